From an optimization exercise on the open Yosys and OpenROAD flow, aimed at small area; shortcuts taken in it are not production practice.
RTL that was checked went through simulation tests only; none was proved equivalent to the original.
Runs are listed by start time; runs that overlapped did not see each other's results, and the first one shown may already differ from the original design.
Not every run is shown, and edits may drop behaviour that the tests do not exercise.
The RTL of runs 1 and 5 was laid out without a check of its function.

## design/flow/design.v

```verilog
`timescale 1ns / 1ps
module signed_mult(a , b , out);
    output [31:0] out;
    input signed [31:0] a;
    input signed [31:0] b;
    wire signed [63:0] mult_out;
    assign mult_out = a*b;
    assign out  = {mult_out[63] , mult_out[55:25]};
endmodule
`timescale 1ns / 1ps
module Slowclock(
    input clk,
    input rst,
    output slowclock,
    output tick
    );
    reg [25:0] counter;
    reg clockout;
    always@(posedge clk)
    begin
        if (rst)
        begin
            counter <= 0;
            clockout <= 0;
        end
        else if( counter == 1)
        begin
            clockout <= !clockout;        
            counter <= 0;
        end
        else
            counter <= counter + 1;
    end
    assign slowclock = clockout;
    assign tick = (counter == 1) && !clockout;
endmodule
`timescale 1ns / 1ps
module Lorenz(clk , rst , en , x_init , y_init , z_init , x , y , z);
    wire signed [31:0] sigma = {7'b0001010 , 25'b0};  
    wire signed [31:0] beta = {7'b0000010 , 25'b1010101010101010101010101};  
    wire signed [31:0] rho = {7'b0011100 , 25'b0};  
    wire signed [31:0] dt = {7'b0 , 20'b00000001000000000000};
    input wire clk;
    input wire rst;
    input wire en;
    input wire signed [31:0] x_init;
    input wire signed [31:0] y_init;
    input wire signed [31:0] z_init;
    output reg signed [31:0] x;
    output reg signed [31:0] y;
    output reg signed [31:0] z;
    reg signed [26:0] dx;
    reg signed [26:0] dy;
    reg signed [26:0] dz;
    wire signed [31:0] m1 , m2 , m3 , m4 , m5 , m6 , m7 , m8 , m9;
    wire signed [31:0] xn , yn , zn;
    wire signed [31:0] scale = {7'b0000010 , 25'b0};
    signed_mult sm1 (.a(m1) , .b(sigma) , .out(m2));
    signed_mult sm2 (.a(m3) , .b(m4) , .out(m5));
    signed_mult sm3 (.a(m3) , .b(y) , .out(m6));
    signed_mult sm4 (.a(m7) , .b(beta) , .out(m8));
    assign m1 = (y - x) >>> 8;
    assign m3 = x >>> 8;
    assign m4 = rho - z;
    assign m7 = z >>> 8;
    assign m9 = (y >>> 8);
    always@(posedge clk)
    begin
        if (rst)
        begin
            x <= x_init;
            y <= y_init;
            z <= z_init;
        end
        else if (en)
        begin
            x <= x + m2;
            y <= y + m5 - m9;
            z <= z + m6 - m8;
        end
    end
    signed_mult sm5 (.a(x) , .b(scale) , .out(xn));
    signed_mult sm6 (.a(y) , .b(scale) , .out(yn));
    signed_mult sm7 (.a(z) , .b(scale) , .out(zn));
endmodule
`timescale 1ns / 1ps
module second_DSM_DAC#(
    parameter dac_bw = 16,
    parameter osr    = 6
)
(
    input clk,
    input rst,
    input wire [15:0] din,
    output wire dout
);
    localparam  mid_val = (1 << (dac_bw - 1)) + (1 << (osr + 2));
    localparam  bw_extra = 2;
    localparam  bw_total = dac_bw + bw_extra;
    reg  dout_r;
    reg  dac_dout;
    reg signed [bw_total - 1 : 0] DAC_ACC1;
    wire signed [bw_total - 1 : 0] max_val = mid_val;
    wire signed [bw_total - 1 : 0] min_val = -mid_val;
    wire signed [bw_total - 1 : 0] dac_val = (!dout_r) ? max_val : min_val;
    wire signed [bw_total - 1 : 0] in_ext = {{bw_extra{din[dac_bw - 1]}} , din};
    wire signed [bw_total - 1 : 0] delta_s0_c0 = in_ext + dac_val;
    wire signed [bw_total - 1 : 0] delta_s0_c1 = DAC_ACC1 + delta_s0_c0;
    always@(posedge clk)
    begin
        if (rst)
            DAC_ACC1 <= 0;
        else
            DAC_ACC1 <= delta_s0_c1;
    end
    localparam  bw_total2 = bw_total + osr;
    reg signed  [bw_total2 - 1 : 0] DAC_ACC2;
    wire signed [bw_total2 - 1 : 0] max_val2 = mid_val;
    wire signed [bw_total2 - 1 : 0] min_val2 = -mid_val;
    wire signed [bw_total2 - 1 : 0] dac_val2 = (!dout_r) ? max_val2 : min_val2;
    wire signed [bw_total2 - 1 : 0] in_ext2 = {{osr{delta_s0_c1[bw_total - 1]}} , delta_s0_c1};
    wire signed [bw_total2 - 1 : 0] delta_s1_c0 = in_ext2 + dac_val2;
    wire signed [bw_total2 - 1 : 0] delta_s1_c1 = DAC_ACC2 + delta_s1_c0;
    always@(posedge clk)
    begin
        if (rst)
            DAC_ACC2 <= 0;
        else
            DAC_ACC2 <= delta_s1_c1;
    end
    always@(posedge clk)
    begin
        if (rst)
        begin
            dout_r   <= 1'b0;
            dac_dout <= 1'b0;
        end
        else
        begin
            dout_r   <= delta_s1_c1[bw_total2 - 1];
            dac_dout <= ~dout_r;
        end
    end
    assign dout = dout_r;
endmodule
`timescale 1ns / 1ps
module Lorenz3D(
    clk,
    rst,
    x_init,
    y_init,
    z_init,
    pinX,
    pinY,
    pinZ,
    x,
    y,
    z
    );
   input wire clk;
   input wire rst;
   input wire [31:0] x_init;
   input wire [31:0] y_init;
   input wire [31:0] z_init;
   output wire pinX;
   output wire pinY;
   output wire pinZ;
   output wire [31:0] x;
   output wire [31:0] y;
   output wire [31:0] z;
	 wire signed [31:0] xm , ym , zm;
	 wire signed [31:0] scale1 = {7'b0000011 , 25'b11100001000000000000};
	 wire signed [7:0] xs , ys , zs;
	reg [31:0] key; 
	 wire slowclock;
	 wire tick;
	 Slowclock clock ( .clk(clk), .rst(rst), .slowclock(slowclock), .tick(tick));
     Lorenz  L1(
     .clk(clk),
     .rst(rst),
     .en(tick),
     .x_init(x_init),
     .y_init(y_init),
     .z_init(z_init),
     .x(x),
     .y(y),
     .z(z)
    );
	second_DSM_DAC #(16 , 6) DSA11 (.clk(clk) , .rst(rst) , .din(x[31:16]) , .dout(pinX));
	second_DSM_DAC #(16 , 6) DSA12 (.clk(clk) , .rst(rst) , .din(y[31:16]) , .dout(pinY));
	second_DSM_DAC #(16 , 6) DSA13 (.clk(clk) , .rst(rst) , .din(z[31:16]) , .dout(pinZ));
	signed_mult sm1 (.a(x) , .b(scale1) , .out(xm));
	signed_mult sm2 (.a(y) , .b(scale1) , .out(ym));
	signed_mult sm3 (.a(z) , .b(scale1) , .out(zm));
endmodule
```

## design/flow/run.sh

```bash
#!/bin/bash
# synth_recipe.tcl (not shown) runs the flow's synth.tcl, then flattens the netlist and writes it again
# the make line also repeats each setting of config.mk as NAME=value (left out here)
make -C /OpenROAD-flow-scripts/flow DESIGN_CONFIG=/design/flow/config.mk WORK_HOME=/design/flow/orfs CLKGATE_MAP_FILE= SYNTH_SCRIPT=/design/flow/synth_recipe.tcl finish
```

## design/flow/config.mk

```make
export PLATFORM = sky130hd
export DESIGN_NAME = Lorenz3D
export DESIGN_NICKNAME = Lorenz3D
export VERILOG_FILES = /design/flow/design.v
export SDC_FILE = /design/flow/constraint.sdc
export NUM_CORES = 4
export LEC_CHECK = 0
export CAP_MARGIN = 20
export CORE_MARGIN = 2
export CORE_UTILIZATION = 40
export SLEW_MARGIN = 20
```

## design/flow/constraint.sdc

```tcl
create_clock -name core_clock -period 18.0 [get_ports {clk}]
set_input_delay 3.6000 -clock core_clock [delete_from_list [all_inputs] [get_ports {clk}]]
set_output_delay 3.6000 -clock core_clock [all_outputs]
set_load 0.01 [all_outputs]
```

==> results of run 1 <==
[Yosys cell counts, drive strengths merged, types with 13 or more instances]
library cell  instances
inv                2071
fa                 1844
nand2              1038
ha                  840
nor2                520
and2                471
clkbuf              304
xnor2               240
a21oi               233
o21ai               207
dfxtp               153
xor2                136
a21o                105
edfxtp               96
nor3                 81
nand3                78
o21a                 58
nor2b                54
nand2b               43
nand4                41
o21bai               40
and3                 37
a211oi               31
or3                  28
clkinv               25
o31ai                24
a31oi                20
nor4                 18
buf                  16
or2                  15
a2111oi              13
o31a                 13
[metrics by stage]
step / util [%] / cells / instance area, sq um / setup slack (ps) / hold WS [ps]
detailed placement: 43.0 / 11700 / 88200 / 2890 / 478
floorplan: - / 9033 / 82700 / 5630 / 441
CTS: 43.7 / 11800 / 89600 / 2760 / 491
global placement: 43.0 / 11700 / 88200 / 3150 / 462
finish: 43.7 / 11800 / 89600 / 3200 / 489
global route: 43.7 / 11800 / 89600 / 2380 / 550
[cell type report]
class                   count  area, sq um
fillers                 19900       115000
multi-input cells        6368        68000
inverters                2096         7870
flip-flops and latches    249         5950
well taps                2688         3360
repair buffers            341         3080
clock buffers              54         1160
clock inverters            19          190
diodes                      3         7.51
[per-layer routing]
metal	routed length (microns)	up-vias
met5	101	-
met4	14100	16
met3	21100	548
met2	121000	2236
met1	106000	32200
li1	-	27400
[flip-flops by register name, indices dropped and copies added (netlist names)]
signal          flops
clock.clockout      1
DSA12.DAC_ACC1     18
DSA13.DAC_ACC1     18
DSA11.DAC_ACC2     24
DSA11.DAC_ACC1     18
DSA13.DAC_ACC2     24
L1.x               32
DSA12.DAC_ACC2     24
L1.z               32
clock.counter      26
L1.y               32
[how the worst min path moves through the flow]
stage | cells past startpoint | end | startpoint | slack (ps)
floorplan | 1 | clock.counter[0]$_SDFF_PP0_ | clock.counter[0]$_SDFF_PP0_ | 440
global placement | 1 | clock.counter[0]$_SDFF_PP0_ | clock.counter[0]$_SDFF_PP0_ | 460
detailed placement | 1 | clock.counter[0]$_SDFF_PP0_ | clock.counter[0]$_SDFF_PP0_ | 480
CTS | 1 | clock.counter[0]$_SDFF_PP0_ | clock.counter[0]$_SDFF_PP0_ | 490
global route | 1 | clock.counter[0]$_SDFF_PP0_ | clock.counter[0]$_SDFF_PP0_ | 550
finish | 1 | clock.counter[0]$_SDFF_PP0_ | clock.counter[0]$_SDFF_PP0_ | 490
[cell families (layout without fill, tap and decap cells)]
kind of cell	Yosys count	count (layout)	share of synthesized area (%)
compound gates	842	842	6.50
simple gates	2456	2456	13.8
fa+ha+maj	2684	2684	57.4
other cells	0	3	0
buf+inv	2416	2510	11.0
xor+xnor	378	378	4.05
flops	249	249	7.19
mux	8	8	0.104
[worst register-to-register path: cells and delay by family, from the launching register on]
kind                       cells  cell delay, ps
and+or+nand+nor               13            5200
adders and majority gates     10            4590
AOI/OAI and AO/OA             11            3180
buffers and inverters          5             560
DFF                            1             550
xor gates and xnor gates       3             480
==> run_results.csv, run 1 <==
group,metric,value,unit
status,outcome,"finished clean",
synth,postSynthCellCount,9033,
timing,drv_slew,0,
floorplanning,die_outline_area,0.210,sq mm
setup_path,crit_start,"L1.z[9]$_DFFE_PN_",
grt,gr-usage-met2,41.6,%
timing,clock.fmax,67.6,MHz
grt,gr-usage-met3,5.39,%
setup_path,critical_path_capture_point_type,"register",
floorplanning,starting_density_of_the_core,40.3,%
synth,post_synth_edffs,96,
setup_path,reg2reg_setup_slack,3200,ps
floorplanning,pin_count,197,
drt,detailedRoute.firstPassIterationCount,6,
place,hpwl,206,mm
clock_network,cts_inserted_buffers,40,
timing,timing_worst_slew_pin_value,1160,ps
clock_network,cts.htree.levels,2,
drt,vias_per_cell,5.28,
setup_path,crit_buf_inv,5,
synth,ys.flop_type,"sky130_fd_sc_hd__dfxtp_1",
drt,detail_route.iter0.violations,4324,
setup_path,crit_cells,42,
layout,post_route_cells_drive_above_1_share,3.21,%
floorplanning,placeable_core_area,0.205,sq mm
synth,postSynth.asyncResetShare,0,%
clock_network,tritoncts_clock_tree,"built",
grt,pin_count_of_the_biggest_net_entering_global_routing,96,
drt,drt-wirelength-per-cell,22.2,microns
layout,layout.cells.most_common_list,"2067 x sky130_fd_sc_hd__inv_1, 1844 x sky130_fd_sc_hd__fa_1, 1035 x sky130_fd_sc_hd__nand2_1, 840 x sky130_fd_sc_hd__ha_1, 520 x sky130_fd_sc_hd__nor2_1",
setup_path,critPathTopFamily,"simple AND/OR/NAND/NOR gates",
timing,finalWorstPathRequiredPeriod,14800,ps
synth,synth_cell_type_count,83,
drt,remaining_drc_errors,0,
setup_path,reg2regPathDepth,42,
grt,grt_overflow,0,
grt,vias_in_the_first_global_route,67700,
setup_path,critical-path-max-stage-delay,890,ps
grt,grt_util_all_layers,25.6,%
setup_path,cp_dominant_cell_by_count,"sky130_fd_sc_hd__fa_1",
setup_path,path_class,"reg -> reg",
clock_network,clock-root-buffer,"sky130_fd_sc_hd__clkbuf_16",
clock_network,post_cts.repair.setup_buffers,0,
clock_network,postCtsResizedCells,0,
synth,ys_seq_elements,249,
flow_run,cap_violations,0,
synth,yosys_warnings,3,
clock_network,cts_max_path_buffers,3,
clock_network,clkSlewWorstSetupHoldPaths,60,ps
drt,dr_total_vias,62400,
place,routabilityCongestion,0.963,
clock_network,clock_sinks,249,
timing,timing.clock.skew,29.9,ps
grt,grt_first_pass_wirelength,409,mm
setup_path,critPathRequiredTime,18340,ps
setup_path,cp_slowest_cell,"sky130_fd_sc_hd__nor4_1",
timing,final.setup.tns,0,ps
layout,final_nets,11900,
grt,met1_use_gr,32.9,%
setup_path,critPathCapture,"L1.y[31]$_DFFE_PN_",
synth,synth.top_cell.area_share,44.7,%
grt,number_of_antenna_violations_at_the_first_check_in_global_routing,14,
timing,share_of_the_clock_period_used_by_the_worst_path,82.2,%
timing,slew_headroom,21.9,%
setup_path,critical_path.reg2reg.endpoint,"L1.y[31]$_DFFE_PN_",
setup_path,worstSetupStartpointType,"register",
min_path,hold_crit_path_type,"reg -> reg",
setup_path,regToRegStartpoint,"L1.z[9]$_DFFE_PN_",
synth,synth.top_cells.by_area,"sky130_fd_sc_hd__fa_1 45%, sky130_fd_sc_hd__ha_1 13%, sky130_fd_sc_hd__inv_1 9.4%, sky130_fd_sc_hd__nand2_1 4.7%, sky130_fd_sc_hd__dfxtp_1 3.7%",
layout,area_growth,8.40,%
grt,grt-busiest-layer,"met2",
place,portBuffers,196,
timing,setup_repair_after_global_routing_missed_its_margin,"no",
floorplanning,floorplan.die.width,459,microns
clock_network,ctsHoldBuffers,0,
floorplanning,die_y,459,microns
drt,postRouteAntennaNets,0,
synth,synthesis.area,0.0827,sq mm
synth,avgSynthCellArea,9.15,sq um
floorplanning,placement_rows,166,
synth,ys_seq_area_share,7.19,%
timing,final-hold-violation-count,0,
drt,totalWireLength,262,mm
clock_network,clkLatencyLatePin,640,ps
synth,synth_top_area_cell,"sky130_fd_sc_hd__fa_1",
setup_path,critical_path_peak_fanout,24,
layout,layout_commonest_cell,"sky130_fd_sc_hd__inv_1",
setup_path,timing.critical_path.arrival,15140,ps
timing,report.final.setup_viol,0,
Power of run 1 is not shown: default switching activity piles up to over one toggle a cycle in this logic, so the estimate is an artifact.
==> run 2, diff against run 1 <==
==> design/flow/design.v (replaced) <==
`timescale 1ns / 1ps
module signed_mult(a, b, c, cin, out);
    input  wire [23:0] a;
    input  wire [31:0] b;
    input  wire [31:0] c;
    input  wire        cin;
    output wire [31:0] out;
    function [56:0] kconst;
        input dummy;
        integer k;
        begin
            kconst = 57'd0;
            for (k = 0; k < 12; k = k + 1)
                kconst = kconst - (57'd1 << (32 + 2 * k));
        end
    endfunction
    localparam [56:0] K = kconst(1'b0);
    wire [32:0] bx = {b[31], b};
    reg  [56:0] rows [0:11];
    reg  [56:0] negs;
    integer k, j;
    reg one, two, neg, s;
    reg [32:0] e;
    always @* begin
        negs = 57'd0;
        for (k = 0; k < 12; k = k + 1) begin
            neg = a[2*k+1];
            one = a[2*k] ^ ((k == 0) ? 1'b0 : a[2*k-1]);
            two = (a[2*k+1] & ~a[2*k] & ~((k == 0) ? 1'b0 : a[2*k-1])) |
                  (~a[2*k+1] & a[2*k] & ((k == 0) ? 1'b0 : a[2*k-1]));
            for (j = 0; j < 33; j = j + 1)
                e[j] = ((one & bx[j]) | (two & ((j == 0) ? 1'b0 : bx[j-1]))) ^ neg;
            rows[k] = {24'd0, ~e[32], e[31:0]} << (2 * k);
            negs[2*k] = neg;
        end
    end
    wire [56:0] sum = K + rows[0] + rows[1] + rows[2] + rows[3] + rows[4] + rows[5]
                    + rows[6] + rows[7] + rows[8] + rows[9] + rows[10] + rows[11]
                    + negs + {c, 25'd0} + {31'd0, cin, 25'd0};
    assign out = sum[56:25];
endmodule
`timescale 1ns / 1ps
module Slowclock(
    input clk,
    input rst,
    output reg [1:0] phase
    );
    always @(posedge clk)
    begin
        if (rst)
            phase <= 2'd0;
        else
            phase <= phase + 2'd1;
    end
endmodule
`timescale 1ns / 1ps
module Lorenz(clk, rst, phase, x_init, y_init, z_init, x, y, z);
    input wire clk;
    input wire rst;
    input wire [1:0] phase;
    input wire [31:0] x_init;
    input wire [31:0] y_init;
    input wire [31:0] z_init;
    output reg [31:0] x;
    output reg [31:0] y;
    output reg [31:0] z;
    localparam [31:0] RHO  = 32'h3800_0000;
    localparam [31:0] NEGB = 32'hFAAA_AAAB;    
    reg [31:0] t;
    wire [31:0] xs = rst ? x_init : x;
    wire [31:0] w  = RHO - z;
    wire [31:0] ym = y - {{8{y[31]}}, y[31:8]};
    wire [23:0] ma = (!rst && phase == 2'd0) ? z[31:8] : xs[31:8];
    wire [31:0] mb = rst ? y_init : phase[1] ? y : phase[0] ? w : NEGB;
    wire [31:0] mc = rst ? z_init : phase[1] ? z : phase[0] ? ym : t;
    wire        mcin = !rst && phase == 2'd0 && (z[31:8] != 24'd0);
    wire [31:0] mo;
    signed_mult mac (.a(ma), .b(mb), .c(mc), .cin(mcin), .out(mo));
    wire [31:0] d  = y - x;
    wire [31:0] d8 = {{8{d[31]}}, d[31:8]};
    wire [31:0] xn = x + {d8[28:0], 3'b0} + {d8[30:0], 1'b0};
    always @(posedge clk)
    begin
        if (rst || phase == 2'd3 || phase == 2'd0)
            t <= mo;
    end
    always @(posedge clk)
    begin
        if (rst)
        begin
            x <= x_init;
            y <= y_init;
            z <= z_init;
        end
        else if (phase == 2'd1)
        begin
            x <= xn;
            y <= mo;
            z <= t;
        end
    end
endmodule
`timescale 1ns / 1ps
module second_DSM_DAC(
    input clk,
    input rst,
    input wire [15:0] din,
    output reg dout
);
    reg  [17:0] acc1;
    reg  [23:0] acc2;
    wire [17:0] f1 = dout ? 18'h37F00 : 18'h08100;
    wire [17:0] s1 = acc1 + {{2{din[15]}}, din} + f1;
    wire [23:0] s2 = acc2 + {{6{s1[17]}}, s1} + {{6{f1[17]}}, f1};
    always @(posedge clk)
    begin
        if (rst)
        begin
            acc1 <= 18'd0;
            acc2 <= 24'd0;
            dout <= 1'b0;
        end
        else
        begin
            acc1 <= s1;
            acc2 <= s2;
            dout <= s2[23];
        end
    end
endmodule
`timescale 1ns / 1ps
module Lorenz3D(
    clk,
    rst,
    x_init,
    y_init,
    z_init,
    pinX,
    pinY,
    pinZ,
    x,
    y,
    z
    );
   input wire clk;
   input wire rst;
   input wire [31:0] x_init;
   input wire [31:0] y_init;
   input wire [31:0] z_init;
   output wire pinX;
   output wire pinY;
   output wire pinZ;
   output wire [31:0] x;
   output wire [31:0] y;
   output wire [31:0] z;
   wire [1:0] phase;
   Slowclock clock (.clk(clk), .rst(rst), .phase(phase));
   Lorenz L1 (
     .clk(clk),
     .rst(rst),
     .phase(phase),
     .x_init(x_init),
     .y_init(y_init),
     .z_init(z_init),
     .x(x),
     .y(y),
     .z(z)
   );
   second_DSM_DAC DSA11 (.clk(clk), .rst(rst), .din(x[31:16]), .dout(pinX));
   second_DSM_DAC DSA12 (.clk(clk), .rst(rst), .din(y[31:16]), .dout(pinY));
   second_DSM_DAC DSA13 (.clk(clk), .rst(rst), .din(z[31:16]), .dout(pinZ));
endmodule
==> run 2 against run 1 <==
Net effect:
- area after synthesis fell by 44%
- sequential cell count rose by 7
- still clean on timing, DRC and antenna
- critical path depth fell by 14
- critical endpoint is now L1.y[31]$_DFFE_PP_
==> run_results.csv, run 2 <==
group,metric,value,unit
grt,grt-busiest-layer,"met2",
clock_network,clkLatencyLatePin,630,ps
synth,ys_seq_elements,256,
setup_path,critPathRequiredTime,18350,ps
floorplanning,die_outline_area,0.118,sq mm
grt,vias_in_the_first_global_route,44000,
layout,top_regs,"L1.t: 32 flops, L1.y: 32 flops, L1.z: 32 flops",
synth,yosys_warnings,5,
floorplanning,placement_rows,124,
setup_path,critical_path_capture_point_type,"register",
grt,met1_use_gr,42.9,%
place,hpwl,141,mm
grt,pin_count_of_the_biggest_net_entering_global_routing,139,
drt,detail_route.iter0.violations,7037,
layout,final_nets,6592,
layout,post_route_cells_drive_above_1_share,5.96,%
drt,totalWireLength,195,mm
drt,drt-wirelength-per-cell,27.3,microns
timing,finalWorstPathRequiredPeriod,14120,ps
synth,synth.top_cell.area_share,18.5,%
timing,clock.fmax,70.8,MHz
place,dpl.cell_count,7077,
clock_network,tritoncts_clock_tree,"built",
floorplanning,pin_count,197,
clock_network,cts.htree.levels,1,
clock_network,cts_max_path_buffers,3,
synth,synth_top_area_cell,"sky130_fd_sc_hd__fa_1",
clock_network,cts_inserted_buffers,31,
floorplanning,die_y,343,microns
grt,grt_overflow,0,
timing,drv_slew,0,
drt,detailedRoute.firstPassIterationCount,11,
timing,report.final.setup_viol,0,
timing,final-hold-violation-count,0,
floorplanning,placeable_core_area,0.114,sq mm
synth,ys_seq_area_share,13.9,%
min_path,hold_crit_path_type,"reg -> reg",
clock_network,clkSlewWorstSetupHoldPaths,60,ps
drt,dr_total_vias,46500,
layout,layout.cells.most_common_list,"625 x sky130_fd_sc_hd__a21oi_1, 599 x sky130_fd_sc_hd__inv_1, 552 x sky130_fd_sc_hd__o21ai_0, 468 x sky130_fd_sc_hd__ha_1, 426 x sky130_fd_sc_hd__fa_1",
timing,final.setup.tns,0,ps
grt,grt_first_pass_wirelength,287,mm
clock_network,post_cts.repair.setup_buffers,0,
clock_network,clock_sinks,256,
setup_path,regToRegStartpoint,"clock.phase[1]$_SDFF_PP0_",
synth,avgSynthCellArea,8.06,sq um
setup_path,crit_start,"rst",
place,dp_worst_setup_slack,3610,ps
grt,gr-usage-met3,9.63,%
floorplanning,floorplan.die.width,343,microns
grt,grt_util_all_layers,32.2,%
timing,slew_headroom,19.6,%
setup_path,critPathCapture,"L1.y[31]$_DFFE_PP_",
place,portBuffers,196,
timing,timing.clock.skew,26.3,ps
timing,share_of_the_clock_period_used_by_the_worst_path,78.5,%
flow_run,cap_violations,0,
layout,layout_commonest_cell,"sky130_fd_sc_hd__a21oi_1",
setup_path,reg2regPathDepth,33,
clock_network,postCtsResizedCells,0,
setup_path,reg2reg_setup_slack,6100,ps
drt,vias_per_cell,6.51,
grt,gr-usage-met2,48.0,%
setup_path,critical_path.reg2reg.endpoint,"L1.y[31]$_DFFE_PP_",
synth,synthesis.area,0.0460,sq mm
drt,remaining_drc_errors,0,
synth,ys.flop_type,"sky130_fd_sc_hd__edfxtp_1",
layout,instances_no_fill,7139,
clock_network,clock-root-buffer,"sky130_fd_sc_hd__clkbuf_16",
synth,top_post_synthesis_cells_by_count,"626 x sky130_fd_sc_hd__a21oi_1, 599 x sky130_fd_sc_hd__inv_1, 555 x sky130_fd_sc_hd__o21ai_0",
place,routabilityCongestion,1.00,
timing,timing_worst_slew_pin_value,1190,ps
grt,number_of_antenna_violations_at_the_first_check_in_global_routing,6,
synth,synth.top_cells.by_area,"sky130_fd_sc_hd__fa_1 19%, sky130_fd_sc_hd__ha_1 13%, sky130_fd_sc_hd__edfxtp_1 8.4%, sky130_fd_sc_hd__a21oi_1 6.8%, sky130_fd_sc_hd__o21ai_0 6.0%",
synth,post_synth_edffs,128,
floorplanning,starting_density_of_the_core,40.3,%
setup_path,worstSetupStartpointType,"primary input",
timing,setup_repair_after_global_routing_missed_its_margin,"no",
status,outcome,"finished clean",
setup_path,timing.critical_path.arrival,14470,ps
drt,postRouteAntennaNets,0,
setup_path,path_class,"in -> reg",
synth,postSynth.asyncResetShare,0,%
timing,final_critical_path_setup_slack,3880,ps
synth,postSynthCellCount,5711,
layout,area_growth,9.80,%
clock_network,ctsHoldBuffers,0,
setup_path,critical_path_peak_fanout,138,
min_path,hold_path_startpoint,"DSA11.acc2[0]$_SDFF_PP0_",
synth,synth_cell_type_count,85,
synth,synth.most_common_cell,"sky130_fd_sc_hd__a21oi_1",
==> run 2: changes by cell type after synthesis, moves of 371 or more <==
cell | previous run | this run
sky130_fd_sc_hd__inv_1 | 2068 | 599
sky130_fd_sc_hd__a21oi_1 | 233 | 626
sky130_fd_sc_hd__and2_1 | 467 | 39
sky130_fd_sc_hd__ha_1 | 840 | 469
sky130_fd_sc_hd__nand2_1 | 1035 | 292
sky130_fd_sc_hd__fa_1 | 1844 | 426
==> run 2: worst min-delay path by stage <==
stage,endpoint,cells after the start
3_5_place_dp,DSA11.acc2[0]$_SDFF_PP0_,2
6_report,DSA11.acc2[0]$_SDFF_PP0_,2
4_1_cts,DSA11.acc2[0]$_SDFF_PP0_,2
3_3_place_gp,DSA13.acc2[0]$_SDFF_PP0_,2
2_1_floorplan,DSA11.acc2[0]$_SDFF_PP0_,2
5_1_grt,DSA12.acc2[0]$_SDFF_PP0_,2
==> run 2: stage by stage <==
step	hold WS, ps	cell area [sq um]	utilization, %
finish	564	50500	44.2
global route	580	50500	44.2
CTS	574	50500	44.2
detailed placement	552	49500	43.4
global placement	547	49500	43.4
floorplan	536	46000	-
==> run 2: worst max-delay path, stage by stage <==
cell                        delay, ps
sky130_fd_sc_hd__buf_8            370
sky130_fd_sc_hd__buf_12           560
sky130_fd_sc_hd__nand2_1          140
sky130_fd_sc_hd__o21a_1           150
sky130_fd_sc_hd__buf_4            260
sky130_fd_sc_hd__inv_1            660
sky130_fd_sc_hd__nand2_1          780
sky130_fd_sc_hd__o221ai_1         390
sky130_fd_sc_hd__a21oi_1          150
sky130_fd_sc_hd__fa_1             560
sky130_fd_sc_hd__fa_1             620
sky130_fd_sc_hd__fa_1             460
sky130_fd_sc_hd__fa_1             520
sky130_fd_sc_hd__fa_1             440
sky130_fd_sc_hd__ha_1             290
sky130_fd_sc_hd__ha_1             280
sky130_fd_sc_hd__nand4_1          200
sky130_fd_sc_hd__nor4_1           830
sky130_fd_sc_hd__nand3_1          140
sky130_fd_sc_hd__o211ai_1         800
sky130_fd_sc_hd__nand4_1          400
sky130_fd_sc_hd__a21oi_1          380
sky130_fd_sc_hd__nor3_1           160
sky130_fd_sc_hd__nand2b_1         190
sky130_fd_sc_hd__a2111oi_1        430
sky130_fd_sc_hd__xor2_1           290
sky130_fd_sc_hd__xor2_1           160
sky130_fd_sc_hd__o21ai_0           80
==> run 2: cells by family (layout without fill, tap and decap cells) <==
group | count (synthesis) | count (layout) | share of synthesized area, %
and+or+nand+nor | 914 | 914 | 9.13
xor gates and xnor gates | 247 | 247 | 4.70
other | 0 | 3 | 0
muxes | 73 | 73 | 1.67
AOI/OAI and AO/OA | 2221 | 2221 | 30.2
adders and majority gates | 896 | 896 | 31.3
DFF | 256 | 256 | 13.9
buffers and inverters | 1104 | 1017 | 9.04
==> run 2: area by class of cell <==
type / instances / area (sq um)
repair buffers: 355 / 3190
well taps: 1512 / 1890
diodes: 3 / 7.51
multi-input cells: 4351 / 35800
clock buffers: 48 / 912
fillers: 11400 / 63700
clock inverters: 10 / 75.1
inverters: 604 / 2270
flip-flops and latches: 256 / 6410
==> run 2: routing by layer <==
metal | share of wire (%) | routed length, microns
met5 | 0.029 | 57
met4 | 5.3 | 10300
met3 | 14 | 26300
met2 | 42 | 81300
met1 | 39 | 76700
Power of run 2 is left out for the same reason.
==> run 3, diff against run 2 <==
==> design/flow/design.v (replaced) <==
`timescale 1ns / 1ps
module signed_mult(a, b, c, r, cin, out);
    input  wire [23:0] a;
    input  wire [31:0] b;
    input  wire [31:0] c;
    input  wire [31:0] r;
    input  wire        cin;
    output wire [31:0] out;
    wire [11:0] neg, one, two;
    wire [24:0] ax = {a, 1'b0};
    genvar k;
    generate for (k = 0; k < 12; k = k + 1) begin : enc
        mac_benc be (.a2(ax[2*k+2]), .a1(ax[2*k+1]), .a0(ax[2*k]),
                     .one(one[k]), .two(two[k]), .neg(neg[k]));
    end endgenerate
    wire [32:0] e0;
    mac_brow br0 (.b(b), .one(one[0]), .two(two[0]), .neg(neg[0]), .e(e0));
    wire [32:0] e1;
    mac_brow br1 (.b(b), .one(one[1]), .two(two[1]), .neg(neg[1]), .e(e1));
    wire [32:0] e2;
    mac_brow br2 (.b(b), .one(one[2]), .two(two[2]), .neg(neg[2]), .e(e2));
    wire [32:0] e3;
    mac_brow br3 (.b(b), .one(one[3]), .two(two[3]), .neg(neg[3]), .e(e3));
    wire [32:0] e4;
    mac_brow br4 (.b(b), .one(one[4]), .two(two[4]), .neg(neg[4]), .e(e4));
    wire [32:0] e5;
    mac_brow br5 (.b(b), .one(one[5]), .two(two[5]), .neg(neg[5]), .e(e5));
    wire [32:0] e6;
    mac_brow br6 (.b(b), .one(one[6]), .two(two[6]), .neg(neg[6]), .e(e6));
    wire [32:0] e7;
    mac_brow br7 (.b(b), .one(one[7]), .two(two[7]), .neg(neg[7]), .e(e7));
    wire [32:0] e8;
    mac_brow br8 (.b(b), .one(one[8]), .two(two[8]), .neg(neg[8]), .e(e8));
    wire [32:0] e9;
    mac_brow br9 (.b(b), .one(one[9]), .two(two[9]), .neg(neg[9]), .e(e9));
    wire [32:0] e10;
    mac_brow br10 (.b(b), .one(one[10]), .two(two[10]), .neg(neg[10]), .e(e10));
    wire [32:0] e11;
    mac_brow br11 (.b(b), .one(one[11]), .two(two[11]), .neg(neg[11]), .e(e11));
    wire m0s, m0c, m1s, m1c, m2s, m2c, m3s, m3c, m4s, m4c, m5s, m5c, m6s, m6c, m7s, m7c;
    wire m8s, m8c, m9s, m9c, m10s, m10c, m11s, m11c, m12s, m12c, m13s, m13c, m14s, m14c, m15s, m15c;
    wire m16s, m16c, m17s, m17c, m18s, m18c, m19s, m19c, m20s, m20c, m21s, m21c, m22s, m22c, m23s, m23c;
    wire m24s, m24c, m25s, m25c, m26s, m26c, m27s, m27c, m28s, m28c, m29s, m29c, m30s, m30c, m31s, m31c;
    wire m32s, m32c, m33s, m33c, m34s, m34c, m35s, m35c, m36s, m36c, m37s, m37c, m38s, m38c, m39s, m39c;
    wire m40s, m40c, m41s, m41c, m42s, m42c, m43s, m43c, m44s, m44c, m45s, m45c, m46s, m46c, m47s, m47c;
    wire m48s, m48c, m49s, m49c, m50s, m50c, m51s, m51c, m52s, m52c, m53s, m53c, m54s, m54c, m55s, m55c;
    wire m56s, m56c, m57s, m57c, m58s, m58c, m59s, m59c, m60s, m60c, m61s, m61c, m62s, m62c, m63s, m63c;
    wire m64s, m64c, m65s, m65c, m66s, m66c, m67s, m67c, m68s, m68c, m69s, m69c, m70s, m70c, m71s, m71c;
    wire m72s, m72c, m73s, m73c, m74s, m74c, m75s, m75c, m76s, m76c, m77s, m77c, m78s, m78c, m79s, m79c;
    wire m80s, m80c, m81s, m81c, m82s, m82c, m83s, m83c, m84s, m84c, m85s, m85c, m86s, m86c, m87s, m87c;
    wire m88s, m88c, m89s, m89c, m90s, m90c, m91s, m91c, m92s, m92c, m93s, m93c, m94s, m94c, m95s, m95c;
    wire m96s, m96c, m97s, m97c, m98s, m98c, m99s, m99c, m100s, m100c, m101s, m101c, m102s, m102c, m103s, m103c;
    wire m104s, m104c, m105s, m105c, m106s, m106c, m107s, m107c, m108s, m108c, m109s, m109c, m110s, m110c, m111s, m111c;
    wire m112s, m112c, m113s, m113c, m114s, m114c, m115s, m115c, m116s, m116c, m117s, m117c, m118s, m118c, m119s, m119c;
    wire m120s, m120c, m121s, m121c, m122s, m122c, m123s, m123c, m124s, m124c, m125s, m125c, m126s, m126c, m127s, m127c;
    wire m128s, m128c, m129s, m129c, m130s, m130c, m131s, m131c, m132s, m132c, m133s, m133c, m134s, m134c, m135s, m135c;
    wire m136s, m136c, m137s, m137c, m138s, m138c, m139s, m139c, m140s, m140c, m141s, m141c, m142s, m142c, m143s, m143c;
    wire m144s, m144c, m145s, m145c, m146s, m146c, m147s, m147c, m148s, m148c, m149s, m149c, m150s, m150c, m151s, m151c;
    wire m152s, m152c, m153s, m153c, m154s, m154c, m155s, m155c, m156s, m156c, m157s, m157c, m158s, m158c, m159s, m159c;
    wire m160s, m160c, m161s, m161c, m162s, m162c, m163s, m163c, m164s, m164c, m165s, m165c, m166s, m166c, m167s, m167c;
    wire m168s, m168c, m169s, m169c, m170s, m170c, m171s, m171c, m172s, m172c, m173s, m173c, m174s, m174c, m175s, m175c;
    wire m176s, m176c, m177s, m177c, m178s, m178c, m179s, m179c, m180s, m180c, m181s, m181c, m182s, m182c, m183s, m183c;
    wire m184s, m184c, m185s, m185c, m186s, m186c, m187s, m187c, m188s, m188c, m189s, m189c, m190s, m190c, m191s, m191c;
    wire m192s, m192c, m193s, m193c, m194s, m194c, m195s, m195c, m196s, m196c, m197s, m197c, m198s, m198c, m199s, m199c;
    wire m200s, m200c, m201s, m201c, m202s, m202c, m203s, m203c, m204s, m204c, m205s, m205c, m206s, m206c, m207s, m207c;
    wire m208s, m208c, m209s, m209c, m210s, m210c, m211s, m211c, m212s, m212c, m213s, m213c, m214s, m214c, m215s, m215c;
    wire m216s, m216c, m217s, m217c, m218s, m218c, m219s, m219c, m220s, m220c, m221s, m221c, m222s, m222c, m223s, m223c;
    wire m224s, m224c, m225s, m225c, m226s, m226c, m227s, m227c, m228s, m228c, m229s, m229c, m230s, m230c, m231s, m231c;
    wire m232s, m232c, m233s, m233c, m234s, m234c, m235s, m235c, m236s, m236c, m237s, m237c, m238s, m238c, m239s, m239c;
    wire m240s, m240c, m241s, m241c, m242s, m242c, m243s, m243c, m244s, m244c, m245s, m245c, m246s, m246c, m247s, m247c;
    wire m248s, m248c, m249s, m249c, m250s, m250c, m251s, m251c, m252s, m252c, m253s, m253c, m254s, m254c, m255s, m255c;
    wire m256s, m256c, m257s, m257c, m258s, m258c, m259s, m259c, m260s, m260c, m261s, m261c, m262s, m262c, m263s, m263c;
    wire m264s, m264c, m265s, m265c, m266s, m266c, m267s, m267c, m268s, m268c, m269s, m269c, m270s, m270c, m271s, m271c;
    wire m272s, m272c, m273s, m273c, m274s, m274c, m275s, m275c, m276s, m276c, m277s, m277c, m278s, m278c, m279s, m279c;
    wire m280s, m280c, m281s, m281c, m282s, m282c, m283s, m283c, m284s, m284c, m285s, m285c, m286s, m286c, m287s, m287c;
    wire m288s, m288c, m289s, m289c, m290s, m290c, m291s, m291c, m292s, m292c, m293s, m293c, m294s, m294c, m295s, m295c;
    wire m296s, m296c, m297s, m297c, m298s, m298c, m299s, m299c, m300s, m300c, m301s, m301c, m302s, m302c, m303s, m303c;
    wire m304s, m304c, m305s, m305c, m306s, m306c, m307s, m307c, m308s, m308c, m309s, m309c, m310s, m310c, m311s, m311c;
    wire m312s, m312c, m313s, m313c, m314s, m314c, m315s, m315c, m316s, m316c, m317s, m317c, m318s, m318c, m319s, m319c;
    wire m320s, m320c, m321s, m321c, m322s, m322c, m323s, m323c, m324s, m324c, m325s, m325c, m326s, m326c, m327s, m327c;
    wire m328s, m328c, m329s, m329c, m330s, m330c, m331s, m331c, m332s, m332c, m333s, m333c, m334s, m334c, m335s, m335c;
    wire m336s, m336c, m337s, m337c, m338s, m338c, m339s, m339c, m340s, m340c, m341s, m341c, m342s, m342c, m343s, m343c;
    wire m344s, m344c, m345s, m345c, m346s, m346c, m347s, m347c, m348s, m348c, m349s, m349c, m350s, m350c, m351s, m351c;
    wire m352s, m352c, m353s, m353c, m354s, m354c, m355s, m355c, m356s, m356c, m357s, m357c, m358s, m358c, m359s, m359c;
    wire m360s, m360c, m361s, m361c, m362s, m362c, m363s, m363c, m364s, m364c, m365s, m365c, m366s, m366c, m367s, m367c;
    wire m368s, m368c, m369s, m369c, m370s, m370c, m371s, m371c, m372s, m372c, m373s, m373c, m374s, m374c, m375s, m375c;
    wire m376s, m376c, m377s, m377c, m378s, m378c, m379s, m379c, m380s, m380c, m381s, m381c, m382s, m382c, m383s, m383c;
    wire m384s, m384c, m385s, m385c, m386s, m386c, m387s, m387c, m388s, m388c, m389s, m389c, m390s, m390c, m391s, m391c;
    wire m392s, m392c, m393s, m393c, m394s, m394c, m395s, m395c, m396s, m396c, m397s, m397c, m398s, m398c, m399s, m399c;
    wire m400s, m400c, m401s, m401c, m402s, m402c, m403s, m403c, m404s, m404c, m405s, m405c, m406s, m406c, m407s, m407c;
    wire m408s, m408c, m409g, m410g, m411g, m412g, m413g, m414g, m415g, m416g, m417g, m418g, m419g, m420g, m421g, m422g;
    wire m423g, m424g, m425g, m426g, m427g, m428g, m429g, m430g, m431g, m432g, m433g, m434g, m435g, m436g, m437g, m438g;
    wire m439g, m440g, m441g, m442g, m443g, m444g, m445g, m446g, m447g, m448g, m449g, m450g, m451g, m452g, m453g, m454g;
    wire m455g, m456g, m457g, m458g, m459g, m460g, m461g, m462g, m463g, m464g, m465g, m466g, m467g, m468g, m469g, m470g;
    wire m471g, m472g, m473g, m474g, m475g, m476g, m477g, m478g, m479g, m480g, m481g, m482g, m483g, m484g, m485g, m486g;
    wire m487g, m488g, m489g, m490g, m491g, m492g, m493g, m494g, m495g, m496g, m497g, m498g, m499g, m500s, m500c, m501s;
    wire m501c, m502s, m502c, m503s, m503c, m504s, m504c, m505s, m505c, m506s, m506c, m507s, m507c, m508s, m508c, m509s;
    wire m509c, m510s, m510c, m511s, m511c, m512s, m512c, m513s, m513c, m514s, m514c, m515s, m515c, m516s, m516c, m517s;
    wire m517c, m518s, m518c, m519s, m519c, m520s, m520c, m521s, m521c, m522s, m522c, m523s, m523c, m524s, m524c, m525s;
    wire m525c, m526s, m526c, m527s, m527c, m528s, m528c, m529s, m529c, m530s, m530c, m531s, m531c, m532g, m533g, m534g;
    wire m535g, m536g, m537g, m538g, m539g, m540g, m541g, m542g, m543g, m544g, m545g, m546g, m547g, m548g, m549g, m550g;
    wire m551g, m552g, m553g, m554g, m555g, m556g, m557g, m558g, m559g, m560g, m561g, m562g, m563g, m564g, m565g, m566g;
    wire m567g, m568g, m569g, m570g, m571g, m572g, m573g, m574g, m575g, m576g, m577g, m578g, m579g, m580g, m581g, m582g;
    wire m583g, m584g, m585g, m586g, m587g, m588g, m589g, m590g, m591g, m592g, m593g, m594g, m595g, m596g, m597g, m598g;
    wire m599g, m600g, m601g, m602g, m603g, m604g, m605g, m606g, m607g, m608g, m609g, m610g, m611g, m612g, m613g, m614g;
    wire m615g;
    mac_fa mu0 (.a(e0[25]), .b(e1[23]), .c(e2[21]), .s(m0s), .co(m0c));
    mac_fa mu1 (.a(e0[26]), .b(e1[24]), .c(e2[22]), .s(m1s), .co(m1c));
    mac_fa mu2 (.a(e0[27]), .b(e1[25]), .c(e2[23]), .s(m2s), .co(m2c));
    mac_fa mu3 (.a(e0[28]), .b(e1[26]), .c(e2[24]), .s(m3s), .co(m3c));
    mac_fa mu4 (.a(e0[29]), .b(e1[27]), .c(e2[25]), .s(m4s), .co(m4c));
    mac_fa mu5 (.a(e0[30]), .b(e1[28]), .c(e2[26]), .s(m5s), .co(m5c));
    mac_fa mu6 (.a(e0[31]), .b(e1[29]), .c(e2[27]), .s(m6s), .co(m6c));
    mac_fa mu7 (.a(~e0[32]), .b(e1[30]), .c(e2[28]), .s(m7s), .co(m7c));
    mac_ha mu8 (.a(e3[26]), .b(e4[24]), .s(m8s), .co(m8c));
    mac_fa mu9 (.a(e1[31]), .b(e2[29]), .c(e3[27]), .s(m9s), .co(m9c));
    mac_ha mu10 (.a(e4[25]), .b(e5[23]), .s(m10s), .co(m10c));
    mac_fa mu11 (.a(~e1[32]), .b(e2[30]), .c(e3[28]), .s(m11s), .co(m11c));
    mac_ha mu12 (.a(e2[31]), .b(e3[29]), .s(m12s), .co(m12c));
    mac_ha mu13 (.a(e0[16]), .b(e1[14]), .s(m13s), .co(m13c));
    mac_ha mu14 (.a(e0[17]), .b(e1[15]), .s(m14s), .co(m14c));
    mac_fa mu15 (.a(e0[18]), .b(e1[16]), .c(e2[14]), .s(m15s), .co(m15c));
    mac_ha mu16 (.a(e3[12]), .b(e4[10]), .s(m16s), .co(m16c));
    mac_fa mu17 (.a(e0[19]), .b(e1[17]), .c(e2[15]), .s(m17s), .co(m17c));
    mac_ha mu18 (.a(e3[13]), .b(e4[11]), .s(m18s), .co(m18c));
    mac_fa mu19 (.a(e0[20]), .b(e1[18]), .c(e2[16]), .s(m19s), .co(m19c));
    mac_fa mu20 (.a(e3[14]), .b(e4[12]), .c(e5[10]), .s(m20s), .co(m20c));
    mac_ha mu21 (.a(e6[8]), .b(e7[6]), .s(m21s), .co(m21c));
    mac_fa mu22 (.a(e0[21]), .b(e1[19]), .c(e2[17]), .s(m22s), .co(m22c));
    mac_fa mu23 (.a(e3[15]), .b(e4[13]), .c(e5[11]), .s(m23s), .co(m23c));
    mac_ha mu24 (.a(e6[9]), .b(e7[7]), .s(m24s), .co(m24c));
    mac_fa mu25 (.a(e0[22]), .b(e1[20]), .c(e2[18]), .s(m25s), .co(m25c));
    mac_fa mu26 (.a(e3[16]), .b(e4[14]), .c(e5[12]), .s(m26s), .co(m26c));
    mac_fa mu27 (.a(e6[10]), .b(e7[8]), .c(e8[6]), .s(m27s), .co(m27c));
    mac_ha mu28 (.a(e9[4]), .b(e10[2]), .s(m28s), .co(m28c));
    mac_fa mu29 (.a(e0[23]), .b(e1[21]), .c(e2[19]), .s(m29s), .co(m29c));
    mac_fa mu30 (.a(e3[17]), .b(e4[15]), .c(e5[13]), .s(m30s), .co(m30c));
    mac_fa mu31 (.a(e6[11]), .b(e7[9]), .c(e8[7]), .s(m31s), .co(m31c));
    mac_ha mu32 (.a(e9[5]), .b(e10[3]), .s(m32s), .co(m32c));
    mac_fa mu33 (.a(e0[24]), .b(e1[22]), .c(e2[20]), .s(m33s), .co(m33c));
    mac_fa mu34 (.a(e3[18]), .b(e4[16]), .c(e5[14]), .s(m34s), .co(m34c));
    mac_fa mu35 (.a(e6[12]), .b(e7[10]), .c(e8[8]), .s(m35s), .co(m35c));
    mac_ha mu36 (.a(e9[6]), .b(e10[4]), .s(m36s), .co(m36c));
    mac_fa mu37 (.a(m0s), .b(e3[19]), .c(e4[17]), .s(m37s), .co(m37c));
    mac_fa mu38 (.a(e5[15]), .b(e6[13]), .c(e7[11]), .s(m38s), .co(m38c));
    mac_fa mu39 (.a(e8[9]), .b(e9[7]), .c(e10[5]), .s(m39s), .co(m39c));
    mac_fa mu40 (.a(e11[3]), .b(c[0]), .c(r[0]), .s(m40s), .co(m40c));
    mac_fa mu41 (.a(m0c), .b(m1s), .c(e3[20]), .s(m41s), .co(m41c));
    mac_fa mu42 (.a(e4[18]), .b(e5[16]), .c(e6[14]), .s(m42s), .co(m42c));
    mac_fa mu43 (.a(e7[12]), .b(e8[10]), .c(e9[8]), .s(m43s), .co(m43c));
    mac_fa mu44 (.a(e10[6]), .b(e11[4]), .c(c[1]), .s(m44s), .co(m44c));
    mac_fa mu45 (.a(m1c), .b(m2s), .c(e3[21]), .s(m45s), .co(m45c));
    mac_fa mu46 (.a(e4[19]), .b(e5[17]), .c(e6[15]), .s(m46s), .co(m46c));
    mac_fa mu47 (.a(e7[13]), .b(e8[11]), .c(e9[9]), .s(m47s), .co(m47c));
    mac_fa mu48 (.a(e10[7]), .b(e11[5]), .c(c[2]), .s(m48s), .co(m48c));
    mac_fa mu49 (.a(m2c), .b(m3s), .c(e3[22]), .s(m49s), .co(m49c));
    mac_fa mu50 (.a(e4[20]), .b(e5[18]), .c(e6[16]), .s(m50s), .co(m50c));
    mac_fa mu51 (.a(e7[14]), .b(e8[12]), .c(e9[10]), .s(m51s), .co(m51c));
    mac_fa mu52 (.a(e10[8]), .b(e11[6]), .c(c[3]), .s(m52s), .co(m52c));
    mac_fa mu53 (.a(m3c), .b(m4s), .c(e3[23]), .s(m53s), .co(m53c));
    mac_fa mu54 (.a(e4[21]), .b(e5[19]), .c(e6[17]), .s(m54s), .co(m54c));
    mac_fa mu55 (.a(e7[15]), .b(e8[13]), .c(e9[11]), .s(m55s), .co(m55c));
    mac_fa mu56 (.a(e10[9]), .b(e11[7]), .c(c[4]), .s(m56s), .co(m56c));
    mac_fa mu57 (.a(m4c), .b(m5s), .c(e3[24]), .s(m57s), .co(m57c));
    mac_fa mu58 (.a(e4[22]), .b(e5[20]), .c(e6[18]), .s(m58s), .co(m58c));
    mac_fa mu59 (.a(e7[16]), .b(e8[14]), .c(e9[12]), .s(m59s), .co(m59c));
    mac_fa mu60 (.a(e10[10]), .b(e11[8]), .c(c[5]), .s(m60s), .co(m60c));
    mac_fa mu61 (.a(m5c), .b(m6s), .c(e3[25]), .s(m61s), .co(m61c));
    mac_fa mu62 (.a(e4[23]), .b(e5[21]), .c(e6[19]), .s(m62s), .co(m62c));
    mac_fa mu63 (.a(e7[17]), .b(e8[15]), .c(e9[13]), .s(m63s), .co(m63c));
    mac_fa mu64 (.a(e10[11]), .b(e11[9]), .c(c[6]), .s(m64s), .co(m64c));
    mac_fa mu65 (.a(m6c), .b(m7s), .c(m8s), .s(m65s), .co(m65c));
    mac_fa mu66 (.a(e5[22]), .b(e6[20]), .c(e7[18]), .s(m66s), .co(m66c));
    mac_fa mu67 (.a(e8[16]), .b(e9[14]), .c(e10[12]), .s(m67s), .co(m67c));
    mac_fa mu68 (.a(e11[10]), .b(c[7]), .c(r[7]), .s(m68s), .co(m68c));
    mac_fa mu69 (.a(m7c), .b(m8c), .c(m9s), .s(m69s), .co(m69c));
    mac_fa mu70 (.a(m10s), .b(e6[21]), .c(e7[19]), .s(m70s), .co(m70c));
    mac_fa mu71 (.a(e8[17]), .b(e9[15]), .c(e10[13]), .s(m71s), .co(m71c));
    mac_fa mu72 (.a(e11[11]), .b(c[8]), .c(r[8]), .s(m72s), .co(m72c));
    mac_fa mu73 (.a(m9c), .b(m10c), .c(m11s), .s(m73s), .co(m73c));
    mac_fa mu74 (.a(e4[26]), .b(e5[24]), .c(e6[22]), .s(m74s), .co(m74c));
    mac_fa mu75 (.a(e7[20]), .b(e8[18]), .c(e9[16]), .s(m75s), .co(m75c));
    mac_fa mu76 (.a(e10[14]), .b(e11[12]), .c(c[9]), .s(m76s), .co(m76c));
    mac_fa mu77 (.a(m11c), .b(m12s), .c(e4[27]), .s(m77s), .co(m77c));
    mac_fa mu78 (.a(e5[25]), .b(e6[23]), .c(e7[21]), .s(m78s), .co(m78c));
    mac_fa mu79 (.a(e8[19]), .b(e9[17]), .c(e10[15]), .s(m79s), .co(m79c));
    mac_fa mu80 (.a(e11[13]), .b(c[10]), .c(r[10]), .s(m80s), .co(m80c));
    mac_fa mu81 (.a(m12c), .b(~e2[32]), .c(e3[30]), .s(m81s), .co(m81c));
    mac_fa mu82 (.a(e4[28]), .b(e5[26]), .c(e6[24]), .s(m82s), .co(m82c));
    mac_fa mu83 (.a(e7[22]), .b(e8[20]), .c(e9[18]), .s(m83s), .co(m83c));
    mac_fa mu84 (.a(e10[16]), .b(e11[14]), .c(c[11]), .s(m84s), .co(m84c));
    mac_fa mu85 (.a(e3[31]), .b(e4[29]), .c(e5[27]), .s(m85s), .co(m85c));
    mac_fa mu86 (.a(e6[25]), .b(e7[23]), .c(e8[21]), .s(m86s), .co(m86c));
    mac_fa mu87 (.a(e9[19]), .b(e10[17]), .c(e11[15]), .s(m87s), .co(m87c));
    mac_ha mu88 (.a(c[12]), .b(r[12]), .s(m88s), .co(m88c));
    mac_fa mu89 (.a(~e3[32]), .b(e4[30]), .c(e5[28]), .s(m89s), .co(m89c));
    mac_fa mu90 (.a(e6[26]), .b(e7[24]), .c(e8[22]), .s(m90s), .co(m90c));
    mac_fa mu91 (.a(e9[20]), .b(e10[18]), .c(e11[16]), .s(m91s), .co(m91c));
    mac_fa mu92 (.a(e4[31]), .b(e5[29]), .c(e6[27]), .s(m92s), .co(m92c));
    mac_fa mu93 (.a(e7[25]), .b(e8[23]), .c(e9[21]), .s(m93s), .co(m93c));
    mac_ha mu94 (.a(e10[19]), .b(e11[17]), .s(m94s), .co(m94c));
    mac_fa mu95 (.a(~e4[32]), .b(e5[30]), .c(e6[28]), .s(m95s), .co(m95c));
    mac_fa mu96 (.a(e7[26]), .b(e8[24]), .c(e9[22]), .s(m96s), .co(m96c));
    mac_fa mu97 (.a(e5[31]), .b(e6[29]), .c(e7[27]), .s(m97s), .co(m97c));
    mac_ha mu98 (.a(e8[25]), .b(e9[23]), .s(m98s), .co(m98c));
    mac_fa mu99 (.a(~e5[32]), .b(e6[30]), .c(e7[28]), .s(m99s), .co(m99c));
    mac_ha mu100 (.a(e6[31]), .b(e7[29]), .s(m100s), .co(m100c));
    mac_ha mu101 (.a(e0[10]), .b(e1[8]), .s(m101s), .co(m101c));
    mac_ha mu102 (.a(e0[11]), .b(e1[9]), .s(m102s), .co(m102c));
    mac_fa mu103 (.a(e0[12]), .b(e1[10]), .c(e2[8]), .s(m103s), .co(m103c));
    mac_ha mu104 (.a(e3[6]), .b(e4[4]), .s(m104s), .co(m104c));
    mac_fa mu105 (.a(e0[13]), .b(e1[11]), .c(e2[9]), .s(m105s), .co(m105c));
    mac_ha mu106 (.a(e3[7]), .b(e4[5]), .s(m106s), .co(m106c));
    mac_fa mu107 (.a(e0[14]), .b(e1[12]), .c(e2[10]), .s(m107s), .co(m107c));
    mac_fa mu108 (.a(e3[8]), .b(e4[6]), .c(e5[4]), .s(m108s), .co(m108c));
    mac_ha mu109 (.a(e6[2]), .b(e7[0]), .s(m109s), .co(m109c));
    mac_fa mu110 (.a(e0[15]), .b(e1[13]), .c(e2[11]), .s(m110s), .co(m110c));
    mac_fa mu111 (.a(e3[9]), .b(e4[7]), .c(e5[5]), .s(m111s), .co(m111c));
    mac_ha mu112 (.a(e6[3]), .b(e7[1]), .s(m112s), .co(m112c));
    mac_fa mu113 (.a(m13s), .b(e2[12]), .c(e3[10]), .s(m113s), .co(m113c));
    mac_fa mu114 (.a(e4[8]), .b(e5[6]), .c(e6[4]), .s(m114s), .co(m114c));
    mac_fa mu115 (.a(e7[2]), .b(e8[0]), .c(neg[8]), .s(m115s), .co(m115c));
    mac_fa mu116 (.a(m13c), .b(m14s), .c(e2[13]), .s(m116s), .co(m116c));
    mac_fa mu117 (.a(e3[11]), .b(e4[9]), .c(e5[7]), .s(m117s), .co(m117c));
    mac_fa mu118 (.a(e6[5]), .b(e7[3]), .c(e8[1]), .s(m118s), .co(m118c));
    mac_fa mu119 (.a(m14c), .b(m15s), .c(m16s), .s(m119s), .co(m119c));
    mac_fa mu120 (.a(e5[8]), .b(e6[6]), .c(e7[4]), .s(m120s), .co(m120c));
    mac_fa mu121 (.a(e8[2]), .b(e9[0]), .c(neg[9]), .s(m121s), .co(m121c));
    mac_fa mu122 (.a(m15c), .b(m16c), .c(m17s), .s(m122s), .co(m122c));
    mac_fa mu123 (.a(m18s), .b(e5[9]), .c(e6[7]), .s(m123s), .co(m123c));
    mac_fa mu124 (.a(e7[5]), .b(e8[3]), .c(e9[1]), .s(m124s), .co(m124c));
    mac_fa mu125 (.a(m17c), .b(m18c), .c(m19s), .s(m125s), .co(m125c));
    mac_fa mu126 (.a(m20s), .b(m21s), .c(e8[4]), .s(m126s), .co(m126c));
    mac_fa mu127 (.a(e9[2]), .b(e10[0]), .c(neg[10]), .s(m127s), .co(m127c));
    mac_fa mu128 (.a(m19c), .b(m20c), .c(m21c), .s(m128s), .co(m128c));
    mac_fa mu129 (.a(m22s), .b(m23s), .c(m24s), .s(m129s), .co(m129c));
    mac_fa mu130 (.a(e8[5]), .b(e9[3]), .c(e10[1]), .s(m130s), .co(m130c));
    mac_fa mu131 (.a(m22c), .b(m23c), .c(m24c), .s(m131s), .co(m131c));
    mac_fa mu132 (.a(m25s), .b(m26s), .c(m27s), .s(m132s), .co(m132c));
    mac_fa mu133 (.a(m28s), .b(e11[0]), .c(neg[11]), .s(m133s), .co(m133c));
    mac_fa mu134 (.a(m25c), .b(m26c), .c(m27c), .s(m134s), .co(m134c));
    mac_fa mu135 (.a(m28c), .b(m29s), .c(m30s), .s(m135s), .co(m135c));
    mac_fa mu136 (.a(m31s), .b(m32s), .c(e11[1]), .s(m136s), .co(m136c));
    mac_fa mu137 (.a(m29c), .b(m30c), .c(m31c), .s(m137s), .co(m137c));
    mac_fa mu138 (.a(m32c), .b(m33s), .c(m34s), .s(m138s), .co(m138c));
    mac_fa mu139 (.a(m35s), .b(m36s), .c(e11[2]), .s(m139s), .co(m139c));
    mac_fa mu140 (.a(m33c), .b(m34c), .c(m35c), .s(m140s), .co(m140c));
    mac_fa mu141 (.a(m36c), .b(m37s), .c(m38s), .s(m141s), .co(m141c));
    mac_fa mu142 (.a(m39s), .b(m40s), .c(cin), .s(m142s), .co(m142c));
    mac_fa mu143 (.a(m37c), .b(m38c), .c(m39c), .s(m143s), .co(m143c));
    mac_fa mu144 (.a(m40c), .b(m41s), .c(m42s), .s(m144s), .co(m144c));
    mac_fa mu145 (.a(m43s), .b(m44s), .c(r[1]), .s(m145s), .co(m145c));
    mac_fa mu146 (.a(m41c), .b(m42c), .c(m43c), .s(m146s), .co(m146c));
    mac_fa mu147 (.a(m44c), .b(m45s), .c(m46s), .s(m147s), .co(m147c));
    mac_fa mu148 (.a(m47s), .b(m48s), .c(r[2]), .s(m148s), .co(m148c));
    mac_fa mu149 (.a(m45c), .b(m46c), .c(m47c), .s(m149s), .co(m149c));
    mac_fa mu150 (.a(m48c), .b(m49s), .c(m50s), .s(m150s), .co(m150c));
    mac_fa mu151 (.a(m51s), .b(m52s), .c(r[3]), .s(m151s), .co(m151c));
    mac_fa mu152 (.a(m49c), .b(m50c), .c(m51c), .s(m152s), .co(m152c));
    mac_fa mu153 (.a(m52c), .b(m53s), .c(m54s), .s(m153s), .co(m153c));
    mac_fa mu154 (.a(m55s), .b(m56s), .c(r[4]), .s(m154s), .co(m154c));
    mac_fa mu155 (.a(m53c), .b(m54c), .c(m55c), .s(m155s), .co(m155c));
    mac_fa mu156 (.a(m56c), .b(m57s), .c(m58s), .s(m156s), .co(m156c));
    mac_fa mu157 (.a(m59s), .b(m60s), .c(r[5]), .s(m157s), .co(m157c));
    mac_fa mu158 (.a(m57c), .b(m58c), .c(m59c), .s(m158s), .co(m158c));
    mac_fa mu159 (.a(m60c), .b(m61s), .c(m62s), .s(m159s), .co(m159c));
    mac_fa mu160 (.a(m63s), .b(m64s), .c(r[6]), .s(m160s), .co(m160c));
    mac_fa mu161 (.a(m61c), .b(m62c), .c(m63c), .s(m161s), .co(m161c));
    mac_fa mu162 (.a(m64c), .b(m65s), .c(m66s), .s(m162s), .co(m162c));
    mac_fa mu163 (.a(m67s), .b(m68s), .c(1'b1), .s(m163s), .co(m163c));
    mac_fa mu164 (.a(m65c), .b(m66c), .c(m67c), .s(m164s), .co(m164c));
    mac_fa mu165 (.a(m68c), .b(m69s), .c(m70s), .s(m165s), .co(m165c));
    mac_fa mu166 (.a(m71s), .b(m72s), .c(1'b1), .s(m166s), .co(m166c));
    mac_fa mu167 (.a(m69c), .b(m70c), .c(m71c), .s(m167s), .co(m167c));
    mac_fa mu168 (.a(m72c), .b(m73s), .c(m74s), .s(m168s), .co(m168c));
    mac_fa mu169 (.a(m75s), .b(m76s), .c(r[9]), .s(m169s), .co(m169c));
    mac_fa mu170 (.a(m73c), .b(m74c), .c(m75c), .s(m170s), .co(m170c));
    mac_fa mu171 (.a(m76c), .b(m77s), .c(m78s), .s(m171s), .co(m171c));
    mac_fa mu172 (.a(m79s), .b(m80s), .c(1'b1), .s(m172s), .co(m172c));
    mac_fa mu173 (.a(m77c), .b(m78c), .c(m79c), .s(m173s), .co(m173c));
    mac_fa mu174 (.a(m80c), .b(m81s), .c(m82s), .s(m174s), .co(m174c));
    mac_fa mu175 (.a(m83s), .b(m84s), .c(r[11]), .s(m175s), .co(m175c));
    mac_fa mu176 (.a(m81c), .b(m82c), .c(m83c), .s(m176s), .co(m176c));
    mac_fa mu177 (.a(m84c), .b(m85s), .c(m86s), .s(m177s), .co(m177c));
    mac_fa mu178 (.a(m87s), .b(m88s), .c(1'b1), .s(m178s), .co(m178c));
    mac_fa mu179 (.a(m85c), .b(m86c), .c(m87c), .s(m179s), .co(m179c));
    mac_fa mu180 (.a(m88c), .b(m89s), .c(m90s), .s(m180s), .co(m180c));
    mac_fa mu181 (.a(m91s), .b(c[13]), .c(r[13]), .s(m181s), .co(m181c));
    mac_fa mu182 (.a(m89c), .b(m90c), .c(m91c), .s(m182s), .co(m182c));
    mac_fa mu183 (.a(m92s), .b(m93s), .c(m94s), .s(m183s), .co(m183c));
    mac_fa mu184 (.a(c[14]), .b(r[14]), .c(1'b1), .s(m184s), .co(m184c));
    mac_fa mu185 (.a(m92c), .b(m93c), .c(m94c), .s(m185s), .co(m185c));
    mac_fa mu186 (.a(m95s), .b(m96s), .c(e10[20]), .s(m186s), .co(m186c));
    mac_fa mu187 (.a(e11[18]), .b(c[15]), .c(r[15]), .s(m187s), .co(m187c));
    mac_fa mu188 (.a(m95c), .b(m96c), .c(m97s), .s(m188s), .co(m188c));
    mac_fa mu189 (.a(m98s), .b(e10[21]), .c(e11[19]), .s(m189s), .co(m189c));
    mac_fa mu190 (.a(c[16]), .b(r[16]), .c(1'b1), .s(m190s), .co(m190c));
    mac_fa mu191 (.a(m97c), .b(m98c), .c(m99s), .s(m191s), .co(m191c));
    mac_fa mu192 (.a(e8[26]), .b(e9[24]), .c(e10[22]), .s(m192s), .co(m192c));
    mac_fa mu193 (.a(e11[20]), .b(c[17]), .c(r[17]), .s(m193s), .co(m193c));
    mac_fa mu194 (.a(m99c), .b(m100s), .c(e8[27]), .s(m194s), .co(m194c));
    mac_fa mu195 (.a(e9[25]), .b(e10[23]), .c(e11[21]), .s(m195s), .co(m195c));
    mac_fa mu196 (.a(c[18]), .b(r[18]), .c(1'b1), .s(m196s), .co(m196c));
    mac_fa mu197 (.a(m100c), .b(~e6[32]), .c(e7[30]), .s(m197s), .co(m197c));
    mac_fa mu198 (.a(e8[28]), .b(e9[26]), .c(e10[24]), .s(m198s), .co(m198c));
    mac_fa mu199 (.a(e11[22]), .b(c[19]), .c(r[19]), .s(m199s), .co(m199c));
    mac_fa mu200 (.a(e7[31]), .b(e8[29]), .c(e9[27]), .s(m200s), .co(m200c));
    mac_fa mu201 (.a(e10[25]), .b(e11[23]), .c(c[20]), .s(m201s), .co(m201c));
    mac_ha mu202 (.a(r[20]), .b(1'b1), .s(m202s), .co(m202c));
    mac_fa mu203 (.a(~e7[32]), .b(e8[30]), .c(e9[28]), .s(m203s), .co(m203c));
    mac_fa mu204 (.a(e10[26]), .b(e11[24]), .c(c[21]), .s(m204s), .co(m204c));
    mac_fa mu205 (.a(e8[31]), .b(e9[29]), .c(e10[27]), .s(m205s), .co(m205c));
    mac_ha mu206 (.a(e11[25]), .b(c[22]), .s(m206s), .co(m206c));
    mac_fa mu207 (.a(~e8[32]), .b(e9[30]), .c(e10[28]), .s(m207s), .co(m207c));
    mac_ha mu208 (.a(e9[31]), .b(e10[29]), .s(m208s), .co(m208c));
    mac_ha mu209 (.a(e0[6]), .b(e1[4]), .s(m209s), .co(m209c));
    mac_ha mu210 (.a(e0[7]), .b(e1[5]), .s(m210s), .co(m210c));
    mac_fa mu211 (.a(e0[8]), .b(e1[6]), .c(e2[4]), .s(m211s), .co(m211c));
    mac_ha mu212 (.a(e3[2]), .b(e4[0]), .s(m212s), .co(m212c));
    mac_fa mu213 (.a(e0[9]), .b(e1[7]), .c(e2[5]), .s(m213s), .co(m213c));
    mac_ha mu214 (.a(e3[3]), .b(e4[1]), .s(m214s), .co(m214c));
    mac_fa mu215 (.a(m101s), .b(e2[6]), .c(e3[4]), .s(m215s), .co(m215c));
    mac_fa mu216 (.a(e4[2]), .b(e5[0]), .c(neg[5]), .s(m216s), .co(m216c));
    mac_fa mu217 (.a(m101c), .b(m102s), .c(e2[7]), .s(m217s), .co(m217c));
    mac_fa mu218 (.a(e3[5]), .b(e4[3]), .c(e5[1]), .s(m218s), .co(m218c));
    mac_fa mu219 (.a(m102c), .b(m103s), .c(m104s), .s(m219s), .co(m219c));
    mac_fa mu220 (.a(e5[2]), .b(e6[0]), .c(neg[6]), .s(m220s), .co(m220c));
    mac_fa mu221 (.a(m103c), .b(m104c), .c(m105s), .s(m221s), .co(m221c));
    mac_fa mu222 (.a(m106s), .b(e5[3]), .c(e6[1]), .s(m222s), .co(m222c));
    mac_fa mu223 (.a(m105c), .b(m106c), .c(m107s), .s(m223s), .co(m223c));
    mac_fa mu224 (.a(m108s), .b(m109s), .c(neg[7]), .s(m224s), .co(m224c));
    mac_fa mu225 (.a(m107c), .b(m108c), .c(m109c), .s(m225s), .co(m225c));
    mac_fa mu226 (.a(m110s), .b(m111s), .c(m112s), .s(m226s), .co(m226c));
    mac_fa mu227 (.a(m110c), .b(m111c), .c(m112c), .s(m227s), .co(m227c));
    mac_fa mu228 (.a(m113s), .b(m114s), .c(m115s), .s(m228s), .co(m228c));
    mac_fa mu229 (.a(m113c), .b(m114c), .c(m115c), .s(m229s), .co(m229c));
    mac_fa mu230 (.a(m116s), .b(m117s), .c(m118s), .s(m230s), .co(m230c));
    mac_fa mu231 (.a(m116c), .b(m117c), .c(m118c), .s(m231s), .co(m231c));
    mac_fa mu232 (.a(m119s), .b(m120s), .c(m121s), .s(m232s), .co(m232c));
    mac_fa mu233 (.a(m119c), .b(m120c), .c(m121c), .s(m233s), .co(m233c));
    mac_fa mu234 (.a(m122s), .b(m123s), .c(m124s), .s(m234s), .co(m234c));
    mac_fa mu235 (.a(m122c), .b(m123c), .c(m124c), .s(m235s), .co(m235c));
    mac_fa mu236 (.a(m125s), .b(m126s), .c(m127s), .s(m236s), .co(m236c));
    mac_fa mu237 (.a(m125c), .b(m126c), .c(m127c), .s(m237s), .co(m237c));
    mac_fa mu238 (.a(m128s), .b(m129s), .c(m130s), .s(m238s), .co(m238c));
    mac_fa mu239 (.a(m128c), .b(m129c), .c(m130c), .s(m239s), .co(m239c));
    mac_fa mu240 (.a(m131s), .b(m132s), .c(m133s), .s(m240s), .co(m240c));
    mac_fa mu241 (.a(m131c), .b(m132c), .c(m133c), .s(m241s), .co(m241c));
    mac_fa mu242 (.a(m134s), .b(m135s), .c(m136s), .s(m242s), .co(m242c));
    mac_fa mu243 (.a(m134c), .b(m135c), .c(m136c), .s(m243s), .co(m243c));
    mac_fa mu244 (.a(m137s), .b(m138s), .c(m139s), .s(m244s), .co(m244c));
    mac_fa mu245 (.a(m137c), .b(m138c), .c(m139c), .s(m245s), .co(m245c));
    mac_fa mu246 (.a(m140s), .b(m141s), .c(m142s), .s(m246s), .co(m246c));
    mac_fa mu247 (.a(m140c), .b(m141c), .c(m142c), .s(m247s), .co(m247c));
    mac_fa mu248 (.a(m143s), .b(m144s), .c(m145s), .s(m248s), .co(m248c));
    mac_fa mu249 (.a(m143c), .b(m144c), .c(m145c), .s(m249s), .co(m249c));
    mac_fa mu250 (.a(m146s), .b(m147s), .c(m148s), .s(m250s), .co(m250c));
    mac_fa mu251 (.a(m146c), .b(m147c), .c(m148c), .s(m251s), .co(m251c));
    mac_fa mu252 (.a(m149s), .b(m150s), .c(m151s), .s(m252s), .co(m252c));
    mac_fa mu253 (.a(m149c), .b(m150c), .c(m151c), .s(m253s), .co(m253c));
    mac_fa mu254 (.a(m152s), .b(m153s), .c(m154s), .s(m254s), .co(m254c));
    mac_fa mu255 (.a(m152c), .b(m153c), .c(m154c), .s(m255s), .co(m255c));
    mac_fa mu256 (.a(m155s), .b(m156s), .c(m157s), .s(m256s), .co(m256c));
    mac_fa mu257 (.a(m155c), .b(m156c), .c(m157c), .s(m257s), .co(m257c));
    mac_fa mu258 (.a(m158s), .b(m159s), .c(m160s), .s(m258s), .co(m258c));
    mac_fa mu259 (.a(m158c), .b(m159c), .c(m160c), .s(m259s), .co(m259c));
    mac_fa mu260 (.a(m161s), .b(m162s), .c(m163s), .s(m260s), .co(m260c));
    mac_fa mu261 (.a(m161c), .b(m162c), .c(m163c), .s(m261s), .co(m261c));
    mac_fa mu262 (.a(m164s), .b(m165s), .c(m166s), .s(m262s), .co(m262c));
    mac_fa mu263 (.a(m164c), .b(m165c), .c(m166c), .s(m263s), .co(m263c));
    mac_fa mu264 (.a(m167s), .b(m168s), .c(m169s), .s(m264s), .co(m264c));
    mac_fa mu265 (.a(m167c), .b(m168c), .c(m169c), .s(m265s), .co(m265c));
    mac_fa mu266 (.a(m170s), .b(m171s), .c(m172s), .s(m266s), .co(m266c));
    mac_fa mu267 (.a(m170c), .b(m171c), .c(m172c), .s(m267s), .co(m267c));
    mac_fa mu268 (.a(m173s), .b(m174s), .c(m175s), .s(m268s), .co(m268c));
    mac_fa mu269 (.a(m173c), .b(m174c), .c(m175c), .s(m269s), .co(m269c));
    mac_fa mu270 (.a(m176s), .b(m177s), .c(m178s), .s(m270s), .co(m270c));
    mac_fa mu271 (.a(m176c), .b(m177c), .c(m178c), .s(m271s), .co(m271c));
    mac_fa mu272 (.a(m179s), .b(m180s), .c(m181s), .s(m272s), .co(m272c));
    mac_fa mu273 (.a(m179c), .b(m180c), .c(m181c), .s(m273s), .co(m273c));
    mac_fa mu274 (.a(m182s), .b(m183s), .c(m184s), .s(m274s), .co(m274c));
    mac_fa mu275 (.a(m182c), .b(m183c), .c(m184c), .s(m275s), .co(m275c));
    mac_fa mu276 (.a(m185s), .b(m186s), .c(m187s), .s(m276s), .co(m276c));
    mac_fa mu277 (.a(m185c), .b(m186c), .c(m187c), .s(m277s), .co(m277c));
    mac_fa mu278 (.a(m188s), .b(m189s), .c(m190s), .s(m278s), .co(m278c));
    mac_fa mu279 (.a(m188c), .b(m189c), .c(m190c), .s(m279s), .co(m279c));
    mac_fa mu280 (.a(m191s), .b(m192s), .c(m193s), .s(m280s), .co(m280c));
    mac_fa mu281 (.a(m191c), .b(m192c), .c(m193c), .s(m281s), .co(m281c));
    mac_fa mu282 (.a(m194s), .b(m195s), .c(m196s), .s(m282s), .co(m282c));
    mac_fa mu283 (.a(m194c), .b(m195c), .c(m196c), .s(m283s), .co(m283c));
    mac_fa mu284 (.a(m197s), .b(m198s), .c(m199s), .s(m284s), .co(m284c));
    mac_fa mu285 (.a(m197c), .b(m198c), .c(m199c), .s(m285s), .co(m285c));
    mac_fa mu286 (.a(m200s), .b(m201s), .c(m202s), .s(m286s), .co(m286c));
    mac_fa mu287 (.a(m200c), .b(m201c), .c(m202c), .s(m287s), .co(m287c));
    mac_fa mu288 (.a(m203s), .b(m204s), .c(r[21]), .s(m288s), .co(m288c));
    mac_fa mu289 (.a(m203c), .b(m204c), .c(m205s), .s(m289s), .co(m289c));
    mac_fa mu290 (.a(m206s), .b(r[22]), .c(1'b1), .s(m290s), .co(m290c));
    mac_fa mu291 (.a(m205c), .b(m206c), .c(m207s), .s(m291s), .co(m291c));
    mac_fa mu292 (.a(e11[26]), .b(c[23]), .c(r[23]), .s(m292s), .co(m292c));
    mac_fa mu293 (.a(m207c), .b(m208s), .c(e11[27]), .s(m293s), .co(m293c));
    mac_fa mu294 (.a(c[24]), .b(r[24]), .c(1'b1), .s(m294s), .co(m294c));
    mac_fa mu295 (.a(m208c), .b(~e9[32]), .c(e10[30]), .s(m295s), .co(m295c));
    mac_fa mu296 (.a(e11[28]), .b(c[25]), .c(r[25]), .s(m296s), .co(m296c));
    mac_fa mu297 (.a(e10[31]), .b(e11[29]), .c(c[26]), .s(m297s), .co(m297c));
    mac_ha mu298 (.a(r[26]), .b(1'b1), .s(m298s), .co(m298c));
    mac_fa mu299 (.a(~e10[32]), .b(e11[30]), .c(c[27]), .s(m299s), .co(m299c));
    mac_ha mu300 (.a(e11[31]), .b(c[28]), .s(m300s), .co(m300c));
    mac_ha mu301 (.a(e0[4]), .b(e1[2]), .s(m301s), .co(m301c));
    mac_ha mu302 (.a(e0[5]), .b(e1[3]), .s(m302s), .co(m302c));
    mac_fa mu303 (.a(m209s), .b(e2[2]), .c(e3[0]), .s(m303s), .co(m303c));
    mac_fa mu304 (.a(m209c), .b(m210s), .c(e2[3]), .s(m304s), .co(m304c));
    mac_fa mu305 (.a(m210c), .b(m211s), .c(m212s), .s(m305s), .co(m305c));
    mac_fa mu306 (.a(m211c), .b(m212c), .c(m213s), .s(m306s), .co(m306c));
    mac_fa mu307 (.a(m213c), .b(m214c), .c(m215s), .s(m307s), .co(m307c));
    mac_fa mu308 (.a(m215c), .b(m216c), .c(m217s), .s(m308s), .co(m308c));
    mac_fa mu309 (.a(m217c), .b(m218c), .c(m219s), .s(m309s), .co(m309c));
    mac_fa mu310 (.a(m219c), .b(m220c), .c(m221s), .s(m310s), .co(m310c));
    mac_fa mu311 (.a(m221c), .b(m222c), .c(m223s), .s(m311s), .co(m311c));
    mac_fa mu312 (.a(m223c), .b(m224c), .c(m225s), .s(m312s), .co(m312c));
    mac_fa mu313 (.a(m225c), .b(m226c), .c(m227s), .s(m313s), .co(m313c));
    mac_fa mu314 (.a(m227c), .b(m228c), .c(m229s), .s(m314s), .co(m314c));
    mac_fa mu315 (.a(m229c), .b(m230c), .c(m231s), .s(m315s), .co(m315c));
    mac_fa mu316 (.a(m231c), .b(m232c), .c(m233s), .s(m316s), .co(m316c));
    mac_fa mu317 (.a(m233c), .b(m234c), .c(m235s), .s(m317s), .co(m317c));
    mac_fa mu318 (.a(m235c), .b(m236c), .c(m237s), .s(m318s), .co(m318c));
    mac_fa mu319 (.a(m237c), .b(m238c), .c(m239s), .s(m319s), .co(m319c));
    mac_fa mu320 (.a(m239c), .b(m240c), .c(m241s), .s(m320s), .co(m320c));
    mac_fa mu321 (.a(m241c), .b(m242c), .c(m243s), .s(m321s), .co(m321c));
    mac_fa mu322 (.a(m243c), .b(m244c), .c(m245s), .s(m322s), .co(m322c));
    mac_fa mu323 (.a(m245c), .b(m246c), .c(m247s), .s(m323s), .co(m323c));
    mac_fa mu324 (.a(m247c), .b(m248c), .c(m249s), .s(m324s), .co(m324c));
    mac_fa mu325 (.a(m249c), .b(m250c), .c(m251s), .s(m325s), .co(m325c));
    mac_fa mu326 (.a(m251c), .b(m252c), .c(m253s), .s(m326s), .co(m326c));
    mac_fa mu327 (.a(m253c), .b(m254c), .c(m255s), .s(m327s), .co(m327c));
    mac_fa mu328 (.a(m255c), .b(m256c), .c(m257s), .s(m328s), .co(m328c));
    mac_fa mu329 (.a(m257c), .b(m258c), .c(m259s), .s(m329s), .co(m329c));
    mac_fa mu330 (.a(m259c), .b(m260c), .c(m261s), .s(m330s), .co(m330c));
    mac_fa mu331 (.a(m261c), .b(m262c), .c(m263s), .s(m331s), .co(m331c));
    mac_fa mu332 (.a(m263c), .b(m264c), .c(m265s), .s(m332s), .co(m332c));
    mac_fa mu333 (.a(m265c), .b(m266c), .c(m267s), .s(m333s), .co(m333c));
    mac_fa mu334 (.a(m267c), .b(m268c), .c(m269s), .s(m334s), .co(m334c));
    mac_fa mu335 (.a(m269c), .b(m270c), .c(m271s), .s(m335s), .co(m335c));
    mac_fa mu336 (.a(m271c), .b(m272c), .c(m273s), .s(m336s), .co(m336c));
    mac_fa mu337 (.a(m273c), .b(m274c), .c(m275s), .s(m337s), .co(m337c));
    mac_fa mu338 (.a(m275c), .b(m276c), .c(m277s), .s(m338s), .co(m338c));
    mac_fa mu339 (.a(m277c), .b(m278c), .c(m279s), .s(m339s), .co(m339c));
    mac_fa mu340 (.a(m279c), .b(m280c), .c(m281s), .s(m340s), .co(m340c));
    mac_fa mu341 (.a(m281c), .b(m282c), .c(m283s), .s(m341s), .co(m341c));
    mac_fa mu342 (.a(m283c), .b(m284c), .c(m285s), .s(m342s), .co(m342c));
    mac_fa mu343 (.a(m285c), .b(m286c), .c(m287s), .s(m343s), .co(m343c));
    mac_fa mu344 (.a(m287c), .b(m288c), .c(m289s), .s(m344s), .co(m344c));
    mac_fa mu345 (.a(m289c), .b(m290c), .c(m291s), .s(m345s), .co(m345c));
    mac_fa mu346 (.a(m291c), .b(m292c), .c(m293s), .s(m346s), .co(m346c));
    mac_fa mu347 (.a(m293c), .b(m294c), .c(m295s), .s(m347s), .co(m347c));
    mac_fa mu348 (.a(m295c), .b(m296c), .c(m297s), .s(m348s), .co(m348c));
    mac_fa mu349 (.a(m297c), .b(m298c), .c(m299s), .s(m349s), .co(m349c));
    mac_fa mu350 (.a(m299c), .b(m300s), .c(r[28]), .s(m350s), .co(m350c));
    mac_fa mu351 (.a(m300c), .b(~e11[32]), .c(c[29]), .s(m351s), .co(m351c));
    mac_ha mu352 (.a(c[30]), .b(r[30]), .s(m352s), .co(m352c));
    mac_ha mu353 (.a(c[31]), .b(r[31]), .s(m353s), .co(m353c));
    mac_ha mu354 (.a(e0[2]), .b(e1[0]), .s(m354s), .co(m354c));
    mac_ha mu355 (.a(e0[3]), .b(e1[1]), .s(m355s), .co(m355c));
    mac_fa mu356 (.a(m301s), .b(e2[0]), .c(neg[2]), .s(m356s), .co(m356c));
    mac_fa mu357 (.a(m301c), .b(m302s), .c(e2[1]), .s(m357s), .co(m357c));
    mac_fa mu358 (.a(m302c), .b(m303s), .c(neg[3]), .s(m358s), .co(m358c));
    mac_fa mu359 (.a(m303c), .b(m304s), .c(e3[1]), .s(m359s), .co(m359c));
    mac_fa mu360 (.a(m304c), .b(m305s), .c(neg[4]), .s(m360s), .co(m360c));
    mac_fa mu361 (.a(m305c), .b(m306s), .c(m214s), .s(m361s), .co(m361c));
    mac_fa mu362 (.a(m306c), .b(m307s), .c(m216s), .s(m362s), .co(m362c));
    mac_fa mu363 (.a(m307c), .b(m308s), .c(m218s), .s(m363s), .co(m363c));
    mac_fa mu364 (.a(m308c), .b(m309s), .c(m220s), .s(m364s), .co(m364c));
    mac_fa mu365 (.a(m309c), .b(m310s), .c(m222s), .s(m365s), .co(m365c));
    mac_fa mu366 (.a(m310c), .b(m311s), .c(m224s), .s(m366s), .co(m366c));
    mac_fa mu367 (.a(m311c), .b(m312s), .c(m226s), .s(m367s), .co(m367c));
    mac_fa mu368 (.a(m312c), .b(m313s), .c(m228s), .s(m368s), .co(m368c));
    mac_fa mu369 (.a(m313c), .b(m314s), .c(m230s), .s(m369s), .co(m369c));
    mac_fa mu370 (.a(m314c), .b(m315s), .c(m232s), .s(m370s), .co(m370c));
    mac_fa mu371 (.a(m315c), .b(m316s), .c(m234s), .s(m371s), .co(m371c));
    mac_fa mu372 (.a(m316c), .b(m317s), .c(m236s), .s(m372s), .co(m372c));
    mac_fa mu373 (.a(m317c), .b(m318s), .c(m238s), .s(m373s), .co(m373c));
    mac_fa mu374 (.a(m318c), .b(m319s), .c(m240s), .s(m374s), .co(m374c));
    mac_fa mu375 (.a(m319c), .b(m320s), .c(m242s), .s(m375s), .co(m375c));
    mac_fa mu376 (.a(m320c), .b(m321s), .c(m244s), .s(m376s), .co(m376c));
    mac_fa mu377 (.a(m321c), .b(m322s), .c(m246s), .s(m377s), .co(m377c));
    mac_fa mu378 (.a(m322c), .b(m323s), .c(m248s), .s(m378s), .co(m378c));
    mac_fa mu379 (.a(m323c), .b(m324s), .c(m250s), .s(m379s), .co(m379c));
    mac_fa mu380 (.a(m324c), .b(m325s), .c(m252s), .s(m380s), .co(m380c));
    mac_fa mu381 (.a(m325c), .b(m326s), .c(m254s), .s(m381s), .co(m381c));
    mac_fa mu382 (.a(m326c), .b(m327s), .c(m256s), .s(m382s), .co(m382c));
    mac_fa mu383 (.a(m327c), .b(m328s), .c(m258s), .s(m383s), .co(m383c));
    mac_fa mu384 (.a(m328c), .b(m329s), .c(m260s), .s(m384s), .co(m384c));
    mac_fa mu385 (.a(m329c), .b(m330s), .c(m262s), .s(m385s), .co(m385c));
    mac_fa mu386 (.a(m330c), .b(m331s), .c(m264s), .s(m386s), .co(m386c));
    mac_fa mu387 (.a(m331c), .b(m332s), .c(m266s), .s(m387s), .co(m387c));
    mac_fa mu388 (.a(m332c), .b(m333s), .c(m268s), .s(m388s), .co(m388c));
    mac_fa mu389 (.a(m333c), .b(m334s), .c(m270s), .s(m389s), .co(m389c));
    mac_fa mu390 (.a(m334c), .b(m335s), .c(m272s), .s(m390s), .co(m390c));
    mac_fa mu391 (.a(m335c), .b(m336s), .c(m274s), .s(m391s), .co(m391c));
    mac_fa mu392 (.a(m336c), .b(m337s), .c(m276s), .s(m392s), .co(m392c));
    mac_fa mu393 (.a(m337c), .b(m338s), .c(m278s), .s(m393s), .co(m393c));
    mac_fa mu394 (.a(m338c), .b(m339s), .c(m280s), .s(m394s), .co(m394c));
    mac_fa mu395 (.a(m339c), .b(m340s), .c(m282s), .s(m395s), .co(m395c));
    mac_fa mu396 (.a(m340c), .b(m341s), .c(m284s), .s(m396s), .co(m396c));
    mac_fa mu397 (.a(m341c), .b(m342s), .c(m286s), .s(m397s), .co(m397c));
    mac_fa mu398 (.a(m342c), .b(m343s), .c(m288s), .s(m398s), .co(m398c));
    mac_fa mu399 (.a(m343c), .b(m344s), .c(m290s), .s(m399s), .co(m399c));
    mac_fa mu400 (.a(m344c), .b(m345s), .c(m292s), .s(m400s), .co(m400c));
    mac_fa mu401 (.a(m345c), .b(m346s), .c(m294s), .s(m401s), .co(m401c));
    mac_fa mu402 (.a(m346c), .b(m347s), .c(m296s), .s(m402s), .co(m402c));
    mac_fa mu403 (.a(m347c), .b(m348s), .c(m298s), .s(m403s), .co(m403c));
    mac_fa mu404 (.a(m348c), .b(m349s), .c(r[27]), .s(m404s), .co(m404c));
    mac_fa mu405 (.a(m349c), .b(m350s), .c(1'b1), .s(m405s), .co(m405c));
    mac_fa mu406 (.a(m350c), .b(m351s), .c(r[29]), .s(m406s), .co(m406c));
    mac_fa mu407 (.a(m351c), .b(m352s), .c(1'b1), .s(m407s), .co(m407c));
    mac_fa mu408 (.a(m352c), .b(m353s), .c(1'b1), .s(m408s), .co(m408c));
    assign m409g = e0[0] & neg[0];
    assign m410g = e0[0] | neg[0];
    assign m411g = m354s & neg[1];
    assign m412g = m354s | neg[1];
    assign m413g = m354c & m355s;
    assign m414g = m354c | m355s;
    assign m415g = m355c & m356s;
    assign m416g = m355c | m356s;
    assign m417g = m356c & m357s;
    assign m418g = m356c | m357s;
    assign m419g = m357c & m358s;
    assign m420g = m357c | m358s;
    assign m421g = m358c & m359s;
    assign m422g = m358c | m359s;
    assign m423g = m359c & m360s;
    assign m424g = m359c | m360s;
    assign m425g = m360c & m361s;
    assign m426g = m360c | m361s;
    assign m427g = m361c & m362s;
    assign m428g = m361c | m362s;
    assign m429g = m362c & m363s;
    assign m430g = m362c | m363s;
    assign m431g = m363c & m364s;
    assign m432g = m363c | m364s;
    assign m433g = m364c & m365s;
    assign m434g = m364c | m365s;
    assign m435g = m365c & m366s;
    assign m436g = m365c | m366s;
    assign m437g = m366c & m367s;
    assign m438g = m366c | m367s;
    assign m439g = m367c & m368s;
    assign m440g = m367c | m368s;
    assign m441g = m368c & m369s;
    assign m442g = m368c | m369s;
    assign m443g = m369c & m370s;
    assign m444g = m369c | m370s;
    assign m445g = m370c & m371s;
    assign m446g = m370c | m371s;
    assign m447g = m371c & m372s;
    assign m448g = m371c | m372s;
    assign m449g = m372c & m373s;
    assign m450g = m372c | m373s;
    assign m451g = m373c & m374s;
    assign m452g = m373c | m374s;
    assign m453g = m374c & m375s;
    assign m454g = m374c | m375s;
    assign m455g = m375c & m376s;
    assign m456g = m375c | m376s;
    assign m457g = e0[1] & m409g;
    assign m458g = m413g | (m414g & m411g);
    assign m459g = m414g & m412g;
    assign m460g = m417g | (m418g & m415g);
    assign m461g = m418g & m416g;
    assign m462g = m421g | (m422g & m419g);
    assign m463g = m422g & m420g;
    assign m464g = m425g | (m426g & m423g);
    assign m465g = m426g & m424g;
    assign m466g = m429g | (m430g & m427g);
    assign m467g = m430g & m428g;
    assign m468g = m433g | (m434g & m431g);
    assign m469g = m434g & m432g;
    assign m470g = m437g | (m438g & m435g);
    assign m471g = m438g & m436g;
    assign m472g = m441g | (m442g & m439g);
    assign m473g = m442g & m440g;
    assign m474g = m445g | (m446g & m443g);
    assign m475g = m446g & m444g;
    assign m476g = m449g | (m450g & m447g);
    assign m477g = m450g & m448g;
    assign m478g = m453g | (m454g & m451g);
    assign m479g = m454g & m452g;
    assign m480g = m458g | (m459g & m457g);
    assign m481g = m462g | (m463g & m460g);
    assign m482g = m463g & m461g;
    assign m483g = m466g | (m467g & m464g);
    assign m484g = m467g & m465g;
    assign m485g = m470g | (m471g & m468g);
    assign m486g = m471g & m469g;
    assign m487g = m474g | (m475g & m472g);
    assign m488g = m475g & m473g;
    assign m489g = m478g | (m479g & m476g);
    assign m490g = m479g & m477g;
    assign m491g = m481g | (m482g & m480g);
    assign m492g = m485g | (m486g & m483g);
    assign m493g = m486g & m484g;
    assign m494g = m489g | (m490g & m487g);
    assign m495g = m490g & m488g;
    assign m496g = m492g | (m493g & m491g);
    assign m497g = m455g | (m456g & m494g);
    assign m498g = m456g & m495g;
    assign m499g = m497g | (m498g & m496g);
    mac_ha mu500 (.a(m376c), .b(m377s), .s(m500s), .co(m500c));
    mac_ha mu501 (.a(m377c), .b(m378s), .s(m501s), .co(m501c));
    mac_ha mu502 (.a(m378c), .b(m379s), .s(m502s), .co(m502c));
    mac_ha mu503 (.a(m379c), .b(m380s), .s(m503s), .co(m503c));
    mac_ha mu504 (.a(m380c), .b(m381s), .s(m504s), .co(m504c));
    mac_ha mu505 (.a(m381c), .b(m382s), .s(m505s), .co(m505c));
    mac_ha mu506 (.a(m382c), .b(m383s), .s(m506s), .co(m506c));
    mac_ha mu507 (.a(m383c), .b(m384s), .s(m507s), .co(m507c));
    mac_ha mu508 (.a(m384c), .b(m385s), .s(m508s), .co(m508c));
    mac_ha mu509 (.a(m385c), .b(m386s), .s(m509s), .co(m509c));
    mac_ha mu510 (.a(m386c), .b(m387s), .s(m510s), .co(m510c));
    mac_ha mu511 (.a(m387c), .b(m388s), .s(m511s), .co(m511c));
    mac_ha mu512 (.a(m388c), .b(m389s), .s(m512s), .co(m512c));
    mac_ha mu513 (.a(m389c), .b(m390s), .s(m513s), .co(m513c));
    mac_ha mu514 (.a(m390c), .b(m391s), .s(m514s), .co(m514c));
    mac_ha mu515 (.a(m391c), .b(m392s), .s(m515s), .co(m515c));
    mac_ha mu516 (.a(m392c), .b(m393s), .s(m516s), .co(m516c));
    mac_ha mu517 (.a(m393c), .b(m394s), .s(m517s), .co(m517c));
    mac_ha mu518 (.a(m394c), .b(m395s), .s(m518s), .co(m518c));
    mac_ha mu519 (.a(m395c), .b(m396s), .s(m519s), .co(m519c));
    mac_ha mu520 (.a(m396c), .b(m397s), .s(m520s), .co(m520c));
    mac_ha mu521 (.a(m397c), .b(m398s), .s(m521s), .co(m521c));
    mac_ha mu522 (.a(m398c), .b(m399s), .s(m522s), .co(m522c));
    mac_ha mu523 (.a(m399c), .b(m400s), .s(m523s), .co(m523c));
    mac_ha mu524 (.a(m400c), .b(m401s), .s(m524s), .co(m524c));
    mac_ha mu525 (.a(m401c), .b(m402s), .s(m525s), .co(m525c));
    mac_ha mu526 (.a(m402c), .b(m403s), .s(m526s), .co(m526c));
    mac_ha mu527 (.a(m403c), .b(m404s), .s(m527s), .co(m527c));
    mac_ha mu528 (.a(m404c), .b(m405s), .s(m528s), .co(m528c));
    mac_ha mu529 (.a(m405c), .b(m406s), .s(m529s), .co(m529c));
    mac_ha mu530 (.a(m406c), .b(m407s), .s(m530s), .co(m530c));
    mac_ha mu531 (.a(m407c), .b(m408s), .s(m531s), .co(m531c));
    assign m532g = m500c | (m500s & m499g);
    assign m533g = m502c | (m502s & m501c);
    assign m534g = m502s & m501s;
    assign m535g = m504c | (m504s & m503c);
    assign m536g = m504s & m503s;
    assign m537g = m506c | (m506s & m505c);
    assign m538g = m506s & m505s;
    assign m539g = m508c | (m508s & m507c);
    assign m540g = m508s & m507s;
    assign m541g = m510c | (m510s & m509c);
    assign m542g = m510s & m509s;
    assign m543g = m512c | (m512s & m511c);
    assign m544g = m512s & m511s;
    assign m545g = m514c | (m514s & m513c);
    assign m546g = m514s & m513s;
    assign m547g = m516c | (m516s & m515c);
    assign m548g = m516s & m515s;
    assign m549g = m518c | (m518s & m517c);
    assign m550g = m518s & m517s;
    assign m551g = m520c | (m520s & m519c);
    assign m552g = m520s & m519s;
    assign m553g = m522c | (m522s & m521c);
    assign m554g = m522s & m521s;
    assign m555g = m524c | (m524s & m523c);
    assign m556g = m524s & m523s;
    assign m557g = m526c | (m526s & m525c);
    assign m558g = m526s & m525s;
    assign m559g = m528c | (m528s & m527c);
    assign m560g = m528s & m527s;
    assign m561g = m530c | (m530s & m529c);
    assign m562g = m530s & m529s;
    assign m563g = m533g | (m534g & m532g);
    assign m564g = m537g | (m538g & m535g);
    assign m565g = m538g & m536g;
    assign m566g = m541g | (m542g & m539g);
    assign m567g = m542g & m540g;
    assign m568g = m545g | (m546g & m543g);
    assign m569g = m546g & m544g;
    assign m570g = m549g | (m550g & m547g);
    assign m571g = m550g & m548g;
    assign m572g = m553g | (m554g & m551g);
    assign m573g = m554g & m552g;
    assign m574g = m557g | (m558g & m555g);
    assign m575g = m558g & m556g;
    assign m576g = m561g | (m562g & m559g);
    assign m577g = m562g & m560g;
    assign m578g = m564g | (m565g & m563g);
    assign m579g = m568g | (m569g & m566g);
    assign m580g = m569g & m567g;
    assign m581g = m572g | (m573g & m570g);
    assign m582g = m573g & m571g;
    assign m583g = m576g | (m577g & m574g);
    assign m584g = m577g & m575g;
    assign m585g = m579g | (m580g & m578g);
    assign m586g = m583g | (m584g & m581g);
    assign m587g = m584g & m582g;
    assign m588g = m586g | (m587g & m585g);
    assign m589g = m581g | (m582g & m585g);
    assign m590g = m566g | (m567g & m578g);
    assign m591g = m570g | (m571g & m585g);
    assign m592g = m574g | (m575g & m589g);
    assign m593g = m535g | (m536g & m563g);
    assign m594g = m539g | (m540g & m578g);
    assign m595g = m543g | (m544g & m590g);
    assign m596g = m547g | (m548g & m585g);
    assign m597g = m551g | (m552g & m591g);
    assign m598g = m555g | (m556g & m589g);
    assign m599g = m559g | (m560g & m592g);
    assign m600g = m501c | (m501s & m532g);
    assign m601g = m503c | (m503s & m563g);
    assign m602g = m505c | (m505s & m593g);
    assign m603g = m507c | (m507s & m578g);
    assign m604g = m509c | (m509s & m594g);
    assign m605g = m511c | (m511s & m590g);
    assign m606g = m513c | (m513s & m595g);
    assign m607g = m515c | (m515s & m585g);
    assign m608g = m517c | (m517s & m596g);
    assign m609g = m519c | (m519s & m591g);
    assign m610g = m521c | (m521s & m597g);
    assign m611g = m523c | (m523s & m589g);
    assign m612g = m525c | (m525s & m598g);
    assign m613g = m527c | (m527s & m592g);
    assign m614g = m529c | (m529s & m599g);
    assign m615g = m531c | (m531s & m588g);
    assign out[0] = m500s ^ m499g;
    assign out[1] = m501s ^ m532g;
    assign out[2] = m502s ^ m600g;
    assign out[3] = m503s ^ m563g;
    assign out[4] = m504s ^ m601g;
    assign out[5] = m505s ^ m593g;
    assign out[6] = m506s ^ m602g;
    assign out[7] = m507s ^ m578g;
    assign out[8] = m508s ^ m603g;
    assign out[9] = m509s ^ m594g;
    assign out[10] = m510s ^ m604g;
    assign out[11] = m511s ^ m590g;
    assign out[12] = m512s ^ m605g;
    assign out[13] = m513s ^ m595g;
    assign out[14] = m514s ^ m606g;
    assign out[15] = m515s ^ m585g;
    assign out[16] = m516s ^ m607g;
    assign out[17] = m517s ^ m596g;
    assign out[18] = m518s ^ m608g;
    assign out[19] = m519s ^ m591g;
    assign out[20] = m520s ^ m609g;
    assign out[21] = m521s ^ m597g;
    assign out[22] = m522s ^ m610g;
    assign out[23] = m523s ^ m589g;
    assign out[24] = m524s ^ m611g;
    assign out[25] = m525s ^ m598g;
    assign out[26] = m526s ^ m612g;
    assign out[27] = m527s ^ m592g;
    assign out[28] = m528s ^ m613g;
    assign out[29] = m529s ^ m599g;
    assign out[30] = m530s ^ m614g;
    assign out[31] = m531s ^ m588g;
endmodule
module dsm_add(acc1, acc2, d, o, s1, s2);
    input  wire [17:0] acc1;
    input  wire [23:0] acc2;
    input  wire [15:0] d;
    input  wire        o;
    output wire [17:0] s1;
    output wire [23:0] s2;
    wire on = ~o;
    wire p0c, p1c, p2c, p3c, p4c, p5c, p6c, p7c, p8s, p8c, p9c, p10s, p10c, p11c, p12s, p12c;
    wire p13c, p14s, p14c, p15c, p16s, p16c, p17c, p18s, p18c, p19c, p20s, p20c, p21c, p22s, p22c, p23s;
    wire p23c, p24c, p25s, p25c, p26s, p26c, p27c, p28x, p29x, q0c, q1c, q2c, q3c, q4c, q5c, q6c;
    wire q7c, q8s, q8c, q9c, q10s, q10c, q11c, q12s, q12c, q13c, q14s, q14c, q15c, q16s, q16c, q17c;
    wire q18s, q18c, q19c, q20s, q20c, q21c, q22s, q22c, q23c, q24s, q24c, q25c, q26s, q26c, q27c, q28s;
    wire q28c, q29c, q30s, q30c, q31c, q32s, q32c, q33c, q34s, q34c, q35c, q36s, q36c, q37c, q38x;
    mac_ha pu0 (.a(acc1[0]), .b(d[0]), .s(s1[0]), .co(p0c));
    mac_fa pu1 (.a(acc1[1]), .b(d[1]), .c(p0c), .s(s1[1]), .co(p1c));
    mac_fa pu2 (.a(acc1[2]), .b(d[2]), .c(p1c), .s(s1[2]), .co(p2c));
    mac_fa pu3 (.a(acc1[3]), .b(d[3]), .c(p2c), .s(s1[3]), .co(p3c));
    mac_fa pu4 (.a(acc1[4]), .b(d[4]), .c(p3c), .s(s1[4]), .co(p4c));
    mac_fa pu5 (.a(acc1[5]), .b(d[5]), .c(p4c), .s(s1[5]), .co(p5c));
    mac_fa pu6 (.a(acc1[6]), .b(d[6]), .c(p5c), .s(s1[6]), .co(p6c));
    mac_fa pu7 (.a(acc1[7]), .b(d[7]), .c(p6c), .s(s1[7]), .co(p7c));
    mac_fa pu8 (.a(acc1[8]), .b(d[8]), .c(1'b1), .s(p8s), .co(p8c));
    mac_ha pu9 (.a(p7c), .b(p8s), .s(s1[8]), .co(p9c));
    mac_fa pu10 (.a(acc1[9]), .b(d[9]), .c(o), .s(p10s), .co(p10c));
    mac_fa pu11 (.a(p8c), .b(p9c), .c(p10s), .s(s1[9]), .co(p11c));
    mac_fa pu12 (.a(acc1[10]), .b(d[10]), .c(o), .s(p12s), .co(p12c));
    mac_fa pu13 (.a(p10c), .b(p11c), .c(p12s), .s(s1[10]), .co(p13c));
    mac_fa pu14 (.a(acc1[11]), .b(d[11]), .c(o), .s(p14s), .co(p14c));
    mac_fa pu15 (.a(p12c), .b(p13c), .c(p14s), .s(s1[11]), .co(p15c));
    mac_fa pu16 (.a(acc1[12]), .b(d[12]), .c(o), .s(p16s), .co(p16c));
    mac_fa pu17 (.a(p14c), .b(p15c), .c(p16s), .s(s1[12]), .co(p17c));
    mac_fa pu18 (.a(acc1[13]), .b(d[13]), .c(o), .s(p18s), .co(p18c));
    mac_fa pu19 (.a(p16c), .b(p17c), .c(p18s), .s(s1[13]), .co(p19c));
    mac_fa pu20 (.a(acc1[14]), .b(d[14]), .c(o), .s(p20s), .co(p20c));
    mac_fa pu21 (.a(p18c), .b(p19c), .c(p20s), .s(s1[14]), .co(p21c));
    mac_fa pu22 (.a(acc1[15]), .b(~d[15]), .c(on), .s(p22s), .co(p22c));
    mac_fa pu23 (.a(1'b1), .b(p20c), .c(p21c), .s(p23s), .co(p23c));
    mac_ha pu24 (.a(p22s), .b(p23s), .s(s1[15]), .co(p24c));
    mac_fa pu25 (.a(acc1[16]), .b(o), .c(1'b1), .s(p25s), .co(p25c));
    mac_fa pu26 (.a(p22c), .b(p23c), .c(p24c), .s(p26s), .co(p26c));
    mac_ha pu27 (.a(p25s), .b(p26s), .s(s1[16]), .co(p27c));
    assign p28x = acc1[17] ^ o ^ 1'b1;
    assign p29x = p25c ^ p26c ^ p27c;
    assign s1[17] = p28x ^ p29x;
    mac_ha qu0 (.a(acc2[0]), .b(s1[0]), .s(s2[0]), .co(q0c));
    mac_fa qu1 (.a(acc2[1]), .b(s1[1]), .c(q0c), .s(s2[1]), .co(q1c));
    mac_fa qu2 (.a(acc2[2]), .b(s1[2]), .c(q1c), .s(s2[2]), .co(q2c));
    mac_fa qu3 (.a(acc2[3]), .b(s1[3]), .c(q2c), .s(s2[3]), .co(q3c));
    mac_fa qu4 (.a(acc2[4]), .b(s1[4]), .c(q3c), .s(s2[4]), .co(q4c));
    mac_fa qu5 (.a(acc2[5]), .b(s1[5]), .c(q4c), .s(s2[5]), .co(q5c));
    mac_fa qu6 (.a(acc2[6]), .b(s1[6]), .c(q5c), .s(s2[6]), .co(q6c));
    mac_fa qu7 (.a(acc2[7]), .b(s1[7]), .c(q6c), .s(s2[7]), .co(q7c));
    mac_fa qu8 (.a(acc2[8]), .b(s1[8]), .c(1'b1), .s(q8s), .co(q8c));
    mac_ha qu9 (.a(q7c), .b(q8s), .s(s2[8]), .co(q9c));
    mac_fa qu10 (.a(acc2[9]), .b(s1[9]), .c(o), .s(q10s), .co(q10c));
    mac_fa qu11 (.a(q8c), .b(q9c), .c(q10s), .s(s2[9]), .co(q11c));
    mac_fa qu12 (.a(acc2[10]), .b(s1[10]), .c(o), .s(q12s), .co(q12c));
    mac_fa qu13 (.a(q10c), .b(q11c), .c(q12s), .s(s2[10]), .co(q13c));
    mac_fa qu14 (.a(acc2[11]), .b(s1[11]), .c(o), .s(q14s), .co(q14c));
    mac_fa qu15 (.a(q12c), .b(q13c), .c(q14s), .s(s2[11]), .co(q15c));
    mac_fa qu16 (.a(acc2[12]), .b(s1[12]), .c(o), .s(q16s), .co(q16c));
    mac_fa qu17 (.a(q14c), .b(q15c), .c(q16s), .s(s2[12]), .co(q17c));
    mac_fa qu18 (.a(acc2[13]), .b(s1[13]), .c(o), .s(q18s), .co(q18c));
    mac_fa qu19 (.a(q16c), .b(q17c), .c(q18s), .s(s2[13]), .co(q19c));
    mac_fa qu20 (.a(acc2[14]), .b(s1[14]), .c(o), .s(q20s), .co(q20c));
    mac_fa qu21 (.a(q18c), .b(q19c), .c(q20s), .s(s2[14]), .co(q21c));
    mac_fa qu22 (.a(acc2[15]), .b(s1[15]), .c(on), .s(q22s), .co(q22c));
    mac_fa qu23 (.a(q20c), .b(q21c), .c(q22s), .s(s2[15]), .co(q23c));
    mac_fa qu24 (.a(acc2[16]), .b(s1[16]), .c(o), .s(q24s), .co(q24c));
    mac_fa qu25 (.a(q22c), .b(q23c), .c(q24s), .s(s2[16]), .co(q25c));
    mac_fa qu26 (.a(acc2[17]), .b(~s1[17]), .c(~o), .s(q26s), .co(q26c));
    mac_fa qu27 (.a(q24c), .b(q25c), .c(q26s), .s(s2[17]), .co(q27c));
    mac_fa qu28 (.a(acc2[18]), .b(1'b1), .c(q26c), .s(q28s), .co(q28c));
    mac_ha qu29 (.a(q27c), .b(q28s), .s(s2[18]), .co(q29c));
    mac_fa qu30 (.a(acc2[19]), .b(1'b1), .c(q28c), .s(q30s), .co(q30c));
    mac_ha qu31 (.a(q29c), .b(q30s), .s(s2[19]), .co(q31c));
    mac_fa qu32 (.a(acc2[20]), .b(1'b1), .c(q30c), .s(q32s), .co(q32c));
    mac_ha qu33 (.a(q31c), .b(q32s), .s(s2[20]), .co(q33c));
    mac_fa qu34 (.a(acc2[21]), .b(1'b1), .c(q32c), .s(q34s), .co(q34c));
    mac_ha qu35 (.a(q33c), .b(q34s), .s(s2[21]), .co(q35c));
    mac_fa qu36 (.a(acc2[22]), .b(1'b1), .c(q34c), .s(q36s), .co(q36c));
    mac_ha qu37 (.a(q35c), .b(q36s), .s(s2[22]), .co(q37c));
    assign q38x = acc2[23] ^ 1'b1 ^ q36c;
    assign s2[23] = q37c ^ q38x;
endmodule
module lz_xstep(x, y, xn);
    input  wire [31:0] x;
    input  wire [31:0] y;
    output wire [31:0] xn;
    wire [23:0] dd;    
    wire d0s, d0c, d1s, d1c, d2s, d2c, d3s, d3c, d4s, d4c, d5s, d5c, d6s, d6c, d7s, d7c;
    wire d8c, d9c, d10c, d11c, d12c, d13c, d14c, d15c, d16c, d17c, d18c, d19c, d20c, d21c, d22c, d23c;
    wire d24c, d25c, d26c, d27c, d28c, d29c, d30c, x0c, x1c, x2s, x2c, x3c, x4s, x4c, x5c, x6s;
    wire x6c, x7c, x8s, x8c, x9c, x10s, x10c, x11c, x12s, x12c, x13c, x14s, x14c, x15c, x16s, x16c;
    wire x17c, x18s, x18c, x19c, x20s, x20c, x21c, x22s, x22c, x23c, x24s, x24c, x25c, x26s, x26c, x27c;
    wire x28s, x28c, x29c, x30s, x30c, x31c, x32s, x32c, x33c, x34s, x34c, x35c, x36s, x36c, x37c, x38s;
    wire x38c, x39c, x40s, x40c, x41c, x42s, x42c, x43c, x44s, x44c, x45s, x45c, x46c, x47s, x47c, x48s;
    wire x48c, x49c, x50s, x50c, x51c, x52s, x52c, x53c, x54s, x54c, x55c, x56s, x56c, x57c, x58s, x58c;
    wire x59c, x60x;
    mac_maj du0 (.a(y[0]), .b(~x[0]), .c(1'b1), .y(d0c));
    mac_maj du1 (.a(y[1]), .b(~x[1]), .c(d0c), .y(d1c));
    mac_maj du2 (.a(y[2]), .b(~x[2]), .c(d1c), .y(d2c));
    mac_maj du3 (.a(y[3]), .b(~x[3]), .c(d2c), .y(d3c));
    mac_maj du4 (.a(y[4]), .b(~x[4]), .c(d3c), .y(d4c));
    mac_maj du5 (.a(y[5]), .b(~x[5]), .c(d4c), .y(d5c));
    mac_maj du6 (.a(y[6]), .b(~x[6]), .c(d5c), .y(d6c));
    mac_maj du7 (.a(y[7]), .b(~x[7]), .c(d6c), .y(d7c));
    mac_fa du8 (.a(y[8]), .b(~x[8]), .c(d7c), .s(dd[0]), .co(d8c));
    mac_fa du9 (.a(y[9]), .b(~x[9]), .c(d8c), .s(dd[1]), .co(d9c));
    mac_fa du10 (.a(y[10]), .b(~x[10]), .c(d9c), .s(dd[2]), .co(d10c));
    mac_fa du11 (.a(y[11]), .b(~x[11]), .c(d10c), .s(dd[3]), .co(d11c));
    mac_fa du12 (.a(y[12]), .b(~x[12]), .c(d11c), .s(dd[4]), .co(d12c));
    mac_fa du13 (.a(y[13]), .b(~x[13]), .c(d12c), .s(dd[5]), .co(d13c));
    mac_fa du14 (.a(y[14]), .b(~x[14]), .c(d13c), .s(dd[6]), .co(d14c));
    mac_fa du15 (.a(y[15]), .b(~x[15]), .c(d14c), .s(dd[7]), .co(d15c));
    mac_fa du16 (.a(y[16]), .b(~x[16]), .c(d15c), .s(dd[8]), .co(d16c));
    mac_fa du17 (.a(y[17]), .b(~x[17]), .c(d16c), .s(dd[9]), .co(d17c));
    mac_fa du18 (.a(y[18]), .b(~x[18]), .c(d17c), .s(dd[10]), .co(d18c));
    mac_fa du19 (.a(y[19]), .b(~x[19]), .c(d18c), .s(dd[11]), .co(d19c));
    mac_fa du20 (.a(y[20]), .b(~x[20]), .c(d19c), .s(dd[12]), .co(d20c));
    mac_fa du21 (.a(y[21]), .b(~x[21]), .c(d20c), .s(dd[13]), .co(d21c));
    mac_fa du22 (.a(y[22]), .b(~x[22]), .c(d21c), .s(dd[14]), .co(d22c));
    mac_fa du23 (.a(y[23]), .b(~x[23]), .c(d22c), .s(dd[15]), .co(d23c));
    mac_fa du24 (.a(y[24]), .b(~x[24]), .c(d23c), .s(dd[16]), .co(d24c));
    mac_fa du25 (.a(y[25]), .b(~x[25]), .c(d24c), .s(dd[17]), .co(d25c));
    mac_fa du26 (.a(y[26]), .b(~x[26]), .c(d25c), .s(dd[18]), .co(d26c));
    mac_fa du27 (.a(y[27]), .b(~x[27]), .c(d26c), .s(dd[19]), .co(d27c));
    mac_fa du28 (.a(y[28]), .b(~x[28]), .c(d27c), .s(dd[20]), .co(d28c));
    mac_fa du29 (.a(y[29]), .b(~x[29]), .c(d28c), .s(dd[21]), .co(d29c));
    mac_fa du30 (.a(y[30]), .b(~x[30]), .c(d29c), .s(dd[22]), .co(d30c));
    assign dd[23] = y[31] ^ ~x[31] ^ d30c;
    assign xn[0] = x[0];
    mac_ha xu0 (.a(x[1]), .b(dd[0]), .s(xn[1]), .co(x0c));
    mac_fa xu1 (.a(x[2]), .b(dd[1]), .c(x0c), .s(xn[2]), .co(x1c));
    mac_fa xu2 (.a(x[3]), .b(dd[0]), .c(dd[2]), .s(x2s), .co(x2c));
    mac_ha xu3 (.a(x1c), .b(x2s), .s(xn[3]), .co(x3c));
    mac_fa xu4 (.a(x[4]), .b(dd[1]), .c(dd[3]), .s(x4s), .co(x4c));
    mac_fa xu5 (.a(x2c), .b(x3c), .c(x4s), .s(xn[4]), .co(x5c));
    mac_fa xu6 (.a(x[5]), .b(dd[2]), .c(dd[4]), .s(x6s), .co(x6c));
    mac_fa xu7 (.a(x4c), .b(x5c), .c(x6s), .s(xn[5]), .co(x7c));
    mac_fa xu8 (.a(x[6]), .b(dd[3]), .c(dd[5]), .s(x8s), .co(x8c));
    mac_fa xu9 (.a(x6c), .b(x7c), .c(x8s), .s(xn[6]), .co(x9c));
    mac_fa xu10 (.a(x[7]), .b(dd[4]), .c(dd[6]), .s(x10s), .co(x10c));
    mac_fa xu11 (.a(x8c), .b(x9c), .c(x10s), .s(xn[7]), .co(x11c));
    mac_fa xu12 (.a(x[8]), .b(dd[5]), .c(dd[7]), .s(x12s), .co(x12c));
    mac_fa xu13 (.a(x10c), .b(x11c), .c(x12s), .s(xn[8]), .co(x13c));
    mac_fa xu14 (.a(x[9]), .b(dd[6]), .c(dd[8]), .s(x14s), .co(x14c));
    mac_fa xu15 (.a(x12c), .b(x13c), .c(x14s), .s(xn[9]), .co(x15c));
    mac_fa xu16 (.a(x[10]), .b(dd[7]), .c(dd[9]), .s(x16s), .co(x16c));
    mac_fa xu17 (.a(x14c), .b(x15c), .c(x16s), .s(xn[10]), .co(x17c));
    mac_fa xu18 (.a(x[11]), .b(dd[8]), .c(dd[10]), .s(x18s), .co(x18c));
    mac_fa xu19 (.a(x16c), .b(x17c), .c(x18s), .s(xn[11]), .co(x19c));
    mac_fa xu20 (.a(x[12]), .b(dd[9]), .c(dd[11]), .s(x20s), .co(x20c));
    mac_fa xu21 (.a(x18c), .b(x19c), .c(x20s), .s(xn[12]), .co(x21c));
    mac_fa xu22 (.a(x[13]), .b(dd[10]), .c(dd[12]), .s(x22s), .co(x22c));
    mac_fa xu23 (.a(x20c), .b(x21c), .c(x22s), .s(xn[13]), .co(x23c));
    mac_fa xu24 (.a(x[14]), .b(dd[11]), .c(dd[13]), .s(x24s), .co(x24c));
    mac_fa xu25 (.a(x22c), .b(x23c), .c(x24s), .s(xn[14]), .co(x25c));
    mac_fa xu26 (.a(x[15]), .b(dd[12]), .c(dd[14]), .s(x26s), .co(x26c));
    mac_fa xu27 (.a(x24c), .b(x25c), .c(x26s), .s(xn[15]), .co(x27c));
    mac_fa xu28 (.a(x[16]), .b(dd[13]), .c(dd[15]), .s(x28s), .co(x28c));
    mac_fa xu29 (.a(x26c), .b(x27c), .c(x28s), .s(xn[16]), .co(x29c));
    mac_fa xu30 (.a(x[17]), .b(dd[14]), .c(dd[16]), .s(x30s), .co(x30c));
    mac_fa xu31 (.a(x28c), .b(x29c), .c(x30s), .s(xn[17]), .co(x31c));
    mac_fa xu32 (.a(x[18]), .b(dd[15]), .c(dd[17]), .s(x32s), .co(x32c));
    mac_fa xu33 (.a(x30c), .b(x31c), .c(x32s), .s(xn[18]), .co(x33c));
    mac_fa xu34 (.a(x[19]), .b(dd[16]), .c(dd[18]), .s(x34s), .co(x34c));
    mac_fa xu35 (.a(x32c), .b(x33c), .c(x34s), .s(xn[19]), .co(x35c));
    mac_fa xu36 (.a(x[20]), .b(dd[17]), .c(dd[19]), .s(x36s), .co(x36c));
    mac_fa xu37 (.a(x34c), .b(x35c), .c(x36s), .s(xn[20]), .co(x37c));
    mac_fa xu38 (.a(x[21]), .b(dd[18]), .c(dd[20]), .s(x38s), .co(x38c));
    mac_fa xu39 (.a(x36c), .b(x37c), .c(x38s), .s(xn[21]), .co(x39c));
    mac_fa xu40 (.a(x[22]), .b(dd[19]), .c(dd[21]), .s(x40s), .co(x40c));
    mac_fa xu41 (.a(x38c), .b(x39c), .c(x40s), .s(xn[22]), .co(x41c));
    mac_fa xu42 (.a(x[23]), .b(dd[20]), .c(dd[22]), .s(x42s), .co(x42c));
    mac_fa xu43 (.a(x40c), .b(x41c), .c(x42s), .s(xn[23]), .co(x43c));
    mac_fa xu44 (.a(x[24]), .b(dd[21]), .c(~dd[23]), .s(x44s), .co(x44c));
    mac_fa xu45 (.a(1'b1), .b(x42c), .c(x43c), .s(x45s), .co(x45c));
    mac_ha xu46 (.a(x44s), .b(x45s), .s(xn[24]), .co(x46c));
    mac_fa xu47 (.a(x[25]), .b(dd[22]), .c(1'b1), .s(x47s), .co(x47c));
    mac_fa xu48 (.a(x44c), .b(x45c), .c(x46c), .s(x48s), .co(x48c));
    mac_ha xu49 (.a(x47s), .b(x48s), .s(xn[25]), .co(x49c));
    mac_fa xu50 (.a(x[26]), .b(~dd[23]), .c(x47c), .s(x50s), .co(x50c));
    mac_fa xu51 (.a(x48c), .b(x49c), .c(x50s), .s(xn[26]), .co(x51c));
    mac_fa xu52 (.a(x[27]), .b(1'b1), .c(x50c), .s(x52s), .co(x52c));
    mac_ha xu53 (.a(x51c), .b(x52s), .s(xn[27]), .co(x53c));
    mac_fa xu54 (.a(x[28]), .b(1'b1), .c(x52c), .s(x54s), .co(x54c));
    mac_ha xu55 (.a(x53c), .b(x54s), .s(xn[28]), .co(x55c));
    mac_fa xu56 (.a(x[29]), .b(1'b1), .c(x54c), .s(x56s), .co(x56c));
    mac_ha xu57 (.a(x55c), .b(x56s), .s(xn[29]), .co(x57c));
    mac_fa xu58 (.a(x[30]), .b(1'b1), .c(x56c), .s(x58s), .co(x58c));
    mac_ha xu59 (.a(x57c), .b(x58s), .s(xn[30]), .co(x59c));
    assign x60x = x[31] ^ 1'b1 ^ x58c;
    assign xn[31] = x59c ^ x60x;
endmodule
module mac_brow(b, one, two, neg, e);
    input  wire [31:0] b;
    input  wire one, two, neg;
    output wire [32:0] e;
    mac_bsel0 s0 (.b0(b[0]), .one(one), .neg(neg), .e(e[0]));
    genvar j;
    generate for (j = 1; j < 33; j = j + 1) begin : s
        mac_bsel sj (.b1(b[(j < 32) ? j : 31]), .b0(b[j-1]), .one(one), .two(two), .neg(neg), .e(e[j]));
    end endgenerate
endmodule
module mac_benc(a2, a1, a0, one, two, neg);
    input  wire a2, a1, a0;
    output wire one, two, neg;
    assign neg = a2;
    assign one = a1 ^ a0;
    assign two = (a2 & ~a1 & ~a0) | (~a2 & a1 & a0);
endmodule
module mac_bsel(b1, b0, one, two, neg, e);
    input  wire b1, b0, one, two, neg;
    output wire e;
    assign e = ((one & b1) | (two & b0)) ^ neg;
endmodule
module mac_bsel0(b0, one, neg, e);
    input  wire b0, one, neg;
    output wire e;
    assign e = (one & b0) ^ neg;
endmodule
module mac_fa(a, b, c, s, co);
    input  wire a, b, c;
    output wire s, co;
    assign s  = a ^ b ^ c;
    assign co = (a & b) | (a & c) | (b & c);
endmodule
module mac_ha(a, b, s, co);
    input  wire a, b;
    output wire s, co;
    assign s  = a ^ b;
    assign co = a & b;
endmodule
module mac_maj(a, b, c, y);
    input  wire a, b, c;
    output wire y;
    assign y = (a & b) | (a & c) | (b & c);
endmodule
`timescale 1ns / 1ps
module Slowclock(
    input clk,
    input rst,
    output reg [1:0] phase
    );
    always @(posedge clk)
    begin
        if (rst)
            phase <= 2'd0;
        else
            phase <= phase + 2'd1;
    end
endmodule
`timescale 1ns / 1ps
module Lorenz(clk, rst, phase, x_init, y_init, z_init, x, y, z);
    input wire clk;
    input wire rst;
    input wire [1:0] phase;
    input wire [31:0] x_init;
    input wire [31:0] y_init;
    input wire [31:0] z_init;
    output reg [31:0] x;
    output reg [31:0] y;
    output reg [31:0] z;
    localparam [31:0] NEGB = 32'hFAAA_AAAB;    
    reg [31:0] t;
    wire sa = rst || phase == 2'd3;
    wire sb = !rst && phase == 2'd0;
    wire sc = !rst && phase == 2'd1;
    wire [26:0] zor;
    assign zor[0] = 1'b0;
    genvar i;
    generate for (i = 1; i < 27; i = i + 1) begin : zo
        assign zor[i] = zor[i-1] | z[i-1];
    end endgenerate
    wire [31:0] w;
    assign w[26:0] = z[26:0] ^ zor;
    assign w[31:27] = ~z[31:27] + 5'b00111 + {4'b0, ~(zor[26] | z[26])};
    wire [23:0] ma = rst ? z_init[31:8] : phase[1] ? z[31:8] : x[31:8];
    wire [31:0] mb = (rst || phase[1]) ? NEGB : phase[0] ? w : y;
    wire [31:0] mc = ({32{sb}} & t) | ({32{sc}} & y);
    wire [31:0] mr = ({32{sb}} & z) | ({32{sc}} & ~{{8{y[31]}}, y[31:8]});
    wire        mcin = sc || (sa && (ma != 24'd0));
    wire [31:0] mo;
    signed_mult mac (.a(ma), .b(mb), .c(mc), .r(mr), .cin(mcin), .out(mo));
    wire [31:0] xn;
    lz_xstep xs (.x(x), .y(y), .xn(xn));
    always @(posedge clk)
    begin
        if (sa || sb)
            t <= mo;
    end
    wire sh = !rst && phase != 2'd1;
    wire [31:0] xd, yd, zd;
    lz_next nx (.init(x_init), .nw(xn), .q(x), .si(rst), .sn(sc), .sh(sh), .d(xd));
    lz_next ny (.init(y_init), .nw(mo), .q(y), .si(rst), .sn(sc), .sh(sh), .d(yd));
    lz_next nz (.init(z_init), .nw(t),  .q(z), .si(rst), .sn(sc), .sh(sh), .d(zd));
    always @(posedge clk)
    begin
        x <= xd;
        y <= yd;
        z <= zd;
    end
endmodule
module lz_next(init, nw, q, si, sn, sh, d);
    input  wire [31:0] init, nw, q;
    input  wire si, sn, sh;
    output wire [31:0] d;
    assign d = ({32{si}} & init) | ({32{sn}} & nw) | ({32{sh}} & q);
endmodule
`timescale 1ns / 1ps
module second_DSM_DAC(
    input clk,
    input rst,
    input wire [15:0] din,
    output wire dout
);
    reg  [17:0] acc1;
    reg  [23:0] acc2;
    wire [17:0] s1;
    wire [23:0] s2;
    assign dout = acc2[23];
    dsm_add add (.acc1(acc1), .acc2(acc2), .d(din), .o(acc2[23]), .s1(s1), .s2(s2));
    always @(posedge clk)
    begin
        if (rst)
        begin
            acc1 <= 18'd0;
            acc2 <= 24'd0;
        end
        else
        begin
            acc1 <= s1;
            acc2 <= s2;
        end
    end
endmodule
`timescale 1ns / 1ps
module Lorenz3D(
    clk,
    rst,
    x_init,
    y_init,
    z_init,
    pinX,
    pinY,
    pinZ,
    x,
    y,
    z
    );
   input wire clk;
   input wire rst;
   input wire [31:0] x_init;
   input wire [31:0] y_init;
   input wire [31:0] z_init;
   output wire pinX;
   output wire pinY;
   output wire pinZ;
   output wire [31:0] x;
   output wire [31:0] y;
   output wire [31:0] z;
   wire [1:0] phase;
   Slowclock clock (.clk(clk), .rst(rst), .phase(phase));
   Lorenz L1 (
     .clk(clk),
     .rst(rst),
     .phase(phase),
     .x_init(x_init),
     .y_init(y_init),
     .z_init(z_init),
     .x(x),
     .y(y),
     .z(z)
   );
   second_DSM_DAC DSA11 (.clk(clk), .rst(rst), .din(x[31:16]), .dout(pinX));
   second_DSM_DAC DSA12 (.clk(clk), .rst(rst), .din(y[31:16]), .dout(pinY));
   second_DSM_DAC DSA13 (.clk(clk), .rst(rst), .din(z[31:16]), .dout(pinZ));
endmodule
--- a/design/flow/config.mk
+++ b/design/flow/config.mk
@@ -9,3 +9,4 @@
 export CORE_MARGIN = 2
 export CORE_UTILIZATION = 40
 export SLEW_MARGIN = 20
+export SYNTH_HIERARCHICAL = 1
==> run 3 against run 2 <==
Net effect:
- design area shrank 21%
- final cell count shrank 40%
- worst hold slack lost 63 ps
- worst setup slack lost 2800 ps
- non-clock buffer count shrank 70
- core utilization grew 2.3 points
- maximum frequency shrank 17%
- sequential share of layout area grew 1.0 points
- global-route usage shrank 5.9 points
- die area shrank 25%
- sequential cell count is the same
- clock skew is essentially flat
==> run_results.csv, run 3 <==
group,metric,value,unit
timing,clock.fmax,59.0,MHz
setup_path,timing.critical_path.arrival,17380,ps
synth,synth_top_area_cell,"sky130_fd_sc_hd__fa_1",
setup_path,path_class,"reg -> reg",
layout,final_nets,3978,
timing,slew_headroom,22.0,%
min_path,hold_path_startpoint,"L1.t[9]$_DFFE_PP_",
drt,totalWireLength,115,mm
drt,drt-wirelength-per-cell,26.8,microns
flow_run,cap_violations,0,
layout,layout_commonest_cell,"sky130_fd_sc_hd__fa_1",
setup_path,crit_buf_inv,2,
floorplanning,die_outline_area,0.0885,sq mm
drt,dr_total_vias,25200,
drt,detailedRoute.firstPassIterationCount,9,
drt,postRouteAntennaNets,0,
floorplanning,placement_rows,107,
place,dpl.cell_count,4222,
setup_path,critical_path_capture_point_type,"register",
setup_path,cp_dominant_cell_by_count,"sky130_fd_sc_hd__fa_1",
drt,remaining_drc_errors,0,
min_path,timing.hold.worst_path_depth,2,
setup_path,reg2regPathDepth,46,
timing,drv_slew,0,
synth,yosys_warnings,9,
place,hpwl,81.6,mm
setup_path,worstSetupStartpointType,"register",
clock_network,clock_sinks,256,
layout,post_route_cells_drive_above_1_share,19.2,%
clock_network,cts_inserted_buffers,34,
clock_network,postCtsResizedCells,0,
status,outcome,"finished clean",
floorplanning,floorplan.die.width,297,microns
place,dpl_cell_area,0.0387,sq mm
layout,antenna-diode-count,0,
synth,avgSynthCellArea,12.2,sq um
grt,vias_in_the_first_global_route,28200,
layout,fillCellCount,7823,
synth,ys_seq_elements,256,
synth,synth.top_cell.area_share,35.6,%
setup_path,critical-path-max-stage-delay,580,ps
place,dp_worst_setup_slack,987,ps
min_path,hold_crit_path_type,"reg -> reg",
grt,grt_overflow,0,
synth,postSynthCellCount,2833,
clock_network,clkLatencyLatePin,550,ps
grt,number_of_antenna_violations_at_the_first_check_in_global_routing,2,
timing,report.final.setup_viol,0,
setup_path,reg2reg_setup_slack,1050,ps
timing,finalWorstPathRequiredPeriod,16950,ps
synth,synthesis.area,0.0344,sq mm
synth,postSynth.asyncResetShare,0,%
layout,finish.instance_area,0.0397,sq mm
grt,pin_count_of_the_biggest_net_entering_global_routing,87,
setup_path,critical_path.reg2reg.endpoint,"L1.x[31]$_DFF_P_",
synth,ys_seq_area_share,15.8,%
grt,grt_util_all_layers,26.2,%
clock_network,tritoncts_clock_tree,"built",
timing,setup_repair_after_global_routing_missed_its_margin,"no",
timing,timing_worst_slew_pin_value,1160,ps
synth,synth.most_common_cell,"sky130_fd_sc_hd__fa_1",
place,routabilityCongestion,0.906,
place,portBuffers,196,
synth,synth.top_cells.by_area,"sky130_fd_sc_hd__fa_1 36%, sky130_fd_sc_hd__a22oi_2 14%, sky130_fd_sc_hd__dfxtp_1 13%, sky130_fd_sc_hd__xnor2_1 11%, sky130_fd_sc_hd__ha_1 5.6%",
grt,grt_first_pass_wirelength,178,mm
floorplanning,placeable_core_area,0.0853,sq mm
clock_network,ctsHoldBuffers,0,
clock_network,clock-root-buffer,"sky130_fd_sc_hd__clkbuf_16",
layout,layout.cells.most_common_list,"612 x sky130_fd_sc_hd__fa_1, 422 x sky130_fd_sc_hd__xnor2_1, 384 x sky130_fd_sc_hd__a22oi_2, 222 x sky130_fd_sc_hd__dfxtp_1, 195 x sky130_fd_sc_hd__clkdlybuf4s50_1",
setup_path,regToRegStartpoint,"L1.x[0]$_DFF_P_",
min_path,min_to,"L1.z[9]$_DFF_P_",
synth,top_post_synthesis_cells_by_count,"612 x sky130_fd_sc_hd__fa_1, 422 x sky130_fd_sc_hd__xnor2_1, 384 x sky130_fd_sc_hd__a22oi_2",
synth,post_synth_edffs,32,
floorplanning,die_y,297,microns
clock_network,clkSlewWorstSetupHoldPaths,50,ps
clock_network,post_cts.repair.setup_buffers,0,
layout,flip_flop_and_latch_area,0.00545,sq mm
synth,synth_cell_type_count,61,
layout,instances_no_fill,4282,
timing,final.setup.tns,0,ps
timing,timing.clock.skew,26.0,ps
setup_path,cp_slowest_cell,"sky130_fd_sc_hd__fa_1",
drt,vias_per_cell,5.89,
clock_network,cts_max_path_buffers,3,
timing,final_critical_path_setup_slack,1050,ps
synth,ys.flop_type,"sky130_fd_sc_hd__dfxtp_1",
setup_path,critPathTopFamily,"adder cells",
floorplanning,pin_count,197,
floorplanning,starting_density_of_the_core,40.4,%
timing,share_of_the_clock_period_used_by_the_worst_path,94.2,%
timing,final-hold-violation-count,0,
setup_path,critical_path_peak_fanout,4,
layout,area_used_by_multi_input_combinational_logic,0.0285,sq mm
layout,area_growth,15.4,%
drt,detail_route.iter0.violations,2624,
clock_network,cts.htree.levels,2,
setup_path,critPathRequiredTime,18430,ps
[run 3: how the worst max path moves through the flow]
stage	slack [ps]	startpoint	depth (start not counted)	to
after floorplan	1650	L1.x[0]$_DFF_P_	46	L1.x[31]$_DFF_P_
after global placement	1340	L1.x[0]$_DFF_P_	46	L1.x[31]$_DFF_P_
after detailed placement	990	L1.x[0]$_DFF_P_	46	L1.x[31]$_DFF_P_
after CTS	970	L1.x[0]$_DFF_P_	46	L1.x[31]$_DFF_P_
after global routing	410	L1.x[0]$_DFF_P_	46	L1.x[31]$_DFF_P_
final	1050	L1.x[0]$_DFF_P_	46	L1.x[31]$_DFF_P_
[run 3: through the flow]
stage	utilization (%)	hold slack (ps)
2_1_floorplan	-	433
3_3_place_gp	45.3	479
3_5_place_dp	45.3	487
4_1_cts	46.6	504
5_1_grt	46.6	518
6_report	46.6	502
[run 3: worst min-delay path: cells and delay by family (launching register included)]
kind / cells / cell delay, ps
DFF: 1 / 340
AOI/OAI and AO/OA: 1 / 80
buffers and inverters: 1 / 60
[run 3: area by class of cell]
cell class                      count  area share [%]
Clock buffer                       48            2.48
Clock inverter                     12           0.205
Inverter                          181            1.71
Timing Repair Buffer              285            6.63
Sequential cell                   256            13.7
Tap cell                         1144            3.60
Multi-Input combinational cell   2356            71.7
[run 3: routing by layer]
layer  global-route usage, %  routed length, microns
met5                       0                      13
met4                    9.46                    4640
met3                    4.55                    8810
met2                    43.3                   55400
met1                    34.6                   45900
[run 3: per-module statistics from Yosys, one instance, submodules excluded, a selection]
module	cells	flip-flops and latches	copies in the design	area [sq um]
Slowclock	5	2	1	56.3
mac_maj	1	0	8	11.3
mac_bsel0	2	0	12	12.5
mac_benc	5	0	12	38.8
signed_mult	202	0	1	1270
mac_fa	1	0	612	20.0
mac_bsel	2	0	384	21.3
mac_ha	1	0	110	12.5
[run 3: cell families (layout without fill, tap and decap cells)]
family	after synthesis	after routing	share of synthesized area [%]
fa+ha+maj	774	774	41.4
compound gates	631	631	19.9
xor+xnor	448	448	11.6
simple gates	367	367	5.23
buf+inv	266	526	3.48
flops	256	256	15.8
mux	85	85	2.47
other cells	6	51	0.0654
Power of run 3 is left out for the same reason.
==> run 4, diff against run 3 <==
==> design/flow/flow/run.sh (new file) <==
#!/bin/bash
# Layout flow: the standard synthesis and layout, with one extra step
# between them: combinational cells that synthesis sized up but that drive
# few loads are set back to their smallest drive strength (registers are
# left as synthesis made them); the layout's own timing repair sizes up
# again wherever timing needs it.  Port buffers use the smallest buffer.
set -euo pipefail
bash standard.sh synth > synth.log 2>&1
RESULTS=orfs/results/$FLOW_PLATFORM/Lorenz3D/base \
  openroad -no_init -exit flow/downsize.tcl > downsize.log 2>&1
BUFFER_PORTS_ARGS="-buffer_cell sky130_fd_sc_hd__buf_1" \
  bash standard.sh > layout.log 2>&1
==> design/flow/flow/downsize.tcl (new file) <==
set odb $::env(RESULTS)/1_synth.odb
read_db $odb
set db [ord::get_db]
set block [ord::get_db_block]
set n 0
set saved 0.0
foreach inst [$block getInsts] {
  set master [$inst getMaster]
  set name [$master getName]
  if {[$master isSequential]} { continue }
  if {![regexp {^(sky130_fd_sc_hd__([a-z0-9]+))_([0-9]+)$} $name -> base func size]} { continue }
  if {[regexp {^(df|edf|sdf|dl|buf|clk|conb|tap|fill|decap|diode|fa$|ha$)} $func]} { continue }
  set fanout 0
  foreach it [$inst getITerms] {
    if {[$it isOutputSignal]} {
      set net [$it getNet]
      if {$net ne "NULL"} {
        incr fanout [expr {[llength [$net getITerms]] + [llength [$net getBTerms]] - 1}]
      }
    }
  }
  if {$fanout > 4} { continue }
  foreach s {0 1} {
    if {$s >= $size} { break }
    set m [$db findMaster ${base}_$s]
    if {$m ne "NULL"} {
      set saved [expr {$saved + ([$master getWidth] - [$m getWidth]) * [$master getHeight] / 1e6}]
      $inst swapMaster $m
      incr n
      break
    }
  }
}
puts "downsized $n instances, [format %.1f $saved] um^2"
write_db $odb
==> design/flow/standard.sh (new file) <==
#!/bin/bash
# synth_recipe.tcl (not shown) runs the flow's synth.tcl, then flattens the netlist and writes it again
# the make line also repeats each setting of config.mk as NAME=value (left out here)
make -C /OpenROAD-flow-scripts/flow DESIGN_CONFIG=/design/flow/config.mk WORK_HOME=/design/flow/orfs CLKGATE_MAP_FILE= SYNTH_SCRIPT=/design/flow/synth_recipe.tcl "${@:-finish}"
--- a/design/flow/config.mk
+++ b/design/flow/config.mk
@@ -8,5 +8,6 @@
 export CAP_MARGIN = 20
 export CORE_MARGIN = 2
 export CORE_UTILIZATION = 40
+export CTS_BUF_LIST = sky130_fd_sc_hd__clkbuf_4
 export SLEW_MARGIN = 20
 export SYNTH_HIERARCHICAL = 1
removed: design/flow/run.sh
==> run 4 against run 3 <==
Net effect:
- sequential cell count is the same
- synthesized cell count is the same
- register-to-register slack lost 260 ps
- critical path depth is the same
==> run_results.csv, run 4 <==
group,metric,value,unit
drt,dr_total_vias,25400,
grt,grt_first_pass_wirelength,170,mm
grt,gr-usage-met2,41.5,%
synth,yosys_warnings,9,
clock_network,clock-root-buffer,"sky130_fd_sc_hd__clkbuf_4",
drt,totalWireLength,112,mm
layout,layout_commonest_cell,"sky130_fd_sc_hd__fa_1",
clock_network,postCtsResizedCells,0,
clock_network,ctsHoldBuffers,0,
setup_path,critPathRequiredTime,18700,ps
clock_network,clock_sinks,256,
timing,finalWorstPathRequiredPeriod,17210,ps
setup_path,worstSetupStartpointType,"register",
place,routabilityCongestion,0.970,
drt,detail_route.iter0.violations,3322,
place,portBuffers,196,
timing,clock.fmax,58.1,MHz
floorplanning,floorplan.die.width,289,microns
setup_path,timing.critical_path.arrival,17910,ps
timing,slew_headroom,26.2,%
floorplanning,placement_rows,104,
place,dpl.cell_count,4149,
grt,grt_util_all_layers,27.2,%
drt,detailedRoute.firstPassIterationCount,9,
clock_network,tritoncts_clock_tree,"built",
synth,postSynthCellCount,2833,
grt,vias_in_the_first_global_route,26700,
grt,pin_count_of_the_biggest_net_entering_global_routing,125,
layout,post_route_cells_drive_above_1_share,8.08,%
drt,vias_per_cell,5.94,
grt,grt_overflow,0,
drt,drt-wirelength-per-cell,26.1,microns
floorplanning,pin_count,197,
timing,timing_worst_slew_pin_value,1100,ps
grt,met1_use_gr,36.2,%
synth,synthesis.area,0.0324,sq mm
setup_path,critical-path-max-stage-delay,570,ps
timing,timing.clock.skew,86.4,ps
setup_path,critical_path_capture_point_type,"register",
place,hpwl,77.2,mm
flow_run,cap_violations,0,
clock_network,clkSlewWorstSetupHoldPaths,80,ps
layout,fillCellCount,7697,
timing,drv_slew,0,
clock_network,cts.htree.levels,3,
clock_network,cts_max_path_buffers,3,
layout,finalCoreUtilization,44.9,%
synth,avgSynthCellArea,11.5,sq um
layout,final_nets,4029,
layout,layout.cells.most_common_list,"612 x sky130_fd_sc_hd__fa_1, 422 x sky130_fd_sc_hd__xnor2_1, 386 x sky130_fd_sc_hd__a22oi_1, 222 x sky130_fd_sc_hd__dfxtp_1, 195 x sky130_fd_sc_hd__buf_1",
setup_path,cp_slowest_cell,"sky130_fd_sc_hd__fa_1",
floorplanning,placeable_core_area,0.0804,sq mm
timing,final-hold-violation-count,0,
timing,setup_repair_after_global_routing_missed_its_margin,"no",
setup_path,cp_dominant_cell_by_count,"sky130_fd_sc_hd__fa_1",
floorplanning,die_outline_area,0.0834,sq mm
grt,number_of_antenna_violations_at_the_first_check_in_global_routing,5,
timing,share_of_the_clock_period_used_by_the_worst_path,95.6,%
layout,instances_no_fill,4282,
min_path,hold_crit_path_type,"reg -> reg",
drt,remaining_drc_errors,0,
floorplanning,starting_density_of_the_core,40.4,%
timing,final.setup.tns,0,ps
status,outcome,"finished clean",
setup_path,critical_path_peak_fanout,4,
clock_network,cts_inserted_buffers,74,
clock_network,clkLatencyLatePin,880,ps
floorplanning,die_y,289,microns
drt,postRouteAntennaNets,0,
layout,area_growth,11.4,%
grt,gr-usage-met3,8.29,%
grt,grt-busiest-layer,"met2",
timing,report.final.setup_viol,0,
clock_network,post_cts.repair.setup_buffers,0,
setup_path,path_class,"reg -> reg",
[run 4: layout make-up]
| cell class | instances | area, sq um | share of cell area [%] |
|---|---|---|---|
| multi-input combinational | 2356 | 26200 | 72.6 |
| sequential | 256 | 5450 | 15.1 |
| timing repair buffer | 296 | 1500 | 4.16 |
| tap | 1060 | 1330 | 3.67 |
| clock buffer | 109 | 818 | 2.26 |
| inverter | 181 | 679 | 1.88 |
| clock inverter | 20 | 128 | 0.353 |
| antenna | 4 | 10.0 | 0.0277 |
[run 4: per-layer routing]
layer  vias up  share of wire [%]
met4         0                4.3
met1     12900                 39
met3       343                 12
li1      10700                  -
met5         -                  0
met2      1526                 45
[run 4: worst max-delay path: cells and delay by family (launching register included)]
| kind | cells | cell delay (ps) |
|---|---|---|
| xor gates and xnor gates | 1 | 180 |
| adders and majority gates | 42 | 16110 |
| DFF | 1 | 370 |
| buffers and inverters | 2 | 130 |
| AOI/OAI and AO/OA | 1 | 300 |
[run 4: per-stage QoR]
step / hold slack (ps) / setup slack [ps] / instance area (sq um)
6_report: 498 / 791 / 36100
3_5_place_dp: 487 / 710 / 35200
5_1_grt: 532 / 108 / 36100
2_1_floorplan: 433 / 1260 / 32600
4_1_cts: 504 / 659 / 36100
3_3_place_gp: 484 / 975 / 35200
[run 4: path summary, 6_finish.rpt]
path                            cells past startpoint                from  slack, ps               end
worst max-delay path                               46     L1.x[0]$_DFF_P_        790  L1.x[31]$_DFF_P_
worst min-delay path                                2  L1.t[29]$_DFFE_PP_        500  L1.z[29]$_DFF_P_
worst max register to register                     46     L1.x[0]$_DFF_P_        790  L1.x[31]$_DFF_P_
worst min register to register                      2  L1.t[29]$_DFFE_PP_        500  L1.z[29]$_DFF_P_
Power of run 4 is left out for the same reason.
==> run 5, diff against run 4 <==
--- a/design/flow/design.v
+++ b/design/flow/design.v
@@ -3,7 +3,7 @@
     input  wire [23:0] a;
     input  wire [31:0] b;
     input  wire [31:0] c;
-    input  wire [31:0] r;
+    input  wire [23:0] r;
     input  wire        cin;
     output wire [31:0] out;
     wire [11:0] neg, one, two;
@@ -87,23 +87,22 @@
     wire m376s, m376c, m377s, m377c, m378s, m378c, m379s, m379c, m380s, m380c, m381s, m381c, m382s, m382c, m383s, m383c;
     wire m384s, m384c, m385s, m385c, m386s, m386c, m387s, m387c, m388s, m388c, m389s, m389c, m390s, m390c, m391s, m391c;
     wire m392s, m392c, m393s, m393c, m394s, m394c, m395s, m395c, m396s, m396c, m397s, m397c, m398s, m398c, m399s, m399c;
-    wire m400s, m400c, m401s, m401c, m402s, m402c, m403s, m403c, m404s, m404c, m405s, m405c, m406s, m406c, m407s, m407c;
-    wire m408s, m408c, m409g, m410g, m411g, m412g, m413g, m414g, m415g, m416g, m417g, m418g, m419g, m420g, m421g, m422g;
-    wire m423g, m424g, m425g, m426g, m427g, m428g, m429g, m430g, m431g, m432g, m433g, m434g, m435g, m436g, m437g, m438g;
-    wire m439g, m440g, m441g, m442g, m443g, m444g, m445g, m446g, m447g, m448g, m449g, m450g, m451g, m452g, m453g, m454g;
-    wire m455g, m456g, m457g, m458g, m459g, m460g, m461g, m462g, m463g, m464g, m465g, m466g, m467g, m468g, m469g, m470g;
-    wire m471g, m472g, m473g, m474g, m475g, m476g, m477g, m478g, m479g, m480g, m481g, m482g, m483g, m484g, m485g, m486g;
-    wire m487g, m488g, m489g, m490g, m491g, m492g, m493g, m494g, m495g, m496g, m497g, m498g, m499g, m500s, m500c, m501s;
+    wire m400s, m400c, m401s, m401c, m402g, m403g, m404g, m405g, m406g, m407g, m408g, m409g, m410g, m411g, m412g, m413g;
+    wire m414g, m415g, m416g, m417g, m418g, m419g, m420g, m421g, m422g, m423g, m424g, m425g, m426g, m427g, m428g, m429g;
+    wire m430g, m431g, m432g, m433g, m434g, m435g, m436g, m437g, m438g, m439g, m440g, m441g, m442g, m443g, m444g, m445g;
+    wire m446g, m447g, m448g, m449g, m450g, m451g, m452g, m453g, m454g, m455g, m456g, m457g, m458g, m459g, m460g, m461g;
+    wire m462g, m463g, m464g, m465g, m466g, m467g, m468g, m469g, m470g, m471g, m472g, m473g, m474g, m475g, m476g, m477g;
+    wire m478g, m479g, m480g, m481g, m482g, m483g, m484g, m485g, m486g, m487g, m488g, m489g, m490g, m491g, m492g, m493s;
+    wire m493c, m494s, m494c, m495s, m495c, m496s, m496c, m497s, m497c, m498s, m498c, m499s, m499c, m500s, m500c, m501s;
     wire m501c, m502s, m502c, m503s, m503c, m504s, m504c, m505s, m505c, m506s, m506c, m507s, m507c, m508s, m508c, m509s;
     wire m509c, m510s, m510c, m511s, m511c, m512s, m512c, m513s, m513c, m514s, m514c, m515s, m515c, m516s, m516c, m517s;
-    wire m517c, m518s, m518c, m519s, m519c, m520s, m520c, m521s, m521c, m522s, m522c, m523s, m523c, m524s, m524c, m525s;
-    wire m525c, m526s, m526c, m527s, m527c, m528s, m528c, m529s, m529c, m530s, m530c, m531s, m531c, m532g, m533g, m534g;
-    wire m535g, m536g, m537g, m538g, m539g, m540g, m541g, m542g, m543g, m544g, m545g, m546g, m547g, m548g, m549g, m550g;
-    wire m551g, m552g, m553g, m554g, m555g, m556g, m557g, m558g, m559g, m560g, m561g, m562g, m563g, m564g, m565g, m566g;
-    wire m567g, m568g, m569g, m570g, m571g, m572g, m573g, m574g, m575g, m576g, m577g, m578g, m579g, m580g, m581g, m582g;
-    wire m583g, m584g, m585g, m586g, m587g, m588g, m589g, m590g, m591g, m592g, m593g, m594g, m595g, m596g, m597g, m598g;
-    wire m599g, m600g, m601g, m602g, m603g, m604g, m605g, m606g, m607g, m608g, m609g, m610g, m611g, m612g, m613g, m614g;
-    wire m615g;
+    wire m517c, m518s, m518c, m519s, m519c, m520s, m520c, m521s, m521c, m522s, m522c, m523s, m523c, m524s, m524c, m525g;
+    wire m526g, m527g, m528g, m529g, m530g, m531g, m532g, m533g, m534g, m535g, m536g, m537g, m538g, m539g, m540g, m541g;
+    wire m542g, m543g, m544g, m545g, m546g, m547g, m548g, m549g, m550g, m551g, m552g, m553g, m554g, m555g, m556g, m557g;
+    wire m558g, m559g, m560g, m561g, m562g, m563g, m564g, m565g, m566g, m567g, m568g, m569g, m570g, m571g, m572g, m573g;
+    wire m574g, m575g, m576g, m577g, m578g, m579g, m580g, m581g, m582g, m583g, m584g, m585g, m586g, m587g, m588g, m589g;
+    wire m590g, m591g, m592g, m593g, m594g, m595g, m596g, m597g, m598g, m599g, m600g, m601g, m602g, m603g, m604g, m605g;
+    wire m606g, m607g, m608g;
     mac_fa mu0 (.a(e0[25]), .b(e1[23]), .c(e2[21]), .s(m0s), .co(m0c));
     mac_fa mu1 (.a(e0[26]), .b(e1[24]), .c(e2[22]), .s(m1s), .co(m1c));
     mac_fa mu2 (.a(e0[27]), .b(e1[25]), .c(e2[23]), .s(m2s), .co(m2c));
@@ -312,7 +311,7 @@
     mac_fa mu205 (.a(e8[31]), .b(e9[29]), .c(e10[27]), .s(m205s), .co(m205c));
     mac_ha mu206 (.a(e11[25]), .b(c[22]), .s(m206s), .co(m206c));
     mac_fa mu207 (.a(~e8[32]), .b(e9[30]), .c(e10[28]), .s(m207s), .co(m207c));
-    mac_ha mu208 (.a(e9[31]), .b(e10[29]), .s(m208s), .co(m208c));
+    mac_ha mu208 (.a(e11[26]), .b(c[23]), .s(m208s), .co(m208c));
     mac_ha mu209 (.a(e0[6]), .b(e1[4]), .s(m209s), .co(m209c));
     mac_ha mu210 (.a(e0[7]), .b(e1[5]), .s(m210s), .co(m210c));
     mac_fa mu211 (.a(e0[8]), .b(e1[6]), .c(e2[4]), .s(m211s), .co(m211c));
@@ -396,214 +395,214 @@
     mac_fa mu289 (.a(m203c), .b(m204c), .c(m205s), .s(m289s), .co(m289c));
     mac_fa mu290 (.a(m206s), .b(r[22]), .c(1'b1), .s(m290s), .co(m290c));
     mac_fa mu291 (.a(m205c), .b(m206c), .c(m207s), .s(m291s), .co(m291c));
-    mac_fa mu292 (.a(e11[26]), .b(c[23]), .c(r[23]), .s(m292s), .co(m292c));
-    mac_fa mu293 (.a(m207c), .b(m208s), .c(e11[27]), .s(m293s), .co(m293c));
-    mac_fa mu294 (.a(c[24]), .b(r[24]), .c(1'b1), .s(m294s), .co(m294c));
-    mac_fa mu295 (.a(m208c), .b(~e9[32]), .c(e10[30]), .s(m295s), .co(m295c));
-    mac_fa mu296 (.a(e11[28]), .b(c[25]), .c(r[25]), .s(m296s), .co(m296c));
-    mac_fa mu297 (.a(e10[31]), .b(e11[29]), .c(c[26]), .s(m297s), .co(m297c));
-    mac_ha mu298 (.a(r[26]), .b(1'b1), .s(m298s), .co(m298c));
-    mac_fa mu299 (.a(~e10[32]), .b(e11[30]), .c(c[27]), .s(m299s), .co(m299c));
-    mac_ha mu300 (.a(e11[31]), .b(c[28]), .s(m300s), .co(m300c));
-    mac_ha mu301 (.a(e0[4]), .b(e1[2]), .s(m301s), .co(m301c));
-    mac_ha mu302 (.a(e0[5]), .b(e1[3]), .s(m302s), .co(m302c));
-    mac_fa mu303 (.a(m209s), .b(e2[2]), .c(e3[0]), .s(m303s), .co(m303c));
-    mac_fa mu304 (.a(m209c), .b(m210s), .c(e2[3]), .s(m304s), .co(m304c));
-    mac_fa mu305 (.a(m210c), .b(m211s), .c(m212s), .s(m305s), .co(m305c));
-    mac_fa mu306 (.a(m211c), .b(m212c), .c(m213s), .s(m306s), .co(m306c));
-    mac_fa mu307 (.a(m213c), .b(m214c), .c(m215s), .s(m307s), .co(m307c));
-    mac_fa mu308 (.a(m215c), .b(m216c), .c(m217s), .s(m308s), .co(m308c));
-    mac_fa mu309 (.a(m217c), .b(m218c), .c(m219s), .s(m309s), .co(m309c));
-    mac_fa mu310 (.a(m219c), .b(m220c), .c(m221s), .s(m310s), .co(m310c));
-    mac_fa mu311 (.a(m221c), .b(m222c), .c(m223s), .s(m311s), .co(m311c));
-    mac_fa mu312 (.a(m223c), .b(m224c), .c(m225s), .s(m312s), .co(m312c));
-    mac_fa mu313 (.a(m225c), .b(m226c), .c(m227s), .s(m313s), .co(m313c));
-    mac_fa mu314 (.a(m227c), .b(m228c), .c(m229s), .s(m314s), .co(m314c));
-    mac_fa mu315 (.a(m229c), .b(m230c), .c(m231s), .s(m315s), .co(m315c));
-    mac_fa mu316 (.a(m231c), .b(m232c), .c(m233s), .s(m316s), .co(m316c));
-    mac_fa mu317 (.a(m233c), .b(m234c), .c(m235s), .s(m317s), .co(m317c));
-    mac_fa mu318 (.a(m235c), .b(m236c), .c(m237s), .s(m318s), .co(m318c));
-    mac_fa mu319 (.a(m237c), .b(m238c), .c(m239s), .s(m319s), .co(m319c));
-    mac_fa mu320 (.a(m239c), .b(m240c), .c(m241s), .s(m320s), .co(m320c));
-    mac_fa mu321 (.a(m241c), .b(m242c), .c(m243s), .s(m321s), .co(m321c));
-    mac_fa mu322 (.a(m243c), .b(m244c), .c(m245s), .s(m322s), .co(m322c));
-    mac_fa mu323 (.a(m245c), .b(m246c), .c(m247s), .s(m323s), .co(m323c));
-    mac_fa mu324 (.a(m247c), .b(m248c), .c(m249s), .s(m324s), .co(m324c));
-    mac_fa mu325 (.a(m249c), .b(m250c), .c(m251s), .s(m325s), .co(m325c));
-    mac_fa mu326 (.a(m251c), .b(m252c), .c(m253s), .s(m326s), .co(m326c));
-    mac_fa mu327 (.a(m253c), .b(m254c), .c(m255s), .s(m327s), .co(m327c));
-    mac_fa mu328 (.a(m255c), .b(m256c), .c(m257s), .s(m328s), .co(m328c));
-    mac_fa mu329 (.a(m257c), .b(m258c), .c(m259s), .s(m329s), .co(m329c));
-    mac_fa mu330 (.a(m259c), .b(m260c), .c(m261s), .s(m330s), .co(m330c));
-    mac_fa mu331 (.a(m261c), .b(m262c), .c(m263s), .s(m331s), .co(m331c));
-    mac_fa mu332 (.a(m263c), .b(m264c), .c(m265s), .s(m332s), .co(m332c));
-    mac_fa mu333 (.a(m265c), .b(m266c), .c(m267s), .s(m333s), .co(m333c));
-    mac_fa mu334 (.a(m267c), .b(m268c), .c(m269s), .s(m334s), .co(m334c));
-    mac_fa mu335 (.a(m269c), .b(m270c), .c(m271s), .s(m335s), .co(m335c));
-    mac_fa mu336 (.a(m271c), .b(m272c), .c(m273s), .s(m336s), .co(m336c));
-    mac_fa mu337 (.a(m273c), .b(m274c), .c(m275s), .s(m337s), .co(m337c));
-    mac_fa mu338 (.a(m275c), .b(m276c), .c(m277s), .s(m338s), .co(m338c));
-    mac_fa mu339 (.a(m277c), .b(m278c), .c(m279s), .s(m339s), .co(m339c));
-    mac_fa mu340 (.a(m279c), .b(m280c), .c(m281s), .s(m340s), .co(m340c));
-    mac_fa mu341 (.a(m281c), .b(m282c), .c(m283s), .s(m341s), .co(m341c));
-    mac_fa mu342 (.a(m283c), .b(m284c), .c(m285s), .s(m342s), .co(m342c));
-    mac_fa mu343 (.a(m285c), .b(m286c), .c(m287s), .s(m343s), .co(m343c));
-    mac_fa mu344 (.a(m287c), .b(m288c), .c(m289s), .s(m344s), .co(m344c));
-    mac_fa mu345 (.a(m289c), .b(m290c), .c(m291s), .s(m345s), .co(m345c));
-    mac_fa mu346 (.a(m291c), .b(m292c), .c(m293s), .s(m346s), .co(m346c));
-    mac_fa mu347 (.a(m293c), .b(m294c), .c(m295s), .s(m347s), .co(m347c));
-    mac_fa mu348 (.a(m295c), .b(m296c), .c(m297s), .s(m348s), .co(m348c));
-    mac_fa mu349 (.a(m297c), .b(m298c), .c(m299s), .s(m349s), .co(m349c));
-    mac_fa mu350 (.a(m299c), .b(m300s), .c(r[28]), .s(m350s), .co(m350c));
-    mac_fa mu351 (.a(m300c), .b(~e11[32]), .c(c[29]), .s(m351s), .co(m351c));
-    mac_ha mu352 (.a(c[30]), .b(r[30]), .s(m352s), .co(m352c));
-    mac_ha mu353 (.a(c[31]), .b(r[31]), .s(m353s), .co(m353c));
-    mac_ha mu354 (.a(e0[2]), .b(e1[0]), .s(m354s), .co(m354c));
-    mac_ha mu355 (.a(e0[3]), .b(e1[1]), .s(m355s), .co(m355c));
-    mac_fa mu356 (.a(m301s), .b(e2[0]), .c(neg[2]), .s(m356s), .co(m356c));
-    mac_fa mu357 (.a(m301c), .b(m302s), .c(e2[1]), .s(m357s), .co(m357c));
-    mac_fa mu358 (.a(m302c), .b(m303s), .c(neg[3]), .s(m358s), .co(m358c));
-    mac_fa mu359 (.a(m303c), .b(m304s), .c(e3[1]), .s(m359s), .co(m359c));
-    mac_fa mu360 (.a(m304c), .b(m305s), .c(neg[4]), .s(m360s), .co(m360c));
-    mac_fa mu361 (.a(m305c), .b(m306s), .c(m214s), .s(m361s), .co(m361c));
-    mac_fa mu362 (.a(m306c), .b(m307s), .c(m216s), .s(m362s), .co(m362c));
-    mac_fa mu363 (.a(m307c), .b(m308s), .c(m218s), .s(m363s), .co(m363c));
-    mac_fa mu364 (.a(m308c), .b(m309s), .c(m220s), .s(m364s), .co(m364c));
-    mac_fa mu365 (.a(m309c), .b(m310s), .c(m222s), .s(m365s), .co(m365c));
-    mac_fa mu366 (.a(m310c), .b(m311s), .c(m224s), .s(m366s), .co(m366c));
-    mac_fa mu367 (.a(m311c), .b(m312s), .c(m226s), .s(m367s), .co(m367c));
-    mac_fa mu368 (.a(m312c), .b(m313s), .c(m228s), .s(m368s), .co(m368c));
-    mac_fa mu369 (.a(m313c), .b(m314s), .c(m230s), .s(m369s), .co(m369c));
-    mac_fa mu370 (.a(m314c), .b(m315s), .c(m232s), .s(m370s), .co(m370c));
-    mac_fa mu371 (.a(m315c), .b(m316s), .c(m234s), .s(m371s), .co(m371c));
-    mac_fa mu372 (.a(m316c), .b(m317s), .c(m236s), .s(m372s), .co(m372c));
-    mac_fa mu373 (.a(m317c), .b(m318s), .c(m238s), .s(m373s), .co(m373c));
-    mac_fa mu374 (.a(m318c), .b(m319s), .c(m240s), .s(m374s), .co(m374c));
-    mac_fa mu375 (.a(m319c), .b(m320s), .c(m242s), .s(m375s), .co(m375c));
-    mac_fa mu376 (.a(m320c), .b(m321s), .c(m244s), .s(m376s), .co(m376c));
-    mac_fa mu377 (.a(m321c), .b(m322s), .c(m246s), .s(m377s), .co(m377c));
-    mac_fa mu378 (.a(m322c), .b(m323s), .c(m248s), .s(m378s), .co(m378c));
-    mac_fa mu379 (.a(m323c), .b(m324s), .c(m250s), .s(m379s), .co(m379c));
-    mac_fa mu380 (.a(m324c), .b(m325s), .c(m252s), .s(m380s), .co(m380c));
-    mac_fa mu381 (.a(m325c), .b(m326s), .c(m254s), .s(m381s), .co(m381c));
-    mac_fa mu382 (.a(m326c), .b(m327s), .c(m256s), .s(m382s), .co(m382c));
-    mac_fa mu383 (.a(m327c), .b(m328s), .c(m258s), .s(m383s), .co(m383c));
-    mac_fa mu384 (.a(m328c), .b(m329s), .c(m260s), .s(m384s), .co(m384c));
-    mac_fa mu385 (.a(m329c), .b(m330s), .c(m262s), .s(m385s), .co(m385c));
-    mac_fa mu386 (.a(m330c), .b(m331s), .c(m264s), .s(m386s), .co(m386c));
-    mac_fa mu387 (.a(m331c), .b(m332s), .c(m266s), .s(m387s), .co(m387c));
-    mac_fa mu388 (.a(m332c), .b(m333s), .c(m268s), .s(m388s), .co(m388c));
-    mac_fa mu389 (.a(m333c), .b(m334s), .c(m270s), .s(m389s), .co(m389c));
-    mac_fa mu390 (.a(m334c), .b(m335s), .c(m272s), .s(m390s), .co(m390c));
-    mac_fa mu391 (.a(m335c), .b(m336s), .c(m274s), .s(m391s), .co(m391c));
-    mac_fa mu392 (.a(m336c), .b(m337s), .c(m276s), .s(m392s), .co(m392c));
-    mac_fa mu393 (.a(m337c), .b(m338s), .c(m278s), .s(m393s), .co(m393c));
-    mac_fa mu394 (.a(m338c), .b(m339s), .c(m280s), .s(m394s), .co(m394c));
-    mac_fa mu395 (.a(m339c), .b(m340s), .c(m282s), .s(m395s), .co(m395c));
-    mac_fa mu396 (.a(m340c), .b(m341s), .c(m284s), .s(m396s), .co(m396c));
-    mac_fa mu397 (.a(m341c), .b(m342s), .c(m286s), .s(m397s), .co(m397c));
-    mac_fa mu398 (.a(m342c), .b(m343s), .c(m288s), .s(m398s), .co(m398c));
-    mac_fa mu399 (.a(m343c), .b(m344s), .c(m290s), .s(m399s), .co(m399c));
-    mac_fa mu400 (.a(m344c), .b(m345s), .c(m292s), .s(m400s), .co(m400c));
-    mac_fa mu401 (.a(m345c), .b(m346s), .c(m294s), .s(m401s), .co(m401c));
-    mac_fa mu402 (.a(m346c), .b(m347s), .c(m296s), .s(m402s), .co(m402c));
-    mac_fa mu403 (.a(m347c), .b(m348s), .c(m298s), .s(m403s), .co(m403c));
-    mac_fa mu404 (.a(m348c), .b(m349s), .c(r[27]), .s(m404s), .co(m404c));
-    mac_fa mu405 (.a(m349c), .b(m350s), .c(1'b1), .s(m405s), .co(m405c));
-    mac_fa mu406 (.a(m350c), .b(m351s), .c(r[29]), .s(m406s), .co(m406c));
-    mac_fa mu407 (.a(m351c), .b(m352s), .c(1'b1), .s(m407s), .co(m407c));
-    mac_fa mu408 (.a(m352c), .b(m353s), .c(1'b1), .s(m408s), .co(m408c));
-    assign m409g = e0[0] & neg[0];
-    assign m410g = e0[0] | neg[0];
-    assign m411g = m354s & neg[1];
-    assign m412g = m354s | neg[1];
-    assign m413g = m354c & m355s;
-    assign m414g = m354c | m355s;
-    assign m415g = m355c & m356s;
-    assign m416g = m355c | m356s;
-    assign m417g = m356c & m357s;
-    assign m418g = m356c | m357s;
-    assign m419g = m357c & m358s;
-    assign m420g = m357c | m358s;
-    assign m421g = m358c & m359s;
-    assign m422g = m358c | m359s;
-    assign m423g = m359c & m360s;
-    assign m424g = m359c | m360s;
-    assign m425g = m360c & m361s;
-    assign m426g = m360c | m361s;
-    assign m427g = m361c & m362s;
-    assign m428g = m361c | m362s;
-    assign m429g = m362c & m363s;
-    assign m430g = m362c | m363s;
-    assign m431g = m363c & m364s;
-    assign m432g = m363c | m364s;
-    assign m433g = m364c & m365s;
-    assign m434g = m364c | m365s;
-    assign m435g = m365c & m366s;
-    assign m436g = m365c | m366s;
-    assign m437g = m366c & m367s;
-    assign m438g = m366c | m367s;
-    assign m439g = m367c & m368s;
-    assign m440g = m367c | m368s;
-    assign m441g = m368c & m369s;
-    assign m442g = m368c | m369s;
-    assign m443g = m369c & m370s;
-    assign m444g = m369c | m370s;
-    assign m445g = m370c & m371s;
-    assign m446g = m370c | m371s;
-    assign m447g = m371c & m372s;
-    assign m448g = m371c | m372s;
-    assign m449g = m372c & m373s;
-    assign m450g = m372c | m373s;
-    assign m451g = m373c & m374s;
-    assign m452g = m373c | m374s;
-    assign m453g = m374c & m375s;
-    assign m454g = m374c | m375s;
-    assign m455g = m375c & m376s;
-    assign m456g = m375c | m376s;
-    assign m457g = e0[1] & m409g;
-    assign m458g = m413g | (m414g & m411g);
-    assign m459g = m414g & m412g;
-    assign m460g = m417g | (m418g & m415g);
-    assign m461g = m418g & m416g;
-    assign m462g = m421g | (m422g & m419g);
-    assign m463g = m422g & m420g;
-    assign m464g = m425g | (m426g & m423g);
-    assign m465g = m426g & m424g;
-    assign m466g = m429g | (m430g & m427g);
-    assign m467g = m430g & m428g;
-    assign m468g = m433g | (m434g & m431g);
-    assign m469g = m434g & m432g;
-    assign m470g = m437g | (m438g & m435g);
-    assign m471g = m438g & m436g;
-    assign m472g = m441g | (m442g & m439g);
-    assign m473g = m442g & m440g;
-    assign m474g = m445g | (m446g & m443g);
-    assign m475g = m446g & m444g;
-    assign m476g = m449g | (m450g & m447g);
-    assign m477g = m450g & m448g;
-    assign m478g = m453g | (m454g & m451g);
-    assign m479g = m454g & m452g;
-    assign m480g = m458g | (m459g & m457g);
-    assign m481g = m462g | (m463g & m460g);
-    assign m482g = m463g & m461g;
-    assign m483g = m466g | (m467g & m464g);
-    assign m484g = m467g & m465g;
-    assign m485g = m470g | (m471g & m468g);
-    assign m486g = m471g & m469g;
-    assign m487g = m474g | (m475g & m472g);
-    assign m488g = m475g & m473g;
-    assign m489g = m478g | (m479g & m476g);
-    assign m490g = m479g & m477g;
-    assign m491g = m481g | (m482g & m480g);
-    assign m492g = m485g | (m486g & m483g);
-    assign m493g = m486g & m484g;
-    assign m494g = m489g | (m490g & m487g);
-    assign m495g = m490g & m488g;
-    assign m496g = m492g | (m493g & m491g);
-    assign m497g = m455g | (m456g & m494g);
-    assign m498g = m456g & m495g;
-    assign m499g = m497g | (m498g & m496g);
+    mac_fa mu292 (.a(m208s), .b(~r[23]), .c(1'b1), .s(m292s), .co(m292c));
+    mac_fa mu293 (.a(m207c), .b(m208c), .c(e9[31]), .s(m293s), .co(m293c));
+    mac_fa mu294 (.a(e10[29]), .b(e11[27]), .c(c[24]), .s(m294s), .co(m294c));
+    mac_fa mu295 (.a(~e9[32]), .b(e10[30]), .c(e11[28]), .s(m295s), .co(m295c));
+    mac_ha mu296 (.a(e10[31]), .b(e11[29]), .s(m296s), .co(m296c));
+    mac_ha mu297 (.a(e0[4]), .b(e1[2]), .s(m297s), .co(m297c));
+    mac_ha mu298 (.a(e0[5]), .b(e1[3]), .s(m298s), .co(m298c));
+    mac_fa mu299 (.a(m209s), .b(e2[2]), .c(e3[0]), .s(m299s), .co(m299c));
+    mac_fa mu300 (.a(m209c), .b(m210s), .c(e2[3]), .s(m300s), .co(m300c));
+    mac_fa mu301 (.a(m210c), .b(m211s), .c(m212s), .s(m301s), .co(m301c));
+    mac_fa mu302 (.a(m211c), .b(m212c), .c(m213s), .s(m302s), .co(m302c));
+    mac_fa mu303 (.a(m213c), .b(m214c), .c(m215s), .s(m303s), .co(m303c));
+    mac_fa mu304 (.a(m215c), .b(m216c), .c(m217s), .s(m304s), .co(m304c));
+    mac_fa mu305 (.a(m217c), .b(m218c), .c(m219s), .s(m305s), .co(m305c));
+    mac_fa mu306 (.a(m219c), .b(m220c), .c(m221s), .s(m306s), .co(m306c));
+    mac_fa mu307 (.a(m221c), .b(m222c), .c(m223s), .s(m307s), .co(m307c));
+    mac_fa mu308 (.a(m223c), .b(m224c), .c(m225s), .s(m308s), .co(m308c));
+    mac_fa mu309 (.a(m225c), .b(m226c), .c(m227s), .s(m309s), .co(m309c));
+    mac_fa mu310 (.a(m227c), .b(m228c), .c(m229s), .s(m310s), .co(m310c));
+    mac_fa mu311 (.a(m229c), .b(m230c), .c(m231s), .s(m311s), .co(m311c));
+    mac_fa mu312 (.a(m231c), .b(m232c), .c(m233s), .s(m312s), .co(m312c));
+    mac_fa mu313 (.a(m233c), .b(m234c), .c(m235s), .s(m313s), .co(m313c));
+    mac_fa mu314 (.a(m235c), .b(m236c), .c(m237s), .s(m314s), .co(m314c));
+    mac_fa mu315 (.a(m237c), .b(m238c), .c(m239s), .s(m315s), .co(m315c));
+    mac_fa mu316 (.a(m239c), .b(m240c), .c(m241s), .s(m316s), .co(m316c));
+    mac_fa mu317 (.a(m241c), .b(m242c), .c(m243s), .s(m317s), .co(m317c));
+    mac_fa mu318 (.a(m243c), .b(m244c), .c(m245s), .s(m318s), .co(m318c));
+    mac_fa mu319 (.a(m245c), .b(m246c), .c(m247s), .s(m319s), .co(m319c));
+    mac_fa mu320 (.a(m247c), .b(m248c), .c(m249s), .s(m320s), .co(m320c));
+    mac_fa mu321 (.a(m249c), .b(m250c), .c(m251s), .s(m321s), .co(m321c));
+    mac_fa mu322 (.a(m251c), .b(m252c), .c(m253s), .s(m322s), .co(m322c));
+    mac_fa mu323 (.a(m253c), .b(m254c), .c(m255s), .s(m323s), .co(m323c));
+    mac_fa mu324 (.a(m255c), .b(m256c), .c(m257s), .s(m324s), .co(m324c));
+    mac_fa mu325 (.a(m257c), .b(m258c), .c(m259s), .s(m325s), .co(m325c));
+    mac_fa mu326 (.a(m259c), .b(m260c), .c(m261s), .s(m326s), .co(m326c));
+    mac_fa mu327 (.a(m261c), .b(m262c), .c(m263s), .s(m327s), .co(m327c));
+    mac_fa mu328 (.a(m263c), .b(m264c), .c(m265s), .s(m328s), .co(m328c));
+    mac_fa mu329 (.a(m265c), .b(m266c), .c(m267s), .s(m329s), .co(m329c));
+    mac_fa mu330 (.a(m267c), .b(m268c), .c(m269s), .s(m330s), .co(m330c));
+    mac_fa mu331 (.a(m269c), .b(m270c), .c(m271s), .s(m331s), .co(m331c));
+    mac_fa mu332 (.a(m271c), .b(m272c), .c(m273s), .s(m332s), .co(m332c));
+    mac_fa mu333 (.a(m273c), .b(m274c), .c(m275s), .s(m333s), .co(m333c));
+    mac_fa mu334 (.a(m275c), .b(m276c), .c(m277s), .s(m334s), .co(m334c));
+    mac_fa mu335 (.a(m277c), .b(m278c), .c(m279s), .s(m335s), .co(m335c));
+    mac_fa mu336 (.a(m279c), .b(m280c), .c(m281s), .s(m336s), .co(m336c));
+    mac_fa mu337 (.a(m281c), .b(m282c), .c(m283s), .s(m337s), .co(m337c));
+    mac_fa mu338 (.a(m283c), .b(m284c), .c(m285s), .s(m338s), .co(m338c));
+    mac_fa mu339 (.a(m285c), .b(m286c), .c(m287s), .s(m339s), .co(m339c));
+    mac_fa mu340 (.a(m287c), .b(m288c), .c(m289s), .s(m340s), .co(m340c));
+    mac_fa mu341 (.a(m289c), .b(m290c), .c(m291s), .s(m341s), .co(m341c));
+    mac_fa mu342 (.a(m291c), .b(m292c), .c(m293s), .s(m342s), .co(m342c));
+    mac_fa mu343 (.a(m293c), .b(m294c), .c(m295s), .s(m343s), .co(m343c));
+    mac_fa mu344 (.a(m295c), .b(m296s), .c(c[26]), .s(m344s), .co(m344c));
+    mac_fa mu345 (.a(m296c), .b(~e10[32]), .c(e11[30]), .s(m345s), .co(m345c));
+    mac_ha mu346 (.a(e11[31]), .b(c[28]), .s(m346s), .co(m346c));
+    mac_ha mu347 (.a(e0[2]), .b(e1[0]), .s(m347s), .co(m347c));
+    mac_ha mu348 (.a(e0[3]), .b(e1[1]), .s(m348s), .co(m348c));
+    mac_fa mu349 (.a(m297s), .b(e2[0]), .c(neg[2]), .s(m349s), .co(m349c));
+    mac_fa mu350 (.a(m297c), .b(m298s), .c(e2[1]), .s(m350s), .co(m350c));
+    mac_fa mu351 (.a(m298c), .b(m299s), .c(neg[3]), .s(m351s), .co(m351c));
+    mac_fa mu352 (.a(m299c), .b(m300s), .c(e3[1]), .s(m352s), .co(m352c));
+    mac_fa mu353 (.a(m300c), .b(m301s), .c(neg[4]), .s(m353s), .co(m353c));
+    mac_fa mu354 (.a(m301c), .b(m302s), .c(m214s), .s(m354s), .co(m354c));
+    mac_fa mu355 (.a(m302c), .b(m303s), .c(m216s), .s(m355s), .co(m355c));
+    mac_fa mu356 (.a(m303c), .b(m304s), .c(m218s), .s(m356s), .co(m356c));
+    mac_fa mu357 (.a(m304c), .b(m305s), .c(m220s), .s(m357s), .co(m357c));
+    mac_fa mu358 (.a(m305c), .b(m306s), .c(m222s), .s(m358s), .co(m358c));
+    mac_fa mu359 (.a(m306c), .b(m307s), .c(m224s), .s(m359s), .co(m359c));
+    mac_fa mu360 (.a(m307c), .b(m308s), .c(m226s), .s(m360s), .co(m360c));
+    mac_fa mu361 (.a(m308c), .b(m309s), .c(m228s), .s(m361s), .co(m361c));
+    mac_fa mu362 (.a(m309c), .b(m310s), .c(m230s), .s(m362s), .co(m362c));
+    mac_fa mu363 (.a(m310c), .b(m311s), .c(m232s), .s(m363s), .co(m363c));
+    mac_fa mu364 (.a(m311c), .b(m312s), .c(m234s), .s(m364s), .co(m364c));
+    mac_fa mu365 (.a(m312c), .b(m313s), .c(m236s), .s(m365s), .co(m365c));
+    mac_fa mu366 (.a(m313c), .b(m314s), .c(m238s), .s(m366s), .co(m366c));
+    mac_fa mu367 (.a(m314c), .b(m315s), .c(m240s), .s(m367s), .co(m367c));
+    mac_fa mu368 (.a(m315c), .b(m316s), .c(m242s), .s(m368s), .co(m368c));
+    mac_fa mu369 (.a(m316c), .b(m317s), .c(m244s), .s(m369s), .co(m369c));
+    mac_fa mu370 (.a(m317c), .b(m318s), .c(m246s), .s(m370s), .co(m370c));
+    mac_fa mu371 (.a(m318c), .b(m319s), .c(m248s), .s(m371s), .co(m371c));
+    mac_fa mu372 (.a(m319c), .b(m320s), .c(m250s), .s(m372s), .co(m372c));
+    mac_fa mu373 (.a(m320c), .b(m321s), .c(m252s), .s(m373s), .co(m373c));
+    mac_fa mu374 (.a(m321c), .b(m322s), .c(m254s), .s(m374s), .co(m374c));
+    mac_fa mu375 (.a(m322c), .b(m323s), .c(m256s), .s(m375s), .co(m375c));
+    mac_fa mu376 (.a(m323c), .b(m324s), .c(m258s), .s(m376s), .co(m376c));
+    mac_fa mu377 (.a(m324c), .b(m325s), .c(m260s), .s(m377s), .co(m377c));
+    mac_fa mu378 (.a(m325c), .b(m326s), .c(m262s), .s(m378s), .co(m378c));
+    mac_fa mu379 (.a(m326c), .b(m327s), .c(m264s), .s(m379s), .co(m379c));
+    mac_fa mu380 (.a(m327c), .b(m328s), .c(m266s), .s(m380s), .co(m380c));
+    mac_fa mu381 (.a(m328c), .b(m329s), .c(m268s), .s(m381s), .co(m381c));
+    mac_fa mu382 (.a(m329c), .b(m330s), .c(m270s), .s(m382s), .co(m382c));
+    mac_fa mu383 (.a(m330c), .b(m331s), .c(m272s), .s(m383s), .co(m383c));
+    mac_fa mu384 (.a(m331c), .b(m332s), .c(m274s), .s(m384s), .co(m384c));
+    mac_fa mu385 (.a(m332c), .b(m333s), .c(m276s), .s(m385s), .co(m385c));
+    mac_fa mu386 (.a(m333c), .b(m334s), .c(m278s), .s(m386s), .co(m386c));
+    mac_fa mu387 (.a(m334c), .b(m335s), .c(m280s), .s(m387s), .co(m387c));
+    mac_fa mu388 (.a(m335c), .b(m336s), .c(m282s), .s(m388s), .co(m388c));
+    mac_fa mu389 (.a(m336c), .b(m337s), .c(m284s), .s(m389s), .co(m389c));
+    mac_fa mu390 (.a(m337c), .b(m338s), .c(m286s), .s(m390s), .co(m390c));
+    mac_fa mu391 (.a(m338c), .b(m339s), .c(m288s), .s(m391s), .co(m391c));
+    mac_fa mu392 (.a(m339c), .b(m340s), .c(m290s), .s(m392s), .co(m392c));
+    mac_fa mu393 (.a(m340c), .b(m341s), .c(m292s), .s(m393s), .co(m393c));
+    mac_fa mu394 (.a(m341c), .b(m342s), .c(m294s), .s(m394s), .co(m394c));
+    mac_fa mu395 (.a(m342c), .b(m343s), .c(c[25]), .s(m395s), .co(m395c));
+    mac_fa mu396 (.a(m343c), .b(m344s), .c(1'b1), .s(m396s), .co(m396c));
+    mac_fa mu397 (.a(m344c), .b(m345s), .c(c[27]), .s(m397s), .co(m397c));
+    mac_fa mu398 (.a(m345c), .b(m346s), .c(1'b1), .s(m398s), .co(m398c));
+    mac_fa mu399 (.a(m346c), .b(~e11[32]), .c(c[29]), .s(m399s), .co(m399c));
+    mac_ha mu400 (.a(c[30]), .b(1'b1), .s(m400s), .co(m400c));
+    mac_ha mu401 (.a(c[31]), .b(1'b1), .s(m401s), .co(m401c));
+    assign m402g = e0[0] & neg[0];
+    assign m403g = e0[0] | neg[0];
+    assign m404g = m347s & neg[1];
+    assign m405g = m347s | neg[1];
+    assign m406g = m347c & m348s;
+    assign m407g = m347c | m348s;
+    assign m408g = m348c & m349s;
+    assign m409g = m348c | m349s;
+    assign m410g = m349c & m350s;
+    assign m411g = m349c | m350s;
+    assign m412g = m350c & m351s;
+    assign m413g = m350c | m351s;
+    assign m414g = m351c & m352s;
+    assign m415g = m351c | m352s;
+    assign m416g = m352c & m353s;
+    assign m417g = m352c | m353s;
+    assign m418g = m353c & m354s;
+    assign m419g = m353c | m354s;
+    assign m420g = m354c & m355s;
+    assign m421g = m354c | m355s;
+    assign m422g = m355c & m356s;
+    assign m423g = m355c | m356s;
+    assign m424g = m356c & m357s;
+    assign m425g = m356c | m357s;
+    assign m426g = m357c & m358s;
+    assign m427g = m357c | m358s;
+    assign m428g = m358c & m359s;
+    assign m429g = m358c | m359s;
+    assign m430g = m359c & m360s;
+    assign m431g = m359c | m360s;
+    assign m432g = m360c & m361s;
+    assign m433g = m360c | m361s;
+    assign m434g = m361c & m362s;
+    assign m435g = m361c | m362s;
+    assign m436g = m362c & m363s;
+    assign m437g = m362c | m363s;
+    assign m438g = m363c & m364s;
+    assign m439g = m363c | m364s;
+    assign m440g = m364c & m365s;
+    assign m441g = m364c | m365s;
+    assign m442g = m365c & m366s;
+    assign m443g = m365c | m366s;
+    assign m444g = m366c & m367s;
+    assign m445g = m366c | m367s;
+    assign m446g = m367c & m368s;
+    assign m447g = m367c | m368s;
+    assign m448g = m368c & m369s;
+    assign m449g = m368c | m369s;
+    assign m450g = e0[1] & m402g;
+    assign m451g = m406g | (m407g & m404g);
+    assign m452g = m407g & m405g;
+    assign m453g = m410g | (m411g & m408g);
+    assign m454g = m411g & m409g;
+    assign m455g = m414g | (m415g & m412g);
+    assign m456g = m415g & m413g;
+    assign m457g = m418g | (m419g & m416g);
+    assign m458g = m419g & m417g;
+    assign m459g = m422g | (m423g & m420g);
+    assign m460g = m423g & m421g;
+    assign m461g = m426g | (m427g & m424g);
+    assign m462g = m427g & m425g;
+    assign m463g = m430g | (m431g & m428g);
+    assign m464g = m431g & m429g;
+    assign m465g = m434g | (m435g & m432g);
+    assign m466g = m435g & m433g;
+    assign m467g = m438g | (m439g & m436g);
+    assign m468g = m439g & m437g;
+    assign m469g = m442g | (m443g & m440g);
+    assign m470g = m443g & m441g;
+    assign m471g = m446g | (m447g & m444g);
+    assign m472g = m447g & m445g;
+    assign m473g = m451g | (m452g & m450g);
+    assign m474g = m455g | (m456g & m453g);
+    assign m475g = m456g & m454g;
+    assign m476g = m459g | (m460g & m457g);
+    assign m477g = m460g & m458g;
+    assign m478g = m463g | (m464g & m461g);
+    assign m479g = m464g & m462g;
+    assign m480g = m467g | (m468g & m465g);
+    assign m481g = m468g & m466g;
+    assign m482g = m471g | (m472g & m469g);
+    assign m483g = m472g & m470g;
+    assign m484g = m474g | (m475g & m473g);
+    assign m485g = m478g | (m479g & m476g);
+    assign m486g = m479g & m477g;
+    assign m487g = m482g | (m483g & m480g);
+    assign m488g = m483g & m481g;
+    assign m489g = m485g | (m486g & m484g);
+    assign m490g = m448g | (m449g & m487g);
+    assign m491g = m449g & m488g;
+    assign m492g = m490g | (m491g & m489g);
+    mac_ha mu493 (.a(m369c), .b(m370s), .s(m493s), .co(m493c));
+    mac_ha mu494 (.a(m370c), .b(m371s), .s(m494s), .co(m494c));
+    mac_ha mu495 (.a(m371c), .b(m372s), .s(m495s), .co(m495c));
+    mac_ha mu496 (.a(m372c), .b(m373s), .s(m496s), .co(m496c));
+    mac_ha mu497 (.a(m373c), .b(m374s), .s(m497s), .co(m497c));
+    mac_ha mu498 (.a(m374c), .b(m375s), .s(m498s), .co(m498c));
+    mac_ha mu499 (.a(m375c), .b(m376s), .s(m499s), .co(m499c));
     mac_ha mu500 (.a(m376c), .b(m377s), .s(m500s), .co(m500c));
     mac_ha mu501 (.a(m377c), .b(m378s), .s(m501s), .co(m501c));
     mac_ha mu502 (.a(m378c), .b(m379s), .s(m502s), .co(m502c));
@@ -629,129 +628,122 @@
     mac_ha mu522 (.a(m398c), .b(m399s), .s(m522s), .co(m522c));
     mac_ha mu523 (.a(m399c), .b(m400s), .s(m523s), .co(m523c));
     mac_ha mu524 (.a(m400c), .b(m401s), .s(m524s), .co(m524c));
-    mac_ha mu525 (.a(m401c), .b(m402s), .s(m525s), .co(m525c));
-    mac_ha mu526 (.a(m402c), .b(m403s), .s(m526s), .co(m526c));
-    mac_ha mu527 (.a(m403c), .b(m404s), .s(m527s), .co(m527c));
-    mac_ha mu528 (.a(m404c), .b(m405s), .s(m528s), .co(m528c));
-    mac_ha mu529 (.a(m405c), .b(m406s), .s(m529s), .co(m529c));
-    mac_ha mu530 (.a(m406c), .b(m407s), .s(m530s), .co(m530c));
-    mac_ha mu531 (.a(m407c), .b(m408s), .s(m531s), .co(m531c));
-    assign m532g = m500c | (m500s & m499g);
-    assign m533g = m502c | (m502s & m501c);
-    assign m534g = m502s & m501s;
-    assign m535g = m504c | (m504s & m503c);
-    assign m536g = m504s & m503s;
-    assign m537g = m506c | (m506s & m505c);
-    assign m538g = m506s & m505s;
-    assign m539g = m508c | (m508s & m507c);
-    assign m540g = m508s & m507s;
-    assign m541g = m510c | (m510s & m509c);
-    assign m542g = m510s & m509s;
-    assign m543g = m512c | (m512s & m511c);
-    assign m544g = m512s & m511s;
-    assign m545g = m514c | (m514s & m513c);
-    assign m546g = m514s & m513s;
-    assign m547g = m516c | (m516s & m515c);
-    assign m548g = m516s & m515s;
-    assign m549g = m518c | (m518s & m517c);
-    assign m550g = m518s & m517s;
-    assign m551g = m520c | (m520s & m519c);
-    assign m552g = m520s & m519s;
-    assign m553g = m522c | (m522s & m521c);
-    assign m554g = m522s & m521s;
-    assign m555g = m524c | (m524s & m523c);
-    assign m556g = m524s & m523s;
-    assign m557g = m526c | (m526s & m525c);
-    assign m558g = m526s & m525s;
-    assign m559g = m528c | (m528s & m527c);
-    assign m560g = m528s & m527s;
-    assign m561g = m530c | (m530s & m529c);
-    assign m562g = m530s & m529s;
-    assign m563g = m533g | (m534g & m532g);
-    assign m564g = m537g | (m538g & m535g);
-    assign m565g = m538g & m536g;
-    assign m566g = m541g | (m542g & m539g);
-    assign m567g = m542g & m540g;
-    assign m568g = m545g | (m546g & m543g);
-    assign m569g = m546g & m544g;
-    assign m570g = m549g | (m550g & m547g);
-    assign m571g = m550g & m548g;
-    assign m572g = m553g | (m554g & m551g);
-    assign m573g = m554g & m552g;
-    assign m574g = m557g | (m558g & m555g);
-    assign m575g = m558g & m556g;
-    assign m576g = m561g | (m562g & m559g);
-    assign m577g = m562g & m560g;
-    assign m578g = m564g | (m565g & m563g);
-    assign m579g = m568g | (m569g & m566g);
-    assign m580g = m569g & m567g;
-    assign m581g = m572g | (m573g & m570g);
-    assign m582g = m573g & m571g;
-    assign m583g = m576g | (m577g & m574g);
-    assign m584g = m577g & m575g;
-    assign m585g = m579g | (m580g & m578g);
-    assign m586g = m583g | (m584g & m581g);
-    assign m587g = m584g & m582g;
-    assign m588g = m586g | (m587g & m585g);
-    assign m589g = m581g | (m582g & m585g);
-    assign m590g = m566g | (m567g & m578g);
-    assign m591g = m570g | (m571g & m585g);
-    assign m592g = m574g | (m575g & m589g);
-    assign m593g = m535g | (m536g & m563g);
-    assign m594g = m539g | (m540g & m578g);
-    assign m595g = m543g | (m544g & m590g);
-    assign m596g = m547g | (m548g & m585g);
-    assign m597g = m551g | (m552g & m591g);
-    assign m598g = m555g | (m556g & m589g);
-    assign m599g = m559g | (m560g & m592g);
-    assign m600g = m501c | (m501s & m532g);
-    assign m601g = m503c | (m503s & m563g);
-    assign m602g = m505c | (m505s & m593g);
-    assign m603g = m507c | (m507s & m578g);
-    assign m604g = m509c | (m509s & m594g);
-    assign m605g = m511c | (m511s & m590g);
-    assign m606g = m513c | (m513s & m595g);
-    assign m607g = m515c | (m515s & m585g);
-    assign m608g = m517c | (m517s & m596g);
-    assign m609g = m519c | (m519s & m591g);
-    assign m610g = m521c | (m521s & m597g);
-    assign m611g = m523c | (m523s & m589g);
-    assign m612g = m525c | (m525s & m598g);
-    assign m613g = m527c | (m527s & m592g);
-    assign m614g = m529c | (m529s & m599g);
-    assign m615g = m531c | (m531s & m588g);
-    assign out[0] = m500s ^ m499g;
-    assign out[1] = m501s ^ m532g;
-    assign out[2] = m502s ^ m600g;
-    assign out[3] = m503s ^ m563g;
-    assign out[4] = m504s ^ m601g;
-    assign out[5] = m505s ^ m593g;
-    assign out[6] = m506s ^ m602g;
-    assign out[7] = m507s ^ m578g;
-    assign out[8] = m508s ^ m603g;
-    assign out[9] = m509s ^ m594g;
-    assign out[10] = m510s ^ m604g;
-    assign out[11] = m511s ^ m590g;
-    assign out[12] = m512s ^ m605g;
-    assign out[13] = m513s ^ m595g;
-    assign out[14] = m514s ^ m606g;
-    assign out[15] = m515s ^ m585g;
-    assign out[16] = m516s ^ m607g;
-    assign out[17] = m517s ^ m596g;
-    assign out[18] = m518s ^ m608g;
-    assign out[19] = m519s ^ m591g;
-    assign out[20] = m520s ^ m609g;
-    assign out[21] = m521s ^ m597g;
-    assign out[22] = m522s ^ m610g;
-    assign out[23] = m523s ^ m589g;
-    assign out[24] = m524s ^ m611g;
-    assign out[25] = m525s ^ m598g;
-    assign out[26] = m526s ^ m612g;
-    assign out[27] = m527s ^ m592g;
-    assign out[28] = m528s ^ m613g;
-    assign out[29] = m529s ^ m599g;
-    assign out[30] = m530s ^ m614g;
-    assign out[31] = m531s ^ m588g;
+    assign m525g = m493c | (m493s & m492g);
+    assign m526g = m495c | (m495s & m494c);
+    assign m527g = m495s & m494s;
+    assign m528g = m497c | (m497s & m496c);
+    assign m529g = m497s & m496s;
+    assign m530g = m499c | (m499s & m498c);
+    assign m531g = m499s & m498s;
+    assign m532g = m501c | (m501s & m500c);
+    assign m533g = m501s & m500s;
+    assign m534g = m503c | (m503s & m502c);
+    assign m535g = m503s & m502s;
+    assign m536g = m505c | (m505s & m504c);
+    assign m537g = m505s & m504s;
+    assign m538g = m507c | (m507s & m506c);
+    assign m539g = m507s & m506s;
+    assign m540g = m509c | (m509s & m508c);
+    assign m541g = m509s & m508s;
+    assign m542g = m511c | (m511s & m510c);
+    assign m543g = m511s & m510s;
+    assign m544g = m513c | (m513s & m512c);
+    assign m545g = m513s & m512s;
+    assign m546g = m515c | (m515s & m514c);
+    assign m547g = m515s & m514s;
+    assign m548g = m517c | (m517s & m516c);
+    assign m549g = m517s & m516s;
+    assign m550g = m519c | (m519s & m518c);
+    assign m551g = m519s & m518s;
+    assign m552g = m521c | (m521s & m520c);
+    assign m553g = m521s & m520s;
+    assign m554g = m523c | (m523s & m522c);
+    assign m555g = m523s & m522s;
+    assign m556g = m526g | (m527g & m525g);
+    assign m557g = m530g | (m531g & m528g);
+    assign m558g = m531g & m529g;
+    assign m559g = m534g | (m535g & m532g);
+    assign m560g = m535g & m533g;
+    assign m561g = m538g | (m539g & m536g);
+    assign m562g = m539g & m537g;
+    assign m563g = m542g | (m543g & m540g);
+    assign m564g = m543g & m541g;
+    assign m565g = m546g | (m547g & m544g);
+    assign m566g = m547g & m545g;
+    assign m567g = m550g | (m551g & m548g);
+    assign m568g = m551g & m549g;
+    assign m569g = m554g | (m555g & m552g);
+    assign m570g = m555g & m553g;
+    assign m571g = m557g | (m558g & m556g);
+    assign m572g = m561g | (m562g & m559g);
+    assign m573g = m562g & m560g;
+    assign m574g = m565g | (m566g & m563g);
+    assign m575g = m566g & m564g;
+    assign m576g = m569g | (m570g & m567g);
+    assign m577g = m570g & m568g;
+    assign m578g = m572g | (m573g & m571g);
+    assign m579g = m576g | (m577g & m574g);
+    assign m580g = m577g & m575g;
+    assign m581g = m579g | (m580g & m578g);
+    assign m582g = m574g | (m575g & m578g);
+    assign m583g = m559g | (m560g & m571g);
+    assign m584g = m563g | (m564g & m578g);
+    assign m585g = m567g | (m568g & m582g);
+    assign m586g = m528g | (m529g & m556g);
+    assign m587g = m532g | (m533g & m571g);
+    assign m588g = m536g | (m537g & m583g);
+    assign m589g = m540g | (m541g & m578g);
+    assign m590g = m544g | (m545g & m584g);
+    assign m591g = m548g | (m549g & m582g);
+    assign m592g = m552g | (m553g & m585g);
+    assign m593g = m494c | (m494s & m525g);
+    assign m594g = m496c | (m496s & m556g);
+    assign m595g = m498c | (m498s & m586g);
+    assign m596g = m500c | (m500s & m571g);
+    assign m597g = m502c | (m502s & m587g);
+    assign m598g = m504c | (m504s & m583g);
+    assign m599g = m506c | (m506s & m588g);
+    assign m600g = m508c | (m508s & m578g);
+    assign m601g = m510c | (m510s & m589g);
+    assign m602g = m512c | (m512s & m584g);
+    assign m603g = m514c | (m514s & m590g);
+    assign m604g = m516c | (m516s & m582g);
+    assign m605g = m518c | (m518s & m591g);
+    assign m606g = m520c | (m520s & m585g);
+    assign m607g = m522c | (m522s & m592g);
+    assign m608g = m524c | (m524s & m581g);
+    assign out[0] = m493s ^ m492g;
+    assign out[1] = m494s ^ m525g;
+    assign out[2] = m495s ^ m593g;
+    assign out[3] = m496s ^ m556g;
+    assign out[4] = m497s ^ m594g;
+    assign out[5] = m498s ^ m586g;
+    assign out[6] = m499s ^ m595g;
+    assign out[7] = m500s ^ m571g;
+    assign out[8] = m501s ^ m596g;
+    assign out[9] = m502s ^ m587g;
+    assign out[10] = m503s ^ m597g;
+    assign out[11] = m504s ^ m583g;
+    assign out[12] = m505s ^ m598g;
+    assign out[13] = m506s ^ m588g;
+    assign out[14] = m507s ^ m599g;
+    assign out[15] = m508s ^ m578g;
+    assign out[16] = m509s ^ m600g;
+    assign out[17] = m510s ^ m589g;
+    assign out[18] = m511s ^ m601g;
+    assign out[19] = m512s ^ m584g;
+    assign out[20] = m513s ^ m602g;
+    assign out[21] = m514s ^ m590g;
+    assign out[22] = m515s ^ m603g;
+    assign out[23] = m516s ^ m582g;
+    assign out[24] = m517s ^ m604g;
+    assign out[25] = m518s ^ m591g;
+    assign out[26] = m519s ^ m605g;
+    assign out[27] = m520s ^ m585g;
+    assign out[28] = m521s ^ m606g;
+    assign out[29] = m522s ^ m592g;
+    assign out[30] = m523s ^ m607g;
+    assign out[31] = m524s ^ m581g;
 endmodule
 module dsm_add(acc1, acc2, d, o, s1, s2);
     input  wire [17:0] acc1;
@@ -1032,10 +1024,11 @@
     wire [31:0] w;
     assign w[26:0] = z[26:0] ^ zor;
     assign w[31:27] = ~z[31:27] + 5'b00111 + {4'b0, ~(zor[26] | z[26])};
-    wire [23:0] ma = rst ? z_init[31:8] : phase[1] ? z[31:8] : x[31:8];
+    wire [31:0] xd, yd, zd;
+    wire [23:0] ma = sa ? zd[31:8] : x[31:8];
     wire [31:0] mb = (rst || phase[1]) ? NEGB : phase[0] ? w : y;
-    wire [31:0] mc = ({32{sb}} & t) | ({32{sc}} & y);
-    wire [31:0] mr = ({32{sb}} & z) | ({32{sc}} & ~{{8{y[31]}}, y[31:8]});
+    wire [31:0] mc = sa ? zd : sb ? t : y;
+    wire [23:0] mr = {24{sc}} & ~y[31:8];
     wire        mcin = sc || (sa && (ma != 24'd0));
     wire [31:0] mo;
     signed_mult mac (.a(ma), .b(mb), .c(mc), .r(mr), .cin(mcin), .out(mo));
@@ -1047,7 +1040,6 @@
             t <= mo;
     end
     wire sh = !rst && phase != 2'd1;
-    wire [31:0] xd, yd, zd;
     lz_next nx (.init(x_init), .nw(xn), .q(x), .si(rst), .sn(sc), .sh(sh), .d(xd));
     lz_next ny (.init(y_init), .nw(mo), .q(y), .si(rst), .sn(sc), .sh(sh), .d(yd));
     lz_next nz (.init(z_init), .nw(t),  .q(z), .si(rst), .sn(sc), .sh(sh), .d(zd));
==> design/flow/config.mk (replaced) <==
export PLATFORM = sky130hd
export DESIGN_NAME = Lorenz3D
export DESIGN_NICKNAME = Lorenz3D
export VERILOG_FILES = /design/flow/design.v
export SDC_FILE = /design/flow/constraint.sdc
export NUM_CORES = 4
export LEC_CHECK = 0
export CAP_MARGIN = 0
export CORE_MARGIN = 2
export CORE_UTILIZATION = 60
export CTS_BUF_LIST = sky130_fd_sc_hd__clkbuf_8
export CTS_CLUSTER_DIAMETER = 50
export CTS_CLUSTER_SIZE = 12
export SLEW_MARGIN = 0
export SYNTH_HIERARCHICAL = 1
==> run 5 against run 4 <==
Net effect:
- register-to-register slack got worse by 120 ps
- global-route usage rose by 12 points
- maximum frequency fell by 0.71%
- sequential share of layout area rose by 0.48 points
- core utilization rose by 22 points
- design area fell by 3.1%
- worst hold slack improved by 22 ps
==> run_results.csv, run 5 <==
group,metric,value,unit
timing,drv_slew,0,
setup_path,critPathTopFamily,"adder cells",
layout,area_growth,9.30,%
clock_network,clkLatencyLatePin,630,ps
grt,number_of_antenna_violations_at_the_first_check_in_global_routing,4,
setup_path,crit_buf_inv,2,
drt,vias_per_cell,6.65,
setup_path,cp_dominant_cell_by_count,"sky130_fd_sc_hd__fa_1",
layout,post_route_cells_drive_above_1_share,6.30,%
drt,drt-wirelength-per-cell,27.4,microns
grt,vias_in_the_first_global_route,27400,
clock_network,postCtsResizedCells,0,
timing,share_of_the_clock_period_used_by_the_worst_path,96.3,%
setup_path,timing.critical_path.arrival,17840,ps
timing,final.setup.tns,0,ps
setup_path,critical_path_capture_point_type,"register",
setup_path,critPathRequiredTime,18510,ps
synth,synthesis.area,0.0320,sq mm
synth,postSynthCellCount,2802,
place,portBuffers,196,
clock_network,cts_max_path_buffers,3,
drt,dr_total_vias,25400,
setup_path,reg2reg_setup_slack,670,ps
floorplanning,die_outline_area,0.0552,sq mm
clock_network,cts.htree.levels,2,
timing,clock.fmax,57.7,MHz
place,hpwl,75.1,mm
timing,holdWs,520,ps
grt,pin_count_of_the_biggest_net_entering_global_routing,84,
clock_network,clock-root-buffer,"sky130_fd_sc_hd__clkbuf_8",
timing,timing.clock.skew,54.1,ps
status,outcome,"finished clean",
drt,detail_route.iter0.violations,3357,
floorplanning,floorplan.die.width,235,microns
timing,setup_repair_after_global_routing_missed_its_margin,"no",
clock_network,clkSlewWorstSetupHoldPaths,80,ps
clock_network,cts_inserted_buffers,34,
floorplanning,placement_rows,84,
timing,slew_headroom,25.8,%
grt,grt_first_pass_wirelength,164,mm
drt,totalWireLength,104,mm
floorplanning,die_y,235,microns
setup_path,path_class,"reg -> reg",
clock_network,ctsHoldBuffers,0,
setup_path,cp_slowest_cell,"sky130_fd_sc_hd__fa_1",
floorplanning,placeable_core_area,0.0527,sq mm
setup_path,worstSetupStartpointType,"register",
timing,report.final.setup_viol,0,
setup_path,critical_path_peak_fanout,4,
synth,yosys_warnings,9,
clock_network,clock_sinks,256,
setup_path,critical-path-max-stage-delay,580,ps
layout,layout_commonest_cell,"sky130_fd_sc_hd__fa_1",
timing,final-hold-violation-count,0,
grt,grt_util_all_layers,38.8,%
drt,postRouteAntennaNets,0,
flow_run,cap_violations,0,
drt,detailedRoute.firstPassIterationCount,8,
timing,finalWorstPathRequiredPeriod,17330,ps
clock_network,tritoncts_clock_tree,"built",
layout,final_nets,3958,
synth,avgSynthCellArea,11.4,sq um
layout,layout.cells.most_common_list,"605 x sky130_fd_sc_hd__fa_1, 422 x sky130_fd_sc_hd__xnor2_1, 385 x sky130_fd_sc_hd__a22oi_1, 223 x sky130_fd_sc_hd__dfxtp_1, 195 x sky130_fd_sc_hd__buf_1",
min_path,hold_crit_path_type,"reg -> reg",
floorplanning,starting_density_of_the_core,60.8,%
grt,grt_overflow,0,
drt,remaining_drc_errors,0,
place,routabilityCongestion,0.925,
timing,timing_worst_slew_pin_value,1110,ps
clock_network,post_cts.repair.setup_buffers,0,
floorplanning,pin_count,197,
==> run 5: path summary, 6_finish.rpt <==
path / startpoint / cells past startpoint / end
worst max-delay path: L1.x[0]$_DFF_P_ / 46 / L1.x[31]$_DFF_P_
worst min-delay path: L1.x[0]$_DFF_P_ / 2 / L1.x[0]$_DFF_P_
worst max register to register: L1.x[0]$_DFF_P_ / 46 / L1.x[31]$_DFF_P_
worst min register to register: L1.x[0]$_DFF_P_ / 2 / L1.x[0]$_DFF_P_
==> run 5: layer usage <==
metal | track usage (%) | part of all wire, % | up-vias
met5 | 0 | 0.012 | -
met1 | 50.0 | 36 | 13000
met4 | 20.3 | 5.8 | 2
li1 | - | - | 10400
met3 | 6.92 | 9.7 | 381
met2 | 63.0 | 48 | 1604
==> run 5: worst min-delay path: cells and delay by family (launching register included) <==
family                 cells  cell delay [ps]
AOI/OAI and AO/OA          1               80
buffers and inverters      1               50
DFF                        1              370
==> run 5: per-stage QoR <==
stage               worst slack (ps)  std cells  area [sq um]  util [%]
finish                           668       3816         35000      66.5
global route                    45.7       3816         35000      66.5
CTS                              626       3813         35000      66.5
detailed placement               619       3753         34300      65.1
global placement                 870       3753         34300      65.1
floorplan                       1260       2847         32200         -
==> run 5: final cells by class <==
| type | instances | area, sq um |
|---|---|---|
| multi-input cells | 2335 | 25800 |
| diodes | 3 | 7.51 |
| flip-flops and latches | 256 | 5450 |
| well taps | 688 | 861 |
| inverters | 181 | 681 |
| clock buffers | 38 | 523 |
| clock inverters | 22 | 206 |
| repair buffers | 293 | 1470 |
| fillers | 4165 | 17700 |
Power of run 5 is left out for the same reason.
==> run 6, diff against run 5 <==
--- a/design/flow/design.v
+++ b/design/flow/design.v
@@ -1012,8 +1012,7 @@
     output reg [31:0] z;
     localparam [31:0] NEGB = 32'hFAAA_AAAB;    
     reg [31:0] t;
-    wire sa = rst || phase == 2'd3;
-    wire sb = !rst && phase == 2'd0;
+    wire sa = rst || phase[1];
     wire sc = !rst && phase == 2'd1;
     wire [26:0] zor;
     assign zor[0] = 1'b0;
@@ -1026,8 +1025,8 @@
     assign w[31:27] = ~z[31:27] + 5'b00111 + {4'b0, ~(zor[26] | z[26])};
     wire [31:0] xd, yd, zd;
     wire [23:0] ma = sa ? zd[31:8] : x[31:8];
-    wire [31:0] mb = (rst || phase[1]) ? NEGB : phase[0] ? w : y;
-    wire [31:0] mc = sa ? zd : sb ? t : y;
+    wire [31:0] mb = sa ? NEGB : phase[0] ? w : y;
+    wire [31:0] mc = sa ? zd : phase[0] ? y : t;
     wire [23:0] mr = {24{sc}} & ~y[31:8];
     wire        mcin = sc || (sa && (ma != 24'd0));
     wire [31:0] mo;
@@ -1035,10 +1034,7 @@
     wire [31:0] xn;
     lz_xstep xs (.x(x), .y(y), .xn(xn));
     always @(posedge clk)
-    begin
-        if (sa || sb)
-            t <= mo;
-    end
+        t <= mo;
     wire sh = !rst && phase != 2'd1;
     lz_next nx (.init(x_init), .nw(xn), .q(x), .si(rst), .sn(sc), .sh(sh), .d(xd));
     lz_next ny (.init(y_init), .nw(mo), .q(y), .si(rst), .sn(sc), .sh(sh), .d(yd));
--- a/design/flow/flow/run.sh
+++ b/design/flow/flow/run.sh
@@ -8,5 +8,5 @@
 bash standard.sh synth > synth.log 2>&1
 RESULTS=orfs/results/$FLOW_PLATFORM/Lorenz3D/base \
   openroad -no_init -exit flow/downsize.tcl > downsize.log 2>&1
-BUFFER_PORTS_ARGS="-buffer_cell sky130_fd_sc_hd__buf_1" \
+RECOVER_POWER=100 BUFFER_PORTS_ARGS="-buffer_cell sky130_fd_sc_hd__buf_1" \
   bash standard.sh > layout.log 2>&1
--- a/design/flow/config.mk
+++ b/design/flow/config.mk
@@ -8,8 +8,8 @@
 export CAP_MARGIN = 0
 export CORE_MARGIN = 2
 export CORE_UTILIZATION = 60
-export CTS_BUF_LIST = sky130_fd_sc_hd__clkbuf_8
-export CTS_CLUSTER_DIAMETER = 50
-export CTS_CLUSTER_SIZE = 12
+export CTS_BUF_LIST = sky130_fd_sc_hd__clkbuf_16
+export CTS_CLUSTER_DIAMETER = 60
+export CTS_CLUSTER_SIZE = 20
 export SLEW_MARGIN = 0
 export SYNTH_HIERARCHICAL = 1
==> run 6 against run 5 <==
Net effect:
- the layout now fails its checks (capacitance limit, slew limit)
- design area fell by 0.85%
- maximum frequency down 0.53%
- synthesized cell count is 0.39% lower
- wire length down 4.5%
- critical path depth fell by 11
- first-iteration DRC count fell by 19%
- sequential cell count unchanged
==> run_results.csv, run 6 <==
group,metric,value,unit
status,outcome,"finished with violations",
status,checkFailReasons,"capacitance limit, slew limit",
drt,drt-wirelength-per-cell,26.4,microns
floorplanning,placeable_core_area,0.0523,sq mm
setup_path,critPathRequiredTime,18440,ps
setup_path,cp_dominant_cell_by_count,"sky130_fd_sc_hd__fa_1",
layout,final_nets,3929,
clock_network,clock-root-buffer,"sky130_fd_sc_hd__clkbuf_16",
grt,pin_count_of_the_biggest_net_entering_global_routing,86,
flow_run,cap_violations,4,
setup_path,crit_buf_inv,6,
floorplanning,die_outline_area,0.0546,sq mm
place,hpwl,71.7,mm
setup_path,critical-path-max-stage-delay,1630,ps
grt,met1_use_gr,49.6,%
clock_network,cts.htree.levels,1,
timing,report.final.setup_viol,0,
clock_network,cts_max_path_buffers,3,
clock_network,clkSlewWorstSetupHoldPaths,80,ps
layout,layout.cells.most_common_list,"602 x sky130_fd_sc_hd__fa_1, 422 x sky130_fd_sc_hd__xnor2_1, 385 x sky130_fd_sc_hd__a22oi_1, 255 x sky130_fd_sc_hd__dfxtp_1, 195 x sky130_fd_sc_hd__buf_1",
grt,grt_overflow,0,
floorplanning,die_y,234,microns
setup_path,cp_slowest_cell,"sky130_fd_sc_hd__clkinvlp_2",
setup_path,critical_path_capture_point_type,"register",
layout,fillCellCount,4249,
setup_path,path_class,"in -> reg",
layout,post_route_cells_drive_above_1_share,5.47,%
drt,postRouteAntennaNets,0,
synth,synthesis.area,0.0317,sq mm
grt,number_of_antenna_violations_at_the_first_check_in_global_routing,1,
timing,final-hold-violation-count,0,
floorplanning,floorplan.die.width,234,microns
synth,postSynthCellCount,2791,
place,portBuffers,196,
drt,remaining_drc_errors,0,
clock_network,tritoncts_clock_tree,"built",
timing,share_of_the_clock_period_used_by_the_worst_path,96.8,%
synth,avgSynthCellArea,11.3,sq um
grt,grt_first_pass_wirelength,155,mm
grt,gr-usage-met2,61.1,%
clock_network,clkLatencyLatePin,590,ps
drt,detailedRoute.firstPassIterationCount,10,
timing,timing.clock.skew,42.4,ps
grt,gr-usage-met3,6.12,%
grt,vias_in_the_first_global_route,26300,
drt,vias_per_cell,6.49,
timing,slew_headroom,-141,%
timing,timing_worst_slew_pin_value,3610,ps
drt,dr_total_vias,24500,
layout,area_growth,9.61,%
synth,yosys_warnings,9,
grt,grt_util_all_layers,37.5,%
floorplanning,pin_count,197,
place,routabilityCongestion,0.898,
timing,finalWorstPathRequiredPeriod,17420,ps
floorplanning,placement_rows,84,
grt,grt-busiest-layer,"met2",
setup_path,critical_path_peak_fanout,49,
timing,final.setup.tns,0,ps
min_path,hold_crit_path_type,"reg -> reg",
timing,drv_slew,213,
clock_network,clock_sinks,256,
setup_path,timing.critical_path.arrival,17860,ps
floorplanning,starting_density_of_the_core,60.5,%
clock_network,post_cts.repair.setup_buffers,0,
setup_path,critPathTopFamily,"buffers and inverters",
layout,layout_commonest_cell,"sky130_fd_sc_hd__fa_1",
timing,clock.fmax,57.4,MHz
timing,setup_repair_after_global_routing_missed_its_margin,"no",
clock_network,cts_inserted_buffers,26,
setup_path,worstSetupStartpointType,"primary input",
drt,totalWireLength,99.8,mm
drt,detail_route.iter0.violations,2713,
==> run 6: path summary, 6_finish.rpt <==
| check | startpoint | endpoint | slack (ps) | depth (start not counted) |
|---|---|---|---|---|
| setup / recovery | rst | L1.y[26]$_DFF_P_ | 580 | 35 |
| hold / removal | L1.t[21]$_DFF_P_ | L1.z[21]$_DFF_P_ | 520 | 2 |
| setup reg to reg | L1.x[0]$_DFF_P_ | L1.x[31]$_DFF_P_ | 740 | 46 |
| hold reg to reg | L1.t[21]$_DFF_P_ | L1.z[21]$_DFF_P_ | 520 | 2 |
==> run 6: repair_timing <==
action,CTS,global route
gates resized for setup,0,3
hold buffers,0,0
endpoints found under the setup margin,0,1
hold endpoints to repair,0,0
==> run 6: worst register-to-register path, delay by kind of cell, from the launching register on <==
family | cells | cell delay [ps]
AOI/OAI and AO/OA | 1 | 280
xor gates and xnor gates | 1 | 170
adders and majority gates | 42 | 16120
buffers and inverters | 2 | 130
DFF | 1 | 370
==> run 6: cell type report <==
class | count | area (sq um) | share of cell area, %
Antenna cell | 1 | 2.50 | 0.00721
Clock buffer | 26 | 651 | 1.87
Clock inverter | 21 | 320 | 0.923
Inverter | 182 | 684 | 1.97
Multi-Input combinational cell | 2323 | 25700 | 74.1
Sequential cell | 256 | 5130 | 14.8
Tap cell | 688 | 861 | 2.48
Timing Repair Buffer | 283 | 1360 | 3.90
==> run 6: metal layers <==
layer | share of wire (%) | wire length (microns) | up-vias
li1 | - | - | 10300
met1 | 38 | 37400 | 12600
met2 | 48 | 48200 | 1368
met3 | 9.1 | 9050 | 300
met4 | 5.2 | 5150 | 0
met5 | 0 | 0 | -
==> run 6: through the flow <==
step           hold slack, ps  cell area (sq um)  instances  util (%)  worst slack [ps]
2_1_floorplan             422              31800       2836         -              1260
3_3_place_gp              482              33800       3732      64.5               678
3_5_place_dp              487              33800       3732      64.5               608
4_1_cts                   498              34700       3779      66.4               543
5_1_grt                   535              34700       3780      66.3              18.6
6_report                  523              34700       3780      66.3               577
Power of run 6 is left out for the same reason.
==> run 7, diff against run 6 <==
--- a/design/flow/flow/run.sh
+++ b/design/flow/flow/run.sh
@@ -8,5 +8,5 @@
 bash standard.sh synth > synth.log 2>&1
 RESULTS=orfs/results/$FLOW_PLATFORM/Lorenz3D/base \
   openroad -no_init -exit flow/downsize.tcl > downsize.log 2>&1
-RECOVER_POWER=100 BUFFER_PORTS_ARGS="-buffer_cell sky130_fd_sc_hd__buf_1" \
+BUFFER_PORTS_ARGS="-buffer_cell sky130_fd_sc_hd__buf_1" \
   bash standard.sh > layout.log 2>&1
--- a/design/flow/config.mk
+++ b/design/flow/config.mk
@@ -8,8 +8,8 @@
 export CAP_MARGIN = 0
 export CORE_MARGIN = 2
 export CORE_UTILIZATION = 60
-export CTS_BUF_LIST = sky130_fd_sc_hd__clkbuf_16
-export CTS_CLUSTER_DIAMETER = 60
-export CTS_CLUSTER_SIZE = 20
+export CTS_BUF_LIST = sky130_fd_sc_hd__clkbuf_8
+export CTS_CLUSTER_DIAMETER = 50
+export CTS_CLUSTER_SIZE = 12
 export SLEW_MARGIN = 0
 export SYNTH_HIERARCHICAL = 1
==> run 7 against run 6 <==
Net effect:
- the run now finishes clean
- final cell count up 0.16%
- worst hold slack worse by 27 ps
- clock skew up 22 ps
- wire length down 0.33%
- design area down 0.83%
- register-to-register slack worse by 30 ps
- critical path depth up 11
- synthesized cell count unchanged
- die area unchanged
- maximum frequency up 0.78%
- worst setup slack better by 130 ps
- critical endpoint is now L1.x[31]$_DFF_P_
==> run_results.csv, run 7 <==
group,metric,value,unit
grt,grt_first_pass_wirelength,155,mm
min_path,hold_crit_path_type,"reg -> reg",
timing,final-hold-violation-count,0,
clock_network,tritoncts_clock_tree,"built",
synth,synthesis.area,0.0317,sq mm
clock_network,cts_inserted_buffers,31,
drt,dr_total_vias,24600,
drt,met3_length,9.19,mm
timing,final.setup.tns,0,ps
setup_path,reg2reg_setup_slack,710,ps
setup_path,critical_path_peak_fanout,4,
clock_network,cts_max_path_buffers,3,
setup_path,cp_slowest_cell,"sky130_fd_sc_hd__fa_2",
setup_path,critical_path_capture_point_type,"register",
setup_path,worstSetupStartpointType,"register",
synth,yosys_warnings,9,
drt,totalWireLength,99.5,mm
drt,detailedRoute.firstPassIterationCount,10,
clock_network,clock_sinks,256,
place,dp_worst_setup_slack,608,ps
synth,postSynthCellCount,2791,
setup_path,critPathCapture,"L1.x[31]$_DFF_P_",
synth,avgSynthCellArea,11.3,sq um
flow_run,cap_violations,0,
timing,timing_worst_slew_pin_value,1220,ps
timing,slew_headroom,18.8,%
setup_path,critical_path.reg2reg.endpoint,"L1.x[31]$_DFF_P_",
setup_path,path_class,"reg -> reg",
grt,pin_count_of_the_biggest_net_entering_global_routing,86,
drt,detail_route.iter0.violations,2676,
place,dpl_cell_area,0.0338,sq mm
grt,grt_overflow,0,
floorplanning,starting_density_of_the_core,60.5,%
timing,clock.fmax,57.8,MHz
timing,drv_slew,0,
place,portBuffers,196,
floorplanning,floorplan.die.width,234,microns
clock_network,postCtsResizedCells,0,
clock_network,cts.htree.levels,1,
grt,grt_util_all_layers,37.4,%
floorplanning,placeable_core_area,0.0523,sq mm
setup_path,timing.critical_path.arrival,17820,ps
floorplanning,die_y,234,microns
drt,postRouteAntennaNets,0,
drt,met2RoutedLength,47.9,mm
clock_network,clkLatencyLatePin,690,ps
clock_network,ctsHoldBuffers,0,
drt,vias_per_cell,6.50,
setup_path,cp_dominant_cell_by_count,"sky130_fd_sc_hd__fa_1",
setup_path,reg2regPathDepth,46,
place,hpwl,71.7,mm
clock_network,clock-root-buffer,"sky130_fd_sc_hd__clkbuf_8",
setup_path,critical-path-max-stage-delay,580,ps
status,outcome,"finished clean",
setup_path,critPathRequiredTime,18530,ps
timing,final_critical_path_setup_slack,711,ps
timing,report.final.setup_viol,0,
layout,finish.instance_area,0.0344,sq mm
clock_network,clkSlewWorstSetupHoldPaths,90,ps
drt,route.top_layer_used,"met4",
layout,layout_commonest_cell,"sky130_fd_sc_hd__fa_1",
layout,area_growth,8.70,%
timing,share_of_the_clock_period_used_by_the_worst_path,96.0,%
drt,drt-wirelength-per-cell,26.3,microns
setup_path,crit_start,"L1.x[0]$_DFF_P_",
clock_network,post_cts.repair.setup_buffers,0,
timing,setup_repair_after_global_routing_missed_its_margin,"no",
grt,vias_in_the_first_global_route,26400,
layout,post_route_cells_drive_above_1_share,5.88,%
layout,layout.cells.most_common_list,"602 x sky130_fd_sc_hd__fa_1, 422 x sky130_fd_sc_hd__xnor2_1, 385 x sky130_fd_sc_hd__a22oi_1, 255 x sky130_fd_sc_hd__dfxtp_1, 195 x sky130_fd_sc_hd__buf_1",
grt,number_of_antenna_violations_at_the_first_check_in_global_routing,2,
floorplanning,placement_rows,84,
drt,m1WireLength,37.3,mm
timing,timing.clock.skew,64.5,ps
layout,final_nets,3934,
floorplanning,die_outline_area,0.0546,sq mm
place,routabilityCongestion,0.898,
drt,remaining_drc_errors,0,
setup_path,regToRegStartpoint,"L1.x[0]$_DFF_P_",
floorplanning,pin_count,197,
timing,finalWorstPathRequiredPeriod,17290,ps
[run 7: worst min-delay path by stage]
| stage | startpoint | end | cells past startpoint |
|---|---|---|---|
| 5_1_grt | L1.t[21]$_DFF_P_ | L1.z[21]$_DFF_P_ | 2 |
| 6_report | L1.t[21]$_DFF_P_ | L1.z[21]$_DFF_P_ | 2 |
| 2_1_floorplan | clock.phase[0]$_SDFF_PP0_ | clock.phase[0]$_SDFF_PP0_ | 1 |
| 4_1_cts | L1.t[21]$_DFF_P_ | L1.z[21]$_DFF_P_ | 2 |
| 3_3_place_gp | L1.t[4]$_DFF_P_ | L1.z[4]$_DFF_P_ | 2 |
| 3_5_place_dp | L1.t[5]$_DFF_P_ | L1.z[5]$_DFF_P_ | 2 |
[run 7: cell type report]
cell class	instances	area [sq um]
Multi-Input combinational cell	2323	25700
Inverter	182	684
Timing Repair Buffer	283	1390
Tap cell	688	861
Antenna cell	2	5.00
Fill cell	4275	17900
Sequential cell	256	5130
Clock inverter	18	173
Clock buffer	34	468
[run 7: critical path, delay by kind of cell (launching register included)]
family                   cells  cell delay (ps)
adder cells (fa/ha/maj)     42            16170
flip-flops                   1              370
AO/OA/AOI/OAI                1              280
XOR/XNOR                     1              170
buffers and inverters        2              130
[run 7: per-layer routing]
| metal | GRT usage, % | vias up |
|---|---|---|
| met5 | 0 | - |
| met4 | 17.5 | 0 |
| met3 | 6.45 | 298 |
| met2 | 60.7 | 1421 |
| met1 | 49.2 | 12600 |
| li1 | - | 10300 |
[run 7: through the flow]
stage / std cells / utilization [%] / hold slack (ps)
floorplan: 2836 / - / 422
global placement: 3732 / 64.5 / 482
detailed placement: 3732 / 64.5 / 487
CTS: 3784 / 65.7 / 500
global route: 3786 / 65.8 / 526
finish: 3786 / 65.8 / 495
Power of run 7 is left out for the same reason.
==> run 8, diff against run 7 <==
--- a/design/flow/design.v
+++ b/design/flow/design.v
@@ -1,6 +1,7 @@
 `timescale 1ns / 1ps
-module signed_mult(a, b, c, r, cin, out);
+module signed_mult(a, na, b, c, r, cin, out);
     input  wire [23:0] a;
+    input  wire        na;
     input  wire [31:0] b;
     input  wire [31:0] c;
     input  wire [23:0] r;
@@ -10,7 +11,7 @@
     wire [24:0] ax = {a, 1'b0};
     genvar k;
     generate for (k = 0; k < 12; k = k + 1) begin : enc
-        mac_benc be (.a2(ax[2*k+2]), .a1(ax[2*k+1]), .a0(ax[2*k]),
+        mac_benc be (.a2(ax[2*k+2]), .a1(ax[2*k+1]), .a0(ax[2*k]), .inv(na),
                      .one(one[k]), .two(two[k]), .neg(neg[k]));
     end endgenerate
     wire [32:0] e0;
@@ -951,10 +952,10 @@
         mac_bsel sj (.b1(b[(j < 32) ? j : 31]), .b0(b[j-1]), .one(one), .two(two), .neg(neg), .e(e[j]));
     end endgenerate
 endmodule
-module mac_benc(a2, a1, a0, one, two, neg);
-    input  wire a2, a1, a0;
+module mac_benc(a2, a1, a0, inv, one, two, neg);
+    input  wire a2, a1, a0, inv;
     output wire one, two, neg;
-    assign neg = a2;
+    assign neg = a2 ^ inv;
     assign one = a1 ^ a0;
     assign two = (a2 & ~a1 & ~a0) | (~a2 & a1 & a0);
 endmodule
@@ -1014,23 +1015,16 @@
     reg [31:0] t;
     wire sa = rst || phase[1];
     wire sc = !rst && phase == 2'd1;
-    wire [26:0] zor;
-    assign zor[0] = 1'b0;
-    genvar i;
-    generate for (i = 1; i < 27; i = i + 1) begin : zo
-        assign zor[i] = zor[i-1] | z[i-1];
-    end endgenerate
-    wire [31:0] w;
-    assign w[26:0] = z[26:0] ^ zor;
-    assign w[31:27] = ~z[31:27] + 5'b00111 + {4'b0, ~(zor[26] | z[26])};
+    wire [31:0] v = {z[31:27] - 5'b00111, z[26:0]};
+    wire        vn = sc && (z != 32'hB800_0000);
     wire [31:0] xd, yd, zd;
     wire [23:0] ma = sa ? zd[31:8] : x[31:8];
-    wire [31:0] mb = sa ? NEGB : phase[0] ? w : y;
+    wire [31:0] mb = sa ? NEGB : phase[0] ? v : y;
     wire [31:0] mc = sa ? zd : phase[0] ? y : t;
     wire [23:0] mr = {24{sc}} & ~y[31:8];
     wire        mcin = sc || (sa && (ma != 24'd0));
     wire [31:0] mo;
-    signed_mult mac (.a(ma), .b(mb), .c(mc), .r(mr), .cin(mcin), .out(mo));
+    signed_mult mac (.a(ma), .na(vn), .b(mb), .c(mc), .r(mr), .cin(mcin), .out(mo));
     wire [31:0] xn;
     lz_xstep xs (.x(x), .y(y), .xn(xn));
     always @(posedge clk)
==> run 8 against run 7 <==
Net effect:
- still clean on timing, DRC and antenna
- worst hold slack gained 24 ps
- clock skew is 20 ps lower
- worst setup slack worse by 130 ps
- non-clock buffer count increased by 4
- area after synthesis down 1.2%
- sequential cell count is the same
- maximum frequency decreased by 0.72%
- highest routed layer unchanged
==> run_results.csv, run 8 <==
group,metric,value,unit
place,portBuffers,196,
synth,yosys_warnings,9,
timing,timing_worst_slew_pin_value,1080,ps
timing,report.final.setup_viol,0,
timing,final-hold-violation-count,0,
clock_network,clkSlewWorstSetupHoldPaths,80,ps
clock_network,cts.htree.levels,2,
grt,gr-usage-met3,7.61,%
min_path,hold_crit_path_type,"reg -> reg",
clock_network,cts_max_path_buffers,3,
status,outcome,"finished clean",
place,routabilityCongestion,0.908,
floorplanning,floorplan.die.width,232,microns
timing,slew_headroom,27.9,%
clock_network,ctsHoldBuffers,0,
clock_network,post_cts.repair.setup_buffers,0,
drt,remaining_drc_errors,0,
drt,postRouteAntennaNets,0,
floorplanning,placement_rows,83,
synth,postSynthCellCount,2746,
drt,vias_per_cell,6.60,
grt,grt-busiest-layer,"met2",
layout,layout_commonest_cell,"sky130_fd_sc_hd__fa_1",
place,dpl_cell_area,0.0337,sq mm
timing,timing.clock.skew,44.4,ps
setup_path,critical-path-max-stage-delay,590,ps
setup_path,timing.critical_path.arrival,17920,ps
timing,final.setup.tns,0,ps
drt,detailedRoute.firstPassIterationCount,13,
timing,share_of_the_clock_period_used_by_the_worst_path,96.7,%
floorplanning,die_outline_area,0.0540,sq mm
setup_path,cp_slowest_cell,"sky130_fd_sc_hd__fa_2",
clock_network,clkLatencyLatePin,620,ps
layout,finish.instance_area,0.0345,sq mm
grt,gr-usage-met2,62.1,%
layout,final_nets,3882,
timing,setup_repair_after_global_routing_missed_its_margin,"no",
flow_run,cap_violations,0,
layout,finalCoreUtilization,67.2,%
layout,layout.cells.most_common_list,"603 x sky130_fd_sc_hd__fa_1, 423 x sky130_fd_sc_hd__xnor2_1, 385 x sky130_fd_sc_hd__a22oi_1, 255 x sky130_fd_sc_hd__dfxtp_1, 195 x sky130_fd_sc_hd__buf_1",
clock_network,postCtsResizedCells,0,
grt,pin_count_of_the_biggest_net_entering_global_routing,99,
setup_path,path_class,"reg -> reg",
setup_path,critPathRequiredTime,18500,ps
synth,avgSynthCellArea,11.4,sq um
grt,number_of_antenna_violations_at_the_first_check_in_global_routing,0,
place,hpwl,73.1,mm
floorplanning,starting_density_of_the_core,60.8,%
grt,vias_in_the_first_global_route,26700,
grt,met1_use_gr,49.9,%
floorplanning,pin_count,197,
timing,clock.fmax,57.4,MHz
floorplanning,placeable_core_area,0.0514,sq mm
clock_network,cts_inserted_buffers,35,
clock_network,tritoncts_clock_tree,"built",
layout,antenna-diode-count,0,
clock_network,clock_sinks,256,
timing,finalWorstPathRequiredPeriod,17410,ps
timing,drv_slew,0,
drt,detail_route.iter0.violations,3181,
setup_path,critical_path_capture_point_type,"register",
drt,totalWireLength,101,mm
setup_path,cp_dominant_cell_by_count,"sky130_fd_sc_hd__fa_1",
synth,synthesis.area,0.0313,sq mm
grt,grt_util_all_layers,38.5,%
drt,dr_total_vias,24800,
drt,drt-wirelength-per-cell,26.9,microns
grt,grt_overflow,0,
layout,fillCellCount,4107,
setup_path,critical_path_peak_fanout,4,
layout,area_growth,10.5,%
floorplanning,die_y,232,microns
grt,grt_first_pass_wirelength,157,mm
layout,post_route_cells_drive_above_1_share,6.31,%
setup_path,worstSetupStartpointType,"register",
clock_network,clock-root-buffer,"sky130_fd_sc_hd__clkbuf_8",
run 8: changes by cell type in the layout (fill, tap and decap cells not counted), moves of 3 or more:
cell                        change
sky130_fd_sc_hd__inv_1         -30
sky130_fd_sc_hd__nor4_1         +3
sky130_fd_sc_hd__bufinv_16      +3
sky130_fd_sc_hd__buf_4          +4
sky130_fd_sc_hd__nand2_1       +13
sky130_fd_sc_hd__ha_1          -27
sky130_fd_sc_hd__clkbuf_8       +3
sky130_fd_sc_hd__xor2_4        +12
sky130_fd_sc_hd__nand2_2       -12
run 8: area by class of cell:
type                       instances  area, sq um  area share (%)
clock buffer                      37          509            1.47
clock inverter                    23          297           0.858
inverter                         154          579            1.68
multi-input combinational       2318        25800            74.6
sequential                       256         5130            14.8
tap                              680          851            2.46
timing repair buffer             287         1420            4.12
run 8: through the flow:
stage / instances / hold WS [ps] / worst slack [ps]
finish: 3755 / 520 / 586
CTS: 3755 / 516 / 474
detailed placement: 3695 / 496 / 443
floorplan: 2791 / 422 / 1260
global route: 3755 / 554 / 83.8
global placement: 3695 / 485 / 682
run 8: worst paths after layout:
path	cells past startpoint	slack, ps	start	endpoint
setup / recovery	46	590	L1.x[0]$_DFF_P_	L1.x[31]$_DFF_P_
hold / removal	2	520	L1.t[4]$_DFF_P_	L1.z[4]$_DFF_P_
setup reg to reg	46	590	L1.x[0]$_DFF_P_	L1.x[31]$_DFF_P_
hold reg to reg	2	520	L1.t[4]$_DFF_P_	L1.z[4]$_DFF_P_
run 8: critical path: cells and delay by family, from the launching register on:
| family | cells | cell delay, ps |
|---|---|---|
| adders and majority gates | 42 | 16400 |
| DFF | 1 | 360 |
| xor gates and xnor gates | 1 | 180 |
| buffers and inverters | 2 | 120 |
| AOI/OAI and AO/OA | 1 | 290 |
run 8: layer usage:
| layer | wire [microns] | up-vias | part of all wire, % |
|---|---|---|---|
| li1 | - | 10200 | - |
| met1 | 37300 | 12700 | 37 |
| met2 | 48200 | 1483 | 48 |
| met3 | 9700 | 356 | 9.6 |
| met4 | 5650 | 0 | 5.6 |
| met5 | 0 | - | 0 |
Power of run 8 is left out for the same reason.
==> run 9, diff against run 8 <==
==> design/flow/design.v (replaced) <==
`timescale 1ns / 1ps
module signed_mult(a, na, b, c, r, cin, out);
    input  wire [23:0] a;
    input  wire        na;
    input  wire [31:0] b;
    input  wire [31:0] c;
    input  wire [23:0] r;
    input  wire        cin;
    output wire [31:0] out;
    wire [11:0] neg, one, two;
    wire [24:0] ax = {a, 1'b0};
    genvar k;
    generate for (k = 0; k < 12; k = k + 1) begin : enc
        mac_benc be (.a2(ax[2*k+2]), .a1(ax[2*k+1]), .a0(ax[2*k]), .inv(na),
                     .one(one[k]), .two(two[k]), .neg(neg[k]));
    end endgenerate
    wire [32:0] e0;
    mac_brow br0 (.b(b), .one(one[0]), .two(two[0]), .neg(neg[0]), .e(e0));
    wire [32:0] e1;
    mac_brow br1 (.b(b), .one(one[1]), .two(two[1]), .neg(neg[1]), .e(e1));
    wire [32:0] e2;
    mac_brow br2 (.b(b), .one(one[2]), .two(two[2]), .neg(neg[2]), .e(e2));
    wire [32:0] e3;
    mac_brow br3 (.b(b), .one(one[3]), .two(two[3]), .neg(neg[3]), .e(e3));
    wire [32:0] e4;
    mac_brow br4 (.b(b), .one(one[4]), .two(two[4]), .neg(neg[4]), .e(e4));
    wire [32:0] e5;
    mac_brow br5 (.b(b), .one(one[5]), .two(two[5]), .neg(neg[5]), .e(e5));
    wire [32:0] e6;
    mac_brow br6 (.b(b), .one(one[6]), .two(two[6]), .neg(neg[6]), .e(e6));
    wire [32:0] e7;
    mac_brow br7 (.b(b), .one(one[7]), .two(two[7]), .neg(neg[7]), .e(e7));
    wire [32:0] e8;
    mac_brow br8 (.b(b), .one(one[8]), .two(two[8]), .neg(neg[8]), .e(e8));
    wire [32:0] e9;
    mac_brow br9 (.b(b), .one(one[9]), .two(two[9]), .neg(neg[9]), .e(e9));
    wire [32:0] e10;
    mac_brow br10 (.b(b), .one(one[10]), .two(two[10]), .neg(neg[10]), .e(e10));
    wire [32:0] e11;
    mac_brow br11 (.b(b), .one(one[11]), .two(two[11]), .neg(neg[11]), .e(e11));
    wire m0s, m0c, m1s, m1c, m2s, m2c, m3s, m3c, m4s, m4c, m5s, m5c, m6s, m6c, m7s, m7c;
    wire m8s, m8c, m9s, m9c, m10s, m10c, m11s, m11c, m12s, m12c, m13s, m13c, m14s, m14c, m15s, m15c;
    wire m16s, m16c, m17s, m17c, m18s, m18c, m19s, m19c, m20s, m20c, m21s, m21c, m22s, m22c, m23s, m23c;
    wire m24s, m24c, m25s, m25c, m26s, m26c, m27s, m27c, m28s, m28c, m29s, m29c, m30s, m30c, m31s, m31c;
    wire m32s, m32c, m33s, m33c, m34s, m34c, m35s, m35c, m36s, m36c, m37s, m37c, m38s, m38c, m39s, m39c;
    wire m40s, m40c, m41s, m41c, m42s, m42c, m43s, m43c, m44s, m44c, m45s, m45c, m46s, m46c, m47s, m47c;
    wire m48s, m48c, m49s, m49c, m50s, m50c, m51s, m51c, m52s, m52c, m53s, m53c, m54s, m54c, m55s, m55c;
    wire m56s, m56c, m57s, m57c, m58s, m58c, m59s, m59c, m60s, m60c, m61s, m61c, m62s, m62c, m63s, m63c;
    wire m64s, m64c, m65s, m65c, m66s, m66c, m67s, m67c, m68s, m68c, m69s, m69c, m70s, m70c, m71s, m71c;
    wire m72s, m72c, m73s, m73c, m74s, m74c, m75s, m75c, m76s, m76c, m77s, m77c, m78s, m78c, m79s, m79c;
    wire m80s, m80c, m81s, m81c, m82s, m82c, m83s, m83c, m84s, m84c, m85s, m85c, m86s, m86c, m87s, m87c;
    wire m88s, m88c, m89s, m89c, m90s, m90c, m91s, m91c, m92s, m92c, m93s, m93c, m94s, m94c, m95s, m95c;
    wire m96s, m96c, m97s, m97c, m98s, m98c, m99s, m99c, m100s, m100c, m101s, m101c, m102s, m102c, m103s, m103c;
    wire m104s, m104c, m105s, m105c, m106s, m106c, m107s, m107c, m108s, m108c, m109s, m109c, m110s, m110c, m111s, m111c;
    wire m112s, m112c, m113s, m113c, m114s, m114c, m115s, m115c, m116s, m116c, m117s, m117c, m118s, m118c, m119s, m119c;
    wire m120s, m120c, m121s, m121c, m122s, m122c, m123s, m123c, m124s, m124c, m125s, m125c, m126s, m126c, m127s, m127c;
    wire m128s, m128c, m129s, m129c, m130s, m130c, m131s, m131c, m132s, m132c, m133s, m133c, m134s, m134c, m135s, m135c;
    wire m136s, m136c, m137s, m137c, m138s, m138c, m139s, m139c, m140s, m140c, m141s, m141c, m142s, m142c, m143s, m143c;
    wire m144s, m144c, m145s, m145c, m146s, m146c, m147s, m147c, m148s, m148c, m149s, m149c, m150s, m150c, m151s, m151c;
    wire m152s, m152c, m153s, m153c, m154s, m154c, m155s, m155c, m156s, m156c, m157s, m157c, m158s, m158c, m159s, m159c;
    wire m160s, m160c, m161s, m161c, m162s, m162c, m163s, m163c, m164s, m164c, m165s, m165c, m166s, m166c, m167s, m167c;
    wire m168s, m168c, m169s, m169c, m170s, m170c, m171s, m171c, m172s, m172c, m173s, m173c, m174s, m174c, m175s, m175c;
    wire m176s, m176c, m177s, m177c, m178s, m178c, m179s, m179c, m180s, m180c, m181s, m181c, m182s, m182c, m183s, m183c;
    wire m184s, m184c, m185s, m185c, m186s, m186c, m187s, m187c, m188s, m188c, m189s, m189c, m190s, m190c, m191s, m191c;
    wire m192s, m192c, m193s, m193c, m194s, m194c, m195s, m195c, m196s, m196c, m197s, m197c, m198s, m198c, m199s, m199c;
    wire m200s, m200c, m201s, m201c, m202s, m202c, m203s, m203c, m204s, m204c, m205s, m205c, m206s, m206c, m207s, m207c;
    wire m208s, m208c, m209s, m209c, m210s, m210c, m211s, m211c, m212s, m212c, m213s, m213c, m214s, m214c, m215s, m215c;
    wire m216s, m216c, m217s, m217c, m218s, m218c, m219s, m219c, m220s, m220c, m221s, m221c, m222s, m222c, m223s, m223c;
    wire m224s, m224c, m225s, m225c, m226s, m226c, m227s, m227c, m228s, m228c, m229s, m229c, m230s, m230c, m231s, m231c;
    wire m232s, m232c, m233s, m233c, m234s, m234c, m235s, m235c, m236s, m236c, m237s, m237c, m238s, m238c, m239s, m239c;
    wire m240s, m240c, m241s, m241c, m242s, m242c, m243s, m243c, m244s, m244c, m245s, m245c, m246s, m246c, m247s, m247c;
    wire m248s, m248c, m249s, m249c, m250s, m250c, m251s, m251c, m252s, m252c, m253s, m253c, m254s, m254c, m255s, m255c;
    wire m256s, m256c, m257s, m257c, m258s, m258c, m259s, m259c, m260s, m260c, m261s, m261c, m262s, m262c, m263s, m263c;
    wire m264s, m264c, m265s, m265c, m266s, m266c, m267s, m267c, m268s, m268c, m269s, m269c, m270s, m270c, m271s, m271c;
    wire m272s, m272c, m273s, m273c, m274s, m274c, m275s, m275c, m276s, m276c, m277s, m277c, m278s, m278c, m279s, m279c;
    wire m280s, m280c, m281s, m281c, m282s, m282c, m283s, m283c, m284s, m284c, m285s, m285c, m286s, m286c, m287s, m287c;
    wire m288s, m288c, m289s, m289c, m290s, m290c, m291s, m291c, m292s, m292c, m293s, m293c, m294s, m294c, m295s, m295c;
    wire m296s, m296c, m297s, m297c, m298s, m298c, m299s, m299c, m300s, m300c, m301s, m301c, m302s, m302c, m303s, m303c;
    wire m304s, m304c, m305s, m305c, m306s, m306c, m307s, m307c, m308s, m308c, m309s, m309c, m310s, m310c, m311s, m311c;
    wire m312s, m312c, m313s, m313c, m314s, m314c, m315s, m315c, m316s, m316c, m317s, m317c, m318s, m318c, m319s, m319c;
    wire m320s, m320c, m321s, m321c, m322s, m322c, m323s, m323c, m324s, m324c, m325s, m325c, m326s, m326c, m327s, m327c;
    wire m328s, m328c, m329s, m329c, m330s, m330c, m331s, m331c, m332s, m332c, m333s, m333c, m334s, m334c, m335s, m335c;
    wire m336s, m336c, m337s, m337c, m338s, m338c, m339s, m339c, m340s, m340c, m341s, m341c, m342s, m342c, m343s, m343c;
    wire m344s, m344c, m345s, m345c, m346s, m346c, m347s, m347c, m348s, m348c, m349s, m349c, m350s, m350c, m351s, m351c;
    wire m352s, m352c, m353s, m353c, m354s, m354c, m355s, m355c, m356s, m356c, m357s, m357c, m358s, m358c, m359s, m359c;
    wire m360s, m360c, m361s, m361c, m362s, m362c, m363s, m363c, m364s, m364c, m365s, m365c, m366s, m366c, m367s, m367c;
    wire m368s, m368c, m369s, m369c, m370s, m370c, m371s, m371c, m372s, m372c, m373s, m373c, m374s, m374c, m375s, m375c;
    wire m376s, m376c, m377s, m377c, m378s, m378c, m379s, m379c, m380s, m380c, m381s, m381c, m382s, m382c, m383s, m383c;
    wire m384s, m384c, m385s, m385c, m386s, m386c, m387s, m387c, m388s, m388c, m389s, m389c, m390s, m390c, m391s, m391c;
    wire m392s, m392c, m393s, m393c, m394s, m394c, m395s, m395c, m396s, m396c, m397s, m397c, m398s, m398c, m399g, m400g;
    wire m401g, m402g, m403g, m404g, m405g, m406g, m407g, m408g, m409g, m410g, m411g, m412g, m413g, m414g, m415g, m416g;
    wire m417g, m418g, m419g, m420g, m421g, m422g, m423g, m424g, m425g, m426g, m427g, m428g, m429g, m430g, m431g, m432g;
    wire m433g, m434g, m435g, m436g, m437g, m438g, m439g, m440g, m441g, m442g, m443g, m444g, m445g, m446g, m447g, m448g;
    wire m449g, m450g, m451g, m452g, m453g, m454g, m455g, m456g, m457g, m458g, m459g, m460g, m461g, m462g, m463g, m464g;
    wire m465g, m466g, m467g, m468g, m469g, m470g, m471g, m472g, m473g, m474g, m475g, m476g, m477g, m478g, m479g, m480g;
    wire m481g, m482g, m483g, m484g, m485g, m486g, m487g, m488g, m489g, m490s, m490c, m491s, m491c, m492s, m492c, m493s;
    wire m493c, m494s, m494c, m495s, m495c, m496s, m496c, m497s, m497c, m498s, m498c, m499s, m499c, m500s, m500c, m501s;
    wire m501c, m502s, m502c, m503s, m503c, m504s, m504c, m505s, m505c, m506s, m506c, m507s, m507c, m508s, m508c, m509s;
    wire m509c, m510s, m510c, m511s, m511c, m512s, m512c, m513s, m513c, m514s, m514c, m515s, m515c, m516s, m516c, m517s;
    wire m517c, m518s, m518c, m519s, m519c, m520s, m520c, m521s, m521c, m522g, m523g, m524g, m525g, m526g, m527g, m528g;
    wire m529g, m530g, m531g, m532g, m533g, m534g, m535g, m536g, m537g, m538g, m539g, m540g, m541g, m542g, m543g, m544g;
    wire m545g, m546g, m547g, m548g, m549g, m550g, m551g, m552g, m553g, m554g, m555g, m556g, m557g, m558g, m559g, m560g;
    wire m561g, m562g, m563g, m564g, m565g, m566g, m567g, m568g, m569g, m570g, m571g, m572g, m573g, m574g, m575g, m576g;
    wire m577g, m578g, m579g, m580g, m581g, m582g, m583g, m584g, m585g, m586g, m587g, m588g, m589g, m590g, m591g, m592g;
    wire m593g, m594g, m595g, m596g, m597g, m598g, m599g, m600g, m601g, m602g, m603g, m604g, m605g;
    mac_fa mu0 (.a(e0[25]), .b(e1[23]), .c(e2[21]), .s(m0s), .co(m0c));
    mac_fa mu1 (.a(e0[26]), .b(e1[24]), .c(e2[22]), .s(m1s), .co(m1c));
    mac_fa mu2 (.a(e0[27]), .b(e1[25]), .c(e2[23]), .s(m2s), .co(m2c));
    mac_fa mu3 (.a(e0[28]), .b(e1[26]), .c(e2[24]), .s(m3s), .co(m3c));
    mac_fa mu4 (.a(e0[29]), .b(e1[27]), .c(e2[25]), .s(m4s), .co(m4c));
    mac_fa mu5 (.a(e0[30]), .b(e1[28]), .c(e2[26]), .s(m5s), .co(m5c));
    mac_fa mu6 (.a(e0[31]), .b(e1[29]), .c(e2[27]), .s(m6s), .co(m6c));
    mac_fa mu7 (.a(~e0[32]), .b(e1[30]), .c(e2[28]), .s(m7s), .co(m7c));
    mac_ha mu8 (.a(e3[26]), .b(e4[24]), .s(m8s), .co(m8c));
    mac_fa mu9 (.a(e1[31]), .b(e2[29]), .c(e3[27]), .s(m9s), .co(m9c));
    mac_ha mu10 (.a(e4[25]), .b(e5[23]), .s(m10s), .co(m10c));
    mac_fa mu11 (.a(~e1[32]), .b(e2[30]), .c(e3[28]), .s(m11s), .co(m11c));
    mac_ha mu12 (.a(e2[31]), .b(e3[29]), .s(m12s), .co(m12c));
    mac_ha mu13 (.a(e0[16]), .b(e1[14]), .s(m13s), .co(m13c));
    mac_ha mu14 (.a(e0[17]), .b(e1[15]), .s(m14s), .co(m14c));
    mac_fa mu15 (.a(e0[18]), .b(e1[16]), .c(e2[14]), .s(m15s), .co(m15c));
    mac_ha mu16 (.a(e3[12]), .b(e4[10]), .s(m16s), .co(m16c));
    mac_fa mu17 (.a(e0[19]), .b(e1[17]), .c(e2[15]), .s(m17s), .co(m17c));
    mac_ha mu18 (.a(e3[13]), .b(e4[11]), .s(m18s), .co(m18c));
    mac_fa mu19 (.a(e0[20]), .b(e1[18]), .c(e2[16]), .s(m19s), .co(m19c));
    mac_fa mu20 (.a(e3[14]), .b(e4[12]), .c(e5[10]), .s(m20s), .co(m20c));
    mac_ha mu21 (.a(e6[8]), .b(e7[6]), .s(m21s), .co(m21c));
    mac_fa mu22 (.a(e0[21]), .b(e1[19]), .c(e2[17]), .s(m22s), .co(m22c));
    mac_fa mu23 (.a(e3[15]), .b(e4[13]), .c(e5[11]), .s(m23s), .co(m23c));
    mac_ha mu24 (.a(e6[9]), .b(e7[7]), .s(m24s), .co(m24c));
    mac_fa mu25 (.a(e0[22]), .b(e1[20]), .c(e2[18]), .s(m25s), .co(m25c));
    mac_fa mu26 (.a(e3[16]), .b(e4[14]), .c(e5[12]), .s(m26s), .co(m26c));
    mac_fa mu27 (.a(e6[10]), .b(e7[8]), .c(e8[6]), .s(m27s), .co(m27c));
    mac_ha mu28 (.a(e9[4]), .b(e10[2]), .s(m28s), .co(m28c));
    mac_fa mu29 (.a(e0[23]), .b(e1[21]), .c(e2[19]), .s(m29s), .co(m29c));
    mac_fa mu30 (.a(e3[17]), .b(e4[15]), .c(e5[13]), .s(m30s), .co(m30c));
    mac_fa mu31 (.a(e6[11]), .b(e7[9]), .c(e8[7]), .s(m31s), .co(m31c));
    mac_ha mu32 (.a(e9[5]), .b(e10[3]), .s(m32s), .co(m32c));
    mac_fa mu33 (.a(e0[24]), .b(e1[22]), .c(e2[20]), .s(m33s), .co(m33c));
    mac_fa mu34 (.a(e3[18]), .b(e4[16]), .c(e5[14]), .s(m34s), .co(m34c));
    mac_fa mu35 (.a(e6[12]), .b(e7[10]), .c(e8[8]), .s(m35s), .co(m35c));
    mac_ha mu36 (.a(e9[6]), .b(e10[4]), .s(m36s), .co(m36c));
    mac_fa mu37 (.a(m0s), .b(e3[19]), .c(e4[17]), .s(m37s), .co(m37c));
    mac_fa mu38 (.a(e5[15]), .b(e6[13]), .c(e7[11]), .s(m38s), .co(m38c));
    mac_fa mu39 (.a(e8[9]), .b(e9[7]), .c(e10[5]), .s(m39s), .co(m39c));
    mac_fa mu40 (.a(e11[3]), .b(c[0]), .c(r[0]), .s(m40s), .co(m40c));
    mac_fa mu41 (.a(m0c), .b(m1s), .c(e3[20]), .s(m41s), .co(m41c));
    mac_fa mu42 (.a(e4[18]), .b(e5[16]), .c(e6[14]), .s(m42s), .co(m42c));
    mac_fa mu43 (.a(e7[12]), .b(e8[10]), .c(e9[8]), .s(m43s), .co(m43c));
    mac_fa mu44 (.a(e10[6]), .b(e11[4]), .c(c[1]), .s(m44s), .co(m44c));
    mac_fa mu45 (.a(m1c), .b(m2s), .c(e3[21]), .s(m45s), .co(m45c));
    mac_fa mu46 (.a(e4[19]), .b(e5[17]), .c(e6[15]), .s(m46s), .co(m46c));
    mac_fa mu47 (.a(e7[13]), .b(e8[11]), .c(e9[9]), .s(m47s), .co(m47c));
    mac_fa mu48 (.a(e10[7]), .b(e11[5]), .c(c[2]), .s(m48s), .co(m48c));
    mac_fa mu49 (.a(m2c), .b(m3s), .c(e3[22]), .s(m49s), .co(m49c));
    mac_fa mu50 (.a(e4[20]), .b(e5[18]), .c(e6[16]), .s(m50s), .co(m50c));
    mac_fa mu51 (.a(e7[14]), .b(e8[12]), .c(e9[10]), .s(m51s), .co(m51c));
    mac_fa mu52 (.a(e10[8]), .b(e11[6]), .c(c[3]), .s(m52s), .co(m52c));
    mac_fa mu53 (.a(m3c), .b(m4s), .c(e3[23]), .s(m53s), .co(m53c));
    mac_fa mu54 (.a(e4[21]), .b(e5[19]), .c(e6[17]), .s(m54s), .co(m54c));
    mac_fa mu55 (.a(e7[15]), .b(e8[13]), .c(e9[11]), .s(m55s), .co(m55c));
    mac_fa mu56 (.a(e10[9]), .b(e11[7]), .c(c[4]), .s(m56s), .co(m56c));
    mac_fa mu57 (.a(m4c), .b(m5s), .c(e3[24]), .s(m57s), .co(m57c));
    mac_fa mu58 (.a(e4[22]), .b(e5[20]), .c(e6[18]), .s(m58s), .co(m58c));
    mac_fa mu59 (.a(e7[16]), .b(e8[14]), .c(e9[12]), .s(m59s), .co(m59c));
    mac_fa mu60 (.a(e10[10]), .b(e11[8]), .c(c[5]), .s(m60s), .co(m60c));
    mac_fa mu61 (.a(m5c), .b(m6s), .c(e3[25]), .s(m61s), .co(m61c));
    mac_fa mu62 (.a(e4[23]), .b(e5[21]), .c(e6[19]), .s(m62s), .co(m62c));
    mac_fa mu63 (.a(e7[17]), .b(e8[15]), .c(e9[13]), .s(m63s), .co(m63c));
    mac_fa mu64 (.a(e10[11]), .b(e11[9]), .c(c[6]), .s(m64s), .co(m64c));
    mac_fa mu65 (.a(m6c), .b(m7s), .c(m8s), .s(m65s), .co(m65c));
    mac_fa mu66 (.a(e5[22]), .b(e6[20]), .c(e7[18]), .s(m66s), .co(m66c));
    mac_fa mu67 (.a(e8[16]), .b(e9[14]), .c(e10[12]), .s(m67s), .co(m67c));
    mac_fa mu68 (.a(e11[10]), .b(c[7]), .c(r[7]), .s(m68s), .co(m68c));
    mac_fa mu69 (.a(m7c), .b(m8c), .c(m9s), .s(m69s), .co(m69c));
    mac_fa mu70 (.a(m10s), .b(e6[21]), .c(e7[19]), .s(m70s), .co(m70c));
    mac_fa mu71 (.a(e8[17]), .b(e9[15]), .c(e10[13]), .s(m71s), .co(m71c));
    mac_fa mu72 (.a(e11[11]), .b(c[8]), .c(r[8]), .s(m72s), .co(m72c));
    mac_fa mu73 (.a(m9c), .b(m10c), .c(m11s), .s(m73s), .co(m73c));
    mac_fa mu74 (.a(e4[26]), .b(e5[24]), .c(e6[22]), .s(m74s), .co(m74c));
    mac_fa mu75 (.a(e7[20]), .b(e8[18]), .c(e9[16]), .s(m75s), .co(m75c));
    mac_fa mu76 (.a(e10[14]), .b(e11[12]), .c(c[9]), .s(m76s), .co(m76c));
    mac_fa mu77 (.a(m11c), .b(m12s), .c(e4[27]), .s(m77s), .co(m77c));
    mac_fa mu78 (.a(e5[25]), .b(e6[23]), .c(e7[21]), .s(m78s), .co(m78c));
    mac_fa mu79 (.a(e8[19]), .b(e9[17]), .c(e10[15]), .s(m79s), .co(m79c));
    mac_fa mu80 (.a(e11[13]), .b(c[10]), .c(r[10]), .s(m80s), .co(m80c));
    mac_fa mu81 (.a(m12c), .b(~e2[32]), .c(e3[30]), .s(m81s), .co(m81c));
    mac_fa mu82 (.a(e4[28]), .b(e5[26]), .c(e6[24]), .s(m82s), .co(m82c));
    mac_fa mu83 (.a(e7[22]), .b(e8[20]), .c(e9[18]), .s(m83s), .co(m83c));
    mac_fa mu84 (.a(e10[16]), .b(e11[14]), .c(c[11]), .s(m84s), .co(m84c));
    mac_fa mu85 (.a(e3[31]), .b(e4[29]), .c(e5[27]), .s(m85s), .co(m85c));
    mac_fa mu86 (.a(e6[25]), .b(e7[23]), .c(e8[21]), .s(m86s), .co(m86c));
    mac_fa mu87 (.a(e9[19]), .b(e10[17]), .c(e11[15]), .s(m87s), .co(m87c));
    mac_ha mu88 (.a(c[12]), .b(r[12]), .s(m88s), .co(m88c));
    mac_fa mu89 (.a(~e3[32]), .b(e4[30]), .c(e5[28]), .s(m89s), .co(m89c));
    mac_fa mu90 (.a(e6[26]), .b(e7[24]), .c(e8[22]), .s(m90s), .co(m90c));
    mac_fa mu91 (.a(e9[20]), .b(e10[18]), .c(e11[16]), .s(m91s), .co(m91c));
    mac_fa mu92 (.a(e4[31]), .b(e5[29]), .c(e6[27]), .s(m92s), .co(m92c));
    mac_fa mu93 (.a(e7[25]), .b(e8[23]), .c(e9[21]), .s(m93s), .co(m93c));
    mac_ha mu94 (.a(e10[19]), .b(e11[17]), .s(m94s), .co(m94c));
    mac_fa mu95 (.a(~e4[32]), .b(e5[30]), .c(e6[28]), .s(m95s), .co(m95c));
    mac_fa mu96 (.a(e7[26]), .b(e8[24]), .c(e9[22]), .s(m96s), .co(m96c));
    mac_fa mu97 (.a(e5[31]), .b(e6[29]), .c(e7[27]), .s(m97s), .co(m97c));
    mac_ha mu98 (.a(e8[25]), .b(e9[23]), .s(m98s), .co(m98c));
    mac_fa mu99 (.a(~e5[32]), .b(e6[30]), .c(e7[28]), .s(m99s), .co(m99c));
    mac_ha mu100 (.a(e6[31]), .b(e7[29]), .s(m100s), .co(m100c));
    mac_ha mu101 (.a(e0[10]), .b(e1[8]), .s(m101s), .co(m101c));
    mac_ha mu102 (.a(e0[11]), .b(e1[9]), .s(m102s), .co(m102c));
    mac_fa mu103 (.a(e0[12]), .b(e1[10]), .c(e2[8]), .s(m103s), .co(m103c));
    mac_ha mu104 (.a(e3[6]), .b(e4[4]), .s(m104s), .co(m104c));
    mac_fa mu105 (.a(e0[13]), .b(e1[11]), .c(e2[9]), .s(m105s), .co(m105c));
    mac_ha mu106 (.a(e3[7]), .b(e4[5]), .s(m106s), .co(m106c));
    mac_fa mu107 (.a(e0[14]), .b(e1[12]), .c(e2[10]), .s(m107s), .co(m107c));
    mac_fa mu108 (.a(e3[8]), .b(e4[6]), .c(e5[4]), .s(m108s), .co(m108c));
    mac_ha mu109 (.a(e6[2]), .b(e7[0]), .s(m109s), .co(m109c));
    mac_fa mu110 (.a(e0[15]), .b(e1[13]), .c(e2[11]), .s(m110s), .co(m110c));
    mac_fa mu111 (.a(e3[9]), .b(e4[7]), .c(e5[5]), .s(m111s), .co(m111c));
    mac_ha mu112 (.a(e6[3]), .b(e7[1]), .s(m112s), .co(m112c));
    mac_fa mu113 (.a(m13s), .b(e2[12]), .c(e3[10]), .s(m113s), .co(m113c));
    mac_fa mu114 (.a(e4[8]), .b(e5[6]), .c(e6[4]), .s(m114s), .co(m114c));
    mac_fa mu115 (.a(e7[2]), .b(e8[0]), .c(neg[8]), .s(m115s), .co(m115c));
    mac_fa mu116 (.a(m13c), .b(m14s), .c(e2[13]), .s(m116s), .co(m116c));
    mac_fa mu117 (.a(e3[11]), .b(e4[9]), .c(e5[7]), .s(m117s), .co(m117c));
    mac_fa mu118 (.a(e6[5]), .b(e7[3]), .c(e8[1]), .s(m118s), .co(m118c));
    mac_fa mu119 (.a(m14c), .b(m15s), .c(m16s), .s(m119s), .co(m119c));
    mac_fa mu120 (.a(e5[8]), .b(e6[6]), .c(e7[4]), .s(m120s), .co(m120c));
    mac_fa mu121 (.a(e8[2]), .b(e9[0]), .c(neg[9]), .s(m121s), .co(m121c));
    mac_fa mu122 (.a(m15c), .b(m16c), .c(m17s), .s(m122s), .co(m122c));
    mac_fa mu123 (.a(m18s), .b(e5[9]), .c(e6[7]), .s(m123s), .co(m123c));
    mac_fa mu124 (.a(e7[5]), .b(e8[3]), .c(e9[1]), .s(m124s), .co(m124c));
    mac_fa mu125 (.a(m17c), .b(m18c), .c(m19s), .s(m125s), .co(m125c));
    mac_fa mu126 (.a(m20s), .b(m21s), .c(e8[4]), .s(m126s), .co(m126c));
    mac_fa mu127 (.a(e9[2]), .b(e10[0]), .c(neg[10]), .s(m127s), .co(m127c));
    mac_fa mu128 (.a(m19c), .b(m20c), .c(m21c), .s(m128s), .co(m128c));
    mac_fa mu129 (.a(m22s), .b(m23s), .c(m24s), .s(m129s), .co(m129c));
    mac_fa mu130 (.a(e8[5]), .b(e9[3]), .c(e10[1]), .s(m130s), .co(m130c));
    mac_fa mu131 (.a(m22c), .b(m23c), .c(m24c), .s(m131s), .co(m131c));
    mac_fa mu132 (.a(m25s), .b(m26s), .c(m27s), .s(m132s), .co(m132c));
    mac_fa mu133 (.a(m28s), .b(e11[0]), .c(neg[11]), .s(m133s), .co(m133c));
    mac_fa mu134 (.a(m25c), .b(m26c), .c(m27c), .s(m134s), .co(m134c));
    mac_fa mu135 (.a(m28c), .b(m29s), .c(m30s), .s(m135s), .co(m135c));
    mac_fa mu136 (.a(m31s), .b(m32s), .c(e11[1]), .s(m136s), .co(m136c));
    mac_fa mu137 (.a(m29c), .b(m30c), .c(m31c), .s(m137s), .co(m137c));
    mac_fa mu138 (.a(m32c), .b(m33s), .c(m34s), .s(m138s), .co(m138c));
    mac_fa mu139 (.a(m35s), .b(m36s), .c(e11[2]), .s(m139s), .co(m139c));
    mac_fa mu140 (.a(m33c), .b(m34c), .c(m35c), .s(m140s), .co(m140c));
    mac_fa mu141 (.a(m36c), .b(m37s), .c(m38s), .s(m141s), .co(m141c));
    mac_fa mu142 (.a(m39s), .b(m40s), .c(cin), .s(m142s), .co(m142c));
    mac_fa mu143 (.a(m37c), .b(m38c), .c(m39c), .s(m143s), .co(m143c));
    mac_fa mu144 (.a(m40c), .b(m41s), .c(m42s), .s(m144s), .co(m144c));
    mac_fa mu145 (.a(m43s), .b(m44s), .c(r[1]), .s(m145s), .co(m145c));
    mac_fa mu146 (.a(m41c), .b(m42c), .c(m43c), .s(m146s), .co(m146c));
    mac_fa mu147 (.a(m44c), .b(m45s), .c(m46s), .s(m147s), .co(m147c));
    mac_fa mu148 (.a(m47s), .b(m48s), .c(r[2]), .s(m148s), .co(m148c));
    mac_fa mu149 (.a(m45c), .b(m46c), .c(m47c), .s(m149s), .co(m149c));
    mac_fa mu150 (.a(m48c), .b(m49s), .c(m50s), .s(m150s), .co(m150c));
    mac_fa mu151 (.a(m51s), .b(m52s), .c(r[3]), .s(m151s), .co(m151c));
    mac_fa mu152 (.a(m49c), .b(m50c), .c(m51c), .s(m152s), .co(m152c));
    mac_fa mu153 (.a(m52c), .b(m53s), .c(m54s), .s(m153s), .co(m153c));
    mac_fa mu154 (.a(m55s), .b(m56s), .c(r[4]), .s(m154s), .co(m154c));
    mac_fa mu155 (.a(m53c), .b(m54c), .c(m55c), .s(m155s), .co(m155c));
    mac_fa mu156 (.a(m56c), .b(m57s), .c(m58s), .s(m156s), .co(m156c));
    mac_fa mu157 (.a(m59s), .b(m60s), .c(r[5]), .s(m157s), .co(m157c));
    mac_fa mu158 (.a(m57c), .b(m58c), .c(m59c), .s(m158s), .co(m158c));
    mac_fa mu159 (.a(m60c), .b(m61s), .c(m62s), .s(m159s), .co(m159c));
    mac_fa mu160 (.a(m63s), .b(m64s), .c(r[6]), .s(m160s), .co(m160c));
    mac_fa mu161 (.a(m61c), .b(m62c), .c(m63c), .s(m161s), .co(m161c));
    mac_fa mu162 (.a(m64c), .b(m65s), .c(m66s), .s(m162s), .co(m162c));
    mac_fa mu163 (.a(m67s), .b(m68s), .c(1'b1), .s(m163s), .co(m163c));
    mac_fa mu164 (.a(m65c), .b(m66c), .c(m67c), .s(m164s), .co(m164c));
    mac_fa mu165 (.a(m68c), .b(m69s), .c(m70s), .s(m165s), .co(m165c));
    mac_fa mu166 (.a(m71s), .b(m72s), .c(1'b1), .s(m166s), .co(m166c));
    mac_fa mu167 (.a(m69c), .b(m70c), .c(m71c), .s(m167s), .co(m167c));
    mac_fa mu168 (.a(m72c), .b(m73s), .c(m74s), .s(m168s), .co(m168c));
    mac_fa mu169 (.a(m75s), .b(m76s), .c(r[9]), .s(m169s), .co(m169c));
    mac_fa mu170 (.a(m73c), .b(m74c), .c(m75c), .s(m170s), .co(m170c));
    mac_fa mu171 (.a(m76c), .b(m77s), .c(m78s), .s(m171s), .co(m171c));
    mac_fa mu172 (.a(m79s), .b(m80s), .c(1'b1), .s(m172s), .co(m172c));
    mac_fa mu173 (.a(m77c), .b(m78c), .c(m79c), .s(m173s), .co(m173c));
    mac_fa mu174 (.a(m80c), .b(m81s), .c(m82s), .s(m174s), .co(m174c));
    mac_fa mu175 (.a(m83s), .b(m84s), .c(r[11]), .s(m175s), .co(m175c));
    mac_fa mu176 (.a(m81c), .b(m82c), .c(m83c), .s(m176s), .co(m176c));
    mac_fa mu177 (.a(m84c), .b(m85s), .c(m86s), .s(m177s), .co(m177c));
    mac_fa mu178 (.a(m87s), .b(m88s), .c(1'b1), .s(m178s), .co(m178c));
    mac_fa mu179 (.a(m85c), .b(m86c), .c(m87c), .s(m179s), .co(m179c));
    mac_fa mu180 (.a(m88c), .b(m89s), .c(m90s), .s(m180s), .co(m180c));
    mac_fa mu181 (.a(m91s), .b(c[13]), .c(r[13]), .s(m181s), .co(m181c));
    mac_fa mu182 (.a(m89c), .b(m90c), .c(m91c), .s(m182s), .co(m182c));
    mac_fa mu183 (.a(m92s), .b(m93s), .c(m94s), .s(m183s), .co(m183c));
    mac_fa mu184 (.a(c[14]), .b(r[14]), .c(1'b1), .s(m184s), .co(m184c));
    mac_fa mu185 (.a(m92c), .b(m93c), .c(m94c), .s(m185s), .co(m185c));
    mac_fa mu186 (.a(m95s), .b(m96s), .c(e10[20]), .s(m186s), .co(m186c));
    mac_fa mu187 (.a(e11[18]), .b(c[15]), .c(r[15]), .s(m187s), .co(m187c));
    mac_fa mu188 (.a(m95c), .b(m96c), .c(m97s), .s(m188s), .co(m188c));
    mac_fa mu189 (.a(m98s), .b(e10[21]), .c(e11[19]), .s(m189s), .co(m189c));
    mac_fa mu190 (.a(c[16]), .b(r[16]), .c(1'b1), .s(m190s), .co(m190c));
    mac_fa mu191 (.a(m97c), .b(m98c), .c(m99s), .s(m191s), .co(m191c));
    mac_fa mu192 (.a(e8[26]), .b(e9[24]), .c(e10[22]), .s(m192s), .co(m192c));
    mac_fa mu193 (.a(e11[20]), .b(c[17]), .c(r[17]), .s(m193s), .co(m193c));
    mac_fa mu194 (.a(m99c), .b(m100s), .c(e8[27]), .s(m194s), .co(m194c));
    mac_fa mu195 (.a(e9[25]), .b(e10[23]), .c(e11[21]), .s(m195s), .co(m195c));
    mac_fa mu196 (.a(c[18]), .b(r[18]), .c(1'b1), .s(m196s), .co(m196c));
    mac_fa mu197 (.a(m100c), .b(~e6[32]), .c(e7[30]), .s(m197s), .co(m197c));
    mac_fa mu198 (.a(e8[28]), .b(e9[26]), .c(e10[24]), .s(m198s), .co(m198c));
    mac_fa mu199 (.a(e11[22]), .b(c[19]), .c(r[19]), .s(m199s), .co(m199c));
    mac_fa mu200 (.a(e7[31]), .b(e8[29]), .c(e9[27]), .s(m200s), .co(m200c));
    mac_fa mu201 (.a(e10[25]), .b(e11[23]), .c(c[20]), .s(m201s), .co(m201c));
    mac_fa mu202 (.a(~e7[32]), .b(e8[30]), .c(e9[28]), .s(m202s), .co(m202c));
    mac_fa mu203 (.a(e10[26]), .b(e11[24]), .c(c[21]), .s(m203s), .co(m203c));
    mac_fa mu204 (.a(e8[31]), .b(e9[29]), .c(e10[27]), .s(m204s), .co(m204c));
    mac_ha mu205 (.a(e11[25]), .b(c[22]), .s(m205s), .co(m205c));
    mac_fa mu206 (.a(~e8[32]), .b(e9[30]), .c(e10[28]), .s(m206s), .co(m206c));
    mac_ha mu207 (.a(e11[26]), .b(c[23]), .s(m207s), .co(m207c));
    mac_ha mu208 (.a(e0[6]), .b(e1[4]), .s(m208s), .co(m208c));
    mac_ha mu209 (.a(e0[7]), .b(e1[5]), .s(m209s), .co(m209c));
    mac_fa mu210 (.a(e0[8]), .b(e1[6]), .c(e2[4]), .s(m210s), .co(m210c));
    mac_ha mu211 (.a(e3[2]), .b(e4[0]), .s(m211s), .co(m211c));
    mac_fa mu212 (.a(e0[9]), .b(e1[7]), .c(e2[5]), .s(m212s), .co(m212c));
    mac_ha mu213 (.a(e3[3]), .b(e4[1]), .s(m213s), .co(m213c));
    mac_fa mu214 (.a(m101s), .b(e2[6]), .c(e3[4]), .s(m214s), .co(m214c));
    mac_fa mu215 (.a(e4[2]), .b(e5[0]), .c(neg[5]), .s(m215s), .co(m215c));
    mac_fa mu216 (.a(m101c), .b(m102s), .c(e2[7]), .s(m216s), .co(m216c));
    mac_fa mu217 (.a(e3[5]), .b(e4[3]), .c(e5[1]), .s(m217s), .co(m217c));
    mac_fa mu218 (.a(m102c), .b(m103s), .c(m104s), .s(m218s), .co(m218c));
    mac_fa mu219 (.a(e5[2]), .b(e6[0]), .c(neg[6]), .s(m219s), .co(m219c));
    mac_fa mu220 (.a(m103c), .b(m104c), .c(m105s), .s(m220s), .co(m220c));
    mac_fa mu221 (.a(m106s), .b(e5[3]), .c(e6[1]), .s(m221s), .co(m221c));
    mac_fa mu222 (.a(m105c), .b(m106c), .c(m107s), .s(m222s), .co(m222c));
    mac_fa mu223 (.a(m108s), .b(m109s), .c(neg[7]), .s(m223s), .co(m223c));
    mac_fa mu224 (.a(m107c), .b(m108c), .c(m109c), .s(m224s), .co(m224c));
    mac_fa mu225 (.a(m110s), .b(m111s), .c(m112s), .s(m225s), .co(m225c));
    mac_fa mu226 (.a(m110c), .b(m111c), .c(m112c), .s(m226s), .co(m226c));
    mac_fa mu227 (.a(m113s), .b(m114s), .c(m115s), .s(m227s), .co(m227c));
    mac_fa mu228 (.a(m113c), .b(m114c), .c(m115c), .s(m228s), .co(m228c));
    mac_fa mu229 (.a(m116s), .b(m117s), .c(m118s), .s(m229s), .co(m229c));
    mac_fa mu230 (.a(m116c), .b(m117c), .c(m118c), .s(m230s), .co(m230c));
    mac_fa mu231 (.a(m119s), .b(m120s), .c(m121s), .s(m231s), .co(m231c));
    mac_fa mu232 (.a(m119c), .b(m120c), .c(m121c), .s(m232s), .co(m232c));
    mac_fa mu233 (.a(m122s), .b(m123s), .c(m124s), .s(m233s), .co(m233c));
    mac_fa mu234 (.a(m122c), .b(m123c), .c(m124c), .s(m234s), .co(m234c));
    mac_fa mu235 (.a(m125s), .b(m126s), .c(m127s), .s(m235s), .co(m235c));
    mac_fa mu236 (.a(m125c), .b(m126c), .c(m127c), .s(m236s), .co(m236c));
    mac_fa mu237 (.a(m128s), .b(m129s), .c(m130s), .s(m237s), .co(m237c));
    mac_fa mu238 (.a(m128c), .b(m129c), .c(m130c), .s(m238s), .co(m238c));
    mac_fa mu239 (.a(m131s), .b(m132s), .c(m133s), .s(m239s), .co(m239c));
    mac_fa mu240 (.a(m131c), .b(m132c), .c(m133c), .s(m240s), .co(m240c));
    mac_fa mu241 (.a(m134s), .b(m135s), .c(m136s), .s(m241s), .co(m241c));
    mac_fa mu242 (.a(m134c), .b(m135c), .c(m136c), .s(m242s), .co(m242c));
    mac_fa mu243 (.a(m137s), .b(m138s), .c(m139s), .s(m243s), .co(m243c));
    mac_fa mu244 (.a(m137c), .b(m138c), .c(m139c), .s(m244s), .co(m244c));
    mac_fa mu245 (.a(m140s), .b(m141s), .c(m142s), .s(m245s), .co(m245c));
    mac_fa mu246 (.a(m140c), .b(m141c), .c(m142c), .s(m246s), .co(m246c));
    mac_fa mu247 (.a(m143s), .b(m144s), .c(m145s), .s(m247s), .co(m247c));
    mac_fa mu248 (.a(m143c), .b(m144c), .c(m145c), .s(m248s), .co(m248c));
    mac_fa mu249 (.a(m146s), .b(m147s), .c(m148s), .s(m249s), .co(m249c));
    mac_fa mu250 (.a(m146c), .b(m147c), .c(m148c), .s(m250s), .co(m250c));
    mac_fa mu251 (.a(m149s), .b(m150s), .c(m151s), .s(m251s), .co(m251c));
    mac_fa mu252 (.a(m149c), .b(m150c), .c(m151c), .s(m252s), .co(m252c));
    mac_fa mu253 (.a(m152s), .b(m153s), .c(m154s), .s(m253s), .co(m253c));
    mac_fa mu254 (.a(m152c), .b(m153c), .c(m154c), .s(m254s), .co(m254c));
    mac_fa mu255 (.a(m155s), .b(m156s), .c(m157s), .s(m255s), .co(m255c));
    mac_fa mu256 (.a(m155c), .b(m156c), .c(m157c), .s(m256s), .co(m256c));
    mac_fa mu257 (.a(m158s), .b(m159s), .c(m160s), .s(m257s), .co(m257c));
    mac_fa mu258 (.a(m158c), .b(m159c), .c(m160c), .s(m258s), .co(m258c));
    mac_fa mu259 (.a(m161s), .b(m162s), .c(m163s), .s(m259s), .co(m259c));
    mac_fa mu260 (.a(m161c), .b(m162c), .c(m163c), .s(m260s), .co(m260c));
    mac_fa mu261 (.a(m164s), .b(m165s), .c(m166s), .s(m261s), .co(m261c));
    mac_fa mu262 (.a(m164c), .b(m165c), .c(m166c), .s(m262s), .co(m262c));
    mac_fa mu263 (.a(m167s), .b(m168s), .c(m169s), .s(m263s), .co(m263c));
    mac_fa mu264 (.a(m167c), .b(m168c), .c(m169c), .s(m264s), .co(m264c));
    mac_fa mu265 (.a(m170s), .b(m171s), .c(m172s), .s(m265s), .co(m265c));
    mac_fa mu266 (.a(m170c), .b(m171c), .c(m172c), .s(m266s), .co(m266c));
    mac_fa mu267 (.a(m173s), .b(m174s), .c(m175s), .s(m267s), .co(m267c));
    mac_fa mu268 (.a(m173c), .b(m174c), .c(m175c), .s(m268s), .co(m268c));
    mac_fa mu269 (.a(m176s), .b(m177s), .c(m178s), .s(m269s), .co(m269c));
    mac_fa mu270 (.a(m176c), .b(m177c), .c(m178c), .s(m270s), .co(m270c));
    mac_fa mu271 (.a(m179s), .b(m180s), .c(m181s), .s(m271s), .co(m271c));
    mac_fa mu272 (.a(m179c), .b(m180c), .c(m181c), .s(m272s), .co(m272c));
    mac_fa mu273 (.a(m182s), .b(m183s), .c(m184s), .s(m273s), .co(m273c));
    mac_fa mu274 (.a(m182c), .b(m183c), .c(m184c), .s(m274s), .co(m274c));
    mac_fa mu275 (.a(m185s), .b(m186s), .c(m187s), .s(m275s), .co(m275c));
    mac_fa mu276 (.a(m185c), .b(m186c), .c(m187c), .s(m276s), .co(m276c));
    mac_fa mu277 (.a(m188s), .b(m189s), .c(m190s), .s(m277s), .co(m277c));
    mac_fa mu278 (.a(m188c), .b(m189c), .c(m190c), .s(m278s), .co(m278c));
    mac_fa mu279 (.a(m191s), .b(m192s), .c(m193s), .s(m279s), .co(m279c));
    mac_fa mu280 (.a(m191c), .b(m192c), .c(m193c), .s(m280s), .co(m280c));
    mac_fa mu281 (.a(m194s), .b(m195s), .c(m196s), .s(m281s), .co(m281c));
    mac_fa mu282 (.a(m194c), .b(m195c), .c(m196c), .s(m282s), .co(m282c));
    mac_fa mu283 (.a(m197s), .b(m198s), .c(m199s), .s(m283s), .co(m283c));
    mac_fa mu284 (.a(m197c), .b(m198c), .c(m199c), .s(m284s), .co(m284c));
    mac_fa mu285 (.a(m200s), .b(m201s), .c(~r[20]), .s(m285s), .co(m285c));
    mac_fa mu286 (.a(m200c), .b(m201c), .c(r[20]), .s(m286s), .co(m286c));
    mac_fa mu287 (.a(m202s), .b(m203s), .c(r[21]), .s(m287s), .co(m287c));
    mac_fa mu288 (.a(m202c), .b(m203c), .c(m204s), .s(m288s), .co(m288c));
    mac_fa mu289 (.a(m205s), .b(r[22]), .c(1'b1), .s(m289s), .co(m289c));
    mac_fa mu290 (.a(m204c), .b(m205c), .c(m206s), .s(m290s), .co(m290c));
    mac_fa mu291 (.a(m207s), .b(~r[23]), .c(1'b1), .s(m291s), .co(m291c));
    mac_fa mu292 (.a(m206c), .b(m207c), .c(e9[31]), .s(m292s), .co(m292c));
    mac_fa mu293 (.a(e10[29]), .b(e11[27]), .c(c[24]), .s(m293s), .co(m293c));
    mac_fa mu294 (.a(~e9[32]), .b(e10[30]), .c(e11[28]), .s(m294s), .co(m294c));
    mac_ha mu295 (.a(e10[31]), .b(e11[29]), .s(m295s), .co(m295c));
    mac_ha mu296 (.a(e0[4]), .b(e1[2]), .s(m296s), .co(m296c));
    mac_ha mu297 (.a(e0[5]), .b(e1[3]), .s(m297s), .co(m297c));
    mac_fa mu298 (.a(m208s), .b(e2[2]), .c(e3[0]), .s(m298s), .co(m298c));
    mac_fa mu299 (.a(m208c), .b(m209s), .c(e2[3]), .s(m299s), .co(m299c));
    mac_fa mu300 (.a(m209c), .b(m210s), .c(m211s), .s(m300s), .co(m300c));
    mac_fa mu301 (.a(m210c), .b(m211c), .c(m212s), .s(m301s), .co(m301c));
    mac_fa mu302 (.a(m212c), .b(m213c), .c(m214s), .s(m302s), .co(m302c));
    mac_fa mu303 (.a(m214c), .b(m215c), .c(m216s), .s(m303s), .co(m303c));
    mac_fa mu304 (.a(m216c), .b(m217c), .c(m218s), .s(m304s), .co(m304c));
    mac_fa mu305 (.a(m218c), .b(m219c), .c(m220s), .s(m305s), .co(m305c));
    mac_fa mu306 (.a(m220c), .b(m221c), .c(m222s), .s(m306s), .co(m306c));
    mac_fa mu307 (.a(m222c), .b(m223c), .c(m224s), .s(m307s), .co(m307c));
    mac_fa mu308 (.a(m224c), .b(m225c), .c(m226s), .s(m308s), .co(m308c));
    mac_fa mu309 (.a(m226c), .b(m227c), .c(m228s), .s(m309s), .co(m309c));
    mac_fa mu310 (.a(m228c), .b(m229c), .c(m230s), .s(m310s), .co(m310c));
    mac_fa mu311 (.a(m230c), .b(m231c), .c(m232s), .s(m311s), .co(m311c));
    mac_fa mu312 (.a(m232c), .b(m233c), .c(m234s), .s(m312s), .co(m312c));
    mac_fa mu313 (.a(m234c), .b(m235c), .c(m236s), .s(m313s), .co(m313c));
    mac_fa mu314 (.a(m236c), .b(m237c), .c(m238s), .s(m314s), .co(m314c));
    mac_fa mu315 (.a(m238c), .b(m239c), .c(m240s), .s(m315s), .co(m315c));
    mac_fa mu316 (.a(m240c), .b(m241c), .c(m242s), .s(m316s), .co(m316c));
    mac_fa mu317 (.a(m242c), .b(m243c), .c(m244s), .s(m317s), .co(m317c));
    mac_fa mu318 (.a(m244c), .b(m245c), .c(m246s), .s(m318s), .co(m318c));
    mac_fa mu319 (.a(m246c), .b(m247c), .c(m248s), .s(m319s), .co(m319c));
    mac_fa mu320 (.a(m248c), .b(m249c), .c(m250s), .s(m320s), .co(m320c));
    mac_fa mu321 (.a(m250c), .b(m251c), .c(m252s), .s(m321s), .co(m321c));
    mac_fa mu322 (.a(m252c), .b(m253c), .c(m254s), .s(m322s), .co(m322c));
    mac_fa mu323 (.a(m254c), .b(m255c), .c(m256s), .s(m323s), .co(m323c));
    mac_fa mu324 (.a(m256c), .b(m257c), .c(m258s), .s(m324s), .co(m324c));
    mac_fa mu325 (.a(m258c), .b(m259c), .c(m260s), .s(m325s), .co(m325c));
    mac_fa mu326 (.a(m260c), .b(m261c), .c(m262s), .s(m326s), .co(m326c));
    mac_fa mu327 (.a(m262c), .b(m263c), .c(m264s), .s(m327s), .co(m327c));
    mac_fa mu328 (.a(m264c), .b(m265c), .c(m266s), .s(m328s), .co(m328c));
    mac_fa mu329 (.a(m266c), .b(m267c), .c(m268s), .s(m329s), .co(m329c));
    mac_fa mu330 (.a(m268c), .b(m269c), .c(m270s), .s(m330s), .co(m330c));
    mac_fa mu331 (.a(m270c), .b(m271c), .c(m272s), .s(m331s), .co(m331c));
    mac_fa mu332 (.a(m272c), .b(m273c), .c(m274s), .s(m332s), .co(m332c));
    mac_fa mu333 (.a(m274c), .b(m275c), .c(m276s), .s(m333s), .co(m333c));
    mac_fa mu334 (.a(m276c), .b(m277c), .c(m278s), .s(m334s), .co(m334c));
    mac_fa mu335 (.a(m278c), .b(m279c), .c(m280s), .s(m335s), .co(m335c));
    mac_fa mu336 (.a(m280c), .b(m281c), .c(m282s), .s(m336s), .co(m336c));
    mac_fa mu337 (.a(m282c), .b(m283c), .c(m284s), .s(m337s), .co(m337c));
    mac_fa mu338 (.a(m284c), .b(m285c), .c(m286s), .s(m338s), .co(m338c));
    mac_fa mu339 (.a(m286c), .b(m287c), .c(m288s), .s(m339s), .co(m339c));
    mac_fa mu340 (.a(m288c), .b(m289c), .c(m290s), .s(m340s), .co(m340c));
    mac_fa mu341 (.a(m290c), .b(m291c), .c(m292s), .s(m341s), .co(m341c));
    mac_fa mu342 (.a(m292c), .b(m293c), .c(m294s), .s(m342s), .co(m342c));
    mac_fa mu343 (.a(m294c), .b(m295s), .c(c[26]), .s(m343s), .co(m343c));
    mac_fa mu344 (.a(m295c), .b(~e10[32]), .c(e11[30]), .s(m344s), .co(m344c));
    mac_ha mu345 (.a(e11[31]), .b(c[28]), .s(m345s), .co(m345c));
    mac_ha mu346 (.a(e0[2]), .b(e1[0]), .s(m346s), .co(m346c));
    mac_ha mu347 (.a(e0[3]), .b(e1[1]), .s(m347s), .co(m347c));
    mac_fa mu348 (.a(m296s), .b(e2[0]), .c(neg[2]), .s(m348s), .co(m348c));
    mac_fa mu349 (.a(m296c), .b(m297s), .c(e2[1]), .s(m349s), .co(m349c));
    mac_fa mu350 (.a(m297c), .b(m298s), .c(neg[3]), .s(m350s), .co(m350c));
    mac_fa mu351 (.a(m298c), .b(m299s), .c(e3[1]), .s(m351s), .co(m351c));
    mac_fa mu352 (.a(m299c), .b(m300s), .c(neg[4]), .s(m352s), .co(m352c));
    mac_fa mu353 (.a(m300c), .b(m301s), .c(m213s), .s(m353s), .co(m353c));
    mac_fa mu354 (.a(m301c), .b(m302s), .c(m215s), .s(m354s), .co(m354c));
    mac_fa mu355 (.a(m302c), .b(m303s), .c(m217s), .s(m355s), .co(m355c));
    mac_fa mu356 (.a(m303c), .b(m304s), .c(m219s), .s(m356s), .co(m356c));
    mac_fa mu357 (.a(m304c), .b(m305s), .c(m221s), .s(m357s), .co(m357c));
    mac_fa mu358 (.a(m305c), .b(m306s), .c(m223s), .s(m358s), .co(m358c));
    mac_fa mu359 (.a(m306c), .b(m307s), .c(m225s), .s(m359s), .co(m359c));
    mac_fa mu360 (.a(m307c), .b(m308s), .c(m227s), .s(m360s), .co(m360c));
    mac_fa mu361 (.a(m308c), .b(m309s), .c(m229s), .s(m361s), .co(m361c));
    mac_fa mu362 (.a(m309c), .b(m310s), .c(m231s), .s(m362s), .co(m362c));
    mac_fa mu363 (.a(m310c), .b(m311s), .c(m233s), .s(m363s), .co(m363c));
    mac_fa mu364 (.a(m311c), .b(m312s), .c(m235s), .s(m364s), .co(m364c));
    mac_fa mu365 (.a(m312c), .b(m313s), .c(m237s), .s(m365s), .co(m365c));
    mac_fa mu366 (.a(m313c), .b(m314s), .c(m239s), .s(m366s), .co(m366c));
    mac_fa mu367 (.a(m314c), .b(m315s), .c(m241s), .s(m367s), .co(m367c));
    mac_fa mu368 (.a(m315c), .b(m316s), .c(m243s), .s(m368s), .co(m368c));
    mac_fa mu369 (.a(m316c), .b(m317s), .c(m245s), .s(m369s), .co(m369c));
    mac_fa mu370 (.a(m317c), .b(m318s), .c(m247s), .s(m370s), .co(m370c));
    mac_fa mu371 (.a(m318c), .b(m319s), .c(m249s), .s(m371s), .co(m371c));
    mac_fa mu372 (.a(m319c), .b(m320s), .c(m251s), .s(m372s), .co(m372c));
    mac_fa mu373 (.a(m320c), .b(m321s), .c(m253s), .s(m373s), .co(m373c));
    mac_fa mu374 (.a(m321c), .b(m322s), .c(m255s), .s(m374s), .co(m374c));
    mac_fa mu375 (.a(m322c), .b(m323s), .c(m257s), .s(m375s), .co(m375c));
    mac_fa mu376 (.a(m323c), .b(m324s), .c(m259s), .s(m376s), .co(m376c));
    mac_fa mu377 (.a(m324c), .b(m325s), .c(m261s), .s(m377s), .co(m377c));
    mac_fa mu378 (.a(m325c), .b(m326s), .c(m263s), .s(m378s), .co(m378c));
    mac_fa mu379 (.a(m326c), .b(m327s), .c(m265s), .s(m379s), .co(m379c));
    mac_fa mu380 (.a(m327c), .b(m328s), .c(m267s), .s(m380s), .co(m380c));
    mac_fa mu381 (.a(m328c), .b(m329s), .c(m269s), .s(m381s), .co(m381c));
    mac_fa mu382 (.a(m329c), .b(m330s), .c(m271s), .s(m382s), .co(m382c));
    mac_fa mu383 (.a(m330c), .b(m331s), .c(m273s), .s(m383s), .co(m383c));
    mac_fa mu384 (.a(m331c), .b(m332s), .c(m275s), .s(m384s), .co(m384c));
    mac_fa mu385 (.a(m332c), .b(m333s), .c(m277s), .s(m385s), .co(m385c));
    mac_fa mu386 (.a(m333c), .b(m334s), .c(m279s), .s(m386s), .co(m386c));
    mac_fa mu387 (.a(m334c), .b(m335s), .c(m281s), .s(m387s), .co(m387c));
    mac_fa mu388 (.a(m335c), .b(m336s), .c(m283s), .s(m388s), .co(m388c));
    mac_fa mu389 (.a(m336c), .b(m337s), .c(m285s), .s(m389s), .co(m389c));
    mac_fa mu390 (.a(m337c), .b(m338s), .c(m287s), .s(m390s), .co(m390c));
    mac_fa mu391 (.a(m338c), .b(m339s), .c(m289s), .s(m391s), .co(m391c));
    mac_fa mu392 (.a(m339c), .b(m340s), .c(m291s), .s(m392s), .co(m392c));
    mac_fa mu393 (.a(m340c), .b(m341s), .c(m293s), .s(m393s), .co(m393c));
    mac_fa mu394 (.a(m341c), .b(m342s), .c(c[25]), .s(m394s), .co(m394c));
    mac_fa mu395 (.a(m342c), .b(m343s), .c(1'b1), .s(m395s), .co(m395c));
    mac_fa mu396 (.a(m343c), .b(m344s), .c(c[27]), .s(m396s), .co(m396c));
    mac_fa mu397 (.a(m344c), .b(m345s), .c(1'b1), .s(m397s), .co(m397c));
    mac_fa mu398 (.a(m345c), .b(~e11[32]), .c(c[29]), .s(m398s), .co(m398c));
    assign m399g = e0[0] & neg[0];
    assign m400g = e0[0] | neg[0];
    assign m401g = m346s & neg[1];
    assign m402g = m346s | neg[1];
    assign m403g = m346c & m347s;
    assign m404g = m346c | m347s;
    assign m405g = m347c & m348s;
    assign m406g = m347c | m348s;
    assign m407g = m348c & m349s;
    assign m408g = m348c | m349s;
    assign m409g = m349c & m350s;
    assign m410g = m349c | m350s;
    assign m411g = m350c & m351s;
    assign m412g = m350c | m351s;
    assign m413g = m351c & m352s;
    assign m414g = m351c | m352s;
    assign m415g = m352c & m353s;
    assign m416g = m352c | m353s;
    assign m417g = m353c & m354s;
    assign m418g = m353c | m354s;
    assign m419g = m354c & m355s;
    assign m420g = m354c | m355s;
    assign m421g = m355c & m356s;
    assign m422g = m355c | m356s;
    assign m423g = m356c & m357s;
    assign m424g = m356c | m357s;
    assign m425g = m357c & m358s;
    assign m426g = m357c | m358s;
    assign m427g = m358c & m359s;
    assign m428g = m358c | m359s;
    assign m429g = m359c & m360s;
    assign m430g = m359c | m360s;
    assign m431g = m360c & m361s;
    assign m432g = m360c | m361s;
    assign m433g = m361c & m362s;
    assign m434g = m361c | m362s;
    assign m435g = m362c & m363s;
    assign m436g = m362c | m363s;
    assign m437g = m363c & m364s;
    assign m438g = m363c | m364s;
    assign m439g = m364c & m365s;
    assign m440g = m364c | m365s;
    assign m441g = m365c & m366s;
    assign m442g = m365c | m366s;
    assign m443g = m366c & m367s;
    assign m444g = m366c | m367s;
    assign m445g = m367c & m368s;
    assign m446g = m367c | m368s;
    assign m447g = e0[1] & m399g;
    assign m448g = m403g | (m404g & m401g);
    assign m449g = m404g & m402g;
    assign m450g = m407g | (m408g & m405g);
    assign m451g = m408g & m406g;
    assign m452g = m411g | (m412g & m409g);
    assign m453g = m412g & m410g;
    assign m454g = m415g | (m416g & m413g);
    assign m455g = m416g & m414g;
    assign m456g = m419g | (m420g & m417g);
    assign m457g = m420g & m418g;
    assign m458g = m423g | (m424g & m421g);
    assign m459g = m424g & m422g;
    assign m460g = m427g | (m428g & m425g);
    assign m461g = m428g & m426g;
    assign m462g = m431g | (m432g & m429g);
    assign m463g = m432g & m430g;
    assign m464g = m435g | (m436g & m433g);
    assign m465g = m436g & m434g;
    assign m466g = m439g | (m440g & m437g);
    assign m467g = m440g & m438g;
    assign m468g = m443g | (m444g & m441g);
    assign m469g = m444g & m442g;
    assign m470g = m448g | (m449g & m447g);
    assign m471g = m452g | (m453g & m450g);
    assign m472g = m453g & m451g;
    assign m473g = m456g | (m457g & m454g);
    assign m474g = m457g & m455g;
    assign m475g = m460g | (m461g & m458g);
    assign m476g = m461g & m459g;
    assign m477g = m464g | (m465g & m462g);
    assign m478g = m465g & m463g;
    assign m479g = m468g | (m469g & m466g);
    assign m480g = m469g & m467g;
    assign m481g = m471g | (m472g & m470g);
    assign m482g = m475g | (m476g & m473g);
    assign m483g = m476g & m474g;
    assign m484g = m479g | (m480g & m477g);
    assign m485g = m480g & m478g;
    assign m486g = m482g | (m483g & m481g);
    assign m487g = m445g | (m446g & m484g);
    assign m488g = m446g & m485g;
    assign m489g = m487g | (m488g & m486g);
    mac_ha mu490 (.a(m368c), .b(m369s), .s(m490s), .co(m490c));
    mac_ha mu491 (.a(m369c), .b(m370s), .s(m491s), .co(m491c));
    mac_ha mu492 (.a(m370c), .b(m371s), .s(m492s), .co(m492c));
    mac_ha mu493 (.a(m371c), .b(m372s), .s(m493s), .co(m493c));
    mac_ha mu494 (.a(m372c), .b(m373s), .s(m494s), .co(m494c));
    mac_ha mu495 (.a(m373c), .b(m374s), .s(m495s), .co(m495c));
    mac_ha mu496 (.a(m374c), .b(m375s), .s(m496s), .co(m496c));
    mac_ha mu497 (.a(m375c), .b(m376s), .s(m497s), .co(m497c));
    mac_ha mu498 (.a(m376c), .b(m377s), .s(m498s), .co(m498c));
    mac_ha mu499 (.a(m377c), .b(m378s), .s(m499s), .co(m499c));
    mac_ha mu500 (.a(m378c), .b(m379s), .s(m500s), .co(m500c));
    mac_ha mu501 (.a(m379c), .b(m380s), .s(m501s), .co(m501c));
    mac_ha mu502 (.a(m380c), .b(m381s), .s(m502s), .co(m502c));
    mac_ha mu503 (.a(m381c), .b(m382s), .s(m503s), .co(m503c));
    mac_ha mu504 (.a(m382c), .b(m383s), .s(m504s), .co(m504c));
    mac_ha mu505 (.a(m383c), .b(m384s), .s(m505s), .co(m505c));
    mac_ha mu506 (.a(m384c), .b(m385s), .s(m506s), .co(m506c));
    mac_ha mu507 (.a(m385c), .b(m386s), .s(m507s), .co(m507c));
    mac_ha mu508 (.a(m386c), .b(m387s), .s(m508s), .co(m508c));
    mac_ha mu509 (.a(m387c), .b(m388s), .s(m509s), .co(m509c));
    mac_ha mu510 (.a(m388c), .b(m389s), .s(m510s), .co(m510c));
    mac_ha mu511 (.a(m389c), .b(m390s), .s(m511s), .co(m511c));
    mac_ha mu512 (.a(m390c), .b(m391s), .s(m512s), .co(m512c));
    mac_ha mu513 (.a(m391c), .b(m392s), .s(m513s), .co(m513c));
    mac_ha mu514 (.a(m392c), .b(m393s), .s(m514s), .co(m514c));
    mac_ha mu515 (.a(m393c), .b(m394s), .s(m515s), .co(m515c));
    mac_ha mu516 (.a(m394c), .b(m395s), .s(m516s), .co(m516c));
    mac_ha mu517 (.a(m395c), .b(m396s), .s(m517s), .co(m517c));
    mac_ha mu518 (.a(m396c), .b(m397s), .s(m518s), .co(m518c));
    mac_ha mu519 (.a(m397c), .b(m398s), .s(m519s), .co(m519c));
    mac_ha mu520 (.a(m398c), .b(~c[30]), .s(m520s), .co(m520c));
    mac_ha mu521 (.a(c[30]), .b(~c[31]), .s(m521s), .co(m521c));
    assign m522g = m490c | (m490s & m489g);
    assign m523g = m492c | (m492s & m491c);
    assign m524g = m492s & m491s;
    assign m525g = m494c | (m494s & m493c);
    assign m526g = m494s & m493s;
    assign m527g = m496c | (m496s & m495c);
    assign m528g = m496s & m495s;
    assign m529g = m498c | (m498s & m497c);
    assign m530g = m498s & m497s;
    assign m531g = m500c | (m500s & m499c);
    assign m532g = m500s & m499s;
    assign m533g = m502c | (m502s & m501c);
    assign m534g = m502s & m501s;
    assign m535g = m504c | (m504s & m503c);
    assign m536g = m504s & m503s;
    assign m537g = m506c | (m506s & m505c);
    assign m538g = m506s & m505s;
    assign m539g = m508c | (m508s & m507c);
    assign m540g = m508s & m507s;
    assign m541g = m510c | (m510s & m509c);
    assign m542g = m510s & m509s;
    assign m543g = m512c | (m512s & m511c);
    assign m544g = m512s & m511s;
    assign m545g = m514c | (m514s & m513c);
    assign m546g = m514s & m513s;
    assign m547g = m516c | (m516s & m515c);
    assign m548g = m516s & m515s;
    assign m549g = m518c | (m518s & m517c);
    assign m550g = m518s & m517s;
    assign m551g = m520c | (m520s & m519c);
    assign m552g = m520s & m519s;
    assign m553g = m523g | (m524g & m522g);
    assign m554g = m527g | (m528g & m525g);
    assign m555g = m528g & m526g;
    assign m556g = m531g | (m532g & m529g);
    assign m557g = m532g & m530g;
    assign m558g = m535g | (m536g & m533g);
    assign m559g = m536g & m534g;
    assign m560g = m539g | (m540g & m537g);
    assign m561g = m540g & m538g;
    assign m562g = m543g | (m544g & m541g);
    assign m563g = m544g & m542g;
    assign m564g = m547g | (m548g & m545g);
    assign m565g = m548g & m546g;
    assign m566g = m551g | (m552g & m549g);
    assign m567g = m552g & m550g;
    assign m568g = m554g | (m555g & m553g);
    assign m569g = m558g | (m559g & m556g);
    assign m570g = m559g & m557g;
    assign m571g = m562g | (m563g & m560g);
    assign m572g = m563g & m561g;
    assign m573g = m566g | (m567g & m564g);
    assign m574g = m567g & m565g;
    assign m575g = m569g | (m570g & m568g);
    assign m576g = m573g | (m574g & m571g);
    assign m577g = m574g & m572g;
    assign m578g = m576g | (m577g & m575g);
    assign m579g = m571g | (m572g & m575g);
    assign m580g = m556g | (m557g & m568g);
    assign m581g = m560g | (m561g & m575g);
    assign m582g = m564g | (m565g & m579g);
    assign m583g = m525g | (m526g & m553g);
    assign m584g = m529g | (m530g & m568g);
    assign m585g = m533g | (m534g & m580g);
    assign m586g = m537g | (m538g & m575g);
    assign m587g = m541g | (m542g & m581g);
    assign m588g = m545g | (m546g & m579g);
    assign m589g = m549g | (m550g & m582g);
    assign m590g = m491c | (m491s & m522g);
    assign m591g = m493c | (m493s & m553g);
    assign m592g = m495c | (m495s & m583g);
    assign m593g = m497c | (m497s & m568g);
    assign m594g = m499c | (m499s & m584g);
    assign m595g = m501c | (m501s & m580g);
    assign m596g = m503c | (m503s & m585g);
    assign m597g = m505c | (m505s & m575g);
    assign m598g = m507c | (m507s & m586g);
    assign m599g = m509c | (m509s & m581g);
    assign m600g = m511c | (m511s & m587g);
    assign m601g = m513c | (m513s & m579g);
    assign m602g = m515c | (m515s & m588g);
    assign m603g = m517c | (m517s & m582g);
    assign m604g = m519c | (m519s & m589g);
    assign m605g = m521c | (m521s & m578g);
    assign out[0] = m490s ^ m489g;
    assign out[1] = m491s ^ m522g;
    assign out[2] = m492s ^ m590g;
    assign out[3] = m493s ^ m553g;
    assign out[4] = m494s ^ m591g;
    assign out[5] = m495s ^ m583g;
    assign out[6] = m496s ^ m592g;
    assign out[7] = m497s ^ m568g;
    assign out[8] = m498s ^ m593g;
    assign out[9] = m499s ^ m584g;
    assign out[10] = m500s ^ m594g;
    assign out[11] = m501s ^ m580g;
    assign out[12] = m502s ^ m595g;
    assign out[13] = m503s ^ m585g;
    assign out[14] = m504s ^ m596g;
    assign out[15] = m505s ^ m575g;
    assign out[16] = m506s ^ m597g;
    assign out[17] = m507s ^ m586g;
    assign out[18] = m508s ^ m598g;
    assign out[19] = m509s ^ m581g;
    assign out[20] = m510s ^ m599g;
    assign out[21] = m511s ^ m587g;
    assign out[22] = m512s ^ m600g;
    assign out[23] = m513s ^ m579g;
    assign out[24] = m514s ^ m601g;
    assign out[25] = m515s ^ m588g;
    assign out[26] = m516s ^ m602g;
    assign out[27] = m517s ^ m582g;
    assign out[28] = m518s ^ m603g;
    assign out[29] = m519s ^ m589g;
    assign out[30] = m520s ^ m604g;
    assign out[31] = m521s ^ m578g;
endmodule
module dsm_add(acc1, acc2, d, o, s1, s2);
    input  wire [17:0] acc1;
    input  wire [23:0] acc2;
    input  wire [15:0] d;
    input  wire        o;
    output wire [17:0] s1;
    output wire [23:0] s2;
    wire on = ~o;
    wire y0s, y0c, y1s, y1c, y2s, y2c, y3s, y3c, y4s, y4c, y5s, y5c, y6s, y6c, y7s, y7c;
    wire y8s, y8c, p0c, p1c, p2c, p3c, p4c, p5c, p6c, p7c, p8c, p9c, p10c, p11c, p12c, p13c;
    wire p14c, p15c, p16c, p17c, x0s, x0c, x1s, x1c, x2s, x2c, x3s, x3c, x4s, x4c, x5s, x5c;
    wire x6s, x6c, x7s, x7c, x8s, x8c, x9s, x9c, q0c, q1c, q2c, q3c, q4c, q5c, q6c, q7c;
    wire q8c, q9c, q10c, q11c, q12c, q13c, q14c, q15c, q16c, q17c, q18c, q19c, q20c, q21c, q22c, q23c;
    mac_fa yu0 (.a(d[9]), .b(o), .c(d[8]), .s(y0s), .co(y0c));
    mac_fa yu1 (.a(d[10]), .b(o), .c(y0c), .s(y1s), .co(y1c));
    mac_fa yu2 (.a(d[11]), .b(o), .c(y1c), .s(y2s), .co(y2c));
    mac_fa yu3 (.a(d[12]), .b(o), .c(y2c), .s(y3s), .co(y3c));
    mac_fa yu4 (.a(d[13]), .b(o), .c(y3c), .s(y4s), .co(y4c));
    mac_fa yu5 (.a(d[14]), .b(o), .c(y4c), .s(y5s), .co(y5c));
    mac_fa yu6 (.a(d[15]), .b(on), .c(y5c), .s(y6s), .co(y6c));
    mac_fa yu7 (.a(d[15]), .b(o), .c(y6c), .s(y7s), .co(y7c));
    mac_fa yu8 (.a(d[15]), .b(o), .c(y7c), .s(y8s), .co(y8c));
    mac_ha pu0 (.a(acc1[0]), .b(d[0]), .s(s1[0]), .co(p0c));
    mac_fa pu1 (.a(acc1[1]), .b(d[1]), .c(p0c), .s(s1[1]), .co(p1c));
    mac_fa pu2 (.a(acc1[2]), .b(d[2]), .c(p1c), .s(s1[2]), .co(p2c));
    mac_fa pu3 (.a(acc1[3]), .b(d[3]), .c(p2c), .s(s1[3]), .co(p3c));
    mac_fa pu4 (.a(acc1[4]), .b(d[4]), .c(p3c), .s(s1[4]), .co(p4c));
    mac_fa pu5 (.a(acc1[5]), .b(d[5]), .c(p4c), .s(s1[5]), .co(p5c));
    mac_fa pu6 (.a(acc1[6]), .b(d[6]), .c(p5c), .s(s1[6]), .co(p6c));
    mac_fa pu7 (.a(acc1[7]), .b(d[7]), .c(p6c), .s(s1[7]), .co(p7c));
    mac_fa pu8 (.a(acc1[8]), .b(~d[8]), .c(p7c), .s(s1[8]), .co(p8c));
    mac_fa pu9 (.a(acc1[9]), .b(y0s), .c(p8c), .s(s1[9]), .co(p9c));
    mac_fa pu10 (.a(acc1[10]), .b(y1s), .c(p9c), .s(s1[10]), .co(p10c));
    mac_fa pu11 (.a(acc1[11]), .b(y2s), .c(p10c), .s(s1[11]), .co(p11c));
    mac_fa pu12 (.a(acc1[12]), .b(y3s), .c(p11c), .s(s1[12]), .co(p12c));
    mac_fa pu13 (.a(acc1[13]), .b(y4s), .c(p12c), .s(s1[13]), .co(p13c));
    mac_fa pu14 (.a(acc1[14]), .b(y5s), .c(p13c), .s(s1[14]), .co(p14c));
    mac_fa pu15 (.a(acc1[15]), .b(y6s), .c(p14c), .s(s1[15]), .co(p15c));
    mac_fa pu16 (.a(acc1[16]), .b(y7s), .c(p15c), .s(s1[16]), .co(p16c));
    mac_fa pu17 (.a(acc1[17]), .b(y8s), .c(p16c), .s(s1[17]), .co(p17c));
    mac_fa xu0 (.a(s1[9]), .b(o), .c(s1[8]), .s(x0s), .co(x0c));
    mac_fa xu1 (.a(s1[10]), .b(o), .c(x0c), .s(x1s), .co(x1c));
    mac_fa xu2 (.a(s1[11]), .b(o), .c(x1c), .s(x2s), .co(x2c));
    mac_fa xu3 (.a(s1[12]), .b(o), .c(x2c), .s(x3s), .co(x3c));
    mac_fa xu4 (.a(s1[13]), .b(o), .c(x3c), .s(x4s), .co(x4c));
    mac_fa xu5 (.a(s1[14]), .b(o), .c(x4c), .s(x5s), .co(x5c));
    mac_fa xu6 (.a(s1[15]), .b(on), .c(x5c), .s(x6s), .co(x6c));
    mac_fa xu7 (.a(s1[16]), .b(o), .c(x6c), .s(x7s), .co(x7c));
    mac_fa xu8 (.a(s1[17]), .b(o), .c(x7c), .s(x8s), .co(x8c));
    mac_fa xu9 (.a(s1[17]), .b(o), .c(x8c), .s(x9s), .co(x9c));
    mac_ha qu0 (.a(acc2[0]), .b(s1[0]), .s(s2[0]), .co(q0c));
    mac_fa qu1 (.a(acc2[1]), .b(s1[1]), .c(q0c), .s(s2[1]), .co(q1c));
    mac_fa qu2 (.a(acc2[2]), .b(s1[2]), .c(q1c), .s(s2[2]), .co(q2c));
    mac_fa qu3 (.a(acc2[3]), .b(s1[3]), .c(q2c), .s(s2[3]), .co(q3c));
    mac_fa qu4 (.a(acc2[4]), .b(s1[4]), .c(q3c), .s(s2[4]), .co(q4c));
    mac_fa qu5 (.a(acc2[5]), .b(s1[5]), .c(q4c), .s(s2[5]), .co(q5c));
    mac_fa qu6 (.a(acc2[6]), .b(s1[6]), .c(q5c), .s(s2[6]), .co(q6c));
    mac_fa qu7 (.a(acc2[7]), .b(s1[7]), .c(q6c), .s(s2[7]), .co(q7c));
    mac_fa qu8 (.a(acc2[8]), .b(~s1[8]), .c(q7c), .s(s2[8]), .co(q8c));
    mac_fa qu9 (.a(acc2[9]), .b(x0s), .c(q8c), .s(s2[9]), .co(q9c));
    mac_fa qu10 (.a(acc2[10]), .b(x1s), .c(q9c), .s(s2[10]), .co(q10c));
    mac_fa qu11 (.a(acc2[11]), .b(x2s), .c(q10c), .s(s2[11]), .co(q11c));
    mac_fa qu12 (.a(acc2[12]), .b(x3s), .c(q11c), .s(s2[12]), .co(q12c));
    mac_fa qu13 (.a(acc2[13]), .b(x4s), .c(q12c), .s(s2[13]), .co(q13c));
    mac_fa qu14 (.a(acc2[14]), .b(x5s), .c(q13c), .s(s2[14]), .co(q14c));
    mac_fa qu15 (.a(acc2[15]), .b(x6s), .c(q14c), .s(s2[15]), .co(q15c));
    mac_fa qu16 (.a(acc2[16]), .b(x7s), .c(q15c), .s(s2[16]), .co(q16c));
    mac_fa qu17 (.a(acc2[17]), .b(x8s), .c(q16c), .s(s2[17]), .co(q17c));
    mac_fa qu18 (.a(acc2[18]), .b(x9s), .c(q17c), .s(s2[18]), .co(q18c));
    mac_fa qu19 (.a(acc2[19]), .b(x9s), .c(q18c), .s(s2[19]), .co(q19c));
    mac_fa qu20 (.a(acc2[20]), .b(x9s), .c(q19c), .s(s2[20]), .co(q20c));
    mac_fa qu21 (.a(acc2[21]), .b(x9s), .c(q20c), .s(s2[21]), .co(q21c));
    mac_fa qu22 (.a(acc2[22]), .b(x9s), .c(q21c), .s(s2[22]), .co(q22c));
    mac_fa qu23 (.a(acc2[23]), .b(x9s), .c(q22c), .s(s2[23]), .co(q23c));
endmodule
module lz_xstep(x, y, xn);
    input  wire [31:0] x;
    input  wire [31:0] y;
    output wire [31:0] xn;
    wire [23:0] dd;    
    wire d0s, d0c, d1s, d1c, d2s, d2c, d3s, d3c, d4s, d4c, d5s, d5c, d6s, d6c, d7s, d7c;
    wire d8c, d9c, d10c, d11c, d12c, d13c, d14c, d15c, d16c, d17c, d18c, d19c, d20c, d21c, d22c, d23c;
    wire d24c, d25c, d26c, d27c, d28c, d29c, d30c, d31c, x0c, x1c, x2s, x2c, x3c, x4s, x4c, x5c;
    wire x6s, x6c, x7c, x8s, x8c, x9c, x10s, x10c, x11c, x12s, x12c, x13c, x14s, x14c, x15c, x16s;
    wire x16c, x17c, x18s, x18c, x19c, x20s, x20c, x21c, x22s, x22c, x23c, x24s, x24c, x25c, x26s, x26c;
    wire x27c, x28s, x28c, x29c, x30s, x30c, x31c, x32s, x32c, x33c, x34s, x34c, x35c, x36s, x36c, x37c;
    wire x38s, x38c, x39c, x40s, x40c, x41c, x42s, x42c, x43c, x44s, x44c, x45s, x45c, x46c, x47s, x47c;
    wire x48s, x48c, x49c, x50s, x50c, x51c, x52s, x52c, x53c, x54s, x54c, x55c, x56s, x56c, x57c, x58s;
    wire x58c, x59c, x60s, x60c;
    mac_maj du0 (.a(y[0]), .b(~x[0]), .c(1'b1), .y(d0c));
    mac_maj du1 (.a(y[1]), .b(~x[1]), .c(d0c), .y(d1c));
    mac_maj du2 (.a(y[2]), .b(~x[2]), .c(d1c), .y(d2c));
    mac_maj du3 (.a(y[3]), .b(~x[3]), .c(d2c), .y(d3c));
    mac_maj du4 (.a(y[4]), .b(~x[4]), .c(d3c), .y(d4c));
    mac_maj du5 (.a(y[5]), .b(~x[5]), .c(d4c), .y(d5c));
    mac_maj du6 (.a(y[6]), .b(~x[6]), .c(d5c), .y(d6c));
    mac_maj du7 (.a(y[7]), .b(~x[7]), .c(d6c), .y(d7c));
    mac_fa du8 (.a(y[8]), .b(~x[8]), .c(d7c), .s(dd[0]), .co(d8c));
    mac_fa du9 (.a(y[9]), .b(~x[9]), .c(d8c), .s(dd[1]), .co(d9c));
    mac_fa du10 (.a(y[10]), .b(~x[10]), .c(d9c), .s(dd[2]), .co(d10c));
    mac_fa du11 (.a(y[11]), .b(~x[11]), .c(d10c), .s(dd[3]), .co(d11c));
    mac_fa du12 (.a(y[12]), .b(~x[12]), .c(d11c), .s(dd[4]), .co(d12c));
    mac_fa du13 (.a(y[13]), .b(~x[13]), .c(d12c), .s(dd[5]), .co(d13c));
    mac_fa du14 (.a(y[14]), .b(~x[14]), .c(d13c), .s(dd[6]), .co(d14c));
    mac_fa du15 (.a(y[15]), .b(~x[15]), .c(d14c), .s(dd[7]), .co(d15c));
    mac_fa du16 (.a(y[16]), .b(~x[16]), .c(d15c), .s(dd[8]), .co(d16c));
    mac_fa du17 (.a(y[17]), .b(~x[17]), .c(d16c), .s(dd[9]), .co(d17c));
    mac_fa du18 (.a(y[18]), .b(~x[18]), .c(d17c), .s(dd[10]), .co(d18c));
    mac_fa du19 (.a(y[19]), .b(~x[19]), .c(d18c), .s(dd[11]), .co(d19c));
    mac_fa du20 (.a(y[20]), .b(~x[20]), .c(d19c), .s(dd[12]), .co(d20c));
    mac_fa du21 (.a(y[21]), .b(~x[21]), .c(d20c), .s(dd[13]), .co(d21c));
    mac_fa du22 (.a(y[22]), .b(~x[22]), .c(d21c), .s(dd[14]), .co(d22c));
    mac_fa du23 (.a(y[23]), .b(~x[23]), .c(d22c), .s(dd[15]), .co(d23c));
    mac_fa du24 (.a(y[24]), .b(~x[24]), .c(d23c), .s(dd[16]), .co(d24c));
    mac_fa du25 (.a(y[25]), .b(~x[25]), .c(d24c), .s(dd[17]), .co(d25c));
    mac_fa du26 (.a(y[26]), .b(~x[26]), .c(d25c), .s(dd[18]), .co(d26c));
    mac_fa du27 (.a(y[27]), .b(~x[27]), .c(d26c), .s(dd[19]), .co(d27c));
    mac_fa du28 (.a(y[28]), .b(~x[28]), .c(d27c), .s(dd[20]), .co(d28c));
    mac_fa du29 (.a(y[29]), .b(~x[29]), .c(d28c), .s(dd[21]), .co(d29c));
    mac_fa du30 (.a(y[30]), .b(~x[30]), .c(d29c), .s(dd[22]), .co(d30c));
    mac_fa du31 (.a(y[31]), .b(~x[31]), .c(d30c), .s(dd[23]), .co(d31c));
    assign xn[0] = x[0];
    mac_ha xu0 (.a(x[1]), .b(dd[0]), .s(xn[1]), .co(x0c));
    mac_fa xu1 (.a(x[2]), .b(dd[1]), .c(x0c), .s(xn[2]), .co(x1c));
    mac_fa xu2 (.a(x[3]), .b(dd[0]), .c(dd[2]), .s(x2s), .co(x2c));
    mac_ha xu3 (.a(x1c), .b(x2s), .s(xn[3]), .co(x3c));
    mac_fa xu4 (.a(x[4]), .b(dd[1]), .c(dd[3]), .s(x4s), .co(x4c));
    mac_fa xu5 (.a(x2c), .b(x3c), .c(x4s), .s(xn[4]), .co(x5c));
    mac_fa xu6 (.a(x[5]), .b(dd[2]), .c(dd[4]), .s(x6s), .co(x6c));
    mac_fa xu7 (.a(x4c), .b(x5c), .c(x6s), .s(xn[5]), .co(x7c));
    mac_fa xu8 (.a(x[6]), .b(dd[3]), .c(dd[5]), .s(x8s), .co(x8c));
    mac_fa xu9 (.a(x6c), .b(x7c), .c(x8s), .s(xn[6]), .co(x9c));
    mac_fa xu10 (.a(x[7]), .b(dd[4]), .c(dd[6]), .s(x10s), .co(x10c));
    mac_fa xu11 (.a(x8c), .b(x9c), .c(x10s), .s(xn[7]), .co(x11c));
    mac_fa xu12 (.a(x[8]), .b(dd[5]), .c(dd[7]), .s(x12s), .co(x12c));
    mac_fa xu13 (.a(x10c), .b(x11c), .c(x12s), .s(xn[8]), .co(x13c));
    mac_fa xu14 (.a(x[9]), .b(dd[6]), .c(dd[8]), .s(x14s), .co(x14c));
    mac_fa xu15 (.a(x12c), .b(x13c), .c(x14s), .s(xn[9]), .co(x15c));
    mac_fa xu16 (.a(x[10]), .b(dd[7]), .c(dd[9]), .s(x16s), .co(x16c));
    mac_fa xu17 (.a(x14c), .b(x15c), .c(x16s), .s(xn[10]), .co(x17c));
    mac_fa xu18 (.a(x[11]), .b(dd[8]), .c(dd[10]), .s(x18s), .co(x18c));
    mac_fa xu19 (.a(x16c), .b(x17c), .c(x18s), .s(xn[11]), .co(x19c));
    mac_fa xu20 (.a(x[12]), .b(dd[9]), .c(dd[11]), .s(x20s), .co(x20c));
    mac_fa xu21 (.a(x18c), .b(x19c), .c(x20s), .s(xn[12]), .co(x21c));
    mac_fa xu22 (.a(x[13]), .b(dd[10]), .c(dd[12]), .s(x22s), .co(x22c));
    mac_fa xu23 (.a(x20c), .b(x21c), .c(x22s), .s(xn[13]), .co(x23c));
    mac_fa xu24 (.a(x[14]), .b(dd[11]), .c(dd[13]), .s(x24s), .co(x24c));
    mac_fa xu25 (.a(x22c), .b(x23c), .c(x24s), .s(xn[14]), .co(x25c));
    mac_fa xu26 (.a(x[15]), .b(dd[12]), .c(dd[14]), .s(x26s), .co(x26c));
    mac_fa xu27 (.a(x24c), .b(x25c), .c(x26s), .s(xn[15]), .co(x27c));
    mac_fa xu28 (.a(x[16]), .b(dd[13]), .c(dd[15]), .s(x28s), .co(x28c));
    mac_fa xu29 (.a(x26c), .b(x27c), .c(x28s), .s(xn[16]), .co(x29c));
    mac_fa xu30 (.a(x[17]), .b(dd[14]), .c(dd[16]), .s(x30s), .co(x30c));
    mac_fa xu31 (.a(x28c), .b(x29c), .c(x30s), .s(xn[17]), .co(x31c));
    mac_fa xu32 (.a(x[18]), .b(dd[15]), .c(dd[17]), .s(x32s), .co(x32c));
    mac_fa xu33 (.a(x30c), .b(x31c), .c(x32s), .s(xn[18]), .co(x33c));
    mac_fa xu34 (.a(x[19]), .b(dd[16]), .c(dd[18]), .s(x34s), .co(x34c));
    mac_fa xu35 (.a(x32c), .b(x33c), .c(x34s), .s(xn[19]), .co(x35c));
    mac_fa xu36 (.a(x[20]), .b(dd[17]), .c(dd[19]), .s(x36s), .co(x36c));
    mac_fa xu37 (.a(x34c), .b(x35c), .c(x36s), .s(xn[20]), .co(x37c));
    mac_fa xu38 (.a(x[21]), .b(dd[18]), .c(dd[20]), .s(x38s), .co(x38c));
    mac_fa xu39 (.a(x36c), .b(x37c), .c(x38s), .s(xn[21]), .co(x39c));
    mac_fa xu40 (.a(x[22]), .b(dd[19]), .c(dd[21]), .s(x40s), .co(x40c));
    mac_fa xu41 (.a(x38c), .b(x39c), .c(x40s), .s(xn[22]), .co(x41c));
    mac_fa xu42 (.a(x[23]), .b(dd[20]), .c(dd[22]), .s(x42s), .co(x42c));
    mac_fa xu43 (.a(x40c), .b(x41c), .c(x42s), .s(xn[23]), .co(x43c));
    mac_fa xu44 (.a(x[24]), .b(dd[21]), .c(~dd[23]), .s(x44s), .co(x44c));
    mac_fa xu45 (.a(1'b1), .b(x42c), .c(x43c), .s(x45s), .co(x45c));
    mac_ha xu46 (.a(x44s), .b(x45s), .s(xn[24]), .co(x46c));
    mac_fa xu47 (.a(x[25]), .b(dd[22]), .c(1'b1), .s(x47s), .co(x47c));
    mac_fa xu48 (.a(x44c), .b(x45c), .c(x46c), .s(x48s), .co(x48c));
    mac_ha xu49 (.a(x47s), .b(x48s), .s(xn[25]), .co(x49c));
    mac_fa xu50 (.a(x[26]), .b(~dd[23]), .c(x47c), .s(x50s), .co(x50c));
    mac_fa xu51 (.a(x48c), .b(x49c), .c(x50s), .s(xn[26]), .co(x51c));
    mac_fa xu52 (.a(x[27]), .b(1'b1), .c(x50c), .s(x52s), .co(x52c));
    mac_ha xu53 (.a(x51c), .b(x52s), .s(xn[27]), .co(x53c));
    mac_fa xu54 (.a(x[28]), .b(1'b1), .c(x52c), .s(x54s), .co(x54c));
    mac_ha xu55 (.a(x53c), .b(x54s), .s(xn[28]), .co(x55c));
    mac_fa xu56 (.a(x[29]), .b(1'b1), .c(x54c), .s(x56s), .co(x56c));
    mac_ha xu57 (.a(x55c), .b(x56s), .s(xn[29]), .co(x57c));
    mac_fa xu58 (.a(x[30]), .b(1'b1), .c(x56c), .s(x58s), .co(x58c));
    mac_ha xu59 (.a(x57c), .b(x58s), .s(xn[30]), .co(x59c));
    mac_fa xu60 (.a(x[31]), .b(1'b1), .c(x58c), .s(x60s), .co(x60c));
    assign xn[31] = x59c ^ x60s;
endmodule
module mac_brow(b, one, two, neg, e);
    input  wire [31:0] b;
    input  wire one, two, neg;
    output wire [32:0] e;
    mac_bsel0 s0 (.b0(b[0]), .one(one), .neg(neg), .e(e[0]));
    genvar j;
    generate for (j = 1; j < 33; j = j + 1) begin : s
        mac_bsel sj (.b1(b[(j < 32) ? j : 31]), .b0(b[j-1]), .one(one), .two(two), .neg(neg), .e(e[j]));
    end endgenerate
endmodule
module mac_benc(a2, a1, a0, inv, one, two, neg);
    input  wire a2, a1, a0, inv;
    output wire one, two, neg;
    assign neg = a2 ^ inv;
    assign one = a1 ^ a0;
    assign two = (a2 & ~a1 & ~a0) | (~a2 & a1 & a0);
endmodule
module mac_bsel(b1, b0, one, two, neg, e);
    input  wire b1, b0, one, two, neg;
    output wire e;
    assign e = ((one & b1) | (two & b0)) ^ neg;
endmodule
module mac_bsel0(b0, one, neg, e);
    input  wire b0, one, neg;
    output wire e;
    assign e = (one & b0) ^ neg;
endmodule
module mac_fa(a, b, c, s, co);
    input  wire a, b, c;
    output wire s, co;
    assign s  = a ^ b ^ c;
    assign co = (a & b) | (a & c) | (b & c);
endmodule
module mac_ha(a, b, s, co);
    input  wire a, b;
    output wire s, co;
    assign s  = a ^ b;
    assign co = a & b;
endmodule
module mac_maj(a, b, c, y);
    input  wire a, b, c;
    output wire y;
    assign y = (a & b) | (a & c) | (b & c);
endmodule
`timescale 1ns / 1ps
module Slowclock(
    input clk,
    input rst,
    output reg [1:0] phase
    );
    always @(posedge clk)
    begin
        if (rst)
            phase <= 2'd0;
        else
            phase <= phase + 2'd1;
    end
endmodule
`timescale 1ns / 1ps
module Lorenz(clk, rst, phase, x_init, y_init, z_init, x, y, z);
    input wire clk;
    input wire rst;
    input wire [1:0] phase;
    input wire [31:0] x_init;
    input wire [31:0] y_init;
    input wire [31:0] z_init;
    output reg [31:0] x;
    output reg [31:0] y;
    output reg [31:0] z;
    localparam [31:0] NEGB = 32'hFAAA_AAAB;    
    reg [31:0] t;
    wire sa = rst || phase[1];
    wire sc = !rst && phase == 2'd1;
    wire [31:0] v = {z[31:27] - 5'b00111, z[26:0]};
    wire        vn = sc && (z != 32'hB800_0000);
    wire [31:0] xd, yd, zd;
    wire [23:0] ma = sa ? zd[31:8] : x[31:8];
    wire [31:0] mb = sa ? NEGB : phase[0] ? v : y;
    wire [31:0] mc = sa ? zd : phase[0] ? y : t;
    wire [23:0] mr = {24{sc}} & ~y[31:8];
    wire        mcin = sc || (sa && (ma != 24'd0));
    wire [31:0] mo;
    signed_mult mac (.a(ma), .na(vn), .b(mb), .c(mc), .r(mr), .cin(mcin), .out(mo));
    wire [31:0] xn;
    lz_xstep xs (.x(x), .y(y), .xn(xn));
    always @(posedge clk)
        t <= mo;
    wire sh = !rst && phase != 2'd1;
    lz_next nx (.init(x_init), .nw(xn), .q(x), .si(rst), .sn(sc), .sh(sh), .d(xd));
    lz_next ny (.init(y_init), .nw(mo), .q(y), .si(rst), .sn(sc), .sh(sh), .d(yd));
    lz_next nz (.init(z_init), .nw(t),  .q(z), .si(rst), .sn(sc), .sh(sh), .d(zd));
    always @(posedge clk)
    begin
        x <= xd;
        y <= yd;
        z <= zd;
    end
endmodule
module lz_next(init, nw, q, si, sn, sh, d);
    input  wire [31:0] init, nw, q;
    input  wire si, sn, sh;
    output wire [31:0] d;
    assign d = ({32{si}} & init) | ({32{sn}} & nw) | ({32{sh}} & q);
endmodule
`timescale 1ns / 1ps
module second_DSM_DAC(
    input clk,
    input rst,
    input wire [15:0] din,
    output wire dout
);
    reg  [17:0] acc1;
    reg  [23:0] acc2;
    wire [17:0] s1;
    wire [23:0] s2;
    assign dout = acc2[23];
    dsm_add add (.acc1(acc1), .acc2(acc2), .d(din), .o(acc2[23]), .s1(s1), .s2(s2));
    always @(posedge clk)
    begin
        if (rst)
        begin
            acc1 <= 18'd0;
            acc2 <= 24'd0;
        end
        else
        begin
            acc1 <= s1;
            acc2 <= s2;
        end
    end
endmodule
`timescale 1ns / 1ps
module Lorenz3D(
    clk,
    rst,
    x_init,
    y_init,
    z_init,
    pinX,
    pinY,
    pinZ,
    x,
    y,
    z
    );
   input wire clk;
   input wire rst;
   input wire [31:0] x_init;
   input wire [31:0] y_init;
   input wire [31:0] z_init;
   output wire pinX;
   output wire pinY;
   output wire pinZ;
   output wire [31:0] x;
   output wire [31:0] y;
   output wire [31:0] z;
   wire [1:0] phase;
   Slowclock clock (.clk(clk), .rst(rst), .phase(phase));
   Lorenz L1 (
     .clk(clk),
     .rst(rst),
     .phase(phase),
     .x_init(x_init),
     .y_init(y_init),
     .z_init(z_init),
     .x(x),
     .y(y),
     .z(z)
   );
   second_DSM_DAC DSA11 (.clk(clk), .rst(rst), .din(x[31:16]), .dout(pinX));
   second_DSM_DAC DSA12 (.clk(clk), .rst(rst), .din(y[31:16]), .dout(pinY));
   second_DSM_DAC DSA13 (.clk(clk), .rst(rst), .din(z[31:16]), .dout(pinZ));
endmodule
==> run 9 against run 8 <==
Net effect:
- still clean
- synthesized cell count is 1.0% lower
- worst hold slack lost 33 ps
- critical path depth is the same
- non-clock buffer count did not move
- wire length up 1.3%
- critical path type unchanged
- critical endpoint unchanged
- largest cell class unchanged
- highest routed layer unchanged
==> run_results.csv, run 9 <==
group,metric,value,unit
drt,detail_route.iter0.violations,3114,
floorplanning,starting_density_of_the_core,60.5,%
clock_network,cts_inserted_buffers,30,
clock_network,cts_max_path_buffers,3,
min_path,hold_crit_path_type,"reg -> reg",
clock_network,clkSlewWorstSetupHoldPaths,90,ps
flow_run,cap_violations,0,
timing,clock.fmax,58.0,MHz
setup_path,worstSetupStartpointType,"register",
setup_path,reg2reg_setup_slack,760,ps
floorplanning,pin_count,197,
synth,synthesis.area,0.0310,sq mm
setup_path,critical_path.reg2reg.endpoint,"L1.x[31]$_DFF_P_",
clock_network,post_cts.repair.setup_buffers,0,
floorplanning,die_outline_area,0.0534,sq mm
setup_path,critical-path-max-stage-delay,570,ps
timing,drv_slew,0,
timing,final.setup.tns,0,ps
setup_path,path_class,"reg -> reg",
layout,post_route_cells_drive_above_1_share,6.07,%
place,portBuffers,196,
setup_path,cp_dominant_cell_by_count,"sky130_fd_sc_hd__fa_1",
grt,grt_overflow,0,
clock_network,clock-root-buffer,"sky130_fd_sc_hd__clkbuf_8",
timing,timing_worst_slew_pin_value,1210,ps
drt,dr_total_vias,24400,
grt,number_of_antenna_violations_at_the_first_check_in_global_routing,0,
clock_network,clock_sinks,256,
drt,vias_per_cell,6.60,
timing,setup_repair_after_global_routing_missed_its_margin,"no",
layout,final_nets,3807,
floorplanning,die_y,231,microns
timing,finalWorstPathRequiredPeriod,17240,ps
place,dp_worst_setup_slack,764,ps
setup_path,cp_slowest_cell,"sky130_fd_sc_hd__fa_1",
setup_path,crit_start,"L1.x[0]$_DFF_P_",
grt,grt_first_pass_wirelength,158,mm
setup_path,critPathCapture,"L1.x[31]$_DFF_P_",
setup_path,regToRegStartpoint,"L1.x[0]$_DFF_P_",
timing,report.final.setup_viol,0,
layout,layout_commonest_cell,"sky130_fd_sc_hd__fa_1",
synth,postSynthCellCount,2718,
setup_path,critical_path_capture_point_type,"register",
synth,yosys_warnings,9,
setup_path,critical_path_peak_fanout,4,
floorplanning,placement_rows,83,
clock_network,tritoncts_clock_tree,"built",
drt,detailedRoute.firstPassIterationCount,11,
timing,final_critical_path_setup_slack,755,ps
layout,finalCoreUtilization,66.4,%
drt,remaining_drc_errors,0,
grt,pin_count_of_the_biggest_net_entering_global_routing,104,
grt,grt_util_all_layers,39.0,%
layout,layout.cells.most_common_list,"619 x sky130_fd_sc_hd__fa_1, 414 x sky130_fd_sc_hd__xnor2_1, 385 x sky130_fd_sc_hd__a22oi_1, 255 x sky130_fd_sc_hd__dfxtp_1, 195 x sky130_fd_sc_hd__buf_1",
status,outcome,"finished clean",
grt,vias_in_the_first_global_route,26100,
layout,area_growth,9.89,%
clock_network,postCtsResizedCells,0,
min_path,hold_path_startpoint,"L1.t[20]$_DFF_P_",
place,hpwl,74.2,mm
timing,slew_headroom,19.0,%
clock_network,cts.htree.levels,1,
timing,timing.clock.skew,53.7,ps
place,routabilityCongestion,0.960,
layout,antenna-diode-count,0,
clock_network,clkLatencyLatePin,660,ps
floorplanning,floorplan.die.width,231,microns
drt,drt-wirelength-per-cell,27.7,microns
timing,holdWs,487,ps
setup_path,timing.critical_path.arrival,17750,ps
setup_path,critPathRequiredTime,18510,ps
drt,totalWireLength,102,mm
timing,share_of_the_clock_period_used_by_the_worst_path,95.8,%
timing,final-hold-violation-count,0,
floorplanning,placeable_core_area,0.0512,sq mm
setup_path,reg2regPathDepth,46,
drt,postRouteAntennaNets,0,
synth,avgSynthCellArea,11.4,sq um
clock_network,ctsHoldBuffers,0,
run 9: worst max-delay path: cells and delay by family (launching register included):
kind            cells  cell delay [ps]
fa+ha+maj          42            16150
flops               1              380
compound gates      1              270
xor+xnor            1              140
buf+inv             2              130
run 9: routing by layer:
layer  GRT usage [%]  up-vias  part of all wire [%]
met3            10.5      268                    12
met1            53.9    12400                    39
met5               0        -                     0
met2            59.9     1627                    45
li1                -    10000                     -
met4            13.2        0                   3.7
run 9: cell type report:
class / instances / area [sq um]
multi-input combinational: 2255 / 25300
fill: 4100 / 17200
sequential: 256 / 5130
timing repair buffer: 287 / 1440
tap: 680 / 851
inverter: 163 / 613
clock buffer: 37 / 509
clock inverter: 16 / 228
run 9: worst min-delay path by stage:
stage | cells after the start | slack (ps) | endpoint
floorplan | 1 | 420 | clock.phase[0]$_SDFF_PP0_
global placement | 2 | 480 | L1.z[7]$_DFF_P_
detailed placement | 2 | 490 | L1.z[1]$_DFF_P_
CTS | 2 | 490 | L1.z[20]$_DFF_P_
global route | 2 | 540 | L1.z[7]$_DFF_P_
finish | 2 | 490 | L1.z[20]$_DFF_P_
run 9: stage by stage:
step | instances | instance area (sq um)
after floorplan | 2737 | 31000
after global placement | 3641 | 33300
after detailed placement | 3641 | 33300
after CTS | 3694 | 34000
after global routing | 3694 | 34000
final | 3694 | 34000
Power of run 9 is left out for the same reason.
==> run 10, diff against run 9 <==
--- a/design/flow/config.mk
+++ b/design/flow/config.mk
@@ -7,9 +7,9 @@
 export LEC_CHECK = 0
 export CAP_MARGIN = 0
 export CORE_MARGIN = 2
-export CORE_UTILIZATION = 60
+export CORE_UTILIZATION = 70
 export CTS_BUF_LIST = sky130_fd_sc_hd__clkbuf_8
-export CTS_CLUSTER_DIAMETER = 50
-export CTS_CLUSTER_SIZE = 12
+export CTS_CLUSTER_DIAMETER = 60
+export CTS_CLUSTER_SIZE = 16
 export SLEW_MARGIN = 0
 export SYNTH_HIERARCHICAL = 1
==> run 10 against run 9 <==
Net effect:
- clock-buffer cell count fell by 12
- critical endpoint unchanged
- critical path type unchanged
- non-clock buffer count fell by 8
- area after synthesis did not move
- still clean
- worst hold slack improved by 37 ps
- worst setup slack got worse by 14 ps
- die area fell by 14%
- sequential cell count did not move
==> run_results.csv, run 10 <==
group,metric,value,unit
setup_path,critPathRequiredTime,18490,ps
clock_network,ctsHoldBuffers,0,
grt,grt_first_pass_wirelength,153,mm
setup_path,path_class,"reg -> reg",
layout,layout_commonest_cell,"sky130_fd_sc_hd__fa_1",
setup_path,critical_path_peak_fanout,4,
grt,pin_count_of_the_biggest_net_entering_global_routing,100,
setup_path,reg2regPathDepth,46,
grt,grt_util_all_layers,43.3,%
drt,dr_total_vias,24900,
synth,yosys_warnings,9,
min_path,hold_crit_path_type,"reg -> reg",
synth,synthesis.area,0.0310,sq mm
grt,vias_in_the_first_global_route,26300,
grt,grt_overflow,0,
timing,finalWorstPathRequiredPeriod,17260,ps
timing,timing.clock.skew,46.9,ps
clock_network,clock-root-buffer,"sky130_fd_sc_hd__clkbuf_8",
drt,vias_per_cell,6.95,
floorplanning,die_y,214,microns
drt,remaining_drc_errors,0,
synth,avgSynthCellArea,11.4,sq um
floorplanning,die_outline_area,0.0459,sq mm
clock_network,cts_inserted_buffers,24,
timing,final-hold-violation-count,0,
layout,final_nets,3793,
place,portBuffers,196,
setup_path,critical-path-max-stage-delay,570,ps
timing,final.setup.tns,0,ps
timing,timing_worst_slew_pin_value,1310,ps
floorplanning,starting_density_of_the_core,70.5,%
setup_path,worstSetupStartpointType,"register",
timing,report.final.setup_viol,0,
clock_network,postCtsResizedCells,0,
layout,area_growth,8.50,%
clock_network,post_cts.repair.setup_buffers,0,
setup_path,cp_dominant_cell_by_count,"sky130_fd_sc_hd__fa_1",
place,hpwl,71.5,mm
min_path,timing.hold.worst_path_depth,2,
synth,postSynthCellCount,2718,
status,outcome,"finished clean",
setup_path,critPathTopFamily,"adder cells",
timing,clock.fmax,57.9,MHz
layout,layout.cells.most_common_list,"619 x sky130_fd_sc_hd__fa_1, 414 x sky130_fd_sc_hd__xnor2_1, 385 x sky130_fd_sc_hd__a22oi_1, 255 x sky130_fd_sc_hd__dfxtp_1, 195 x sky130_fd_sc_hd__buf_1",
floorplanning,placement_rows,77,
layout,post_route_cells_drive_above_1_share,5.55,%
timing,slew_headroom,12.4,%
clock_network,cts.htree.levels,1,
flow_run,cap_violations,0,
setup_path,critical_path_capture_point_type,"register",
clock_network,tritoncts_clock_tree,"built",
setup_path,timing.critical_path.arrival,17750,ps
floorplanning,placeable_core_area,0.0439,sq mm
drt,detail_route.iter0.violations,3805,
floorplanning,pin_count,197,
drt,detailedRoute.firstPassIterationCount,10,
setup_path,crit_buf_inv,2,
drt,drt-wirelength-per-cell,27.3,microns
drt,postRouteAntennaNets,0,
setup_path,cp_slowest_cell,"sky130_fd_sc_hd__fa_1",
timing,drv_slew,0,
timing,share_of_the_clock_period_used_by_the_worst_path,95.9,%
clock_network,clkLatencyLatePin,630,ps
drt,totalWireLength,97.9,mm
clock_network,clkSlewWorstSetupHoldPaths,100,ps
setup_path,crit_cells,46,
place,routabilityCongestion,0.972,
clock_network,clock_sinks,256,
clock_network,cts_max_path_buffers,3,
floorplanning,floorplan.die.width,214,microns
timing,setup_repair_after_global_routing_missed_its_margin,"no",
grt,number_of_antenna_violations_at_the_first_check_in_global_routing,2,
-- run 10: worst paths after layout --
check	from	end	slack [ps]
setup / recovery	L1.x[0]$_DFF_P_	L1.x[31]$_DFF_P_	740
hold / removal	L1.t[3]$_DFF_P_	L1.z[3]$_DFF_P_	520
setup reg to reg	L1.x[0]$_DFF_P_	L1.x[31]$_DFF_P_	740
hold reg to reg	L1.t[3]$_DFF_P_	L1.z[3]$_DFF_P_	520
-- run 10: worst reg2reg max path: cells and delay by family (launching register included) --
kind	cells	cell delay, ps
buffers and inverters	2	130
flip-flops	1	390
XOR/XNOR	1	140
adder cells (fa/ha/maj)	42	16170
AO/OA/AOI/OAI	1	310
-- run 10: layer usage --
layer / up-vias / global-route usage [%] / share of wire (%) / routed length [microns]
met5: - / 0.313 / 0 / 0
met4: 0 / 18.7 / 5.0 / 4930
met3: 423 / 11.8 / 14 / 13600
met2: 2022 / 65.8 / 45 / 43700
met1: 12500 / 59.3 / 36 / 35700
li1: 10000 / - / - / -
-- run 10: final cells by class --
| class | count | area (sq um) |
|---|---|---|
| clock inverters | 15 | 138 |
| multi-input cells | 2255 | 25300 |
| fillers | 3073 | 10300 |
| repair buffers | 279 | 1360 |
| well taps | 592 | 741 |
| inverters | 163 | 613 |
| clock buffers | 25 | 344 |
| diodes | 2 | 5.00 |
| flip-flops and latches | 256 | 5130 |
-- run 10: per-stage QoR --
stage	hold WS [ps]	worst slack, ps	cells	util [%]	instance area (sq um)
floorplan	422	1290	2737	-	31000
global placement	476	949	3545	75.3	33100
detailed placement	498	728	3545	75.3	33100
CTS	521	688	3585	76.4	33600
global route	562	119	3585	76.4	33600
finish	524	741	3587	76.4	33600
Power of run 10 is left out for the same reason.
==> run 11, diff against run 10 <==
--- a/design/flow/design.v
+++ b/design/flow/design.v
@@ -1,7 +1,6 @@
 `timescale 1ns / 1ps
-module signed_mult(a, na, b, c, r, cin, out);
+module signed_mult(a, b, c, r, cin, out);
     input  wire [23:0] a;
-    input  wire        na;
     input  wire [31:0] b;
     input  wire [31:0] c;
     input  wire [23:0] r;
@@ -11,7 +10,7 @@
     wire [24:0] ax = {a, 1'b0};
     genvar k;
     generate for (k = 0; k < 12; k = k + 1) begin : enc
-        mac_benc be (.a2(ax[2*k+2]), .a1(ax[2*k+1]), .a0(ax[2*k]), .inv(na),
+        mac_benc be (.a2(ax[2*k+2]), .a1(ax[2*k+1]), .a0(ax[2*k]),
                      .one(one[k]), .two(two[k]), .neg(neg[k]));
     end endgenerate
     wire [32:0] e0;
@@ -937,10 +936,10 @@
         mac_bsel sj (.b1(b[(j < 32) ? j : 31]), .b0(b[j-1]), .one(one), .two(two), .neg(neg), .e(e[j]));
     end endgenerate
 endmodule
-module mac_benc(a2, a1, a0, inv, one, two, neg);
-    input  wire a2, a1, a0, inv;
+module mac_benc(a2, a1, a0, one, two, neg);
+    input  wire a2, a1, a0;
     output wire one, two, neg;
-    assign neg = a2 ^ inv;
+    assign neg = a2;
     assign one = a1 ^ a0;
     assign two = (a2 & ~a1 & ~a0) | (~a2 & a1 & a0);
 endmodule
@@ -1000,16 +999,23 @@
     reg [31:0] t;
     wire sa = rst || phase[1];
     wire sc = !rst && phase == 2'd1;
-    wire [31:0] v = {z[31:27] - 5'b00111, z[26:0]};
-    wire        vn = sc && (z != 32'hB800_0000);
+    wire [26:0] zor;
+    assign zor[0] = 1'b0;
+    genvar i;
+    generate for (i = 1; i < 27; i = i + 1) begin : zo
+        assign zor[i] = zor[i-1] | z[i-1];
+    end endgenerate
+    wire [31:0] w;
+    assign w[26:0] = z[26:0] ^ zor;
+    assign w[31:27] = ~z[31:27] + 5'b00111 + {4'b0, ~(zor[26] | z[26])};
     wire [31:0] xd, yd, zd;
     wire [23:0] ma = sa ? zd[31:8] : x[31:8];
-    wire [31:0] mb = sa ? NEGB : phase[0] ? v : y;
+    wire [31:0] mb = sa ? NEGB : phase[0] ? w : y;
     wire [31:0] mc = sa ? zd : phase[0] ? y : t;
     wire [23:0] mr = {24{sc}} & ~y[31:8];
     wire        mcin = sc || (sa && (ma != 24'd0));
     wire [31:0] mo;
-    signed_mult mac (.a(ma), .na(vn), .b(mb), .c(mc), .r(mr), .cin(mcin), .out(mo));
+    signed_mult mac (.a(ma), .b(mb), .c(mc), .r(mr), .cin(mcin), .out(mo));
     wire [31:0] xn;
     lz_xstep xs (.x(x), .y(y), .xn(xn));
     always @(posedge clk)
--- a/design/flow/config.mk
+++ b/design/flow/config.mk
@@ -7,9 +7,9 @@
 export LEC_CHECK = 0
 export CAP_MARGIN = 0
 export CORE_MARGIN = 2
-export CORE_UTILIZATION = 70
+export CORE_UTILIZATION = 60
 export CTS_BUF_LIST = sky130_fd_sc_hd__clkbuf_8
-export CTS_CLUSTER_DIAMETER = 60
-export CTS_CLUSTER_SIZE = 16
+export CTS_CLUSTER_DIAMETER = 50
+export CTS_CLUSTER_SIZE = 12
 export SLEW_MARGIN = 0
 export SYNTH_HIERARCHICAL = 1
==> run 11 against run 10 <==
Net effect:
- still clean
- design area grew 1.4%
- area after synthesis grew 1.3%
- core utilization shrank 10 points
- clock-buffer cell count grew 12
- synthesized cell count grew 1.7%
- via count shrank 2.1%
- critical path type unchanged
==> run_results.csv, run 11 <==
group,metric,value,unit
status,outcome,"finished clean",
floorplanning,die_outline_area,0.0541,sq mm
floorplanning,placeable_core_area,0.0515,sq mm
timing,report.final.setup_viol,0,
floorplanning,pin_count,197,
timing,holdWs,513,ps
floorplanning,die_y,233,microns
drt,m1WireLength,39.3,mm
clock_network,ctsHoldBuffers,0,
setup_path,critical_path_peak_fanout,4,
drt,postRouteAntennaNets,0,
grt,grt_first_pass_wirelength,153,mm
timing,slew_headroom,27.3,%
layout,post_route_cells_drive_above_1_share,5.95,%
setup_path,timing.critical_path.arrival,17810,ps
place,hpwl,70.3,mm
setup_path,critical_path_capture_point_type,"register",
layout,area_growth,8.67,%
drt,detailedRoute.firstPassIterationCount,10,
clock_network,cts_inserted_buffers,31,
floorplanning,starting_density_of_the_core,60.9,%
layout,layout_commonest_cell,"sky130_fd_sc_hd__fa_1",
clock_network,clock-root-buffer,"sky130_fd_sc_hd__clkbuf_8",
layout,finish.instance_area,0.0341,sq mm
min_path,hold_crit_path_type,"reg -> reg",
setup_path,crit_buf_inv,2,
timing,share_of_the_clock_period_used_by_the_worst_path,96.0,%
drt,met2RoutedLength,44.0,mm
setup_path,reg2reg_setup_slack,730,ps
grt,vias_in_the_first_global_route,26000,
floorplanning,placement_rows,83,
clock_network,tritoncts_clock_tree,"built",
timing,timing_worst_slew_pin_value,1090,ps
drt,remaining_drc_errors,0,
setup_path,critPathRequiredTime,18540,ps
floorplanning,floorplan.die.width,233,microns
synth,avgSynthCellArea,11.3,sq um
clock_network,postCtsResizedCells,0,
setup_path,cp_slowest_cell,"sky130_fd_sc_hd__fa_1",
place,dpl_cell_area,0.0334,sq mm
clock_network,cts.htree.levels,1,
layout,final_nets,3862,
clock_network,clkSlewWorstSetupHoldPaths,90,ps
drt,met3_length,12.0,mm
grt,grt_overflow,0,
timing,setup_repair_after_global_routing_missed_its_margin,"no",
drt,dr_total_vias,24400,
drt,vias_per_cell,6.56,
setup_path,cp_dominant_cell_by_count,"sky130_fd_sc_hd__fa_1",
place,portBuffers,196,
drt,detail_route.iter0.violations,2989,
setup_path,worstSetupStartpointType,"register",
setup_path,path_class,"reg -> reg",
clock_network,post_cts.repair.setup_buffers,0,
layout,fillCellCount,4129,
grt,pin_count_of_the_biggest_net_entering_global_routing,102,
drt,drt-wirelength-per-cell,26.4,microns
place,routabilityCongestion,0.940,
timing,finalWorstPathRequiredPeriod,17270,ps
timing,drv_slew,0,
layout,layout.cells.most_common_list,"619 x sky130_fd_sc_hd__fa_1, 413 x sky130_fd_sc_hd__xnor2_1, 385 x sky130_fd_sc_hd__a22oi_1, 255 x sky130_fd_sc_hd__dfxtp_1, 195 x sky130_fd_sc_hd__buf_1",
timing,final-hold-violation-count,0,
flow_run,cap_violations,0,
clock_network,cts_max_path_buffers,3,
drt,totalWireLength,98.3,mm
layout,area_used_by_multi_input_combinational_logic,0.0253,sq mm
grt,grt_util_all_layers,37.2,%
grt,number_of_antenna_violations_at_the_first_check_in_global_routing,0,
setup_path,critPathTopFamily,"adder cells",
clock_network,clkLatencyLatePin,640,ps
timing,timing.clock.skew,20.2,ps
layout,flip_flop_and_latch_area,0.00513,sq mm
timing,clock.fmax,57.9,MHz
synth,yosys_warnings,9,
synth,postSynthCellCount,2763,
setup_path,critical-path-max-stage-delay,580,ps
layout,antenna-diode-count,0,
timing,final.setup.tns,0,ps
synth,synthesis.area,0.0313,sq mm
clock_network,clock_sinks,256,
drt,route.top_layer_used,"met4",
## run 11: stage by stage
stage | setup slack [ps] | util (%) | std cells
final | 725 | 66.1 | 3720
after floorplan | 1290 | - | 2782
after global routing | 204 | 66.1 | 3720
after global placement | 823 | 64.8 | 3668
after CTS | 685 | 66.1 | 3720
after detailed placement | 700 | 64.8 | 3668
## run 11: final cells by class
cell class,instances,area share [%]
multi-input cells,2260,74.3
flip-flops and latches,256,15.1
repair buffers,281,4.04
well taps,680,2.50
inverters,191,2.11
clock buffers,37,1.50
clock inverters,15,0.536
## run 11: path summary, 6_finish.rpt
check,start,endpoint,cells past startpoint
hold / removal,L1.t[1]$_DFF_P_,L1.z[1]$_DFF_P_,2
hold reg to reg,L1.t[1]$_DFF_P_,L1.z[1]$_DFF_P_,2
setup / recovery,L1.x[0]$_DFF_P_,L1.x[31]$_DFF_P_,46
setup reg to reg,L1.x[0]$_DFF_P_,L1.x[31]$_DFF_P_,46
## run 11: worst register-to-register path: cells and delay by family (launching register included)
kind | cells | cell delay [ps]
XOR/XNOR | 1 | 140
adder cells (fa/ha/maj) | 42 | 16220
flip-flops | 1 | 390
AO/OA/AOI/OAI | 1 | 290
buffers and inverters | 2 | 130
## run 11: routing by layer
metal,GRT usage (%),vias to the layer above
li1,-,10100
met1,53.0,12500
met2,56.7,1575
met3,9.15,257
met4,10.9,0
met5,0,-
Power of run 11 is left out for the same reason.
==> run 12, diff against run 11 <==
--- a/design/flow/design.v
+++ b/design/flow/design.v
@@ -1,6 +1,7 @@
 `timescale 1ns / 1ps
-module signed_mult(a, b, c, r, cin, out);
+module signed_mult(a, na, b, c, r, cin, out);
     input  wire [23:0] a;
+    input  wire        na;
     input  wire [31:0] b;
     input  wire [31:0] c;
     input  wire [23:0] r;
@@ -10,7 +11,7 @@
     wire [24:0] ax = {a, 1'b0};
     genvar k;
     generate for (k = 0; k < 12; k = k + 1) begin : enc
-        mac_benc be (.a2(ax[2*k+2]), .a1(ax[2*k+1]), .a0(ax[2*k]),
+        mac_benc be (.a2(ax[2*k+2]), .a1(ax[2*k+1]), .a0(ax[2*k]), .inv(na),
                      .one(one[k]), .two(two[k]), .neg(neg[k]));
     end endgenerate
     wire [32:0] e0;
@@ -821,16 +822,15 @@
     input  wire [31:0] y;
     output wire [31:0] xn;
     wire [23:0] dd;    
-    wire d0s, d0c, d1s, d1c, d2s, d2c, d3s, d3c, d4s, d4c, d5s, d5c, d6s, d6c, d7s, d7c;
-    wire d8c, d9c, d10c, d11c, d12c, d13c, d14c, d15c, d16c, d17c, d18c, d19c, d20c, d21c, d22c, d23c;
-    wire d24c, d25c, d26c, d27c, d28c, d29c, d30c, d31c, x0c, x1c, x2s, x2c, x3c, x4s, x4c, x5c;
-    wire x6s, x6c, x7c, x8s, x8c, x9c, x10s, x10c, x11c, x12s, x12c, x13c, x14s, x14c, x15c, x16s;
-    wire x16c, x17c, x18s, x18c, x19c, x20s, x20c, x21c, x22s, x22c, x23c, x24s, x24c, x25c, x26s, x26c;
-    wire x27c, x28s, x28c, x29c, x30s, x30c, x31c, x32s, x32c, x33c, x34s, x34c, x35c, x36s, x36c, x37c;
-    wire x38s, x38c, x39c, x40s, x40c, x41c, x42s, x42c, x43c, x44s, x44c, x45s, x45c, x46c, x47s, x47c;
-    wire x48s, x48c, x49c, x50s, x50c, x51c, x52s, x52c, x53c, x54s, x54c, x55c, x56s, x56c, x57c, x58s;
-    wire x58c, x59c, x60s, x60c;
-    mac_maj du0 (.a(y[0]), .b(~x[0]), .c(1'b1), .y(d0c));
+    wire d0c, d1s, d1c, d2s, d2c, d3s, d3c, d4s, d4c, d5s, d5c, d6s, d6c, d7s, d7c, d8c;
+    wire d9c, d10c, d11c, d12c, d13c, d14c, d15c, d16c, d17c, d18c, d19c, d20c, d21c, d22c, d23c, d24c;
+    wire d25c, d26c, d27c, d28c, d29c, d30c, d31c, x0c, x1c, x2s, x2c, x3c, x4s, x4c, x5c, x6s;
+    wire x6c, x7c, x8s, x8c, x9c, x10s, x10c, x11c, x12s, x12c, x13c, x14s, x14c, x15c, x16s, x16c;
+    wire x17c, x18s, x18c, x19c, x20s, x20c, x21c, x22s, x22c, x23c, x24s, x24c, x25c, x26s, x26c, x27c;
+    wire x28s, x28c, x29c, x30s, x30c, x31c, x32s, x32c, x33c, x34s, x34c, x35c, x36s, x36c, x37c, x38s;
+    wire x38c, x39c, x40s, x40c, x41c, x42s, x42c, x43c, x44s, x44c, x45c, x46s, x46c, x47c, x48c, x49c;
+    wire x50c, x51c, x52c, x53c;
+    assign d0c = y[0] | ~x[0];
     mac_maj du1 (.a(y[1]), .b(~x[1]), .c(d0c), .y(d1c));
     mac_maj du2 (.a(y[2]), .b(~x[2]), .c(d1c), .y(d2c));
     mac_maj du3 (.a(y[3]), .b(~x[3]), .c(d2c), .y(d3c));
@@ -907,24 +907,16 @@
     mac_fa xu41 (.a(x38c), .b(x39c), .c(x40s), .s(xn[22]), .co(x41c));
     mac_fa xu42 (.a(x[23]), .b(dd[20]), .c(dd[22]), .s(x42s), .co(x42c));
     mac_fa xu43 (.a(x40c), .b(x41c), .c(x42s), .s(xn[23]), .co(x43c));
-    mac_fa xu44 (.a(x[24]), .b(dd[21]), .c(~dd[23]), .s(x44s), .co(x44c));
-    mac_fa xu45 (.a(1'b1), .b(x42c), .c(x43c), .s(x45s), .co(x45c));
-    mac_ha xu46 (.a(x44s), .b(x45s), .s(xn[24]), .co(x46c));
-    mac_fa xu47 (.a(x[25]), .b(dd[22]), .c(1'b1), .s(x47s), .co(x47c));
-    mac_fa xu48 (.a(x44c), .b(x45c), .c(x46c), .s(x48s), .co(x48c));
-    mac_ha xu49 (.a(x47s), .b(x48s), .s(xn[25]), .co(x49c));
-    mac_fa xu50 (.a(x[26]), .b(~dd[23]), .c(x47c), .s(x50s), .co(x50c));
-    mac_fa xu51 (.a(x48c), .b(x49c), .c(x50s), .s(xn[26]), .co(x51c));
-    mac_fa xu52 (.a(x[27]), .b(1'b1), .c(x50c), .s(x52s), .co(x52c));
-    mac_ha xu53 (.a(x51c), .b(x52s), .s(xn[27]), .co(x53c));
-    mac_fa xu54 (.a(x[28]), .b(1'b1), .c(x52c), .s(x54s), .co(x54c));
-    mac_ha xu55 (.a(x53c), .b(x54s), .s(xn[28]), .co(x55c));
-    mac_fa xu56 (.a(x[29]), .b(1'b1), .c(x54c), .s(x56s), .co(x56c));
-    mac_ha xu57 (.a(x55c), .b(x56s), .s(xn[29]), .co(x57c));
-    mac_fa xu58 (.a(x[30]), .b(1'b1), .c(x56c), .s(x58s), .co(x58c));
-    mac_ha xu59 (.a(x57c), .b(x58s), .s(xn[30]), .co(x59c));
-    mac_fa xu60 (.a(x[31]), .b(1'b1), .c(x58c), .s(x60s), .co(x60c));
-    assign xn[31] = x59c ^ x60s;
+    mac_fa xu44 (.a(x[24]), .b(dd[21]), .c(dd[23]), .s(x44s), .co(x44c));
+    mac_fa xu45 (.a(x42c), .b(x43c), .c(x44s), .s(xn[24]), .co(x45c));
+    mac_fa xu46 (.a(x[25]), .b(dd[22]), .c(dd[23]), .s(x46s), .co(x46c));
+    mac_fa xu47 (.a(x44c), .b(x45c), .c(x46s), .s(xn[25]), .co(x47c));
+    mac_fa xu48 (.a(x[26]), .b(x46c), .c(x47c), .s(xn[26]), .co(x48c));
+    mac_fa xu49 (.a(x[27]), .b(dd[23]), .c(x48c), .s(xn[27]), .co(x49c));
+    mac_fa xu50 (.a(x[28]), .b(dd[23]), .c(x49c), .s(xn[28]), .co(x50c));
+    mac_fa xu51 (.a(x[29]), .b(dd[23]), .c(x50c), .s(xn[29]), .co(x51c));
+    mac_fa xu52 (.a(x[30]), .b(dd[23]), .c(x51c), .s(xn[30]), .co(x52c));
+    mac_fa xu53 (.a(x[31]), .b(dd[23]), .c(x52c), .s(xn[31]), .co(x53c));
 endmodule
 module mac_brow(b, one, two, neg, e);
     input  wire [31:0] b;
@@ -936,10 +928,10 @@
         mac_bsel sj (.b1(b[(j < 32) ? j : 31]), .b0(b[j-1]), .one(one), .two(two), .neg(neg), .e(e[j]));
     end endgenerate
 endmodule
-module mac_benc(a2, a1, a0, one, two, neg);
-    input  wire a2, a1, a0;
+module mac_benc(a2, a1, a0, inv, one, two, neg);
+    input  wire a2, a1, a0, inv;
     output wire one, two, neg;
-    assign neg = a2;
+    assign neg = a2 ^ inv;
     assign one = a1 ^ a0;
     assign two = (a2 & ~a1 & ~a0) | (~a2 & a1 & a0);
 endmodule
@@ -999,23 +991,16 @@
     reg [31:0] t;
     wire sa = rst || phase[1];
     wire sc = !rst && phase == 2'd1;
-    wire [26:0] zor;
-    assign zor[0] = 1'b0;
-    genvar i;
-    generate for (i = 1; i < 27; i = i + 1) begin : zo
-        assign zor[i] = zor[i-1] | z[i-1];
-    end endgenerate
-    wire [31:0] w;
-    assign w[26:0] = z[26:0] ^ zor;
-    assign w[31:27] = ~z[31:27] + 5'b00111 + {4'b0, ~(zor[26] | z[26])};
+    wire [31:0] v = {z[31:27] - 5'b00111, z[26:0]};
+    wire        vn = sc && (z != 32'hB800_0000);
     wire [31:0] xd, yd, zd;
     wire [23:0] ma = sa ? zd[31:8] : x[31:8];
-    wire [31:0] mb = sa ? NEGB : phase[0] ? w : y;
+    wire [31:0] mb = sa ? NEGB : phase[0] ? v : y;
     wire [31:0] mc = sa ? zd : phase[0] ? y : t;
     wire [23:0] mr = {24{sc}} & ~y[31:8];
     wire        mcin = sc || (sa && (ma != 24'd0));
     wire [31:0] mo;
-    signed_mult mac (.a(ma), .b(mb), .c(mc), .r(mr), .cin(mcin), .out(mo));
+    signed_mult mac (.a(ma), .na(vn), .b(mb), .c(mc), .r(mr), .cin(mcin), .out(mo));
     wire [31:0] xn;
     lz_xstep xs (.x(x), .y(y), .xn(xn));
     always @(posedge clk)
--- a/design/flow/config.mk
+++ b/design/flow/config.mk
@@ -7,7 +7,7 @@
 export LEC_CHECK = 0
 export CAP_MARGIN = 0
 export CORE_MARGIN = 2
-export CORE_UTILIZATION = 60
+export CORE_UTILIZATION = 70
 export CTS_BUF_LIST = sky130_fd_sc_hd__clkbuf_8
 export CTS_CLUSTER_DIAMETER = 50
 export CTS_CLUSTER_SIZE = 12
==> run 12 against run 11 <==
Net effect:
- synthesized cell count down 2.0%
- sequential cell count unchanged
- sequential share of layout area up 0.22 points
- wire length up 0.17%
- register-to-register slack worse by 170 ps
- highest routed layer is now met5
- still clean on timing, DRC and antenna
- die area down 15%
- maximum frequency down 0.97%
- worst hold slack better by 1.9 ps
- design area down 1.5%
- final cell count down 4.1%
==> run_results.csv, run 12 <==
group,metric,value,unit
setup_path,critical_path_peak_fanout,5,
clock_network,ctsHoldBuffers,0,
layout,area_used_by_multi_input_combinational_logic,0.0251,sq mm
drt,totalWireLength,98.5,mm
setup_path,reg2reg_setup_slack,560,ps
clock_network,cts_inserted_buffers,28,
min_path,timing.hold.worst_path_depth,2,
drt,remaining_drc_errors,0,
timing,final.setup.tns,0,ps
timing,clock.fmax,57.3,MHz
grt,vias_in_the_first_global_route,26500,
synth,avgSynthCellArea,11.4,sq um
place,portBuffers,196,
clock_network,tritoncts_clock_tree,"built",
setup_path,reg2regPathDepth,43,
floorplanning,floorplan.die.width,214,microns
layout,fillCellCount,2890,
layout,layout.cells.most_common_list,"615 x sky130_fd_sc_hd__fa_1, 414 x sky130_fd_sc_hd__xnor2_1, 385 x sky130_fd_sc_hd__a22oi_1, 255 x sky130_fd_sc_hd__dfxtp_1, 195 x sky130_fd_sc_hd__buf_1",
drt,dr_total_vias,25000,
floorplanning,die_y,214,microns
grt,grt_overflow,0,
timing,report.final.setup_viol,0,
synth,synthesis.area,0.0308,sq mm
synth,postSynthCellCount,2707,
grt,number_of_antenna_violations_at_the_first_check_in_global_routing,2,
setup_path,regToRegStartpoint,"L1.y[0]$_DFF_P_",
setup_path,worstSetupStartpointType,"register",
drt,detail_route.iter0.violations,4217,
layout,flip_flop_and_latch_area,0.00513,sq mm
clock_network,cts_max_path_buffers,3,
setup_path,critical-path-max-stage-delay,580,ps
status,outcome,"finished clean",
layout,layout_commonest_cell,"sky130_fd_sc_hd__fa_1",
setup_path,cp_slowest_cell,"sky130_fd_sc_hd__fa_2",
synth,yosys_warnings,9,
floorplanning,placeable_core_area,0.0433,sq mm
drt,detailedRoute.firstPassIterationCount,10,
flow_run,cap_violations,0,
layout,post_route_cells_drive_above_1_share,5.80,%
timing,share_of_the_clock_period_used_by_the_worst_path,96.9,%
grt,pin_count_of_the_biggest_net_entering_global_routing,156,
setup_path,timing.critical_path.arrival,17940,ps
timing,timing_worst_slew_pin_value,1240,ps
grt,gr-usage-met3,13.7,%
min_path,hold_crit_path_type,"reg -> reg",
floorplanning,starting_density_of_the_core,71.3,%
timing,slew_headroom,17.2,%
place,hpwl,70.6,mm
timing,timing.clock.skew,34.1,ps
clock_network,clkLatencyLatePin,630,ps
setup_path,path_class,"reg -> reg",
floorplanning,die_outline_area,0.0457,sq mm
setup_path,critical_path_capture_point_type,"register",
layout,area_growth,8.84,%
setup_path,critPathRequiredTime,18500,ps
min_path,min_to,"L1.z[0]$_DFF_P_",
setup_path,cp_dominant_cell_by_count,"sky130_fd_sc_hd__fa_1",
timing,drv_slew,0,
layout,final_nets,3775,
grt,met1_use_gr,58.6,%
floorplanning,pin_count,197,
clock_network,clock_sinks,256,
setup_path,critical_path.reg2reg.endpoint,"L1.x[31]$_DFF_P_",
timing,finalWorstPathRequiredPeriod,17440,ps
place,routabilityCongestion,0.972,
grt,grt_first_pass_wirelength,153,mm
drt,postRouteAntennaNets,0,
timing,final_critical_path_setup_slack,556,ps
grt,grt_util_all_layers,44.5,%
clock_network,cts.htree.levels,1,
floorplanning,placement_rows,76,
place,dp_worst_setup_slack,473,ps
grt,gr-usage-met2,67.8,%
min_path,hold_path_startpoint,"L1.t[0]$_DFF_P_",
drt,vias_per_cell,7.01,
drt,drt-wirelength-per-cell,27.6,microns
timing,setup_repair_after_global_routing_missed_its_margin,"no",
grt,grt-busiest-layer,"met2",
clock_network,clock-root-buffer,"sky130_fd_sc_hd__clkbuf_8",
clock_network,clkSlewWorstSetupHoldPaths,80,ps
timing,final-hold-violation-count,0,
==> run 12: worst max-delay path, delay by kind of cell (launching register included) <==
family / cells / cell delay (ps)
adder cells (fa/ha/maj): 40 / 16380
buffers and inverters: 1 / 80
AO/OA/AOI/OAI: 1 / 330
AND/OR/NAND/NOR: 1 / 160
flip-flops: 1 / 360
==> run 12: layer usage <==
layer | routed length (microns) | up-vias
met1 | 35300 | 12500
met4 | 5470 | 2
met2 | 44000 | 2014
li1 | - | 9988
met3 | 13600 | 471
met5 | 14 | -
==> run 12: what timing repair did <==
item | 4_1_cts | 5_1_grt
setup buffers | 0 | 0
gates resized for setup | 0 | 3
endpoints found under the setup margin | 0 | 1
==> run 12: layout make-up <==
cell class | count | share of cell area [%]
clock inverters | 10 | 0.358
multi-input cells | 2239 | 74.9
clock buffers | 33 | 1.35
diodes | 1 | 0.00746
well taps | 585 | 2.18
flip-flops and latches | 256 | 15.3
repair buffers | 282 | 4.16
inverters | 161 | 1.80
==> run 12: worst max-delay path by stage <==
stage                        to  slack (ps)             from
6_report       L1.x[31]$_DFF_P_         560  L1.y[0]$_DFF_P_
3_5_place_dp   L1.x[31]$_DFF_P_         470  L1.y[0]$_DFF_P_
2_1_floorplan  L1.x[31]$_DFF_P_         960  L1.y[0]$_DFF_P_
3_3_place_gp   L1.x[31]$_DFF_P_         650  L1.y[0]$_DFF_P_
5_1_grt        L1.x[31]$_DFF_P_          20  L1.y[0]$_DFF_P_
4_1_cts        L1.x[31]$_DFF_P_         460  L1.y[0]$_DFF_P_
==> run 12: per-stage QoR <==
stage               hold slack, ps  instance area, sq um  utilization (%)  instances
finish                         515                 33600             77.6       3567
floorplan                      422                 30900                -       2719
CTS                            506                 33600             77.6       3566
global placement               482                 33000             76.2       3523
global route                   542                 33600             77.6       3566
detailed placement             486                 33000             76.2       3523
Power of run 12 is left out for the same reason.
==> run 13, diff against run 12 <==
--- a/design/flow/config.mk
+++ b/design/flow/config.mk
@@ -7,7 +7,7 @@
 export LEC_CHECK = 0
 export CAP_MARGIN = 0
 export CORE_MARGIN = 2
-export CORE_UTILIZATION = 70
+export CORE_UTILIZATION = 60
 export CTS_BUF_LIST = sky130_fd_sc_hd__clkbuf_8
 export CTS_CLUSTER_DIAMETER = 50
 export CTS_CLUSTER_SIZE = 12
==> run 13 against run 12 <==
Net effect:
- still clean
- wire length increased by 2.1%
- first-iteration DRC count shrank 20%
- worst setup slack improved by 130 ps
- sequential cell count unchanged
- maximum frequency increased by 0.73%
- synthesized cell count is the same
- largest cell class unchanged
==> run_results.csv, run 13 <==
group,metric,value,unit
status,outcome,"finished clean",
grt,number_of_antenna_violations_at_the_first_check_in_global_routing,3,
setup_path,crit_start,"L1.y[0]$_DFF_P_",
place,routabilityCongestion,0.931,
timing,slew_headroom,23.5,%
timing,timing_worst_slew_pin_value,1140,ps
floorplanning,floorplan.die.width,231,microns
min_path,hold_crit_path_type,"reg -> reg",
layout,final_nets,3779,
synth,avgSynthCellArea,11.4,sq um
layout,area_growth,9.28,%
timing,setup_repair_after_global_routing_missed_its_margin,"no",
drt,postRouteAntennaNets,0,
setup_path,path_class,"reg -> reg",
setup_path,critPathRequiredTime,18510,ps
setup_path,critPathTopFamily,"adder cells",
clock_network,cts.htree.levels,1,
grt,grt-busiest-layer,"met2",
floorplanning,starting_density_of_the_core,60.4,%
setup_path,timing.critical_path.arrival,17820,ps
timing,finalWorstPathRequiredPeriod,17320,ps
setup_path,critical_path.reg2reg.endpoint,"L1.x[31]$_DFF_P_",
setup_path,cp_dominant_cell_by_count,"sky130_fd_sc_hd__fa_1",
setup_path,crit_buf_inv,1,
grt,grt_overflow,0,
setup_path,reg2regPathDepth,43,
timing,clock.fmax,57.7,MHz
grt,pin_count_of_the_biggest_net_entering_global_routing,159,
timing,final.setup.tns,0,ps
synth,yosys_warnings,9,
clock_network,cts_inserted_buffers,30,
grt,vias_in_the_first_global_route,25600,
place,hpwl,72.6,mm
drt,vias_per_cell,6.60,
clock_network,clock_sinks,256,
timing,timing.clock.skew,65.7,ps
grt,met1_use_gr,54.3,%
setup_path,worstSetupStartpointType,"register",
place,portBuffers,196,
clock_network,cts_max_path_buffers,3,
min_path,timing.hold.worst_path_depth,2,
floorplanning,die_outline_area,0.0532,sq mm
setup_path,reg2reg_setup_slack,680,ps
setup_path,critPathCapture,"L1.x[31]$_DFF_P_",
drt,drt-wirelength-per-cell,27.4,microns
timing,final-hold-violation-count,0,
drt,detailedRoute.firstPassIterationCount,9,
clock_network,tritoncts_clock_tree,"built",
layout,layout_commonest_cell,"sky130_fd_sc_hd__fa_1",
clock_network,ctsHoldBuffers,0,
drt,detail_route.iter0.violations,3384,
grt,grt_util_all_layers,38.6,%
clock_network,clkSlewWorstSetupHoldPaths,80,ps
floorplanning,die_y,231,microns
flow_run,cap_violations,0,
synth,postSynthCellCount,2707,
floorplanning,placement_rows,83,
layout,fillCellCount,4111,
setup_path,critical-path-max-stage-delay,580,ps
setup_path,crit_cells,43,
clock_network,clkLatencyLatePin,660,ps
setup_path,critical_path_capture_point_type,"register",
layout,post_route_cells_drive_above_1_share,6.10,%
setup_path,critical_path_peak_fanout,5,
floorplanning,pin_count,197,
setup_path,cp_slowest_cell,"sky130_fd_sc_hd__fa_2",
timing,share_of_the_clock_period_used_by_the_worst_path,96.2,%
grt,gr-usage-met2,59.3,%
setup_path,regToRegStartpoint,"L1.y[0]$_DFF_P_",
layout,layout.cells.most_common_list,"611 x sky130_fd_sc_hd__fa_1, 414 x sky130_fd_sc_hd__xnor2_1, 385 x sky130_fd_sc_hd__a22oi_1, 255 x sky130_fd_sc_hd__dfxtp_1, 195 x sky130_fd_sc_hd__buf_1",
drt,dr_total_vias,24200,
grt,gr-usage-met3,9.31,%
timing,drv_slew,0,
synth,synthesis.area,0.0308,sq mm
grt,grt_first_pass_wirelength,156,mm
drt,totalWireLength,100,mm
floorplanning,placeable_core_area,0.0511,sq mm
drt,remaining_drc_errors,0,
clock_network,clock-root-buffer,"sky130_fd_sc_hd__clkbuf_8",
timing,report.final.setup_viol,0,
## run 13: repair_timing
action | in CTS | in global routing
setup buffers | 0 | 0
setup endpoints to repair | 0 | 1
gates resized for setup | 0 | 7
## run 13: layer usage
metal  wire length [microns]  up-vias
met3                   12200      244
met4                    3450        2
li1                        -     9988
met2                   45400     1613
met5                      13        -
met1                   39500    12400
## run 13: area by class of cell
class,count,area [sq um],share of cell area [%]
well taps,680,851,2.52
inverters,161,606,1.80
repair buffers,284,1410,4.19
clock inverters,14,125,0.371
multi-input cells,2239,25100,74.6
diodes,1,2.50,0.00743
flip-flops and latches,256,5130,15.2
clock buffers,32,440,1.31
## run 13: through the flow
| step | instances | util, % | setup WS [ps] | area, sq um | hold slack, ps |
|---|---|---|---|---|---|
| floorplan | 2719 | - | 964 | 30900 | 422 |
| global placement | 3620 | 64.8 | 612 | 33100 | 484 |
| detailed placement | 3620 | 64.8 | 389 | 33100 | 485 |
| CTS | 3666 | 65.9 | 347 | 33700 | 510 |
| global route | 3666 | 66.0 | 43.4 | 33700 | 545 |
| finish | 3667 | 66.0 | 684 | 33700 | 510 |
## run 13: worst reg2reg max path: cells and delay by family, from the launching register on
family          cells  cell delay [ps]
compound gates      1              310
fa+ha+maj          40            16300
buf+inv             1               70
flops               1              350
simple gates        1              160
## run 13: how the worst min path moves through the flow
stage                                          from                   endpoint  slack [ps]
after floorplan           clock.phase[0]$_SDFF_PP0_  clock.phase[0]$_SDFF_PP0_         420
final                               L1.t[0]$_DFF_P_            L1.z[0]$_DFF_P_         510
after CTS                           L1.t[0]$_DFF_P_            L1.z[0]$_DFF_P_         510
after global placement              L1.t[0]$_DFF_P_            L1.z[0]$_DFF_P_         480
after detailed placement            L1.t[0]$_DFF_P_            L1.z[0]$_DFF_P_         490
after global routing                L1.t[0]$_DFF_P_            L1.z[0]$_DFF_P_         550
Power of run 13 is left out for the same reason.

==> static timing again, ports no longer ideal <==
In the flow no input, the clock included, has a driving cell. The finished layouts below were timed again as built, in two steps.
Step 1 assumes that a clkbuf_16 drives the clock port and a buf_2 every other input.
Step 2 moves the port delays by t, midway between the first and last clock arrival at a register: inputs arrive t later, outputs are due t later. That takes back most of the time a late clock gives input paths.
Three values: no drivers, after step 1, after step 2; two values: the first two.
run | shift t [ns] | setup slack, ns | worst setup path at the end
run 1 | 0.711 | 3.201 / 3.201 / 3.201 | register to register
run 2 | 0.687 | 3.875 / 3.888 / 3.201 | input to register
run 3 | 0.599 | 1.049 / 1.049 / 1.049 | register to register
run 4 | 0.893 | 0.791 / 0.791 / 0.791 | register to register
run 5 | 0.666 | 0.668 / 0.668 / 0.668 | register to register
run 6 | 0.630 | 0.577 / 0.594 / -0.036 | input to register
run 7 | 0.717 | 0.711 / 0.711 / 0.711 | register to register
run 8 | 0.655 | 0.586 / 0.586 / 0.586 | register to register
run 9 | 0.691 | 0.755 / 0.755 / 0.755 | register to register
run 10 | 0.655 | 0.741 / 0.741 / 0.741 | register to register
run 11 | 0.696 | 0.725 / 0.725 / 0.725 | register to register
run 12 | 0.665 | 0.556 / 0.556 / 0.556 | register to register
run 13 | 0.677 | 0.684 / 0.684 / 0.684 | register to register
The setup slack of run 2, which loses most, moves by +0.013 ns with the drivers and by -0.674 ns with both steps.
